Context: an optimization exercise on an open-source flow, tuned for small area, a short achievable clock period and few clock cycles. The choices shown serve that exercise and are no tape-out recipe.
Where RTL was checked, it was by simulation tests only, not by an equivalence proof against the original.
The runs stand in the order in which they began. Some may have run side by side, so a run need not build on the results above it, and the first need not be the original design.
Not every run is shown, and edits may drop behaviour that the tests do not exercise.
For runs 2, 3, 6 to 12, 22 and 23, only the layout was checked, not whether the RTL still works.

==> design/flow/config.mk <==
export PLATFORM = sky130hd
export DESIGN_NAME = day12_top
export DESIGN_NICKNAME = day12_top
export VERILOG_FILES = /design/flow/design.v
export SDC_FILE = /design/flow/constraint.sdc
export NUM_CORES = 4
export LEC_CHECK = 0
export CAP_MARGIN = 20
export CORE_MARGIN = 2
export CORE_UTILIZATION = 40
export SLEW_MARGIN = 20
==> design/flow/constraint.sdc <==
create_clock -name core_clock -period 14.5 [get_ports {clk}]
set_input_delay 2.9000 -clock core_clock [delete_from_list [all_inputs] [get_ports {clk}]]
set_output_delay 2.9000 -clock core_clock [all_outputs]
set_load 0.01 [all_outputs]
==> design/flow/design.v <==
`timescale 1ns / 1ps
module accelerator (
    input  wire clk,
    input  wire rst_n,
    input  wire in_valid,
    input  wire [31:0] in_data,
    output wire in_ready,
    output wire out_valid,
    output wire [31:0] out_data,
    input  wire out_ready
);
parameter MAX_SHAPES = 8;
parameter MAX_REGION_W = 64;
parameter MAX_REGION_H = 64;
parameter MAX_SHAPE_CELLS = 16;
function integer clog2;
    input integer value;
    integer v;
    begin
        v = value - 1;
        for (clog2 = 0; v > 0; clog2 = clog2 + 1)
            v = v >> 1;
    end
endfunction
localparam integer SHAPE_IDX_W = clog2(MAX_SHAPES + 1);
localparam ST_IDLE        = 3'd0;
localparam ST_LOAD_SHAPES = 3'd1;
localparam ST_LOAD_REGION = 3'd2;
localparam ST_OUTPUT      = 3'd3;
reg [2:0] state;
reg [15:0] num_shapes;
reg [15:0] num_regions;
reg [15:0] regions_seen;
reg [31:0] regions_that_fit;
reg [7:0] shape_num_cells [0:MAX_SHAPES-1];
reg [SHAPE_IDX_W-1:0] shape_idx;
reg [1:0] shape_substate;  
reg [7:0] cells_remaining;
reg [15:0] region_w;
reg [15:0] region_h;
reg [7:0] region_q [0:MAX_SHAPES-1];
reg [1:0] region_substate;  
integer i;
wire accept = in_valid && in_ready;
wire shape_loading_done = (shape_idx >= num_shapes);
wire region_loading_done = (regions_seen >= num_regions);
assign in_ready =
    (state == ST_IDLE)        ? 1'b1 :
    (state == ST_LOAD_SHAPES) ? !shape_loading_done :
    (state == ST_LOAD_REGION) ? !region_loading_done :
    1'b0;  
assign out_valid = (state == ST_OUTPUT);
assign out_data  = regions_that_fit;
always @(posedge clk) begin
    if (!rst_n) begin
        state <= ST_IDLE;
        num_shapes <= 16'd0;
        num_regions <= 16'd0;
        regions_seen <= 16'd0;
        regions_that_fit <= 32'd0;
        shape_idx <= {SHAPE_IDX_W{1'b0}};
        shape_substate <= 2'd0;
        cells_remaining <= 8'd0;
        region_substate <= 2'd0;
        region_w <= 16'd0;
        region_h <= 16'd0;
        for (i = 0; i < MAX_SHAPES; i = i + 1) begin
            shape_num_cells[i] <= 8'd0;
            region_q[i] <= 8'd0;
        end
    end else begin
        case (state)
            ST_IDLE: begin
                if (accept) begin
                    num_shapes <= (in_data[15:0] > MAX_SHAPES) ? MAX_SHAPES : in_data[15:0];
                    num_regions <= in_data[31:16];
                    regions_seen <= 16'd0;
                    regions_that_fit <= 32'd0;
                    shape_idx <= {SHAPE_IDX_W{1'b0}};
                    shape_substate <= 2'd0;
                    cells_remaining <= 8'd0;
                    region_substate <= 2'd0;
                    state <= ST_LOAD_SHAPES;
                end
            end
            ST_LOAD_SHAPES: begin
                if (shape_idx >= num_shapes) begin
                    region_substate <= 2'd0;
                    state <= ST_LOAD_REGION;
                end else if (accept) begin
                    case (shape_substate)
                        2'd0: begin
                            shape_num_cells[shape_idx] <= in_data[23:16];
                            cells_remaining <= in_data[23:16];
                            if (in_data[23:16] == 0) begin
                                shape_idx <= shape_idx + 1'b1;
                                shape_substate <= 2'd0;
                            end else begin
                                shape_substate <= 2'd1;
                            end
                        end
                        2'd1: begin
                            if (cells_remaining <= 8'd4) begin
                                cells_remaining <= 8'd0;
                                shape_idx <= shape_idx + 1'b1;
                                shape_substate <= 2'd0;
                            end else begin
                                cells_remaining <= cells_remaining - 8'd4;
                                shape_substate <= 2'd1;
                            end
                        end
                        default: shape_substate <= 2'd0;
                    endcase
                end
            end
            ST_LOAD_REGION: begin
                if (regions_seen >= num_regions) begin
                    state <= ST_OUTPUT;
                end else if (accept) begin
                    case (region_substate)
                        2'd0: begin
                            region_w <= in_data[15:0];
                            region_h <= in_data[31:16];
                            for (i = 0; i < MAX_SHAPES; i = i + 1) begin
                                region_q[i] <= 8'd0;
                            end
                            region_substate <= 2'd1;
                        end
                        2'd1: begin
                            region_q[0] <= in_data[7:0];
                            if (MAX_SHAPES > 1) region_q[1] <= in_data[15:8];
                            if (MAX_SHAPES > 2) region_q[2] <= in_data[23:16];
                            if (MAX_SHAPES > 3) region_q[3] <= in_data[31:24];
                            region_substate <= 2'd2;
                        end
                        2'd2: begin
                            if (MAX_SHAPES > 4) region_q[4] <= in_data[7:0];
                            if (MAX_SHAPES > 5) region_q[5] <= in_data[15:8];
                            if (MAX_SHAPES > 6) region_q[6] <= in_data[23:16];
                            if (MAX_SHAPES > 7) region_q[7] <= in_data[31:24];
                            begin : area_calc_block
                                reg [31:0] ra;
                                reg [31:0] ta;
                                integer k;
                                ra = region_w * region_h;
                                ta = 32'd0;
                                for (k = 0; (k < MAX_SHAPES) && (k < 4); k = k + 1) begin
                                    ta = ta + (shape_num_cells[k] * region_q[k]);
                                end
                                if (MAX_SHAPES > 4) ta = ta + (shape_num_cells[4] * in_data[7:0]);
                                if (MAX_SHAPES > 5) ta = ta + (shape_num_cells[5] * in_data[15:8]);
                                if (MAX_SHAPES > 6) ta = ta + (shape_num_cells[6] * in_data[23:16]);
                                if (MAX_SHAPES > 7) ta = ta + (shape_num_cells[7] * in_data[31:24]);
                                if (ta <= ra) begin
                                    regions_that_fit <= regions_that_fit + 1'b1;
                                end
                            end
                            regions_seen <= regions_seen + 1'b1;
                            region_substate <= 2'd0;
                        end
                        default: region_substate <= 2'd0;
                    endcase
                end
            end
            ST_OUTPUT: begin
                if (out_valid && out_ready) begin
                    state <= ST_IDLE;
                end
            end
            default: state <= ST_IDLE;
        endcase
    end
end
endmodule
`timescale 1ns / 1ps
module day12_top #(
    parameter MAX_REGION_W = 64,
    parameter MAX_REGION_H = 64
) (
    input  wire clk,
    input  wire rst_n,
    input  wire in_valid,
    input  wire [31:0] in_data,
    output wire in_ready,
    output wire out_valid,
    output wire [31:0] out_data,
    input  wire out_ready
);
accelerator #(
    .MAX_REGION_W(MAX_REGION_W),
    .MAX_REGION_H(MAX_REGION_H)
) accel (
    .clk(clk),
    .rst_n(rst_n),
    .in_valid(in_valid),
    .in_data(in_data),
    .in_ready(in_ready),
    .out_valid(out_valid),
    .out_data(out_data),
    .out_ready(out_ready)
);
endmodule
==> design/flow/run.sh <==
#!/bin/bash
# synth_recipe.tcl (not shown) runs the flow's synth.tcl, then flattens the netlist and writes it again
# the make line also repeats each setting of config.mk as NAME=value (left out here)
make -C /OpenROAD-flow-scripts/flow DESIGN_CONFIG=/design/flow/config.mk WORK_HOME=/design/flow/orfs CLKGATE_MAP_FILE= SYNTH_SCRIPT=/design/flow/synth_recipe.tcl finish
==> impl_metrics.toml, run 1 <==
[status]
run_status = "timing/DRC/antenna clean"

[synth]
synth_xor_area_share_pct = 4.28
synth_top_area_share_pct = 27.7
synth_compound_area_share_pct = 9.68
synth_area_mm2 = 0.0385
synth-seq-area-share_pct = 13.4
synth_top_family_by_area = "adder cells"
netlist_top_cells_area = "fa_1 (28%), ha_1 (17%), and2_1 (8.6%)"
ys_ff_latch = 225
async_flop_share_pct = 0
synth_cells = 4401
synth.mux.area_fraction_pct = 0.107
yosysUniqueCellTypes = 78
synth-edff-count = 64
ys.flop_type = "dfxtp_1"
synth_fa_ha_area_share_pct = 44.3
avgSynthCellArea_um2 = 8.74
yosysTopAreaCell = "fa_1"
yosys.area_share.simple_pct = 19.9
synth_warnings = 2

[timing]
finalCriticalPeriod_ns = 14.12
setup-tns-final_ns = 0
clock_skew_ns = 0.0195
rsz0062_at_grt = "yes"
hold_viol_final = 0
finalCritPeriodShare_pct = 97.4
tightest_slew_ns = 1.07
slew_viol_final = 0
fmax_ghz = 0.0708
maxSlewHeadroom_pct = 27.9
finalSetupViolCount = 0
whs_ns = 0.453

[finish]
register_area_mm2 = 0.00514
nFillCells = 9321
multiInputGateArea_mm2 = 0.0306
drive_gt1_share_pct = 8.19
syn2layout_area_growth_pct = 12.7
nets = 5651

[critical_path]
critPathTopFamily = "adder cells"
cp_max_fo = 7
worst_setup_path_start_kind = "primary input"
arrival_ns = 14.62
end_kind = "flip-flop"
slowest_stage = "fa_1"
max_stage_delay_ns = 0.53
crit_type = "in2reg"
required_ns = 15.01
crit_buf_inv = 7

[floorplanning]
ioPinCount = 70
die_area_mm2 = 0.0987
die_w_um = 314
coreArea_mm2 = 0.0952
row_count = 113
floorplan.initialDensity_pct = 40.4
dieHeight_um = 314

[clock_network]
root_buffer = "clkbuf_16"
insertion_delay_ns = 0.58
tritoncts = "done"
numCtsBuffers = 26
htreeDepth = 1
clkTransAtPathRegs_ns = 0.06
cts_num_sinks = 225
clockBufferDepth = 3

[grt]
grt_pass1_wl_um = 170000
grt_start_max_net_pins = 80
antenna_found_initial = 10
globalRoute.totalOverflow = 0
grtUsageTotal_pct = 21.8
grt_pass1_vias = 30868

[placement]
hpwl_um = 83800
portBuffers = 69
gp_congestion = 0.912

[job]
drv_cap = 0

[min_path]
hold_path.class = "reg2reg"

[detailed_routing]
detail_route.iter0.violations = 1872
vias = 30263
viasPerCell = 5.17
finalWirelength_um = 105000
dr.pass1.iters = 5
drc_errors = 0
final_antenna_net_count = 0
wl_per_cell_um = 18.0
## layer usage
layer / vias up / wire, µm / global-route usage [%]
met1: 15011 / 48200 / 30.3
li1: 14397 / - / -
met3: 136 / 6590 / 3.13
met4: 0 / 2850 / 5.76
met2: 719 / 47700 / 35.5
met5: - / 0 / 0
## metrics by stage
| stage | util [%] | instance area, µm² | cells | setup WS, ns |
|---|---|---|---|---|
| floorplan | - | 38500 | 4402 | 0.0578 |
| global route | 45.6 | 43400 | 5856 | -0.0861 |
| global placement | 43.9 | 41800 | 5789 | -0.961 |
| detailed placement | 43.9 | 41800 | 5789 | -1.14 |
| CTS | 45.1 | 42900 | 5844 | 0.00802 |
| finish | 45.6 | 43400 | 5857 | 0.381 |
## flip-flops by register name (all words and copies together), names as in the netlist
name	cells
accel.region_q	32
accel.region_substate	2
accel.cells_remaining	8
accel.regions_seen	16
accel.num_regions	16
accel.region_h	16
accel.shape_num_cells	64
accel.regions_that_fit	32
accel.state	2
accel.region_w	16
accel.shape_substate	1
accel.num_shapes	16
accel.shape_idx	4
## cell families (layout without fill, tap and decap cells)
| group | count (synthesis) | in the layout |
|---|---|---|
| simple gates | 1504 | 1504 |
| fa+ha+maj | 1043 | 1043 |
| buf+inv | 849 | 1038 |
| compound gates | 587 | 587 |
| flops | 225 | 225 |
| xor+xnor | 188 | 188 |
| mux | 4 | 4 |
| other cells | 1 | 3 |
## final cells by class
cell class,instances,area share [%]
Clock inverter,16,0.430
Inverter,698,6.05
Clock buffer,31,1.67
Sequential cell,225,11.9
Tap cell,1265,3.65
Timing Repair Buffer,293,5.71
Antenna cell,1,0.00577
Multi-Input combinational cell,3328,70.6
## synth_stat cells, types with 6 or more instances
cell type  count
nand3b_1       9
nor3b_1        7
or3_1         23
edfxtp_1      64
a21oi_1      234
xor2_1        53
a21o_1        59
clkbuf_1     140
nand4b_1       6
and2_1       531
xnor2_1      135
nand4_1       23
o41ai_1        7
o21ai_0       96
o21a_1        41
nor2_1       136
nor2b_1       31
nand3_1       65
o21bai_1      23
nand2b_1      39
nor4_1        13
or2_2          6
nand2_1      537
dfxtp_1      161
a211oi_1      24
inv_1        697
a31oi_1        7
and3_1        29
ha_1         511
or4_1         12
buf_1          7
o31ai_1       10
fa_1         532
nor3_1        30
a21boi_0      18
## cells in the final DEF, fill, tap and decap left out, types with 27 or more instances in the layout
cell type and n:
a21o_1 58, a21oi_1 220, and2_1 530, and3_1 27
buf_4 211, clkbuf_16 30, clkdlybuf4s50_1 60, dfxtp_1 161
edfxtp_1 64, fa_1 529, ha_1 504, inv_1 695
nand2_1 533, nand2b_1 39, nand3_1 64, nor2_1 125
nor2b_1 29, nor3_1 28, o21a_1 41, o21ai_0 84
xnor2_1 128, xor2_1 53
## path summary, 6_finish.rpt
| kind | to | depth (start not counted) | from | slack (ns) |
|---|---|---|---|---|
| setup / recovery | accel.regions_that_fit[25]$_SDFFE_PN0P_ | 58 | in_data[4] | 0.38 |
| hold / removal | accel.num_regions[12]$_SDFFE_PN0P_ | 2 | accel.num_regions[12]$_SDFFE_PN0P_ | 0.45 |
| hold reg to reg | accel.num_regions[12]$_SDFFE_PN0P_ | 2 | accel.num_regions[12]$_SDFFE_PN0P_ | 0.45 |
| setup reg to reg | accel.regions_that_fit[25]$_SDFFE_PN0P_ | 56 | accel.shape_num_cells[3][5]$_SDFFCE_PN0P_ | 1.85 |
## what timing repair did
item / CTS / global route
setup endpoints to repair: 32 / 32
resized for setup: 29 / 96
cloned: 1 / 2
pin swaps: 32 / 94
hold buffers: 0 / 0
buffers inserted: 8 / 11
## worst min-delay path: stages, from the launching register on
cell and delay [ns]:
dfxtp_1 0.31, nand2_1 0.05, a21oi_1 0.05
Testbench counts, summed over its fixed seeds: cycles 41,721.
Power of run 1 is not shown: the default activity estimate is doubtful for this run.
==> run 2: changes to the inputs <==
==> design/flow/design.v (replaced) <==
module accelerator (
    input  wire clk,
    input  wire rst_n,
    input  wire in_valid,
    input  wire [31:0] in_data,
    output wire in_ready,
    output wire out_valid,
    output wire [31:0] out_data,
    input  wire out_ready
);
parameter MAX_SHAPES = 8;
parameter MAX_REGION_W = 64;
parameter MAX_REGION_H = 64;
parameter MAX_SHAPE_CELLS = 16;
localparam PH_HDR   = 2'd0;
localparam PH_SHDR  = 2'd1;
localparam PH_SDATA = 2'd2;
localparam PH_REG   = 2'd3;
reg  [1:0]  phase;
reg  [2:0]  idx;           
reg  [3:0]  sleft;         
reg  [6:0]  wl;            
reg  [15:0] rleft;         
reg  [1:0]  rsub;          
reg         busy;          
reg         ovalid;
reg  [15:0] count;
reg  [7:0]  cells [0:7];
wire accept = in_valid & ~busy;
assign in_ready  = ~busy;
assign out_valid = ovalid;
assign out_data  = {16'd0, count};
wire [7:0]  hc       = in_data[23:16];
wire        hc_zero  = (hc == 8'd0);
wire        ns_zero  = (in_data[15:0] == 16'd0);
wire        nr_zero  = (in_data[31:16] == 16'd0);
wire [3:0]  ns_clamp = (in_data[15:4] != 12'd0 || in_data[3]) ? 4'd8 : {1'b0, in_data[2:0]};
wire        rleft_zero = (rleft == 16'd0);
wire        last_shape = (sleft == 4'd1);
wire        shape_done = (phase == PH_SHDR && hc_zero) || (phase == PH_SDATA && wl == 7'd1);
reg t_wh, t_q1, t_q2, t_end;
always @(*) begin
    t_wh = 1'b0; t_q1 = 1'b0; t_q2 = 1'b0; t_end = 1'b0;
    if (accept) begin
        case (phase)
            PH_HDR:   t_end = ns_zero & nr_zero;
            PH_SHDR,
            PH_SDATA: t_end = shape_done & last_shape & rleft_zero;
            default: begin
                t_wh = (rsub == 2'd0);
                t_q1 = (rsub == 2'd1);
                t_q2 = (rsub == 2'd2);
                t_end = (rsub == 2'd2) && (rleft == 16'd1);
            end
        endcase
    end
end
integer i;
always @(posedge clk) begin
    if (!rst_n) begin
        phase <= PH_HDR;
        busy  <= 1'b0;
        for (i = 0; i < 8; i = i + 1)
            cells[i] <= 8'd0;
    end else begin
        if (ovalid && out_ready)
            busy <= 1'b0;
        if (accept) begin
            if (t_end) begin
                busy  <= 1'b1;
                phase <= PH_HDR;
            end
            case (phase)
                PH_HDR: begin
                    sleft <= ns_clamp;
                    rleft <= in_data[31:16];
                    idx   <= 3'd0;
                    rsub  <= 2'd0;
                    if (!ns_zero)
                        phase <= PH_SHDR;
                    else if (!nr_zero)
                        phase <= PH_REG;
                end
                PH_SHDR, PH_SDATA: begin
                    if (phase == PH_SHDR) begin
                        cells[idx] <= hc;
                        wl <= {1'b0, hc[7:2]} + {6'd0, (hc[1:0] != 2'd0)};
                        if (!hc_zero)
                            phase <= PH_SDATA;
                    end else begin
                        wl <= wl - 7'd1;
                    end
                    if (shape_done) begin
                        idx   <= idx + 3'd1;
                        sleft <= sleft - 4'd1;
                        if (!last_shape)
                            phase <= PH_SHDR;
                        else if (!rleft_zero)
                            phase <= PH_REG;
                    end
                end
                default: begin
                    if (rsub == 2'd2) begin
                        rsub  <= 2'd0;
                        rleft <= rleft - 16'd1;
                    end else begin
                        rsub <= rsub + 2'd1;
                    end
                end
            endcase
        end
    end
end
reg  [31:0] r_data;
reg         r_wh, r_q1, r_q2, r_end;
always @(posedge clk) begin
    r_data <= in_data;
    if (!rst_n) begin
        r_wh <= 1'b0; r_q1 <= 1'b0; r_q2 <= 1'b0; r_end <= 1'b0;
    end else begin
        r_wh <= t_wh; r_q1 <= t_q1; r_q2 <= t_q2; r_end <= t_end;
    end
end
wire wh = r_wh;
wire [7:0] by0 = r_data[7:0];
wire [7:0] by1 = r_data[15:8];
wire [7:0] by2 = r_data[23:16];
wire [7:0] by3 = r_data[31:24];
wire [7:0] a0 = ({8{wh}} & by2) | ({8{r_q1}} & cells[0]) | ({8{r_q2}} & cells[4]);
wire [7:0] a1 = ({8{wh}} & by3) | ({8{r_q1}} & cells[1]) | ({8{r_q2}} & cells[5]);
wire [7:0] a2 = ({8{wh}} & by1) | ({8{r_q1}} & cells[2]) | ({8{r_q2}} & cells[6]);
wire [7:0] a3 = ({8{wh}} & by0) | ({8{r_q1}} & cells[3]) | ({8{r_q2}} & cells[7]);
wire [7:0] b0 = by0;
wire [7:0] b1q = by1 & {8{~wh}};
wire [7:0] b1w = by1 & {8{wh}};
wire [7:0] b2 = by2;
wire [7:0] b3 = by3;
wire [19:0] tree_s;
wire [19:0] tree_c;
wire pp1;
wire pp2;
wire pp3;
wire pp4;
wire pp5;
wire pp6;
wire pp7;
wire pp8;
wire pp9;
wire pp10;
wire pp11;
wire pp12;
wire pp13;
wire pp14;
wire pp15;
wire pp16;
wire pp17;
wire pp18;
wire pp19;
wire pp20;
wire pp21;
wire pp22;
wire pp23;
wire pp24;
wire pp25;
wire pp26;
wire pp27;
wire pp28;
wire pp29;
wire pp30;
wire pp31;
wire pp32;
wire pp33;
wire pp34;
wire pp35;
wire pp36;
wire pp37;
wire pp38;
wire pp39;
wire pp40;
wire pp41;
wire pp42;
wire pp43;
wire pp44;
wire pp45;
wire pp46;
wire pp47;
wire pp48;
wire pp49;
wire pp50;
wire pp51;
wire pp52;
wire pp53;
wire pp54;
wire pp55;
wire pp56;
wire pp57;
wire pp58;
wire pp59;
wire pp60;
wire pp61;
wire pp62;
wire pp63;
wire pp64;
wire pp65;
wire pp66;
wire pp67;
wire pp68;
wire pp69;
wire pp70;
wire pp71;
wire pp72;
wire pp73;
wire pp74;
wire pp75;
wire pp76;
wire pp77;
wire pp78;
wire pp79;
wire pp80;
wire pp81;
wire pp82;
wire pp83;
wire pp84;
wire pp85;
wire pp86;
wire pp87;
wire pp88;
wire pp89;
wire pp90;
wire pp91;
wire pp92;
wire pp93;
wire pp94;
wire pp95;
wire pp96;
wire pp97;
wire pp98;
wire pp99;
wire pp100;
wire pp101;
wire pp102;
wire pp103;
wire pp104;
wire pp105;
wire pp106;
wire pp107;
wire pp108;
wire pp109;
wire pp110;
wire pp111;
wire pp112;
wire pp113;
wire pp114;
wire pp115;
wire pp116;
wire pp117;
wire pp118;
wire pp119;
wire pp120;
wire pp121;
wire pp122;
wire pp123;
wire pp124;
wire pp125;
wire pp126;
wire pp127;
wire pp128;
wire gs129;
wire gc130;
wire gs131;
wire gc132;
wire gs133;
wire gc134;
wire gs135;
wire gc136;
wire gs137;
wire gc138;
wire gs139;
wire gc140;
wire gs141;
wire gc142;
wire gs143;
wire gc144;
wire gs145;
wire gc146;
wire gs147;
wire gc148;
wire gs149;
wire gc150;
wire gs151;
wire gc152;
wire gs153;
wire gc154;
wire gs155;
wire gc156;
wire gs157;
wire gc158;
wire gs159;
wire gc160;
wire gs161;
wire gc162;
wire gs163;
wire gc164;
wire gs165;
wire gc166;
wire gs167;
wire gc168;
wire gs169;
wire gc170;
wire gs171;
wire gc172;
wire gs173;
wire gc174;
wire gs175;
wire gc176;
wire gs177;
wire gc178;
wire gs179;
wire gc180;
wire gs181;
wire gc182;
wire gs183;
wire gc184;
wire gs185;
wire gc186;
wire gs187;
wire gc188;
wire gs189;
wire gc190;
wire gs191;
wire gc192;
wire gs193;
wire gc194;
wire gs195;
wire gc196;
wire gs197;
wire gc198;
wire gs199;
wire gc200;
wire gs201;
wire gc202;
wire gs203;
wire gc204;
wire gs205;
wire gc206;
wire gs207;
wire gc208;
wire gs209;
wire gc210;
wire gs211;
wire gc212;
wire gs213;
wire gc214;
wire gs215;
wire gc216;
wire gs217;
wire gc218;
wire gs219;
wire gc220;
wire gs221;
wire gc222;
wire gs223;
wire gc224;
wire gs225;
wire gc226;
wire gs227;
wire gc228;
wire gs229;
wire gc230;
wire gs231;
wire gc232;
wire gs233;
wire gc234;
wire gs235;
wire gc236;
wire gs237;
wire gc238;
wire gs239;
wire gc240;
wire gs241;
wire gc242;
wire gs243;
wire gc244;
wire gs245;
wire gc246;
wire gs247;
wire gc248;
wire gs249;
wire gc250;
wire gs251;
wire gc252;
wire gs253;
wire gc254;
wire gs255;
wire gc256;
wire gs257;
wire gc258;
wire gs259;
wire gc260;
wire gs261;
wire gc262;
wire gs263;
wire gc264;
wire gs265;
wire gc266;
wire gs267;
wire gc268;
wire gs269;
wire gc270;
wire gs271;
wire gc272;
wire gs273;
wire gc274;
wire gs275;
wire gc276;
wire gs277;
wire gc278;
wire gs279;
wire gc280;
wire gs281;
wire gc282;
wire gs283;
wire gc284;
wire gs285;
wire gc286;
wire gs287;
wire gc288;
wire gs289;
wire gc290;
wire gs291;
wire gc292;
wire gs293;
wire gc294;
wire gs295;
wire gc296;
wire gs297;
wire gc298;
wire gs299;
wire gc300;
wire gs301;
wire gc302;
wire gs303;
wire gc304;
wire gs305;
wire gc306;
wire gs307;
wire gc308;
wire gs309;
wire gc310;
wire gs311;
wire gc312;
wire gs313;
wire gc314;
wire gs315;
wire gc316;
wire gs317;
wire gc318;
wire gs319;
wire gc320;
wire gs321;
wire gc322;
wire gs323;
wire gc324;
wire gs325;
wire gc326;
wire gs327;
wire gc328;
wire gs329;
wire gc330;
wire gs331;
wire gc332;
wire gs333;
wire gc334;
wire gs335;
wire gc336;
wire pp337;
wire pp338;
wire pp339;
wire pp340;
wire pp341;
wire pp342;
wire pp343;
wire pp344;
wire pp345;
wire pp346;
wire pp347;
wire pp348;
wire pp349;
wire pp350;
wire pp351;
wire pp352;
wire pp353;
wire pp354;
wire pp355;
wire pp356;
wire pp357;
wire pp358;
wire pp359;
wire pp360;
wire pp361;
wire pp362;
wire pp363;
wire pp364;
wire pp365;
wire pp366;
wire pp367;
wire pp368;
wire pp369;
wire pp370;
wire pp371;
wire pp372;
wire pp373;
wire pp374;
wire pp375;
wire pp376;
wire pp377;
wire pp378;
wire pp379;
wire pp380;
wire pp381;
wire pp382;
wire pp383;
wire pp384;
wire pp385;
wire pp386;
wire pp387;
wire pp388;
wire pp389;
wire pp390;
wire pp391;
wire pp392;
wire pp393;
wire pp394;
wire pp395;
wire pp396;
wire pp397;
wire pp398;
wire pp399;
wire pp400;
wire pp401;
wire pp402;
wire pp403;
wire pp404;
wire pp405;
wire pp406;
wire pp407;
wire pp408;
wire pp409;
wire pp410;
wire pp411;
wire pp412;
wire pp413;
wire pp414;
wire pp415;
wire pp416;
wire pp417;
wire pp418;
wire pp419;
wire pp420;
wire pp421;
wire pp422;
wire pp423;
wire pp424;
wire pp425;
wire pp426;
wire pp427;
wire pp428;
wire pp429;
wire pp430;
wire pp431;
wire pp432;
wire pp433;
wire pp434;
wire pp435;
wire pp436;
wire pp437;
wire pp438;
wire pp439;
wire pp440;
wire pp441;
wire pp442;
wire pp443;
wire pp444;
wire pp445;
wire pp446;
wire pp447;
wire pp448;
wire pp449;
wire pp450;
wire pp451;
wire pp452;
wire pp453;
wire pp454;
wire pp455;
wire pp456;
wire pp457;
wire pp458;
wire pp459;
wire pp460;
wire pp461;
wire pp462;
wire pp463;
wire pp464;
wire pp465;
wire pp466;
wire pp467;
wire pp468;
wire pp469;
wire pp470;
wire pp471;
wire pp472;
wire pp473;
wire pp474;
wire gm475;
wire gm476;
wire gm477;
wire gm478;
wire gm479;
wire gm480;
wire gm481;
wire gm482;
wire gm483;
wire gm484;
wire gm485;
wire gm486;
wire gm487;
wire gm488;
wire gm489;
wire gm490;
wire gm491;
wire gm492;
wire gm493;
wire gm494;
wire gm495;
wire gm496;
wire gm497;
wire gm498;
wire gm499;
wire gm500;
wire gm501;
wire gm502;
wire gm503;
wire gm504;
wire gm505;
wire gm506;
wire ms507;
wire mc508;
wire ms509;
wire mc510;
wire ms511;
wire mc512;
wire ms513;
wire mc514;
wire ms515;
wire mc516;
wire ms517;
wire mc518;
wire ms519;
wire mc520;
wire ms521;
wire mc522;
wire ms523;
wire mc524;
wire ms525;
wire mc526;
wire ms527;
wire mc528;
wire ms529;
wire mc530;
wire ms531;
wire mc532;
wire ms533;
wire mc534;
wire ms535;
wire mc536;
wire ms537;
wire mc538;
wire ms539;
wire mc540;
wire ms541;
wire mc542;
wire ms543;
wire mc544;
wire ms545;
wire mc546;
wire ms547;
wire mc548;
wire ms549;
wire mc550;
wire ms551;
wire mc552;
wire ms553;
wire mc554;
wire ms555;
wire mc556;
wire ms557;
wire mc558;
wire ms559;
wire mc560;
wire ms561;
wire mc562;
wire ms563;
wire mc564;
wire ms565;
wire mc566;
wire ms567;
wire mc568;
wire ms569;
wire mc570;
wire ms571;
wire mc572;
wire ms573;
wire mc574;
wire ms575;
wire mc576;
wire ms577;
wire mc578;
wire ms579;
wire mc580;
wire ms581;
wire mc582;
wire ms583;
wire mc584;
wire ms585;
wire mc586;
wire ms587;
wire mc588;
wire ms589;
wire mc590;
wire ms591;
wire mc592;
wire ms593;
wire mc594;
wire ms595;
wire mc596;
wire ms597;
wire mc598;
wire ms599;
wire mc600;
wire ms601;
wire mc602;
wire ms603;
wire mc604;
wire ms605;
wire mc606;
wire ms607;
wire mc608;
wire ms609;
wire mc610;
wire ms611;
wire mc612;
wire ms613;
wire mc614;
wire ms615;
wire mc616;
wire ms617;
wire mc618;
wire ms619;
wire mc620;
wire ms621;
wire mc622;
wire ms623;
wire mc624;
wire ms625;
wire mc626;
wire ms627;
wire mc628;
wire ms629;
wire mc630;
wire ms631;
wire mc632;
wire ms633;
wire mc634;
wire ms635;
wire mc636;
wire ms637;
wire mc638;
wire ms639;
wire mc640;
wire ms641;
wire mc642;
wire ms643;
wire mc644;
wire ms645;
wire mc646;
wire ms647;
wire mc648;
wire ms649;
wire mc650;
wire ms651;
wire mc652;
wire ms653;
wire mc654;
wire ms655;
wire mc656;
wire ms657;
wire mc658;
wire ms659;
wire mc660;
wire ms661;
wire mc662;
wire ms663;
wire mc664;
wire ms665;
wire mc666;
wire ms667;
wire mc668;
wire ms669;
wire mc670;
wire ms671;
wire mc672;
wire ms673;
wire mc674;
wire ms675;
wire mc676;
wire ms677;
wire mc678;
wire ms679;
wire mc680;
wire ms681;
wire mc682;
wire ms683;
wire mc684;
wire ms685;
wire mc686;
wire ms687;
wire mc688;
wire ms689;
wire mc690;
wire ms691;
wire mc692;
wire ms693;
wire mc694;
wire ms695;
wire mc696;
wire ms697;
wire mc698;
wire ms699;
wire mc700;
wire ms701;
wire mc702;
wire ms703;
wire mc704;
wire ms705;
wire mc706;
wire ms707;
wire mc708;
wire ms709;
wire mc710;
wire ms711;
wire mc712;
wire ms713;
wire mc714;
wire ms715;
wire mc716;
wire ms717;
wire mc718;
wire ms719;
wire mc720;
wire ms721;
wire mc722;
wire ms723;
wire mc724;
wire ms725;
wire mc726;
wire ms727;
wire mc728;
wire ms729;
wire mc730;
wire ms731;
wire mc732;
wire ms733;
wire mc734;
wire ms735;
wire mc736;
wire ms737;
wire mc738;
wire ms739;
wire mc740;
wire ms741;
wire mc742;
wire ms743;
wire mc744;
wire ms745;
wire mc746;
wire ms747;
wire mc748;
wire ms749;
wire mc750;
wire ms751;
wire mc752;
wire ms753;
wire mc754;
wire ms755;
wire mc756;
wire ms757;
wire mc758;
wire ms759;
wire mc760;
wire ms761;
wire mc762;
wire ms763;
wire mc764;
wire ms765;
wire mc766;
wire ms767;
wire mc768;
wire ms769;
wire ms770;
wire ms771;
assign pp1 = a2[0] & b2[0];
assign pp2 = a2[0] & b2[1];
assign pp3 = a2[0] & b2[2];
assign pp4 = a2[0] & b2[3];
assign pp5 = a2[0] & b2[4];
assign pp6 = a2[0] & b2[5];
assign pp7 = a2[0] & b2[6];
assign pp8 = a2[0] & b2[7];
assign pp9 = a2[1] & b2[0];
assign pp10 = a2[1] & b2[1];
assign pp11 = a2[1] & b2[2];
assign pp12 = a2[1] & b2[3];
assign pp13 = a2[1] & b2[4];
assign pp14 = a2[1] & b2[5];
assign pp15 = a2[1] & b2[6];
assign pp16 = a2[1] & b2[7];
assign pp17 = a2[2] & b2[0];
assign pp18 = a2[2] & b2[1];
assign pp19 = a2[2] & b2[2];
assign pp20 = a2[2] & b2[3];
assign pp21 = a2[2] & b2[4];
assign pp22 = a2[2] & b2[5];
assign pp23 = a2[2] & b2[6];
assign pp24 = a2[2] & b2[7];
assign pp25 = a2[3] & b2[0];
assign pp26 = a2[3] & b2[1];
assign pp27 = a2[3] & b2[2];
assign pp28 = a2[3] & b2[3];
assign pp29 = a2[3] & b2[4];
assign pp30 = a2[3] & b2[5];
assign pp31 = a2[3] & b2[6];
assign pp32 = a2[3] & b2[7];
assign pp33 = a2[4] & b2[0];
assign pp34 = a2[4] & b2[1];
assign pp35 = a2[4] & b2[2];
assign pp36 = a2[4] & b2[3];
assign pp37 = a2[4] & b2[4];
assign pp38 = a2[4] & b2[5];
assign pp39 = a2[4] & b2[6];
assign pp40 = a2[4] & b2[7];
assign pp41 = a2[5] & b2[0];
assign pp42 = a2[5] & b2[1];
assign pp43 = a2[5] & b2[2];
assign pp44 = a2[5] & b2[3];
assign pp45 = a2[5] & b2[4];
assign pp46 = a2[5] & b2[5];
assign pp47 = a2[5] & b2[6];
assign pp48 = a2[5] & b2[7];
assign pp49 = a2[6] & b2[0];
assign pp50 = a2[6] & b2[1];
assign pp51 = a2[6] & b2[2];
assign pp52 = a2[6] & b2[3];
assign pp53 = a2[6] & b2[4];
assign pp54 = a2[6] & b2[5];
assign pp55 = a2[6] & b2[6];
assign pp56 = a2[6] & b2[7];
assign pp57 = a2[7] & b2[0];
assign pp58 = a2[7] & b2[1];
assign pp59 = a2[7] & b2[2];
assign pp60 = a2[7] & b2[3];
assign pp61 = a2[7] & b2[4];
assign pp62 = a2[7] & b2[5];
assign pp63 = a2[7] & b2[6];
assign pp64 = a2[7] & b2[7];
assign pp65 = a3[0] & b3[0];
assign pp66 = a3[0] & b3[1];
assign pp67 = a3[0] & b3[2];
assign pp68 = a3[0] & b3[3];
assign pp69 = a3[0] & b3[4];
assign pp70 = a3[0] & b3[5];
assign pp71 = a3[0] & b3[6];
assign pp72 = a3[0] & b3[7];
assign pp73 = a3[1] & b3[0];
assign pp74 = a3[1] & b3[1];
assign pp75 = a3[1] & b3[2];
assign pp76 = a3[1] & b3[3];
assign pp77 = a3[1] & b3[4];
assign pp78 = a3[1] & b3[5];
assign pp79 = a3[1] & b3[6];
assign pp80 = a3[1] & b3[7];
assign pp81 = a3[2] & b3[0];
assign pp82 = a3[2] & b3[1];
assign pp83 = a3[2] & b3[2];
assign pp84 = a3[2] & b3[3];
assign pp85 = a3[2] & b3[4];
assign pp86 = a3[2] & b3[5];
assign pp87 = a3[2] & b3[6];
assign pp88 = a3[2] & b3[7];
assign pp89 = a3[3] & b3[0];
assign pp90 = a3[3] & b3[1];
assign pp91 = a3[3] & b3[2];
assign pp92 = a3[3] & b3[3];
assign pp93 = a3[3] & b3[4];
assign pp94 = a3[3] & b3[5];
assign pp95 = a3[3] & b3[6];
assign pp96 = a3[3] & b3[7];
assign pp97 = a3[4] & b3[0];
assign pp98 = a3[4] & b3[1];
assign pp99 = a3[4] & b3[2];
assign pp100 = a3[4] & b3[3];
assign pp101 = a3[4] & b3[4];
assign pp102 = a3[4] & b3[5];
assign pp103 = a3[4] & b3[6];
assign pp104 = a3[4] & b3[7];
assign pp105 = a3[5] & b3[0];
assign pp106 = a3[5] & b3[1];
assign pp107 = a3[5] & b3[2];
assign pp108 = a3[5] & b3[3];
assign pp109 = a3[5] & b3[4];
assign pp110 = a3[5] & b3[5];
assign pp111 = a3[5] & b3[6];
assign pp112 = a3[5] & b3[7];
assign pp113 = a3[6] & b3[0];
assign pp114 = a3[6] & b3[1];
assign pp115 = a3[6] & b3[2];
assign pp116 = a3[6] & b3[3];
assign pp117 = a3[6] & b3[4];
assign pp118 = a3[6] & b3[5];
assign pp119 = a3[6] & b3[6];
assign pp120 = a3[6] & b3[7];
assign pp121 = a3[7] & b3[0];
assign pp122 = a3[7] & b3[1];
assign pp123 = a3[7] & b3[2];
assign pp124 = a3[7] & b3[3];
assign pp125 = a3[7] & b3[4];
assign pp126 = a3[7] & b3[5];
assign pp127 = a3[7] & b3[6];
assign pp128 = a3[7] & b3[7];
assign gs129 = pp2 ^ pp9 ^ pp66;
assign gc130 = (pp2 & pp9) | (pp66 & (pp2 ^ pp9));
assign gs131 = pp3 ^ pp10 ^ pp17;
assign gc132 = (pp3 & pp10) | (pp17 & (pp3 ^ pp10));
assign gs133 = pp67 ^ pp74 ^ pp81;
assign gc134 = (pp67 & pp74) | (pp81 & (pp67 ^ pp74));
assign gs135 = gc130 ^ gs131 ^ gs133;
assign gc136 = (gc130 & gs131) | (gs133 & (gc130 ^ gs131));
assign gs137 = pp4 ^ pp11 ^ pp18;
assign gc138 = (pp4 & pp11) | (pp18 & (pp4 ^ pp11));
assign gs139 = pp25 ^ pp68 ^ pp75;
assign gc140 = (pp25 & pp68) | (pp75 & (pp25 ^ pp68));
assign gs141 = pp82 ^ pp89 ^ gc132;
assign gc142 = (pp82 & pp89) | (gc132 & (pp82 ^ pp89));
assign gs143 = gc134 ^ gs137 ^ gs139;
assign gc144 = (gc134 & gs137) | (gs139 & (gc134 ^ gs137));
assign gs145 = gc136 ^ gs141 ^ gs143;
assign gc146 = (gc136 & gs141) | (gs143 & (gc136 ^ gs141));
assign gs147 = pp5 ^ pp12 ^ pp19;
assign gc148 = (pp5 & pp12) | (pp19 & (pp5 ^ pp12));
assign gs149 = pp26 ^ pp33 ^ pp69;
assign gc150 = (pp26 & pp33) | (pp69 & (pp26 ^ pp33));
assign gs151 = pp76 ^ pp83 ^ pp90;
assign gc152 = (pp76 & pp83) | (pp90 & (pp76 ^ pp83));
assign gs153 = pp97 ^ gc138 ^ gc140;
assign gc154 = (pp97 & gc138) | (gc140 & (pp97 ^ gc138));
assign gs155 = gs147 ^ gs149 ^ gs151;
assign gc156 = (gs147 & gs149) | (gs151 & (gs147 ^ gs149));
assign gs157 = gc142 ^ gc144 ^ gs153;
assign gc158 = (gc142 & gc144) | (gs153 & (gc142 ^ gc144));
assign gs159 = gs155 ^ gc146 ^ gs157;
assign gc160 = (gs155 & gc146) | (gs157 & (gs155 ^ gc146));
assign gs161 = pp6 ^ pp13 ^ pp20;
assign gc162 = (pp6 & pp13) | (pp20 & (pp6 ^ pp13));
assign gs163 = pp27 ^ pp34 ^ pp41;
assign gc164 = (pp27 & pp34) | (pp41 & (pp27 ^ pp34));
assign gs165 = pp70 ^ pp77 ^ pp84;
assign gc166 = (pp70 & pp77) | (pp84 & (pp70 ^ pp77));
assign gs167 = pp91 ^ pp98 ^ pp105;
assign gc168 = (pp91 & pp98) | (pp105 & (pp91 ^ pp98));
assign gs169 = gc148 ^ gc150 ^ gc152;
assign gc170 = (gc148 & gc150) | (gc152 & (gc148 ^ gc150));
assign gs171 = gs161 ^ gs163 ^ gs165;
assign gc172 = (gs161 & gs163) | (gs165 & (gs161 ^ gs163));
assign gs173 = gs167 ^ gc154 ^ gc156;
assign gc174 = (gs167 & gc154) | (gc156 & (gs167 ^ gc154));
assign gs175 = gs169 ^ gs171 ^ gc158;
assign gc176 = (gs169 & gs171) | (gc158 & (gs169 ^ gs171));
assign gs177 = gs173 ^ gc160 ^ gs175;
assign gc178 = (gs173 & gc160) | (gs175 & (gs173 ^ gc160));
assign gs179 = pp7 ^ pp14 ^ pp21;
assign gc180 = (pp7 & pp14) | (pp21 & (pp7 ^ pp14));
assign gs181 = pp28 ^ pp35 ^ pp42;
assign gc182 = (pp28 & pp35) | (pp42 & (pp28 ^ pp35));
assign gs183 = pp49 ^ pp71 ^ pp78;
assign gc184 = (pp49 & pp71) | (pp78 & (pp49 ^ pp71));
assign gs185 = pp85 ^ pp92 ^ pp99;
assign gc186 = (pp85 & pp92) | (pp99 & (pp85 ^ pp92));
assign gs187 = pp106 ^ pp113 ^ gc162;
assign gc188 = (pp106 & pp113) | (gc162 & (pp106 ^ pp113));
assign gs189 = gc164 ^ gc166 ^ gc168;
assign gc190 = (gc164 & gc166) | (gc168 & (gc164 ^ gc166));
assign gs191 = gs179 ^ gs181 ^ gs183;
assign gc192 = (gs179 & gs181) | (gs183 & (gs179 ^ gs181));
assign gs193 = gs185 ^ gc170 ^ gc172;
assign gc194 = (gs185 & gc170) | (gc172 & (gs185 ^ gc170));
assign gs195 = gs187 ^ gs189 ^ gs191;
assign gc196 = (gs187 & gs189) | (gs191 & (gs187 ^ gs189));
assign gs197 = gc174 ^ gs193 ^ gs195;
assign gc198 = (gc174 & gs193) | (gs195 & (gc174 ^ gs193));
assign gs199 = gc176 ^ gs197 ^ gc178;
assign gc200 = (gc176 & gs197) | (gc178 & (gc176 ^ gs197));
assign gs201 = pp8 ^ pp15 ^ pp22;
assign gc202 = (pp8 & pp15) | (pp22 & (pp8 ^ pp15));
assign gs203 = pp29 ^ pp36 ^ pp43;
assign gc204 = (pp29 & pp36) | (pp43 & (pp29 ^ pp36));
assign gs205 = pp50 ^ pp57 ^ pp72;
assign gc206 = (pp50 & pp57) | (pp72 & (pp50 ^ pp57));
assign gs207 = pp79 ^ pp86 ^ pp93;
assign gc208 = (pp79 & pp86) | (pp93 & (pp79 ^ pp86));
assign gs209 = pp100 ^ pp107 ^ pp114;
assign gc210 = (pp100 & pp107) | (pp114 & (pp100 ^ pp107));
assign gs211 = pp121 ^ gc180 ^ gc182;
assign gc212 = (pp121 & gc180) | (gc182 & (pp121 ^ gc180));
assign gs213 = gc184 ^ gc186 ^ gs201;
assign gc214 = (gc184 & gc186) | (gs201 & (gc184 ^ gc186));
assign gs215 = gs203 ^ gs205 ^ gs207;
assign gc216 = (gs203 & gs205) | (gs207 & (gs203 ^ gs205));
assign gs217 = gs209 ^ gc188 ^ gc190;
assign gc218 = (gs209 & gc188) | (gc190 & (gs209 ^ gc188));
assign gs219 = gc192 ^ gs211 ^ gs213;
assign gc220 = (gc192 & gs211) | (gs213 & (gc192 ^ gs211));
assign gs221 = gs215 ^ gc194 ^ gc196;
assign gc222 = (gs215 & gc194) | (gc196 & (gs215 ^ gc194));
assign gs223 = gs217 ^ gs219 ^ gc198;
assign gc224 = (gs217 & gs219) | (gc198 & (gs217 ^ gs219));
assign gs225 = gs221 ^ gs223 ^ gc200;
assign gc226 = (gs221 & gs223) | (gc200 & (gs221 ^ gs223));
assign gs227 = pp16 ^ pp23 ^ pp30;
assign gc228 = (pp16 & pp23) | (pp30 & (pp16 ^ pp23));
assign gs229 = pp37 ^ pp44 ^ pp51;
assign gc230 = (pp37 & pp44) | (pp51 & (pp37 ^ pp44));
assign gs231 = pp58 ^ pp80 ^ pp87;
assign gc232 = (pp58 & pp80) | (pp87 & (pp58 ^ pp80));
assign gs233 = pp94 ^ pp101 ^ pp108;
assign gc234 = (pp94 & pp101) | (pp108 & (pp94 ^ pp101));
assign gs235 = pp115 ^ pp122 ^ gc202;
assign gc236 = (pp115 & pp122) | (gc202 & (pp115 ^ pp122));
assign gs237 = gc204 ^ gc206 ^ gc208;
assign gc238 = (gc204 & gc206) | (gc208 & (gc204 ^ gc206));
assign gs239 = gc210 ^ gs227 ^ gs229;
assign gc240 = (gc210 & gs227) | (gs229 & (gc210 ^ gs227));
assign gs241 = gs231 ^ gs233 ^ gc212;
assign gc242 = (gs231 & gs233) | (gc212 & (gs231 ^ gs233));
assign gs243 = gc214 ^ gc216 ^ gs235;
assign gc244 = (gc214 & gc216) | (gs235 & (gc214 ^ gc216));
assign gs245 = gs237 ^ gs239 ^ gc218;
assign gc246 = (gs237 & gs239) | (gc218 & (gs237 ^ gs239));
assign gs247 = gc220 ^ gs241 ^ gs243;
assign gc248 = (gc220 & gs241) | (gs243 & (gc220 ^ gs241));
assign gs249 = gc222 ^ gs245 ^ gs247;
assign gc250 = (gc222 & gs245) | (gs247 & (gc222 ^ gs245));
assign gs251 = gc224 ^ gs249 ^ gc226;
assign gc252 = (gc224 & gs249) | (gc226 & (gc224 ^ gs249));
assign gs253 = pp24 ^ pp31 ^ pp38;
assign gc254 = (pp24 & pp31) | (pp38 & (pp24 ^ pp31));
assign gs255 = pp45 ^ pp52 ^ pp59;
assign gc256 = (pp45 & pp52) | (pp59 & (pp45 ^ pp52));
assign gs257 = pp88 ^ pp95 ^ pp102;
assign gc258 = (pp88 & pp95) | (pp102 & (pp88 ^ pp95));
assign gs259 = pp109 ^ pp116 ^ pp123;
assign gc260 = (pp109 & pp116) | (pp123 & (pp109 ^ pp116));
assign gs261 = gc228 ^ gc230 ^ gc232;
assign gc262 = (gc228 & gc230) | (gc232 & (gc228 ^ gc230));
assign gs263 = gc234 ^ gs253 ^ gs255;
assign gc264 = (gc234 & gs253) | (gs255 & (gc234 ^ gs253));
assign gs265 = gs257 ^ gs259 ^ gc236;
assign gc266 = (gs257 & gs259) | (gc236 & (gs257 ^ gs259));
assign gs267 = gc238 ^ gc240 ^ gs261;
assign gc268 = (gc238 & gc240) | (gs261 & (gc238 ^ gc240));
assign gs269 = gs263 ^ gc242 ^ gc244;
assign gc270 = (gs263 & gc242) | (gc244 & (gs263 ^ gc242));
assign gs271 = gs265 ^ gs267 ^ gc246;
assign gc272 = (gs265 & gs267) | (gc246 & (gs265 ^ gs267));
assign gs273 = gc248 ^ gs269 ^ gc250;
assign gc274 = (gc248 & gs269) | (gc250 & (gc248 ^ gs269));
assign gs275 = gs271 ^ gs273 ^ gc252;
assign gc276 = (gs271 & gs273) | (gc252 & (gs271 ^ gs273));
assign gs277 = pp32 ^ pp39 ^ pp46;
assign gc278 = (pp32 & pp39) | (pp46 & (pp32 ^ pp39));
assign gs279 = pp53 ^ pp60 ^ pp96;
assign gc280 = (pp53 & pp60) | (pp96 & (pp53 ^ pp60));
assign gs281 = pp103 ^ pp110 ^ pp117;
assign gc282 = (pp103 & pp110) | (pp117 & (pp103 ^ pp110));
assign gs283 = pp124 ^ gc254 ^ gc256;
assign gc284 = (pp124 & gc254) | (gc256 & (pp124 ^ gc254));
assign gs285 = gc258 ^ gc260 ^ gs277;
assign gc286 = (gc258 & gc260) | (gs277 & (gc258 ^ gc260));
assign gs287 = gs279 ^ gs281 ^ gc262;
assign gc288 = (gs279 & gs281) | (gc262 & (gs279 ^ gs281));
assign gs289 = gc264 ^ gs283 ^ gs285;
assign gc290 = (gc264 & gs283) | (gs285 & (gc264 ^ gs283));
assign gs291 = gc266 ^ gc268 ^ gs287;
assign gc292 = (gc266 & gc268) | (gs287 & (gc266 ^ gc268));
assign gs293 = gs289 ^ gc270 ^ gs291;
assign gc294 = (gs289 & gc270) | (gs291 & (gs289 ^ gc270));
assign gs295 = gc272 ^ gs293 ^ gc274;
assign gc296 = (gc272 & gs293) | (gc274 & (gc272 ^ gs293));
assign gs297 = pp40 ^ pp47 ^ pp54;
assign gc298 = (pp40 & pp47) | (pp54 & (pp40 ^ pp47));
assign gs299 = pp61 ^ pp104 ^ pp111;
assign gc300 = (pp61 & pp104) | (pp111 & (pp61 ^ pp104));
assign gs301 = pp118 ^ pp125 ^ gc278;
assign gc302 = (pp118 & pp125) | (gc278 & (pp118 ^ pp125));
assign gs303 = gc280 ^ gc282 ^ gs297;
assign gc304 = (gc280 & gc282) | (gs297 & (gc280 ^ gc282));
assign gs305 = gs299 ^ gc284 ^ gc286;
assign gc306 = (gs299 & gc284) | (gc286 & (gs299 ^ gc284));
assign gs307 = gs301 ^ gs303 ^ gc288;
assign gc308 = (gs301 & gs303) | (gc288 & (gs301 ^ gs303));
assign gs309 = gc290 ^ gs305 ^ gc292;
assign gc310 = (gc290 & gs305) | (gc292 & (gc290 ^ gs305));
assign gs311 = gs307 ^ gc294 ^ gs309;
assign gc312 = (gs307 & gc294) | (gs309 & (gs307 ^ gc294));
assign gs313 = pp48 ^ pp55 ^ pp62;
assign gc314 = (pp48 & pp55) | (pp62 & (pp48 ^ pp55));
assign gs315 = pp112 ^ pp119 ^ pp126;
assign gc316 = (pp112 & pp119) | (pp126 & (pp112 ^ pp119));
assign gs317 = gc298 ^ gc300 ^ gs313;
assign gc318 = (gc298 & gc300) | (gs313 & (gc298 ^ gc300));
assign gs319 = gs315 ^ gc302 ^ gc304;
assign gc320 = (gs315 & gc302) | (gc304 & (gs315 ^ gc302));
assign gs321 = gs317 ^ gc306 ^ gs319;
assign gc322 = (gs317 & gc306) | (gs319 & (gs317 ^ gc306));
assign gs323 = gc308 ^ gs321 ^ gc310;
assign gc324 = (gc308 & gs321) | (gc310 & (gc308 ^ gs321));
assign gs325 = pp56 ^ pp63 ^ pp120;
assign gc326 = (pp56 & pp63) | (pp120 & (pp56 ^ pp63));
assign gs327 = pp127 ^ gc314 ^ gc316;
assign gc328 = (pp127 & gc314) | (gc316 & (pp127 ^ gc314));
assign gs329 = gs325 ^ gc318 ^ gs327;
assign gc330 = (gs325 & gc318) | (gs327 & (gs325 ^ gc318));
assign gs331 = gc320 ^ gs329 ^ gc322;
assign gc332 = (gc320 & gs329) | (gc322 & (gc320 ^ gs329));
assign gs333 = pp64 ^ pp128 ^ gc326;
assign gc334 = (pp64 & pp128) | (gc326 & (pp64 ^ pp128));
assign gs335 = gc328 ^ gs333 ^ gc330;
assign gc336 = (gc328 & gs333) | (gc330 & (gc328 ^ gs333));
assign pp337 = a0[0] & b0[0];
assign pp338 = a1[0] & b1q[0];
assign pp339 = a1[0] & b1w[0];
assign pp340 = a0[0] & b0[1];
assign pp341 = a1[0] & b1q[1];
assign pp342 = a1[0] & b1w[1];
assign pp343 = a0[0] & b0[2];
assign pp344 = a1[0] & b1q[2];
assign pp345 = a1[0] & b1w[2];
assign pp346 = a0[0] & b0[3];
assign pp347 = a1[0] & b1q[3];
assign pp348 = a1[0] & b1w[3];
assign pp349 = a0[0] & b0[4];
assign pp350 = a1[0] & b1q[4];
assign pp351 = a0[0] & b0[5];
assign pp352 = a1[0] & b1q[5];
assign pp353 = a0[0] & b0[6];
assign pp354 = a1[0] & b1q[6];
assign pp355 = a0[0] & b0[7];
assign pp356 = a1[0] & b1q[7];
assign pp357 = a0[1] & b0[0];
assign pp358 = a1[1] & b1q[0];
assign pp359 = a1[1] & b1w[0];
assign pp360 = a0[1] & b0[1];
assign pp361 = a1[1] & b1q[1];
assign pp362 = a1[1] & b1w[1];
assign pp363 = a0[1] & b0[2];
assign pp364 = a1[1] & b1q[2];
assign pp365 = a1[1] & b1w[2];
assign pp366 = a0[1] & b0[3];
assign pp367 = a1[1] & b1q[3];
assign pp368 = a0[1] & b0[4];
assign pp369 = a1[1] & b1q[4];
assign pp370 = a0[1] & b0[5];
assign pp371 = a1[1] & b1q[5];
assign pp372 = a0[1] & b0[6];
assign pp373 = a1[1] & b1q[6];
assign pp374 = a0[1] & b0[7];
assign pp375 = a1[1] & b1q[7];
assign pp376 = a0[2] & b0[0];
assign pp377 = a1[2] & b1q[0];
assign pp378 = a1[2] & b1w[0];
assign pp379 = a0[2] & b0[1];
assign pp380 = a1[2] & b1q[1];
assign pp381 = a1[2] & b1w[1];
assign pp382 = a0[2] & b0[2];
assign pp383 = a1[2] & b1q[2];
assign pp384 = a0[2] & b0[3];
assign pp385 = a1[2] & b1q[3];
assign pp386 = a0[2] & b0[4];
assign pp387 = a1[2] & b1q[4];
assign pp388 = a0[2] & b0[5];
assign pp389 = a1[2] & b1q[5];
assign pp390 = a0[2] & b0[6];
assign pp391 = a1[2] & b1q[6];
assign pp392 = a0[2] & b0[7];
assign pp393 = a1[2] & b1q[7];
assign pp394 = a0[3] & b0[0];
assign pp395 = a1[3] & b1q[0];
assign pp396 = a1[3] & b1w[0];
assign pp397 = a0[3] & b0[1];
assign pp398 = a1[3] & b1q[1];
assign pp399 = a0[3] & b0[2];
assign pp400 = a1[3] & b1q[2];
assign pp401 = a0[3] & b0[3];
assign pp402 = a1[3] & b1q[3];
assign pp403 = a0[3] & b0[4];
assign pp404 = a1[3] & b1q[4];
assign pp405 = a0[3] & b0[5];
assign pp406 = a1[3] & b1q[5];
assign pp407 = a0[3] & b0[6];
assign pp408 = a1[3] & b1q[6];
assign pp409 = a0[3] & b0[7];
assign pp410 = a1[3] & b1q[7];
assign pp411 = a0[4] & b0[0];
assign pp412 = a1[4] & b1q[0];
assign pp413 = a0[4] & b0[1];
assign pp414 = a1[4] & b1q[1];
assign pp415 = a0[4] & b0[2];
assign pp416 = a1[4] & b1q[2];
assign pp417 = a0[4] & b0[3];
assign pp418 = a1[4] & b1q[3];
assign pp419 = a0[4] & b0[4];
assign pp420 = a1[4] & b1q[4];
assign pp421 = a0[4] & b0[5];
assign pp422 = a1[4] & b1q[5];
assign pp423 = a0[4] & b0[6];
assign pp424 = a1[4] & b1q[6];
assign pp425 = a0[4] & b0[7];
assign pp426 = a1[4] & b1q[7];
assign pp427 = a0[5] & b0[0];
assign pp428 = a1[5] & b1q[0];
assign pp429 = a0[5] & b0[1];
assign pp430 = a1[5] & b1q[1];
assign pp431 = a0[5] & b0[2];
assign pp432 = a1[5] & b1q[2];
assign pp433 = a0[5] & b0[3];
assign pp434 = a1[5] & b1q[3];
assign pp435 = a0[5] & b0[4];
assign pp436 = a1[5] & b1q[4];
assign pp437 = a0[5] & b0[5];
assign pp438 = a1[5] & b1q[5];
assign pp439 = a0[5] & b0[6];
assign pp440 = a1[5] & b1q[6];
assign pp441 = a0[5] & b0[7];
assign pp442 = a1[5] & b1q[7];
assign pp443 = a0[6] & b0[0];
assign pp444 = a1[6] & b1q[0];
assign pp445 = a0[6] & b0[1];
assign pp446 = a1[6] & b1q[1];
assign pp447 = a0[6] & b0[2];
assign pp448 = a1[6] & b1q[2];
assign pp449 = a0[6] & b0[3];
assign pp450 = a1[6] & b1q[3];
assign pp451 = a0[6] & b0[4];
assign pp452 = a1[6] & b1q[4];
assign pp453 = a0[6] & b0[5];
assign pp454 = a1[6] & b1q[5];
assign pp455 = a0[6] & b0[6];
assign pp456 = a1[6] & b1q[6];
assign pp457 = a0[6] & b0[7];
assign pp458 = a1[6] & b1q[7];
assign pp459 = a0[7] & b0[0];
assign pp460 = a1[7] & b1q[0];
assign pp461 = a0[7] & b0[1];
assign pp462 = a1[7] & b1q[1];
assign pp463 = a0[7] & b0[2];
assign pp464 = a1[7] & b1q[2];
assign pp465 = a0[7] & b0[3];
assign pp466 = a1[7] & b1q[3];
assign pp467 = a0[7] & b0[4];
assign pp468 = a1[7] & b1q[4];
assign pp469 = a0[7] & b0[5];
assign pp470 = a1[7] & b1q[5];
assign pp471 = a0[7] & b0[6];
assign pp472 = a1[7] & b1q[6];
assign pp473 = a0[7] & b0[7];
assign pp474 = a1[7] & b1q[7];
assign gm475 = pp1 & ~wh;
assign gm476 = pp73 & ~wh;
assign gm477 = gs135 & ~wh;
assign gm478 = gs145 & ~wh;
assign gm479 = gs159 & ~wh;
assign gm480 = gs177 & ~wh;
assign gm481 = gs199 & ~wh;
assign gm482 = gs225 & ~wh;
assign gm483 = wh ? pp1 : gs251;
assign gm484 = wh ? pp73 : gs275;
assign gm485 = wh ? gs135 : gc276;
assign gm486 = wh ? gs145 : gc296;
assign gm487 = wh ? gs159 : gc312;
assign gm488 = wh ? gs177 : gc324;
assign gm489 = wh ? gs199 : gc332;
assign gm490 = wh ? gs225 : gc334;
assign gm491 = gs251 & wh;
assign gm492 = gs275 & wh;
assign gm493 = gc276 & wh;
assign gm494 = gc296 & wh;
assign gm495 = pp65 & ~wh;
assign gm496 = gs129 & ~wh;
assign gm497 = pp65 & wh;
assign gm498 = gs129 & wh;
assign gm499 = gs295 & ~wh;
assign gm500 = gs311 & ~wh;
assign gm501 = gs323 & ~wh;
assign gm502 = gs331 & ~wh;
assign gm503 = gs335 & ~wh;
assign gm504 = gc336 & ~wh;
assign gm505 = gs295 & wh;
assign gm506 = gs311 & wh;
assign ms507 = pp337 ^ pp338 ^ gm475;
assign mc508 = (pp337 & pp338) | (gm475 & (pp337 ^ pp338));
assign ms509 = pp340 ^ pp341 ^ pp357;
assign mc510 = (pp340 & pp341) | (pp357 & (pp340 ^ pp341));
assign ms511 = pp358 ^ gm476 ^ ms509;
assign mc512 = (pp358 & gm476) | (ms509 & (pp358 ^ gm476));
assign ms513 = gm496 ^ mc508 ^ ms511;
assign mc514 = (gm496 & mc508) | (ms511 & (gm496 ^ mc508));
assign ms515 = pp343 ^ pp344 ^ pp360;
assign mc516 = (pp343 & pp344) | (pp360 & (pp343 ^ pp344));
assign ms517 = pp361 ^ pp376 ^ pp377;
assign mc518 = (pp361 & pp376) | (pp377 & (pp361 ^ pp376));
assign ms519 = mc510 ^ ms515 ^ ms517;
assign mc520 = (mc510 & ms515) | (ms517 & (mc510 ^ ms515));
assign ms521 = mc512 ^ ms519 ^ gm477;
assign mc522 = (mc512 & ms519) | (gm477 & (mc512 ^ ms519));
assign ms523 = pp346 ^ pp347 ^ pp363;
assign mc524 = (pp346 & pp347) | (pp363 & (pp346 ^ pp347));
assign ms525 = pp364 ^ pp379 ^ pp380;
assign mc526 = (pp364 & pp379) | (pp380 & (pp364 ^ pp379));
assign ms527 = pp394 ^ pp395 ^ mc516;
assign mc528 = (pp394 & pp395) | (mc516 & (pp394 ^ pp395));
assign ms529 = mc518 ^ ms523 ^ ms525;
assign mc530 = (mc518 & ms523) | (ms525 & (mc518 ^ ms523));
assign ms531 = mc520 ^ ms527 ^ ms529;
assign mc532 = (mc520 & ms527) | (ms529 & (mc520 ^ ms527));
assign ms533 = ms531 ^ gm478 ^ mc522;
assign mc534 = (ms531 & gm478) | (mc522 & (ms531 ^ gm478));
assign ms535 = pp349 ^ pp350 ^ pp366;
assign mc536 = (pp349 & pp350) | (pp366 & (pp349 ^ pp350));
assign ms537 = pp367 ^ pp382 ^ pp383;
assign mc538 = (pp367 & pp382) | (pp383 & (pp367 ^ pp382));
assign ms539 = pp397 ^ pp398 ^ pp411;
assign mc540 = (pp397 & pp398) | (pp411 & (pp397 ^ pp398));
assign ms541 = pp412 ^ mc524 ^ mc526;
assign mc542 = (pp412 & mc524) | (mc526 & (pp412 ^ mc524));
assign ms543 = ms535 ^ ms537 ^ ms539;
assign mc544 = (ms535 & ms537) | (ms539 & (ms535 ^ ms537));
assign ms545 = mc528 ^ mc530 ^ ms541;
assign mc546 = (mc528 & mc530) | (ms541 & (mc528 ^ mc530));
assign ms547 = ms543 ^ mc532 ^ ms545;
assign mc548 = (ms543 & mc532) | (ms545 & (ms543 ^ mc532));
assign ms549 = ms547 ^ gm479 ^ mc534;
assign mc550 = (ms547 & gm479) | (mc534 & (ms547 ^ gm479));
assign ms551 = pp351 ^ pp352 ^ pp368;
assign mc552 = (pp351 & pp352) | (pp368 & (pp351 ^ pp352));
assign ms553 = pp369 ^ pp384 ^ pp385;
assign mc554 = (pp369 & pp384) | (pp385 & (pp369 ^ pp384));
assign ms555 = pp399 ^ pp400 ^ pp413;
assign mc556 = (pp399 & pp400) | (pp413 & (pp399 ^ pp400));
assign ms557 = pp414 ^ pp427 ^ pp428;
assign mc558 = (pp414 & pp427) | (pp428 & (pp414 ^ pp427));
assign ms559 = mc536 ^ mc538 ^ mc540;
assign mc560 = (mc536 & mc538) | (mc540 & (mc536 ^ mc538));
assign ms561 = ms551 ^ ms553 ^ ms555;
assign mc562 = (ms551 & ms553) | (ms555 & (ms551 ^ ms553));
assign ms563 = ms557 ^ mc542 ^ mc544;
assign mc564 = (ms557 & mc542) | (mc544 & (ms557 ^ mc542));
assign ms565 = ms559 ^ ms561 ^ mc546;
assign mc566 = (ms559 & ms561) | (mc546 & (ms559 ^ ms561));
assign ms567 = ms563 ^ mc548 ^ ms565;
assign mc568 = (ms563 & mc548) | (ms565 & (ms563 ^ mc548));
assign ms569 = ms567 ^ gm480 ^ mc550;
assign mc570 = (ms567 & gm480) | (mc550 & (ms567 ^ gm480));
assign ms571 = pp353 ^ pp354 ^ pp370;
assign mc572 = (pp353 & pp354) | (pp370 & (pp353 ^ pp354));
assign ms573 = pp371 ^ pp386 ^ pp387;
assign mc574 = (pp371 & pp386) | (pp387 & (pp371 ^ pp386));
assign ms575 = pp401 ^ pp402 ^ pp415;
assign mc576 = (pp401 & pp402) | (pp415 & (pp401 ^ pp402));
assign ms577 = pp416 ^ pp429 ^ pp430;
assign mc578 = (pp416 & pp429) | (pp430 & (pp416 ^ pp429));
assign ms579 = pp443 ^ pp444 ^ mc552;
assign mc580 = (pp443 & pp444) | (mc552 & (pp443 ^ pp444));
assign ms581 = mc554 ^ mc556 ^ mc558;
assign mc582 = (mc554 & mc556) | (mc558 & (mc554 ^ mc556));
assign ms583 = ms571 ^ ms573 ^ ms575;
assign mc584 = (ms571 & ms573) | (ms575 & (ms571 ^ ms573));
assign ms585 = ms577 ^ mc560 ^ mc562;
assign mc586 = (ms577 & mc560) | (mc562 & (ms577 ^ mc560));
assign ms587 = ms579 ^ ms581 ^ ms583;
assign mc588 = (ms579 & ms581) | (ms583 & (ms579 ^ ms581));
assign ms589 = mc564 ^ ms585 ^ ms587;
assign mc590 = (mc564 & ms585) | (ms587 & (mc564 ^ ms585));
assign ms591 = mc566 ^ ms589 ^ mc568;
assign mc592 = (mc566 & ms589) | (mc568 & (mc566 ^ ms589));
assign ms593 = ms591 ^ gm481 ^ mc570;
assign mc594 = (ms591 & gm481) | (mc570 & (ms591 ^ gm481));
assign ms595 = pp355 ^ pp356 ^ pp372;
assign mc596 = (pp355 & pp356) | (pp372 & (pp355 ^ pp356));
assign ms597 = pp373 ^ pp388 ^ pp389;
assign mc598 = (pp373 & pp388) | (pp389 & (pp373 ^ pp388));
assign ms599 = pp403 ^ pp404 ^ pp417;
assign mc600 = (pp403 & pp404) | (pp417 & (pp403 ^ pp404));
assign ms601 = pp418 ^ pp431 ^ pp432;
assign mc602 = (pp418 & pp431) | (pp432 & (pp418 ^ pp431));
assign ms603 = pp445 ^ pp446 ^ pp459;
assign mc604 = (pp445 & pp446) | (pp459 & (pp445 ^ pp446));
assign ms605 = pp460 ^ mc572 ^ mc574;
assign mc606 = (pp460 & mc572) | (mc574 & (pp460 ^ mc572));
assign ms607 = mc576 ^ mc578 ^ ms595;
assign mc608 = (mc576 & mc578) | (ms595 & (mc576 ^ mc578));
assign ms609 = ms597 ^ ms599 ^ ms601;
assign mc610 = (ms597 & ms599) | (ms601 & (ms597 ^ ms599));
assign ms611 = ms603 ^ mc580 ^ mc582;
assign mc612 = (ms603 & mc580) | (mc582 & (ms603 ^ mc580));
assign ms613 = mc584 ^ ms605 ^ ms607;
assign mc614 = (mc584 & ms605) | (ms607 & (mc584 ^ ms605));
assign ms615 = ms609 ^ mc586 ^ mc588;
assign mc616 = (ms609 & mc586) | (mc588 & (ms609 ^ mc586));
assign ms617 = ms611 ^ ms613 ^ mc590;
assign mc618 = (ms611 & ms613) | (mc590 & (ms611 ^ ms613));
assign ms619 = ms615 ^ ms617 ^ mc592;
assign mc620 = (ms615 & ms617) | (mc592 & (ms615 ^ ms617));
assign ms621 = ms619 ^ gm482 ^ mc594;
assign mc622 = (ms619 & gm482) | (mc594 & (ms619 ^ gm482));
assign ms623 = pp374 ^ pp375 ^ pp390;
assign mc624 = (pp374 & pp375) | (pp390 & (pp374 ^ pp375));
assign ms625 = pp391 ^ pp405 ^ pp406;
assign mc626 = (pp391 & pp405) | (pp406 & (pp391 ^ pp405));
assign ms627 = pp419 ^ pp420 ^ pp433;
assign mc628 = (pp419 & pp420) | (pp433 & (pp419 ^ pp420));
assign ms629 = pp434 ^ pp447 ^ pp448;
assign mc630 = (pp434 & pp447) | (pp448 & (pp434 ^ pp447));
assign ms631 = pp461 ^ pp462 ^ gm497;
assign mc632 = (pp461 & pp462) | (gm497 & (pp461 ^ pp462));
assign ms633 = mc596 ^ mc598 ^ mc600;
assign mc634 = (mc596 & mc598) | (mc600 & (mc596 ^ mc598));
assign ms635 = mc602 ^ mc604 ^ ms623;
assign mc636 = (mc602 & mc604) | (ms623 & (mc602 ^ mc604));
assign ms637 = ms625 ^ ms627 ^ ms629;
assign mc638 = (ms625 & ms627) | (ms629 & (ms625 ^ ms627));
assign ms639 = ms631 ^ mc606 ^ mc608;
assign mc640 = (ms631 & mc606) | (mc608 & (ms631 ^ mc606));
assign ms641 = mc610 ^ ms633 ^ ms635;
assign mc642 = (mc610 & ms633) | (ms635 & (mc610 ^ ms633));
assign ms643 = ms637 ^ mc612 ^ mc614;
assign mc644 = (ms637 & mc612) | (mc614 & (ms637 ^ mc612));
assign ms645 = ms639 ^ ms641 ^ mc616;
assign mc646 = (ms639 & ms641) | (mc616 & (ms639 ^ ms641));
assign ms647 = ms643 ^ mc618 ^ ms645;
assign mc648 = (ms643 & mc618) | (ms645 & (ms643 ^ mc618));
assign ms649 = ms647 ^ mc620 ^ mc622;
assign mc650 = (ms647 & mc620) | (mc622 & (ms647 ^ mc620));
assign ms651 = pp392 ^ pp393 ^ pp407;
assign mc652 = (pp392 & pp393) | (pp407 & (pp392 ^ pp393));
assign ms653 = pp408 ^ pp421 ^ pp422;
assign mc654 = (pp408 & pp421) | (pp422 & (pp408 ^ pp421));
assign ms655 = pp435 ^ pp436 ^ pp449;
assign mc656 = (pp435 & pp436) | (pp449 & (pp435 ^ pp436));
assign ms657 = pp450 ^ pp463 ^ pp464;
assign mc658 = (pp450 & pp463) | (pp464 & (pp450 ^ pp463));
assign ms659 = mc624 ^ mc626 ^ mc628;
assign mc660 = (mc624 & mc626) | (mc628 & (mc624 ^ mc626));
assign ms661 = mc630 ^ ms651 ^ ms653;
assign mc662 = (mc630 & ms651) | (ms653 & (mc630 ^ ms651));
assign ms663 = ms655 ^ ms657 ^ gm498;
assign mc664 = (ms655 & ms657) | (gm498 & (ms655 ^ ms657));
assign ms665 = mc632 ^ mc634 ^ mc636;
assign mc666 = (mc632 & mc634) | (mc636 & (mc632 ^ mc634));
assign ms667 = mc638 ^ ms659 ^ ms661;
assign mc668 = (mc638 & ms659) | (ms661 & (mc638 ^ ms659));
assign ms669 = ms663 ^ mc640 ^ mc642;
assign mc670 = (ms663 & mc640) | (mc642 & (ms663 ^ mc640));
assign ms671 = ms665 ^ ms667 ^ mc644;
assign mc672 = (ms665 & ms667) | (mc644 & (ms665 ^ ms667));
assign ms673 = ms669 ^ mc646 ^ ms671;
assign mc674 = (ms669 & mc646) | (ms671 & (ms669 ^ mc646));
assign ms675 = mc648 ^ ms673 ^ mc650;
assign mc676 = (mc648 & ms673) | (mc650 & (mc648 ^ ms673));
assign ms677 = pp409 ^ pp410 ^ pp423;
assign mc678 = (pp409 & pp410) | (pp423 & (pp409 ^ pp410));
assign ms679 = pp424 ^ pp437 ^ pp438;
assign mc680 = (pp424 & pp437) | (pp438 & (pp424 ^ pp437));
assign ms681 = pp451 ^ pp452 ^ pp465;
assign mc682 = (pp451 & pp452) | (pp465 & (pp451 ^ pp452));
assign ms683 = pp466 ^ mc652 ^ mc654;
assign mc684 = (pp466 & mc652) | (mc654 & (pp466 ^ mc652));
assign ms685 = mc656 ^ mc658 ^ ms677;
assign mc686 = (mc656 & mc658) | (ms677 & (mc656 ^ mc658));
assign ms687 = ms679 ^ ms681 ^ mc660;
assign mc688 = (ms679 & ms681) | (mc660 & (ms679 ^ ms681));
assign ms689 = mc662 ^ ms683 ^ ms685;
assign mc690 = (mc662 & ms683) | (ms685 & (mc662 ^ ms683));
assign ms691 = mc664 ^ mc666 ^ mc668;
assign mc692 = (mc664 & mc666) | (mc668 & (mc664 ^ mc666));
assign ms693 = ms687 ^ ms689 ^ mc670;
assign mc694 = (ms687 & ms689) | (mc670 & (ms687 ^ ms689));
assign ms695 = ms691 ^ mc672 ^ ms693;
assign mc696 = (ms691 & mc672) | (ms693 & (ms691 ^ mc672));
assign ms697 = mc674 ^ ms695 ^ gm499;
assign mc698 = (mc674 & ms695) | (gm499 & (mc674 ^ ms695));
assign ms699 = ms697 ^ gm485 ^ mc676;
assign mc700 = (ms697 & gm485) | (mc676 & (ms697 ^ gm485));
assign ms701 = pp425 ^ pp426 ^ pp439;
assign mc702 = (pp425 & pp426) | (pp439 & (pp425 ^ pp426));
assign ms703 = pp440 ^ pp453 ^ pp454;
assign mc704 = (pp440 & pp453) | (pp454 & (pp440 ^ pp453));
assign ms705 = pp467 ^ pp468 ^ mc678;
assign mc706 = (pp467 & pp468) | (mc678 & (pp467 ^ pp468));
assign ms707 = mc680 ^ mc682 ^ ms701;
assign mc708 = (mc680 & mc682) | (ms701 & (mc680 ^ mc682));
assign ms709 = ms703 ^ mc684 ^ mc686;
assign mc710 = (ms703 & mc684) | (mc686 & (ms703 ^ mc684));
assign ms711 = ms705 ^ ms707 ^ mc688;
assign mc712 = (ms705 & ms707) | (mc688 & (ms705 ^ ms707));
assign ms713 = mc690 ^ ms709 ^ mc692;
assign mc714 = (mc690 & ms709) | (mc692 & (mc690 ^ ms709));
assign ms715 = ms711 ^ mc694 ^ ms713;
assign mc716 = (ms711 & mc694) | (ms713 & (ms711 ^ mc694));
assign ms717 = mc696 ^ ms715 ^ gm500;
assign mc718 = (mc696 & ms715) | (gm500 & (mc696 ^ ms715));
assign ms719 = ms717 ^ gm486 ^ mc698;
assign mc720 = (ms717 & gm486) | (mc698 & (ms717 ^ gm486));
assign ms721 = pp441 ^ pp442 ^ pp455;
assign mc722 = (pp441 & pp442) | (pp455 & (pp441 ^ pp442));
assign ms723 = pp456 ^ pp469 ^ pp470;
assign mc724 = (pp456 & pp469) | (pp470 & (pp456 ^ pp469));
assign ms725 = mc702 ^ mc704 ^ ms721;
assign mc726 = (mc702 & mc704) | (ms721 & (mc702 ^ mc704));
assign ms727 = ms723 ^ mc706 ^ mc708;
assign mc728 = (ms723 & mc706) | (mc708 & (ms723 ^ mc706));
assign ms729 = ms725 ^ mc710 ^ ms727;
assign mc730 = (ms725 & mc710) | (ms727 & (ms725 ^ mc710));
assign ms731 = mc712 ^ ms729 ^ mc714;
assign mc732 = (mc712 & ms729) | (mc714 & (mc712 ^ ms729));
assign ms733 = mc716 ^ ms731 ^ gm501;
assign mc734 = (mc716 & ms731) | (gm501 & (mc716 ^ ms731));
assign ms735 = gm487 ^ mc718 ^ ms733;
assign mc736 = (gm487 & mc718) | (ms733 & (gm487 ^ mc718));
assign ms737 = pp457 ^ pp458 ^ pp471;
assign mc738 = (pp457 & pp458) | (pp471 & (pp457 ^ pp458));
assign ms739 = pp472 ^ mc722 ^ mc724;
assign mc740 = (pp472 & mc722) | (mc724 & (pp472 ^ mc722));
assign ms741 = ms737 ^ mc726 ^ ms739;
assign mc742 = (ms737 & mc726) | (ms739 & (ms737 ^ mc726));
assign ms743 = mc728 ^ ms741 ^ mc730;
assign mc744 = (mc728 & ms741) | (mc730 & (mc728 ^ ms741));
assign ms745 = ms743 ^ gm502 ^ mc732;
assign mc746 = (ms743 & gm502) | (mc732 & (ms743 ^ gm502));
assign ms747 = gm488 ^ ms745 ^ mc734;
assign mc748 = (gm488 & ms745) | (mc734 & (gm488 ^ ms745));
assign ms749 = pp473 ^ pp474 ^ mc738;
assign mc750 = (pp473 & pp474) | (mc738 & (pp473 ^ pp474));
assign ms751 = mc740 ^ ms749 ^ mc742;
assign mc752 = (mc740 & ms749) | (mc742 & (mc740 ^ ms749));
assign ms753 = ms751 ^ gm503 ^ mc744;
assign mc754 = (ms751 & gm503) | (mc744 & (ms751 ^ gm503));
assign ms755 = ms753 ^ gm489 ^ mc746;
assign mc756 = (ms753 & gm489) | (mc746 & (ms753 ^ gm489));
assign ms757 = mc750 ^ mc752 ^ gm504;
assign mc758 = (mc750 & mc752) | (gm504 & (mc750 ^ mc752));
assign ms759 = ms757 ^ mc754 ^ gm490;
assign mc760 = (ms757 & mc754) | (gm490 & (ms757 ^ mc754));
assign ms761 = pp339 ^ mc758 ^ gm491;
assign mc762 = (pp339 & mc758) | (gm491 & (pp339 ^ mc758));
assign ms763 = pp342 ^ pp359 ^ gm492;
assign mc764 = (pp342 & pp359) | (gm492 & (pp342 ^ pp359));
assign ms765 = pp345 ^ pp362 ^ pp378;
assign mc766 = (pp345 & pp362) | (pp378 & (pp345 ^ pp362));
assign ms767 = ms765 ^ gm505 ^ gm493;
assign mc768 = (ms765 & gm505) | (gm493 & (ms765 ^ gm505));
assign ms769 = pp348 ^ pp365 ^ pp381;
assign ms770 = pp396 ^ mc766 ^ ms769;
assign ms771 = ms770 ^ gm506 ^ gm494;
assign tree_s = {mc768, mc764, mc762, mc760, mc756, mc748, mc736, mc720, mc700, ms699, gm484, gm483, ms621, ms593, ms569, ms549, ms533, mc514, ms513, gm495};
assign tree_c = {ms771, ms767, ms763, ms761, ms759, ms755, ms747, ms735, ms719, 1'b0, ms675, ms649, 1'b0, 1'b0, 1'b0, 1'b0, 1'b0, ms521, 1'b0, ms507};
wire [15:0] w_in = r_data[15:0];
wire [15:0] h_in = r_data[31:16];
reg big;
integer bi, bj;
always @(*) begin
    big = 1'b0;
    for (bi = 4; bi < 16; bi = bi + 1)
        for (bj = 19 - bi; bj < 16; bj = bj + 1)
            big = big | (w_in[bi] & h_in[bj]);
end
reg  [19:0] p_s, p_c;
reg         p_big;
reg         p_wh, p_q1, p_q2, p_end;
always @(posedge clk) begin
    p_s <= tree_s;
    p_c <= tree_c;
    p_big <= big;
    if (!rst_n) begin
        p_wh <= 1'b0; p_q1 <= 1'b0; p_q2 <= 1'b0; p_end <= 1'b0;
    end else begin
        p_wh <= r_wh; p_q1 <= r_q1; p_q2 <= r_q2; p_end <= r_end;
    end
end
reg  [19:0] acc;
wire [19:0] sum = (acc & {20{~p_wh}}) + p_s + p_c;
wire        sat = p_big | sum[19];
wire        fit = sum[19];
always @(posedge clk) begin
    if (p_wh)
        acc <= {1'b1, ~sum[18:0] & {19{~sat}}};
    else if (p_q1)
        acc <= sum;
    if (!rst_n) begin
        ovalid <= 1'b0;
    end else begin
        if (accept && phase == PH_HDR)
            count <= 16'd0;
        else if (p_q2)
            count <= count + {15'd0, fit};
        if (p_end)
            ovalid <= 1'b1;
        else if (ovalid && out_ready)
            ovalid <= 1'b0;
    end
end
endmodule
`timescale 1ns / 1ps
module day12_top #(
    parameter MAX_REGION_W = 64,
    parameter MAX_REGION_H = 64
) (
    input  wire clk,
    input  wire rst_n,
    input  wire in_valid,
    input  wire [31:0] in_data,
    output wire in_ready,
    output wire out_valid,
    output wire [31:0] out_data,
    input  wire out_ready
);
accelerator #(
    .MAX_REGION_W(MAX_REGION_W),
    .MAX_REGION_H(MAX_REGION_H)
) accel (
    .clk(clk),
    .rst_n(rst_n),
    .in_valid(in_valid),
    .in_data(in_data),
    .in_ready(in_ready),
    .out_valid(out_valid),
    .out_data(out_data),
    .out_ready(out_ready)
);
endmodule
==> impl_metrics.toml, run 2 <==
[status]
run_status = "timing/DRC/antenna clean"

[timing]
finalCritPeriodShare_pct = 45.8
fmax_ghz = 0.151
finalSetupViolCount = 0
tightest_slew_ns = 1.11
clock_skew_ns = 0.0178
setup-tns-final_ns = 0
slew_viol_final = 0
maxSlewHeadroom_pct = 26.1
finalCriticalPeriod_ns = 6.63
rsz0062_at_grt = "no"
hold_viol_final = 0

[min_path]
holdPathStages = 1
hold_path.class = "reg2reg"
holdPathEnd = "accel.p_end$_SDFF_PN0_"
hp-start = "accel.r_end$_SDFF_PN0_"

[detailed_routing]
wl_per_cell_um = 19.8
detail_route.iter0.violations = 951
final_antenna_net_count = 0
dr.pass1.iters = 7
drc_errors = 0
finalWirelength_um = 46000
viasPerCell = 5.08
vias = 11776

[floorplanning]
die_area_mm2 = 0.0450
row_count = 76
dieHeight_um = 212
floorplan.initialDensity_pct = 40.4
ioPinCount = 70
coreArea_mm2 = 0.0429
die_w_um = 212

[critical_path]
reg2reg_from = "accel.r_wh$_SDFF_PP0_"
slowest_stage = "a222oi_1"
worst_setup_path_start_kind = "flip-flop"
crit_type = "reg2reg"
r2r_cells = 17
cp_max_fo = 83
crit_top_cell = "fa_1"
critPathTopFamily = "adder cells"
arrival_ns = 7.07
required_ns = 14.93
critPathLaunch = "accel.r_wh$_SDFF_PP0_"
max_stage_delay_ns = 0.92
end_kind = "flip-flop"
reg2reg_slack_ns = 7.87
reg2reg_to = "accel.p_s[10]$_DFF_P_"
crit_buf_inv = 3
worstPathCellList = "buf_4 -> a222oi_1 -> nand2b_1 -> fa_1 -> inv_1 -> fa_1 -> fa_1 -> fa_1 -> fa_1 -> fa_1 -> fa_1 -> nand2b_1 -> fa_1 -> inv_1 -> fa_1 -> fa_1 -> fa_1"

[clock_network]
htreeDepth = 1
hold_buffers = 0
clkTransAtPathRegs_ns = 0.06
insertion_delay_ns = 0.56
cts_repair_resize_count = 0
tritoncts = "done"
numCtsBuffers = 24
root_buffer = "clkbuf_16"
cts_setup_buffers = 0
cts_num_sinks = 210
clockBufferDepth = 3

[synth]
synth_area_mm2 = 0.0173
synth_warnings = 1
yosysUniqueCellTypes = 75
avgSynthCellArea_um2 = 10.3
synth_cells = 1682
ys_ff_latch = 210
synth-seq-area-share_pct = 31.8
synth_top_area_share_pct = 28.7
netlist_top_cells_area = "fa_1 (29%), edfxtp_1 (23%), dfxtp_1 (9.1%)"
async_flop_share_pct = 0
synth-edff-count = 131
ys.flop_type = "edfxtp_1"
yosysMostFrequentCell = "fa_1"
netlist_top_cells_count = "fa_1 (248), inv_1 (212), nand2_1 (191)"
yosysTopAreaCell = "fa_1"

[finish]
nets = 2042
top_regs = "accel.cells (64), accel.r_data (32)"
layout_common_cells = "fa_1 (248), inv_1 (212), nand2_1 (191)"
syn2layout_area_growth_pct = 11.0
mostFrequentLayoutCell = "fa_1"
regMostFlops = "accel.cells"
drive_gt1_share_pct = 5.42
final_util_pct = 44.8
largest_reg_flops = 64

[grt]
grtUsageTotal_pct = 21.3
globalRoute.totalOverflow = 0
antenna_found_initial = 0
grt_start_max_net_pins = 84
grt_pass1_vias = 12498
grt_pass1_wl_um = 72400

[placement]
gp_congestion = 0.908
hpwl_um = 35300
portBuffers = 53

[job]
drv_cap = 0
run 2: logic make-up (layout without fill, tap and decap cells):
group | after synthesis | in the layout | synth area share, %
xor gates and xnor gates | 58 | 58 | 2.93
muxes | 16 | 16 | 0.990
buffers and inverters | 297 | 333 | 6.93
other | 1 | 17 | 0.0217
adders and majority gates | 291 | 291 | 31.8
AOI/OAI and AO/OA | 168 | 168 | 6.57
and+or+nand+nor | 641 | 641 | 18.9
DFF | 210 | 210 | 31.8
run 2: metrics by stage:
| step | instance area [µm²] | worst slack (ns) | hold slack [ns] | std cells |
|---|---|---|---|---|
| floorplan | 17400 | 8.44 | 0.412 | 1697 |
| finish | 19200 | 7.87 | 0.438 | 2319 |
| detailed placement | 18400 | 7.96 | 0.423 | 2273 |
| CTS | 19200 | 7.94 | 0.438 | 2317 |
| global route | 19200 | 7.64 | 0.460 | 2318 |
| global placement | 18400 | 8.05 | 0.416 | 2273 |
run 2: area by class of cell:
class	instances	area, µm²
repair buffers	73	678
multi-input cells	1190	10700
clock buffers	36	737
flip-flops and latches	210	5520
clock inverters	8	77.6
inverters	216	811
well taps	585	732
diodes	1	2.50
fillers	4136	23700
run 2: worst register-to-register path: cells and delay by family, from the launching register on:
family / cells / cell delay (ns)
compound gates: 1 / 0.96
fa+ha+maj: 11 / 4.38
buf+inv: 3 / 0.50
flops: 1 / 0.31
simple gates: 2 / 0.36
run 2: how the worst max path moves through the flow:
stage	end	slack, ns	cells past startpoint
6_report	accel.p_s[10]$_DFF_P_	7.87	17
5_1_grt	accel.p_s[10]$_DFF_P_	7.64	17
4_1_cts	accel.p_s[10]$_DFF_P_	7.94	18
3_5_place_dp	accel.p_s[10]$_DFF_P_	7.96	18
2_1_floorplan	accel.p_s[10]$_DFF_P_	8.44	20
3_3_place_gp	accel.p_s[10]$_DFF_P_	8.05	17
run 2: routing by layer:
metal	global-route usage, %	wire length [µm]
met1	28.4	20000
met2	34.8	21400
met3	3.43	2810
met4	7.97	1800
met5	0	0
Power of run 2 is not shown: the default activity estimate is doubtful for this run.
--- run 3: outline of the changes from run 2 ---
design/flow/design.v: 1757 -> 1839 lines; modules unchanged: 1
  accelerator: edited, 1729 -> 1811 lines, shown in part
==> module accelerator, changes in run 3, first 47 of 2003 lines <==
@@ -26,99 +26,110 @@
 reg         ovalid;
 reg  [15:0] count;
 reg  [7:0]  cells [0:7];
+reg  [31:0] r_data;
+reg         r_v;
+reg         r_wh, r_q1, r_q2, r_end;
 wire accept = in_valid & ~busy;
 assign in_ready  = ~busy;
 assign out_valid = ovalid;
 assign out_data  = {16'd0, count};
-wire [7:0]  hc       = in_data[23:16];
-wire        hc_zero  = (hc == 8'd0);
-wire        ns_zero  = (in_data[15:0] == 16'd0);
-wire        nr_zero  = (in_data[31:16] == 16'd0);
-wire [3:0]  ns_clamp = (in_data[15:4] != 12'd0 || in_data[3]) ? 4'd8 : {1'b0, in_data[2:0]};
-wire        rleft_zero = (rleft == 16'd0);
-wire        last_shape = (sleft == 4'd1);
-wire        shape_done = (phase == PH_SHDR && hc_zero) || (phase == PH_SDATA && wl == 7'd1);
-reg t_wh, t_q1, t_q2, t_end;
+wire [7:0] rhc = r_data[23:16];
+wire       r_ns_zero = (r_data[15:0] == 16'd0);
+wire       r_nr_zero = (r_data[31:16] == 16'd0);
+wire [3:0] r_ns_clamp = (r_data[15:4] != 12'd0 || r_data[3]) ? 4'd8 : {1'b0, r_data[2:0]};
+reg [1:0]  nxt_phase;
+reg [2:0]  nxt_idx;
+reg [3:0]  nxt_sleft;
+reg [6:0]  nxt_wl;
+reg [15:0] nxt_rleft;
+reg [1:0]  nxt_rsub;
+reg        sdone;
 always @(*) begin
-    t_wh = 1'b0; t_q1 = 1'b0; t_q2 = 1'b0; t_end = 1'b0;
-    if (accept) begin
+    nxt_phase = phase; nxt_idx = idx; nxt_sleft = sleft; nxt_wl = wl;
+    nxt_rleft = rleft; nxt_rsub = rsub;
+    sdone = 1'b0;
+    if (r_v) begin
         case (phase)
-            PH_HDR:   t_end = ns_zero & nr_zero;
-            PH_SHDR,
-            PH_SDATA: t_end = shape_done & last_shape & rleft_zero;
+            PH_HDR: begin
+                nxt_sleft = r_ns_clamp;
+                nxt_rleft = r_data[31:16];
+                nxt_idx   = 3'd0;
+                nxt_rsub  = 2'd0;
==> impl_metrics.toml, run 3 <==
[status]
run_status = "timing/DRC/antenna clean"

[critical_path]
reg2reg_from = "accel.p_wh$_SDFF_PN0_"
reg2reg_to = "accel.acc[2]$_DFF_P_"
worst_setup_path_start_kind = "flip-flop"
max_stage_delay_ns = 0.66
required_ns = 14.96
crit_type = "reg2reg"
slowest_stage = "nand3b_1"
crit_top_cell = "fa_1"
worstPathCellList = "buf_4 -> nor2b_1 -> fa_1 -> inv_1 -> fa_1 -> fa_1 -> inv_1 -> ha_1 -> o21ai_0 -> o21a_1 -> o31a_1 -> a21oi_1 -> o2111ai_1 -> o21ai_0 -> xnor2_1 -> nand3b_1 -> mux2i_1"
critPathTopFamily = "adder cells"
end_kind = "flip-flop"
arrival_ns = 5.98
cp_max_fo = 80
crit_buf_inv = 3
r2r_cells = 17
reg2reg_slack_ns = 8.97

[synth]
yosys.area_share.simple_pct = 19.2
ys_ff_latch = 250
synth_top_family_by_area = "adder cells"
synth_xor_area_share_pct = 1.87
synth_compound_area_share_pct = 7.13
synth-edff-count = 3
ys.flop_type = "dfxtp_1"
synth_fa_ha_area_share_pct = 30.4
netlist_top_cells_area = "dfxtp_1 (26%), fa_1 (26%), nor2b_1 (9.0%)"
synth-seq-area-share_pct = 26.9
netlist_top_cells_count = "inv_1 (301), nor2b_1 (270), dfxtp_1 (247)"
yosysMostFrequentCell = "inv_1"
yosysTopAreaCell = "dfxtp_1"
synth_top_area_share_pct = 26.5
synth.mux.area_fraction_pct = 5.69
synth_area_mm2 = 0.0187
synth_cells = 1926
async_flop_share_pct = 0
synth_warnings = 1
avgSynthCellArea_um2 = 9.71
yosysUniqueCellTypes = 78

[floorplanning]
floorplan.initialDensity_pct = 40.3
row_count = 79
coreArea_mm2 = 0.0464
die_area_mm2 = 0.0485
die_w_um = 220
dieHeight_um = 220
ioPinCount = 70

[grt]
grt_pass1_wl_um = 77500
grt_start_max_net_pins = 81
globalRoute.totalOverflow = 0
grtUsageTotal_pct = 20.8
grt_pass1_vias = 13720
antenna_found_initial = 0

[timing]
finalCriticalPeriod_ns = 5.53
fmax_ghz = 0.181
tightest_slew_ns = 1.02
setup-tns-final_ns = 0
finalSetupViolCount = 0
hold_viol_final = 0
clock_skew_ns = 0.0311
finalCritPeriodShare_pct = 38.1
rsz0062_at_grt = "no"
slew_viol_final = 0
maxSlewHeadroom_pct = 31.9

[placement]
hpwl_um = 36500
portBuffers = 53
gp_congestion = 0.860

[clock_network]
numCtsBuffers = 27
htreeDepth = 1
cts_num_sinks = 250
insertion_delay_ns = 0.58
root_buffer = "clkbuf_16"
clkTransAtPathRegs_ns = 0.06
clockBufferDepth = 3
tritoncts = "done"
cts_setup_buffers = 0
hold_buffers = 0
cts_repair_resize_count = 0

[finish]
largest_reg_flops = 64
mostFrequentLayoutCell = "inv_1"
drive_gt1_share_pct = 6.71
nets = 2305
layout_common_cells = "inv_1 (301), nor2b_1 (270), fa_1 (246), dfxtp_1 (246)"
syn2layout_area_growth_pct = 11.9
nFillCells = 4382
n_antenna_cell = 0
regMostFlops = "accel.cells"
top_regs = "accel.cells (64), accel.r_data (32), accel.acc (20)"

[min_path]
hold_path.class = "reg2reg"
holdPathStages = 1
holdPathEnd = "accel.p_end$_SDFF_PN0_"
hp-start = "accel.r_end$_SDFF_PN0_"

[detailed_routing]
finalWirelength_um = 49200
viasPerCell = 5.12
dr.pass1.iters = 6
detail_route.iter0.violations = 935
vias = 13266
final_antenna_net_count = 0
wl_per_cell_um = 19.0
drc_errors = 0

[job]
drv_cap = 0
[run 3: worst max path at each step]
stage | from | end | slack (ns) | cells past startpoint
after floorplan | accel.p_wh$_SDFF_PN0_ | accel.acc[18]$_DFF_P_ | 9.76 | 18
after global placement | accel.p_wh$_SDFF_PN0_ | accel.acc[5]$_DFF_P_ | 9.14 | 17
after detailed placement | accel.p_wh$_SDFF_PN0_ | accel.acc[2]$_DFF_P_ | 8.94 | 17
after CTS | accel.p_wh$_SDFF_PN0_ | accel.acc[2]$_DFF_P_ | 8.93 | 17
after global routing | accel.p_wh$_SDFF_PN0_ | accel.acc[17]$_DFF_P_ | 8.49 | 17
final | accel.p_wh$_SDFF_PN0_ | accel.acc[2]$_DFF_P_ | 8.97 | 17
[run 3: per-stage QoR]
stage	cell area, µm²	instances	utilization [%]	setup slack (ns)	hold WS [ns]
global placement	19900	2537	43.0	9.14	0.422
finish	20900	2590	45.1	8.97	0.441
CTS	20900	2589	45.1	8.93	0.444
detailed placement	19900	2539	43.0	8.94	0.421
global route	20900	2590	45.1	8.49	0.468
floorplan	18800	1941	-	9.76	0.412
[run 3: cell type report]
cell class,count,area (µm²),share of cell area [%]
Inverter,302,1130,5.42
Multi-Input combinational cell,1275,12100,57.8
Tap cell,607,759,3.63
Clock inverter,17,253,1.21
Sequential cell,250,5040,24.1
Timing Repair Buffer,106,916,4.38
Clock buffer,33,728,3.48
[run 3: logic make-up after synthesis]
group | Yosys count
and+or+nand+nor | 628
buffers and inverters | 416
adders and majority gates | 307
DFF | 250
AOI/OAI and AO/OA | 178
muxes | 106
xor gates and xnor gates | 40
other | 1
[run 3: metal layers]
metal	routed length [µm]	up-vias	part of all wire (%)	global-route usage, %
met3	1920	83	3.9	2.06
met4	1530	0	3.1	6.80
li1	-	6169	-	-
met5	0	-	0	0
met2	23200	331	47	34.6
met1	22500	6683	46	28.4
Power of run 3 is not shown: the default activity estimate is doubtful for this run.
==> run 4: changes to the inputs <==
--- a/design/flow/design.v
+++ b/design/flow/design.v
@@ -966,111 +966,111 @@
 assign pp126 = a3[7] & b3[5];
 assign pp127 = a3[7] & b3[6];
 assign pp128 = a3[7] & b3[7];
-assign {gk130, gh129} = {1'b0, pp7} + {1'b0, pp14};
-assign {gc132, gs131} = {1'b0, pp8} + {1'b0, pp15} + {1'b0, pp22};
-assign {gc134, gs133} = {1'b0, pp29} + {1'b0, pp36} + {1'b0, pp43};
-assign {gc136, gs135} = {1'b0, pp16} + {1'b0, pp23} + {1'b0, pp30};
-assign {gk138, gh137} = {1'b0, pp37} + {1'b0, pp44};
-assign {gk140, gh139} = {1'b0, pp24} + {1'b0, pp31};
-assign {gk142, gh141} = {1'b0, pp5} + {1'b0, pp12};
-assign {gc144, gs143} = {1'b0, pp6} + {1'b0, pp13} + {1'b0, pp20};
-assign {gc146, gs145} = {1'b0, pp27} + {1'b0, pp34} + {1'b0, pp41};
-assign {gc148, gs147} = {1'b0, pp21} + {1'b0, pp28} + {1'b0, pp35};
-assign {gc150, gs149} = {1'b0, pp42} + {1'b0, pp49} + {1'b0, pp71};
-assign {gc152, gs151} = {1'b0, pp78} + {1'b0, pp85} + {1'b0, pp92};
-assign {gc154, gs153} = {1'b0, pp50} + {1'b0, pp57} + {1'b0, pp72};
-assign {gc156, gs155} = {1'b0, pp79} + {1'b0, pp86} + {1'b0, pp93};
-assign {gc158, gs157} = {1'b0, pp100} + {1'b0, pp107} + {1'b0, pp114};
-assign {gk160, gh159} = {1'b0, pp121} + {1'b0, gk130};
-assign {gc162, gs161} = {1'b0, pp51} + {1'b0, pp58} + {1'b0, pp80};
-assign {gc164, gs163} = {1'b0, pp87} + {1'b0, pp94} + {1'b0, pp101};
-assign {gc166, gs165} = {1'b0, pp108} + {1'b0, pp115} + {1'b0, pp122};
-assign {gc168, gs167} = {1'b0, gh137} + {1'b0, gc132} + {1'b0, gc134};
-assign {gc170, gs169} = {1'b0, pp38} + {1'b0, pp45} + {1'b0, pp52};
-assign {gc172, gs171} = {1'b0, pp59} + {1'b0, pp88} + {1'b0, pp95};
-assign {gc174, gs173} = {1'b0, pp102} + {1'b0, pp109} + {1'b0, pp116};
-assign {gc176, gs175} = {1'b0, pp123} + {1'b0, gk138} + {1'b0, gh139};
-assign {gc178, gs177} = {1'b0, pp32} + {1'b0, pp39} + {1'b0, pp46};
-assign {gc180, gs179} = {1'b0, pp53} + {1'b0, pp60} + {1'b0, pp96};
-assign {gc182, gs181} = {1'b0, pp103} + {1'b0, pp110} + {1'b0, pp117};
-assign {gc184, gs183} = {1'b0, pp40} + {1'b0, pp47} + {1'b0, pp54};
-assign {gc186, gs185} = {1'b0, pp4} + {1'b0, pp11} + {1'b0, pp18};
-assign {gc188, gs187} = {1'b0, pp19} + {1'b0, pp26} + {1'b0, pp33};
-assign {gc190, gs189} = {1'b0, pp69} + {1'b0, pp76} + {1'b0, pp83};
-assign {gc192, gs191} = {1'b0, pp70} + {1'b0, pp77} + {1'b0, pp84};
-assign {gc194, gs193} = {1'b0, pp91} + {1'b0, pp98} + {1'b0, pp105};
-assign {gk196, gh195} = {1'b0, gk142} + {1'b0, gs143};
-assign {gc198, gs197} = {1'b0, pp99} + {1'b0, pp106} + {1'b0, pp113};
-assign {gc200, gs199} = {1'b0, gh129} + {1'b0, gc144} + {1'b0, gc146};
-assign {gc202, gs201} = {1'b0, gs147} + {1'b0, gs149} + {1'b0, gs151};
-assign {gc204, gs203} = {1'b0, gc148} + {1'b0, gc150} + {1'b0, gc152};
-assign {gc206, gs205} = {1'b0, gs153} + {1'b0, gs155} + {1'b0, gs157};
-assign {gc208, gs207} = {1'b0, gs131} + {1'b0, gs133} + {1'b0, gh159};
-assign {gc210, gs209} = {1'b0, gc154} + {1'b0, gc156} + {1'b0, gc158};
-assign {gc212, gs211} = {1'b0, gs161} + {1'b0, gs163} + {1'b0, gs165};
-assign {gc214, gs213} = {1'b0, gs135} + {1'b0, gk160} + {1'b0, gs167};
-assign {gc216, gs215} = {1'b0, gc162} + {1'b0, gc164} + {1'b0, gc166};
-assign {gc218, gs217} = {1'b0, gs169} + {1'b0, gs171} + {1'b0, gs173};
-assign {gc220, gs219} = {1'b0, gc136} + {1'b0, gs175} + {1'b0, gc168};
-assign {gc222, gs221} = {1'b0, pp124} + {1'b0, gk140} + {1'b0, gc170};
-assign {gc224, gs223} = {1'b0, gc172} + {1'b0, gc174} + {1'b0, gs177};
-assign {gc226, gs225} = {1'b0, gs179} + {1'b0, gs181} + {1'b0, gc176};
-assign {gc228, gs227} = {1'b0, pp61} + {1'b0, pp104} + {1'b0, pp111};
-assign {gc230, gs229} = {1'b0, pp118} + {1'b0, pp125} + {1'b0, gc178};
-assign {gc232, gs231} = {1'b0, gc180} + {1'b0, gc182} + {1'b0, gs183};
-assign {gc234, gs233} = {1'b0, pp48} + {1'b0, pp55} + {1'b0, pp62};
-assign {gc236, gs235} = {1'b0, pp112} + {1'b0, pp119} + {1'b0, pp126};
-assign {gc238, gs237} = {1'b0, pp3} + {1'b0, pp10} + {1'b0, pp17};
-assign {gc240, gs239} = {1'b0, pp25} + {1'b0, pp68} + {1'b0, pp75};
-assign {gk242, gh241} = {1'b0, pp82} + {1'b0, pp89};
-assign {gc244, gs243} = {1'b0, pp90} + {1'b0, pp97} + {1'b0, gh141};
-assign {gc246, gs245} = {1'b0, gc186} + {1'b0, gs187} + {1'b0, gs189};
-assign {gc248, gs247} = {1'b0, gc188} + {1'b0, gc190} + {1'b0, gs191};
-assign {gc250, gs249} = {1'b0, gs193} + {1'b0, gs145} + {1'b0, gh195};
-assign {gc252, gs251} = {1'b0, gc192} + {1'b0, gc194} + {1'b0, gs197};
-assign {gc254, gs253} = {1'b0, gk196} + {1'b0, gs199} + {1'b0, gs201};
-assign {gc256, gs255} = {1'b0, gc198} + {1'b0, gc200} + {1'b0, gc202};
-assign {gc258, gs257} = {1'b0, gs203} + {1'b0, gs205} + {1'b0, gs207};
-assign {gc260, gs259} = {1'b0, gc204} + {1'b0, gc206} + {1'b0, gs209};
-assign {gc262, gs261} = {1'b0, gs211} + {1'b0, gc208} + {1'b0, gs213};
-assign {gc264, gs263} = {1'b0, gc210} + {1'b0, gc212} + {1'b0, gs215};
-assign {gc266, gs265} = {1'b0, gs217} + {1'b0, gc214} + {1'b0, gs219};
-assign {gc268, gs267} = {1'b0, gc216} + {1'b0, gc218} + {1'b0, gs221};
-assign {gc270, gs269} = {1'b0, gs223} + {1'b0, gs225} + {1'b0, gc220};
-assign {gc272, gs271} = {1'b0, gs227} + {1'b0, gc222} + {1'b0, gc224};
-assign {gc274, gs273} = {1'b0, gs229} + {1'b0, gs231} + {1'b0, gc226};
-assign {gc276, gs275} = {1'b0, gc228} + {1'b0, gs233} + {1'b0, gs235};
-assign {gc278, gs277} = {1'b0, gc184} + {1'b0, gc230} + {1'b0, gc232};
-assign {gc280, gs279} = {1'b0, pp56} + {1'b0, pp63} + {1'b0, pp120};
-assign {gc282, gs281} = {1'b0, pp127} + {1'b0, gc234} + {1'b0, gc236};
-assign {gk284, gh283} = {1'b0, pp2} + {1'b0, pp9};
-assign {gc286, gs285} = {1'b0, pp67} + {1'b0, pp74} + {1'b0, pp81};
-assign {gc288, gs287} = {1'b0, gh241} + {1'b0, gc238} + {1'b0, gs239};
-assign {gc290, gs289} = {1'b0, gk242} + {1'b0, gc240} + {1'b0, gs243};
-assign {gc292, gs291} = {1'b0, gc244} + {1'b0, gc246} + {1'b0, gs247};
-assign {gc294, gs293} = {1'b0, gc248} + {1'b0, gs251} + {1'b0, gc250};
-assign {gc296, gs295} = {1'b0, gc252} + {1'b0, gc254} + {1'b0, gs255};
-assign {gc298, gs297} = {1'b0, gc256} + {1'b0, gs259} + {1'b0, gc258};
-assign {gc300, gs299} = {1'b0, gc260} + {1'b0, gs263} + {1'b0, gc262};
-assign {gc302, gs301} = {1'b0, gc264} + {1'b0, gs267} + {1'b0, gc266};
-assign {gc304, gs303} = {1'b0, gc268} + {1'b0, gs271} + {1'b0, gs273};
-assign {gc306, gs305} = {1'b0, gs275} + {1'b0, gc272} + {1'b0, gs277};
-assign {gc308, gs307} = {1'b0, gs279} + {1'b0, gc276} + {1'b0, gs281};
-assign {gc310, gs309} = {1'b0, pp64} + {1'b0, pp128} + {1'b0, gc280};
-assign {gk312, gh311} = {1'b0, pp66} + {1'b0, pp73};
-assign {gc314, gs313} = {1'b0, gk284} + {1'b0, gs285} + {1'b0, gs237};
-assign {gc316, gs315} = {1'b0, gc286} + {1'b0, gs185} + {1'b0, gs287};
-assign {gc318, gs317} = {1'b0, gc288} + {1'b0, gs245} + {1'b0, gs289};
-assign {gc320, gs319} = {1'b0, gc290} + {1'b0, gs249} + {1'b0, gs291};
-assign {gc322, gs321} = {1'b0, gc292} + {1'b0, gs253} + {1'b0, gs293};
-assign {gc324, gs323} = {1'b0, gs257} + {1'b0, gc294} + {1'b0, gs295};
-assign {gc326, gs325} = {1'b0, gc296} + {1'b0, gs261} + {1'b0, gs297};
-assign {gc328, gs327} = {1'b0, gs265} + {1'b0, gc298} + {1'b0, gs299};
-assign {gc330, gs329} = {1'b0, gs269} + {1'b0, gc300} + {1'b0, gs301};
-assign {gc332, gs331} = {1'b0, gc270} + {1'b0, gs303} + {1'b0, gc302};
-assign {gc334, gs333} = {1'b0, gc274} + {1'b0, gs305} + {1'b0, gc304};
-assign {gc336, gs335} = {1'b0, gs307} + {1'b0, gc278} + {1'b0, gc306};
-assign {gc338, gs337} = {1'b0, gs309} + {1'b0, gc282} + {1'b0, gc308};
+day12_ha u_gh129 (.a(pp7), .b(pp14), .s(gh129), .co(gk130));
+day12_fa u_gs131 (.a(pp8), .b(pp15), .c(pp22), .s(gs131), .co(gc132));
+day12_fa u_gs133 (.a(pp29), .b(pp36), .c(pp43), .s(gs133), .co(gc134));
+day12_fa u_gs135 (.a(pp16), .b(pp23), .c(pp30), .s(gs135), .co(gc136));
+day12_ha u_gh137 (.a(pp37), .b(pp44), .s(gh137), .co(gk138));
+day12_ha u_gh139 (.a(pp24), .b(pp31), .s(gh139), .co(gk140));
+day12_ha u_gh141 (.a(pp5), .b(pp12), .s(gh141), .co(gk142));
+day12_fa u_gs143 (.a(pp6), .b(pp13), .c(pp20), .s(gs143), .co(gc144));
+day12_fa u_gs145 (.a(pp27), .b(pp34), .c(pp41), .s(gs145), .co(gc146));
+day12_fa u_gs147 (.a(pp21), .b(pp28), .c(pp35), .s(gs147), .co(gc148));
+day12_fa u_gs149 (.a(pp42), .b(pp49), .c(pp71), .s(gs149), .co(gc150));
+day12_fa u_gs151 (.a(pp78), .b(pp85), .c(pp92), .s(gs151), .co(gc152));
+day12_fa u_gs153 (.a(pp50), .b(pp57), .c(pp72), .s(gs153), .co(gc154));
+day12_fa u_gs155 (.a(pp79), .b(pp86), .c(pp93), .s(gs155), .co(gc156));
+day12_fa u_gs157 (.a(pp100), .b(pp107), .c(pp114), .s(gs157), .co(gc158));
+day12_ha u_gh159 (.a(pp121), .b(gk130), .s(gh159), .co(gk160));
+day12_fa u_gs161 (.a(pp51), .b(pp58), .c(pp80), .s(gs161), .co(gc162));
+day12_fa u_gs163 (.a(pp87), .b(pp94), .c(pp101), .s(gs163), .co(gc164));
+day12_fa u_gs165 (.a(pp108), .b(pp115), .c(pp122), .s(gs165), .co(gc166));
+day12_fa u_gs167 (.a(gh137), .b(gc132), .c(gc134), .s(gs167), .co(gc168));
+day12_fa u_gs169 (.a(pp38), .b(pp45), .c(pp52), .s(gs169), .co(gc170));
+day12_fa u_gs171 (.a(pp59), .b(pp88), .c(pp95), .s(gs171), .co(gc172));
+day12_fa u_gs173 (.a(pp102), .b(pp109), .c(pp116), .s(gs173), .co(gc174));
+day12_fa u_gs175 (.a(pp123), .b(gk138), .c(gh139), .s(gs175), .co(gc176));
+day12_fa u_gs177 (.a(pp32), .b(pp39), .c(pp46), .s(gs177), .co(gc178));
+day12_fa u_gs179 (.a(pp53), .b(pp60), .c(pp96), .s(gs179), .co(gc180));
+day12_fa u_gs181 (.a(pp103), .b(pp110), .c(pp117), .s(gs181), .co(gc182));
+day12_fa u_gs183 (.a(pp40), .b(pp47), .c(pp54), .s(gs183), .co(gc184));
+day12_fa u_gs185 (.a(pp4), .b(pp11), .c(pp18), .s(gs185), .co(gc186));
+day12_fa u_gs187 (.a(pp19), .b(pp26), .c(pp33), .s(gs187), .co(gc188));
+day12_fa u_gs189 (.a(pp69), .b(pp76), .c(pp83), .s(gs189), .co(gc190));
+day12_fa u_gs191 (.a(pp70), .b(pp77), .c(pp84), .s(gs191), .co(gc192));
+day12_fa u_gs193 (.a(pp91), .b(pp98), .c(pp105), .s(gs193), .co(gc194));
+day12_ha u_gh195 (.a(gk142), .b(gs143), .s(gh195), .co(gk196));
+day12_fa u_gs197 (.a(pp99), .b(pp106), .c(pp113), .s(gs197), .co(gc198));
+day12_fa u_gs199 (.a(gh129), .b(gc144), .c(gc146), .s(gs199), .co(gc200));
+day12_fa u_gs201 (.a(gs147), .b(gs149), .c(gs151), .s(gs201), .co(gc202));
+day12_fa u_gs203 (.a(gc148), .b(gc150), .c(gc152), .s(gs203), .co(gc204));
+day12_fa u_gs205 (.a(gs153), .b(gs155), .c(gs157), .s(gs205), .co(gc206));
+day12_fa u_gs207 (.a(gs131), .b(gs133), .c(gh159), .s(gs207), .co(gc208));
+day12_fa u_gs209 (.a(gc154), .b(gc156), .c(gc158), .s(gs209), .co(gc210));
+day12_fa u_gs211 (.a(gs161), .b(gs163), .c(gs165), .s(gs211), .co(gc212));
+day12_fa u_gs213 (.a(gs135), .b(gk160), .c(gs167), .s(gs213), .co(gc214));
+day12_fa u_gs215 (.a(gc162), .b(gc164), .c(gc166), .s(gs215), .co(gc216));
+day12_fa u_gs217 (.a(gs169), .b(gs171), .c(gs173), .s(gs217), .co(gc218));
+day12_fa u_gs219 (.a(gc136), .b(gs175), .c(gc168), .s(gs219), .co(gc220));
+day12_fa u_gs221 (.a(pp124), .b(gk140), .c(gc170), .s(gs221), .co(gc222));
+day12_fa u_gs223 (.a(gc172), .b(gc174), .c(gs177), .s(gs223), .co(gc224));
+day12_fa u_gs225 (.a(gs179), .b(gs181), .c(gc176), .s(gs225), .co(gc226));
+day12_fa u_gs227 (.a(pp61), .b(pp104), .c(pp111), .s(gs227), .co(gc228));
+day12_fa u_gs229 (.a(pp118), .b(pp125), .c(gc178), .s(gs229), .co(gc230));
+day12_fa u_gs231 (.a(gc180), .b(gc182), .c(gs183), .s(gs231), .co(gc232));
+day12_fa u_gs233 (.a(pp48), .b(pp55), .c(pp62), .s(gs233), .co(gc234));
+day12_fa u_gs235 (.a(pp112), .b(pp119), .c(pp126), .s(gs235), .co(gc236));
+day12_fa u_gs237 (.a(pp3), .b(pp10), .c(pp17), .s(gs237), .co(gc238));
+day12_fa u_gs239 (.a(pp25), .b(pp68), .c(pp75), .s(gs239), .co(gc240));
+day12_ha u_gh241 (.a(pp82), .b(pp89), .s(gh241), .co(gk242));
+day12_fa u_gs243 (.a(pp90), .b(pp97), .c(gh141), .s(gs243), .co(gc244));
+day12_fa u_gs245 (.a(gc186), .b(gs187), .c(gs189), .s(gs245), .co(gc246));
+day12_fa u_gs247 (.a(gc188), .b(gc190), .c(gs191), .s(gs247), .co(gc248));
+day12_fa u_gs249 (.a(gs193), .b(gs145), .c(gh195), .s(gs249), .co(gc250));
+day12_fa u_gs251 (.a(gc192), .b(gc194), .c(gs197), .s(gs251), .co(gc252));
+day12_fa u_gs253 (.a(gk196), .b(gs199), .c(gs201), .s(gs253), .co(gc254));
+day12_fa u_gs255 (.a(gc198), .b(gc200), .c(gc202), .s(gs255), .co(gc256));
+day12_fa u_gs257 (.a(gs203), .b(gs205), .c(gs207), .s(gs257), .co(gc258));
+day12_fa u_gs259 (.a(gc204), .b(gc206), .c(gs209), .s(gs259), .co(gc260));
+day12_fa u_gs261 (.a(gs211), .b(gc208), .c(gs213), .s(gs261), .co(gc262));
+day12_fa u_gs263 (.a(gc210), .b(gc212), .c(gs215), .s(gs263), .co(gc264));
+day12_fa u_gs265 (.a(gs217), .b(gc214), .c(gs219), .s(gs265), .co(gc266));
+day12_fa u_gs267 (.a(gc216), .b(gc218), .c(gs221), .s(gs267), .co(gc268));
+day12_fa u_gs269 (.a(gs223), .b(gs225), .c(gc220), .s(gs269), .co(gc270));
+day12_fa u_gs271 (.a(gs227), .b(gc222), .c(gc224), .s(gs271), .co(gc272));
+day12_fa u_gs273 (.a(gs229), .b(gs231), .c(gc226), .s(gs273), .co(gc274));
+day12_fa u_gs275 (.a(gc228), .b(gs233), .c(gs235), .s(gs275), .co(gc276));
+day12_fa u_gs277 (.a(gc184), .b(gc230), .c(gc232), .s(gs277), .co(gc278));
+day12_fa u_gs279 (.a(pp56), .b(pp63), .c(pp120), .s(gs279), .co(gc280));
+day12_fa u_gs281 (.a(pp127), .b(gc234), .c(gc236), .s(gs281), .co(gc282));
+day12_ha u_gh283 (.a(pp2), .b(pp9), .s(gh283), .co(gk284));
+day12_fa u_gs285 (.a(pp67), .b(pp74), .c(pp81), .s(gs285), .co(gc286));
+day12_fa u_gs287 (.a(gh241), .b(gc238), .c(gs239), .s(gs287), .co(gc288));
+day12_fa u_gs289 (.a(gk242), .b(gc240), .c(gs243), .s(gs289), .co(gc290));
+day12_fa u_gs291 (.a(gc244), .b(gc246), .c(gs247), .s(gs291), .co(gc292));
+day12_fa u_gs293 (.a(gc248), .b(gs251), .c(gc250), .s(gs293), .co(gc294));
+day12_fa u_gs295 (.a(gc252), .b(gc254), .c(gs255), .s(gs295), .co(gc296));
+day12_fa u_gs297 (.a(gc256), .b(gs259), .c(gc258), .s(gs297), .co(gc298));
+day12_fa u_gs299 (.a(gc260), .b(gs263), .c(gc262), .s(gs299), .co(gc300));
+day12_fa u_gs301 (.a(gc264), .b(gs267), .c(gc266), .s(gs301), .co(gc302));
+day12_fa u_gs303 (.a(gc268), .b(gs271), .c(gs273), .s(gs303), .co(gc304));
+day12_fa u_gs305 (.a(gs275), .b(gc272), .c(gs277), .s(gs305), .co(gc306));
+day12_fa u_gs307 (.a(gs279), .b(gc276), .c(gs281), .s(gs307), .co(gc308));
+day12_fa u_gs309 (.a(pp64), .b(pp128), .c(gc280), .s(gs309), .co(gc310));
+day12_ha u_gh311 (.a(pp66), .b(pp73), .s(gh311), .co(gk312));
+day12_fa u_gs313 (.a(gk284), .b(gs285), .c(gs237), .s(gs313), .co(gc314));
+day12_fa u_gs315 (.a(gc286), .b(gs185), .c(gs287), .s(gs315), .co(gc316));
+day12_fa u_gs317 (.a(gc288), .b(gs245), .c(gs289), .s(gs317), .co(gc318));
+day12_fa u_gs319 (.a(gc290), .b(gs249), .c(gs291), .s(gs319), .co(gc320));
+day12_fa u_gs321 (.a(gc292), .b(gs253), .c(gs293), .s(gs321), .co(gc322));
+day12_fa u_gs323 (.a(gs257), .b(gc294), .c(gs295), .s(gs323), .co(gc324));
+day12_fa u_gs325 (.a(gc296), .b(gs261), .c(gs297), .s(gs325), .co(gc326));
+day12_fa u_gs327 (.a(gs265), .b(gc298), .c(gs299), .s(gs327), .co(gc328));
+day12_fa u_gs329 (.a(gs269), .b(gc300), .c(gs301), .s(gs329), .co(gc330));
+day12_fa u_gs331 (.a(gc270), .b(gs303), .c(gc302), .s(gs331), .co(gc332));
+day12_fa u_gs333 (.a(gc274), .b(gs305), .c(gc304), .s(gs333), .co(gc334));
+day12_fa u_gs335 (.a(gs307), .b(gc278), .c(gc306), .s(gs335), .co(gc336));
+day12_fa u_gs337 (.a(gs309), .b(gc282), .c(gc308), .s(gs337), .co(gc338));
 assign pp339 = a0[0] & b0[0];
 assign pp340 = a1[0] & b1q[0];
 assign pp341 = a1[0] & b1w[0];
@@ -1209,114 +1209,114 @@
 assign pp474 = a1[7] & b1q[6];
 assign pp475 = a0[7] & b0[7];
 assign pp476 = a1[7] & b1q[7];
-assign {mk478, mh477} = {1'b0, pp355} + {1'b0, pp356};
-assign {mc480, ms479} = {1'b0, pp357} + {1'b0, pp358} + {1'b0, pp374};
-assign {mc482, ms481} = {1'b0, pp375} + {1'b0, pp390} + {1'b0, pp391};
-assign {mc484, ms483} = {1'b0, pp376} + {1'b0, pp377} + {1'b0, pp392};
-assign {mk486, mh485} = {1'b0, pp393} + {1'b0, pp407};
-assign {mk488, mh487} = {1'b0, pp394} + {1'b0, pp395};
-assign {mk490, mh489} = {1'b0, pp351} + {1'b0, pp352};
-assign {mc492, ms491} = {1'b0, pp353} + {1'b0, pp354} + {1'b0, pp370};
-assign {mc494, ms493} = {1'b0, pp371} + {1'b0, pp386} + {1'b0, pp387};
-assign {mc496, ms495} = {1'b0, pp372} + {1'b0, pp373} + {1'b0, pp388};
-assign {mc498, ms497} = {1'b0, pp389} + {1'b0, pp403} + {1'b0, pp404};
-assign {mc500, ms499} = {1'b0, pp417} + {1'b0, pp418} + {1'b0, pp431};
-assign {mc502, ms501} = {1'b0, pp405} + {1'b0, pp406} + {1'b0, pp419};
-assign {mc504, ms503} = {1'b0, pp420} + {1'b0, pp433} + {1'b0, pp434};
-assign {mc506, ms505} = {1'b0, pp447} + {1'b0, pp448} + {1'b0, pp461};
-assign {mk508, mh507} = {1'b0, pp462} + {1'b0, mk478};
-assign {mc510, ms509} = {1'b0, pp408} + {1'b0, pp421} + {1'b0, pp422};
-assign {mc512, ms511} = {1'b0, pp435} + {1'b0, pp436} + {1'b0, pp449};
-assign {mc514, ms513} = {1'b0, pp450} + {1'b0, pp463} + {1'b0, pp464};
-assign {mc516, ms515} = {1'b0, mh485} + {1'b0, mc480} + {1'b0, mc482};
-assign {mc518, ms517} = {1'b0, pp409} + {1'b0, pp410} + {1'b0, pp423};
-assign {mc520, ms519} = {1'b0, pp424} + {1'b0, pp437} + {1'b0, pp438};
-assign {mc522, ms521} = {1'b0, pp451} + {1'b0, pp452} + {1'b0, pp465};
-assign {mc524, ms523} = {1'b0, pp466} + {1'b0, mk486} + {1'b0, mh487};
-assign {mc526, ms525} = {1'b0, pp411} + {1'b0, pp412} + {1'b0, pp425};
-assign {mc528, ms527} = {1'b0, pp426} + {1'b0, pp439} + {1'b0, pp440};
-assign {mc530, ms529} = {1'b0, pp453} + {1'b0, pp454} + {1'b0, pp467};
-assign {mc532, ms531} = {1'b0, pp427} + {1'b0, pp428} + {1'b0, pp441};
-assign {mc534, ms533} = {1'b0, pp348} + {1'b0, pp349} + {1'b0, pp365};
-assign {mc536, ms535} = {1'b0, pp368} + {1'b0, pp369} + {1'b0, pp384};
-assign {mc538, ms537} = {1'b0, pp385} + {1'b0, pp399} + {1'b0, pp400};
-assign {mc540, ms539} = {1'b0, pp401} + {1'b0, pp402} + {1'b0, pp415};
-assign {mc542, ms541} = {1'b0, pp416} + {1'b0, pp429} + {1'b0, pp430};
-assign {mk544, mh543} = {1'b0, mk490} + {1'b0, ms491};
-assign {mc546, ms545} = {1'b0, pp432} + {1'b0, pp445} + {1'b0, pp446};
-assign {mc548, ms547} = {1'b0, mh477} + {1'b0, mc492} + {1'b0, mc494};
-assign {mc550, ms549} = {1'b0, ms495} + {1'b0, ms497} + {1'b0, ms499};
-assign {mc552, ms551} = {1'b0, mc496} + {1'b0, mc498} + {1'b0, mc500};
-assign {mc554, ms553} = {1'b0, ms501} + {1'b0, ms503} + {1'b0, ms505};
-assign {mc556, ms555} = {1'b0, ms479} + {1'b0, ms481} + {1'b0, mh507};
-assign {mc558, ms557} = {1'b0, mc502} + {1'b0, mc504} + {1'b0, mc506};
-assign {mc560, ms559} = {1'b0, ms509} + {1'b0, ms511} + {1'b0, ms513};
-assign {mc562, ms561} = {1'b0, ms483} + {1'b0, mk508} + {1'b0, ms515};
-assign {mc564, ms563} = {1'b0, mc510} + {1'b0, mc512} + {1'b0, mc514};
-assign {mc566, ms565} = {1'b0, ms517} + {1'b0, ms519} + {1'b0, ms521};
-assign {mc568, ms567} = {1'b0, mc484} + {1'b0, ms523} + {1'b0, mc516};
-assign {mc570, ms569} = {1'b0, pp468} + {1'b0, mk488} + {1'b0, mc518};
-assign {mc572, ms571} = {1'b0, mc520} + {1'b0, mc522} + {1'b0, ms525};
-assign {mc574, ms573} = {1'b0, ms527} + {1'b0, ms529} + {1'b0, mc524};
-assign {mc576, ms575} = {1'b0, pp442} + {1'b0, pp455} + {1'b0, pp456};
-assign {mc578, ms577} = {1'b0, pp469} + {1'b0, pp470} + {1'b0, mc526};
-assign {mc580, ms579} = {1'b0, mc528} + {1'b0, mc530} + {1'b0, ms531};
-assign {mc582, ms581} = {1'b0, pp443} + {1'b0, pp444} + {1'b0, pp457};
-assign {mc584, ms583} = {1'b0, pp458} + {1'b0, pp471} + {1'b0, pp472};
-assign {mc586, ms585} = {1'b0, pp345} + {1'b0, pp346} + {1'b0, pp362};
-assign {mc588, ms587} = {1'b0, pp366} + {1'b0, pp381} + {1'b0, pp382};
-assign {mk590, mh589} = {1'b0, pp396} + {1'b0, pp397};
-assign {mc592, ms591} = {1'b0, pp413} + {1'b0, pp414} + {1'b0, mh489};
-assign {mc594, ms593} = {1'b0, mc534} + {1'b0, ms535} + {1'b0, ms537};
-assign {mc596, ms595} = {1'b0, mc536} + {1'b0, mc538} + {1'b0, ms539};
-assign {mc598, ms597} = {1'b0, ms541} + {1'b0, ms493} + {1'b0, mh543};
-assign {mc600, ms599} = {1'b0, mc540} + {1'b0, mc542} + {1'b0, ms545};
-assign {mc602, ms601} = {1'b0, mk544} + {1'b0, ms547} + {1'b0, ms549};
-assign {mc604, ms603} = {1'b0, mc546} + {1'b0, mc548} + {1'b0, mc550};
-assign {mc606, ms605} = {1'b0, ms551} + {1'b0, ms553} + {1'b0, ms555};
-assign {mc608, ms607} = {1'b0, mc552} + {1'b0, mc554} + {1'b0, ms557};
-assign {mc610, ms609} = {1'b0, ms559} + {1'b0, mc556} + {1'b0, ms561};
-assign {mc612, ms611} = {1'b0, mc558} + {1'b0, mc560} + {1'b0, ms563};
-assign {mc614, ms613} = {1'b0, ms565} + {1'b0, mc562} + {1'b0, ms567};
-assign {mc616, ms615} = {1'b0, mc564} + {1'b0, mc566} + {1'b0, ms569};
-assign {mc618, ms617} = {1'b0, ms571} + {1'b0, ms573} + {1'b0, mc568};
-assign {mc620, ms619} = {1'b0, ms575} + {1'b0, mc570} + {1'b0, mc572};
-assign {mc622, ms621} = {1'b0, ms577} + {1'b0, ms579} + {1'b0, mc574};
-assign {mc624, ms623} = {1'b0, mc576} + {1'b0, ms581} + {1'b0, ms583};
-assign {mc626, ms625} = {1'b0, mc532} + {1'b0, mc578} + {1'b0, mc580};
-assign {mc628, ms627} = {1'b0, pp459} + {1'b0, pp460} + {1'b0, pp473};
-assign {mc630, ms629} = {1'b0, pp474} + {1'b0, mc582} + {1'b0, mc584};
-assign {mk632, mh631} = {1'b0, pp342} + {1'b0, pp343};
-assign {mc634, ms633} = {1'b0, pp363} + {1'b0, pp378} + {1'b0, pp379};
-assign {mc636, ms635} = {1'b0, mh589} + {1'b0, mc586} + {1'b0, ms587};
-assign {mc638, ms637} = {1'b0, mk590} + {1'b0, mc588} + {1'b0, ms591};
-assign {mc640, ms639} = {1'b0, mc592} + {1'b0, mc594} + {1'b0, ms595};
-assign {mc642, ms641} = {1'b0, mc596} + {1'b0, ms599} + {1'b0, mc598};
-assign {mc644, ms643} = {1'b0, mc600} + {1'b0, mc602} + {1'b0, ms603};
-assign {mc646, ms645} = {1'b0, mc604} + {1'b0, ms607} + {1'b0, mc606};
-assign {mc648, ms647} = {1'b0, mc608} + {1'b0, ms611} + {1'b0, mc610};
-assign {mc650, ms649} = {1'b0, mc612} + {1'b0, ms615} + {1'b0, mc614};
-assign {mc652, ms651} = {1'b0, mc616} + {1'b0, ms619} + {1'b0, ms621};
-assign {mc654, ms653} = {1'b0, ms623} + {1'b0, mc620} + {1'b0, ms625};
-assign {mc656, ms655} = {1'b0, ms627} + {1'b0, mc624} + {1'b0, ms629};
-assign {mc658, ms657} = {1'b0, pp475} + {1'b0, pp476} + {1'b0, mc628};
-assign {mk660, mh659} = {1'b0, pp350} + {1'b0, pp367};
-assign {mk662, mh661} = {1'b0, pp359} + {1'b0, pp360};
-assign {mc664, ms663} = {1'b0, mk632} + {1'b0, ms633} + {1'b0, ms585};
-assign {mc666, ms665} = {1'b0, mc634} + {1'b0, ms533} + {1'b0, ms635};
-assign {mc668, ms667} = {1'b0, mc636} + {1'b0, ms593} + {1'b0, ms637};
-assign {mc670, ms669} = {1'b0, mc638} + {1'b0, ms597} + {1'b0, ms639};
-assign {mc672, ms671} = {1'b0, mc640} + {1'b0, ms601} + {1'b0, ms641};
-assign {mc674, ms673} = {1'b0, ms605} + {1'b0, mc642} + {1'b0, ms643};
-assign {mc676, ms675} = {1'b0, mc644} + {1'b0, ms609} + {1'b0, ms645};
-assign {mc678, ms677} = {1'b0, ms613} + {1'b0, mc646} + {1'b0, ms647};
-assign {mc680, ms679} = {1'b0, ms617} + {1'b0, mc648} + {1'b0, ms649};
-assign {mc682, ms681} = {1'b0, mc618} + {1'b0, ms651} + {1'b0, mc650};
-assign {mc684, ms683} = {1'b0, mc622} + {1'b0, ms653} + {1'b0, mc652};
-assign {mc686, ms685} = {1'b0, ms655} + {1'b0, mc626} + {1'b0, mc654};
-assign {mc688, ms687} = {1'b0, ms657} + {1'b0, mc630} + {1'b0, mc656};
-assign {mk690, mh689} = {1'b0, pp347} + {1'b0, pp364};
-assign {mc692, ms691} = {1'b0, pp383} + {1'b0, pp398} + {1'b0, mh659};
+day12_ha u_mh477 (.a(pp355), .b(pp356), .s(mh477), .co(mk478));
+day12_fa u_ms479 (.a(pp357), .b(pp358), .c(pp374), .s(ms479), .co(mc480));
+day12_fa u_ms481 (.a(pp375), .b(pp390), .c(pp391), .s(ms481), .co(mc482));
+day12_fa u_ms483 (.a(pp376), .b(pp377), .c(pp392), .s(ms483), .co(mc484));
+day12_ha u_mh485 (.a(pp393), .b(pp407), .s(mh485), .co(mk486));
+day12_ha u_mh487 (.a(pp394), .b(pp395), .s(mh487), .co(mk488));
+day12_ha u_mh489 (.a(pp351), .b(pp352), .s(mh489), .co(mk490));
+day12_fa u_ms491 (.a(pp353), .b(pp354), .c(pp370), .s(ms491), .co(mc492));
+day12_fa u_ms493 (.a(pp371), .b(pp386), .c(pp387), .s(ms493), .co(mc494));
+day12_fa u_ms495 (.a(pp372), .b(pp373), .c(pp388), .s(ms495), .co(mc496));
+day12_fa u_ms497 (.a(pp389), .b(pp403), .c(pp404), .s(ms497), .co(mc498));
+day12_fa u_ms499 (.a(pp417), .b(pp418), .c(pp431), .s(ms499), .co(mc500));
+day12_fa u_ms501 (.a(pp405), .b(pp406), .c(pp419), .s(ms501), .co(mc502));
+day12_fa u_ms503 (.a(pp420), .b(pp433), .c(pp434), .s(ms503), .co(mc504));
+day12_fa u_ms505 (.a(pp447), .b(pp448), .c(pp461), .s(ms505), .co(mc506));
+day12_ha u_mh507 (.a(pp462), .b(mk478), .s(mh507), .co(mk508));
+day12_fa u_ms509 (.a(pp408), .b(pp421), .c(pp422), .s(ms509), .co(mc510));
+day12_fa u_ms511 (.a(pp435), .b(pp436), .c(pp449), .s(ms511), .co(mc512));
+day12_fa u_ms513 (.a(pp450), .b(pp463), .c(pp464), .s(ms513), .co(mc514));
+day12_fa u_ms515 (.a(mh485), .b(mc480), .c(mc482), .s(ms515), .co(mc516));
+day12_fa u_ms517 (.a(pp409), .b(pp410), .c(pp423), .s(ms517), .co(mc518));
+day12_fa u_ms519 (.a(pp424), .b(pp437), .c(pp438), .s(ms519), .co(mc520));
+day12_fa u_ms521 (.a(pp451), .b(pp452), .c(pp465), .s(ms521), .co(mc522));
+day12_fa u_ms523 (.a(pp466), .b(mk486), .c(mh487), .s(ms523), .co(mc524));
+day12_fa u_ms525 (.a(pp411), .b(pp412), .c(pp425), .s(ms525), .co(mc526));
+day12_fa u_ms527 (.a(pp426), .b(pp439), .c(pp440), .s(ms527), .co(mc528));
+day12_fa u_ms529 (.a(pp453), .b(pp454), .c(pp467), .s(ms529), .co(mc530));
+day12_fa u_ms531 (.a(pp427), .b(pp428), .c(pp441), .s(ms531), .co(mc532));
+day12_fa u_ms533 (.a(pp348), .b(pp349), .c(pp365), .s(ms533), .co(mc534));
+day12_fa u_ms535 (.a(pp368), .b(pp369), .c(pp384), .s(ms535), .co(mc536));
+day12_fa u_ms537 (.a(pp385), .b(pp399), .c(pp400), .s(ms537), .co(mc538));
+day12_fa u_ms539 (.a(pp401), .b(pp402), .c(pp415), .s(ms539), .co(mc540));
+day12_fa u_ms541 (.a(pp416), .b(pp429), .c(pp430), .s(ms541), .co(mc542));
+day12_ha u_mh543 (.a(mk490), .b(ms491), .s(mh543), .co(mk544));
+day12_fa u_ms545 (.a(pp432), .b(pp445), .c(pp446), .s(ms545), .co(mc546));
+day12_fa u_ms547 (.a(mh477), .b(mc492), .c(mc494), .s(ms547), .co(mc548));
+day12_fa u_ms549 (.a(ms495), .b(ms497), .c(ms499), .s(ms549), .co(mc550));
+day12_fa u_ms551 (.a(mc496), .b(mc498), .c(mc500), .s(ms551), .co(mc552));
+day12_fa u_ms553 (.a(ms501), .b(ms503), .c(ms505), .s(ms553), .co(mc554));
+day12_fa u_ms555 (.a(ms479), .b(ms481), .c(mh507), .s(ms555), .co(mc556));
+day12_fa u_ms557 (.a(mc502), .b(mc504), .c(mc506), .s(ms557), .co(mc558));
+day12_fa u_ms559 (.a(ms509), .b(ms511), .c(ms513), .s(ms559), .co(mc560));
+day12_fa u_ms561 (.a(ms483), .b(mk508), .c(ms515), .s(ms561), .co(mc562));
+day12_fa u_ms563 (.a(mc510), .b(mc512), .c(mc514), .s(ms563), .co(mc564));
+day12_fa u_ms565 (.a(ms517), .b(ms519), .c(ms521), .s(ms565), .co(mc566));
+day12_fa u_ms567 (.a(mc484), .b(ms523), .c(mc516), .s(ms567), .co(mc568));
+day12_fa u_ms569 (.a(pp468), .b(mk488), .c(mc518), .s(ms569), .co(mc570));
+day12_fa u_ms571 (.a(mc520), .b(mc522), .c(ms525), .s(ms571), .co(mc572));
+day12_fa u_ms573 (.a(ms527), .b(ms529), .c(mc524), .s(ms573), .co(mc574));
+day12_fa u_ms575 (.a(pp442), .b(pp455), .c(pp456), .s(ms575), .co(mc576));
+day12_fa u_ms577 (.a(pp469), .b(pp470), .c(mc526), .s(ms577), .co(mc578));
+day12_fa u_ms579 (.a(mc528), .b(mc530), .c(ms531), .s(ms579), .co(mc580));
+day12_fa u_ms581 (.a(pp443), .b(pp444), .c(pp457), .s(ms581), .co(mc582));
+day12_fa u_ms583 (.a(pp458), .b(pp471), .c(pp472), .s(ms583), .co(mc584));
+day12_fa u_ms585 (.a(pp345), .b(pp346), .c(pp362), .s(ms585), .co(mc586));
+day12_fa u_ms587 (.a(pp366), .b(pp381), .c(pp382), .s(ms587), .co(mc588));
+day12_ha u_mh589 (.a(pp396), .b(pp397), .s(mh589), .co(mk590));
+day12_fa u_ms591 (.a(pp413), .b(pp414), .c(mh489), .s(ms591), .co(mc592));
+day12_fa u_ms593 (.a(mc534), .b(ms535), .c(ms537), .s(ms593), .co(mc594));
+day12_fa u_ms595 (.a(mc536), .b(mc538), .c(ms539), .s(ms595), .co(mc596));
+day12_fa u_ms597 (.a(ms541), .b(ms493), .c(mh543), .s(ms597), .co(mc598));
+day12_fa u_ms599 (.a(mc540), .b(mc542), .c(ms545), .s(ms599), .co(mc600));
+day12_fa u_ms601 (.a(mk544), .b(ms547), .c(ms549), .s(ms601), .co(mc602));
+day12_fa u_ms603 (.a(mc546), .b(mc548), .c(mc550), .s(ms603), .co(mc604));
+day12_fa u_ms605 (.a(ms551), .b(ms553), .c(ms555), .s(ms605), .co(mc606));
+day12_fa u_ms607 (.a(mc552), .b(mc554), .c(ms557), .s(ms607), .co(mc608));
+day12_fa u_ms609 (.a(ms559), .b(mc556), .c(ms561), .s(ms609), .co(mc610));
+day12_fa u_ms611 (.a(mc558), .b(mc560), .c(ms563), .s(ms611), .co(mc612));
+day12_fa u_ms613 (.a(ms565), .b(mc562), .c(ms567), .s(ms613), .co(mc614));
+day12_fa u_ms615 (.a(mc564), .b(mc566), .c(ms569), .s(ms615), .co(mc616));
+day12_fa u_ms617 (.a(ms571), .b(ms573), .c(mc568), .s(ms617), .co(mc618));
+day12_fa u_ms619 (.a(ms575), .b(mc570), .c(mc572), .s(ms619), .co(mc620));
+day12_fa u_ms621 (.a(ms577), .b(ms579), .c(mc574), .s(ms621), .co(mc622));
+day12_fa u_ms623 (.a(mc576), .b(ms581), .c(ms583), .s(ms623), .co(mc624));
+day12_fa u_ms625 (.a(mc532), .b(mc578), .c(mc580), .s(ms625), .co(mc626));
+day12_fa u_ms627 (.a(pp459), .b(pp460), .c(pp473), .s(ms627), .co(mc628));
+day12_fa u_ms629 (.a(pp474), .b(mc582), .c(mc584), .s(ms629), .co(mc630));
+day12_ha u_mh631 (.a(pp342), .b(pp343), .s(mh631), .co(mk632));
+day12_fa u_ms633 (.a(pp363), .b(pp378), .c(pp379), .s(ms633), .co(mc634));
+day12_fa u_ms635 (.a(mh589), .b(mc586), .c(ms587), .s(ms635), .co(mc636));
+day12_fa u_ms637 (.a(mk590), .b(mc588), .c(ms591), .s(ms637), .co(mc638));
+day12_fa u_ms639 (.a(mc592), .b(mc594), .c(ms595), .s(ms639), .co(mc640));
+day12_fa u_ms641 (.a(mc596), .b(ms599), .c(mc598), .s(ms641), .co(mc642));
+day12_fa u_ms643 (.a(mc600), .b(mc602), .c(ms603), .s(ms643), .co(mc644));
+day12_fa u_ms645 (.a(mc604), .b(ms607), .c(mc606), .s(ms645), .co(mc646));
+day12_fa u_ms647 (.a(mc608), .b(ms611), .c(mc610), .s(ms647), .co(mc648));
+day12_fa u_ms649 (.a(mc612), .b(ms615), .c(mc614), .s(ms649), .co(mc650));
+day12_fa u_ms651 (.a(mc616), .b(ms619), .c(ms621), .s(ms651), .co(mc652));
+day12_fa u_ms653 (.a(ms623), .b(mc620), .c(ms625), .s(ms653), .co(mc654));
+day12_fa u_ms655 (.a(ms627), .b(mc624), .c(ms629), .s(ms655), .co(mc656));
+day12_fa u_ms657 (.a(pp475), .b(pp476), .c(mc628), .s(ms657), .co(mc658));
+day12_ha u_mh659 (.a(pp350), .b(pp367), .s(mh659), .co(mk660));
+day12_ha u_mh661 (.a(pp359), .b(pp360), .s(mh661), .co(mk662));
+day12_fa u_ms663 (.a(mk632), .b(ms633), .c(ms585), .s(ms663), .co(mc664));
+day12_fa u_ms665 (.a(mc634), .b(ms533), .c(ms635), .s(ms665), .co(mc666));
+day12_fa u_ms667 (.a(mc636), .b(ms593), .c(ms637), .s(ms667), .co(mc668));
+day12_fa u_ms669 (.a(mc638), .b(ms597), .c(ms639), .s(ms669), .co(mc670));
+day12_fa u_ms671 (.a(mc640), .b(ms601), .c(ms641), .s(ms671), .co(mc672));
+day12_fa u_ms673 (.a(ms605), .b(mc642), .c(ms643), .s(ms673), .co(mc674));
+day12_fa u_ms675 (.a(mc644), .b(ms609), .c(ms645), .s(ms675), .co(mc676));
+day12_fa u_ms677 (.a(ms613), .b(mc646), .c(ms647), .s(ms677), .co(mc678));
+day12_fa u_ms679 (.a(ms617), .b(mc648), .c(ms649), .s(ms679), .co(mc680));
+day12_fa u_ms681 (.a(mc618), .b(ms651), .c(mc650), .s(ms681), .co(mc682));
+day12_fa u_ms683 (.a(mc622), .b(ms653), .c(mc652), .s(ms683), .co(mc684));
+day12_fa u_ms685 (.a(ms655), .b(mc626), .c(mc654), .s(ms685), .co(mc686));
+day12_fa u_ms687 (.a(ms657), .b(mc630), .c(mc656), .s(ms687), .co(mc688));
+day12_ha u_mh689 (.a(pp347), .b(pp364), .s(mh689), .co(mk690));
+day12_fa u_ms691 (.a(pp383), .b(pp398), .c(mh659), .s(ms691), .co(mc692));
 wire [15:0] w_in = r_data[15:0];
 wire [15:0] h_in = r_data[31:16];
 reg big;
@@ -1721,66 +1721,66 @@
 assign ag58 = acc[17] & ~p_wh;
 assign ag59 = acc[18] & ~p_wh;
 assign ag60 = acc[19] & ~p_wh;
-assign {bk62, bh61} = {1'b0, sm0_0} + {1'b0, sm1_0};
-assign {bc64, bs63} = {1'b0, sm0_1} + {1'b0, sm1_1} + {1'b0, ag42};
-assign {bc66, bs65} = {1'b0, sm0_2} + {1'b0, sm1_2} + {1'b0, ag43};
-assign {bc68, bs67} = {1'b0, sm0_3} + {1'b0, sm1_3} + {1'b0, ag44};
-assign {bc70, bs69} = {1'b0, sm0_4} + {1'b0, sm1_4} + {1'b0, ag45};
-assign {bc72, bs71} = {1'b0, sm0_5} + {1'b0, sm1_5} + {1'b0, ag46};
-assign {bc74, bs73} = {1'b0, sm0_6} + {1'b0, sm1_6} + {1'b0, ag47};
-assign {bc76, bs75} = {1'b0, sm0_7} + {1'b0, sm1_7} + {1'b0, ag48};
-assign {bc78, bs77} = {1'b0, sm0_8} + {1'b0, sm1_8} + {1'b0, ag49};
-assign {bc80, bs79} = {1'b0, sm0_9} + {1'b0, sm1_9} + {1'b0, ag50};
-assign {bc82, bs81} = {1'b0, sm0_10} + {1'b0, sm1_10} + {1'b0, ag51};
-assign {bc84, bs83} = {1'b0, sm0_11} + {1'b0, sm1_11} + {1'b0, ag52};
-assign {bc86, bs85} = {1'b0, sm0_12} + {1'b0, sm1_12} + {1'b0, ag53};
-assign {bc88, bs87} = {1'b0, sm0_13} + {1'b0, sm1_13} + {1'b0, ag54};
-assign {bc90, bs89} = {1'b0, sm0_14} + {1'b0, sm1_14} + {1'b0, ag55};
-assign {bc92, bs91} = {1'b0, sm0_15} + {1'b0, sm1_15} + {1'b0, ag56};
-assign {bk94, bh93} = {1'b0, sm0_16} + {1'b0, ag57};
-assign {bc96, bs95} = {1'b0, sm0_17} + {1'b0, sm1_17} + {1'b0, ag58};
-assign {bc98, bs97} = {1'b0, sm0_18} + {1'b0, sm1_18} + {1'b0, ag59};
-assign {bc100, bs99} = {1'b0, sm0_19} + {1'b0, sm1_19} + {1'b0, ag60};
-assign {bk102, bh101} = {1'b0, ag41} + {1'b0, bh61};
-assign {bc104, bs103} = {1'b0, bk62} + {1'b0, gm2} + {1'b0, gm22};
-assign {bc106, bs105} = {1'b0, gm3} + {1'b0, gm23} + {1'b0, bc64};
-assign {bc108, bs107} = {1'b0, gm4} + {1'b0, gm24} + {1'b0, bc66};
-assign {bc110, bs109} = {1'b0, gm5} + {1'b0, gm25} + {1'b0, bc68};
-assign {bc112, bs111} = {1'b0, gm6} + {1'b0, gm26} + {1'b0, bc70};
-assign {bc114, bs113} = {1'b0, gm7} + {1'b0, gm27} + {1'b0, bc72};
-assign {bc116, bs115} = {1'b0, gm8} + {1'b0, gm28} + {1'b0, bc74};
-assign {bc118, bs117} = {1'b0, gm9} + {1'b0, gm29} + {1'b0, bc76};
-assign {bc120, bs119} = {1'b0, gm10} + {1'b0, gm30} + {1'b0, bc78};
-assign {bc122, bs121} = {1'b0, gm11} + {1'b0, gm31} + {1'b0, bc80};
-assign {bc124, bs123} = {1'b0, gm12} + {1'b0, gm32} + {1'b0, bc82};
-assign {bc126, bs125} = {1'b0, gm13} + {1'b0, gm33} + {1'b0, bc84};
-assign {bc128, bs127} = {1'b0, gm14} + {1'b0, gm34} + {1'b0, bc86};
-assign {bc130, bs129} = {1'b0, gm15} + {1'b0, gm35} + {1'b0, bc88};
-assign {bc132, bs131} = {1'b0, gm16} + {1'b0, gm36} + {1'b0, bc90};
-assign {bc134, bs133} = {1'b0, gm17} + {1'b0, gm37} + {1'b0, bh93};
-assign {bc136, bs135} = {1'b0, gm18} + {1'b0, gm38} + {1'b0, bk94};
-assign {bc138, bs137} = {1'b0, gm19} + {1'b0, gm39} + {1'b0, bc96};
-assign {bc140, bs139} = {1'b0, gm20} + {1'b0, gm40} + {1'b0, bc98};
-assign {bk142, bh141} = {1'b0, gm1} + {1'b0, gm21};
-assign {bc144, bs143} = {1'b0, bk102} + {1'b0, bs63} + {1'b0, bs103};
-assign {bc146, bs145} = {1'b0, bs65} + {1'b0, bc104} + {1'b0, bs105};
-assign {bc148, bs147} = {1'b0, bs67} + {1'b0, bc106} + {1'b0, bs107};
-assign {bc150, bs149} = {1'b0, bs69} + {1'b0, bc108} + {1'b0, bs109};
-assign {bc152, bs151} = {1'b0, bs71} + {1'b0, bc110} + {1'b0, bs111};
-assign {bc154, bs153} = {1'b0, bs73} + {1'b0, bc112} + {1'b0, bs113};
-assign {bc156, bs155} = {1'b0, bs75} + {1'b0, bc114} + {1'b0, bs115};
-assign {bc158, bs157} = {1'b0, bs77} + {1'b0, bc116} + {1'b0, bs117};
-assign {bc160, bs159} = {1'b0, bs79} + {1'b0, bc118} + {1'b0, bs119};
-assign {bc162, bs161} = {1'b0, bs81} + {1'b0, bc120} + {1'b0, bs121};
-assign {bc164, bs163} = {1'b0, bs83} + {1'b0, bc122} + {1'b0, bs123};
-assign {bc166, bs165} = {1'b0, bs85} + {1'b0, bc124} + {1'b0, bs125};
-assign {bc168, bs167} = {1'b0, bs87} + {1'b0, bc126} + {1'b0, bs127};
-assign {bc170, bs169} = {1'b0, bs89} + {1'b0, bc128} + {1'b0, bs129};
-assign {bc172, bs171} = {1'b0, bs91} + {1'b0, bc130} + {1'b0, bs131};
-assign {bc174, bs173} = {1'b0, bc92} + {1'b0, bs133} + {1'b0, bc132};
-assign {bc176, bs175} = {1'b0, bs95} + {1'b0, bc134} + {1'b0, bs135};
-assign {bc178, bs177} = {1'b0, bs97} + {1'b0, bc136} + {1'b0, bs137};
-assign {bc180, bs179} = {1'b0, bs99} + {1'b0, bc138} + {1'b0, bs139};
+day12_ha u_bh61 (.a(sm0_0), .b(sm1_0), .s(bh61), .co(bk62));
+day12_fa u_bs63 (.a(sm0_1), .b(sm1_1), .c(ag42), .s(bs63), .co(bc64));
+day12_fa u_bs65 (.a(sm0_2), .b(sm1_2), .c(ag43), .s(bs65), .co(bc66));
+day12_fa u_bs67 (.a(sm0_3), .b(sm1_3), .c(ag44), .s(bs67), .co(bc68));
+day12_fa u_bs69 (.a(sm0_4), .b(sm1_4), .c(ag45), .s(bs69), .co(bc70));
+day12_fa u_bs71 (.a(sm0_5), .b(sm1_5), .c(ag46), .s(bs71), .co(bc72));
+day12_fa u_bs73 (.a(sm0_6), .b(sm1_6), .c(ag47), .s(bs73), .co(bc74));
+day12_fa u_bs75 (.a(sm0_7), .b(sm1_7), .c(ag48), .s(bs75), .co(bc76));
+day12_fa u_bs77 (.a(sm0_8), .b(sm1_8), .c(ag49), .s(bs77), .co(bc78));
+day12_fa u_bs79 (.a(sm0_9), .b(sm1_9), .c(ag50), .s(bs79), .co(bc80));
+day12_fa u_bs81 (.a(sm0_10), .b(sm1_10), .c(ag51), .s(bs81), .co(bc82));
+day12_fa u_bs83 (.a(sm0_11), .b(sm1_11), .c(ag52), .s(bs83), .co(bc84));
+day12_fa u_bs85 (.a(sm0_12), .b(sm1_12), .c(ag53), .s(bs85), .co(bc86));
+day12_fa u_bs87 (.a(sm0_13), .b(sm1_13), .c(ag54), .s(bs87), .co(bc88));
+day12_fa u_bs89 (.a(sm0_14), .b(sm1_14), .c(ag55), .s(bs89), .co(bc90));
+day12_fa u_bs91 (.a(sm0_15), .b(sm1_15), .c(ag56), .s(bs91), .co(bc92));
+day12_ha u_bh93 (.a(sm0_16), .b(ag57), .s(bh93), .co(bk94));
+day12_fa u_bs95 (.a(sm0_17), .b(sm1_17), .c(ag58), .s(bs95), .co(bc96));
+day12_fa u_bs97 (.a(sm0_18), .b(sm1_18), .c(ag59), .s(bs97), .co(bc98));
+day12_fa u_bs99 (.a(sm0_19), .b(sm1_19), .c(ag60), .s(bs99), .co(bc100));
+day12_ha u_bh101 (.a(ag41), .b(bh61), .s(bh101), .co(bk102));
+day12_fa u_bs103 (.a(bk62), .b(gm2), .c(gm22), .s(bs103), .co(bc104));
+day12_fa u_bs105 (.a(gm3), .b(gm23), .c(bc64), .s(bs105), .co(bc106));
+day12_fa u_bs107 (.a(gm4), .b(gm24), .c(bc66), .s(bs107), .co(bc108));
+day12_fa u_bs109 (.a(gm5), .b(gm25), .c(bc68), .s(bs109), .co(bc110));
+day12_fa u_bs111 (.a(gm6), .b(gm26), .c(bc70), .s(bs111), .co(bc112));
+day12_fa u_bs113 (.a(gm7), .b(gm27), .c(bc72), .s(bs113), .co(bc114));
+day12_fa u_bs115 (.a(gm8), .b(gm28), .c(bc74), .s(bs115), .co(bc116));
+day12_fa u_bs117 (.a(gm9), .b(gm29), .c(bc76), .s(bs117), .co(bc118));
+day12_fa u_bs119 (.a(gm10), .b(gm30), .c(bc78), .s(bs119), .co(bc120));
+day12_fa u_bs121 (.a(gm11), .b(gm31), .c(bc80), .s(bs121), .co(bc122));
+day12_fa u_bs123 (.a(gm12), .b(gm32), .c(bc82), .s(bs123), .co(bc124));
+day12_fa u_bs125 (.a(gm13), .b(gm33), .c(bc84), .s(bs125), .co(bc126));
+day12_fa u_bs127 (.a(gm14), .b(gm34), .c(bc86), .s(bs127), .co(bc128));
+day12_fa u_bs129 (.a(gm15), .b(gm35), .c(bc88), .s(bs129), .co(bc130));
+day12_fa u_bs131 (.a(gm16), .b(gm36), .c(bc90), .s(bs131), .co(bc132));
+day12_fa u_bs133 (.a(gm17), .b(gm37), .c(bh93), .s(bs133), .co(bc134));
+day12_fa u_bs135 (.a(gm18), .b(gm38), .c(bk94), .s(bs135), .co(bc136));
+day12_fa u_bs137 (.a(gm19), .b(gm39), .c(bc96), .s(bs137), .co(bc138));
+day12_fa u_bs139 (.a(gm20), .b(gm40), .c(bc98), .s(bs139), .co(bc140));
+day12_ha u_bh141 (.a(gm1), .b(gm21), .s(bh141), .co(bk142));
+day12_fa u_bs143 (.a(bk102), .b(bs63), .c(bs103), .s(bs143), .co(bc144));
+day12_fa u_bs145 (.a(bs65), .b(bc104), .c(bs105), .s(bs145), .co(bc146));
+day12_fa u_bs147 (.a(bs67), .b(bc106), .c(bs107), .s(bs147), .co(bc148));
+day12_fa u_bs149 (.a(bs69), .b(bc108), .c(bs109), .s(bs149), .co(bc150));
+day12_fa u_bs151 (.a(bs71), .b(bc110), .c(bs111), .s(bs151), .co(bc152));
+day12_fa u_bs153 (.a(bs73), .b(bc112), .c(bs113), .s(bs153), .co(bc154));
+day12_fa u_bs155 (.a(bs75), .b(bc114), .c(bs115), .s(bs155), .co(bc156));
+day12_fa u_bs157 (.a(bs77), .b(bc116), .c(bs117), .s(bs157), .co(bc158));
+day12_fa u_bs159 (.a(bs79), .b(bc118), .c(bs119), .s(bs159), .co(bc160));
+day12_fa u_bs161 (.a(bs81), .b(bc120), .c(bs121), .s(bs161), .co(bc162));
+day12_fa u_bs163 (.a(bs83), .b(bc122), .c(bs123), .s(bs163), .co(bc164));
+day12_fa u_bs165 (.a(bs85), .b(bc124), .c(bs125), .s(bs165), .co(bc166));
+day12_fa u_bs167 (.a(bs87), .b(bc126), .c(bs127), .s(bs167), .co(bc168));
+day12_fa u_bs169 (.a(bs89), .b(bc128), .c(bs129), .s(bs169), .co(bc170));
+day12_fa u_bs171 (.a(bs91), .b(bc130), .c(bs131), .s(bs171), .co(bc172));
+day12_fa u_bs173 (.a(bc92), .b(bs133), .c(bc132), .s(bs173), .co(bc174));
+day12_fa u_bs175 (.a(bs95), .b(bc134), .c(bs135), .s(bs175), .co(bc176));
+day12_fa u_bs177 (.a(bs97), .b(bc136), .c(bs137), .s(bs177), .co(bc178));
+day12_fa u_bs179 (.a(bs99), .b(bc138), .c(bs139), .s(bs179), .co(bc180));
 assign sum_s = {bc178, bc176, bc174, bc172, bc170, bc168, bc166, bc164, bc162, bc160, bc158, bc156, bc154, bc152, bc150, bc148, bc146, bc144, bk142, bh141};
 assign sum_c = {bs179, bs177, bs175, bs173, bs171, bs169, bs167, bs165, bs163, bs161, bs159, bs157, bs155, bs153, bs151, bs149, bs147, bs145, bs143, bh101};
 wire [19:0] sum = sum_s + sum_c;
@@ -1809,6 +1809,25 @@
     end
 end
 endmodule
+module day12_fa (
+    input  wire a,
+    input  wire b,
+    input  wire c,
+    output wire s,
+    output wire co
+);
+assign s  = a ^ b ^ c;
+assign co = (a & b) | (c & (a ^ b));
+endmodule
+module day12_ha (
+    input  wire a,
+    input  wire b,
+    output wire s,
+    output wire co
+);
+assign s  = a ^ b;
+assign co = a & b;
+endmodule
 `timescale 1ns / 1ps
 module day12_top #(
     parameter MAX_REGION_W = 64,
--- a/design/flow/config.mk
+++ b/design/flow/config.mk
@@ -9,3 +9,4 @@
 export CORE_MARGIN = 2
 export CORE_UTILIZATION = 40
 export SLEW_MARGIN = 20
+export SYNTH_HIERARCHICAL = 1
==> impl_metrics.toml, run 4 <==
[status]
run_status = "timing/DRC/antenna clean"

[floorplanning]
die_area_mm2 = 0.0453
dieHeight_um = 213
row_count = 76
coreArea_mm2 = 0.0431
ioPinCount = 70
die_w_um = 213
floorplan.initialDensity_pct = 40.5

[synth]
synth_warnings = 7
yosysMostFrequentCell = "nor2b_1"
ys.flop_type = "dfxtp_1"
synth-edff-count = 3
avgSynthCellArea_um2 = 10.7
synth-seq-area-share_pct = 28.9
yosysUniqueCellTypes = 73
async_flop_share_pct = 0
synth_top_area_share_pct = 28.7
ys_ff_latch = 250
yosysTopAreaCell = "fa_1"
netlist_top_cells_area = "fa_1 (29%), dfxtp_1 (28%), nor2b_1 (11%)"
netlist_top_cells_count = "nor2b_1 (295), fa_1 (250), dfxtp_1 (247)"
synth_cells = 1625
synth_area_mm2 = 0.0174

[detailed_routing]
drc_errors = 0
detail_route.iter0.violations = 1099
dr.pass1.iters = 5
wl_per_cell_um = 20.9
vias = 12128
finalWirelength_um = 47400
viasPerCell = 5.35
final_antenna_net_count = 0

[critical_path]
crit_top_cell = "fa_1"
worst_setup_path_start_kind = "flip-flop"
slowest_stage = "buf_4"
crit_type = "reg2reg"
critPathTopFamily = "adder cells"
required_ns = 14.96
arrival_ns = 6.02
worstPathCellList = "buf_4 -> nor2b_1 -> fa_1 -> fa_1 -> fa_1 -> ha_1 -> or3_1 -> o21ai_0 -> a2bb2oi_1 -> o31ai_1 -> a21oi_1 -> xnor2_1 -> nand3b_1 -> mux2i_1"
end_kind = "flip-flop"
cp_max_fo = 81
max_stage_delay_ns = 0.62
crit_buf_inv = 1

[timing]
rsz0062_at_grt = "no"
slew_viol_final = 0
finalSetupViolCount = 0
finalCriticalPeriod_ns = 5.56
finalCritPeriodShare_pct = 38.3
hold_viol_final = 0
setup-tns-final_ns = 0
fmax_ghz = 0.180
maxSlewHeadroom_pct = 28.4
clock_skew_ns = 0.0221
tightest_slew_ns = 1.07

[finish]
nets = 2009
n_antenna_cell = 0
syn2layout_area_growth_pct = 12.6
regMostFlops = "accel.cells"
drive_gt1_share_pct = 7.49
register_area_mm2 = 0.00504
layout_common_cells = "nor2b_1 (295), fa_1 (250), dfxtp_1 (246)"
largest_reg_flops = 64
multiInputGateArea_mm2 = 0.0119
nFillCells = 4029
top_regs = "accel.cells (64), accel.r_data (32), accel.acc (20)"
mostFrequentLayoutCell = "nor2b_1"

[clock_network]
cts_setup_buffers = 0
clkTransAtPathRegs_ns = 0.06
clockBufferDepth = 3
tritoncts = "done"
cts_num_sinks = 250
hold_buffers = 0
root_buffer = "clkbuf_16"
cts_repair_resize_count = 0
insertion_delay_ns = 0.56
htreeDepth = 1
numCtsBuffers = 28

[grt]
globalRoute.totalOverflow = 0
antenna_found_initial = 1
grt_start_max_net_pins = 82
grtUsageTotal_pct = 21.7
grt_pass1_vias = 12934
grt_pass1_wl_um = 74600

[min_path]
hold_path.class = "reg2reg"

[placement]
portBuffers = 53
gp_congestion = 0.866
hpwl_um = 34900

[job]
drv_cap = 0
## run 4: per-module statistics from Yosys (local to each module, per instance), excerpt
module    cells inside  times used
day12_fa             1         249
day12_ha             1          24
## run 4: worst register-to-register path, cell delays in order (launching register included)
cell and delay (ns):
dfxtp_2 0.31, buf_4 0.62, nor2b_1 0.16, fa_1 0.41, fa_1 0.52, fa_1 0.43
ha_1 0.22, or3_1 0.41, o21ai_0 0.53, a2bb2oi_1 0.39, o31ai_1 0.12, a21oi_1 0.18
xnor2_1 0.19, nand3b_1 0.61, mux2i_1 0.38
## run 4: final cells by class
cell class                 count  share of cell area [%]
inverter                      28                   0.536
multi-input combinational   1255                    60.6
sequential                   250                    25.7
tap                          585                    3.73
clock buffer                  37                    4.10
timing repair buffer          98                    4.40
clock inverter                14                    1.00
## run 4: cells by family after synthesis
family,after synthesis,synth area share (%)
compound gates,155,6.61
xor+xnor,35,1.76
fa+ha+maj,312,33.2
buf+inv,135,3.26
flops,250,28.9
mux,102,5.98
other cells,1,0.0215
simple gates,635,20.3
## run 4: per-stage QoR
step	setup WS (ns)	instance area, µm²	cells	utilization [%]	hold slack, ns
after global routing	8.58	19600	2267	45.6	0.466
after global placement	9.17	18600	2216	43.2	0.416
after detailed placement	8.96	18600	2216	43.2	0.420
after floorplan	10.02	17500	1640	-	0.394
after CTS	8.93	19600	2267	45.6	0.434
final	8.94	19600	2267	45.6	0.435
## run 4: path summary, 6_finish.rpt
path / startpoint / endpoint / slack [ns] / cells after the start
hold reg to reg: accel.p_end$_SDFF_PN0_ / accel.f_end$_SDFF_PN0_ / 0.43 / 1
setup reg to reg: accel.p_wh$_SDFF_PN0_ / accel.acc[11]$_DFF_P_ / 8.94 / 14
setup / recovery: accel.p_wh$_SDFF_PN0_ / accel.acc[11]$_DFF_P_ / 8.94 / 14
hold / removal: accel.p_end$_SDFF_PN0_ / accel.f_end$_SDFF_PN0_ / 0.43 / 1
## run 4: layer usage
| metal | vias to the layer above | global-route usage [%] | wire length, µm |
|---|---|---|---|
| met1 | 6144 | 30.0 | 21500 |
| li1 | 5501 | - | - |
| met4 | 0 | 6.34 | 1360 |
| met3 | 82 | 3.18 | 2570 |
| met2 | 401 | 35.4 | 22000 |
| met5 | - | 0 | 0 |
Testbench counts for the RTL of run 4, summed over its fixed seeds: cycles 41,753.
Power of run 4 is not shown: the default activity estimate is doubtful for this run.
==> run 5: changes to the inputs <==
--- a/design/flow/config.mk
+++ b/design/flow/config.mk
@@ -7,6 +7,7 @@
 export LEC_CHECK = 0
 export CAP_MARGIN = 20
 export CORE_MARGIN = 2
-export CORE_UTILIZATION = 40
+export CORE_UTILIZATION = 60
+export CTS_BUF_LIST = sky130_fd_sc_hd__clkbuf_4
 export SLEW_MARGIN = 20
 export SYNTH_HIERARCHICAL = 1
==> impl_metrics.toml, run 5 <==
[synth]
async_flop_share_pct = 0
ys.flop_type = "dfxtp_1"
synth_fa_ha_area_share_pct = 33.2
synth-seq-area-share_pct = 28.9
yosysUniqueCellTypes = 73
synth_cells = 1625
netlist_top_cells_area = "fa_1 (29%), dfxtp_1 (28%), nor2b_1 (11%)"
ys_ff_latch = 250
synth_warnings = 7
synth_area_mm2 = 0.0174
synth.mux.area_fraction_pct = 5.98
synth-edff-count = 3
synth_xor_area_share_pct = 1.76
yosys.area_share.simple_pct = 20.3
netlist_top_cells_count = "nor2b_1 (295), fa_1 (250), dfxtp_1 (247)"
yosysMostFrequentCell = "nor2b_1"
synth_top_area_share_pct = 28.7
yosysTopAreaCell = "fa_1"
synth_top_family_by_area = "adder cells"
avgSynthCellArea_um2 = 10.7
synth_compound_area_share_pct = 6.61

[timing]
rsz0062_at_grt = "no"
hold_viol_final = 0
finalCritPeriodShare_pct = 37.5
maxSlewHeadroom_pct = 26.1
setup-tns-final_ns = 0
fmax_ghz = 0.184
tightest_slew_ns = 1.11
clock_skew_ns = 0.0543
finalCriticalPeriod_ns = 5.44
slew_viol_final = 0
finalSetupViolCount = 0

[grt]
grt_pass1_vias = 13408
grt_start_max_net_pins = 82
grt_pass1_wl_um = 75100
grtUsageTotal_pct = 32.3
antenna_found_initial = 4
globalRoute.totalOverflow = 0

[floorplanning]
die_area_mm2 = 0.0304
row_count = 62
ioPinCount = 70
coreArea_mm2 = 0.0286
floorplan.initialDensity_pct = 60.9
dieHeight_um = 174
die_w_um = 174

[critical_path]
arrival_ns = 6.07
cp_max_fo = 81
worst_setup_path_start_kind = "flip-flop"
crit_type = "reg2reg"
reg2reg_slack_ns = 9.06
end_kind = "flip-flop"
required_ns = 15.12

[job]
drv_cap = 0

[finish]
largest_reg_flops = 64
drive_gt1_share_pct = 10.6
nets = 2051
top_regs = "accel.cells (64), accel.r_data (32), accel.acc (20)"
final_util_pct = 67.3
syn2layout_area_growth_pct = 10.5
regMostFlops = "accel.cells"
layout_common_cells = "nor2b_1 (295), fa_1 (250), dfxtp_1 (246)"
mostFrequentLayoutCell = "nor2b_1"

[detailed_routing]
detail_route.iter0.violations = 1169
finalWirelength_um = 47200
drc_errors = 0
viasPerCell = 5.92
final_antenna_net_count = 0
wl_per_cell_um = 22.1
dr.pass1.iters = 5
vias = 12626

[clock_network]
hold_buffers = 0
htreeDepth = 3
tritoncts = "done"
numCtsBuffers = 69
cts_repair_resize_count = 0
cts_num_sinks = 250
cts_setup_buffers = 0
clkTransAtPathRegs_ns = 0.07
insertion_delay_ns = 0.74
root_buffer = "clkbuf_4"
clockBufferDepth = 3

[min_path]
hold_path.class = "reg2reg"

[placement]
hpwl_um = 33700
gp_congestion = 0.894
portBuffers = 53

[status]
run_status = "timing/DRC/antenna clean"
run 5: cell types whose count changed in the layout (fill, tap and decap cells not counted), moves of 7 or more:
| cell | delta |
|---|---|
| clkbuf_4 | +96 |
| clkbuf_8 | -7 |
| clkinv_1 | +9 |
| clkbuf_16 | -28 |
run 5: routing by layer:
metal / GRT usage, % / wire length (µm) / up-vias
met5: 0 / 10 / -
met4: 12.3 / 1520 / 2
met3: 6.32 / 3400 / 130
met2: 50.2 / 21600 / 501
met1: 45.2 / 20700 / 6359
li1: - / - / 5634
run 5: stage by stage:
step | instances | cell area [µm²] | hold slack [ns] | worst slack [ns]
after CTS | 2132 | 19300 | 0.385 | 9.08
final | 2134 | 19300 | 0.382 | 9.06
after global routing | 2134 | 19300 | 0.394 | 8.62
after global placement | 2015 | 18400 | 0.414 | 9.35
after detailed placement | 2016 | 18400 | 0.425 | 9.12
after floorplan | 1640 | 17500 | 0.394 | 10.02
run 5: path summary, 6_finish.rpt:
| path | start | to | cells after the start |
|---|---|---|---|
| worst max-delay path | accel.p_wh$_SDFF_PN0_ | accel.acc[12]$_DFF_P_ | 14 |
| worst min-delay path | accel.r_end$_SDFF_PN0_ | accel.p_end$_SDFF_PN0_ | 1 |
| worst max register to register | accel.p_wh$_SDFF_PN0_ | accel.acc[12]$_DFF_P_ | 14 |
| worst min register to register | accel.r_end$_SDFF_PN0_ | accel.p_end$_SDFF_PN0_ | 1 |
run 5: final cells by class:
cell class / instances / area (µm²)
diodes: 2 / 5.00
clock buffers: 96 / 721
clock inverters: 20 / 160
fillers: 2282 / 9360
inverters: 28 / 105
multi-input cells: 1255 / 11900
flip-flops and latches: 250 / 5040
well taps: 384 / 480
repair buffers: 99 / 868
run 5: modules after synthesis, one instance, submodules excluded, a selection:
module | copies in the design | flip-flops and latches
day12_ha | 24 | 0
day12_fa | 249 | 0
run 5: kinds of logic after synthesis:
group / Yosys count
flops: 250
compound gates: 155
mux: 102
fa+ha+maj: 312
simple gates: 635
other cells: 1
xor+xnor: 35
buf+inv: 135
run 5: worst max-delay path, stage by stage, from the launching register on:
cell and delay (ns):
dfxtp_2 0.31, buf_4 0.60, nor2b_1 0.15, fa_1 0.42, fa_1 0.51, fa_1 0.42
ha_1 0.23, or3_1 0.41, o21ai_0 0.45, a2bb2oi_1 0.34, o31ai_1 0.10, a21oi_1 0.18
xnor2_1 0.20, nand3b_1 0.60, mux2i_1 0.40
Power of run 5 is not shown: the default activity estimate is doubtful for this run.
==> run 6: changes to the inputs <==
--- a/design/flow/design.v
+++ b/design/flow/design.v
@@ -838,6 +838,46 @@
 wire mk690;
 wire ms691;
 wire mc692;
+wire gm693;
+wire gm694;
+wire gm695;
+wire gm696;
+wire gm697;
+wire gm698;
+wire gm699;
+wire gm700;
+wire gm701;
+wire gm702;
+wire gm703;
+wire gm704;
+wire gm705;
+wire gm706;
+wire gm707;
+wire gm708;
+wire gm709;
+wire gm710;
+wire gm711;
+wire gm712;
+wire gm713;
+wire gm714;
+wire gm715;
+wire gm716;
+wire gm717;
+wire gm718;
+wire gm719;
+wire gm720;
+wire gm721;
+wire gm722;
+wire gm723;
+wire gm724;
+wire gm725;
+wire gm726;
+wire gm727;
+wire gm728;
+wire gm729;
+wire gm730;
+wire gm731;
+wire gm732;
 assign pp1 = a2[0] & b2[0];
 assign pp2 = a2[0] & b2[1];
 assign pp3 = a2[0] & b2[2];
@@ -1317,6 +1357,46 @@
 day12_fa u_ms687 (.a(ms657), .b(mc630), .c(mc656), .s(ms687), .co(mc688));
 day12_ha u_mh689 (.a(pp347), .b(pp364), .s(mh689), .co(mk690));
 day12_fa u_ms691 (.a(pp383), .b(pp398), .c(mh659), .s(ms691), .co(mc692));
+assign gm693 = pp1 & ~wh;
+assign gm694 = gh311 & ~wh;
+assign gm695 = gk312 & ~wh;
+assign gm696 = gc314 & ~wh;
+assign gm697 = gc316 & ~wh;
+assign gm698 = gc318 & ~wh;
+assign gm699 = gc320 & ~wh;
+assign gm700 = gc322 & ~wh;
+assign gm701 = wh ? pp1 : gc324;
+assign gm702 = wh ? gh311 : gc326;
+assign gm703 = wh ? gk312 : gc328;
+assign gm704 = wh ? gc314 : gc330;
+assign gm705 = wh ? gc316 : gc332;
+assign gm706 = wh ? gc318 : gc334;
+assign gm707 = wh ? gc320 : gc336;
+assign gm708 = wh ? gc322 : gc338;
+assign gm709 = gc324 & wh;
+assign gm710 = gc326 & wh;
+assign gm711 = gc328 & wh;
+assign gm712 = gc330 & wh;
+assign gm713 = pp65 & ~wh;
+assign gm714 = gh283 & ~wh;
+assign gm715 = gs313 & ~wh;
+assign gm716 = gs315 & ~wh;
+assign gm717 = gs317 & ~wh;
+assign gm718 = gs319 & ~wh;
+assign gm719 = gs321 & ~wh;
+assign gm720 = gs323 & ~wh;
+assign gm721 = wh ? pp65 : gs325;
+assign gm722 = wh ? gh283 : gs327;
+assign gm723 = wh ? gs313 : gs329;
+assign gm724 = wh ? gs315 : gs331;
+assign gm725 = wh ? gs317 : gs333;
+assign gm726 = wh ? gs319 : gs335;
+assign gm727 = wh ? gs321 : gs337;
+assign gm728 = wh ? gs323 : gc310;
+assign gm729 = gs325 & wh;
+assign gm730 = gs327 & wh;
+assign gm731 = gs329 & wh;
+assign gm732 = gs331 & wh;
 wire [15:0] w_in = r_data[15:0];
 wire [15:0] h_in = r_data[31:16];
 reg big;
@@ -1359,9 +1439,13 @@
 reg sm0_14;
 reg sg0_15;
 reg sm0_15;
+reg sg0_16;
 reg sm0_16;
+reg sg0_17;
 reg sm0_17;
+reg sg0_18;
 reg sm0_18;
+reg sg0_19;
 reg sm0_19;
 reg sg1_0;
 reg sm1_0;
@@ -1395,82 +1479,94 @@
 reg sm1_14;
 reg sg1_15;
 reg sm1_15;
+reg sg1_16;
+reg sg1_17;
 reg sm1_17;
+reg sg1_18;
 reg sm1_18;
+reg sg1_19;
 reg sm1_19;
 reg         p_big;
 reg         p_wh, p_q2, p_end;
 always @(posedge clk) begin
-    sg0_0 <= pp1;
+    sg0_0 <= gm693;
     sm0_0 <= pp339;
-    sg0_1 <= gh311;
+    sg0_1 <= gm694;
     sm0_1 <= mh661;
-    sg0_2 <= gk312;
+    sg0_2 <= gm695;
     sm0_2 <= mk662;
-    sg0_3 <= gc314;
+    sg0_3 <= gm696;
     sm0_3 <= mc664;
-    sg0_4 <= gc316;
+    sg0_4 <= gm697;
     sm0_4 <= mc666;
-    sg0_5 <= gc318;
+    sg0_5 <= gm698;
     sm0_5 <= mc668;
-    sg0_6 <= gc320;
+    sg0_6 <= gm699;
     sm0_6 <= mc670;
-    sg0_7 <= gc322;
+    sg0_7 <= gm700;
     sm0_7 <= mc672;
-    sg0_8 <= gc324;
+    sg0_8 <= gm701;
     sm0_8 <= mc674;
-    sg0_9 <= gc326;
+    sg0_9 <= gm702;
     sm0_9 <= mc676;
-    sg0_10 <= gc328;
+    sg0_10 <= gm703;
     sm0_10 <= mc678;
-    sg0_11 <= gc330;
+    sg0_11 <= gm704;
     sm0_11 <= mc680;
-    sg0_12 <= gc332;
+    sg0_12 <= gm705;
     sm0_12 <= mc682;
-    sg0_13 <= gc334;
+    sg0_13 <= gm706;
     sm0_13 <= mc684;
-    sg0_14 <= gc336;
+    sg0_14 <= gm707;
     sm0_14 <= mc686;
-    sg0_15 <= gc338;
+    sg0_15 <= gm708;
     sm0_15 <= mc688;
+    sg0_16 <= gm709;
     sm0_16 <= pp341;
+    sg0_17 <= gm710;
     sm0_17 <= pp344;
+    sg0_18 <= gm711;
     sm0_18 <= mh689;
+    sg0_19 <= gm712;
     sm0_19 <= mk690;
-    sg1_0 <= pp65;
+    sg1_0 <= gm713;
     sm1_0 <= pp340;
-    sg1_1 <= gh283;
+    sg1_1 <= gm714;
     sm1_1 <= mh631;
-    sg1_2 <= gs313;
+    sg1_2 <= gm715;
     sm1_2 <= ms663;
-    sg1_3 <= gs315;
+    sg1_3 <= gm716;
     sm1_3 <= ms665;
-    sg1_4 <= gs317;
+    sg1_4 <= gm717;
     sm1_4 <= ms667;
-    sg1_5 <= gs319;
+    sg1_5 <= gm718;
     sm1_5 <= ms669;
-    sg1_6 <= gs321;
+    sg1_6 <= gm719;
     sm1_6 <= ms671;
-    sg1_7 <= gs323;
+    sg1_7 <= gm720;
     sm1_7 <= ms673;
-    sg1_8 <= gs325;
+    sg1_8 <= gm721;
     sm1_8 <= ms675;
-    sg1_9 <= gs327;
+    sg1_9 <= gm722;
     sm1_9 <= ms677;
-    sg1_10 <= gs329;
+    sg1_10 <= gm723;
     sm1_10 <= ms679;
-    sg1_11 <= gs331;
+    sg1_11 <= gm724;
     sm1_11 <= ms681;
-    sg1_12 <= gs333;
+    sg1_12 <= gm725;
     sm1_12 <= ms683;
-    sg1_13 <= gs335;
+    sg1_13 <= gm726;
     sm1_13 <= ms685;
-    sg1_14 <= gs337;
+    sg1_14 <= gm727;
     sm1_14 <= ms687;
-    sg1_15 <= gc310;
+    sg1_15 <= gm728;
     sm1_15 <= mc658;
+    sg1_16 <= gm729;
+    sg1_17 <= gm730;
     sm1_17 <= pp361;
+    sg1_18 <= gm731;
     sm1_18 <= pp380;
+    sg1_19 <= gm732;
     sm1_19 <= ms691;
     p_big <= big;
     if (!rst_n) begin
@@ -1481,68 +1577,68 @@
 end
 reg  [19:0] acc;
 wire [19:0] sum_s, sum_c;
-wire gm1;
-wire gm2;
-wire gm3;
-wire gm4;
-wire gm5;
-wire gm6;
-wire gm7;
-wire gm8;
-wire gm9;
-wire gm10;
-wire gm11;
-wire gm12;
-wire gm13;
-wire gm14;
-wire gm15;
-wire gm16;
-wire gm17;
-wire gm18;
-wire gm19;
-wire gm20;
-wire gm21;
-wire gm22;
-wire gm23;
-wire gm24;
-wire gm25;
-wire gm26;
-wire gm27;
-wire gm28;
-wire gm29;
-wire gm30;
-wire gm31;
-wire gm32;
-wire gm33;
-wire gm34;
-wire gm35;
-wire gm36;
-wire gm37;
-wire gm38;
-wire gm39;
-wire gm40;
-wire ag41;
-wire ag42;
-wire ag43;
-wire ag44;
-wire ag45;
-wire ag46;
-wire ag47;
-wire ag48;
-wire ag49;
-wire ag50;
-wire ag51;
-wire ag52;
-wire ag53;
-wire ag54;
-wire ag55;
-wire ag56;
-wire ag57;
-wire ag58;
-wire ag59;
-wire ag60;
-wire bh61;
-wire bk62;
+wire bh1;
+wire bk2;
+wire bs3;
+wire bc4;
+wire bs5;
+wire bc6;
+wire bs7;
+wire bc8;
+wire bs9;
+wire bc10;
+wire bs11;
+wire bc12;
+wire bs13;
+wire bc14;
+wire bs15;
+wire bc16;
+wire bs17;
+wire bc18;
+wire bs19;
+wire bc20;
+wire bs21;
+wire bc22;
+wire bs23;
+wire bc24;
+wire bs25;
+wire bc26;
+wire bs27;
+wire bc28;
+wire bs29;
+wire bc30;
+wire bs31;
+wire bc32;
+wire bh33;
+wire bk34;
+wire bs35;
+wire bc36;
+wire bs37;
+wire bc38;
+wire bs39;
+wire bc40;
+wire bh41;
+wire bk42;
+wire bs43;
+wire bc44;
+wire bs45;
+wire bc46;
+wire bs47;
+wire bc48;
+wire bs49;
+wire bc50;
+wire bs51;
+wire bc52;
+wire bs53;
+wire bc54;
+wire bs55;
+wire bc56;
+wire bs57;
+wire bc58;
+wire bs59;
+wire bc60;
+wire bs61;
+wire bc62;
 wire bs63;
 wire bc64;
 wire bs65;
@@ -1561,8 +1657,8 @@
 wire bc78;
 wire bs79;
 wire bc80;
-wire bs81;
-wire bc82;
+wire bh81;
+wire bk82;
 wire bs83;
 wire bc84;
 wire bs85;
@@ -1573,16 +1669,16 @@
 wire bc90;
 wire bs91;
 wire bc92;
-wire bh93;
-wire bk94;
+wire bs93;
+wire bc94;
 wire bs95;
 wire bc96;
 wire bs97;
 wire bc98;
 wire bs99;
 wire bc100;
-wire bh101;
-wire bk102;
+wire bs101;
+wire bc102;
 wire bs103;
 wire bc104;
 wire bs105;
@@ -1601,197 +1697,81 @@
 wire bc118;
 wire bs119;
 wire bc120;
-wire bs121;
-wire bc122;
-wire bs123;
-wire bc124;
-wire bs125;
-wire bc126;
-wire bs127;
-wire bc128;
-wire bs129;
-wire bc130;
-wire bs131;
-wire bc132;
-wire bs133;
-wire bc134;
-wire bs135;
-wire bc136;
-wire bs137;
-wire bc138;
-wire bs139;
-wire bc140;
-wire bh141;
-wire bk142;
-wire bs143;
-wire bc144;
-wire bs145;
-wire bc146;
-wire bs147;
-wire bc148;
-wire bs149;
-wire bc150;
-wire bs151;
-wire bc152;
-wire bs153;
-wire bc154;
-wire bs155;
-wire bc156;
-wire bs157;
-wire bc158;
-wire bs159;
-wire bc160;
-wire bs161;
-wire bc162;
-wire bs163;
-wire bc164;
-wire bs165;
-wire bc166;
-wire bs167;
-wire bc168;
-wire bs169;
-wire bc170;
-wire bs171;
-wire bc172;
-wire bs173;
-wire bc174;
-wire bs175;
-wire bc176;
-wire bs177;
-wire bc178;
-wire bs179;
-wire bc180;
-assign gm1 = sg0_0 & ~p_wh;
-assign gm2 = sg0_1 & ~p_wh;
-assign gm3 = sg0_2 & ~p_wh;
-assign gm4 = sg0_3 & ~p_wh;
-assign gm5 = sg0_4 & ~p_wh;
-assign gm6 = sg0_5 & ~p_wh;
-assign gm7 = sg0_6 & ~p_wh;
-assign gm8 = sg0_7 & ~p_wh;
-assign gm9 = p_wh ? sg0_0 : sg0_8;
-assign gm10 = p_wh ? sg0_1 : sg0_9;
-assign gm11 = p_wh ? sg0_2 : sg0_10;
-assign gm12 = p_wh ? sg0_3 : sg0_11;
-assign gm13 = p_wh ? sg0_4 : sg0_12;
-assign gm14 = p_wh ? sg0_5 : sg0_13;
-assign gm15 = p_wh ? sg0_6 : sg0_14;
-assign gm16 = p_wh ? sg0_7 : sg0_15;
-assign gm17 = sg0_8 & p_wh;
-assign gm18 = sg0_9 & p_wh;
-assign gm19 = sg0_10 & p_wh;
-assign gm20 = sg0_11 & p_wh;
-assign gm21 = sg1_0 & ~p_wh;
-assign gm22 = sg1_1 & ~p_wh;
-assign gm23 = sg1_2 & ~p_wh;
-assign gm24 = sg1_3 & ~p_wh;
-assign gm25 = sg1_4 & ~p_wh;
-assign gm26 = sg1_5 & ~p_wh;
-assign gm27 = sg1_6 & ~p_wh;
-assign gm28 = sg1_7 & ~p_wh;
-assign gm29 = p_wh ? sg1_0 : sg1_8;
-assign gm30 = p_wh ? sg1_1 : sg1_9;
-assign gm31 = p_wh ? sg1_2 : sg1_10;
-assign gm32 = p_wh ? sg1_3 : sg1_11;
-assign gm33 = p_wh ? sg1_4 : sg1_12;
-assign gm34 = p_wh ? sg1_5 : sg1_13;
-assign gm35 = p_wh ? sg1_6 : sg1_14;
-assign gm36 = p_wh ? sg1_7 : sg1_15;
-assign gm37 = sg1_8 & p_wh;
-assign gm38 = sg1_9 & p_wh;
-assign gm39 = sg1_10 & p_wh;
-assign gm40 = sg1_11 & p_wh;
-assign ag41 = acc[0] & ~p_wh;
-assign ag42 = acc[1] & ~p_wh;
-assign ag43 = acc[2] & ~p_wh;
-assign ag44 = acc[3] & ~p_wh;
-assign ag45 = acc[4] & ~p_wh;
-assign ag46 = acc[5] & ~p_wh;
-assign ag47 = acc[6] & ~p_wh;
-assign ag48 = acc[7] & ~p_wh;
-assign ag49 = acc[8] & ~p_wh;
-assign ag50 = acc[9] & ~p_wh;
-assign ag51 = acc[10] & ~p_wh;
-assign ag52 = acc[11] & ~p_wh;
-assign ag53 = acc[12] & ~p_wh;
-assign ag54 = acc[13] & ~p_wh;
-assign ag55 = acc[14] & ~p_wh;
-assign ag56 = acc[15] & ~p_wh;
-assign ag57 = acc[16] & ~p_wh;
-assign ag58 = acc[17] & ~p_wh;
-assign ag59 = acc[18] & ~p_wh;
-assign ag60 = acc[19] & ~p_wh;
-day12_ha u_bh61 (.a(sm0_0), .b(sm1_0), .s(bh61), .co(bk62));
-day12_fa u_bs63 (.a(sm0_1), .b(sm1_1), .c(ag42), .s(bs63), .co(bc64));
-day12_fa u_bs65 (.a(sm0_2), .b(sm1_2), .c(ag43), .s(bs65), .co(bc66));
-day12_fa u_bs67 (.a(sm0_3), .b(sm1_3), .c(ag44), .s(bs67), .co(bc68));
-day12_fa u_bs69 (.a(sm0_4), .b(sm1_4), .c(ag45), .s(bs69), .co(bc70));
-day12_fa u_bs71 (.a(sm0_5), .b(sm1_5), .c(ag46), .s(bs71), .co(bc72));
-day12_fa u_bs73 (.a(sm0_6), .b(sm1_6), .c(ag47), .s(bs73), .co(bc74));
-day12_fa u_bs75 (.a(sm0_7), .b(sm1_7), .c(ag48), .s(bs75), .co(bc76));
-day12_fa u_bs77 (.a(sm0_8), .b(sm1_8), .c(ag49), .s(bs77), .co(bc78));
-day12_fa u_bs79 (.a(sm0_9), .b(sm1_9), .c(ag50), .s(bs79), .co(bc80));
-day12_fa u_bs81 (.a(sm0_10), .b(sm1_10), .c(ag51), .s(bs81), .co(bc82));
-day12_fa u_bs83 (.a(sm0_11), .b(sm1_11), .c(ag52), .s(bs83), .co(bc84));
-day12_fa u_bs85 (.a(sm0_12), .b(sm1_12), .c(ag53), .s(bs85), .co(bc86));
-day12_fa u_bs87 (.a(sm0_13), .b(sm1_13), .c(ag54), .s(bs87), .co(bc88));
-day12_fa u_bs89 (.a(sm0_14), .b(sm1_14), .c(ag55), .s(bs89), .co(bc90));
-day12_fa u_bs91 (.a(sm0_15), .b(sm1_15), .c(ag56), .s(bs91), .co(bc92));
-day12_ha u_bh93 (.a(sm0_16), .b(ag57), .s(bh93), .co(bk94));
-day12_fa u_bs95 (.a(sm0_17), .b(sm1_17), .c(ag58), .s(bs95), .co(bc96));
-day12_fa u_bs97 (.a(sm0_18), .b(sm1_18), .c(ag59), .s(bs97), .co(bc98));
-day12_fa u_bs99 (.a(sm0_19), .b(sm1_19), .c(ag60), .s(bs99), .co(bc100));
-day12_ha u_bh101 (.a(ag41), .b(bh61), .s(bh101), .co(bk102));
-day12_fa u_bs103 (.a(bk62), .b(gm2), .c(gm22), .s(bs103), .co(bc104));
-day12_fa u_bs105 (.a(gm3), .b(gm23), .c(bc64), .s(bs105), .co(bc106));
-day12_fa u_bs107 (.a(gm4), .b(gm24), .c(bc66), .s(bs107), .co(bc108));
-day12_fa u_bs109 (.a(gm5), .b(gm25), .c(bc68), .s(bs109), .co(bc110));
-day12_fa u_bs111 (.a(gm6), .b(gm26), .c(bc70), .s(bs111), .co(bc112));
-day12_fa u_bs113 (.a(gm7), .b(gm27), .c(bc72), .s(bs113), .co(bc114));
-day12_fa u_bs115 (.a(gm8), .b(gm28), .c(bc74), .s(bs115), .co(bc116));
-day12_fa u_bs117 (.a(gm9), .b(gm29), .c(bc76), .s(bs117), .co(bc118));
-day12_fa u_bs119 (.a(gm10), .b(gm30), .c(bc78), .s(bs119), .co(bc120));
-day12_fa u_bs121 (.a(gm11), .b(gm31), .c(bc80), .s(bs121), .co(bc122));
-day12_fa u_bs123 (.a(gm12), .b(gm32), .c(bc82), .s(bs123), .co(bc124));
-day12_fa u_bs125 (.a(gm13), .b(gm33), .c(bc84), .s(bs125), .co(bc126));
-day12_fa u_bs127 (.a(gm14), .b(gm34), .c(bc86), .s(bs127), .co(bc128));
-day12_fa u_bs129 (.a(gm15), .b(gm35), .c(bc88), .s(bs129), .co(bc130));
-day12_fa u_bs131 (.a(gm16), .b(gm36), .c(bc90), .s(bs131), .co(bc132));
-day12_fa u_bs133 (.a(gm17), .b(gm37), .c(bh93), .s(bs133), .co(bc134));
-day12_fa u_bs135 (.a(gm18), .b(gm38), .c(bk94), .s(bs135), .co(bc136));
-day12_fa u_bs137 (.a(gm19), .b(gm39), .c(bc96), .s(bs137), .co(bc138));
-day12_fa u_bs139 (.a(gm20), .b(gm40), .c(bc98), .s(bs139), .co(bc140));
-day12_ha u_bh141 (.a(gm1), .b(gm21), .s(bh141), .co(bk142));
-day12_fa u_bs143 (.a(bk102), .b(bs63), .c(bs103), .s(bs143), .co(bc144));
-day12_fa u_bs145 (.a(bs65), .b(bc104), .c(bs105), .s(bs145), .co(bc146));
-day12_fa u_bs147 (.a(bs67), .b(bc106), .c(bs107), .s(bs147), .co(bc148));
-day12_fa u_bs149 (.a(bs69), .b(bc108), .c(bs109), .s(bs149), .co(bc150));
-day12_fa u_bs151 (.a(bs71), .b(bc110), .c(bs111), .s(bs151), .co(bc152));
-day12_fa u_bs153 (.a(bs73), .b(bc112), .c(bs113), .s(bs153), .co(bc154));
-day12_fa u_bs155 (.a(bs75), .b(bc114), .c(bs115), .s(bs155), .co(bc156));
-day12_fa u_bs157 (.a(bs77), .b(bc116), .c(bs117), .s(bs157), .co(bc158));
-day12_fa u_bs159 (.a(bs79), .b(bc118), .c(bs119), .s(bs159), .co(bc160));
-day12_fa u_bs161 (.a(bs81), .b(bc120), .c(bs121), .s(bs161), .co(bc162));
-day12_fa u_bs163 (.a(bs83), .b(bc122), .c(bs123), .s(bs163), .co(bc164));
-day12_fa u_bs165 (.a(bs85), .b(bc124), .c(bs125), .s(bs165), .co(bc166));
-day12_fa u_bs167 (.a(bs87), .b(bc126), .c(bs127), .s(bs167), .co(bc168));
-day12_fa u_bs169 (.a(bs89), .b(bc128), .c(bs129), .s(bs169), .co(bc170));
-day12_fa u_bs171 (.a(bs91), .b(bc130), .c(bs131), .s(bs171), .co(bc172));
-day12_fa u_bs173 (.a(bc92), .b(bs133), .c(bc132), .s(bs173), .co(bc174));
-day12_fa u_bs175 (.a(bs95), .b(bc134), .c(bs135), .s(bs175), .co(bc176));
-day12_fa u_bs177 (.a(bs97), .b(bc136), .c(bs137), .s(bs177), .co(bc178));
-day12_fa u_bs179 (.a(bs99), .b(bc138), .c(bs139), .s(bs179), .co(bc180));
-assign sum_s = {bc178, bc176, bc174, bc172, bc170, bc168, bc166, bc164, bc162, bc160, bc158, bc156, bc154, bc152, bc150, bc148, bc146, bc144, bk142, bh141};
-assign sum_c = {bs179, bs177, bs175, bs173, bs171, bs169, bs167, bs165, bs163, bs161, bs159, bs157, bs155, bs153, bs151, bs149, bs147, bs145, bs143, bh101};
+day12_ha u_bh1 (.a(sg0_0), .b(sm0_0), .s(bh1), .co(bk2));
+day12_fa u_bs3 (.a(sg0_1), .b(sm0_1), .c(sg1_1), .s(bs3), .co(bc4));
+day12_fa u_bs5 (.a(sg0_2), .b(sm0_2), .c(sg1_2), .s(bs5), .co(bc6));
+day12_fa u_bs7 (.a(sg0_3), .b(sm0_3), .c(sg1_3), .s(bs7), .co(bc8));
+day12_fa u_bs9 (.a(sg0_4), .b(sm0_4), .c(sg1_4), .s(bs9), .co(bc10));
+day12_fa u_bs11 (.a(sg0_5), .b(sm0_5), .c(sg1_5), .s(bs11), .co(bc12));
+day12_fa u_bs13 (.a(sg0_6), .b(sm0_6), .c(sg1_6), .s(bs13), .co(bc14));
+day12_fa u_bs15 (.a(sg0_7), .b(sm0_7), .c(sg1_7), .s(bs15), .co(bc16));
+day12_fa u_bs17 (.a(sg0_8), .b(sm0_8), .c(sg1_8), .s(bs17), .co(bc18));
+day12_fa u_bs19 (.a(sg0_9), .b(sm0_9), .c(sg1_9), .s(bs19), .co(bc20));
+day12_fa u_bs21 (.a(sg0_10), .b(sm0_10), .c(sg1_10), .s(bs21), .co(bc22));
+day12_fa u_bs23 (.a(sg0_11), .b(sm0_11), .c(sg1_11), .s(bs23), .co(bc24));
+day12_fa u_bs25 (.a(sg0_12), .b(sm0_12), .c(sg1_12), .s(bs25), .co(bc26));
+day12_fa u_bs27 (.a(sg0_13), .b(sm0_13), .c(sg1_13), .s(bs27), .co(bc28));
+day12_fa u_bs29 (.a(sg0_14), .b(sm0_14), .c(sg1_14), .s(bs29), .co(bc30));
+day12_fa u_bs31 (.a(sg0_15), .b(sm0_15), .c(sg1_15), .s(bs31), .co(bc32));
+day12_ha u_bh33 (.a(sg0_16), .b(sm0_16), .s(bh33), .co(bk34));
+day12_fa u_bs35 (.a(sg0_17), .b(sm0_17), .c(sg1_17), .s(bs35), .co(bc36));
+day12_fa u_bs37 (.a(sg0_18), .b(sm0_18), .c(sg1_18), .s(bs37), .co(bc38));
+day12_fa u_bs39 (.a(sg0_19), .b(sm0_19), .c(sg1_19), .s(bs39), .co(bc40));
+day12_ha u_bh41 (.a(sg1_0), .b(sm1_0), .s(bh41), .co(bk42));
+day12_fa u_bs43 (.a(sm1_1), .b(acc[1]), .c(bk2), .s(bs43), .co(bc44));
+day12_fa u_bs45 (.a(sm1_2), .b(acc[2]), .c(bc4), .s(bs45), .co(bc46));
+day12_fa u_bs47 (.a(sm1_3), .b(acc[3]), .c(bc6), .s(bs47), .co(bc48));
+day12_fa u_bs49 (.a(sm1_4), .b(acc[4]), .c(bc8), .s(bs49), .co(bc50));
+day12_fa u_bs51 (.a(sm1_5), .b(acc[5]), .c(bc10), .s(bs51), .co(bc52));
+day12_fa u_bs53 (.a(sm1_6), .b(acc[6]), .c(bc12), .s(bs53), .co(bc54));
+day12_fa u_bs55 (.a(sm1_7), .b(acc[7]), .c(bc14), .s(bs55), .co(bc56));
+day12_fa u_bs57 (.a(sm1_8), .b(acc[8]), .c(bc16), .s(bs57), .co(bc58));
+day12_fa u_bs59 (.a(sm1_9), .b(acc[9]), .c(bc18), .s(bs59), .co(bc60));
+day12_fa u_bs61 (.a(sm1_10), .b(acc[10]), .c(bc20), .s(bs61), .co(bc62));
+day12_fa u_bs63 (.a(sm1_11), .b(acc[11]), .c(bc22), .s(bs63), .co(bc64));
+day12_fa u_bs65 (.a(sm1_12), .b(acc[12]), .c(bc24), .s(bs65), .co(bc66));
+day12_fa u_bs67 (.a(sm1_13), .b(acc[13]), .c(bc26), .s(bs67), .co(bc68));
+day12_fa u_bs69 (.a(sm1_14), .b(acc[14]), .c(bc28), .s(bs69), .co(bc70));
+day12_fa u_bs71 (.a(sm1_15), .b(acc[15]), .c(bc30), .s(bs71), .co(bc72));
+day12_fa u_bs73 (.a(sg1_16), .b(acc[16]), .c(bh33), .s(bs73), .co(bc74));
+day12_fa u_bs75 (.a(sm1_17), .b(acc[17]), .c(bk34), .s(bs75), .co(bc76));
+day12_fa u_bs77 (.a(sm1_18), .b(acc[18]), .c(bc36), .s(bs77), .co(bc78));
+day12_fa u_bs79 (.a(sm1_19), .b(acc[19]), .c(bc38), .s(bs79), .co(bc80));
+day12_ha u_bh81 (.a(acc[0]), .b(bh41), .s(bh81), .co(bk82));
+day12_fa u_bs83 (.a(bk42), .b(bs3), .c(bs43), .s(bs83), .co(bc84));
+day12_fa u_bs85 (.a(bs5), .b(bc44), .c(bs45), .s(bs85), .co(bc86));
+day12_fa u_bs87 (.a(bs7), .b(bc46), .c(bs47), .s(bs87), .co(bc88));
+day12_fa u_bs89 (.a(bs9), .b(bc48), .c(bs49), .s(bs89), .co(bc90));
+day12_fa u_bs91 (.a(bs11), .b(bc50), .c(bs51), .s(bs91), .co(bc92));
+day12_fa u_bs93 (.a(bs13), .b(bc52), .c(bs53), .s(bs93), .co(bc94));
+day12_fa u_bs95 (.a(bs15), .b(bc54), .c(bs55), .s(bs95), .co(bc96));
+day12_fa u_bs97 (.a(bs17), .b(bc56), .c(bs57), .s(bs97), .co(bc98));
+day12_fa u_bs99 (.a(bs19), .b(bc58), .c(bs59), .s(bs99), .co(bc100));
+day12_fa u_bs101 (.a(bs21), .b(bc60), .c(bs61), .s(bs101), .co(bc102));
+day12_fa u_bs103 (.a(bs23), .b(bc62), .c(bs63), .s(bs103), .co(bc104));
+day12_fa u_bs105 (.a(bs25), .b(bc64), .c(bs65), .s(bs105), .co(bc106));
+day12_fa u_bs107 (.a(bs27), .b(bc66), .c(bs67), .s(bs107), .co(bc108));
+day12_fa u_bs109 (.a(bs29), .b(bc68), .c(bs69), .s(bs109), .co(bc110));
+day12_fa u_bs111 (.a(bs31), .b(bc70), .c(bs71), .s(bs111), .co(bc112));
+day12_fa u_bs113 (.a(bc32), .b(bs73), .c(bc72), .s(bs113), .co(bc114));
+day12_fa u_bs115 (.a(bs35), .b(bc74), .c(bs75), .s(bs115), .co(bc116));
+day12_fa u_bs117 (.a(bs37), .b(bc76), .c(bs77), .s(bs117), .co(bc118));
+day12_fa u_bs119 (.a(bs39), .b(bc78), .c(bs79), .s(bs119), .co(bc120));
+assign sum_s = {bc118, bc116, bc114, bc112, bc110, bc108, bc106, bc104, bc102, bc100, bc98, bc96, bc94, bc92, bc90, bc88, bc86, bc84, bk82, bh81};
+assign sum_c = {bs119, bs117, bs115, bs113, bs111, bs109, bs107, bs105, bs103, bs101, bs99, bs97, bs95, bs93, bs91, bs89, bs87, bs85, bs83, bh1};
 wire [19:0] sum = sum_s + sum_c;
-wire        sat = p_big | sum[19];
-wire        fit = p_q2 & sum[19];
+reg         satf;
+wire        fit = p_q2 & (satf | sum[19]);
 reg         f_fit, f_end;
 always @(posedge clk) begin
-    if (p_wh)
-        acc <= {1'b1, ~sum[18:0] & {19{~sat}}};
+    if (!rst_n || p_q2)
+        acc <= 20'd0;
+    else if (p_wh)
+        acc <= ~sum;
     else
         acc <= sum;
+    if (p_wh)
+        satf <= p_big | sum[19];
     f_fit <= fit;
     if (r_v && phase == PH_HDR)
         count <= 16'd0;
--- a/design/flow/config.mk
+++ b/design/flow/config.mk
@@ -7,7 +7,7 @@
 export LEC_CHECK = 0
 export CAP_MARGIN = 20
 export CORE_MARGIN = 2
-export CORE_UTILIZATION = 60
+export CORE_UTILIZATION = 70
 export CTS_BUF_LIST = sky130_fd_sc_hd__clkbuf_4
 export SLEW_MARGIN = 20
 export SYNTH_HIERARCHICAL = 1
==> impl_metrics.toml, run 6 <==
[timing]
finalSetupViolCount = 0
slew_viol_final = 0
hold_viol_final = 0
setup-tns-final_ns = 0
finalCritPeriodShare_pct = 35.8
rsz0062_at_grt = "no"
fmax_ghz = 0.192
finalCriticalPeriod_ns = 5.20
maxSlewHeadroom_pct = 20.0
tightest_slew_ns = 1.20
clock_skew_ns = 0.0361

[critical_path]
slowest_stage = "a222oi_1"
r2r_cells = 10
end_kind = "flip-flop"
required_ns = 15.04
arrival_ns = 5.74
worstPathCellList = "buf_4 -> a222oi_1 -> nor2b_1 -> fa_1 -> fa_1 -> fa_1 -> fa_1 -> fa_1 -> fa_1 -> mux2_2"
crit_top_cell = "fa_1"
crit_buf_inv = 1
max_stage_delay_ns = 1.08
worst_setup_path_start_kind = "flip-flop"
cp.depth = 10
cp_max_fo = 87
critPathTopFamily = "adder cells"
crit_type = "reg2reg"

[min_path]
holdPathStages = 1
hold_path.class = "reg2reg"

[clock_network]
hold_buffers = 0
cts_repair_resize_count = 0
cts_num_sinks = 259
tritoncts = "done"
insertion_delay_ns = 0.69
htreeDepth = 3
clkTransAtPathRegs_ns = 0.07
cts_setup_buffers = 0
root_buffer = "clkbuf_4"
clockBufferDepth = 3
numCtsBuffers = 69

[floorplanning]
ioPinCount = 70
die_w_um = 163
die_area_mm2 = 0.0266
coreArea_mm2 = 0.0250
floorplan.initialDensity_pct = 70.8
dieHeight_um = 163
row_count = 58

[grt]
antenna_found_initial = 2
globalRoute.totalOverflow = 0
grt_pass1_vias = 13654
grt_pass1_wl_um = 74200
grt_start_max_net_pins = 88
grtUsageTotal_pct = 37.1

[synth]
ys_ff_latch = 259
synth-seq-area-share_pct = 29.5
synth_area_mm2 = 0.0177
avgSynthCellArea_um2 = 10.8
ys.flop_type = "dfxtp_1"
async_flop_share_pct = 0
netlist_top_cells_area = "dfxtp_1 (29%), fa_1 (28%), nor2b_1 (9.8%)"
yosysUniqueCellTypes = 82
synth_cells = 1645
yosysMostFrequentCell = "nor2b_1"
synth_warnings = 7
synth_top_area_share_pct = 28.9
netlist_top_cells_count = "nor2b_1 (277), dfxtp_1 (255), fa_1 (250)"
synth-edff-count = 4
yosysTopAreaCell = "dfxtp_1"

[finish]
regMostFlops = "accel.cells"
top_regs = "accel.cells (64), accel.r_data (32), accel.acc (20)"
layout_common_cells = "nor2b_1 (277), dfxtp_1 (254), fa_1 (250)"
syn2layout_area_growth_pct = 9.98
drive_gt1_share_pct = 10.6
largest_reg_flops = 64
nets = 2066
mostFrequentLayoutCell = "nor2b_1"

[detailed_routing]
detail_route.iter0.violations = 1348
dr.pass1.iters = 9
vias = 13007
drc_errors = 0
finalWirelength_um = 48000
viasPerCell = 6.21
wl_per_cell_um = 22.9
final_antenna_net_count = 0

[job]
drv_cap = 0

[placement]
hpwl_um = 34300
portBuffers = 53
gp_congestion = 0.918

[status]
run_status = "timing/DRC/antenna clean"
## run 6: cell families after synthesis
logic type / count (synthesis) / synth area share, %
AND/OR/NAND/NOR: 637 / 20.1
adder cells (fa/ha/maj): 312 / 32.7
XOR/XNOR: 52 / 2.58
flip-flops: 259 / 29.5
multiplexers: 81 / 4.70
other: 1 / 0.0212
buffers and inverters: 134 / 3.19
AO/OA/AOI/OAI: 169 / 7.17
## run 6: per-layer routing
layer	vias to the layer above	global-route usage, %	part of all wire [%]
met3	167	9.35	9.8
met2	722	58.8	47
met1	6428	48.6	39
li1	5690	-	-
met5	-	0	0
met4	0	16.7	4.5
## run 6: modules after synthesis, one instance, submodules excluded, a selection
module	area (µm²)	times used	flops+latches
day12_fa	20.0	249	0
day12_ha	12.5	24	0
## run 6: path summary, 6_finish.rpt
kind,start,end,slack [ns]
max,accel.r_wh$_SDFF_PN0_,accel.sg1_9$_DFF_P_,9.30
min,accel.f_end$_SDFF_PN0_,accel.ovalid$_SDFFE_PN0P_,0.45
max reg2reg,accel.r_wh$_SDFF_PN0_,accel.sg1_9$_DFF_P_,9.30
min reg2reg,accel.f_end$_SDFF_PN0_,accel.ovalid$_SDFFE_PN0P_,0.45
## run 6: layout make-up
type | count | area [µm²]
fill | 1682 | 5510
multi-input combinational | 1267 | 12000
inverter | 24 | 90.1
antenna | 3 | 7.51
clock buffer | 90 | 676
tap | 330 | 413
clock inverter | 25 | 235
sequential | 259 | 5230
timing repair buffer | 97 | 851
## run 6: stage by stage
stage	util [%]	area [µm²]	cells	hold WS, ns	worst slack (ns)
after floorplan	-	17700	1660	0.412	10.01
after global placement	74.2	18500	1975	0.424	9.52
after detailed placement	74.2	18500	1976	0.435	9.42
after CTS	77.9	19400	2091	0.443	9.40
after global routing	77.9	19400	2093	0.470	9.19
final	77.9	19500	2095	0.450	9.30
Power of run 6 is not shown: the default activity estimate is doubtful for this run.
==> run 7: changes to the inputs <==
--- a/design/flow/design.v
+++ b/design/flow/design.v
@@ -27,6 +27,7 @@
 reg  [15:0] count;
 reg  [7:0]  cells [0:7];
 reg  [31:0] r_data;
+reg  [31:0] r_a;           
 reg         r_v;
 reg         r_wh, r_q1, r_q2, r_end;
 wire accept = in_valid & ~busy;
@@ -106,8 +107,12 @@
 end
 wire t_end = accept & end_if;
 integer i;
+wire [31:0] a_in = ({32{t_wh}} & {in_data[7:0], in_data[15:8], in_data[31:24], in_data[23:16]})
+                 | ({32{t_q1}} & {cells[3], cells[2], cells[1], cells[0]})
+                 | ({32{t_q2}} & {cells[7], cells[6], cells[5], cells[4]});
 always @(posedge clk) begin
     r_data <= in_data;
+    r_a    <= a_in;
     phase <= nxt_phase;
     idx   <= nxt_idx;
     sleft <= nxt_sleft;
@@ -137,10 +142,10 @@
 wire [7:0] by1 = r_data[15:8];
 wire [7:0] by2 = r_data[23:16];
 wire [7:0] by3 = r_data[31:24];
-wire [7:0] a0 = ({8{wh}} & by2) | ({8{r_q1}} & cells[0]) | ({8{r_q2}} & cells[4]);
-wire [7:0] a1 = ({8{wh}} & by3) | ({8{r_q1}} & cells[1]) | ({8{r_q2}} & cells[5]);
-wire [7:0] a2 = ({8{wh}} & by1) | ({8{r_q1}} & cells[2]) | ({8{r_q2}} & cells[6]);
-wire [7:0] a3 = ({8{wh}} & by0) | ({8{r_q1}} & cells[3]) | ({8{r_q2}} & cells[7]);
+wire [7:0] a0 = r_a[7:0];
+wire [7:0] a1 = r_a[15:8];
+wire [7:0] a2 = r_a[23:16];
+wire [7:0] a3 = r_a[31:24];
 wire [7:0] b0 = by0;
 wire [7:0] b1q = by1 & {8{~wh}};
 wire [7:0] b1w = by1 & {8{wh}};
--- a/design/flow/config.mk
+++ b/design/flow/config.mk
@@ -7,7 +7,6 @@
 export LEC_CHECK = 0
 export CAP_MARGIN = 20
 export CORE_MARGIN = 2
-export CORE_UTILIZATION = 70
-export CTS_BUF_LIST = sky130_fd_sc_hd__clkbuf_4
+export CORE_UTILIZATION = 60
 export SLEW_MARGIN = 20
 export SYNTH_HIERARCHICAL = 1
==> impl_metrics.toml, run 7 <==
[detailed_routing]
drc_errors = 0
viasPerCell = 5.79
final_antenna_net_count = 0
detail_route.iter0.violations = 970
vias = 12971
wl_per_cell_um = 22.0
finalWirelength_um = 49200
dr.pass1.iters = 6

[clock_network]
cts_setup_buffers = 0
htreeDepth = 2
cts_num_sinks = 290
insertion_delay_ns = 0.53
clkTransAtPathRegs_ns = 0.06
tritoncts = "done"
root_buffer = "clkbuf_16"
cts_repair_resize_count = 0
hold_buffers = 0
numCtsBuffers = 34
clockBufferDepth = 3

[synth]
yosys.area_share.simple_pct = 20.5
yosysUniqueCellTypes = 70
synth_fa_ha_area_share_pct = 31.2
synth.mux.area_fraction_pct = 4.65
async_flop_share_pct = 0
synth_top_family_by_area = "adder cells"
avgSynthCellArea_um2 = 10.4
synth_xor_area_share_pct = 2.50
yosysTopAreaCell = "dfxtp_1"
synth-edff-count = 4
ys.flop_type = "dfxtp_1"
synth_cells = 1790
synth_warnings = 7
synth_top_area_share_pct = 30.9
netlist_top_cells_count = "dfxtp_1 (286), and2_1 (270), fa_1 (250)"
ys_ff_latch = 290
netlist_top_cells_area = "dfxtp_1 (31%), fa_1 (27%), and2_1 (9.1%)"
synth_area_mm2 = 0.0185
synth_compound_area_share_pct = 6.74
synth-seq-area-share_pct = 31.5
yosysMostFrequentCell = "dfxtp_1"

[finish]
layout_common_cells = "dfxtp_1 (285), and2_1 (270), fa_1 (250)"
design_area_mm2 = 0.0204
regMostFlops = "accel.cells"
mostFrequentLayoutCell = "dfxtp_1"
nFillCells = 2458
finalNonFillerCells = 2239
syn2layout_area_growth_pct = 10.3
multiInputGateArea_mm2 = 0.0122
largest_reg_flops = 64
n_antenna_cell = 0
nets = 2166
top_regs = "accel.cells (64), accel.r_a (32), accel.r_data (32)"
register_area_mm2 = 0.00585
final_util_pct = 67.0
drive_gt1_share_pct = 5.53

[placement]
post-place-cells = 2177
gp_congestion = 0.880
hpwl_um = 36000
dpl_cell_area_mm2 = 0.0193
portBuffers = 53

[timing]
maxSlewHeadroom_pct = 29.8
finalSetupViolCount = 0
hold_viol_final = 0
rsz0062_at_grt = "no"
tightest_slew_ns = 1.05
finalCritPeriodShare_pct = 33.7
fmax_ghz = 0.205
setup-tns-final_ns = 0
finalCriticalPeriod_ns = 4.89
slew_viol_final = 0
clock_skew_ns = 0.0315

[floorplanning]
floorplan.initialDensity_pct = 60.8
row_count = 64
coreArea_mm2 = 0.0305
die_w_um = 180
ioPinCount = 70
dieHeight_um = 180
die_area_mm2 = 0.0323

[grt]
grt_pass1_wl_um = 76400
globalRoute.totalOverflow = 0
antenna_found_initial = 0
grt_start_max_net_pins = 69
grtUsageTotal_pct = 30.7
grt_pass1_vias = 13503

[critical_path]
critPathTopFamily = "simple AND/OR/NAND/NOR gates"
crit_buf_inv = 1
end_kind = "flip-flop"
reg2reg_slack_ns = 10.02
cp_max_fo = 3
slowest_stage = "or4_1"
worst_setup_path_start_kind = "primary input"
worstPathCellList = "clkdlybuf4s50_1 -> nor4_1 -> a21oi_1 -> or3b_2 -> or4_1 -> o31ai_2 -> and3_1"
critPathLaunch = "in_data[23]"
arrival_ns = 5.34
crit_type = "in2reg"
reg2reg_from = "accel.r_data[23]$_DFF_P_"
max_stage_delay_ns = 0.53
required_ns = 14.96

[min_path]
hp-start = "accel.f_end$_SDFF_PN0_"
hold_path.class = "reg2reg"

[status]
run_status = "timing/DRC/antenna clean"

[job]
drv_cap = 0
-- run 7: cell count changes after synthesis, sizes merged, moves of 6 or more --
cell / delta
a222oi: -30
and2: +250
buf: -7
a21oi: +77
nand3: -10
dfxtp: +31
nor2: +32
clkbuf: -9
and3: +12
nand2: +68
inv: +6
nor2b: -250
-- run 7: final timing paths --
check	to	cells past startpoint
worst max register to register	accel.r_end$_SDFF_PN0_	14
worst min register to register	accel.ovalid$_SDFFE_PN0P_	2
worst min-delay path	accel.ovalid$_SDFFE_PN0P_	2
worst max-delay path	accel.r_end$_SDFF_PN0_	7
-- run 7: per-module statistics from Yosys (local to each module, per instance), a selection --
module / cells / times used
day12_fa: 1 / 249
day12_ha: 1 / 24
-- run 7: metal layers --
metal  up-vias  global-route usage (%)  wire [µm]
met3       120                    4.34       2740
met5         -                       0          0
met1      6508                    40.2      20400
li1       5934                       -          -
met4         0                    13.7       2440
met2       409                    51.2      23600
-- run 7: worst min-delay path: cells and delay by family (launching register included) --
kind	cells	cell delay, ns
flip-flops	1	0.30
AND/OR/NAND/NOR	1	0.07
AO/OA/AOI/OAI	1	0.03
-- run 7: logic make-up after synthesis --
| logic type | Yosys count |
|---|---|
| xor gates and xnor gates | 53 |
| other | 1 |
| DFF | 290 |
| muxes | 84 |
| and+or+nand+nor | 721 |
| adders and majority gates | 312 |
| AOI/OAI and AO/OA | 204 |
| buffers and inverters | 125 |
-- run 7: cell type report --
cell class | instances | area share [%]
Clock buffer | 46 | 4.63
Clock inverter | 15 | 0.734
Inverter | 31 | 0.569
Multi-Input combinational cell | 1390 | 59.8
Sequential cell | 290 | 28.6
Tap cell | 396 | 2.42
Timing Repair Buffer | 71 | 3.29
-- run 7: through the flow --
step                      setup slack (ns)  hold slack [ns]
final                                 9.61            0.438
after global routing                  9.52            0.456
after CTS                             9.64            0.437
after detailed placement              9.13            0.418
after global placement                9.19            0.419
after floorplan                       9.81            0.412
Power of run 7 is not shown: the default activity estimate is doubtful for this run.
==> run 8: changes to the inputs <==
--- a/design/flow/design.v
+++ b/design/flow/design.v
@@ -89,9 +89,14 @@
 wire in_ns_zero = (in_data[15:0] == 16'd0);
 wire in_nr_zero = (in_data[31:16] == 16'd0);
 wire in_hc_zero = (in_data[23:16] == 8'd0);
-wire n_last_shape = (nxt_sleft == 4'd1);
-wire n_rl_zero = (nxt_rleft == 16'd0);
-wire n_rl_one  = (nxt_rleft == 16'd1);
+wire hdr_in_r  = r_v && (phase == PH_HDR);
+wire rdec      = r_v && (phase == PH_REG) && (rsub == 2'd2);
+wire sdec      = r_v && (phase == PH_SHDR || phase == PH_SDATA) && sdone;
+wire n_last_shape = hdr_in_r ? (r_ns_clamp == 4'd1) : (sdec ? (sleft == 4'd2) : (sleft == 4'd1));
+wire n_rl_zero = hdr_in_r ? r_nr_zero : (rdec ? (rleft == 16'd1) : (rleft == 16'd0));
+wire n_rl_one  = hdr_in_r ? (r_data[31:16] == 16'd1) : (rdec ? (rleft == 16'd2) : (rleft == 16'd1));
+wire n_wl_one  = (r_v && phase == PH_SHDR) ? (rhc[7:3] == 5'd0 && rhc[2:0] != 3'd0) || (rhc == 8'd4)
+                                           : ((r_v && phase == PH_SDATA) ? (wl == 7'd2) : (wl == 7'd1));
 wire n_reg = (nxt_phase == PH_REG);
 wire t_wh = accept & n_reg & (nxt_rsub == 2'd0);
 wire t_q1 = accept & n_reg & (nxt_rsub == 2'd1);
@@ -101,7 +106,7 @@
     case (nxt_phase)
         PH_HDR:   end_if = in_ns_zero & in_nr_zero;
         PH_SHDR:  end_if = in_hc_zero & n_last_shape & n_rl_zero;
-        PH_SDATA: end_if = (nxt_wl == 7'd1) & n_last_shape & n_rl_zero;
+        PH_SDATA: end_if = n_wl_one & n_last_shape & n_rl_zero;
         default:  end_if = (nxt_rsub == 2'd2) & n_rl_one;
     endcase
 end
==> impl_metrics.toml, run 8 <==
[status]
run_status = "timing/DRC/antenna clean"

[min_path]
hp-start = "accel.r_q2$_SDFF_PN0_"
holdPathEnd = "accel.p_q2$_SDFF_PN0_"
holdPathStages = 1
hold_path.class = "reg2reg"

[detailed_routing]
finalWirelength_um = 48800
drc_errors = 0
viasPerCell = 5.81
wl_per_cell_um = 22.0
vias = 12877
final_antenna_net_count = 0
dr.pass1.iters = 5
detail_route.iter0.violations = 912

[finish]
mostFrequentLayoutCell = "and2_1"
top_regs = "accel.cells (64), accel.r_a (32), accel.r_data (32)"
drive_gt1_share_pct = 5.72
largest_reg_flops = 64
nets = 2147
nFillCells = 2471
regMostFlops = "accel.cells"
layout_common_cells = "and2_1 (276), dfxtp_1 (258), fa_1 (250)"
syn2layout_area_growth_pct = 10.1

[clock_network]
root_buffer = "clkbuf_16"
cts_setup_buffers = 0
tritoncts = "done"
hold_buffers = 0
clkTransAtPathRegs_ns = 0.06
insertion_delay_ns = 0.57
numCtsBuffers = 31
htreeDepth = 1
clockBufferDepth = 3
cts_repair_resize_count = 0
cts_num_sinks = 290

[timing]
whs_ns = 0.428
finalSetupViolCount = 0
maxSlewHeadroom_pct = 31.9
finalCritPeriodShare_pct = 31.6
rsz0062_at_grt = "no"
finalCriticalPeriod_ns = 4.59
setup-tns-final_ns = 0
slew_viol_final = 0
tightest_slew_ns = 1.02
clock_skew_ns = 0.0176
fmax_ghz = 0.218
hold_viol_final = 0

[critical_path]
crit_type = "in2reg"
end_kind = "flip-flop"
reg2reg_to = "accel.sg1_9$_DFF_P_"
max_stage_delay_ns = 0.57
arrival_ns = 5.09
critPathTopFamily = "simple AND/OR/NAND/NOR gates"
crit_buf_inv = 1
cp_max_fo = 3
reg2reg_slack_ns = 10.15
r2r_cells = 9
worst_setup_path_start_kind = "primary input"
crit_top_cell = "nor4_1"
slowest_stage = "nor4_1"
worstPathCellList = "clkdlybuf4s50_1 -> nor4_1 -> nand4_1 -> nor4_1 -> o21ai_0 -> a21boi_1"
cp.depth = 6
reg2reg_from = "accel.r_data[20]$_DFF_P_"
required_ns = 15.00

[synth]
netlist_top_cells_count = "and2_1 (276), dfxtp_1 (259), fa_1 (250)"
synth_cells = 1775
avgSynthCellArea_um2 = 10.6
yosysUniqueCellTypes = 62
ys.flop_type = "dfxtp_1"
synth_area_mm2 = 0.0187
yosysTopAreaCell = "dfxtp_1"
async_flop_share_pct = 0
synth_warnings = 7
synth_top_area_share_pct = 27.7
synth-seq-area-share_pct = 32.6
synth-edff-count = 31
yosysMostFrequentCell = "and2_1"
netlist_top_cells_area = "dfxtp_1 (28%), fa_1 (27%), and2_1 (9.2%)"
ys_ff_latch = 290

[floorplanning]
floorplan.initialDensity_pct = 61.1
die_w_um = 181
coreArea_mm2 = 0.0307
die_area_mm2 = 0.0327
ioPinCount = 70
row_count = 64
dieHeight_um = 181

[job]
drv_cap = 0

[placement]
gp_congestion = 0.867
portBuffers = 53
hpwl_um = 36300

[grt]
grt_pass1_wl_um = 77500
grtUsageTotal_pct = 30.9
grt_pass1_vias = 13483
antenna_found_initial = 0
globalRoute.totalOverflow = 0
grt_start_max_net_pins = 67
==> run 8: cell types whose count changed after synthesis, moves of 9 or more <==
cell      change
a22oi_1      -10
dfxtp_1      -27
nand2_1       -9
edfxtp_1     +27
xor2_1       +11
o21ai_0      +16
==> run 8: per-layer routing <==
layer / wire [µm] / GRT usage (%)
met3: 3290 / 5.42
met5: 0 / 0
met4: 1310 / 8.29
met2: 23000 / 49.8
met1: 21300 / 43.4
==> run 8: worst max path at each step <==
stage | start | endpoint | slack (ns)
after floorplan | rst_n | accel.acc[10]$_SDFF_PP0_ | 10.58
after global placement | in_data[10] | accel.r_end$_SDFF_PN0_ | 9.49
after detailed placement | in_data[10] | accel.r_end$_SDFF_PN0_ | 9.44
after CTS | accel.count[2]$_SDFF_PP0_ | out_data[2] | 9.92
after global routing | in_data[10] | accel.r_end$_SDFF_PN0_ | 9.86
final | in_data[10] | accel.r_end$_SDFF_PN0_ | 9.91
==> run 8: area by class of cell <==
class | count | area, µm² | share of cell area [%]
clock buffers | 43 | 933 | 4.52
repair buffers | 69 | 671 | 3.25
multi-input cells | 1372 | 12200 | 58.9
well taps | 396 | 495 | 2.40
diodes | 1 | 2.50 | 0.0121
clock inverters | 15 | 163 | 0.788
inverters | 30 | 113 | 0.545
flip-flops and latches | 290 | 6120 | 29.6
==> run 8: stage by stage <==
step	cell area [µm²]	instances	util [%]	worst slack (ns)
2_1_floorplan	18800	1790	-	10.58
3_5_place_dp	19500	2157	63.7	9.44
5_1_grt	20600	2215	67.3	9.86
4_1_cts	20600	2215	67.3	9.92
6_report	20600	2216	67.3	9.91
3_3_place_gp	19500	2156	63.6	9.49
==> run 8: logic make-up after synthesis <==
logic type / Yosys count / share of synthesized area [%]
AND/OR/NAND/NOR: 706 / 20.1
adder cells (fa/ha/maj): 317 / 31.2
flip-flops: 290 / 32.6
AO/OA/AOI/OAI: 182 / 5.51
buffers and inverters: 128 / 2.89
multiplexers: 80 / 4.38
XOR/XNOR: 71 / 3.32
other: 1 / 0.0200
==> run 8: worst reg2reg max path: stages (launching register included) <==
cell and delay [ns]:
dfxtp_1 0.77, buf_4 0.34, and2_1 0.16, ha_1 0.25
fa_1 0.57, fa_1 0.43, fa_1 0.40, fa_1 0.52
fa_1 0.50, mux2_2 0.30
==> run 8: Yosys stat by module (local to each module, per instance), excerpt <==
module | flops+latches | cells | cell area [µm²] | times used
day12_ha | 0 | 1 | 12.5 | 24
day12_fa | 0 | 1 | 20.0 | 249
Power of run 8 is not shown: the default activity estimate is doubtful for this run.
==> run 9: changes to the inputs <==
--- a/design/flow/config.mk
+++ b/design/flow/config.mk
@@ -8,5 +8,6 @@
 export CAP_MARGIN = 20
 export CORE_MARGIN = 2
 export CORE_UTILIZATION = 60
+export CTS_BUF_LIST = sky130_fd_sc_hd__clkbuf_8
 export SLEW_MARGIN = 20
 export SYNTH_HIERARCHICAL = 1
==> impl_metrics.toml, run 9 <==
[critical_path]
arrival_ns = 1.67
worst_setup_path_start_kind = "flip-flop"
max_stage_delay_ns = 0.60
worstPathCellList = "clkdlybuf4s50_1"
cp_max_fo = 9
crit_buf_inv = 1
end_kind = "primary output"
required_ns = 11.60
critPathTopFamily = "buffers and inverters"
slowest_stage = "clkdlybuf4s50_1"
crit_type = "reg2out"

[clock_network]
numCtsBuffers = 51
cts_setup_buffers = 0
tritoncts = "done"
hold_buffers = 0
clockBufferDepth = 3
htreeDepth = 2
insertion_delay_ns = 0.61
clkTransAtPathRegs_ns = 0.06
cts_num_sinks = 290
root_buffer = "clkbuf_8"
cts_repair_resize_count = 0

[synth]
synth_warnings = 7
yosysUniqueCellTypes = 62
synth_top_family_by_area = "adder cells"
synth_fa_ha_area_share_pct = 31.2
yosysMostFrequentCell = "and2_1"
async_flop_share_pct = 0
netlist_top_cells_area = "dfxtp_1 (28%), fa_1 (27%), and2_1 (9.2%)"
avgSynthCellArea_um2 = 10.6
ys.flop_type = "dfxtp_1"
synth_cells = 1775
synth.mux.area_fraction_pct = 4.38
ys_ff_latch = 290
synth_area_mm2 = 0.0187
yosysTopAreaCell = "dfxtp_1"
netlist_top_cells_count = "and2_1 (276), dfxtp_1 (259), fa_1 (250)"
yosys.area_share.simple_pct = 20.1
synth-seq-area-share_pct = 32.6
synth-edff-count = 31
synth_top_area_share_pct = 27.7
synth_xor_area_share_pct = 3.32
synth_compound_area_share_pct = 5.51

[timing]
hold_viol_final = 0
clock_skew_ns = 0.0594
fmax_ghz = 0.219
finalCritPeriodShare_pct = 31.5
rsz0062_at_grt = "no"
slew_viol_final = 0
setup-tns-final_ns = 0
fin_ws_ns = 9.93
tightest_slew_ns = 1.06
finalCriticalPeriod_ns = 4.57
maxSlewHeadroom_pct = 29.3
finalSetupViolCount = 0

[floorplanning]
row_count = 64
coreArea_mm2 = 0.0307
floorplan.initialDensity_pct = 61.1
die_area_mm2 = 0.0327
die_w_um = 181
ioPinCount = 70
dieHeight_um = 181

[grt]
grt_pass1_vias = 13634
grt_start_max_net_pins = 67
grt_pass1_wl_um = 77800
antenna_found_initial = 0
grtUsageTotal_pct = 31.1
globalRoute.totalOverflow = 0

[detailed_routing]
finalWirelength_um = 49000
viasPerCell = 5.74
drc_errors = 0
final_antenna_net_count = 0
dr.pass1.iters = 5
vias = 12921
wl_per_cell_um = 21.8
detail_route.iter0.violations = 923

[placement]
dpl_cell_area_mm2 = 0.0195
hpwl_um = 36300
gp_congestion = 0.867
portBuffers = 53
dp_slack_ns = 9.44

[min_path]
hold_path.class = "reg2reg"

[finish]
nFillCells = 2517
regMostFlops = "accel.cells"
design_area_mm2 = 0.0206
mostFrequentLayoutCell = "and2_1"
drive_gt1_share_pct = 7.01
final_util_pct = 67.3
largest_reg_flops = 64
layout_common_cells = "and2_1 (276), dfxtp_1 (258), fa_1 (250)"
syn2layout_area_growth_pct = 10.1
nets = 2167
n_antenna_cell = 0
top_regs = "accel.cells (64), accel.r_a (32), accel.r_data (32)"

[job]
drv_cap = 0

[status]
run_status = "timing/DRC/antenna clean"
-- run 9: cell counts after synthesis --
Identical to the previous run, type by type.
-- run 9: routing by layer --
metal / up-vias / GRT usage [%] / part of all wire [%]
li1: 5857 / - / -
met1: 6498 / 43.2 / 43
met2: 477 / 50.3 / 47
met3: 89 / 5.76 / 7.6
met4: 0 / 8.55 / 2.6
met5: - / 0 / 0
-- run 9: final timing paths --
check / start / to / slack (ns) / depth (start not counted)
hold / removal: accel.r_q2$_SDFF_PN0_ / accel.p_q2$_SDFF_PN0_ / 0.41 / 1
setup / recovery: accel.count[2]$_SDFF_PP0_ / out_data[2] / 9.93 / 1
hold reg to reg: accel.r_q2$_SDFF_PN0_ / accel.p_q2$_SDFF_PN0_ / 0.41 / 1
setup reg to reg: accel.r_data[20]$_DFF_P_ / accel.sg1_9$_DFF_P_ / 10.13 / 9
-- run 9: final cells by class --
| class | count | area [µm²] | area share, % |
|---|---|---|---|
| clock buffers | 66 | 908 | 4.40 |
| flip-flops and latches | 290 | 6120 | 29.6 |
| clock inverters | 28 | 191 | 0.927 |
| inverters | 30 | 113 | 0.545 |
| well taps | 396 | 495 | 2.40 |
| repair buffers | 69 | 671 | 3.25 |
| multi-input cells | 1372 | 12200 | 58.9 |
-- run 9: metrics by stage --
step	std cells	hold WS, ns
2_1_floorplan	1790	0.412
3_3_place_gp	2156	0.418
3_5_place_dp	2157	0.418
4_1_cts	2251	0.400
5_1_grt	2251	0.424
6_report	2251	0.405
-- run 9: cell families (layout without fill, tap and decap cells) --
kind of cell	Yosys count	in the layout
xor+xnor	71	71
compound gates	182	182
fa+ha+maj	317	317
simple gates	706	706
other cells	1	16
flops	290	290
mux	80	80
buf+inv	128	193
-- run 9: modules after synthesis (local to each module, per instance), excerpt --
| module | area [µm²] | cells | times used | flip-flops and latches |
|---|---|---|---|---|
| day12_fa | 20.0 | 1 | 249 | 0 |
| day12_ha | 12.5 | 1 | 24 | 0 |
Power of run 9 is not shown: the default activity estimate is doubtful for this run.
==> run 10: changes to the inputs <==
==> design/flow/flow/run.sh (new file) <==
#!/bin/bash
# The standard layout (standard.sh: standard synthesis, floorplan,
# placement, CTS, routing), with one change: the buffers that global
# placement puts on every input and output port are buf_2 cells instead of
# the cell buffer_ports picks by default.
set -euo pipefail
export BUFFER_PORTS_ARGS="-buffer_cell sky130_fd_sc_hd__buf_2"
bash standard.sh > standard.log 2>&1
==> design/flow/standard.sh (new file) <==
#!/bin/bash
# synth_recipe.tcl (not shown) runs the flow's synth.tcl, then flattens the netlist and writes it again
# the make line also repeats each setting of config.mk as NAME=value (left out here)
make -C /OpenROAD-flow-scripts/flow DESIGN_CONFIG=/design/flow/config.mk WORK_HOME=/design/flow/orfs CLKGATE_MAP_FILE= SYNTH_SCRIPT=/design/flow/synth_recipe.tcl "${@:-finish}"
--- a/design/flow/config.mk
+++ b/design/flow/config.mk
@@ -8,6 +8,5 @@
 export CAP_MARGIN = 20
 export CORE_MARGIN = 2
 export CORE_UTILIZATION = 60
-export CTS_BUF_LIST = sky130_fd_sc_hd__clkbuf_8
 export SLEW_MARGIN = 20
 export SYNTH_HIERARCHICAL = 1
removed: design/flow/run.sh
==> impl_metrics.toml, run 10 <==
[status]
run_status = "timing/DRC/antenna clean"

[job]
drv_cap = 0

[detailed_routing]
drc_errors = 0
dr.pass1.iters = 5
vias = 12881
viasPerCell = 5.81
wl_per_cell_um = 22.2
finalWirelength_um = 49300
final_antenna_net_count = 0
detail_route.iter0.violations = 892

[finish]
syn2layout_area_growth_pct = 8.62
nets = 2148
drive_gt1_share_pct = 8.41
layout_common_cells = "and2_1 (276), dfxtp_1 (258), fa_1 (250)"
mostFrequentLayoutCell = "and2_1"
largest_reg_flops = 64
nFillCells = 2489
regMostFlops = "accel.cells"
top_regs = "accel.cells (64), accel.r_a (32), accel.r_data (32)"

[floorplanning]
coreArea_mm2 = 0.0307
row_count = 64
die_area_mm2 = 0.0327
floorplan.initialDensity_pct = 61.1
ioPinCount = 70
die_w_um = 181
dieHeight_um = 181

[critical_path]
cp_max_fo = 61
slowest_stage = "fa_1"
arrival_ns = 4.66
worstPathCellList = "buf_4 -> nor2b_1 -> and2_1 -> fa_1 -> fa_1 -> fa_1 -> fa_1 -> fa_1 -> fa_1"
worst_setup_path_start_kind = "flip-flop"
end_kind = "flip-flop"
max_stage_delay_ns = 0.53
critPathTopFamily = "adder cells"
required_ns = 14.94
crit_type = "reg2reg"
crit_buf_inv = 1
crit_top_cell = "fa_1"
reg2reg_slack_ns = 10.28

[timing]
finalSetupViolCount = 0
finalCritPeriodShare_pct = 29.1
setup-tns-final_ns = 0
hold_viol_final = 0
finalCriticalPeriod_ns = 4.22
fmax_ghz = 0.237
rsz0062_at_grt = "no"
tightest_slew_ns = 0.983
slew_viol_final = 0
maxSlewHeadroom_pct = 34.2
clock_skew_ns = 0.0418

[clock_network]
cts_setup_buffers = 0
clockBufferDepth = 3
cts_repair_resize_count = 0
hold_buffers = 0
clkTransAtPathRegs_ns = 0.06
numCtsBuffers = 31
tritoncts = "done"
insertion_delay_ns = 0.60
root_buffer = "clkbuf_16"
cts_num_sinks = 290
htreeDepth = 1

[synth]
synth_warnings = 7
yosysUniqueCellTypes = 62
async_flop_share_pct = 0
ys.flop_type = "dfxtp_1"
synth-edff-count = 31
synth_top_area_share_pct = 27.7
netlist_top_cells_count = "and2_1 (276), dfxtp_1 (259), fa_1 (250)"
avgSynthCellArea_um2 = 10.6
synth_area_mm2 = 0.0187
yosysTopAreaCell = "dfxtp_1"
synth_cells = 1775
synth-seq-area-share_pct = 32.6
ys_ff_latch = 290
netlist_top_cells_area = "dfxtp_1 (28%), fa_1 (27%), and2_1 (9.2%)"
yosysMostFrequentCell = "and2_1"

[placement]
hpwl_um = 36300
portBuffers = 53
gp_congestion = 0.866

[grt]
antenna_found_initial = 1
globalRoute.totalOverflow = 0
grt_pass1_vias = 13568
grtUsageTotal_pct = 31.0
grt_start_max_net_pins = 66
grt_pass1_wl_um = 77700

[min_path]
hold_path.class = "reg2reg"
run 10: through the flow:
stage	hold WS [ns]	setup slack (ns)	instances	cell area, µm²	utilization (%)
3_3_place_gp	0.430	9.87	2157	19300	62.8
4_1_cts	0.443	10.28	2215	20300	66.3
2_1_floorplan	0.412	10.58	1790	18800	-
5_1_grt	0.468	10.10	2216	20400	66.4
3_5_place_dp	0.429	9.96	2157	19300	62.8
6_report	0.444	10.28	2217	20400	66.4
run 10: kinds of logic after synthesis:
family                   synth area share, %
AO/OA/AOI/OAI                           5.51
other                                 0.0200
multiplexers                            4.38
adder cells (fa/ha/maj)                 31.2
buffers and inverters                   2.89
flip-flops                              32.6
XOR/XNOR                                3.32
AND/OR/NAND/NOR                         20.1
run 10: per-module statistics from Yosys, one instance, submodules excluded, a selection:
| module | cells | copies in the design | flops+latches | cell area, µm² |
|---|---|---|---|---|
| day12_fa | 1 | 249 | 0 | 20.0 |
| day12_ha | 1 | 24 | 0 | 12.5 |
run 10: worst paths after layout:
check / from / to / cells past startpoint
max reg2reg: accel.r_wh$_SDFF_PN0_ / accel.sm1_9$_DFF_P_ / 9
max: accel.r_wh$_SDFF_PN0_ / accel.sm1_9$_DFF_P_ / 9
min: accel.r_q2$_SDFF_PN0_ / accel.p_q2$_SDFF_PN0_ / 1
min reg2reg: accel.r_q2$_SDFF_PN0_ / accel.p_q2$_SDFF_PN0_ / 1
run 10: final cells by class:
class / instances / area, µm² / share of cell area [%]
Clock inverter: 9 / 114 / 0.559
Clock buffer: 49 / 956 / 4.69
Multi-Input combinational cell: 1372 / 12200 / 59.7
Timing Repair Buffer: 70 / 413 / 2.03
Tap cell: 396 / 495 / 2.43
Antenna cell: 1 / 2.50 / 0.0123
Inverter: 30 / 113 / 0.553
Sequential cell: 290 / 6120 / 30.0
run 10: layer usage:
layer,GRT usage (%),wire (µm)
met1,43.5,21400
met2,49.6,23000
met3,5.54,3410
met4,9.23,1470
met5,0,0
Power of run 10 is not shown: the default activity estimate is doubtful for this run.
==> run 11: changes to the inputs <==
--- a/design/flow/design.v
+++ b/design/flow/design.v
@@ -28,6 +28,7 @@
 reg  [7:0]  cells [0:7];
 reg  [31:0] r_data;
 reg  [31:0] r_a;           
+reg  [3:0]  r_a1w;
 reg         r_v;
 reg         r_wh, r_q1, r_q2, r_end;
 wire accept = in_valid & ~busy;
@@ -112,12 +113,13 @@
 end
 wire t_end = accept & end_if;
 integer i;
-wire [31:0] a_in = ({32{t_wh}} & {in_data[7:0], in_data[15:8], in_data[31:24], in_data[23:16]})
+wire [31:0] a_in = ({32{t_wh}} & {in_data[7:0], in_data[15:8], 8'd0, in_data[23:16]})
                  | ({32{t_q1}} & {cells[3], cells[2], cells[1], cells[0]})
                  | ({32{t_q2}} & {cells[7], cells[6], cells[5], cells[4]});
 always @(posedge clk) begin
     r_data <= in_data;
     r_a    <= a_in;
+    r_a1w  <= {4{t_wh}} & in_data[27:24];
     phase <= nxt_phase;
     idx   <= nxt_idx;
     sleft <= nxt_sleft;
@@ -148,12 +150,12 @@
 wire [7:0] by2 = r_data[23:16];
 wire [7:0] by3 = r_data[31:24];
 wire [7:0] a0 = r_a[7:0];
-wire [7:0] a1 = r_a[15:8];
+wire [7:0] a1 = r_a[15:8];     
 wire [7:0] a2 = r_a[23:16];
 wire [7:0] a3 = r_a[31:24];
+wire [3:0] a1w = r_a1w;     
 wire [7:0] b0 = by0;
-wire [7:0] b1q = by1 & {8{~wh}};
-wire [7:0] b1w = by1 & {8{wh}};
+wire [7:0] b1 = by1;
 wire [7:0] b2 = by2;
 wire [7:0] b3 = by3;
 wire pp1;
@@ -1122,143 +1124,143 @@
 day12_fa u_gs335 (.a(gs307), .b(gc278), .c(gc306), .s(gs335), .co(gc336));
 day12_fa u_gs337 (.a(gs309), .b(gc282), .c(gc308), .s(gs337), .co(gc338));
 assign pp339 = a0[0] & b0[0];
-assign pp340 = a1[0] & b1q[0];
-assign pp341 = a1[0] & b1w[0];
+assign pp340 = a1[0] & b1[0];
+assign pp341 = a1w[0] & b1[0];
 assign pp342 = a0[0] & b0[1];
-assign pp343 = a1[0] & b1q[1];
-assign pp344 = a1[0] & b1w[1];
+assign pp343 = a1[0] & b1[1];
+assign pp344 = a1w[0] & b1[1];
 assign pp345 = a0[0] & b0[2];
-assign pp346 = a1[0] & b1q[2];
-assign pp347 = a1[0] & b1w[2];
+assign pp346 = a1[0] & b1[2];
+assign pp347 = a1w[0] & b1[2];
 assign pp348 = a0[0] & b0[3];
-assign pp349 = a1[0] & b1q[3];
-assign pp350 = a1[0] & b1w[3];
+assign pp349 = a1[0] & b1[3];
+assign pp350 = a1w[0] & b1[3];
 assign pp351 = a0[0] & b0[4];
-assign pp352 = a1[0] & b1q[4];
+assign pp352 = a1[0] & b1[4];
 assign pp353 = a0[0] & b0[5];
-assign pp354 = a1[0] & b1q[5];
+assign pp354 = a1[0] & b1[5];
 assign pp355 = a0[0] & b0[6];
-assign pp356 = a1[0] & b1q[6];
+assign pp356 = a1[0] & b1[6];
 assign pp357 = a0[0] & b0[7];
-assign pp358 = a1[0] & b1q[7];
+assign pp358 = a1[0] & b1[7];
 assign pp359 = a0[1] & b0[0];
-assign pp360 = a1[1] & b1q[0];
-assign pp361 = a1[1] & b1w[0];
+assign pp360 = a1[1] & b1[0];
+assign pp361 = a1w[1] & b1[0];
 assign pp362 = a0[1] & b0[1];
-assign pp363 = a1[1] & b1q[1];
-assign pp364 = a1[1] & b1w[1];
+assign pp363 = a1[1] & b1[1];
+assign pp364 = a1w[1] & b1[1];
 assign pp365 = a0[1] & b0[2];
-assign pp366 = a1[1] & b1q[2];
-assign pp367 = a1[1] & b1w[2];
+assign pp366 = a1[1] & b1[2];
+assign pp367 = a1w[1] & b1[2];
 assign pp368 = a0[1] & b0[3];
-assign pp369 = a1[1] & b1q[3];
+assign pp369 = a1[1] & b1[3];
 assign pp370 = a0[1] & b0[4];
-assign pp371 = a1[1] & b1q[4];
+assign pp371 = a1[1] & b1[4];
 assign pp372 = a0[1] & b0[5];
-assign pp373 = a1[1] & b1q[5];
+assign pp373 = a1[1] & b1[5];
 assign pp374 = a0[1] & b0[6];
-assign pp375 = a1[1] & b1q[6];
+assign pp375 = a1[1] & b1[6];
 assign pp376 = a0[1] & b0[7];
-assign pp377 = a1[1] & b1q[7];
+assign pp377 = a1[1] & b1[7];
 assign pp378 = a0[2] & b0[0];
-assign pp379 = a1[2] & b1q[0];
-assign pp380 = a1[2] & b1w[0];
+assign pp379 = a1[2] & b1[0];
+assign pp380 = a1w[2] & b1[0];
 assign pp381 = a0[2] & b0[1];
-assign pp382 = a1[2] & b1q[1];
-assign pp383 = a1[2] & b1w[1];
+assign pp382 = a1[2] & b1[1];
+assign pp383 = a1w[2] & b1[1];
 assign pp384 = a0[2] & b0[2];
-assign pp385 = a1[2] & b1q[2];
+assign pp385 = a1[2] & b1[2];
 assign pp386 = a0[2] & b0[3];
-assign pp387 = a1[2] & b1q[3];
+assign pp387 = a1[2] & b1[3];
 assign pp388 = a0[2] & b0[4];
-assign pp389 = a1[2] & b1q[4];
+assign pp389 = a1[2] & b1[4];
 assign pp390 = a0[2] & b0[5];
-assign pp391 = a1[2] & b1q[5];
+assign pp391 = a1[2] & b1[5];
 assign pp392 = a0[2] & b0[6];
-assign pp393 = a1[2] & b1q[6];
+assign pp393 = a1[2] & b1[6];
 assign pp394 = a0[2] & b0[7];
-assign pp395 = a1[2] & b1q[7];
+assign pp395 = a1[2] & b1[7];
 assign pp396 = a0[3] & b0[0];
-assign pp397 = a1[3] & b1q[0];
-assign pp398 = a1[3] & b1w[0];
+assign pp397 = a1[3] & b1[0];
+assign pp398 = a1w[3] & b1[0];
 assign pp399 = a0[3] & b0[1];
-assign pp400 = a1[3] & b1q[1];
+assign pp400 = a1[3] & b1[1];
 assign pp401 = a0[3] & b0[2];
-assign pp402 = a1[3] & b1q[2];
+assign pp402 = a1[3] & b1[2];
 assign pp403 = a0[3] & b0[3];
-assign pp404 = a1[3] & b1q[3];
+assign pp404 = a1[3] & b1[3];
 assign pp405 = a0[3] & b0[4];
-assign pp406 = a1[3] & b1q[4];
+assign pp406 = a1[3] & b1[4];
 assign pp407 = a0[3] & b0[5];
-assign pp408 = a1[3] & b1q[5];
+assign pp408 = a1[3] & b1[5];
 assign pp409 = a0[3] & b0[6];
-assign pp410 = a1[3] & b1q[6];
+assign pp410 = a1[3] & b1[6];
 assign pp411 = a0[3] & b0[7];
-assign pp412 = a1[3] & b1q[7];
+assign pp412 = a1[3] & b1[7];
 assign pp413 = a0[4] & b0[0];
-assign pp414 = a1[4] & b1q[0];
+assign pp414 = a1[4] & b1[0];
 assign pp415 = a0[4] & b0[1];
-assign pp416 = a1[4] & b1q[1];
+assign pp416 = a1[4] & b1[1];
 assign pp417 = a0[4] & b0[2];
-assign pp418 = a1[4] & b1q[2];
+assign pp418 = a1[4] & b1[2];
 assign pp419 = a0[4] & b0[3];
-assign pp420 = a1[4] & b1q[3];
+assign pp420 = a1[4] & b1[3];
 assign pp421 = a0[4] & b0[4];
-assign pp422 = a1[4] & b1q[4];
+assign pp422 = a1[4] & b1[4];
 assign pp423 = a0[4] & b0[5];
-assign pp424 = a1[4] & b1q[5];
+assign pp424 = a1[4] & b1[5];
 assign pp425 = a0[4] & b0[6];
-assign pp426 = a1[4] & b1q[6];
+assign pp426 = a1[4] & b1[6];
 assign pp427 = a0[4] & b0[7];
-assign pp428 = a1[4] & b1q[7];
+assign pp428 = a1[4] & b1[7];
 assign pp429 = a0[5] & b0[0];
-assign pp430 = a1[5] & b1q[0];
+assign pp430 = a1[5] & b1[0];
 assign pp431 = a0[5] & b0[1];
-assign pp432 = a1[5] & b1q[1];
+assign pp432 = a1[5] & b1[1];
 assign pp433 = a0[5] & b0[2];
-assign pp434 = a1[5] & b1q[2];
+assign pp434 = a1[5] & b1[2];
 assign pp435 = a0[5] & b0[3];
-assign pp436 = a1[5] & b1q[3];
+assign pp436 = a1[5] & b1[3];
 assign pp437 = a0[5] & b0[4];
-assign pp438 = a1[5] & b1q[4];
+assign pp438 = a1[5] & b1[4];
 assign pp439 = a0[5] & b0[5];
-assign pp440 = a1[5] & b1q[5];
+assign pp440 = a1[5] & b1[5];
 assign pp441 = a0[5] & b0[6];
-assign pp442 = a1[5] & b1q[6];
+assign pp442 = a1[5] & b1[6];
 assign pp443 = a0[5] & b0[7];
-assign pp444 = a1[5] & b1q[7];
+assign pp444 = a1[5] & b1[7];
 assign pp445 = a0[6] & b0[0];
-assign pp446 = a1[6] & b1q[0];
+assign pp446 = a1[6] & b1[0];
 assign pp447 = a0[6] & b0[1];
-assign pp448 = a1[6] & b1q[1];
+assign pp448 = a1[6] & b1[1];
 assign pp449 = a0[6] & b0[2];
-assign pp450 = a1[6] & b1q[2];
+assign pp450 = a1[6] & b1[2];
 assign pp451 = a0[6] & b0[3];
-assign pp452 = a1[6] & b1q[3];
+assign pp452 = a1[6] & b1[3];
 assign pp453 = a0[6] & b0[4];
-assign pp454 = a1[6] & b1q[4];
+assign pp454 = a1[6] & b1[4];
 assign pp455 = a0[6] & b0[5];
-assign pp456 = a1[6] & b1q[5];
+assign pp456 = a1[6] & b1[5];
 assign pp457 = a0[6] & b0[6];
-assign pp458 = a1[6] & b1q[6];
+assign pp458 = a1[6] & b1[6];
 assign pp459 = a0[6] & b0[7];
-assign pp460 = a1[6] & b1q[7];
+assign pp460 = a1[6] & b1[7];
 assign pp461 = a0[7] & b0[0];
-assign pp462 = a1[7] & b1q[0];
+assign pp462 = a1[7] & b1[0];
 assign pp463 = a0[7] & b0[1];
-assign pp464 = a1[7] & b1q[1];
+assign pp464 = a1[7] & b1[1];
 assign pp465 = a0[7] & b0[2];
-assign pp466 = a1[7] & b1q[2];
+assign pp466 = a1[7] & b1[2];
 assign pp467 = a0[7] & b0[3];
-assign pp468 = a1[7] & b1q[3];
+assign pp468 = a1[7] & b1[3];
 assign pp469 = a0[7] & b0[4];
-assign pp470 = a1[7] & b1q[4];
+assign pp470 = a1[7] & b1[4];
 assign pp471 = a0[7] & b0[5];
-assign pp472 = a1[7] & b1q[5];
+assign pp472 = a1[7] & b1[5];
 assign pp473 = a0[7] & b0[6];
-assign pp474 = a1[7] & b1q[6];
+assign pp474 = a1[7] & b1[6];
 assign pp475 = a0[7] & b0[7];
-assign pp476 = a1[7] & b1q[7];
+assign pp476 = a1[7] & b1[7];
 day12_ha u_mh477 (.a(pp355), .b(pp356), .s(mh477), .co(mk478));
 day12_fa u_ms479 (.a(pp357), .b(pp358), .c(pp374), .s(ms479), .co(mc480));
 day12_fa u_ms481 (.a(pp375), .b(pp390), .c(pp391), .s(ms481), .co(mc482));
==> impl_metrics.toml, run 11 <==
[status]
run_status = "timing/DRC/antenna clean"

[timing]
maxSlewHeadroom_pct = 32.8
fmax_ghz = 0.230
tightest_slew_ns = 0.998
clock_skew_ns = 0.0254
finalSetupViolCount = 0
finalCritPeriodShare_pct = 30.0
slew_viol_final = 0
hold_viol_final = 0
setup-tns-final_ns = 0
finalCriticalPeriod_ns = 4.35
rsz0062_at_grt = "no"

[synth]
yosysTopAreaCell = "dfxtp_1"
synth.mux.area_fraction_pct = 5.85
synth_compound_area_share_pct = 5.35
synth_area_mm2 = 0.0189
avgSynthCellArea_um2 = 11.2
synth_warnings = 7
synth_top_area_share_pct = 27.9
synth_xor_area_share_pct = 3.20
ys.flop_type = "dfxtp_1"
synth_top_family_by_area = "adder cells"
yosysUniqueCellTypes = 68
netlist_top_cells_area = "dfxtp_1 (28%), fa_1 (26%), and2_1 (9.5%)"
yosys.area_share.simple_pct = 19.2
synth-seq-area-share_pct = 32.8
ys_ff_latch = 294
netlist_top_cells_count = "and2_1 (288), dfxtp_1 (263), fa_1 (250)"
synth-edff-count = 31
yosysMostFrequentCell = "and2_1"
synth_fa_ha_area_share_pct = 30.9
async_flop_share_pct = 0
synth_cells = 1692

[grt]
grt_start_max_net_pins = 78
grtUsageTotal_pct = 29.4
grt_pass1_vias = 13042
grt_pass1_wl_um = 74100
antenna_found_initial = 2
globalRoute.totalOverflow = 0

[clock_network]
clockBufferDepth = 3
cts_setup_buffers = 0
insertion_delay_ns = 0.52
hold_buffers = 0
clkTransAtPathRegs_ns = 0.06
htreeDepth = 2
cts_num_sinks = 294
root_buffer = "clkbuf_16"
tritoncts = "done"
cts_repair_resize_count = 0
numCtsBuffers = 34

[critical_path]
end_kind = "flip-flop"
crit_type = "in2reg"
cp_max_fo = 3
worstPathCellList = "buf_2 -> nor4_1 -> a21oi_1 -> nor4_1 -> o221a_1 -> o31a_1 -> a31o_1"
max_stage_delay_ns = 0.85
required_ns = 14.97
crit_top_cell = "nor4_1"
critPathTopFamily = "simple AND/OR/NAND/NOR gates"
arrival_ns = 4.82
crit_buf_inv = 1
worst_setup_path_start_kind = "primary input"
slowest_stage = "nor4_1"

[finish]
nets = 2078
nFillCells = 2450
drive_gt1_share_pct = 10.0
syn2layout_area_growth_pct = 8.65
mostFrequentLayoutCell = "and2_1"
finalNonFillerCells = 2146
n_antenna_cell = 0
final_util_pct = 66.6
largest_reg_flops = 64
layout_common_cells = "and2_1 (288), dfxtp_1 (263), fa_1 (250)"
regMostFlops = "accel.cells"
top_regs = "accel.cells (64), accel.r_a (32), accel.r_data (32)"
multiInputGateArea_mm2 = 0.0122
register_area_mm2 = 0.00620

[detailed_routing]
wl_per_cell_um = 21.9
drc_errors = 0
dr.pass1.iters = 5
final_antenna_net_count = 0
vias = 12230
viasPerCell = 5.70
finalWirelength_um = 46900
detail_route.iter0.violations = 777

[floorplanning]
floorplan.initialDensity_pct = 61.3
die_area_mm2 = 0.0329
coreArea_mm2 = 0.0308
die_w_um = 181
ioPinCount = 70
row_count = 64
dieHeight_um = 181

[min_path]
hold_path.class = "reg2reg"

[job]
drv_cap = 0

[placement]
gp_congestion = 0.883
portBuffers = 53
post-place-cells = 2085
hpwl_um = 34800
-- run 11: cell types whose count changed after synthesis, moves of 8 or more --
cell / previous run / this run
nor2_1: 164 / 95
nor2b_1: 26 / 88
a21oi_1: 93 / 36
nand2_1: 108 / 58
a22oi_1: 2 / 34
mux2_2: 17 / 39
and3_1: 17 / 3
and2_1: 276 / 288
clkbuf_1: 75 / 65
xor2_1: 28 / 18
xnor2_1: 43 / 51
-- run 11: cell families (layout without fill, tap and decap cells) --
kind of cell    Yosys count  count (layout)
simple gates            637             637
fa+ha+maj               317             317
flops                   294             294
compound gates          157             157
buf+inv                 112             155
mux                     105             105
xor+xnor                 69              69
other cells               1              16
-- run 11: area by class of cell --
cell class	instances	area share [%]
clock inverter	13	0.671
sequential	294	30.2
tap	396	2.41
timing repair buffer	70	1.91
multi-input combinational	1301	59.7
inverter	24	0.439
clock buffer	48	4.69
-- run 11: path summary, 6_finish.rpt --
path,slack [ns],endpoint,from,depth (start not counted)
setup reg to reg,10.47,accel.sg1_10$_DFF_P_,accel.r_data[22]$_DFF_P_,9
setup / recovery,10.15,accel.busy$_SDFFE_PN0P_,in_data[19],7
hold / removal,0.43,accel.f_end$_SDFF_PN0_,accel.p_end$_SDFF_PN0_,1
hold reg to reg,0.43,accel.f_end$_SDFF_PN0_,accel.p_end$_SDFF_PN0_,1
-- run 11: routing by layer --
metal / wire length, µm / vias up / GRT usage (%)
met5: 13 / - / 0
met4: 1370 / 2 / 9.04
met3: 3100 / 88 / 5.13
met2: 21300 / 405 / 46.2
met1: 21200 / 6108 / 42.1
li1: - / 5627 / -
-- run 11: Yosys stat by module (local to each module, per instance), a selection --
module / cells inside / flip-flops and latches / copies in the design / area, µm²
day12_fa: 1 / 0 / 249 / 20.0
day12_ha: 1 / 0 / 24 / 12.5
-- run 11: per-stage QoR --
step | worst slack [ns] | hold WS (ns) | cell area (µm²)
after global routing | 10.09 | 0.469 | 20500
final | 10.15 | 0.431 | 20500
after floorplan | 10.57 | 0.412 | 18900
after CTS | 10.22 | 0.433 | 20500
after detailed placement | 9.67 | 0.420 | 19400
after global placement | 9.80 | 0.416 | 19400
-- run 11: worst register-to-register path, cell delays in order, from the launching register on --
cell and delay, ns:
dfxtp_1 0.46, buf_4 0.36, and2_1 0.19, ha_1 0.24, fa_1 0.47, fa_1 0.50, fa_1 0.41, fa_1 0.52
fa_1 0.49, mux2_2 0.29
Power of run 11 is not shown: the default activity estimate is doubtful for this run.
==> run 12: changes to the inputs <==
--- a/design/flow/config.mk
+++ b/design/flow/config.mk
@@ -8,5 +8,7 @@
 export CAP_MARGIN = 20
 export CORE_MARGIN = 2
 export CORE_UTILIZATION = 60
+export CTS_CLUSTER_DIAMETER = 80
+export CTS_CLUSTER_SIZE = 24
 export SLEW_MARGIN = 20
 export SYNTH_HIERARCHICAL = 1
==> impl_metrics.toml, run 12 <==
[clock_network]
insertion_delay_ns = 0.53
clkTransAtPathRegs_ns = 0.10
cts_setup_buffers = 0
htreeDepth = 1
cts_repair_resize_count = 0
tritoncts = "done"
cts_num_sinks = 294
hold_buffers = 0
root_buffer = "clkbuf_16"
numCtsBuffers = 19
clockBufferDepth = 3

[critical_path]
cp_max_fo = 3
reg2reg_to = "accel.busy$_SDFFE_PN0P_"
crit_top_cell = "nor4_1"
r2r_cells = 12
max_stage_delay_ns = 0.78
crit_type = "in2reg"
end_kind = "flip-flop"
reg2reg_slack_ns = 10.40
slowest_stage = "nor4_1"
reg2reg_from = "accel.r_data[24]$_DFF_P_"
required_ns = 14.96
worst_setup_path_start_kind = "primary input"
worstPathCellList = "buf_2 -> nor4_1 -> a21oi_1 -> nor4_1 -> o221a_1 -> o31a_1 -> a31o_1"
arrival_ns = 4.77

[min_path]
holdPathStages = 1
hold_path.class = "reg2reg"
hp-start = "accel.f_end$_SDFF_PN0_"
holdPathEnd = "accel.ovalid$_SDFFE_PN0P_"

[synth]
ys.flop_type = "dfxtp_1"
netlist_top_cells_area = "dfxtp_1 (28%), fa_1 (26%), and2_1 (9.5%)"
avgSynthCellArea_um2 = 11.2
synth_cells = 1692
synth_warnings = 7
yosysMostFrequentCell = "and2_1"
netlist_top_cells_count = "and2_1 (288), dfxtp_1 (263), fa_1 (250)"
synth_area_mm2 = 0.0189
async_flop_share_pct = 0
yosysTopAreaCell = "dfxtp_1"
yosysUniqueCellTypes = 68
synth-seq-area-share_pct = 32.8
synth_top_area_share_pct = 27.9
synth-edff-count = 31
ys_ff_latch = 294

[grt]
grt_start_max_net_pins = 78
grt_pass1_vias = 12854
grt_pass1_wl_um = 73700
grtUsageTotal_pct = 29.2
globalRoute.totalOverflow = 0
antenna_found_initial = 2

[floorplanning]
coreArea_mm2 = 0.0308
die_w_um = 181
row_count = 64
dieHeight_um = 181
floorplan.initialDensity_pct = 61.3
ioPinCount = 70
die_area_mm2 = 0.0329

[timing]
clock_skew_ns = 0.0258
setup-tns-final_ns = 0
hold_viol_final = 0
finalCriticalPeriod_ns = 4.30
rsz0062_at_grt = "no"
tightest_slew_ns = 1.00
maxSlewHeadroom_pct = 32.8
fmax_ghz = 0.232
fin_ws_ns = 10.20
finalCritPeriodShare_pct = 29.7
slew_viol_final = 0
whs_ns = 0.423
finalSetupViolCount = 0

[finish]
mostFrequentLayoutCell = "and2_1"
top_regs = "accel.cells (64), accel.r_a (32), accel.r_data (32)"
nets = 2063
layout_common_cells = "and2_1 (288), dfxtp_1 (263), fa_1 (250)"
largest_reg_flops = 64
syn2layout_area_growth_pct = 6.18
n_antenna_cell = 0
drive_gt1_share_pct = 8.83
regMostFlops = "accel.cells"

[detailed_routing]
detail_route.iter0.violations = 764
vias = 12117
finalWirelength_um = 46500
viasPerCell = 5.72
wl_per_cell_um = 22.0
dr.pass1.iters = 5
final_antenna_net_count = 0
drc_errors = 0

[placement]
hpwl_um = 34800
dp_slack_ns = 9.67
gp_congestion = 0.883
portBuffers = 53

[job]
drv_cap = 0

[status]
run_status = "timing/DRC/antenna clean"
==> run 12: through the flow <==
stage | utilization [%] | cell area (µm²) | instances
4_1_cts | 65.1 | 20100 | 2117
2_1_floorplan | - | 18900 | 1707
5_1_grt | 65.1 | 20100 | 2117
3_3_place_gp | 63.0 | 19400 | 2085
3_5_place_dp | 63.0 | 19400 | 2085
6_report | 65.1 | 20100 | 2117
==> run 12: Yosys stat by module, one instance, submodules excluded, a selection <==
module,flip-flops and latches,area (µm²),cells,times used
day12_fa,0,20.0,1,249
day12_ha,0,12.5,1,24
==> run 12: worst max path at each step <==
stage                           start                      end  slack, ns
after floorplan           in_data[23]  accel.busy$_SDFFE_PN0P_      10.57
after global placement    in_data[19]  accel.busy$_SDFFE_PN0P_       9.80
after detailed placement  in_data[19]  accel.busy$_SDFFE_PN0P_       9.67
after CTS                 in_data[19]  accel.busy$_SDFFE_PN0P_      10.23
after global routing      in_data[19]  accel.busy$_SDFFE_PN0P_      10.14
final                     in_data[19]  accel.busy$_SDFFE_PN0P_      10.20
==> run 12: final cells by class <==
type | count | area, µm²
Clock buffer | 24 | 494
Tap cell | 396 | 495
Multi-Input combinational cell | 1301 | 12200
Inverter | 24 | 90.1
Clock inverter | 8 | 140
Fill cell | 2519 | 10800
Sequential cell | 294 | 6200
Timing Repair Buffer | 70 | 393
==> run 12: critical path: cells and delay by family <==
kind,cells,cell delay (ns)
and+or+nand+nor,2,1.09
AOI/OAI and AO/OA,4,0.65
buffers and inverters,1,0.11
==> run 12: cells by family after synthesis <==
logic type,count (synthesis),synth area share (%)
simple gates,637,19.2
buf+inv,112,2.69
other cells,1,0.0199
xor+xnor,69,3.20
fa+ha+maj,317,30.9
flops,294,32.8
compound gates,157,5.35
mux,105,5.85
==> run 12: layer usage <==
metal	share of wire, %	vias to the layer above	track usage (%)
met5	0.028	-	0
met4	2.6	2	7.64
met3	6.3	75	4.83
met2	46	383	46.2
met1	45	6071	42.3
li1	-	5586	-
Power of run 12 is not shown: the default activity estimate is doubtful for this run.
==> run 13: changes to the inputs <==
--- a/design/flow/design.v
+++ b/design/flow/design.v
@@ -96,7 +96,7 @@
 wire n_last_shape = hdr_in_r ? (r_ns_clamp == 4'd1) : (sdec ? (sleft == 4'd2) : (sleft == 4'd1));
 wire n_rl_zero = hdr_in_r ? r_nr_zero : (rdec ? (rleft == 16'd1) : (rleft == 16'd0));
 wire n_rl_one  = hdr_in_r ? (r_data[31:16] == 16'd1) : (rdec ? (rleft == 16'd2) : (rleft == 16'd1));
-wire n_wl_one  = (r_v && phase == PH_SHDR) ? (rhc[7:3] == 5'd0 && rhc[2:0] != 3'd0) || (rhc == 8'd4)
+wire n_wl_one  = (r_v && phase == PH_SHDR) ? (rhc[7:2] == 6'd0 && rhc[1:0] != 2'd0) || (rhc == 8'd4)
                                            : ((r_v && phase == PH_SDATA) ? (wl == 7'd2) : (wl == 7'd1));
 wire n_reg = (nxt_phase == PH_REG);
 wire t_wh = accept & n_reg & (nxt_rsub == 2'd0);
@@ -1775,8 +1775,13 @@
 reg         satf;
 wire        fit = p_q2 & (satf | sum[19]);
 reg         f_fit, f_end;
+reg inreg;
 always @(posedge clk) begin
     if (!rst_n || p_q2)
+        inreg <= 1'b0;
+    else if (p_wh)
+        inreg <= 1'b1;
+    if (!rst_n || p_q2 || !(inreg || p_wh))
         acc <= 20'd0;
     else if (p_wh)
         acc <= ~sum;
--- a/design/flow/config.mk
+++ b/design/flow/config.mk
@@ -8,7 +8,5 @@
 export CAP_MARGIN = 20
 export CORE_MARGIN = 2
 export CORE_UTILIZATION = 60
-export CTS_CLUSTER_DIAMETER = 80
-export CTS_CLUSTER_SIZE = 24
 export SLEW_MARGIN = 20
 export SYNTH_HIERARCHICAL = 1
==> impl_metrics.toml, run 13 <==
[clock_network]
root_buffer = "clkbuf_16"
numCtsBuffers = 34
clkTransAtPathRegs_ns = 0.06
clockBufferDepth = 3
insertion_delay_ns = 0.52
cts_repair_resize_count = 0
cts_setup_buffers = 0
tritoncts = "done"
hold_buffers = 0
htreeDepth = 2
cts_num_sinks = 295

[detailed_routing]
viasPerCell = 5.74
finalWirelength_um = 47600
wl_per_cell_um = 22.3
drc_errors = 0
vias = 12278
final_antenna_net_count = 0
dr.pass1.iters = 6
detail_route.iter0.violations = 821

[synth]
netlist_top_cells_area = "dfxtp_1 (28%), fa_1 (26%), and2_1 (9.3%)"
async_flop_share_pct = 0
synth-seq-area-share_pct = 32.9
synth_cells = 1687
ys.flop_type = "dfxtp_1"
ys_ff_latch = 295
yosysMostFrequentCell = "and2_1"
yosysTopAreaCell = "dfxtp_1"
yosysUniqueCellTypes = 66
netlist_top_cells_count = "and2_1 (282), dfxtp_1 (264), fa_1 (250)"
avgSynthCellArea_um2 = 11.2
synth_area_mm2 = 0.0189
synth-edff-count = 31
synth_top_area_share_pct = 28.0
synth_warnings = 7

[finish]
regMostFlops = "accel.cells"
n_antenna_cell = 0
finalNonFillerCells = 2140
top_regs = "accel.cells (64), accel.r_a (32), accel.r_data (32)"
nets = 2071
syn2layout_area_growth_pct = 9.05
drive_gt1_share_pct = 10.9
mostFrequentLayoutCell = "and2_1"
largest_reg_flops = 64
layout_common_cells = "and2_1 (282), dfxtp_1 (264), fa_1 (250)"
design_area_mm2 = 0.0206

[grt]
grt_pass1_vias = 13026
grt_start_max_net_pins = 77
globalRoute.totalOverflow = 0
antenna_found_initial = 2
grtUsageTotal_pct = 30.0
grt_pass1_wl_um = 74900

[timing]
finalSetupViolCount = 0
finalCriticalPeriod_ns = 4.26
finalCritPeriodShare_pct = 29.4
clock_skew_ns = 0.0158
setup-tns-final_ns = 0
rsz0062_at_grt = "no"
hold_viol_final = 0
slew_viol_final = 0
fmax_ghz = 0.235
maxSlewHeadroom_pct = 36.7
tightest_slew_ns = 0.946

[floorplanning]
dieHeight_um = 181
coreArea_mm2 = 0.0308
die_w_um = 181
floorplan.initialDensity_pct = 61.3
die_area_mm2 = 0.0329
row_count = 64
ioPinCount = 70

[placement]
post-place-cells = 2079
portBuffers = 53
gp_congestion = 0.855
hpwl_um = 35300
dpl_cell_area_mm2 = 0.0194

[critical_path]
reg2reg_from = "accel.r_data[19]$_DFF_P_"
required_ns = 14.95
end_kind = "flip-flop"
cp_max_fo = 3
arrival_ns = 4.71
worst_setup_path_start_kind = "primary input"
crit_type = "in2reg"
critPathLaunch = "in_data[26]"

[min_path]
hp-start = "accel.p_end$_SDFF_PN0_"
hold_path.class = "reg2reg"

[status]
run_status = "timing/DRC/antenna clean"

[job]
drv_cap = 0
==> run 13: per-stage QoR <==
step / util, % / hold WS, ns / setup slack [ns]
global route: 66.8 / 0.453 / 10.11
global placement: 63.1 / 0.417 / 9.75
floorplan: - / 0.412 / 10.63
finish: 66.8 / 0.433 / 10.24
detailed placement: 63.1 / 0.419 / 9.64
CTS: 66.8 / 0.433 / 10.17
==> run 13: area by class of cell <==
type / instances / area [µm²]
clock buffer: 45 / 996
clock inverter: 16 / 163
fill: 2411 / 10200
inverter: 28 / 105
multi-input combinational: 1290 / 12200
sequential: 295 / 6220
tap: 396 / 495
timing repair buffer: 70 / 393
==> run 13: path summary, 6_finish.rpt <==
path	slack [ns]	cells past startpoint	end
max	10.24	6	accel.r_end$_SDFF_PN0_
min	0.43	1	accel.f_end$_SDFF_PN0_
max reg2reg	10.33	9	accel.sg1_9$_DFF_P_
min reg2reg	0.43	1	accel.f_end$_SDFF_PN0_
==> run 13: critical path: stages <==
cell,delay [ns]
buf_2,0.11
nor4_1,0.68
nand4_1,0.18
nor4_1,0.54
o21bai_1,0.15
a21boi_1,0.15
==> run 13: logic make-up (layout without fill, tap and decap cells) <==
logic type | Yosys count | after routing | synth area share (%)
AO/OA/AOI/OAI | 142 | 142 | 4.99
XOR/XNOR | 74 | 74 | 3.43
adder cells (fa/ha/maj) | 316 | 316 | 30.9
buffers and inverters | 117 | 159 | 2.67
flip-flops | 295 | 295 | 32.9
multiplexers | 107 | 107 | 5.93
other | 1 | 16 | 0.0198
AND/OR/NAND/NOR | 635 | 635 | 19.2
==> run 13: routing by layer <==
layer  global-route usage (%)  share of wire (%)  vias to the layer above
li1                         -                  -                     5589
met1                     42.4                 46                     6268
met2                     47.5                 46                      342
met3                     6.10                5.8                       77
met4                     7.93                2.2                        2
met5                        0              0.027                        -
==> run 13: modules after synthesis (local to each module, per instance), excerpt <==
module / flip-flops and latches / cells / area (µm²)
day12_fa: 0 / 1 / 20.0
day12_ha: 0 / 1 / 12.5
Testbench counts for the RTL of run 13, summed over its fixed seeds: cycles 41,753.
Power of run 13 is not shown: the default activity estimate is doubtful for this run.
==> run 14: changes to the inputs <==
--- a/design/flow/design.v
+++ b/design/flow/design.v
@@ -31,8 +31,10 @@
 reg  [3:0]  r_a1w;
 reg         r_v;
 reg         r_wh, r_q1, r_q2, r_end;
-wire accept = in_valid & ~busy;
-assign in_ready  = ~busy;
+reg         pstall;        
+reg         nrdy;          
+wire accept = in_valid & ~nrdy;
+assign in_ready  = ~nrdy;
 assign out_valid = ovalid;
 assign out_data  = {16'd0, count};
 wire [7:0] rhc = r_data[23:16];
@@ -87,9 +89,6 @@
         endcase
     end
 end
-wire in_ns_zero = (in_data[15:0] == 16'd0);
-wire in_nr_zero = (in_data[31:16] == 16'd0);
-wire in_hc_zero = (in_data[23:16] == 8'd0);
 wire hdr_in_r  = r_v && (phase == PH_HDR);
 wire rdec      = r_v && (phase == PH_REG) && (rsub == 2'd2);
 wire sdec      = r_v && (phase == PH_SHDR || phase == PH_SDATA) && sdone;
@@ -105,13 +104,15 @@
 reg  end_if;
 always @(*) begin
     case (nxt_phase)
-        PH_HDR:   end_if = in_ns_zero & in_nr_zero;
-        PH_SHDR:  end_if = in_hc_zero & n_last_shape & n_rl_zero;
+        PH_HDR, PH_SHDR: end_if = 1'b0;
         PH_SDATA: end_if = n_wl_one & n_last_shape & n_rl_zero;
         default:  end_if = (nxt_rsub == 2'd2) & n_rl_one;
     endcase
 end
-wire t_end = accept & end_if;
+wire t_end   = accept & end_if;
+wire t_maybe = accept & ((nxt_phase == PH_HDR) | ((nxt_phase == PH_SHDR) & n_last_shape & n_rl_zero));
+wire late_end = pstall & ((phase == PH_HDR) ? (r_ns_zero & r_nr_zero) : (rhc == 8'd0));
+wire busy_nxt = t_end | late_end | (busy & ~(ovalid & out_ready));
 integer i;
 wire [31:0] a_in = ({32{t_wh}} & {in_data[7:0], in_data[15:8], 8'd0, in_data[23:16]})
                  | ({32{t_q1}} & {cells[3], cells[2], cells[1], cells[0]})
@@ -132,16 +133,17 @@
         phase <= PH_HDR;
         r_v   <= 1'b0;
         busy  <= 1'b0;
+        pstall <= 1'b0;
+        nrdy  <= 1'b0;
         r_wh <= 1'b0; r_q1 <= 1'b0; r_q2 <= 1'b0; r_end <= 1'b0;
         for (i = 0; i < 8; i = i + 1)
             cells[i] <= 8'd0;
     end else begin
         r_v <= accept;
         r_wh <= t_wh; r_q1 <= t_q1; r_q2 <= t_q2; r_end <= t_end;
-        if (t_end)
-            busy <= 1'b1;
-        else if (ovalid && out_ready)
-            busy <= 1'b0;
+        busy   <= busy_nxt;
+        pstall <= t_maybe;
+        nrdy   <= busy_nxt | t_maybe;
     end
 end
 wire wh = r_wh;
@@ -1584,7 +1586,7 @@
     if (!rst_n) begin
         p_wh <= 1'b0; p_q2 <= 1'b0; p_end <= 1'b0;
     end else begin
-        p_wh <= r_wh; p_q2 <= r_q2; p_end <= r_end;
+        p_wh <= r_wh; p_q2 <= r_q2; p_end <= r_end | late_end;
     end
 end
 reg  [19:0] acc;
==> impl_metrics.toml, run 14 <==
[min_path]
hold_path.class = "reg2reg"

[critical_path]
end_kind = "flip-flop"
required_ns = 14.76
reg2reg_from = "accel.sg0_2$_DFF_P_"
crit_type = "reg2reg"
setup.worst_path.end = "accel.satf$_DFFE_PP_"
critPathLaunch = "accel.sg0_2$_DFF_P_"
cp_max_fo = 5
reg2reg_to = "accel.satf$_DFFE_PP_"
reg2reg_slack_ns = 10.19
worst_setup_path_start_kind = "flip-flop"
r2r_cells = 13
arrival_ns = 4.57

[floorplanning]
ioPinCount = 70
die_area_mm2 = 0.0330
coreArea_mm2 = 0.0313
dieHeight_um = 182
die_w_um = 182
row_count = 65
floorplan.initialDensity_pct = 60.4

[synth]
synth_cells = 1700
netlist_top_cells_count = "and2_1 (290), dfxtp_1 (266), fa_1 (250)"
yosysMostFrequentCell = "and2_1"
synth-seq-area-share_pct = 33.1
synth_top_area_share_pct = 28.2
synth_area_mm2 = 0.0189
yosysUniqueCellTypes = 74
avgSynthCellArea_um2 = 11.1
synth-edff-count = 31
ys_ff_latch = 297
netlist_top_cells_area = "dfxtp_1 (28%), fa_1 (26%), and2_1 (9.6%)"
yosysTopAreaCell = "dfxtp_1"
async_flop_share_pct = 0
ys.flop_type = "dfxtp_1"
synth_warnings = 7

[finish]
nets = 2080
regMostFlops = "accel.cells"
layout_common_cells = "and2_1 (290), dfxtp_1 (266), fa_1 (250)"
multiInputGateArea_mm2 = 0.0122
finalNonFillerCells = 2157
largest_reg_flops = 64
register_area_mm2 = 0.00626
n_antenna_cell = 0
drive_gt1_share_pct = 9.17
nFillCells = 2466
syn2layout_area_growth_pct = 8.91
mostFrequentLayoutCell = "and2_1"
top_regs = "accel.cells (64), accel.r_a (32), accel.r_data (32)"

[timing]
rsz0062_at_grt = "no"
setup-tns-final_ns = 0
hold_viol_final = 0
maxSlewHeadroom_pct = 24.9
finalCritPeriodShare_pct = 29.7
finalSetupViolCount = 0
fmax_ghz = 0.232
whs_ns = 0.435
slew_viol_final = 0
finalCriticalPeriod_ns = 4.31
clock_skew_ns = 0.0277
tightest_slew_ns = 1.12

[job]
drv_cap = 0

[detailed_routing]
viasPerCell = 5.68
drc_errors = 0
dr.pass1.iters = 6
wl_per_cell_um = 22.5
vias = 12250
finalWirelength_um = 48400
final_antenna_net_count = 0
detail_route.iter0.violations = 769

[clock_network]
hold_buffers = 0
clkTransAtPathRegs_ns = 0.06
numCtsBuffers = 34
cts_repair_resize_count = 0
insertion_delay_ns = 0.52
cts_setup_buffers = 0
htreeDepth = 2
clockBufferDepth = 3
tritoncts = "done"
root_buffer = "clkbuf_16"
cts_num_sinks = 297

[grt]
antenna_found_initial = 1
grt_pass1_wl_um = 75800
grtUsageTotal_pct = 30.6
grt_start_max_net_pins = 78
globalRoute.totalOverflow = 0
grt_pass1_vias = 12871

[status]
run_status = "timing/DRC/antenna clean"

[placement]
gp_congestion = 0.873
portBuffers = 53
hpwl_um = 35300
post-place-cells = 2098
## run 14: cell types whose count changed after synthesis, moves of 8 or more
cell | previous run | this run
a21oi_1 | 25 | 55
mux2_2 | 39 | 16
nor4_1 | 14 | 5
mux2i_1 | 68 | 87
a22oi_1 | 34 | 10
nor2_1 | 93 | 117
and2_2 | 8 | 0
and2_1 | 282 | 290
nand2_1 | 62 | 51
## run 14: worst max-delay path: stages, from the launching register on
cell,delay (ns)
dfxtp_1,0.31
fa_1,0.44
fa_1,0.53
fa_1,0.42
ha_1,0.38
a21o_1,0.13
a21oi_1,0.07
a21oi_1,0.21
a2bb2oi_1,0.40
a221o_1,0.27
a41oi_1,0.17
a211oi_2,0.35
xnor2_1,0.16
or2_1,0.22
## run 14: kinds of logic (layout without fill, tap and decap cells)
family                   Yosys count  after routing  share of synthesized area (%)
adder cells (fa/ha/maj)          312            312                           30.6
other                              1             16                         0.0198
XOR/XNOR                          75             75                           3.55
multiplexers                     103            103                           5.56
buffers and inverters            115            155                           2.63
AND/OR/NAND/NOR                  647            647                           19.6
flip-flops                       297            297                           33.1
AO/OA/AOI/OAI                    150            150                           4.96
## run 14: metal layers
metal  global-route usage (%)  vias up  share of wire (%)
met5                        0        -                  0
met4                     9.76        0                3.3
met3                     5.62      101                7.2
li1                         -     5601                  -
met1                     44.0     6122                 45
met2                     47.4      426                 45
## run 14: area by class of cell
class                           instances  share of cell area (%)
Multi-Input combinational cell       1303                    59.3
Sequential cell                       297                    30.4
Clock buffer                           47                    5.02
Tap cell                              402                    2.44
Timing Repair Buffer                   72                    1.98
Inverter                               24                   0.437
Clock inverter                         12                   0.425
## run 14: how the worst min path moves through the flow
stage,start,to,cells past startpoint
final,accel.r_q2$_SDFF_PN0_,accel.p_q2$_SDFF_PN0_,1
after floorplan,accel.p_end$_SDFF_PN0_,accel.f_end$_SDFF_PN0_,1
after global placement,accel.r_q2$_SDFF_PN0_,accel.p_q2$_SDFF_PN0_,1
after CTS,accel.r_q2$_SDFF_PN0_,accel.p_q2$_SDFF_PN0_,1
after global routing,accel.r_q2$_SDFF_PN0_,accel.p_q2$_SDFF_PN0_,1
after detailed placement,accel.r_q2$_SDFF_PN0_,accel.p_q2$_SDFF_PN0_,1
## run 14: stage by stage
stage          setup slack (ns)  utilization (%)  area, µm²
4_1_cts                   10.20             65.8      20600
3_5_place_dp              10.18             62.2      19500
5_1_grt                    9.94             65.8      20600
3_3_place_gp              10.23             62.2      19500
6_report                  10.19             65.8      20600
2_1_floorplan             10.48                -      19000
## run 14: Yosys stat by module (local to each module, per instance), a selection
module	cell area, µm²	copies in the design	cells inside
day12_fa	20.0	249	1
day12_ha	12.5	24	1
Testbench counts for the RTL of run 14, summed over its fixed seeds: cycles 41,785.
Power of run 14 is not shown: the default activity estimate is doubtful for this run.
==> run 15: changes to the inputs <==
--- a/design/flow/config.mk
+++ b/design/flow/config.mk
@@ -8,5 +8,8 @@
 export CAP_MARGIN = 20
 export CORE_MARGIN = 2
 export CORE_UTILIZATION = 60
+export CTS_BUF_LIST = sky130_fd_sc_hd__clkbuf_8
+export CTS_CLUSTER_DIAMETER = 60
+export CTS_CLUSTER_SIZE = 20
 export SLEW_MARGIN = 20
 export SYNTH_HIERARCHICAL = 1
==> impl_metrics.toml, run 15 <==
[status]
run_status = "timing/DRC/antenna clean"

[floorplanning]
die_area_mm2 = 0.0330
coreArea_mm2 = 0.0313
floorplan.initialDensity_pct = 60.4
ioPinCount = 70
row_count = 65
die_w_um = 182
dieHeight_um = 182

[synth]
ys.flop_type = "dfxtp_1"
avgSynthCellArea_um2 = 11.1
synth-edff-count = 31
netlist_top_cells_count = "and2_1 (290), dfxtp_1 (266), fa_1 (250)"
synth_fa_ha_area_share_pct = 30.6
synth_compound_area_share_pct = 4.96
synth_warnings = 7
yosysMostFrequentCell = "and2_1"
synth_cells = 1700
synth_top_family_by_area = "adder cells"
synth-seq-area-share_pct = 33.1
synth_xor_area_share_pct = 3.55
synth_area_mm2 = 0.0189
yosys.area_share.simple_pct = 19.6
async_flop_share_pct = 0
synth.mux.area_fraction_pct = 5.56
synth_top_area_share_pct = 28.2
netlist_top_cells_area = "dfxtp_1 (28%), fa_1 (26%), and2_1 (9.6%)"
yosysTopAreaCell = "dfxtp_1"
yosysUniqueCellTypes = 74
ys_ff_latch = 297

[placement]
portBuffers = 53
gp_congestion = 0.873
hpwl_um = 35300

[min_path]
hold_path.class = "reg2reg"
hp-start = "accel.r_q2$_SDFF_PN0_"
holdPathEnd = "accel.p_q2$_SDFF_PN0_"
holdPathStages = 1

[clock_network]
htreeDepth = 1
cts_setup_buffers = 0
clkTransAtPathRegs_ns = 0.11
cts_repair_resize_count = 0
cts_num_sinks = 297
hold_buffers = 0
insertion_delay_ns = 0.60
numCtsBuffers = 28
tritoncts = "done"
clockBufferDepth = 3
root_buffer = "clkbuf_8"

[critical_path]
reg2reg_slack_ns = 10.15
r2r_cells = 13
end_kind = "flip-flop"
crit_type = "reg2reg"
worst_setup_path_start_kind = "flip-flop"
cp_max_fo = 5
reg2reg_from = "accel.sg0_2$_DFF_P_"
reg2reg_to = "accel.satf$_DFFE_PP_"
arrival_ns = 4.70
required_ns = 14.86

[detailed_routing]
drc_errors = 0
dr.pass1.iters = 5
wl_per_cell_um = 22.3
finalWirelength_um = 47900
viasPerCell = 5.67
detail_route.iter0.violations = 852
final_antenna_net_count = 0
vias = 12183

[finish]
layout_common_cells = "and2_1 (290), dfxtp_1 (266), fa_1 (250)"
nFillCells = 2532
regMostFlops = "accel.cells"
syn2layout_area_growth_pct = 6.42
top_regs = "accel.cells (64), accel.r_a (32), accel.r_data (32)"
mostFrequentLayoutCell = "and2_1"
nets = 2074
largest_reg_flops = 64
drive_gt1_share_pct = 8.99

[timing]
maxSlewHeadroom_pct = 25.1
finalCritPeriodShare_pct = 30.0
tightest_slew_ns = 1.12
finalCriticalPeriod_ns = 4.35
slew_viol_final = 0
rsz0062_at_grt = "no"
finalSetupViolCount = 0
hold_viol_final = 0
fmax_ghz = 0.230
clock_skew_ns = 0.0330
setup-tns-final_ns = 0

[grt]
grt_pass1_wl_um = 75200
grt_pass1_vias = 12702
grtUsageTotal_pct = 30.2
grt_start_max_net_pins = 78
globalRoute.totalOverflow = 0
antenna_found_initial = 1

[job]
drv_cap = 0
run 15: per-module statistics from Yosys, one instance, submodules excluded, excerpt:
module | times used | cells inside | flops+latches
day12_ha | 24 | 1 | 0
day12_fa | 249 | 1 | 0
run 15: per-layer routing:
metal	GRT usage, %	up-vias	wire (µm)
met3	4.23	83	2860
met4	8.33	0	1430
met5	0	-	0
met2	47.1	384	21600
met1	44.6	6128	22000
li1	-	5588	-
run 15: worst max-delay path by stage:
stage / startpoint / end / slack, ns
floorplan: in_valid / accel.nrdy$_SDFF_PN0_ / 10.48
global placement: in_valid / accel.nrdy$_SDFF_PN0_ / 10.23
detailed placement: in_valid / accel.nrdy$_SDFF_PN0_ / 10.18
CTS: accel.sg0_2$_DFF_P_ / accel.satf$_DFFE_PP_ / 10.20
global route: accel.sg0_2$_DFF_P_ / accel.satf$_DFFE_PP_ / 9.95
finish: accel.sg0_2$_DFF_P_ / accel.satf$_DFFE_PP_ / 10.15
run 15: kinds of logic (layout without fill, tap and decap cells):
logic type | Yosys count | after routing
and+or+nand+nor | 647 | 647
adders and majority gates | 312 | 312
DFF | 297 | 297
AOI/OAI and AO/OA | 150 | 150
buffers and inverters | 115 | 147
muxes | 103 | 103
xor gates and xnor gates | 75 | 75
other | 1 | 17
run 15: area by class of cell:
cell class	instances	area, µm²	area share, %
flip-flops and latches	297	6260	31.1
clock buffers	31	427	2.12
multi-input cells	1303	12200	60.7
repair buffers	72	408	2.03
clock inverters	20	221	1.10
diodes	1	2.50	0.0124
inverters	24	90.1	0.448
well taps	402	503	2.50
run 15: worst max-delay path, stage by stage (launching register included):
cell and delay, ns:
dfxtp_1 0.32, fa_1 0.44, fa_1 0.52, fa_1 0.43
ha_1 0.38, a21o_1 0.13, a21oi_1 0.07, a21oi_1 0.21
a2bb2oi_1 0.42, a221o_1 0.28, a41oi_1 0.17, a211oi_2 0.35
xnor2_1 0.16, or2_1 0.22
run 15: metrics by stage:
step           utilization (%)  cell area, µm²  hold WS, ns  worst slack, ns  std cells
2_1_floorplan                -           19000        0.412            10.48       1715
3_3_place_gp              62.2           19500        0.414            10.23       2098
3_5_place_dp              62.2           19500        0.421            10.18       2098
4_1_cts                   64.3           20100        0.449            10.20       2149
5_1_grt                   64.3           20100        0.453             9.95       2149
6_report                  64.3           20100        0.447            10.15       2150
Power of run 15 is not shown: the default activity estimate is doubtful for this run.
==> run 16: changes to the inputs <==
--- a/design/flow/config.mk
+++ b/design/flow/config.mk
@@ -8,8 +8,7 @@
 export CAP_MARGIN = 20
 export CORE_MARGIN = 2
 export CORE_UTILIZATION = 60
-export CTS_BUF_LIST = sky130_fd_sc_hd__clkbuf_8
-export CTS_CLUSTER_DIAMETER = 60
-export CTS_CLUSTER_SIZE = 20
+export CTS_CLUSTER_DIAMETER = 80
+export CTS_CLUSTER_SIZE = 24
 export SLEW_MARGIN = 20
 export SYNTH_HIERARCHICAL = 1
==> impl_metrics.toml, run 16 <==
[status]
run_status = "timing/DRC/antenna clean"

[clock_network]
cts_repair_resize_count = 0
clockBufferDepth = 3
clkTransAtPathRegs_ns = 0.10
hold_buffers = 0
numCtsBuffers = 19
tritoncts = "done"
htreeDepth = 1
insertion_delay_ns = 0.52
cts_setup_buffers = 0
root_buffer = "clkbuf_16"
cts_num_sinks = 297

[timing]
hold_viol_final = 0
finalCriticalPeriod_ns = 4.32
setup-tns-final_ns = 0
tightest_slew_ns = 1.12
clock_skew_ns = 0.0311
fin_ws_ns = 10.18
maxSlewHeadroom_pct = 25.0
fmax_ghz = 0.232
finalCritPeriodShare_pct = 29.8
finalSetupViolCount = 0
slew_viol_final = 0
rsz0062_at_grt = "no"

[synth]
ys_ff_latch = 297
yosysTopAreaCell = "dfxtp_1"
ys.flop_type = "dfxtp_1"
synth_xor_area_share_pct = 3.55
synth_top_family_by_area = "adder cells"
synth_area_mm2 = 0.0189
synth_warnings = 7
yosysMostFrequentCell = "and2_1"
synth_fa_ha_area_share_pct = 30.6
synth-seq-area-share_pct = 33.1
synth.mux.area_fraction_pct = 5.56
yosysUniqueCellTypes = 74
netlist_top_cells_count = "and2_1 (290), dfxtp_1 (266), fa_1 (250)"
async_flop_share_pct = 0
synth_cells = 1700
netlist_top_cells_area = "dfxtp_1 (28%), fa_1 (26%), and2_1 (9.6%)"
synth_compound_area_share_pct = 4.96
yosys.area_share.simple_pct = 19.6
synth_top_area_share_pct = 28.2
synth-edff-count = 31
avgSynthCellArea_um2 = 11.1

[placement]
dpl_cell_area_mm2 = 0.0195
gp_congestion = 0.873
hpwl_um = 35300
portBuffers = 53
dp_slack_ns = 10.18
post-place-cells = 2098

[finish]
n_antenna_cell = 0
top_regs = "accel.cells (64), accel.r_a (32), accel.r_data (32)"
design_area_mm2 = 0.0201
mostFrequentLayoutCell = "and2_1"
nFillCells = 2531
largest_reg_flops = 64
layout_common_cells = "and2_1 (290), dfxtp_1 (266), fa_1 (250)"
finalNonFillerCells = 2130
drive_gt1_share_pct = 7.75
regMostFlops = "accel.cells"
syn2layout_area_growth_pct = 6.31
nets = 2065

[critical_path]
max_stage_delay_ns = 0.52
critPathTopFamily = "adder cells"
crit_buf_inv = 0
worstPathCellList = "fa_1 -> fa_1 -> fa_1 -> ha_1 -> a21o_1 -> a21oi_1 -> a21oi_1 -> a2bb2oi_1 -> a221o_1 -> a41oi_1 -> a211oi_2 -> xnor2_1 -> or2_1"
worst_setup_path_start_kind = "flip-flop"
end_kind = "flip-flop"
required_ns = 14.78
crit_top_cell = "fa_1"
crit_type = "reg2reg"
arrival_ns = 4.60
slowest_stage = "fa_1"
cp_max_fo = 5

[detailed_routing]
final_antenna_net_count = 0
vias = 12182
finalWirelength_um = 48000
dr.pass1.iters = 5
wl_per_cell_um = 22.5
drc_errors = 0
detail_route.iter0.violations = 827
viasPerCell = 5.72

[floorplanning]
ioPinCount = 70
row_count = 65
floorplan.initialDensity_pct = 60.4
dieHeight_um = 182
die_w_um = 182
coreArea_mm2 = 0.0313
die_area_mm2 = 0.0330

[grt]
antenna_found_initial = 1
grt_start_max_net_pins = 78
globalRoute.totalOverflow = 0
grtUsageTotal_pct = 30.1
grt_pass1_vias = 12642
grt_pass1_wl_um = 75100

[min_path]
hold_path.class = "reg2reg"

[job]
drv_cap = 0
-- run 16: cell types whose count changed in the layout (fill, tap and decap cells not counted), sizes merged --
| cell | delta |
|---|---|
| clkbuf | -7 |
| inv | -8 |
| diode | -1 |
| clkinvlp | -3 |
| clkinv | -1 |
-- run 16: cell families after synthesis --
logic type,count (synthesis)
buffers and inverters,115
muxes,103
DFF,297
xor gates and xnor gates,75
and+or+nand+nor,647
other,1
adders and majority gates,312
AOI/OAI and AO/OA,150
-- run 16: area by class of cell --
class	instances	area, µm²	share of cell area [%]
clock inverter	8	136	0.678
inverter	24	90.1	0.448
tap	402	503	2.50
sequential	297	6260	31.1
clock buffer	24	494	2.46
timing repair buffer	72	408	2.03
multi-input combinational	1303	12200	60.8
-- run 16: modules after synthesis, one instance, submodules excluded, excerpt --
module / cells / flip-flops and latches / area [µm²] / copies in the design
day12_fa: 1 / 0 / 20.0 / 249
day12_ha: 1 / 0 / 12.5 / 24
-- run 16: path summary, 6_finish.rpt --
check                          from                        end  slack, ns  cells past startpoint
max             accel.sg0_2$_DFF_P_       accel.satf$_DFFE_PP_      10.18                     13
min          accel.f_end$_SDFF_PN0_  accel.ovalid$_SDFFE_PN0P_       0.44                      1
max reg2reg     accel.sg0_2$_DFF_P_       accel.satf$_DFFE_PP_      10.18                     13
min reg2reg  accel.f_end$_SDFF_PN0_  accel.ovalid$_SDFFE_PN0P_       0.44                      1
-- run 16: worst register-to-register path, stage by stage (launching register included) --
cell and delay (ns):
dfxtp_1 0.33, fa_1 0.44, fa_1 0.52, fa_1 0.42, ha_1 0.38, a21o_1 0.13, a21oi_1 0.07, a21oi_1 0.20
a2bb2oi_1 0.41, a221o_1 0.28, a41oi_1 0.17, a211oi_2 0.35, xnor2_1 0.16, or2_1 0.22
-- run 16: metrics by stage --
step / hold slack [ns] / util, %
finish: 0.444 / 64.2
global route: 0.448 / 64.2
CTS: 0.446 / 64.2
detailed placement: 0.421 / 62.2
global placement: 0.414 / 62.2
floorplan: 0.412 / -
-- run 16: layer usage --
layer | wire length (µm) | track usage, % | share of wire, % | up-vias
li1 | - | - | - | 5553
met1 | 22300 | 44.8 | 46 | 6186
met2 | 21800 | 47.6 | 45 | 371
met3 | 2740 | 3.57 | 5.7 | 72
met4 | 1210 | 7.32 | 2.5 | 0
met5 | 0 | 0 | 0 | -
Power of run 16 is not shown: the default activity estimate is doubtful for this run.
==> run 17: changes to the inputs <==
--- a/design/flow/design.v
+++ b/design/flow/design.v
@@ -1589,8 +1589,8 @@
         p_wh <= r_wh; p_q2 <= r_q2; p_end <= r_end | late_end;
     end
 end
-reg  [19:0] acc;
-wire [19:0] sum_s, sum_c;
+reg  [20:0] acc;
+wire [20:0] sum_s, sum_c;
 wire bh1;
 wire bk2;
 wire bs3;
@@ -1711,6 +1711,8 @@
 wire bc118;
 wire bs119;
 wire bc120;
+wire bs121;
+wire bc122;
 day12_ha u_bh1 (.a(sg0_0), .b(sm0_0), .s(bh1), .co(bk2));
 day12_fa u_bs3 (.a(sg0_1), .b(sm0_1), .c(sg1_1), .s(bs3), .co(bc4));
 day12_fa u_bs5 (.a(sg0_2), .b(sm0_2), .c(sg1_2), .s(bs5), .co(bc6));
@@ -1771,11 +1773,12 @@
 day12_fa u_bs115 (.a(bs35), .b(bc74), .c(bs75), .s(bs115), .co(bc116));
 day12_fa u_bs117 (.a(bs37), .b(bc76), .c(bs77), .s(bs117), .co(bc118));
 day12_fa u_bs119 (.a(bs39), .b(bc78), .c(bs79), .s(bs119), .co(bc120));
-assign sum_s = {bc118, bc116, bc114, bc112, bc110, bc108, bc106, bc104, bc102, bc100, bc98, bc96, bc94, bc92, bc90, bc88, bc86, bc84, bk82, bh81};
-assign sum_c = {bs119, bs117, bs115, bs113, bs111, bs109, bs107, bs105, bs103, bs101, bs99, bs97, bs95, bs93, bs91, bs89, bs87, bs85, bs83, bh1};
-wire [19:0] sum = sum_s + sum_c;
-reg         satf;
-wire        fit = p_q2 & (satf | sum[19]);
+day12_fa u_bs121 (.a(acc[20]), .b(bc40), .c(bc80), .s(bs121), .co(bc122));
+assign sum_s = {bc120, bc118, bc116, bc114, bc112, bc110, bc108, bc106, bc104, bc102, bc100, bc98, bc96, bc94, bc92, bc90, bc88, bc86, bc84, bk82, bh81};
+assign sum_c = {bs121, bs119, bs117, bs115, bs113, bs111, bs109, bs107, bs105, bs103, bs101, bs99, bs97, bs95, bs93, bs91, bs89, bs87, bs85, bs83, bh1};
+wire [20:0] sum = sum_s + sum_c;
+reg         bigf;
+wire        fit = p_q2 & (bigf | sum[20]);
 reg         f_fit, f_end;
 reg inreg;
 always @(posedge clk) begin
@@ -1784,13 +1787,13 @@
     else if (p_wh)
         inreg <= 1'b1;
     if (!rst_n || p_q2 || !(inreg || p_wh))
-        acc <= 20'd0;
+        acc <= 21'd0;
     else if (p_wh)
         acc <= ~sum;
     else
         acc <= sum;
     if (p_wh)
-        satf <= p_big | sum[19];
+        bigf <= p_big;
     f_fit <= fit;
     if (r_v && phase == PH_HDR)
         count <= 16'd0;
==> impl_metrics.toml, run 17 <==
[synth]
yosysUniqueCellTypes = 63
yosysMostFrequentCell = "and2_1"
ys_ff_latch = 298
synth_top_area_share_pct = 28.2
synth-edff-count = 31
ys.flop_type = "dfxtp_1"
synth_warnings = 7
netlist_top_cells_count = "and2_1 (288), dfxtp_1 (267), fa_1 (251)"
avgSynthCellArea_um2 = 11.2
yosysTopAreaCell = "dfxtp_1"
synth_area_mm2 = 0.0190
netlist_top_cells_area = "dfxtp_1 (28%), fa_1 (26%), and2_1 (9.5%)"
async_flop_share_pct = 0
synth_cells = 1700
synth-seq-area-share_pct = 33.1

[clock_network]
cts_repair_resize_count = 0
cts_setup_buffers = 0
numCtsBuffers = 20
cts_num_sinks = 298
insertion_delay_ns = 0.55
clockBufferDepth = 3
clkTransAtPathRegs_ns = 0.09
tritoncts = "done"
hold_buffers = 0
root_buffer = "clkbuf_16"
htreeDepth = 1

[status]
run_status = "timing/DRC/antenna clean"

[grt]
grt_start_max_net_pins = 77
globalRoute.totalOverflow = 0
grt_pass1_wl_um = 75700
grtUsageTotal_pct = 30.4
antenna_found_initial = 4
grt_pass1_vias = 13238

[timing]
finalCriticalPeriod_ns = 4.14
hold_viol_final = 0
setup-tns-final_ns = 0
finalSetupViolCount = 0
rsz0062_at_grt = "no"
tightest_slew_ns = 1.10
finalCritPeriodShare_pct = 28.6
maxSlewHeadroom_pct = 26.4
fmax_ghz = 0.242
clock_skew_ns = 0.0220
fin_ws_ns = 10.36
slew_viol_final = 0

[finish]
mostFrequentLayoutCell = "and2_1"
drive_gt1_share_pct = 8.91
largest_reg_flops = 64
layout_common_cells = "and2_1 (288), dfxtp_1 (267), fa_1 (251)"
regMostFlops = "accel.cells"
nFillCells = 2509
top_regs = "accel.cells (64), accel.r_a (32), accel.r_data (32)"
nets = 2065
syn2layout_area_growth_pct = 6.34
final_util_pct = 64.5
n_antenna_cell = 0

[floorplanning]
coreArea_mm2 = 0.0313
floorplan.initialDensity_pct = 60.6
ioPinCount = 70
dieHeight_um = 182
die_w_um = 182
row_count = 65
die_area_mm2 = 0.0331

[detailed_routing]
finalWirelength_um = 48500
detail_route.iter0.violations = 710
drc_errors = 0
wl_per_cell_um = 22.8
dr.pass1.iters = 5
final_antenna_net_count = 0
vias = 12211
viasPerCell = 5.73

[critical_path]
end_kind = "primary output"
reg2reg_from = "accel.r_data[23]$_DFF_P_"
required_ns = 11.60
worst_setup_path_start_kind = "flip-flop"
max_stage_delay_ns = 0.52
r2r_cells = 9
critPathTopFamily = "flip-flops"
crit_buf_inv = 1
reg2reg_to = "accel.sg1_9$_DFF_P_"
cp_max_fo = 9
crit_type = "reg2out"
worstPathCellList = "buf_2"
reg2reg_slack_ns = 10.50
arrival_ns = 1.24
slowest_stage = "dfxtp_1"

[job]
drv_cap = 0

[min_path]
hold_path.class = "reg2reg"
holdPathStages = 1
hp-start = "accel.p_end$_SDFF_PN0_"
holdPathEnd = "accel.f_end$_SDFF_PN0_"

[placement]
hpwl_um = 36100
gp_congestion = 0.878
dp_slack_ns = 10.0
portBuffers = 53
## run 17: worst max-delay path by stage
stage,startpoint,end,slack (ns),cells after the start
after detailed placement,rst_n,accel.acc[19]$_SDFF_PP0_,10.0,5
final,accel.count[2]$_SDFF_PP0_,out_data[2],10.36,1
after CTS,accel.count[2]$_SDFF_PP0_,out_data[2],10.34,1
after global placement,rst_n,accel.acc[19]$_SDFF_PP0_,10.11,5
after global routing,accel.count[2]$_SDFF_PP0_,out_data[2],10.29,1
after floorplan,accel.r_data[20]$_DFF_P_,accel.sg1_9$_DFF_P_,10.66,10
## run 17: modules after synthesis (local to each module, per instance), a selection
| module | cells inside | flip-flops and latches | times used | cell area [µm²] |
|---|---|---|---|---|
| day12_fa | 1 | 0 | 250 | 20.0 |
| day12_ha | 1 | 0 | 24 | 12.5 |
## run 17: per-layer routing
metal | global-route usage (%) | part of all wire [%] | wire, µm | vias up
met5 | 0 | 0 | 0 | -
met4 | 11.5 | 4.1 | 2010 | 0
met3 | 4.69 | 5.6 | 2740 | 103
met2 | 52.0 | 48 | 23400 | 390
met1 | 39.2 | 42 | 20300 | 6143
li1 | - | - | - | 5575
## run 17: final cells by class
class	count	area, µm²	area share [%]
Sequential cell	298	6280	31.1
Multi-Input combinational cell	1296	12200	60.6
Inverter	26	97.6	0.484
Clock inverter	11	148	0.732
Tap cell	402	503	2.49
Clock buffer	25	519	2.57
Timing Repair Buffer	73	415	2.06
## run 17: cell families after synthesis
family          after synthesis  share of synthesized area (%)
compound gates              145                           5.08
fa+ha+maj                   314                           30.6
simple gates                639                           18.9
mux                         105                           5.80
xor+xnor                     77                           3.63
other cells                   1                         0.0198
buf+inv                     121                           2.86
flops                       298                           33.1
## run 17: through the flow
| stage | hold WS (ns) | instances | area, µm² |
|---|---|---|---|
| after floorplan | 0.386 | 1715 | 19000 |
| after global placement | 0.412 | 2095 | 19500 |
| after detailed placement | 0.429 | 2095 | 19500 |
| after CTS | 0.452 | 2131 | 20200 |
| after global routing | 0.461 | 2131 | 20200 |
| final | 0.443 | 2131 | 20200 |
Testbench counts for the RTL of run 17, summed over its fixed seeds: cycles 41,785.
Power of run 17 is not shown: the default activity estimate is doubtful for this run.
==> run 18: changes to the inputs <==
--- a/design/flow/config.mk
+++ b/design/flow/config.mk
@@ -7,7 +7,7 @@
 export LEC_CHECK = 0
 export CAP_MARGIN = 20
 export CORE_MARGIN = 2
-export CORE_UTILIZATION = 60
+export CORE_UTILIZATION = 70
 export CTS_CLUSTER_DIAMETER = 80
 export CTS_CLUSTER_SIZE = 24
 export SLEW_MARGIN = 20
==> impl_metrics.toml, run 18 <==
[timing]
clock_skew_ns = 0.0258
fmax_ghz = 0.242
slew_viol_final = 0
hold_viol_final = 0
whs_ns = 0.417
finalCriticalPeriod_ns = 4.14
finalCritPeriodShare_pct = 28.5
finalSetupViolCount = 0
fin_ws_ns = 10.36
tightest_slew_ns = 1.01
maxSlewHeadroom_pct = 32.5
rsz0062_at_grt = "no"
setup-tns-final_ns = 0

[floorplanning]
floorplan.initialDensity_pct = 70.8
die_w_um = 169
dieHeight_um = 169
row_count = 60
coreArea_mm2 = 0.0268
die_area_mm2 = 0.0284
ioPinCount = 70

[critical_path]
worst_setup_path_start_kind = "flip-flop"
end_kind = "primary output"
reg2reg_from = "accel.r_data[20]$_DFF_P_"
reg2reg_slack_ns = 10.53
r2r_cells = 8
crit_buf_inv = 1
reg2reg_to = "accel.sg1_9$_DFF_P_"
required_ns = 11.60
critPathTopFamily = "flip-flops"
cp_max_fo = 9
crit_type = "reg2out"
arrival_ns = 1.24
slowest_stage = "dfxtp_1"
worstPathCellList = "buf_2"
max_stage_delay_ns = 0.53

[synth]
avgSynthCellArea_um2 = 11.2
yosysMostFrequentCell = "and2_1"
synth_warnings = 7
yosysTopAreaCell = "dfxtp_1"
ys_ff_latch = 298
netlist_top_cells_count = "and2_1 (288), dfxtp_1 (267), fa_1 (251)"
synth-seq-area-share_pct = 33.1
async_flop_share_pct = 0
yosysUniqueCellTypes = 63
synth_top_area_share_pct = 28.2
synth_area_mm2 = 0.0190
ys.flop_type = "dfxtp_1"
netlist_top_cells_area = "dfxtp_1 (28%), fa_1 (26%), and2_1 (9.5%)"
synth-edff-count = 31
synth_cells = 1700

[detailed_routing]
vias = 12449
wl_per_cell_um = 22.3
detail_route.iter0.violations = 1009
drc_errors = 0
viasPerCell = 6.04
final_antenna_net_count = 0
dr.pass1.iters = 5
finalWirelength_um = 46000

[clock_network]
cts_num_sinks = 298
htreeDepth = 1
tritoncts = "done"
cts_setup_buffers = 0
root_buffer = "clkbuf_16"
cts_repair_resize_count = 0
clockBufferDepth = 3
insertion_delay_ns = 0.53
clkTransAtPathRegs_ns = 0.10
hold_buffers = 0
numCtsBuffers = 18

[grt]
grt_start_max_net_pins = 77
antenna_found_initial = 0
grt_pass1_wl_um = 73400
globalRoute.totalOverflow = 0
grt_pass1_vias = 13190
grtUsageTotal_pct = 33.7

[placement]
gp_congestion = 0.893
hpwl_um = 34400
portBuffers = 53
dp_slack_ns = 10.01
post-place-cells = 2032

[finish]
nFillCells = 1866
register_area_mm2 = 0.00628
regMostFlops = "accel.cells"
top_regs = "accel.cells (64), accel.r_a (32), accel.r_data (32)"
layout_common_cells = "and2_1 (288), dfxtp_1 (267), fa_1 (251)"
largest_reg_flops = 64
n_antenna_cell = 0
multiInputGateArea_mm2 = 0.0122
finalNonFillerCells = 2062
drive_gt1_share_pct = 8.60
mostFrequentLayoutCell = "and2_1"
nets = 2061
syn2layout_area_growth_pct = 5.39

[min_path]
hold_path.class = "reg2reg"
holdPathEnd = "accel.bigf$_DFFE_PP_"
hp-start = "accel.p_big$_DFF_P_"
holdPathStages = 0

[status]
run_status = "timing/DRC/antenna clean"

[job]
drv_cap = 0
-- run 18: cell counts after synthesis --
No cell type changed its count.
-- run 18: cell families after synthesis --
| kind of cell | Yosys count | synth area share, % |
|---|---|---|
| multiplexers | 105 | 5.80 |
| AND/OR/NAND/NOR | 639 | 18.9 |
| buffers and inverters | 121 | 2.86 |
| AO/OA/AOI/OAI | 145 | 5.08 |
| adder cells (fa/ha/maj) | 314 | 30.6 |
| XOR/XNOR | 77 | 3.63 |
| other | 1 | 0.0198 |
| flip-flops | 298 | 33.1 |
-- run 18: metal layers --
metal	track usage, %	routed length (µm)
met2	56.1	22100
met3	4.47	2800
met5	0	0
met1	46.8	19900
met4	10.0	1270
-- run 18: layout make-up --
cell class	instances	share of cell area [%]
multi-input combinational	1296	61.1
clock buffer	23	2.50
clock inverter	7	0.388
inverter	26	0.488
timing repair buffer	71	2.00
sequential	298	31.4
tap	341	2.13
-- run 18: stage by stage --
step,utilization (%),cell area [µm²]
final,74.6,20000
after global routing,74.6,20000
after CTS,74.6,20000
after detailed placement,72.5,19400
after global placement,72.5,19400
after floorplan,-,19000
-- run 18: worst max path at each step --
stage / startpoint / to / slack [ns] / cells past startpoint
floorplan: accel.r_data[20]$_DFF_P_ / accel.sg1_9$_DFF_P_ / 10.66 / 10
global placement: rst_n / accel.acc[19]$_SDFF_PP0_ / 9.99 / 6
detailed placement: rst_n / accel.acc[19]$_SDFF_PP0_ / 10.01 / 6
CTS: accel.count[2]$_SDFF_PP0_ / out_data[2] / 10.36 / 1
global route: accel.phase[0]$_SDFF_PN0_ / accel.nrdy$_SDFF_PN0_ / 10.23 / 11
finish: accel.count[2]$_SDFF_PP0_ / out_data[2] / 10.36 / 1
-- run 18: modules after synthesis, one instance, submodules excluded, excerpt --
module    flops+latches  copies in the design  cell area, µm²
day12_ha              0                    24            12.5
day12_fa              0                   250            20.0
Power of run 18 is not shown: the default activity estimate is doubtful for this run.
==> run 19: changes to the inputs <==
--- a/design/flow/config.mk
+++ b/design/flow/config.mk
@@ -5,9 +5,10 @@
 export SDC_FILE = /design/flow/constraint.sdc
 export NUM_CORES = 4
 export LEC_CHECK = 0
+export ABC_AREA = 1
 export CAP_MARGIN = 20
 export CORE_MARGIN = 2
-export CORE_UTILIZATION = 70
+export CORE_UTILIZATION = 60
 export CTS_CLUSTER_DIAMETER = 80
 export CTS_CLUSTER_SIZE = 24
 export SLEW_MARGIN = 20
==> impl_metrics.toml, run 19 <==
[status]
run_status = "timing/DRC/antenna clean"

[clock_network]
hold_buffers = 0
numCtsBuffers = 18
tritoncts = "done"
clkTransAtPathRegs_ns = 0.10
cts_repair_resize_count = 0
insertion_delay_ns = 0.52
root_buffer = "clkbuf_16"
htreeDepth = 1
cts_num_sinks = 298
clockBufferDepth = 3
cts_setup_buffers = 0

[timing]
setup-tns-final_ns = 0
slew_viol_final = 0
clock_skew_ns = 0.0247
fin_ws_ns = 10.10
finalCritPeriodShare_pct = 30.4
hold_viol_final = 0
fmax_ghz = 0.227
maxSlewHeadroom_pct = 31.7
rsz0062_at_grt = "no"
finalCriticalPeriod_ns = 4.40
finalSetupViolCount = 0
tightest_slew_ns = 1.02

[synth]
async_flop_share_pct = 0
synth_xor_area_share_pct = 1.76
synth_top_area_share_pct = 27.6
synth.mux.area_fraction_pct = 0
synth-seq-area-share_pct = 32.4
netlist_top_cells_area = "dfxtp_1 (28%), fa_1 (26%), nand2_1 (8.4%)"
avgSynthCellArea_um2 = 8.58
ys_ff_latch = 298
synth_warnings = 7
synth-edff-count = 31
synth_top_family_by_area = "adder cells"
yosysMostFrequentCell = "nand2_1"
synth_compound_area_share_pct = 7.62
yosys.area_share.simple_pct = 17.4
synth_cells = 2258
synth_fa_ha_area_share_pct = 30.0
yosysTopAreaCell = "dfxtp_1"
synth_area_mm2 = 0.0194
netlist_top_cells_count = "nand2_1 (435), inv_1 (385), dfxtp_1 (267)"
ys.flop_type = "dfxtp_1"
yosysUniqueCellTypes = 47

[critical_path]
end_kind = "flip-flop"
reg2reg_to = "accel.sg1_10$_DFF_P_"
arrival_ns = 4.86
reg2reg_from = "accel.r_data[20]$_DFF_P_"
worst_setup_path_start_kind = "primary input"
cp_max_fo = 70
reg2reg_slack_ns = 10.34
required_ns = 14.96
crit_type = "in2reg"
r2r_cells = 10

[floorplanning]
coreArea_mm2 = 0.0316
dieHeight_um = 184
die_w_um = 184
row_count = 65
floorplan.initialDensity_pct = 61.2
die_area_mm2 = 0.0337
ioPinCount = 70

[detailed_routing]
final_antenna_net_count = 0
wl_per_cell_um = 19.3
drc_errors = 0
finalWirelength_um = 51000
vias = 14451
dr.pass1.iters = 7
viasPerCell = 5.48
detail_route.iter0.violations = 1117

[finish]
design_area_mm2 = 0.0203
n_antenna_cell = 0
drive_gt1_share_pct = 5.41
top_regs = "accel.cells (64), accel.r_a (32), accel.r_data (32)"
largest_reg_flops = 64
layout_common_cells = "nand2_1 (435), inv_1 (385), dfxtp_1 (266)"
nFillCells = 2702
syn2layout_area_growth_pct = 4.66
final_util_pct = 64.1
register_area_mm2 = 0.00628
mostFrequentLayoutCell = "nand2_1"
regMostFlops = "accel.cells"
multiInputGateArea_mm2 = 0.0111
nets = 2574

[placement]
portBuffers = 53
gp_congestion = 0.887
hpwl_um = 37900
dp_slack_ns = 9.58
dpl_cell_area_mm2 = 0.0197

[grt]
antenna_found_initial = 1
grt_pass1_wl_um = 80700
grt_start_max_net_pins = 91
grtUsageTotal_pct = 31.6
globalRoute.totalOverflow = 0
grt_pass1_vias = 14769

[min_path]
holdPathStages = 0
hp-start = "accel.p_big$_DFF_P_"
hold_path.class = "reg2reg"
holdPathEnd = "accel.bigf$_DFFE_PP_"

[job]
drv_cap = 0
run 19: cell families (layout without fill, tap and decap cells):
group                      after synthesis  after routing
xor gates and xnor gates                39             39
AOI/OAI and AO/OA                      277            277
and+or+nand+nor                        804            804
other                                    1             16
buffers and inverters                  525            487
DFF                                    298            298
adders and majority gates              314            314
run 19: metrics by stage:
| step | hold WS (ns) | instances |
|---|---|---|
| finish | 0.412 | 2637 |
| CTS | 0.407 | 2637 |
| global placement | 0.390 | 2606 |
| floorplan | 0.386 | 2273 |
| global route | 0.412 | 2637 |
| detailed placement | 0.391 | 2606 |
run 19: per-layer routing:
metal	GRT usage (%)	share of wire [%]	up-vias
li1	-	-	6804
met1	44.2	44	7011
met2	50.5	45	537
met3	5.67	7.9	99
met4	9.60	2.9	0
met5	0	0	-
run 19: worst max path at each step:
stage	start	slack [ns]	end
final	rst_n	10.10	accel.acc[19]$_SDFF_PP0_
after global routing	rst_n	9.97	accel.acc[19]$_SDFF_PP0_
after CTS	rst_n	10.12	accel.acc[19]$_SDFF_PP0_
after detailed placement	rst_n	9.58	accel.acc[19]$_SDFF_PP0_
after global placement	rst_n	9.60	accel.acc[19]$_SDFF_PP0_
after floorplan	rst_n	10.73	accel.acc[10]$_SDFF_PP0_
run 19: area by class of cell:
| cell class | instances | share of cell area (%) |
|---|---|---|
| multi-input combinational | 1450 | 54.7 |
| sequential | 298 | 31.0 |
| inverter | 392 | 7.26 |
| tap | 402 | 2.48 |
| clock buffer | 22 | 2.40 |
| timing repair buffer | 64 | 1.72 |
| clock inverter | 9 | 0.512 |
run 19: worst max-delay path: stages:
cell	delay [ns]
buf_2	0.07
buf_4	0.49
inv_1	0.36
nor3_1	0.26
buf_4	0.24
inv_1	0.20
a21oi_1	0.17
o21a_1	0.13
run 19: per-module statistics from Yosys (local to each module, per instance), excerpt:
module    cell area, µm²  cells  flip-flops and latches  copies in the design
day12_fa            20.0      1                       0                   250
day12_ha            12.5      1                       0                    24
Power of run 19 is not shown: the default activity estimate is doubtful for this run.
==> run 20: changes to the inputs <==
--- a/design/flow/design.v
+++ b/design/flow/design.v
@@ -892,6 +892,42 @@
 wire gm730;
 wire gm731;
 wire gm732;
+wire fs733;
+wire fc734;
+wire fs735;
+wire fc736;
+wire fs737;
+wire fc738;
+wire fs739;
+wire fc740;
+wire fs741;
+wire fc742;
+wire fs743;
+wire fc744;
+wire fs745;
+wire fc746;
+wire fs747;
+wire fc748;
+wire fs749;
+wire fc750;
+wire fs751;
+wire fc752;
+wire fs753;
+wire fc754;
+wire fs755;
+wire fc756;
+wire fs757;
+wire fc758;
+wire fs759;
+wire fc760;
+wire fs761;
+wire fc762;
+wire fs763;
+wire fc764;
+wire fs765;
+wire fc766;
+wire fs767;
+wire fc768;
 assign pp1 = a2[0] & b2[0];
 assign pp2 = a2[0] & b2[1];
 assign pp3 = a2[0] & b2[2];
@@ -1411,6 +1447,24 @@
 assign gm730 = gs327 & wh;
 assign gm731 = gs329 & wh;
 assign gm732 = gs331 & wh;
+day12_fa u_fs733 (.a(pp339), .b(pp340), .c(gm693), .s(fs733), .co(fc734));
+day12_fa u_fs735 (.a(mh661), .b(mh631), .c(gm694), .s(fs735), .co(fc736));
+day12_fa u_fs737 (.a(gm714), .b(fc734), .c(fs735), .s(fs737), .co(fc738));
+day12_fa u_fs739 (.a(mk662), .b(gm695), .c(ms663), .s(fs739), .co(fc740));
+day12_fa u_fs741 (.a(fc736), .b(gm715), .c(fs739), .s(fs741), .co(fc742));
+day12_fa u_fs743 (.a(mc664), .b(gm696), .c(ms665), .s(fs743), .co(fc744));
+day12_fa u_fs745 (.a(fc740), .b(gm716), .c(fc742), .s(fs745), .co(fc746));
+day12_fa u_fs747 (.a(mc666), .b(ms667), .c(gm697), .s(fs747), .co(fc748));
+day12_fa u_fs749 (.a(fc744), .b(gm717), .c(fs747), .s(fs749), .co(fc750));
+day12_fa u_fs751 (.a(mc668), .b(ms669), .c(gm698), .s(fs751), .co(fc752));
+day12_fa u_fs753 (.a(gm718), .b(fc748), .c(fs751), .s(fs753), .co(fc754));
+day12_fa u_fs755 (.a(mc670), .b(ms671), .c(gm699), .s(fs755), .co(fc756));
+day12_fa u_fs757 (.a(gm719), .b(fc752), .c(fs755), .s(fs757), .co(fc758));
+day12_fa u_fs759 (.a(mc672), .b(ms673), .c(gm700), .s(fs759), .co(fc760));
+day12_fa u_fs761 (.a(mc674), .b(ms675), .c(gm701), .s(fs761), .co(fc762));
+day12_fa u_fs763 (.a(ms685), .b(mc684), .c(gm726), .s(fs763), .co(fc764));
+day12_fa u_fs765 (.a(ms687), .b(mc686), .c(gm727), .s(fs765), .co(fc766));
+day12_fa u_fs767 (.a(mc658), .b(mc688), .c(gm708), .s(fs767), .co(fc768));
 wire [15:0] w_in = r_data[15:0];
 wire [15:0] h_in = r_data[31:16];
 reg big;
@@ -1421,167 +1475,131 @@
         for (bj = 19 - bi; bj < 16; bj = bj + 1)
             big = big | (w_in[bi] & h_in[bj]);
 end
-reg sg0_0;
-reg sm0_0;
-reg sg0_1;
-reg sm0_1;
-reg sg0_2;
-reg sm0_2;
-reg sg0_3;
-reg sm0_3;
-reg sg0_4;
-reg sm0_4;
-reg sg0_5;
-reg sm0_5;
-reg sg0_6;
-reg sm0_6;
-reg sg0_7;
-reg sm0_7;
-reg sg0_8;
-reg sm0_8;
-reg sg0_9;
-reg sm0_9;
-reg sg0_10;
-reg sm0_10;
-reg sg0_11;
-reg sm0_11;
-reg sg0_12;
-reg sm0_12;
-reg sg0_13;
-reg sm0_13;
-reg sg0_14;
-reg sm0_14;
-reg sg0_15;
-reg sm0_15;
-reg sg0_16;
-reg sm0_16;
-reg sg0_17;
-reg sm0_17;
-reg sg0_18;
-reg sm0_18;
-reg sg0_19;
-reg sm0_19;
-reg sg1_0;
-reg sm1_0;
-reg sg1_1;
-reg sm1_1;
-reg sg1_2;
-reg sm1_2;
-reg sg1_3;
-reg sm1_3;
-reg sg1_4;
-reg sm1_4;
-reg sg1_5;
-reg sm1_5;
-reg sg1_6;
-reg sm1_6;
-reg sg1_7;
-reg sm1_7;
-reg sg1_8;
-reg sm1_8;
-reg sg1_9;
-reg sm1_9;
-reg sg1_10;
-reg sm1_10;
-reg sg1_11;
-reg sm1_11;
-reg sg1_12;
-reg sm1_12;
-reg sg1_13;
-reg sm1_13;
-reg sg1_14;
-reg sm1_14;
-reg sg1_15;
-reg sm1_15;
-reg sg1_16;
-reg sg1_17;
-reg sm1_17;
-reg sg1_18;
-reg sm1_18;
-reg sg1_19;
-reg sm1_19;
+reg sr0_0;
+reg sr1_0;
+reg sr0_1;
+reg sr0_2;
+reg sr1_2;
+reg sr0_3;
+reg sr1_3;
+reg sr0_4;
+reg sr1_4;
+reg sr0_5;
+reg sr1_5;
+reg sr0_6;
+reg sr1_6;
+reg sr0_7;
+reg sr1_7;
+reg sr2_7;
+reg sr3_7;
+reg sr0_8;
+reg sr1_8;
+reg sr2_8;
+reg sr0_9;
+reg sr1_9;
+reg sr2_9;
+reg sr3_9;
+reg sr4_9;
+reg sr0_10;
+reg sr1_10;
+reg sr2_10;
+reg sr3_10;
+reg sr0_11;
+reg sr1_11;
+reg sr2_11;
+reg sr3_11;
+reg sr0_12;
+reg sr1_12;
+reg sr2_12;
+reg sr3_12;
+reg sr0_13;
+reg sr1_13;
+reg sr0_14;
+reg sr1_14;
+reg sr2_14;
+reg sr0_15;
+reg sr1_15;
+reg sr2_15;
+reg sr0_16;
+reg sr1_16;
+reg sr2_16;
+reg sr3_16;
+reg sr0_17;
+reg sr1_17;
+reg sr2_17;
+reg sr3_17;
+reg sr0_18;
+reg sr1_18;
+reg sr2_18;
+reg sr3_18;
+reg sr0_19;
+reg sr1_19;
+reg sr2_19;
+reg sr3_19;
 reg         p_big;
 reg         p_wh, p_q2, p_end;
 always @(posedge clk) begin
-    sg0_0 <= gm693;
-    sm0_0 <= pp339;
-    sg0_1 <= gm694;
-    sm0_1 <= mh661;
-    sg0_2 <= gm695;
-    sm0_2 <= mk662;
-    sg0_3 <= gm696;
-    sm0_3 <= mc664;
-    sg0_4 <= gm697;
-    sm0_4 <= mc666;
-    sg0_5 <= gm698;
-    sm0_5 <= mc668;
-    sg0_6 <= gm699;
-    sm0_6 <= mc670;
-    sg0_7 <= gm700;
-    sm0_7 <= mc672;
-    sg0_8 <= gm701;
-    sm0_8 <= mc674;
-    sg0_9 <= gm702;
-    sm0_9 <= mc676;
-    sg0_10 <= gm703;
-    sm0_10 <= mc678;
-    sg0_11 <= gm704;
-    sm0_11 <= mc680;
-    sg0_12 <= gm705;
-    sm0_12 <= mc682;
-    sg0_13 <= gm706;
-    sm0_13 <= mc684;
-    sg0_14 <= gm707;
-    sm0_14 <= mc686;
-    sg0_15 <= gm708;
-    sm0_15 <= mc688;
-    sg0_16 <= gm709;
-    sm0_16 <= pp341;
-    sg0_17 <= gm710;
-    sm0_17 <= pp344;
-    sg0_18 <= gm711;
-    sm0_18 <= mh689;
-    sg0_19 <= gm712;
-    sm0_19 <= mk690;
-    sg1_0 <= gm713;
-    sm1_0 <= pp340;
-    sg1_1 <= gm714;
-    sm1_1 <= mh631;
-    sg1_2 <= gm715;
-    sm1_2 <= ms663;
-    sg1_3 <= gm716;
-    sm1_3 <= ms665;
-    sg1_4 <= gm717;
-    sm1_4 <= ms667;
-    sg1_5 <= gm718;
-    sm1_5 <= ms669;
-    sg1_6 <= gm719;
-    sm1_6 <= ms671;
-    sg1_7 <= gm720;
-    sm1_7 <= ms673;
-    sg1_8 <= gm721;
-    sm1_8 <= ms675;
-    sg1_9 <= gm722;
-    sm1_9 <= ms677;
-    sg1_10 <= gm723;
-    sm1_10 <= ms679;
-    sg1_11 <= gm724;
-    sm1_11 <= ms681;
-    sg1_12 <= gm725;
-    sm1_12 <= ms683;
-    sg1_13 <= gm726;
-    sm1_13 <= ms685;
-    sg1_14 <= gm727;
-    sm1_14 <= ms687;
-    sg1_15 <= gm728;
-    sm1_15 <= mc658;
-    sg1_16 <= gm729;
-    sg1_17 <= gm730;
-    sm1_17 <= pp361;
-    sg1_18 <= gm731;
-    sm1_18 <= pp380;
-    sg1_19 <= gm732;
-    sm1_19 <= ms691;
+    sr0_0 <= gm713;
+    sr1_0 <= fs733;
+    sr0_1 <= fs737;
+    sr0_2 <= fc738;
+    sr1_2 <= fs741;
+    sr0_3 <= fs743;
+    sr1_3 <= fs745;
+    sr0_4 <= fc746;
+    sr1_4 <= fs749;
+    sr0_5 <= fc750;
+    sr1_5 <= fs753;
+    sr0_6 <= fc754;
+    sr1_6 <= fs757;
+    sr0_7 <= gm720;
+    sr1_7 <= fc756;
+    sr2_7 <= fs759;
+    sr3_7 <= fc758;
+    sr0_8 <= gm721;
+    sr1_8 <= fc760;
+    sr2_8 <= fs761;
+    sr0_9 <= mc676;
+    sr1_9 <= gm702;
+    sr2_9 <= ms677;
+    sr3_9 <= gm722;
+    sr4_9 <= fc762;
+    sr0_10 <= mc678;
+    sr1_10 <= ms679;
+    sr2_10 <= gm703;
+    sr3_10 <= gm723;
+    sr0_11 <= mc680;
+    sr1_11 <= ms681;
+    sr2_11 <= gm704;
+    sr3_11 <= gm724;
+    sr0_12 <= ms683;
+    sr1_12 <= mc682;
+    sr2_12 <= gm725;
+    sr3_12 <= gm705;
+    sr0_13 <= gm706;
+    sr1_13 <= fs763;
+    sr0_14 <= gm707;
+    sr1_14 <= fs765;
+    sr2_14 <= fc764;
+    sr0_15 <= gm728;
+    sr1_15 <= fc766;
+    sr2_15 <= fs767;
+    sr0_16 <= pp341;
+    sr1_16 <= gm709;
+    sr2_16 <= gm729;
+    sr3_16 <= fc768;
+    sr0_17 <= pp344;
+    sr1_17 <= pp361;
+    sr2_17 <= gm710;
+    sr3_17 <= gm730;
+    sr0_18 <= pp380;
+    sr1_18 <= mh689;
+    sr2_18 <= gm711;
+    sr3_18 <= gm731;
+    sr0_19 <= mk690;
+    sr1_19 <= ms691;
+    sr2_19 <= gm712;
+    sr3_19 <= gm732;
     p_big <= big;
     if (!rst_n) begin
         p_wh <= 1'b0; p_q2 <= 1'b0; p_end <= 1'b0;
@@ -1593,46 +1611,46 @@
 wire [20:0] sum_s, sum_c;
 wire bh1;
 wire bk2;
-wire bs3;
-wire bc4;
+wire bh3;
+wire bk4;
 wire bs5;
 wire bc6;
-wire bs7;
-wire bc8;
+wire bh7;
+wire bk8;
 wire bs9;
 wire bc10;
-wire bs11;
-wire bc12;
+wire bh11;
+wire bk12;
 wire bs13;
 wire bc14;
-wire bs15;
-wire bc16;
+wire bh15;
+wire bk16;
 wire bs17;
 wire bc18;
-wire bs19;
-wire bc20;
-wire bs21;
-wire bc22;
-wire bs23;
-wire bc24;
-wire bs25;
-wire bc26;
+wire bh19;
+wire bk20;
+wire bh21;
+wire bk22;
+wire bh23;
+wire bk24;
+wire bh25;
+wire bk26;
 wire bs27;
 wire bc28;
 wire bs29;
 wire bc30;
 wire bs31;
 wire bc32;
-wire bh33;
-wire bk34;
-wire bs35;
-wire bc36;
+wire bs33;
+wire bc34;
+wire bh35;
+wire bk36;
 wire bs37;
 wire bc38;
 wire bs39;
 wire bc40;
-wire bh41;
-wire bk42;
+wire bs41;
+wire bc42;
 wire bs43;
 wire bc44;
 wire bs45;
@@ -1651,10 +1669,10 @@
 wire bc58;
 wire bs59;
 wire bc60;
-wire bs61;
-wire bc62;
-wire bs63;
-wire bc64;
+wire bh61;
+wire bk62;
+wire bh63;
+wire bk64;
 wire bs65;
 wire bc66;
 wire bs67;
@@ -1671,8 +1689,8 @@
 wire bc78;
 wire bs79;
 wire bc80;
-wire bh81;
-wire bk82;
+wire bs81;
+wire bc82;
 wire bs83;
 wire bc84;
 wire bs85;
@@ -1693,89 +1711,59 @@
 wire bc100;
 wire bs101;
 wire bc102;
-wire bs103;
-wire bc104;
-wire bs105;
-wire bc106;
-wire bs107;
-wire bc108;
-wire bs109;
-wire bc110;
-wire bs111;
-wire bc112;
-wire bs113;
-wire bc114;
-wire bs115;
-wire bc116;
-wire bs117;
-wire bc118;
-wire bs119;
-wire bc120;
-wire bs121;
-wire bc122;
-day12_ha u_bh1 (.a(sg0_0), .b(sm0_0), .s(bh1), .co(bk2));
-day12_fa u_bs3 (.a(sg0_1), .b(sm0_1), .c(sg1_1), .s(bs3), .co(bc4));
-day12_fa u_bs5 (.a(sg0_2), .b(sm0_2), .c(sg1_2), .s(bs5), .co(bc6));
-day12_fa u_bs7 (.a(sg0_3), .b(sm0_3), .c(sg1_3), .s(bs7), .co(bc8));
-day12_fa u_bs9 (.a(sg0_4), .b(sm0_4), .c(sg1_4), .s(bs9), .co(bc10));
-day12_fa u_bs11 (.a(sg0_5), .b(sm0_5), .c(sg1_5), .s(bs11), .co(bc12));
-day12_fa u_bs13 (.a(sg0_6), .b(sm0_6), .c(sg1_6), .s(bs13), .co(bc14));
-day12_fa u_bs15 (.a(sg0_7), .b(sm0_7), .c(sg1_7), .s(bs15), .co(bc16));
-day12_fa u_bs17 (.a(sg0_8), .b(sm0_8), .c(sg1_8), .s(bs17), .co(bc18));
-day12_fa u_bs19 (.a(sg0_9), .b(sm0_9), .c(sg1_9), .s(bs19), .co(bc20));
-day12_fa u_bs21 (.a(sg0_10), .b(sm0_10), .c(sg1_10), .s(bs21), .co(bc22));
-day12_fa u_bs23 (.a(sg0_11), .b(sm0_11), .c(sg1_11), .s(bs23), .co(bc24));
-day12_fa u_bs25 (.a(sg0_12), .b(sm0_12), .c(sg1_12), .s(bs25), .co(bc26));
-day12_fa u_bs27 (.a(sg0_13), .b(sm0_13), .c(sg1_13), .s(bs27), .co(bc28));
-day12_fa u_bs29 (.a(sg0_14), .b(sm0_14), .c(sg1_14), .s(bs29), .co(bc30));
-day12_fa u_bs31 (.a(sg0_15), .b(sm0_15), .c(sg1_15), .s(bs31), .co(bc32));
-day12_ha u_bh33 (.a(sg0_16), .b(sm0_16), .s(bh33), .co(bk34));
-day12_fa u_bs35 (.a(sg0_17), .b(sm0_17), .c(sg1_17), .s(bs35), .co(bc36));
-day12_fa u_bs37 (.a(sg0_18), .b(sm0_18), .c(sg1_18), .s(bs37), .co(bc38));
-day12_fa u_bs39 (.a(sg0_19), .b(sm0_19), .c(sg1_19), .s(bs39), .co(bc40));
-day12_ha u_bh41 (.a(sg1_0), .b(sm1_0), .s(bh41), .co(bk42));
-day12_fa u_bs43 (.a(sm1_1), .b(acc[1]), .c(bk2), .s(bs43), .co(bc44));
-day12_fa u_bs45 (.a(sm1_2), .b(acc[2]), .c(bc4), .s(bs45), .co(bc46));
-day12_fa u_bs47 (.a(sm1_3), .b(acc[3]), .c(bc6), .s(bs47), .co(bc48));
-day12_fa u_bs49 (.a(sm1_4), .b(acc[4]), .c(bc8), .s(bs49), .co(bc50));
-day12_fa u_bs51 (.a(sm1_5), .b(acc[5]), .c(bc10), .s(bs51), .co(bc52));
-day12_fa u_bs53 (.a(sm1_6), .b(acc[6]), .c(bc12), .s(bs53), .co(bc54));
-day12_fa u_bs55 (.a(sm1_7), .b(acc[7]), .c(bc14), .s(bs55), .co(bc56));
-day12_fa u_bs57 (.a(sm1_8), .b(acc[8]), .c(bc16), .s(bs57), .co(bc58));
-day12_fa u_bs59 (.a(sm1_9), .b(acc[9]), .c(bc18), .s(bs59), .co(bc60));
-day12_fa u_bs61 (.a(sm1_10), .b(acc[10]), .c(bc20), .s(bs61), .co(bc62));
-day12_fa u_bs63 (.a(sm1_11), .b(acc[11]), .c(bc22), .s(bs63), .co(bc64));
-day12_fa u_bs65 (.a(sm1_12), .b(acc[12]), .c(bc24), .s(bs65), .co(bc66));
-day12_fa u_bs67 (.a(sm1_13), .b(acc[13]), .c(bc26), .s(bs67), .co(bc68));
-day12_fa u_bs69 (.a(sm1_14), .b(acc[14]), .c(bc28), .s(bs69), .co(bc70));
-day12_fa u_bs71 (.a(sm1_15), .b(acc[15]), .c(bc30), .s(bs71), .co(bc72));
-day12_fa u_bs73 (.a(sg1_16), .b(acc[16]), .c(bh33), .s(bs73), .co(bc74));
-day12_fa u_bs75 (.a(sm1_17), .b(acc[17]), .c(bk34), .s(bs75), .co(bc76));
-day12_fa u_bs77 (.a(sm1_18), .b(acc[18]), .c(bc36), .s(bs77), .co(bc78));
-day12_fa u_bs79 (.a(sm1_19), .b(acc[19]), .c(bc38), .s(bs79), .co(bc80));
-day12_ha u_bh81 (.a(acc[0]), .b(bh41), .s(bh81), .co(bk82));
-day12_fa u_bs83 (.a(bk42), .b(bs3), .c(bs43), .s(bs83), .co(bc84));
-day12_fa u_bs85 (.a(bs5), .b(bc44), .c(bs45), .s(bs85), .co(bc86));
-day12_fa u_bs87 (.a(bs7), .b(bc46), .c(bs47), .s(bs87), .co(bc88));
-day12_fa u_bs89 (.a(bs9), .b(bc48), .c(bs49), .s(bs89), .co(bc90));
-day12_fa u_bs91 (.a(bs11), .b(bc50), .c(bs51), .s(bs91), .co(bc92));
-day12_fa u_bs93 (.a(bs13), .b(bc52), .c(bs53), .s(bs93), .co(bc94));
-day12_fa u_bs95 (.a(bs15), .b(bc54), .c(bs55), .s(bs95), .co(bc96));
-day12_fa u_bs97 (.a(bs17), .b(bc56), .c(bs57), .s(bs97), .co(bc98));
-day12_fa u_bs99 (.a(bs19), .b(bc58), .c(bs59), .s(bs99), .co(bc100));
-day12_fa u_bs101 (.a(bs21), .b(bc60), .c(bs61), .s(bs101), .co(bc102));
-day12_fa u_bs103 (.a(bs23), .b(bc62), .c(bs63), .s(bs103), .co(bc104));
-day12_fa u_bs105 (.a(bs25), .b(bc64), .c(bs65), .s(bs105), .co(bc106));
-day12_fa u_bs107 (.a(bs27), .b(bc66), .c(bs67), .s(bs107), .co(bc108));
-day12_fa u_bs109 (.a(bs29), .b(bc68), .c(bs69), .s(bs109), .co(bc110));
-day12_fa u_bs111 (.a(bs31), .b(bc70), .c(bs71), .s(bs111), .co(bc112));
-day12_fa u_bs113 (.a(bc32), .b(bs73), .c(bc72), .s(bs113), .co(bc114));
-day12_fa u_bs115 (.a(bs35), .b(bc74), .c(bs75), .s(bs115), .co(bc116));
-day12_fa u_bs117 (.a(bs37), .b(bc76), .c(bs77), .s(bs117), .co(bc118));
-day12_fa u_bs119 (.a(bs39), .b(bc78), .c(bs79), .s(bs119), .co(bc120));
-day12_fa u_bs121 (.a(acc[20]), .b(bc40), .c(bc80), .s(bs121), .co(bc122));
-assign sum_s = {bc120, bc118, bc116, bc114, bc112, bc110, bc108, bc106, bc104, bc102, bc100, bc98, bc96, bc94, bc92, bc90, bc88, bc86, bc84, bk82, bh81};
-assign sum_c = {bs121, bs119, bs117, bs115, bs113, bs111, bs109, bs107, bs105, bs103, bs101, bs99, bs97, bs95, bs93, bs91, bs89, bs87, bs85, bs83, bh1};
+day12_ha u_bh1 (.a(sr0_7), .b(sr1_7), .s(bh1), .co(bk2));
+day12_ha u_bh3 (.a(sr0_8), .b(sr1_8), .s(bh3), .co(bk4));
+day12_fa u_bs5 (.a(sr0_9), .b(sr1_9), .c(sr2_9), .s(bs5), .co(bc6));
+day12_ha u_bh7 (.a(sr3_9), .b(sr4_9), .s(bh7), .co(bk8));
+day12_fa u_bs9 (.a(sr0_10), .b(sr1_10), .c(sr2_10), .s(bs9), .co(bc10));
+day12_ha u_bh11 (.a(sr3_10), .b(acc[10]), .s(bh11), .co(bk12));
+day12_fa u_bs13 (.a(sr0_11), .b(sr1_11), .c(sr2_11), .s(bs13), .co(bc14));
+day12_ha u_bh15 (.a(sr3_11), .b(acc[11]), .s(bh15), .co(bk16));
+day12_fa u_bs17 (.a(sr0_12), .b(sr1_12), .c(sr2_12), .s(bs17), .co(bc18));
+day12_ha u_bh19 (.a(sr3_12), .b(acc[12]), .s(bh19), .co(bk20));
+day12_ha u_bh21 (.a(sr0_13), .b(sr1_13), .s(bh21), .co(bk22));
+day12_ha u_bh23 (.a(sr0_14), .b(sr1_14), .s(bh23), .co(bk24));
+day12_ha u_bh25 (.a(sr0_15), .b(sr1_15), .s(bh25), .co(bk26));
+day12_fa u_bs27 (.a(sr0_16), .b(sr1_16), .c(sr2_16), .s(bs27), .co(bc28));
+day12_fa u_bs29 (.a(sr0_17), .b(sr1_17), .c(sr2_17), .s(bs29), .co(bc30));
+day12_fa u_bs31 (.a(sr0_18), .b(sr1_18), .c(sr2_18), .s(bs31), .co(bc32));
+day12_fa u_bs33 (.a(sr0_19), .b(sr1_19), .c(sr2_19), .s(bs33), .co(bc34));
+day12_ha u_bh35 (.a(sr2_7), .b(sr3_7), .s(bh35), .co(bk36));
+day12_fa u_bs37 (.a(sr2_8), .b(acc[8]), .c(bk2), .s(bs37), .co(bc38));
+day12_fa u_bs39 (.a(acc[9]), .b(bk4), .c(bh7), .s(bs39), .co(bc40));
+day12_fa u_bs41 (.a(bk8), .b(bh11), .c(bc6), .s(bs41), .co(bc42));
+day12_fa u_bs43 (.a(bk12), .b(bh15), .c(bc10), .s(bs43), .co(bc44));
+day12_fa u_bs45 (.a(bk16), .b(bh19), .c(bc14), .s(bs45), .co(bc46));
+day12_fa u_bs47 (.a(acc[13]), .b(bk20), .c(bh21), .s(bs47), .co(bc48));
+day12_fa u_bs49 (.a(sr2_14), .b(acc[14]), .c(bk22), .s(bs49), .co(bc50));
+day12_fa u_bs51 (.a(sr2_15), .b(acc[15]), .c(bk24), .s(bs51), .co(bc52));
+day12_fa u_bs53 (.a(sr3_16), .b(acc[16]), .c(bk26), .s(bs53), .co(bc54));
+day12_fa u_bs55 (.a(sr3_17), .b(acc[17]), .c(bc28), .s(bs55), .co(bc56));
+day12_fa u_bs57 (.a(sr3_18), .b(acc[18]), .c(bc30), .s(bs57), .co(bc58));
+day12_fa u_bs59 (.a(sr3_19), .b(acc[19]), .c(bc32), .s(bs59), .co(bc60));
+day12_ha u_bh61 (.a(sr0_0), .b(sr1_0), .s(bh61), .co(bk62));
+day12_ha u_bh63 (.a(sr0_1), .b(acc[1]), .s(bh63), .co(bk64));
+day12_fa u_bs65 (.a(sr0_2), .b(sr1_2), .c(acc[2]), .s(bs65), .co(bc66));
+day12_fa u_bs67 (.a(sr0_3), .b(sr1_3), .c(acc[3]), .s(bs67), .co(bc68));
+day12_fa u_bs69 (.a(sr0_4), .b(sr1_4), .c(acc[4]), .s(bs69), .co(bc70));
+day12_fa u_bs71 (.a(sr0_5), .b(sr1_5), .c(acc[5]), .s(bs71), .co(bc72));
+day12_fa u_bs73 (.a(sr0_6), .b(sr1_6), .c(acc[6]), .s(bs73), .co(bc74));
+day12_fa u_bs75 (.a(acc[7]), .b(bh35), .c(bh1), .s(bs75), .co(bc76));
+day12_fa u_bs77 (.a(bk36), .b(bh3), .c(bs37), .s(bs77), .co(bc78));
+day12_fa u_bs79 (.a(bs5), .b(bc38), .c(bs39), .s(bs79), .co(bc80));
+day12_fa u_bs81 (.a(bs9), .b(bc40), .c(bs41), .s(bs81), .co(bc82));
+day12_fa u_bs83 (.a(bs13), .b(bc42), .c(bs43), .s(bs83), .co(bc84));
+day12_fa u_bs85 (.a(bs17), .b(bc44), .c(bs45), .s(bs85), .co(bc86));
+day12_fa u_bs87 (.a(bc18), .b(bs47), .c(bc46), .s(bs87), .co(bc88));
+day12_fa u_bs89 (.a(bh23), .b(bc48), .c(bs49), .s(bs89), .co(bc90));
+day12_fa u_bs91 (.a(bh25), .b(bc50), .c(bs51), .s(bs91), .co(bc92));
+day12_fa u_bs93 (.a(bs27), .b(bc52), .c(bs53), .s(bs93), .co(bc94));
+day12_fa u_bs95 (.a(bs29), .b(bc54), .c(bs55), .s(bs95), .co(bc96));
+day12_fa u_bs97 (.a(bs31), .b(bc56), .c(bs57), .s(bs97), .co(bc98));
+day12_fa u_bs99 (.a(bs33), .b(bc58), .c(bs59), .s(bs99), .co(bc100));
+day12_fa u_bs101 (.a(acc[20]), .b(bc34), .c(bc60), .s(bs101), .co(bc102));
+assign sum_s = {bc100, bc98, bc96, bc94, bc92, bc90, bc88, bc86, bc84, bc82, bc80, bc78, bc76, bc74, bc72, bc70, bc68, bc66, bk64, bk62, bh61};
+assign sum_c = {bs101, bs99, bs97, bs95, bs93, bs91, bs89, bs87, bs85, bs83, bs81, bs79, bs77, bs75, bs73, bs71, bs69, bs67, bs65, bh63, acc[0]};
 wire [20:0] sum = sum_s + sum_c;
 reg         bigf;
 wire        fit = p_q2 & (bigf | sum[20]);
--- a/design/flow/config.mk
+++ b/design/flow/config.mk
@@ -5,7 +5,6 @@
 export SDC_FILE = /design/flow/constraint.sdc
 export NUM_CORES = 4
 export LEC_CHECK = 0
-export ABC_AREA = 1
 export CAP_MARGIN = 20
 export CORE_MARGIN = 2
 export CORE_UTILIZATION = 60
==> impl_metrics.toml, run 20 <==
[timing]
slew_viol_final = 0
hold_viol_final = 0
setup-tns-final_ns = 0
rsz0062_at_grt = "no"
finalCriticalPeriod_ns = 4.16
clock_skew_ns = 0.0214
fmax_ghz = 0.241
finalCritPeriodShare_pct = 28.7
finalSetupViolCount = 0
maxSlewHeadroom_pct = 27.1
tightest_slew_ns = 1.09

[floorplanning]
ioPinCount = 70
coreArea_mm2 = 0.0306
die_area_mm2 = 0.0325
die_w_um = 180
dieHeight_um = 180
row_count = 64
floorplan.initialDensity_pct = 60.9

[critical_path]
arrival_ns = 4.57
end_kind = "flip-flop"
worst_setup_path_start_kind = "flip-flop"
required_ns = 14.91
crit_type = "reg2reg"
cp_max_fo = 12

[finish]
register_area_mm2 = 0.00592
nets = 2074
nFillCells = 2525
top_regs = "accel.cells (64), accel.r_a (32), accel.r_data (32)"
mostFrequentLayoutCell = "and2_1"
layout_common_cells = "and2_1 (284), fa_1 (251), dfxtp_1 (249)"
syn2layout_area_growth_pct = 6.03
drive_gt1_share_pct = 8.87
largest_reg_flops = 64
finalNonFillerCells = 2122
multiInputGateArea_mm2 = 0.0122
regMostFlops = "accel.cells"

[grt]
antenna_found_initial = 0
grt_pass1_vias = 12725
grt_start_max_net_pins = 69
grtUsageTotal_pct = 30.0
globalRoute.totalOverflow = 0
grt_pass1_wl_um = 74900

[clock_network]
tritoncts = "done"
htreeDepth = 1
clkTransAtPathRegs_ns = 0.09
root_buffer = "clkbuf_16"
numCtsBuffers = 18
clockBufferDepth = 3
hold_buffers = 0
cts_setup_buffers = 0
cts_num_sinks = 280
insertion_delay_ns = 0.53
cts_repair_resize_count = 0

[synth]
netlist_top_cells_count = "and2_1 (284), fa_1 (251), dfxtp_1 (249)"
yosysTopAreaCell = "fa_1"
synth-seq-area-share_pct = 31.8
async_flop_share_pct = 0
ys_ff_latch = 280
yosysMostFrequentCell = "and2_1"
synth_cells = 1705
synth-edff-count = 31
synth_warnings = 7
ys.flop_type = "dfxtp_1"
synth_area_mm2 = 0.0186
avgSynthCellArea_um2 = 10.9
netlist_top_cells_area = "fa_1 (27%), dfxtp_1 (27%), and2_1 (9.5%)"
yosysUniqueCellTypes = 64
synth_top_area_share_pct = 27.0

[detailed_routing]
dr.pass1.iters = 5
drc_errors = 0
wl_per_cell_um = 22.5
finalWirelength_um = 47700
final_antenna_net_count = 0
viasPerCell = 5.79
detail_route.iter0.violations = 942
vias = 12288

[placement]
gp_congestion = 0.872
hpwl_um = 35300
portBuffers = 53
post-place-cells = 2092

[job]
drv_cap = 0

[status]
run_status = "timing/DRC/antenna clean"

[min_path]
hold_path.class = "reg2reg"
## run 20: cell count changes after synthesis, moves of 38 or more
cell     before  now
a21oi_1     130   32
inv_1       385   26
o21ai_0     114   41
nand2_1     435   61
mux2i_1       0   65
mux2_2        0   38
nand3_1     152   26
and2_1        0  284
## run 20: modules after synthesis, one instance, submodules excluded, excerpt
module | area, µm² | cells inside | copies in the design
day12_fa | 20.0 | 1 | 250
day12_ha | 12.5 | 1 | 32
## run 20: per-stage QoR
stage | hold WS (ns) | area [µm²] | util (%) | setup WS [ns]
floorplan | 0.386 | 18700 | - | 10.53
global placement | 0.415 | 19100 | 62.6 | 9.94
detailed placement | 0.428 | 19100 | 62.6 | 9.94
CTS | 0.435 | 19700 | 64.5 | 10.34
global route | 0.461 | 19700 | 64.5 | 10.25
finish | 0.437 | 19700 | 64.5 | 10.34
## run 20: worst max-delay path, stage by stage, from the launching register on
cell	delay, ns
dfxtp_1	0.77
and2_1	0.24
fa_1	0.45
fa_1	0.48
fa_1	0.42
fa_1	0.55
fa_1	0.20
inv_1	0.05
o21ai_0	0.38
fa_1	0.49
## run 20: path summary, 6_finish.rpt
check / endpoint / slack, ns / cells past startpoint / startpoint
max: accel.sr2_8$_DFF_P_ / 10.34 / 9 / accel.r_data[27]$_DFF_P_
min: accel.f_end$_SDFF_PN0_ / 0.44 / 1 / accel.p_end$_SDFF_PN0_
max reg2reg: accel.sr2_8$_DFF_P_ / 10.34 / 9 / accel.r_data[27]$_DFF_P_
min reg2reg: accel.f_end$_SDFF_PN0_ / 0.44 / 1 / accel.p_end$_SDFF_PN0_
## run 20: cell families after synthesis
kind of cell,share of synthesized area (%)
compound gates,5.31
xor+xnor,3.67
fa+ha+maj,31.8
buf+inv,2.77
flops,31.8
mux,5.79
other cells,0.0201
simple gates,18.9
## run 20: layer usage
layer  global-route usage, %  part of all wire, %  vias to the layer above
met5                       0                    0                        -
met4                    6.10                  2.2                        0
met3                    3.58                  6.0                       58
met2                    47.6                   46                      411
met1                    44.9                   46                     6228
li1                        -                    -                     5591
## run 20: layout make-up
class                   count  area share [%]
clock inverters             8           0.494
diodes                      1          0.0127
repair buffers             69            1.95
well taps                 396            2.51
clock buffers              21            2.50
inverters                  27           0.513
flip-flops and latches    280            30.0
multi-input cells        1320            62.1
Testbench counts for the RTL of run 20, summed over its fixed seeds: cycles 41,785.
Power of run 20 is not shown: the default activity estimate is doubtful for this run.
==> run 21: changes to the inputs <==
--- a/design/flow/config.mk
+++ b/design/flow/config.mk
@@ -7,7 +7,7 @@
 export LEC_CHECK = 0
 export CAP_MARGIN = 20
 export CORE_MARGIN = 2
-export CORE_UTILIZATION = 60
+export CORE_UTILIZATION = 70
 export CTS_CLUSTER_DIAMETER = 80
 export CTS_CLUSTER_SIZE = 24
 export SLEW_MARGIN = 20
==> impl_metrics.toml, run 21 <==
[clock_network]
clkTransAtPathRegs_ns = 0.10
cts_setup_buffers = 0
root_buffer = "clkbuf_16"
cts_num_sinks = 280
htreeDepth = 1
insertion_delay_ns = 0.52
clockBufferDepth = 3
cts_repair_resize_count = 0
tritoncts = "done"
hold_buffers = 0
numCtsBuffers = 16

[critical_path]
slowest_stage = "dfxtp_1"
worstPathCellList = "and2_1 -> fa_1 -> fa_1 -> fa_1 -> fa_1 -> fa_1 -> inv_1 -> o21ai_0 -> fa_1"
worst_setup_path_start_kind = "flip-flop"
critPathTopFamily = "adder cells"
end_kind = "flip-flop"
max_stage_delay_ns = 0.58
crit_buf_inv = 1
crit_type = "reg2reg"
cp_max_fo = 8
crit_top_cell = "fa_1"
required_ns = 14.90
arrival_ns = 4.59

[synth]
yosysMostFrequentCell = "and2_1"
yosys.area_share.simple_pct = 18.9
synth.mux.area_fraction_pct = 5.79
netlist_top_cells_count = "and2_1 (284), fa_1 (251), dfxtp_1 (249)"
async_flop_share_pct = 0
synth-seq-area-share_pct = 31.8
synth_top_area_share_pct = 27.0
synth_warnings = 7
synth_cells = 1705
yosysTopAreaCell = "fa_1"
avgSynthCellArea_um2 = 10.9
synth_xor_area_share_pct = 3.67
netlist_top_cells_area = "fa_1 (27%), dfxtp_1 (27%), and2_1 (9.5%)"
ys_ff_latch = 280
ys.flop_type = "dfxtp_1"
yosysUniqueCellTypes = 64
synth_compound_area_share_pct = 5.31
synth_area_mm2 = 0.0186
synth_fa_ha_area_share_pct = 31.8
synth_top_family_by_area = "adder cells"
synth-edff-count = 31

[timing]
setup-tns-final_ns = 0
hold_viol_final = 0
finalCritPeriodShare_pct = 28.9
finalCriticalPeriod_ns = 4.20
clock_skew_ns = 0.00997
slew_viol_final = 0
tightest_slew_ns = 1.04
maxSlewHeadroom_pct = 30.4
finalSetupViolCount = 0
rsz0062_at_grt = "no"
fmax_ghz = 0.238

[placement]
post-place-cells = 2030
dpl_cell_area_mm2 = 0.0191
gp_congestion = 0.899
portBuffers = 53
hpwl_um = 35000

[floorplanning]
coreArea_mm2 = 0.0261
row_count = 59
ioPinCount = 70
die_area_mm2 = 0.0279
die_w_um = 167
dieHeight_um = 167
floorplan.initialDensity_pct = 71.4

[detailed_routing]
dr.pass1.iters = 7
m1WireLength_um = 19900
met2WireLength_um = 21200
viasPerCell = 6.10
detail_route.iter0.violations = 1263
wl_per_cell_um = 22.8
top_layer = "met4"
vias = 12527
drc_errors = 0
met3_length_um = 3950
finalWirelength_um = 46800
final_antenna_net_count = 0

[finish]
mostFrequentLayoutCell = "and2_1"
n_antenna_cell = 0
design_area_mm2 = 0.0195
nets = 2071
nFillCells = 1817
regMostFlops = "accel.cells"
finalNonFillerCells = 2054
top_regs = "accel.cells (64), accel.r_a (32), accel.r_data (32)"
syn2layout_area_growth_pct = 4.89
layout_common_cells = "and2_1 (284), fa_1 (251), dfxtp_1 (249)"
largest_reg_flops = 64
drive_gt1_share_pct = 8.44
final_util_pct = 74.9

[grt]
grt_start_max_net_pins = 69
globalRoute.totalOverflow = 0
grtUsageTotal_pct = 34.8
antenna_found_initial = 1
grt_pass1_wl_um = 74400
grt_pass1_vias = 13165

[min_path]
hold_path.class = "reg2reg"

[status]
run_status = "timing/DRC/antenna clean"

[job]
drv_cap = 0
[run 21: worst paths after layout]
| kind | from | endpoint | slack [ns] | cells past startpoint |
|---|---|---|---|---|
| worst max-delay path | accel.r_a[20]$_DFF_P_ | accel.sr2_8$_DFF_P_ | 10.30 | 9 |
| worst max register to register | accel.r_a[20]$_DFF_P_ | accel.sr2_8$_DFF_P_ | 10.30 | 9 |
| worst min register to register | accel.r_q2$_SDFF_PN0_ | accel.p_q2$_SDFF_PN0_ | 0.44 | 1 |
| worst min-delay path | accel.r_q2$_SDFF_PN0_ | accel.p_q2$_SDFF_PN0_ | 0.44 | 1 |
[run 21: layout make-up]
type                            count  area (µm²)  share of cell area (%)
Inverter                           27         101                   0.519
Clock inverter                      5        53.8                   0.276
Tap cell                          335         419                    2.15
Clock buffer                       19         412                    2.11
Sequential cell                   280        5920                    30.3
Timing Repair Buffer               68         378                    1.94
Multi-Input combinational cell   1320       12200                    62.7
[run 21: Yosys stat by module (local to each module, per instance), a selection]
module | cell area, µm² | flops+latches | times used | cells inside
day12_fa | 20.0 | 0 | 250 | 1
day12_ha | 12.5 | 0 | 32 | 1
[run 21: stage by stage]
stage,worst slack [ns],hold slack (ns)
after floorplan,10.53,0.386
after global placement,9.99,0.419
after detailed placement,9.98,0.417
after CTS,10.31,0.440
after global routing,10.23,0.473
final,10.30,0.440
[run 21: logic make-up after synthesis]
kind of cell	after synthesis
AND/OR/NAND/NOR	648
adder cells (fa/ha/maj)	322
flip-flops	280
AO/OA/AOI/OAI	153
buffers and inverters	120
multiplexers	103
XOR/XNOR	78
other	1
[run 21: per-layer routing]
metal	vias to the layer above	track usage (%)
met4	0	10.6
li1	5593	-
met1	6311	50.6
met3	97	5.89
met2	526	54.3
met5	-	0
Power of run 21 is not shown: the default activity estimate is doubtful for this run.
==> run 22: changes to the inputs <==
--- a/design/flow/design.v
+++ b/design/flow/design.v
@@ -914,20 +914,6 @@
 wire fc752;
 wire fs753;
 wire fc754;
-wire fs755;
-wire fc756;
-wire fs757;
-wire fc758;
-wire fs759;
-wire fc760;
-wire fs761;
-wire fc762;
-wire fs763;
-wire fc764;
-wire fs765;
-wire fc766;
-wire fs767;
-wire fc768;
 assign pp1 = a2[0] & b2[0];
 assign pp2 = a2[0] & b2[1];
 assign pp3 = a2[0] & b2[2];
@@ -1455,16 +1441,9 @@
 day12_fa u_fs743 (.a(mc664), .b(gm696), .c(ms665), .s(fs743), .co(fc744));
 day12_fa u_fs745 (.a(fc740), .b(gm716), .c(fc742), .s(fs745), .co(fc746));
 day12_fa u_fs747 (.a(mc666), .b(ms667), .c(gm697), .s(fs747), .co(fc748));
-day12_fa u_fs749 (.a(fc744), .b(gm717), .c(fs747), .s(fs749), .co(fc750));
+day12_fa u_fs749 (.a(fc744), .b(gm717), .c(fc746), .s(fs749), .co(fc750));
 day12_fa u_fs751 (.a(mc668), .b(ms669), .c(gm698), .s(fs751), .co(fc752));
-day12_fa u_fs753 (.a(gm718), .b(fc748), .c(fs751), .s(fs753), .co(fc754));
-day12_fa u_fs755 (.a(mc670), .b(ms671), .c(gm699), .s(fs755), .co(fc756));
-day12_fa u_fs757 (.a(gm719), .b(fc752), .c(fs755), .s(fs757), .co(fc758));
-day12_fa u_fs759 (.a(mc672), .b(ms673), .c(gm700), .s(fs759), .co(fc760));
-day12_fa u_fs761 (.a(mc674), .b(ms675), .c(gm701), .s(fs761), .co(fc762));
-day12_fa u_fs763 (.a(ms685), .b(mc684), .c(gm726), .s(fs763), .co(fc764));
-day12_fa u_fs765 (.a(ms687), .b(mc686), .c(gm727), .s(fs765), .co(fc766));
-day12_fa u_fs767 (.a(mc658), .b(mc688), .c(gm708), .s(fs767), .co(fc768));
+day12_fa u_fs753 (.a(mc670), .b(ms671), .c(gm699), .s(fs753), .co(fc754));
 wire [15:0] w_in = r_data[15:0];
 wire [15:0] h_in = r_data[31:16];
 reg big;
@@ -1486,20 +1465,24 @@
 reg sr1_4;
 reg sr0_5;
 reg sr1_5;
+reg sr2_5;
+reg sr3_5;
 reg sr0_6;
 reg sr1_6;
+reg sr2_6;
 reg sr0_7;
 reg sr1_7;
 reg sr2_7;
 reg sr3_7;
+reg sr4_7;
 reg sr0_8;
 reg sr1_8;
 reg sr2_8;
+reg sr3_8;
 reg sr0_9;
 reg sr1_9;
 reg sr2_9;
 reg sr3_9;
-reg sr4_9;
 reg sr0_10;
 reg sr1_10;
 reg sr2_10;
@@ -1514,16 +1497,19 @@
 reg sr3_12;
 reg sr0_13;
 reg sr1_13;
+reg sr2_13;
+reg sr3_13;
 reg sr0_14;
 reg sr1_14;
 reg sr2_14;
+reg sr3_14;
 reg sr0_15;
 reg sr1_15;
 reg sr2_15;
+reg sr3_15;
 reg sr0_16;
 reg sr1_16;
 reg sr2_16;
-reg sr3_16;
 reg sr0_17;
 reg sr1_17;
 reg sr2_17;
@@ -1546,24 +1532,28 @@
     sr1_2 <= fs741;
     sr0_3 <= fs743;
     sr1_3 <= fs745;
-    sr0_4 <= fc746;
+    sr0_4 <= fs747;
     sr1_4 <= fs749;
-    sr0_5 <= fc750;
-    sr1_5 <= fs753;
-    sr0_6 <= fc754;
-    sr1_6 <= fs757;
-    sr0_7 <= gm720;
-    sr1_7 <= fc756;
-    sr2_7 <= fs759;
-    sr3_7 <= fc758;
-    sr0_8 <= gm721;
-    sr1_8 <= fc760;
-    sr2_8 <= fs761;
+    sr0_5 <= gm718;
+    sr1_5 <= fc748;
+    sr2_5 <= fs751;
+    sr3_5 <= fc750;
+    sr0_6 <= gm719;
+    sr1_6 <= fc752;
+    sr2_6 <= fs753;
+    sr0_7 <= mc672;
+    sr1_7 <= ms673;
+    sr2_7 <= gm700;
+    sr3_7 <= gm720;
+    sr4_7 <= fc754;
+    sr0_8 <= mc674;
+    sr1_8 <= ms675;
+    sr2_8 <= gm701;
+    sr3_8 <= gm721;
     sr0_9 <= mc676;
-    sr1_9 <= gm702;
-    sr2_9 <= ms677;
+    sr1_9 <= ms677;
+    sr2_9 <= gm702;
     sr3_9 <= gm722;
-    sr4_9 <= fc762;
     sr0_10 <= mc678;
     sr1_10 <= ms679;
     sr2_10 <= gm703;
@@ -1576,18 +1566,21 @@
     sr1_12 <= mc682;
     sr2_12 <= gm725;
     sr3_12 <= gm705;
-    sr0_13 <= gm706;
-    sr1_13 <= fs763;
-    sr0_14 <= gm707;
-    sr1_14 <= fs765;
-    sr2_14 <= fc764;
-    sr0_15 <= gm728;
-    sr1_15 <= fc766;
-    sr2_15 <= fs767;
+    sr0_13 <= ms685;
+    sr1_13 <= mc684;
+    sr2_13 <= gm726;
+    sr3_13 <= gm706;
+    sr0_14 <= ms687;
+    sr1_14 <= mc686;
+    sr2_14 <= gm727;
+    sr3_14 <= gm707;
+    sr0_15 <= mc658;
+    sr1_15 <= mc688;
+    sr2_15 <= gm708;
+    sr3_15 <= gm728;
     sr0_16 <= pp341;
     sr1_16 <= gm709;
     sr2_16 <= gm729;
-    sr3_16 <= fc768;
     sr0_17 <= pp344;
     sr1_17 <= pp361;
     sr2_17 <= gm710;
@@ -1629,26 +1622,26 @@
 wire bc18;
 wire bh19;
 wire bk20;
-wire bh21;
-wire bk22;
+wire bs21;
+wire bc22;
 wire bh23;
 wire bk24;
-wire bh25;
-wire bk26;
-wire bs27;
-wire bc28;
+wire bs25;
+wire bc26;
+wire bh27;
+wire bk28;
 wire bs29;
 wire bc30;
-wire bs31;
-wire bc32;
+wire bh31;
+wire bk32;
 wire bs33;
 wire bc34;
 wire bh35;
 wire bk36;
 wire bs37;
 wire bc38;
-wire bs39;
-wire bc40;
+wire bh39;
+wire bk40;
 wire bs41;
 wire bc42;
 wire bs43;
@@ -1657,8 +1650,8 @@
 wire bc46;
 wire bs47;
 wire bc48;
-wire bs49;
-wire bc50;
+wire bh49;
+wire bk50;
 wire bs51;
 wire bc52;
 wire bs53;
@@ -1669,10 +1662,10 @@
 wire bc58;
 wire bs59;
 wire bc60;
-wire bh61;
-wire bk62;
-wire bh63;
-wire bk64;
+wire bs61;
+wire bc62;
+wire bs63;
+wire bc64;
 wire bs65;
 wire bc66;
 wire bs67;
@@ -1687,10 +1680,10 @@
 wire bc76;
 wire bs77;
 wire bc78;
-wire bs79;
-wire bc80;
-wire bs81;
-wire bc82;
+wire bh79;
+wire bk80;
+wire bh81;
+wire bk82;
 wire bs83;
 wire bc84;
 wire bs85;
@@ -1711,59 +1704,86 @@
 wire bc100;
 wire bs101;
 wire bc102;
-day12_ha u_bh1 (.a(sr0_7), .b(sr1_7), .s(bh1), .co(bk2));
-day12_ha u_bh3 (.a(sr0_8), .b(sr1_8), .s(bh3), .co(bk4));
-day12_fa u_bs5 (.a(sr0_9), .b(sr1_9), .c(sr2_9), .s(bs5), .co(bc6));
-day12_ha u_bh7 (.a(sr3_9), .b(sr4_9), .s(bh7), .co(bk8));
-day12_fa u_bs9 (.a(sr0_10), .b(sr1_10), .c(sr2_10), .s(bs9), .co(bc10));
-day12_ha u_bh11 (.a(sr3_10), .b(acc[10]), .s(bh11), .co(bk12));
-day12_fa u_bs13 (.a(sr0_11), .b(sr1_11), .c(sr2_11), .s(bs13), .co(bc14));
-day12_ha u_bh15 (.a(sr3_11), .b(acc[11]), .s(bh15), .co(bk16));
-day12_fa u_bs17 (.a(sr0_12), .b(sr1_12), .c(sr2_12), .s(bs17), .co(bc18));
-day12_ha u_bh19 (.a(sr3_12), .b(acc[12]), .s(bh19), .co(bk20));
-day12_ha u_bh21 (.a(sr0_13), .b(sr1_13), .s(bh21), .co(bk22));
-day12_ha u_bh23 (.a(sr0_14), .b(sr1_14), .s(bh23), .co(bk24));
-day12_ha u_bh25 (.a(sr0_15), .b(sr1_15), .s(bh25), .co(bk26));
-day12_fa u_bs27 (.a(sr0_16), .b(sr1_16), .c(sr2_16), .s(bs27), .co(bc28));
-day12_fa u_bs29 (.a(sr0_17), .b(sr1_17), .c(sr2_17), .s(bs29), .co(bc30));
-day12_fa u_bs31 (.a(sr0_18), .b(sr1_18), .c(sr2_18), .s(bs31), .co(bc32));
-day12_fa u_bs33 (.a(sr0_19), .b(sr1_19), .c(sr2_19), .s(bs33), .co(bc34));
-day12_ha u_bh35 (.a(sr2_7), .b(sr3_7), .s(bh35), .co(bk36));
-day12_fa u_bs37 (.a(sr2_8), .b(acc[8]), .c(bk2), .s(bs37), .co(bc38));
-day12_fa u_bs39 (.a(acc[9]), .b(bk4), .c(bh7), .s(bs39), .co(bc40));
-day12_fa u_bs41 (.a(bk8), .b(bh11), .c(bc6), .s(bs41), .co(bc42));
-day12_fa u_bs43 (.a(bk12), .b(bh15), .c(bc10), .s(bs43), .co(bc44));
-day12_fa u_bs45 (.a(bk16), .b(bh19), .c(bc14), .s(bs45), .co(bc46));
-day12_fa u_bs47 (.a(acc[13]), .b(bk20), .c(bh21), .s(bs47), .co(bc48));
-day12_fa u_bs49 (.a(sr2_14), .b(acc[14]), .c(bk22), .s(bs49), .co(bc50));
-day12_fa u_bs51 (.a(sr2_15), .b(acc[15]), .c(bk24), .s(bs51), .co(bc52));
-day12_fa u_bs53 (.a(sr3_16), .b(acc[16]), .c(bk26), .s(bs53), .co(bc54));
-day12_fa u_bs55 (.a(sr3_17), .b(acc[17]), .c(bc28), .s(bs55), .co(bc56));
-day12_fa u_bs57 (.a(sr3_18), .b(acc[18]), .c(bc30), .s(bs57), .co(bc58));
-day12_fa u_bs59 (.a(sr3_19), .b(acc[19]), .c(bc32), .s(bs59), .co(bc60));
-day12_ha u_bh61 (.a(sr0_0), .b(sr1_0), .s(bh61), .co(bk62));
-day12_ha u_bh63 (.a(sr0_1), .b(acc[1]), .s(bh63), .co(bk64));
-day12_fa u_bs65 (.a(sr0_2), .b(sr1_2), .c(acc[2]), .s(bs65), .co(bc66));
-day12_fa u_bs67 (.a(sr0_3), .b(sr1_3), .c(acc[3]), .s(bs67), .co(bc68));
-day12_fa u_bs69 (.a(sr0_4), .b(sr1_4), .c(acc[4]), .s(bs69), .co(bc70));
-day12_fa u_bs71 (.a(sr0_5), .b(sr1_5), .c(acc[5]), .s(bs71), .co(bc72));
-day12_fa u_bs73 (.a(sr0_6), .b(sr1_6), .c(acc[6]), .s(bs73), .co(bc74));
-day12_fa u_bs75 (.a(acc[7]), .b(bh35), .c(bh1), .s(bs75), .co(bc76));
-day12_fa u_bs77 (.a(bk36), .b(bh3), .c(bs37), .s(bs77), .co(bc78));
-day12_fa u_bs79 (.a(bs5), .b(bc38), .c(bs39), .s(bs79), .co(bc80));
-day12_fa u_bs81 (.a(bs9), .b(bc40), .c(bs41), .s(bs81), .co(bc82));
-day12_fa u_bs83 (.a(bs13), .b(bc42), .c(bs43), .s(bs83), .co(bc84));
-day12_fa u_bs85 (.a(bs17), .b(bc44), .c(bs45), .s(bs85), .co(bc86));
-day12_fa u_bs87 (.a(bc18), .b(bs47), .c(bc46), .s(bs87), .co(bc88));
-day12_fa u_bs89 (.a(bh23), .b(bc48), .c(bs49), .s(bs89), .co(bc90));
-day12_fa u_bs91 (.a(bh25), .b(bc50), .c(bs51), .s(bs91), .co(bc92));
-day12_fa u_bs93 (.a(bs27), .b(bc52), .c(bs53), .s(bs93), .co(bc94));
-day12_fa u_bs95 (.a(bs29), .b(bc54), .c(bs55), .s(bs95), .co(bc96));
-day12_fa u_bs97 (.a(bs31), .b(bc56), .c(bs57), .s(bs97), .co(bc98));
-day12_fa u_bs99 (.a(bs33), .b(bc58), .c(bs59), .s(bs99), .co(bc100));
-day12_fa u_bs101 (.a(acc[20]), .b(bc34), .c(bc60), .s(bs101), .co(bc102));
-assign sum_s = {bc100, bc98, bc96, bc94, bc92, bc90, bc88, bc86, bc84, bc82, bc80, bc78, bc76, bc74, bc72, bc70, bc68, bc66, bk64, bk62, bh61};
-assign sum_c = {bs101, bs99, bs97, bs95, bs93, bs91, bs89, bs87, bs85, bs83, bs81, bs79, bs77, bs75, bs73, bs71, bs69, bs67, bs65, bh63, acc[0]};
+wire bs103;
+wire bc104;
+wire bs105;
+wire bc106;
+wire bs107;
+wire bc108;
+wire bs109;
+wire bc110;
+wire bs111;
+wire bc112;
+wire bs113;
+wire bc114;
+wire bs115;
+wire bc116;
+wire bs117;
+wire bc118;
+wire bs119;
+wire bc120;
+day12_ha u_bh1 (.a(sr0_5), .b(sr1_5), .s(bh1), .co(bk2));
+day12_ha u_bh3 (.a(sr0_6), .b(sr1_6), .s(bh3), .co(bk4));
+day12_fa u_bs5 (.a(sr0_7), .b(sr1_7), .c(sr2_7), .s(bs5), .co(bc6));
+day12_ha u_bh7 (.a(sr3_7), .b(sr4_7), .s(bh7), .co(bk8));
+day12_fa u_bs9 (.a(sr0_8), .b(sr1_8), .c(sr2_8), .s(bs9), .co(bc10));
+day12_ha u_bh11 (.a(sr3_8), .b(acc[8]), .s(bh11), .co(bk12));
+day12_fa u_bs13 (.a(sr0_9), .b(sr1_9), .c(sr2_9), .s(bs13), .co(bc14));
+day12_ha u_bh15 (.a(sr3_9), .b(acc[9]), .s(bh15), .co(bk16));
+day12_fa u_bs17 (.a(sr0_10), .b(sr1_10), .c(sr2_10), .s(bs17), .co(bc18));
+day12_ha u_bh19 (.a(sr3_10), .b(acc[10]), .s(bh19), .co(bk20));
+day12_fa u_bs21 (.a(sr0_11), .b(sr1_11), .c(sr2_11), .s(bs21), .co(bc22));
+day12_ha u_bh23 (.a(sr3_11), .b(acc[11]), .s(bh23), .co(bk24));
+day12_fa u_bs25 (.a(sr0_12), .b(sr1_12), .c(sr2_12), .s(bs25), .co(bc26));
+day12_ha u_bh27 (.a(sr3_12), .b(acc[12]), .s(bh27), .co(bk28));
+day12_fa u_bs29 (.a(sr0_13), .b(sr1_13), .c(sr2_13), .s(bs29), .co(bc30));
+day12_ha u_bh31 (.a(sr3_13), .b(acc[13]), .s(bh31), .co(bk32));
+day12_fa u_bs33 (.a(sr0_14), .b(sr1_14), .c(sr2_14), .s(bs33), .co(bc34));
+day12_ha u_bh35 (.a(sr3_14), .b(acc[14]), .s(bh35), .co(bk36));
+day12_fa u_bs37 (.a(sr0_15), .b(sr1_15), .c(sr2_15), .s(bs37), .co(bc38));
+day12_ha u_bh39 (.a(sr3_15), .b(acc[15]), .s(bh39), .co(bk40));
+day12_fa u_bs41 (.a(sr0_16), .b(sr1_16), .c(sr2_16), .s(bs41), .co(bc42));
+day12_fa u_bs43 (.a(sr0_17), .b(sr1_17), .c(sr2_17), .s(bs43), .co(bc44));
+day12_fa u_bs45 (.a(sr0_18), .b(sr1_18), .c(sr2_18), .s(bs45), .co(bc46));
+day12_fa u_bs47 (.a(sr0_19), .b(sr1_19), .c(sr2_19), .s(bs47), .co(bc48));
+day12_ha u_bh49 (.a(sr2_5), .b(sr3_5), .s(bh49), .co(bk50));
+day12_fa u_bs51 (.a(sr2_6), .b(acc[6]), .c(bk2), .s(bs51), .co(bc52));
+day12_fa u_bs53 (.a(acc[7]), .b(bk4), .c(bh7), .s(bs53), .co(bc54));
+day12_fa u_bs55 (.a(bk8), .b(bh11), .c(bc6), .s(bs55), .co(bc56));
+day12_fa u_bs57 (.a(bk12), .b(bh15), .c(bc10), .s(bs57), .co(bc58));
+day12_fa u_bs59 (.a(bk16), .b(bh19), .c(bc14), .s(bs59), .co(bc60));
+day12_fa u_bs61 (.a(bk20), .b(bh23), .c(bc18), .s(bs61), .co(bc62));
+day12_fa u_bs63 (.a(bk24), .b(bh27), .c(bc22), .s(bs63), .co(bc64));
+day12_fa u_bs65 (.a(bk28), .b(bh31), .c(bc26), .s(bs65), .co(bc66));
+day12_fa u_bs67 (.a(bk32), .b(bh35), .c(bc30), .s(bs67), .co(bc68));
+day12_fa u_bs69 (.a(bk36), .b(bh39), .c(bc34), .s(bs69), .co(bc70));
+day12_fa u_bs71 (.a(acc[16]), .b(bk40), .c(bc38), .s(bs71), .co(bc72));
+day12_fa u_bs73 (.a(sr3_17), .b(acc[17]), .c(bc42), .s(bs73), .co(bc74));
+day12_fa u_bs75 (.a(sr3_18), .b(acc[18]), .c(bc44), .s(bs75), .co(bc76));
+day12_fa u_bs77 (.a(sr3_19), .b(acc[19]), .c(bc46), .s(bs77), .co(bc78));
+day12_ha u_bh79 (.a(sr0_0), .b(sr1_0), .s(bh79), .co(bk80));
+day12_ha u_bh81 (.a(sr0_1), .b(acc[1]), .s(bh81), .co(bk82));
+day12_fa u_bs83 (.a(sr0_2), .b(sr1_2), .c(acc[2]), .s(bs83), .co(bc84));
+day12_fa u_bs85 (.a(sr0_3), .b(sr1_3), .c(acc[3]), .s(bs85), .co(bc86));
+day12_fa u_bs87 (.a(sr0_4), .b(sr1_4), .c(acc[4]), .s(bs87), .co(bc88));
+day12_fa u_bs89 (.a(acc[5]), .b(bh49), .c(bh1), .s(bs89), .co(bc90));
+day12_fa u_bs91 (.a(bk50), .b(bh3), .c(bs51), .s(bs91), .co(bc92));
+day12_fa u_bs93 (.a(bs5), .b(bc52), .c(bs53), .s(bs93), .co(bc94));
+day12_fa u_bs95 (.a(bs9), .b(bc54), .c(bs55), .s(bs95), .co(bc96));
+day12_fa u_bs97 (.a(bs13), .b(bc56), .c(bs57), .s(bs97), .co(bc98));
+day12_fa u_bs99 (.a(bs17), .b(bc58), .c(bs59), .s(bs99), .co(bc100));
+day12_fa u_bs101 (.a(bs21), .b(bc60), .c(bs61), .s(bs101), .co(bc102));
+day12_fa u_bs103 (.a(bs25), .b(bc62), .c(bs63), .s(bs103), .co(bc104));
+day12_fa u_bs105 (.a(bs29), .b(bc64), .c(bs65), .s(bs105), .co(bc106));
+day12_fa u_bs107 (.a(bs33), .b(bc66), .c(bs67), .s(bs107), .co(bc108));
+day12_fa u_bs109 (.a(bs37), .b(bc68), .c(bs69), .s(bs109), .co(bc110));
+day12_fa u_bs111 (.a(bs41), .b(bc70), .c(bs71), .s(bs111), .co(bc112));
+day12_fa u_bs113 (.a(bs43), .b(bc72), .c(bs73), .s(bs113), .co(bc114));
+day12_fa u_bs115 (.a(bs45), .b(bc74), .c(bs75), .s(bs115), .co(bc116));
+day12_fa u_bs117 (.a(bs47), .b(bc76), .c(bs77), .s(bs117), .co(bc118));
+day12_fa u_bs119 (.a(acc[20]), .b(bc48), .c(bc78), .s(bs119), .co(bc120));
+assign sum_s = {bc118, bc116, bc114, bc112, bc110, bc108, bc106, bc104, bc102, bc100, bc98, bc96, bc94, bc92, bc90, bc88, bc86, bc84, bk82, bk80, bh79};
+assign sum_c = {bs119, bs117, bs115, bs113, bs111, bs109, bs107, bs105, bs103, bs101, bs99, bs97, bs95, bs93, bs91, bs89, bs87, bs85, bs83, bh81, acc[0]};
 wire [20:0] sum = sum_s + sum_c;
 reg         bigf;
 wire        fit = p_q2 & (bigf | sum[20]);
==> impl_metrics.toml, run 22 <==
[status]
run_status = "timing/DRC/antenna clean"

[synth]
ys.flop_type = "dfxtp_1"
synth-seq-area-share_pct = 32.4
netlist_top_cells_count = "and2_1 (278), dfxtp_1 (256), fa_1 (251)"
synth_area_mm2 = 0.0187
avgSynthCellArea_um2 = 11.0
yosysUniqueCellTypes = 61
synth_cells = 1701
netlist_top_cells_area = "dfxtp_1 (27%), fa_1 (27%), and2_1 (9.3%)"
ys_ff_latch = 287
yosysTopAreaCell = "dfxtp_1"
synth_top_area_share_pct = 27.4
synth-edff-count = 31
async_flop_share_pct = 0
yosysMostFrequentCell = "and2_1"
synth_warnings = 7

[clock_network]
root_buffer = "clkbuf_16"
hold_buffers = 0
insertion_delay_ns = 0.51
numCtsBuffers = 16
clockBufferDepth = 3
cts_repair_resize_count = 0
htreeDepth = 1
cts_num_sinks = 287
tritoncts = "done"
clkTransAtPathRegs_ns = 0.09
cts_setup_buffers = 0

[grt]
antenna_found_initial = 1
grtUsageTotal_pct = 33.4
globalRoute.totalOverflow = 0
grt_start_max_net_pins = 71
grt_pass1_wl_um = 72300
grt_pass1_vias = 13244

[placement]
portBuffers = 53
post-place-cells = 2033
hpwl_um = 33700
gp_congestion = 0.928

[floorplanning]
die_w_um = 168
floorplan.initialDensity_pct = 71.6
coreArea_mm2 = 0.0261
die_area_mm2 = 0.0281
ioPinCount = 70
dieHeight_um = 168
row_count = 59

[critical_path]
worst_setup_path_start_kind = "flip-flop"
crit_type = "reg2reg"
reg2reg_slack_ns = 10.32
cp_max_fo = 5
setup.worst_path.end = "accel.acc[19]$_SDFF_PP0_"
reg2reg_from = "accel.sr0_7$_DFF_P_"
reg2reg_to = "accel.acc[19]$_SDFF_PP0_"
end_kind = "flip-flop"
required_ns = 14.87
arrival_ns = 4.55
r2r_cells = 12
critPathLaunch = "accel.sr0_7$_DFF_P_"

[job]
drv_cap = 0

[timing]
fmax_ghz = 0.239
slew_viol_final = 0
tightest_slew_ns = 1.10
clock_skew_ns = 0.0247
rsz0062_at_grt = "no"
hold_viol_final = 0
finalSetupViolCount = 0
maxSlewHeadroom_pct = 26.1
finalCriticalPeriod_ns = 4.18
finalCritPeriodShare_pct = 28.8
whs_ns = 0.422
setup-tns-final_ns = 0

[finish]
syn2layout_area_growth_pct = 5.08
mostFrequentLayoutCell = "and2_1"
finalNonFillerCells = 2058
final_util_pct = 75.3
nFillCells = 1833
top_regs = "accel.cells (64), accel.r_a (32), accel.r_data (32)"
layout_common_cells = "and2_1 (278), dfxtp_1 (256), fa_1 (251)"
drive_gt1_share_pct = 8.42
nets = 2076
largest_reg_flops = 64
regMostFlops = "accel.cells"

[detailed_routing]
vias = 12479
detail_route.iter0.violations = 860
dr.pass1.iters = 16
wl_per_cell_um = 22.1
final_antenna_net_count = 0
finalWirelength_um = 45500
drc_errors = 0
viasPerCell = 6.06

[min_path]
hold_path.class = "reg2reg"
==> run 22: cell count changes in the layout (fill, tap and decap cells not counted), moves of 5 or more <==
cell,previous run,this run
a21oi_1,32,24
and2_1,284,278
nand3_1,26,20
o31ai_1,0,5
nor4_1,9,19
dfxtp_1,249,256
nor3_1,17,12
==> run 22: final cells by class <==
type / instances / area [µm²] / share of cell area [%]
diodes: 1 / 2.50 / 0.0127
clock buffers: 22 / 444 / 2.26
clock inverters: 2 / 28.8 / 0.146
inverters: 27 / 101 / 0.515
multi-input cells: 1313 / 12200 / 62.1
flip-flops and latches: 287 / 6060 / 30.8
well taps: 335 / 419 / 2.13
repair buffers: 71 / 400 / 2.04
==> run 22: Yosys stat by module (local to each module, per instance), excerpt <==
module,flops+latches,copies in the design,area (µm²)
day12_fa,0,250,20.0
day12_ha,0,34,12.5
==> run 22: logic make-up (layout without fill, tap and decap cells) <==
kind of cell	count (synthesis)	after routing	share of synthesized area (%)
DFF	287	287	32.4
buffers and inverters	116	122	2.78
xor gates and xnor gates	79	79	3.77
other	1	17	0.0200
and+or+nand+nor	643	643	18.3
adders and majority gates	324	324	31.7
AOI/OAI and AO/OA	145	145	5.05
muxes	106	106	5.94
==> run 22: worst min path at each step <==
stage	endpoint	start	cells past startpoint
finish	accel.bigf$_DFFE_PP_	accel.p_big$_DFF_P_	0
global route	accel.bigf$_DFFE_PP_	accel.p_big$_DFF_P_	0
CTS	accel.bigf$_DFFE_PP_	accel.p_big$_DFF_P_	0
detailed placement	accel.bigf$_DFFE_PP_	accel.p_big$_DFF_P_	0
global placement	accel.bigf$_DFFE_PP_	accel.p_big$_DFF_P_	0
floorplan	accel.bigf$_DFFE_PP_	accel.p_big$_DFF_P_	0
==> run 22: stage by stage <==
stage / instance area (µm²) / setup slack, ns
4_1_cts: 19700 / 10.40
6_report: 19700 / 10.32
2_1_floorplan: 18800 / 10.59
3_5_place_dp: 19200 / 10.18
5_1_grt: 19700 / 10.17
3_3_place_gp: 19200 / 10.20
==> run 22: worst max-delay path, cell delays in order (launching register included) <==
cell and delay [ns]:
dfxtp_1 0.33, fa_1 0.47, fa_1 0.53, fa_1 0.42, ha_1 0.37, a21oi_1 0.16, nor2_1 0.06, a211oi_1 0.28
o31ai_1 0.22, a2111oi_0 0.77, o31ai_1 0.21, xnor2_1 0.20, nor2_1 0.05
==> run 22: routing by layer <==
metal / vias up / part of all wire, % / global-route usage, %
li1: 5604 / - / -
met1: 6258 / 40 / 44.1
met2: 513 / 49 / 56.7
met3: 104 / 7.0 / 5.03
met4: 0 / 3.6 / 12.4
met5: - / 0 / 0
Power of run 22 is not shown: the default activity estimate is doubtful for this run.
==> run 23: changes to the inputs <==
--- a/design/flow/design.v
+++ b/design/flow/design.v
@@ -29,6 +29,7 @@
 reg  [31:0] r_data;
 reg  [31:0] r_a;           
 reg  [3:0]  r_a1w;
+reg         r_big;
 reg         r_v;
 reg         r_wh, r_q1, r_q2, r_end;
 reg         pstall;        
@@ -121,6 +122,7 @@
     r_data <= in_data;
     r_a    <= a_in;
     r_a1w  <= {4{t_wh}} & in_data[27:24];
+    r_big  <= big;
     phase <= nxt_phase;
     idx   <= nxt_idx;
     sleft <= nxt_sleft;
@@ -1444,8 +1446,8 @@
 day12_fa u_fs749 (.a(fc744), .b(gm717), .c(fc746), .s(fs749), .co(fc750));
 day12_fa u_fs751 (.a(mc668), .b(ms669), .c(gm698), .s(fs751), .co(fc752));
 day12_fa u_fs753 (.a(mc670), .b(ms671), .c(gm699), .s(fs753), .co(fc754));
-wire [15:0] w_in = r_data[15:0];
-wire [15:0] h_in = r_data[31:16];
+wire [15:0] w_in = in_data[15:0];
+wire [15:0] h_in = in_data[31:16];
 reg big;
 integer bi, bj;
 always @(*) begin
@@ -1593,7 +1595,7 @@
     sr1_19 <= ms691;
     sr2_19 <= gm712;
     sr3_19 <= gm732;
-    p_big <= big;
+    p_big <= r_big;
     if (!rst_n) begin
         p_wh <= 1'b0; p_q2 <= 1'b0; p_end <= 1'b0;
     end else begin
==> impl_metrics.toml, run 23 <==
[detailed_routing]
dr.pass1.iters = 8
final_antenna_net_count = 0
drc_errors = 0
vias = 12839
wl_per_cell_um = 22.3
viasPerCell = 6.10
detail_route.iter0.violations = 1159
finalWirelength_um = 47000

[finish]
largest_reg_flops = 64
nets = 2124
mostFrequentLayoutCell = "and2_1"
n_antenna_cell = 0
drive_gt1_share_pct = 7.06
design_area_mm2 = 0.0197
regMostFlops = "accel.cells"
syn2layout_area_growth_pct = 5.06
layout_common_cells = "and2_1 (285), dfxtp_1 (257), fa_1 (251)"
top_regs = "accel.cells (64), accel.r_a (32), accel.r_data (32)"

[synth]
synth-seq-area-share_pct = 32.4
yosysMostFrequentCell = "and2_1"
yosysUniqueCellTypes = 74
ys.flop_type = "dfxtp_1"
avgSynthCellArea_um2 = 10.7
netlist_top_cells_count = "and2_1 (285), dfxtp_1 (257), fa_1 (251)"
netlist_top_cells_area = "dfxtp_1 (27%), fa_1 (27%), and2_1 (9.5%)"
synth_warnings = 7
ys_ff_latch = 288
synth_cells = 1748
synth_area_mm2 = 0.0188
yosysTopAreaCell = "dfxtp_1"
synth_top_area_share_pct = 27.4
async_flop_share_pct = 0
synth-edff-count = 31

[critical_path]
setup.worst_path.end = "accel.acc[19]$_SDFF_PP0_"
required_ns = 14.90
reg2reg_from = "accel.phase[0]$_SDFF_PN0_"
crit_type = "in2reg"
cp_max_fo = 69
reg2reg_slack_ns = 10.36
r2r_cells = 9
arrival_ns = 5.19
worst_setup_path_start_kind = "primary input"
critPathLaunch = "rst_n"
end_kind = "flip-flop"
reg2reg_to = "accel.r_a[12]$_DFF_P_"

[grt]
globalRoute.totalOverflow = 0
grt_pass1_wl_um = 74700
grt_pass1_vias = 13287
grt_start_max_net_pins = 70
grtUsageTotal_pct = 34.8
antenna_found_initial = 1

[clock_network]
tritoncts = "done"
htreeDepth = 1
cts_num_sinks = 288
clkTransAtPathRegs_ns = 0.09
insertion_delay_ns = 0.51
numCtsBuffers = 17
cts_repair_resize_count = 0
hold_buffers = 0
cts_setup_buffers = 0
clockBufferDepth = 3
root_buffer = "clkbuf_16"

[floorplanning]
dieHeight_um = 168
ioPinCount = 70
die_w_um = 168
floorplan.initialDensity_pct = 71.6
row_count = 59
coreArea_mm2 = 0.0262
die_area_mm2 = 0.0281

[timing]
hold_viol_final = 0
finalCritPeriodShare_pct = 33.0
clock_skew_ns = 0.0230
slew_viol_final = 0
finalCriticalPeriod_ns = 4.79
tightest_slew_ns = 1.05
setup-tns-final_ns = 0
rsz0062_at_grt = "no"
fmax_ghz = 0.209
maxSlewHeadroom_pct = 29.8
finalSetupViolCount = 0

[job]
drv_cap = 0

[placement]
hpwl_um = 35000
gp_congestion = 0.930
dpl_cell_area_mm2 = 0.0192
portBuffers = 53

[status]
run_status = "timing/DRC/antenna clean"

[min_path]
hold_path.class = "reg2reg"
## run 23: worst min path at each step
| stage | from | slack, ns | cells after the start | to |
|---|---|---|---|---|
| 2_1_floorplan | accel.r_big$_DFF_P_ | 0.31 | 0 | accel.p_big$_DFF_P_ |
| 3_3_place_gp | accel.r_big$_DFF_P_ | 0.32 | 0 | accel.p_big$_DFF_P_ |
| 3_5_place_dp | accel.r_big$_DFF_P_ | 0.33 | 0 | accel.p_big$_DFF_P_ |
| 4_1_cts | accel.r_big$_DFF_P_ | 0.35 | 0 | accel.p_big$_DFF_P_ |
| 5_1_grt | accel.r_big$_DFF_P_ | 0.35 | 0 | accel.p_big$_DFF_P_ |
| 6_report | accel.r_big$_DFF_P_ | 0.35 | 0 | accel.p_big$_DFF_P_ |
## run 23: cell type report
cell class | instances | area [µm²]
Clock buffer | 19 | 433
Clock inverter | 6 | 80.1
Fill cell | 1881 | 6500
Inverter | 30 | 113
Multi-Input combinational cell | 1359 | 12200
Sequential cell | 288 | 6080
Tap cell | 335 | 419
Timing Repair Buffer | 68 | 378
## run 23: critical path, cell delays in order
cell and delay (ns):
buf_2 0.14, inv_2 0.05, buf_4 0.59, or3_1 0.85, nor2_1 0.18, nand3_1 0.13, o41ai_1 0.08, a21oi_1 0.15
nand2_1 0.06
## run 23: kinds of logic (layout without fill, tap and decap cells)
group | Yosys count | after routing | share of synthesized area [%]
compound gates | 183 | 183 | 5.87
other cells | 1 | 16 | 0.0200
buf+inv | 116 | 123 | 2.86
mux | 81 | 81 | 4.42
fa+ha+maj | 324 | 324 | 31.7
simple gates | 681 | 681 | 19.2
xor+xnor | 74 | 74 | 3.53
flops | 288 | 288 | 32.4
## run 23: metal layers
| metal | wire [µm] | GRT usage [%] | vias up | part of all wire (%) |
|---|---|---|---|---|
| li1 | - | - | 5742 | - |
| met1 | 20100 | 50.9 | 6425 | 43 |
| met2 | 21500 | 54.4 | 593 | 46 |
| met3 | 4240 | 6.67 | 79 | 9.0 |
| met5 | 0 | 0 | - | 0 |
| met4 | 1240 | 8.96 | 0 | 2.6 |
## run 23: metrics by stage
step           hold WS [ns]  setup slack, ns  cells  utilization, %
2_1_floorplan         0.310            10.29   1763               -
5_1_grt               0.350             9.52   2105            75.2
3_3_place_gp          0.321             9.25   2080            73.2
6_report              0.351             9.71   2105            75.2
3_5_place_dp          0.330             9.22   2080            73.2
4_1_cts               0.349             9.77   2105            75.2
## run 23: Yosys stat by module, one instance, submodules excluded, excerpt
module,flops+latches,cells,times used
day12_fa,0,1,250
day12_ha,0,1,34
Power of run 23 is not shown: the default activity estimate is doubtful for this run.
==> run 24: changes to the inputs <==
==> design/flow/design.v: back to that of run 20 <==
--- a/design/flow/config.mk
+++ b/design/flow/config.mk
@@ -8,7 +8,7 @@
 export CAP_MARGIN = 20
 export CORE_MARGIN = 2
 export CORE_UTILIZATION = 70
-export CTS_CLUSTER_DIAMETER = 80
-export CTS_CLUSTER_SIZE = 24
+export CTS_CLUSTER_DIAMETER = 100
+export CTS_CLUSTER_SIZE = 30
 export SLEW_MARGIN = 20
 export SYNTH_HIERARCHICAL = 1
==> impl_metrics.toml, run 24 <==
[synth]
synth-edff-count = 31
synth_cells = 1705
yosysTopAreaCell = "fa_1"
yosysUniqueCellTypes = 64
synth_fa_ha_area_share_pct = 31.8
synth_warnings = 7
synth-seq-area-share_pct = 31.8
yosysMostFrequentCell = "and2_1"
avgSynthCellArea_um2 = 10.9
synth_compound_area_share_pct = 5.31
async_flop_share_pct = 0
synth_xor_area_share_pct = 3.67
synth_top_family_by_area = "adder cells"
ys.flop_type = "dfxtp_1"
ys_ff_latch = 280
yosys.area_share.simple_pct = 18.9
synth_top_area_share_pct = 27.0
netlist_top_cells_count = "and2_1 (284), fa_1 (251), dfxtp_1 (249)"
netlist_top_cells_area = "fa_1 (27%), dfxtp_1 (27%), and2_1 (9.5%)"
synth.mux.area_fraction_pct = 5.79
synth_area_mm2 = 0.0186

[detailed_routing]
viasPerCell = 6.14
finalWirelength_um = 46900
vias = 12591
drc_errors = 0
final_antenna_net_count = 0
detail_route.iter0.violations = 1076
dr.pass1.iters = 7
wl_per_cell_um = 22.9

[clock_network]
htreeDepth = 1
clockBufferDepth = 3
cts_setup_buffers = 0
numCtsBuffers = 14
cts_num_sinks = 280
insertion_delay_ns = 0.53
clkTransAtPathRegs_ns = 0.12
tritoncts = "done"
hold_buffers = 0
cts_repair_resize_count = 0
root_buffer = "clkbuf_16"

[finish]
final_util_pct = 74.9
nets = 2069
regMostFlops = "accel.cells"
mostFrequentLayoutCell = "and2_1"
n_antenna_cell = 0
syn2layout_area_growth_pct = 4.85
design_area_mm2 = 0.0195
top_regs = "accel.cells (64), accel.r_a (32), accel.r_data (32)"
largest_reg_flops = 64
layout_common_cells = "and2_1 (284), fa_1 (251), dfxtp_1 (249)"
drive_gt1_share_pct = 8.33

[timing]
slew_viol_final = 0
finalCritPeriodShare_pct = 29.2
maxSlewHeadroom_pct = 28.7
finalSetupViolCount = 0
clock_skew_ns = 0.0382
finalCriticalPeriod_ns = 4.23
hold_viol_final = 0
fmax_ghz = 0.236
setup-tns-final_ns = 0
rsz0062_at_grt = "no"
tightest_slew_ns = 1.07
fin_ws_ns = 10.27

[placement]
gp_congestion = 0.899
hpwl_um = 35000
portBuffers = 53
dp_slack_ns = 9.98
dpl_cell_area_mm2 = 0.0191

[floorplanning]
ioPinCount = 70
coreArea_mm2 = 0.0261
die_area_mm2 = 0.0279
row_count = 59
die_w_um = 167
dieHeight_um = 167
floorplan.initialDensity_pct = 71.4

[grt]
grt_pass1_wl_um = 74400
grt_start_max_net_pins = 69
antenna_found_initial = 1
globalRoute.totalOverflow = 0
grtUsageTotal_pct = 34.9
grt_pass1_vias = 13191

[critical_path]
crit_type = "reg2reg"
worstPathCellList = "and2_1 -> fa_1 -> fa_1 -> fa_1 -> fa_1 -> fa_1 -> inv_1 -> o21ai_0 -> fa_1"
crit_top_cell = "fa_1"
end_kind = "flip-flop"
worst_setup_path_start_kind = "flip-flop"
r2r_cells = 9
arrival_ns = 4.63
slowest_stage = "dfxtp_1"
required_ns = 14.90
max_stage_delay_ns = 0.61
cp_max_fo = 8

[min_path]
hold_path.class = "reg2reg"
holdPathStages = 1

[job]
drv_cap = 0

[status]
run_status = "timing/DRC/antenna clean"
[run 24: cell types whose count changed in the layout (fill, tap and decap cells not counted), moves of 4 or more]
cell / previous run / this run
nor2_1: 165 / 174
xnor2_1: 43 / 50
nand4_1: 11 / 6
o21a_1: 3 / 8
a22oi_1: 9 / 36
a21oi_1: 84 / 32
o31a_1: 4 / 0
or2_2: 0 / 5
and3_1: 3 / 7
dfxtp_1: 257 / 249
nand2_1: 104 / 61
mux2_2: 15 / 38
[run 24: per-layer routing]
metal / wire, µm / track usage (%)
met5: 12 / 0
met2: 21100 / 54.1
met1: 20300 / 50.4
met3: 3820 / 6.42
met4: 1670 / 11.1
[run 24: metrics by stage]
stage,hold WS [ns],cells
2_1_floorplan,0.386,1720
3_3_place_gp,0.419,2030
3_5_place_dp,0.417,2030
4_1_cts,0.445,2051
5_1_grt,0.490,2051
6_report,0.446,2051
[run 24: worst paths after layout]
kind | start | end | slack [ns]
setup reg to reg | accel.r_a[20]$_DFF_P_ | accel.sr2_8$_DFF_P_ | 10.27
hold reg to reg | accel.r_q2$_SDFF_PN0_ | accel.p_q2$_SDFF_PN0_ | 0.45
hold / removal | accel.r_q2$_SDFF_PN0_ | accel.p_q2$_SDFF_PN0_ | 0.45
setup / recovery | accel.r_a[20]$_DFF_P_ | accel.sr2_8$_DFF_P_ | 10.27
[run 24: cell type report]
cell class | count | area, µm²
Sequential cell | 280 | 5920
Clock buffer | 18 | 397
Fill cell | 1805 | 6540
Timing Repair Buffer | 68 | 378
Inverter | 27 | 101
Multi-Input combinational cell | 1320 | 12200
Tap cell | 335 | 419
Clock inverter | 3 | 61.3
[run 24: worst max-delay path, delay by kind of cell (launching register included)]
family                   cells  cell delay (ns)
AO/OA/AOI/OAI                1             0.47
adder cells (fa/ha/maj)      6             2.69
buffers and inverters        1             0.05
flip-flops                   1             0.61
AND/OR/NAND/NOR              1             0.32
[run 24: modules after synthesis, one instance, submodules excluded, excerpt]
| module | cells inside | copies in the design | area (µm²) |
|---|---|---|---|
| day12_fa | 1 | 250 | 20.0 |
| day12_ha | 1 | 32 | 12.5 |
[run 24: cell families (layout without fill, tap and decap cells)]
group,after synthesis,after routing
AO/OA/AOI/OAI,153,153
XOR/XNOR,78,78
adder cells (fa/ha/maj),322,322
buffers and inverters,120,116
flip-flops,280,280
multiplexers,103,103
other,1,16
AND/OR/NAND/NOR,648,648
Testbench counts for the RTL of run 24, summed over its fixed seeds: cycles 41,785.
Power of run 24 is not shown: the default activity estimate is doubtful for this run.
==> run 25: changes to the inputs <==
--- a/design/flow/config.mk
+++ b/design/flow/config.mk
@@ -7,8 +7,8 @@
 export LEC_CHECK = 0
 export CAP_MARGIN = 20
 export CORE_MARGIN = 2
-export CORE_UTILIZATION = 70
-export CTS_CLUSTER_DIAMETER = 100
-export CTS_CLUSTER_SIZE = 30
+export CORE_UTILIZATION = 80
+export CTS_CLUSTER_DIAMETER = 80
+export CTS_CLUSTER_SIZE = 24
 export SLEW_MARGIN = 20
 export SYNTH_HIERARCHICAL = 1
==> impl_metrics.toml, run 25 <==
[critical_path]
r2r_cells = 9
worst_setup_path_start_kind = "flip-flop"
arrival_ns = 4.58
crit_type = "reg2reg"
required_ns = 14.89
end_kind = "flip-flop"
cp_max_fo = 12

[timing]
slew_viol_final = 0
rsz0062_at_grt = "no"
fmax_ghz = 0.239
finalCriticalPeriod_ns = 4.19
maxSlewHeadroom_pct = 29.6
finalSetupViolCount = 0
whs_ns = 0.457
hold_viol_final = 0
setup-tns-final_ns = 0
clock_skew_ns = 0.0213
tightest_slew_ns = 1.05
finalCritPeriodShare_pct = 28.9

[job]
drv_cap = 0

[placement]
gp_congestion = 0.944
post-place-cells = 1980
hpwl_um = 35100
portBuffers = 53

[grt]
gr-usage-met3_pct = 7.81
globalRoute.totalOverflow = 0
grt_start_max_net_pins = 69
grt.met2_usage_pct = 65.0
busiest_layer = "met2"
grt_pass1_vias = 13755
antenna_found_initial = 0
grt_pass1_wl_um = 75400
met1_usage_pct = 56.0
grtUsageTotal_pct = 40.9

[finish]
finalNonFillerCells = 2006
layout_common_cells = "and2_1 (284), fa_1 (251), dfxtp_1 (249)"
drive_gt1_share_pct = 8.37
register_area_mm2 = 0.00592
largest_reg_flops = 64
final_util_pct = 85.8
syn2layout_area_growth_pct = 4.66
top_regs = "accel.cells (64), accel.r_a (32), accel.r_data (32)"
multiInputGateArea_mm2 = 0.0122
regMostFlops = "accel.cells"
mostFrequentLayoutCell = "and2_1"
nFillCells = 1261
nets = 2071

[synth]
netlist_top_cells_count = "and2_1 (284), fa_1 (251), dfxtp_1 (249)"
netlist_top_cells_area = "fa_1 (27%), dfxtp_1 (27%), and2_1 (9.5%)"
yosysUniqueCellTypes = 64
synth_top_area_share_pct = 27.0
yosysTopAreaCell = "fa_1"
async_flop_share_pct = 0
yosysMostFrequentCell = "and2_1"
synth-seq-area-share_pct = 31.8
synth_warnings = 7
synth_cells = 1705
ys.flop_type = "dfxtp_1"
ys_ff_latch = 280
synth_area_mm2 = 0.0186
synth-edff-count = 31
avgSynthCellArea_um2 = 10.9

[detailed_routing]
wl_per_cell_um = 24.0
finalWirelength_um = 48200
drc_errors = 0
dr.pass1.iters = 6
vias = 13061
viasPerCell = 6.51
final_antenna_net_count = 0
detail_route.iter0.violations = 1379

[clock_network]
insertion_delay_ns = 0.51
htreeDepth = 1
cts_setup_buffers = 0
hold_buffers = 0
cts_repair_resize_count = 0
cts_num_sinks = 280
clkTransAtPathRegs_ns = 0.09
root_buffer = "clkbuf_16"
tritoncts = "done"
clockBufferDepth = 3
numCtsBuffers = 16

[floorplanning]
die_area_mm2 = 0.0245
coreArea_mm2 = 0.0227
floorplan.initialDensity_pct = 82.0
dieHeight_um = 157
die_w_um = 157
row_count = 55
ioPinCount = 70

[min_path]
holdPathStages = 1
hold_path.class = "reg2reg"

[status]
run_status = "timing/DRC/antenna clean"
run 25: cell types whose count changed in the layout (fill, tap and decap cells not counted), sizes merged:
cell / before / now
clkinv: 1 / 2
diode: 0 / 1
inv: 29 / 28
clkbuf: 18 / 22
run 25: cell families (layout without fill, tap and decap cells):
family,after synthesis,in the layout,share of synthesized area (%)
and+or+nand+nor,648,648,18.9
adders and majority gates,322,322,31.8
DFF,280,280,31.8
AOI/OAI and AO/OA,153,153,5.31
buffers and inverters,120,120,2.77
muxes,103,103,5.79
xor gates and xnor gates,78,78,3.67
other,1,17,0.0201
run 25: critical path: stages (launching register included):
cell	delay, ns
dfxtp_1	0.74
and2_1	0.24
fa_1	0.44
fa_1	0.47
fa_1	0.42
fa_1	0.56
fa_1	0.20
inv_1	0.07
o21ai_0	0.44
fa_1	0.50
run 25: cell type report:
| type | count | area share, % |
|---|---|---|
| Multi-Input combinational cell | 1320 | 62.9 |
| Timing Repair Buffer | 68 | 1.94 |
| Tap cell | 285 | 1.83 |
| Clock inverter | 3 | 0.193 |
| Antenna cell | 1 | 0.0128 |
| Inverter | 27 | 0.520 |
| Sequential cell | 280 | 30.4 |
| Clock buffer | 22 | 2.28 |
run 25: modules after synthesis (local to each module, per instance), excerpt:
module    cells  copies in the design
day12_fa      1                   250
day12_ha      1                    32
run 25: final timing paths:
kind / from / end / slack, ns
setup / recovery: accel.r_data[27]$_DFF_P_ / accel.sr2_8$_DFF_P_ / 10.31
hold reg to reg: accel.r_q2$_SDFF_PN0_ / accel.p_q2$_SDFF_PN0_ / 0.46
hold / removal: accel.r_q2$_SDFF_PN0_ / accel.p_q2$_SDFF_PN0_ / 0.46
setup reg to reg: accel.r_data[27]$_DFF_P_ / accel.sr2_8$_DFF_P_ / 10.31
run 25: metal layers:
metal / up-vias / routed length, µm
met5: - / 0
met4: 0 / 2260
met3: 181 / 4560
met2: 783 / 22200
met1: 6514 / 19100
li1: 5583 / -
run 25: stage by stage:
| stage | setup slack (ns) | cell area (µm²) |
|---|---|---|
| after floorplan | 10.53 | 18700 |
| after global placement | 9.99 | 19000 |
| after detailed placement | 9.99 | 19000 |
| after CTS | 10.42 | 19500 |
| after global routing | 10.11 | 19500 |
| final | 10.31 | 19500 |
Power of run 25 is not shown: the default activity estimate is doubtful for this run.

-- separate check: timing with driven ports --
The results above use ideal ports. As a check the final layouts listed here were re-extracted and re-timed, cells and wires unchanged. Step 1 (the two cells are an assumption about what drives the block):
set clk [get_ports {clk}]
set_driving_cell -lib_cell sky130_fd_sc_hd__clkbuf_16 $clk
set_driving_cell -lib_cell sky130_fd_sc_hd__buf_2 [delete_from_list [all_inputs] $clk]
Step 2 times the ports against the registers' clock, not the clock port: input delays grow and output delays shrink by t, the midpoint of the rising clock arrivals with the driver on. a / b / c = no drivers / after step 1 / after step 2; a / b = the first two.
run | t, ns | setup WS [ns] | cell pins on the clock port's net
run 1 | 0.633 | 0.381 / 0.419 / -0.215 | 1
run 2 | 0.607 | 7.866 / 7.866 / 7.866 | 1
run 3 | 0.631 | 8.975 / 8.975 / 8.975 | 1
run 4 | 0.602 | 8.939 / 8.939 / 8.939 | 1
run 5 | 0.760 | 9.055 / 9.055 / 9.055 | 1
run 6 | 0.720 | 9.303 / 9.303 / 9.303 | 1
run 7 | 0.567 | 9.614 / 9.642 / 9.075 | 1
run 8 | 0.621 | 9.914 / 9.895 / 9.328 | 1
run 9 | 0.637 | 9.933 / 9.882 / 9.354 | 1
run 10 | 0.629 | 10.280 / 10.238 / 9.936 | 1
run 11 | 0.564 | 10.150 / 10.186 / 9.623 | 1
run 12 | 0.577 | 10.196 / 10.233 / 9.655 | 1
run 13 | 0.562 | 10.236 / 10.270 / 9.708 | 1
run 14 | 0.563 | 10.189 / 10.189 / 10.189 | 1
run 15 | 0.639 | 10.152 / 10.152 / 10.152 | 1
run 16 | 0.560 | 10.181 / 10.181 / 10.181 | 1
run 17 | 0.588 | 10.360 / 10.307 / 9.976 | 1
run 18 | 0.572 | 10.362 / 10.306 / 10.001 | 1
run 19 | 0.560 | 10.096 / 10.132 / 9.572 | 1
run 20 | 0.575 | 10.344 / 10.344 / 9.995 | 1
run 21 | 0.565 | 10.304 / 10.304 / 9.986 | 1
run 22 | 0.551 | 10.319 / 10.319 / 10.229 | 1
run 23 | 0.552 | 9.713 / 9.745 / 9.193 | 1
run 24 | 0.565 | 10.267 / 10.267 / 9.980 | 1
run 25 | 0.551 | 10.312 / 10.312 / 9.960 | 1
With both steps, setup timing fails in run 1, where it was met with ideal ports. For run 1, which loses most, drivers alone change the setup slack by +0.038 ns; drivers and shift together by -0.596 ns.
